This is an optimization exercise on Yosys and OpenROAD, whose aim is small area, a short achievable clock period and few clock cycles per item, not a production implementation. Where RTL was checked, it was by simulation tests only, not by an equivalence proof against the original. The runs stand in the order in which they began. Some may have run side by side, so a run need not build on the results above it, and the first need not be the original design. Not every run is shown, and edits may drop behaviour that the tests do not exercise. Function not checked in runs 3, 4, 8, 12 to 15, 26, 27, 30, 31 and 36: the RTL went through the layout flow alone.

**flow/config.mk**
```make
export PLATFORM = sky130hd
export DESIGN_NAME = ebpc_encoder
export DESIGN_NICKNAME = ebpc_encoder
export VERILOG_FILES = /design/flow/design.v
export SDC_FILE = /design/flow/constraint.sdc
export NUM_CORES = 4
export LEC_CHECK = 0
export CAP_MARGIN = 20
export CORE_MARGIN = 2
export CORE_UTILIZATION = 40
export PLACE_DENSITY = 0.6
export SLEW_MARGIN = 20
```
**flow/constraint.sdc**
```tcl
create_clock -name core_clock -period 12.0 [get_ports {clk_i}]
set_input_delay 2.4000 -clock core_clock [delete_from_list [all_inputs] [get_ports {clk_i}]]
set_output_delay 2.4000 -clock core_clock [all_outputs]
set_load 0.01 [all_outputs]
```
**flow/design.v**
```verilog
package ebpc_pkg;
  localparam logic [5-1:0] ALL_ONES = 5'b00000;
  localparam logic [5-1:0] DBXZ_DBPNZ = 5'b00001;
  localparam logic [5-1:0] TWO_ONES_PREFIX = 5'b00010;
  localparam logic [5-1:0] SINGLE_ONE_PREFIX = 5'b00011;
  parameter int unsigned   LOG_MAX_WORDS = 24;
  parameter int unsigned   LOG_MAX_ZRLE_LEN = 4;
  parameter int unsigned   MAX_ZRLE_LEN = 2**LOG_MAX_ZRLE_LEN;
  parameter int unsigned   LOG_DATA_W = 3;  
  parameter int unsigned   DATA_W = 2**LOG_DATA_W;
  parameter int unsigned   BLOCK_SIZE = 8;
  parameter int unsigned   MAX_SYMB_LEN = BLOCK_SIZE > 3+$clog2(DATA_W) ? (BLOCK_SIZE > 5+$clog2(BLOCK_SIZE) ? BLOCK_SIZE : 5+$clog2(BLOCK_SIZE)): (3+$clog2(DATA_W)> 5+$clog2(BLOCK_SIZE)? 3+$clog2(DATA_W) : 5+$clog2(BLOCK_SIZE));
  typedef enum             {
                            TWO,
                            THREE_PLUS_LOGM,
                            FIVE,
                            FIVE_PLUS_LOGN,
                            N
                            } symb_len_t;
  typedef struct packed {
    logic [0:DATA_W] [BLOCK_SIZE-2:0] dbp;
    logic [DATA_W-1:0]                base;
  } dbp_block_t;
  typedef struct packed {
    logic [MAX_SYMB_LEN-1:0] symb;
    symb_len_t            len;
    logic                 zero;
  } encoding_t;
endpackage  
module fifo_slice
  #(
    parameter int unsigned W = 1
    )
  (
   input  logic  clk_i,
   input  logic  rst_ni,
   input  logic [W-1:0] din_i,
   input  logic  vld_i,
   output logic  rdy_o,
   output logic [W-1:0] dout_o,
   output logic  vld_o,
   input  logic  rdy_i
   );
  logic [W-1:0] data_d, data_q;
  typedef enum  {empty, full} state_t;
  state_t       state_d, state_q;
  assign dout_o = data_q;
  always_comb begin : fsm
    vld_o   = 1'b0;
    rdy_o = 1'b0;
    data_d  = data_q;
    state_d = state_q;
    case (state_q)
      empty: begin
        rdy_o = 1'b1;
        if (vld_i) begin
          state_d = full;
          data_d  = din_i;
        end
      end
      full: begin
        vld_o = 1'b1;
        if (rdy_i) begin
          rdy_o = 1'b1;
          if (vld_i)
            data_d = din_i;
          else
            state_d = empty;
        end
      end
      endcase  
  end  
  always @(posedge clk_i or negedge rst_ni) begin : sequential
    if (~rst_ni) begin
      state_q <= empty;
      data_q  <= '0;
    end else begin
      state_q <= state_d;
      data_q  <= data_d;
    end
  end
endmodule  
import ebpc_pkg::*;
module bpc_buffer
  (
   input logic               clk_i,
   input logic               rst_ni,
   input logic [DATA_W-1:0]  data_i,
   input logic               last_i,
   input logic               vld_i,
   output logic              rdy_o,
   input logic               was_last_i,
   output logic [DATA_W-1:0] data_o,
   output logic              last_o,
   output logic              vld_o,
   input logic               rdy_i,
   output logic              full_o
   );
  typedef enum               {empty, full, last} state_t;
  state_t                    state_d, state_q;
  logic [DATA_W-1:0]         data_d, data_q;
  assign data_o = data_q;
  always_comb begin : fsm
    last_o  = 1'b0;
    rdy_o   = 1'b0;
    vld_o   = 1'b0;
    data_d  = data_q;
    state_d = state_q;
    full_o = 1'b0;
    case(state_q)
      empty : begin
        rdy_o = 1'b1;
        if (vld_i) begin
          data_d = data_i;
          if (last_i)
            state_d = last;
          else
            state_d = full;
        end
      end
      full : begin
        rdy_o = rdy_i;
        full_o = 1'b1;
        if (vld_i) begin
          vld_o = 1'b1;
          last_o = was_last_i;
          if (rdy_i) begin
            data_d = data_i;
            if (last_i)
              state_d = last;
          end
        end else if (was_last_i) begin
          last_o  = 1'b1;
          vld_o   = 1'b1;
          if (rdy_i)
            state_d = empty;
          else
            state_d = last;
        end
      end  
      last : begin
        vld_o  = 1'b1;
        last_o = 1'b1;
        full_o = 1'b1;
        if (rdy_i) begin
          rdy_o = 1'b1;
          if (vld_i) begin
            data_d = data_i;
            if (~last_i)
              state_d = full;
          end else
            state_d = empty;
        end
      end  
    endcase  
  end  
  always_ff @(posedge clk_i or negedge rst_ni) begin : sequential
    if (~rst_ni) begin
      state_q <= empty;
      data_q  <= 'd0;
    end else begin
      state_q <= state_d;
      data_q  <= data_d;
    end
  end
endmodule  
import ebpc_pkg::*;
module shift_streamer
  (
   input logic                        clk_i,
   input logic                        rst_ni,
   input logic [2*DATA_W-1:0]         data_i,
   input logic [$clog2(DATA_W+1)-1:0] shift_i,
   input logic                        flush_i,
   input logic                        vld_i,
   output logic                       rdy_o,
   output logic [DATA_W-1:0]          data_o,
   output logic                       last_o,
   output logic                       vld_o,
   input logic                        rdy_i,
   output logic                       idle_o
   );
  logic [2*DATA_W-1:0]                    stream_reg_d, stream_reg_q;
  logic [$clog2(DATA_W):0]                shift_cnt_d, shift_cnt_q;
  typedef enum                            {empty, filling, flush, full} state_t;
  state_t                                 st_d, st_q;
  assign data_o = stream_reg_q[2*DATA_W-1:DATA_W];
always_comb begin : fsm
  stream_reg_d = stream_reg_q;
  shift_cnt_d  = shift_cnt_q;
  st_d         = st_q;
  last_o       = 1'b0;
  rdy_o        = 1'b0;
  vld_o        = 1'b0;
  idle_o       = 1'b0;
  case (st_q)
    empty: begin
      shift_cnt_d = 'd0;
      rdy_o       = 1'b1;
      idle_o      = 1'b1;
      if (vld_i) begin
        idle_o       = 1'b0;
        stream_reg_d = stream_reg_q | (data_i>>shift_cnt_q);
        if (shift_i == DATA_W)  
          st_d = full;
        else begin
          st_d = filling;
          shift_cnt_d = shift_cnt_q + shift_i;
        end
      end
    end  
    filling: begin
      rdy_o = 1'b1;
      if (vld_i) begin
        stream_reg_d = stream_reg_q |  (data_i>>shift_cnt_q);
        shift_cnt_d  = shift_cnt_q + shift_i;
        if (shift_cnt_d >= DATA_W) begin
          shift_cnt_d = shift_cnt_d - DATA_W;
          st_d        = full;
        end
      end  
      if (flush_i)
        st_d = flush;
    end  
    full: begin
      vld_o  = 1'b1;
      last_o = flush_i && (shift_cnt_q == 'd0);
      if (rdy_i) begin
        rdy_o       = 1'b1;
        if (vld_i) begin
          shift_cnt_d    = shift_cnt_q + shift_i;
          stream_reg_d = {stream_reg_q[DATA_W-1:0], {DATA_W{1'b0}}} | (data_i>>shift_cnt_q);
          if (shift_cnt_d >= DATA_W)
            shift_cnt_d = shift_cnt_d - DATA_W;
          else
            st_d = filling;
        end else begin  
          stream_reg_d      = {stream_reg_q[DATA_W-1:0], {DATA_W{1'b0}}};
            if (shift_cnt_q == 'd0)
              st_d = empty;
            else if (flush_i)
              st_d = flush;
            else
              st_d   = filling;
          end  
      end  
    end  
    flush: begin
      vld_o = 1'b1;
      last_o = 1'b1;
      if (rdy_i) begin
        stream_reg_d = {stream_reg_q[DATA_W-1:0], {DATA_W{1'b0}}};
        if (shift_cnt_q > DATA_W) begin
          shift_cnt_d = shift_cnt_q - DATA_W;
        end else begin
          shift_cnt_d = 'd0;
          st_d        = empty;
        end
      end
    end  
  endcase  
end  
always @(posedge clk_i or negedge rst_ni) begin : sequential
  if (~rst_ni) begin
    st_q         <= empty;
    stream_reg_q <= '0;
    shift_cnt_q  <= '0;
  end else begin
    st_q         <= st_d;
    stream_reg_q <= stream_reg_d;
    shift_cnt_q  <= shift_cnt_d;
  end
end
endmodule  
import ebpc_pkg::*;
module dbx_compressor
  (
   input logic [0:DATA_W] [BLOCK_SIZE-2:0] dbp,
   input logic [$clog2(DATA_W+1)-1:0] dbp_cnt,
   output ebpc_pkg::encoding_t            code_symb
   );
  localparam LOG2N = $clog2(BLOCK_SIZE);
  logic [0:DATA_W] [BLOCK_SIZE-2:0] dbx;
  always_comb begin : dbx_assignment
    for (int i=0; i<DATA_W+1; i++) begin
      if (i<DATA_W)
        dbx[i]         = dbp[i] ^ dbp[i+1];
      else
        dbx[i] = dbp[i];
    end;
  end
  always_comb begin : encode
    automatic logic [LOG2N-1:0] cnt, pos;
    automatic logic prev_was_one, consec_ones, stop;
    automatic logic [BLOCK_SIZE-2:0] dbp_i, dbx_i;
    dbp_i          = dbp[dbp_cnt];
    dbx_i          = dbx[dbp_cnt];
    code_symb.symb = {1'b1, dbx_i};
    code_symb.len  = N;
    code_symb.zero = 1'b0;
    if (|dbx_i == 1'b0) begin
      code_symb.zero        = 1'b1;
      code_symb.symb        = 'd0; 
      code_symb.len         = TWO;
    end else if (&dbx_i == 1'b1) begin
      code_symb.symb    = {ALL_ONES,{(MAX_SYMB_LEN-5){1'b0}}};
      code_symb.len = FIVE;
    end else if (|dbp_i == 1'b0) begin
      code_symb.symb      = {DBXZ_DBPNZ, {(MAX_SYMB_LEN-5){1'b0}}};
      code_symb.len       = FIVE;
    end else begin
      cnt          = 'd0;
      pos          = 'd0;
      prev_was_one = 1'b0;
      consec_ones = 1'b0;
      stop        = 1'b0;
      for (int i=BLOCK_SIZE-2; i>=0; i--) begin
        if (!stop) begin
          cnt = cnt+dbx_i[i];
          if (dbx_i[i]) begin
            if (prev_was_one)
              consec_ones = 1'b1;
            else
              pos           = BLOCK_SIZE-2-i;
            prev_was_one  = 1'b1;
          end else
            prev_was_one = 1'b0;
          if (cnt >2)
            stop = 1'b1;
        end
      end  
      if (cnt==1) begin
        code_symb.symb = {SINGLE_ONE_PREFIX, pos, {(MAX_SYMB_LEN-5-LOG2N){1'b0}}};
        code_symb.len  = FIVE_PLUS_LOGN;
      end else if (cnt==2 && consec_ones) begin
        code_symb.symb = {TWO_ONES_PREFIX, pos, {(MAX_SYMB_LEN-5-LOG2N){1'b0}}};
        code_symb.len  = FIVE_PLUS_LOGN;
      end
    end  
  end  
endmodule  
import ebpc_pkg::*;
module dbp_dbx_enc
  (
   input logic                     clk_i,
   input logic                     rst_ni,
   input logic signed [DATA_W-1:0] data_i,
   input logic                     flush_i,
   input logic                     vld_i,
   output logic                    rdy_o,
   output ebpc_pkg::dbp_block_t              dbp_block_o,
   output logic                    vld_o,
   input logic                     rdy_i,
   output logic                    flush_o,
   output logic                    idle_o,
   output logic                    waiting_for_data_o
);
  logic [0:BLOCK_SIZE-1][DATA_W:0]        diffs_d, diffs_q;
  logic signed [DATA_W-1:0]               last_item_d, last_item_q;
  typedef enum                     {idle, fill, dbx_comp, wait_out} state_t;
  state_t                          state_d, state_q;
  logic [$clog2(BLOCK_SIZE)-1:0]   fill_cnt_d, fill_cnt_q;
  logic                            shift;
  logic [0:DATA_W] [BLOCK_SIZE-2:0] dbp;
  always_comb begin : dbp_assignment
    for (int i=0; i<BLOCK_SIZE-1; i++) begin
      for (int j=0; j<DATA_W+1; j++) begin
        dbp[j][BLOCK_SIZE-2-i] = diffs_q[BLOCK_SIZE-2-i][DATA_W-j];
      end
    end
  end
  assign dbp_block_o.dbp = dbp;
  assign dbp_block_o.base = diffs_q[BLOCK_SIZE-1][DATA_W-1:0];
  always_comb begin : fsm
    diffs_d            = diffs_q;
    state_d            = state_q;
    fill_cnt_d         = fill_cnt_q;
    rdy_o              = 1'b0;
    vld_o              = 1'b0;
    last_item_d        = last_item_q;
    shift              = 1'b0;
    flush_o            = 1'b0;
    idle_o             = 1'b0;
    waiting_for_data_o = 1'b0;
    case (state_q)
      idle: begin
        fill_cnt_d         = BLOCK_SIZE-1;
        rdy_o              = 1'b1;
        last_item_d        = 'd0;
        idle_o             = 1'b1;
        flush_o            = flush_i;
        waiting_for_data_o = 1'b1;
        if (vld_i) begin
          idle_o      = 1'b0;
          last_item_d = data_i;
          flush_o     = 1'b0;
          shift       = 1'b1;
          state_d     = fill;
          fill_cnt_d  = fill_cnt_q-1;
        end
      end  
      fill: begin
        rdy_o = 1'b1;
        waiting_for_data_o = 1'b1;
        if (vld_i) begin
          shift          = 1'b1;
          last_item_d    = data_i;
          fill_cnt_d     = fill_cnt_q-1;
          if (fill_cnt_q == 0) begin
            waiting_for_data_o = 1'b0;
            last_item_d        = 'd0;
            state_d            = wait_out;
          end
        end
      end
      wait_out: begin
        vld_o = 1'b1;
        if (rdy_i) begin
          rdy_o = 1'b1;
          if (vld_i) begin
            shift       = 1'b1;
            last_item_d = data_i;
            fill_cnt_d  = fill_cnt_q-1;
            state_d     = fill;
          end else
            state_d = idle;
        end
      end  
      default:
        state_d = idle;
    endcase  
      diffs_d[0] = data_i - last_item_q;
      for (int i=1; i<BLOCK_SIZE; i++)
        diffs_d[i] = diffs_q[i-1];
  end  
  always @(posedge clk_i or negedge rst_ni) begin : sequential
    if (~rst_ni) begin
      for (int i=0; i<BLOCK_SIZE; i++)
        diffs_q[i] <= 'd0;
      state_q      <= idle;
      fill_cnt_q   <= BLOCK_SIZE-1;
      last_item_q  <= 'd0;
    end else begin
      for (int i=0; i<BLOCK_SIZE; i++)
        if (shift)
          diffs_q[i] <= diffs_d[i];
      state_q         <= state_d;
      fill_cnt_q      <= fill_cnt_d;
      last_item_q     <= last_item_d;
    end
  end  
endmodule : dbp_dbx_enc
import ebpc_pkg::*;
module seq_coder
  (
   input logic               clk_i,
   input logic               rst_ni,
   input ebpc_pkg::dbp_block_t         dbp_block_i,
   input logic               flush_i,
   input logic               vld_i,
   output logic              rdy_o,
   output logic [DATA_W-1:0] data_o,
   output logic              last_o,
   output logic              vld_o,
   input logic               rdy_i,
   output logic              idle_o,
   output logic              waiting_for_data_o
   );
  function logic[$clog2(BLOCK_SIZE+1)-1:0] get_shift(ebpc_pkg::symb_len_t s);
    if (s == FIVE)
      get_shift = 5;
    else if (s == FIVE_PLUS_LOGN)
      get_shift = 5 + $clog2(BLOCK_SIZE-1);
    else
      get_shift = BLOCK_SIZE;
  endfunction 
  ebpc_pkg::dbp_block_t                  dbp_block_from_fifo;
  ebpc_pkg::encoding_t                 code_symb;
  typedef enum               {idle, fill, flush_st} state_t;
  state_t                    state_d, state_q;
  logic [$clog2(DATA_W+1)-1:0] dbx_cnt_d, dbx_cnt_q;
  logic [$clog2(DATA_W+1)-1:0] zero_cnt_d, zero_cnt_q;
  logic                        vld_from_slice, rdy_to_slice;
  logic                        last_was_zero_d, last_was_zero_q;
  logic                        flush;
  logic [DATA_W-1:0]           data;
  logic [$clog2(DATA_W+1)-1:0] shift;
  logic                        shift_vld, shift_rdy;
  logic                          streamer_idle;
  assign waiting_for_data_o = !vld_from_slice;
  always_comb begin : fsm
    automatic logic [$clog2(DATA_W):0] zeros;
    automatic logic write_zero, stall;
    write_zero                 = 1'b0;
    zeros                      = zero_cnt_q;
    state_d                    = state_q;
    dbx_cnt_d                  = dbx_cnt_q;
    zero_cnt_d                 = zero_cnt_q;
    last_was_zero_d            = last_was_zero_q;
    flush                      = 1'b0;
    rdy_to_slice               = 1'b0;
    data                       = 'd0;
    shift_vld                  = 1'b0;
    shift                      = 'd0;
    stall                      = 1'b0;
    idle_o                     = 1'b0;
    case (state_q)
      idle: begin
        zero_cnt_d = 'd0;
        dbx_cnt_d  = DATA_W;
        idle_o     = streamer_idle;
        flush = flush_i;
        if (vld_from_slice) begin
          idle_o    = 1'b0;
          flush = 1'b0;
          shift     = DATA_W;
          data      = dbp_block_from_fifo.base;
          shift_vld = 1'b1;
          if (shift_rdy)
            state_d = fill;
        end
      end
      fill: begin
        shift_vld       = 1'b1;
        if (code_symb.zero) begin
          if (dbx_cnt_q != 'd0) begin
            zero_cnt_d      = zero_cnt_q+1;
            dbx_cnt_d       = dbx_cnt_q-1;
            last_was_zero_d = 1'b1;
            shift_vld       = 1'b0;
          end else begin
            zeros      = zeros + 1;
            write_zero = 1'b1;
          end
        end else begin  
          if (last_was_zero_q) begin 
            write_zero = 1'b1;
            stall = 1'b1;
          end else begin
            shift         = get_shift(code_symb.len);
            data          = {code_symb.symb, {(DATA_W-MAX_SYMB_LEN){1'b0}}};
          end
        end  
        if (write_zero) begin
          if (zeros == 'd1) begin
            shift = 2;
            data  = {2'b01, {DATA_W-2{1'b0}}};
          end else begin
            shift = 3+$clog2(DATA_W);
            data  = {3'b001, $clog2(DATA_W)'(zeros-2), {DATA_W-3-$clog2(DATA_W){1'b0}}};
          end
        end
        if (shift_rdy) begin
          if (write_zero) begin
            last_was_zero_d = 1'b0;
            zero_cnt_d = 'd0;
          end  
          if (~stall) begin
            if (dbx_cnt_q != 'd0) begin
              dbx_cnt_d = dbx_cnt_q-1;
            end else begin
              rdy_to_slice = 1'b1;
              state_d      = idle;
              dbx_cnt_d    = DATA_W;
            end
          end  
        end  
      end  
      default:
        state_d = idle;
    endcase  
  end  
  always @(posedge clk_i or negedge rst_ni) begin : sequential
    if (~rst_ni) begin
      state_q         <= idle;
      dbx_cnt_q       <= DATA_W;
      zero_cnt_q      <= 'd0;
      last_was_zero_q <= 1'b0;
    end else begin
      state_q         <= state_d;
      dbx_cnt_q       <= dbx_cnt_d;
      zero_cnt_q      <= zero_cnt_d;
      last_was_zero_q <= last_was_zero_d;
    end  
  end  
  fifo_slice #(
               .W((DATA_W+1)*(BLOCK_SIZE-1)+DATA_W)
               )
  slice_i (
           .clk_i(clk_i),
           .rst_ni(rst_ni),
           .din_i(dbp_block_i),
           .vld_i(vld_i),
           .rdy_o(rdy_o),
           .dout_o(dbp_block_from_fifo),
           .vld_o(vld_from_slice),
           .rdy_i(rdy_to_slice)
           );
  dbx_compressor
    compressor_i (
                  .dbp(dbp_block_from_fifo.dbp),
                  .dbp_cnt(dbx_cnt_q),
                  .code_symb(code_symb)
                  );
  shift_streamer
    streamer_i (
                .clk_i(clk_i),
                .rst_ni(rst_ni),
                .data_i({data,{DATA_W{1'b0}}}),
                .shift_i(shift),
                .flush_i(flush),
                .vld_i(shift_vld),
                .rdy_o(shift_rdy),
                .data_o(data_o),
                .last_o(last_o),
                .vld_o(vld_o),
                .rdy_i(rdy_i),
                .idle_o(streamer_idle)
                );
endmodule : seq_coder
import ebpc_pkg::*;
module bpc_encoder
  (
   input logic               clk_i,
   input logic               rst_ni,
   input logic [DATA_W-1:0]  data_i,
   input logic               flush_i,
   input logic               vld_i,
   output logic              rdy_o,
   output logic [DATA_W-1:0] data_o,
   output logic              last_o,
   output logic              vld_o,
   input logic               rdy_i,
   output logic              idle_o,
   output logic              waiting_for_data_o
   );
  ebpc_pkg::dbp_block_t                  dbp_enc_to_coder;
  logic                      vld_enc_to_coder;
  logic                      rdy_coder_to_enc;
  logic                      dbp_dbx_idle;
  logic                      dbp_waiting;
  logic                      seq_coder_idle;
  logic                      sc_waiting;
  logic                      flush_dbp_dbx_to_coder;
  assign idle_o = seq_coder_idle && dbp_dbx_idle;
  assign waiting_for_data_o = sc_waiting & dbp_waiting;
  dbp_dbx_enc
    dbp_dbx_i (
               .clk_i(clk_i),
               .rst_ni(rst_ni),
               .data_i(data_i),
               .flush_i(flush_i),
               .vld_i(vld_i),
               .rdy_o(rdy_o),
               .flush_o(flush_dbp_dbx_to_coder),
               .dbp_block_o(dbp_enc_to_coder),
               .vld_o(vld_enc_to_coder),
               .rdy_i(rdy_coder_to_enc),
               .idle_o(dbp_dbx_idle),
               .waiting_for_data_o(dbp_waiting)
               );
  seq_coder
    seq_coder_i (
                 .clk_i(clk_i),
                 .rst_ni(rst_ni),
                 .dbp_block_i(dbp_enc_to_coder),
                 .flush_i(flush_dbp_dbx_to_coder),
                 .vld_i(vld_enc_to_coder),
                 .rdy_o(rdy_coder_to_enc),
                 .data_o(data_o),
                 .last_o(last_o),
                 .vld_o(vld_o),
                 .rdy_i(rdy_i),
                 .idle_o(seq_coder_idle),
                 .waiting_for_data_o(sc_waiting)
                 );
endmodule  
import ebpc_pkg::*;
module zrle
  (
   input logic               clk_i,
   input logic               rst_ni,
   input logic               is_one_i,
   input logic               flush_i,
   input logic               vld_i,
   output logic              rdy_o,
   output logic [DATA_W-1:0] data_o,
   output logic              last_o,
   output logic              vld_o,
   input logic               rdy_i,
   output logic              idle_o
   );
  typedef enum {empty, filling, full, flush, flush_zeros} state_t;
  state_t      state_d, state_q;
  logic [LOG_MAX_ZRLE_LEN-1:0] zero_cnt_d, zero_cnt_q;
  logic [2*DATA_W-1:0]         stream_reg_d, stream_reg_q;
  logic [$clog2(DATA_W):0]     shift_cnt_d, shift_cnt_q;
  assign data_o = stream_reg_q[2*DATA_W-1:DATA_W];
  always_comb begin : fsm
    state_d      = state_q;
    zero_cnt_d   = zero_cnt_q;
    stream_reg_d = stream_reg_q;
    shift_cnt_d  = shift_cnt_q;
    rdy_o        = 1'b0;
    vld_o        = 1'b0;
    idle_o       = 1'b0;
    last_o       = 1'b0;
    case (state_q)
      empty : begin
        rdy_o = 1'b1;
        idle_o = 1'b1;
        if (vld_i) begin
          idle_o = 1'b0;
          state_d = filling;
          if (is_one_i) begin
            shift_cnt_d  = shift_cnt_q + 1;
            stream_reg_d = stream_reg_q | ({1'b1, {2*DATA_W-1{1'b0}}} >> shift_cnt_q);
          end else begin
            zero_cnt_d = zero_cnt_q + 1;
          end
          if (flush_i) begin
            if (is_one_i)
              state_d = flush;
            else
              state_d = flush_zeros;
          end
        end
      end  
      filling : begin
        rdy_o = 1'b1;
        if (vld_i) begin
          if (is_one_i) begin
            zero_cnt_d   = 'd0;
            if (zero_cnt_q != 'd0) begin
              stream_reg_d = stream_reg_q
                             | ({1'b0, LOG_MAX_ZRLE_LEN'(zero_cnt_q-1), 1'b1, {2*DATA_W-LOG_MAX_ZRLE_LEN-2{1'b0}}}
                                         >> shift_cnt_q);
              shift_cnt_d             = shift_cnt_q + 1 + 1 + LOG_MAX_ZRLE_LEN;
            end else begin
              shift_cnt_d  = shift_cnt_q + 1;
              stream_reg_d = stream_reg_q | ({1'b1, {2*DATA_W-1{1'b0}}} >> shift_cnt_q);
            end
          end else if (zero_cnt_q == MAX_ZRLE_LEN-1) begin
            stream_reg_d          = stream_reg_q |
                                    ({1'b0, LOG_MAX_ZRLE_LEN'(MAX_ZRLE_LEN-1), {2*DATA_W-LOG_MAX_ZRLE_LEN-1{1'b0}}}
                                     >> shift_cnt_q);
            shift_cnt_d = shift_cnt_q + 1 + LOG_MAX_ZRLE_LEN;
            zero_cnt_d  = 'd0;
          end else
            zero_cnt_d = zero_cnt_q + 1;
          if (flush_i) begin
            if (zero_cnt_d != 'd0)
              state_d = flush_zeros;
            else
              state_d                  = flush;
          end else if (shift_cnt_d >= DATA_W) begin
            state_d                = full;
            shift_cnt_d            = shift_cnt_d - DATA_W;
          end
        end  
      end  
      flush_zeros : begin
        zero_cnt_d = 'd0;
        stream_reg_d     = stream_reg_q
                           | ({1'b0, LOG_MAX_ZRLE_LEN'(zero_cnt_q-1), {2*DATA_W-LOG_MAX_ZRLE_LEN-1{1'b0}}}
                              >> shift_cnt_q);
        shift_cnt_d = shift_cnt_q + LOG_MAX_ZRLE_LEN + 1;
        state_d = flush;
      end
      full : begin
        vld_o = 1'b1;
        if (rdy_i) begin
          rdy_o        = 1'b1;
          stream_reg_d = {stream_reg_q[DATA_W-1:0], {DATA_W{1'b0}}};
          state_d = filling;
          if (vld_i) begin
            if (is_one_i) begin
              shift_cnt_d                 = shift_cnt_q+1;
              stream_reg_d                = stream_reg_d | ({1'b1, {2*DATA_W-1{1'b0}}} >> shift_cnt_q);
            end else if (zero_cnt_q == MAX_ZRLE_LEN - 1) begin
              shift_cnt_d = shift_cnt_q + 1 + LOG_MAX_ZRLE_LEN;
              stream_reg_d              = stream_reg_d |
                                          ({1'b0, LOG_MAX_ZRLE_LEN'(MAX_ZRLE_LEN-1), {2*DATA_W-LOG_MAX_ZRLE_LEN-1{1'b0}}}
                                           >> shift_cnt_q);
            end else
              zero_cnt_d = zero_cnt_q + 1;
            if (flush_i) begin
              if (zero_cnt_d != 'd0)
                state_d                = flush_zeros;
              else
                state_d = flush;
            end else if (shift_cnt_d >= DATA_W) begin
                state_d                = full;
                shift_cnt_d            = shift_cnt_d - DATA_W;
            end
          end else begin  
            if (shift_cnt_q == 'd0)
              state_d = empty;
            else
              state_d = filling;
          end  
        end
      end  
      flush : begin
        vld_o = 1'b1;
        if (shift_cnt_q <= DATA_W)
          last_o = 1'b1;
        if (rdy_i) begin
          stream_reg_d = {stream_reg_q[DATA_W-1:0], {DATA_W{1'b0}}};
          if (shift_cnt_q > DATA_W)
            shift_cnt_d = shift_cnt_q-DATA_W;
          else begin
            shift_cnt_d = 'd0;
            state_d     = empty;
          end
      end
      end  
    endcase  
  end
always @(posedge clk_i or negedge rst_ni) begin
  if (~rst_ni) begin
    state_q         <= empty;
    zero_cnt_q      <= 'd0;
    stream_reg_q    <= 'd0;
    shift_cnt_q     <= 'd0;
  end else begin
    state_q      <= state_d;
    zero_cnt_q   <= zero_cnt_d;
    stream_reg_q <= stream_reg_d;
    shift_cnt_q  <= shift_cnt_d;
  end
end
endmodule  
module done_gen
  (
   input logic  clk_i,
   input logic  rst_ni,
   input logic  vld_to_znz_i,
   input logic  znz_last_i,
   input logic  znz_hs_active_i,
   input logic  bpc_idle_i,
   input logic  bpc_last_i,
   input logic  bpc_last_hs_active_i,
   input logic  bpc_was_last_i,
   input logic  bpc_was_last_hs_active_i,
   output logic blk_done_o
   );
  logic        znz_fin, bpc_fin;
  logic signed [3:0] diff_d, diff_q;
  assign znz_fin = znz_last_i && znz_hs_active_i;
  assign bpc_fin = bpc_last_i && bpc_last_hs_active_i;
  always_comb begin : fsm
    diff_d     = diff_q;
    blk_done_o = 1'b0;
    if (znz_fin && bpc_fin) begin
      blk_done_o = 1'b1;
    end else if (znz_fin) begin
      blk_done_o = (diff_q < 0);
      diff_d     = diff_q + 1;
    end else if (bpc_fin) begin
      blk_done_o = (diff_q > 0);
      diff_d     = diff_q - 1;
    end
  end
  always_ff @(posedge clk_i, negedge rst_ni) begin : sequential
    if (~rst_ni) begin
      diff_q <= '0;
    end else begin
      diff_q <= diff_d;
    end
  end
endmodule
import ebpc_pkg::*;
module ebpc_encoder
  (
   input logic               clk_i,
   input logic               rst_ni,
   input logic [DATA_W-1:0]  data_i,
   input logic               last_i,
   input logic               vld_i,
   output logic              rdy_o,
   output logic              idle_o,
   output logic [DATA_W-1:0] znz_data_o,
   output logic              znz_last_o,
   output logic              znz_vld_o,
   input logic               znz_rdy_i,
   output logic [DATA_W-1:0] bpc_data_o,
   output logic              bpc_last_o,
   output logic              bpc_vld_o,
   input logic               bpc_rdy_i,
   output logic              blk_done_o
   );
  logic [DATA_W-1:0]         data_reg_d, data_reg_q;
  logic                      last_d, last_q;
  logic                      flush;
  logic                      data_reg_en;
  logic [DATA_W-1:0]         data_to_bpc;
  logic                      vld_to_bpc, rdy_from_bpc;
  logic                      vld_to_znz, rdy_from_znz;
  logic                      is_one_to_znz;
  logic                      bpc_idle, bpc_waiting;
  logic                      last_from_bpc;
  logic                      znz_idle;
  logic [DATA_W-1:0]         data_from_bpc;
  logic                      vld_from_bpc, rdy_to_bpc;
  logic                      bpc_was_last;
  logic                      bpc_buf_full;
  typedef enum               {idle, running, wait_rdy, flush_st, last_bpc} state_t;
  logic                      wait_rdy_d, wait_rdy_q;
  state_t                    state_d, state_q;
  logic [$clog2(BLOCK_SIZE)-1:0] block_cnt_d, block_cnt_q;
  assign last_d = last_i;
  assign data_reg_d = data_i;
  always_comb begin : fsm
    automatic logic rdy_to_wait_for;
    automatic logic incr_block_cnt;
    incr_block_cnt = 1'd0;
    state_d        = state_q;
    block_cnt_d    = block_cnt_q;
    wait_rdy_d     = wait_rdy_q;
    block_cnt_d    = block_cnt_q;
    data_to_bpc    = data_reg_q;
    vld_to_bpc     = 1'b0;
    is_one_to_znz  = 1'b0;
    vld_to_znz     = 1'b0;
    data_reg_en    = 1'b0;
    rdy_o          = 1'b0;
    idle_o         = 1'b0;
    flush          = 1'b0;
    bpc_was_last   = 1'b0;
    case (state_q)
      idle : begin
        rdy_o = 1'b1;
        if (vld_i) begin
          data_reg_en = 1'b1;
          state_d     = running;
        end
      end
      running : begin
        if (data_reg_q != '0) begin
          is_one_to_znz = 1'b1;
          vld_to_bpc    = 1'b1;
          vld_to_znz    = 1'b1;
          if (rdy_from_bpc && rdy_from_znz) begin
            incr_block_cnt = 1'b1;
            if (last_q)
              state_d  = flush_st;
            else begin
              rdy_o = 1'b1;
              if (vld_i)
                data_reg_en = 1'b1;
              else
                state_d = idle;
            end
          end else if (rdy_from_bpc || rdy_from_znz) begin  
            wait_rdy_d = rdy_from_znz;
            state_d    = wait_rdy;
          end
        end else begin  
          vld_to_znz = 1'b1;
          if (rdy_from_znz) begin
            if (last_q) begin
              if (bpc_idle) begin
                bpc_was_last = 1'b1;
                state_d = idle;
              end else begin
                state_d = flush_st;
              end
            end else begin
              rdy_o = 1'b1;
              if (vld_i) begin
                data_reg_en    = 1'b1;
              end else begin
                state_d = idle;
              end
            end  
          end  
        end  
      end  
      wait_rdy : begin
        is_one_to_znz = 1'b1;
        if (wait_rdy_q) begin
          vld_to_bpc = 1'b1;
          rdy_to_wait_for = rdy_from_bpc;
        end else begin  
          vld_to_znz = 1'b1;
          rdy_to_wait_for = rdy_from_znz;
        end
        if (rdy_to_wait_for) begin
          incr_block_cnt = 1'b1;
          if (last_q)
            state_d = flush_st;
          else begin
              rdy_o = 1'b1;
            if (vld_i) begin
              data_reg_en = 1'b1;
              state_d     = running;
            end else
              state_d = idle;
          end
        end
      end  
      flush_st : begin
        data_to_bpc = 'd0;
        if (block_cnt_q > 0) begin
          vld_to_bpc = 1'b1;
          if (rdy_from_bpc)
            incr_block_cnt = 1'b1;
        end else if (~bpc_idle)
          flush = 1'b1;
        else begin
          bpc_was_last = 1'b1;
          state_d = idle;
        end
      end  
      default : begin
        state_d = idle;
      end
    endcase  
    if (incr_block_cnt)
      if (block_cnt_q == BLOCK_SIZE-1)
        block_cnt_d = 'd0;
      else
        block_cnt_d = block_cnt_q + 1;
  end  
  always @(posedge clk_i or negedge rst_ni) begin : sequential
    if (~rst_ni) begin
      data_reg_q  <= 'd0;
      last_q     <= 'd0;
      wait_rdy_q  <= 1'b0;
      state_q     <= idle;
      block_cnt_q <= 'd0;
    end else begin
      if (data_reg_en) begin
        data_reg_q  <= data_reg_d;
        last_q     <= last_d;
      end
      wait_rdy_q  <= wait_rdy_d;
      state_q     <= state_d;
      block_cnt_q <= block_cnt_d;
    end
  end  
  bpc_encoder
    bpc_encoder_i (
                   .clk_i(clk_i),
                   .rst_ni(rst_ni),
                   .data_i(data_to_bpc),
                   .flush_i(flush),
                   .vld_i(vld_to_bpc),
                   .rdy_o(rdy_from_bpc),
                   .data_o(data_from_bpc),
                   .last_o(last_from_bpc),
                   .vld_o(vld_from_bpc),
                   .rdy_i(rdy_to_bpc),
                   .idle_o(bpc_idle),
                   .waiting_for_data_o(bpc_waiting)
                   );
  bpc_buffer
    bpc_buf_i (
               .clk_i(clk_i),
               .rst_ni(rst_ni),
               .data_i(data_from_bpc),
               .last_i(last_from_bpc),
               .vld_i(vld_from_bpc),
               .rdy_o(rdy_to_bpc),
               .was_last_i(bpc_was_last),
               .data_o(bpc_data_o),
               .last_o(bpc_last_o),
               .vld_o(bpc_vld_o),
               .rdy_i(bpc_rdy_i),
               .full_o(bpc_buf_full)
               );
  zrle
    zrle_i (
            .clk_i(clk_i),
            .rst_ni(rst_ni),
            .is_one_i(is_one_to_znz),
            .flush_i(last_q),
            .vld_i(vld_to_znz),
            .rdy_o(rdy_from_znz),
            .data_o(znz_data_o),
            .last_o(znz_last_o),
            .vld_o(znz_vld_o),
            .rdy_i(znz_rdy_i),
            .idle_o(znz_idle)
            );
  done_gen
    done_gen_i(
               .clk_i(clk_i),
               .rst_ni(rst_ni),
               .vld_to_znz_i(vld_to_znz),
               .znz_last_i(znz_last_o),
               .znz_hs_active_i(znz_vld_o && znz_rdy_i),
               .bpc_idle_i(bpc_idle),
               .bpc_last_i(bpc_last_o),
               .bpc_last_hs_active_i(bpc_vld_o && bpc_rdy_i),
               .bpc_was_last_i(bpc_was_last),
               .bpc_was_last_hs_active_i((vld_from_bpc && rdy_to_bpc) || ~bpc_buf_full),
               .blk_done_o(blk_done_o)
               );
endmodule  
```
**flow/run.sh**
```bash
#!/bin/bash
# synth_recipe.tcl (not shown) runs the flow's synth.tcl, then flattens the netlist and writes it again
# the make line also repeats each setting of config.mk as NAME=value (left out here)
make -C /OpenROAD-flow-scripts/flow DESIGN_CONFIG=/design/flow/config.mk WORK_HOME=/design/flow/orfs CLKGATE_MAP_FILE= SYNTH_SCRIPT=/design/flow/synth_recipe.tcl finish
```
==> results.yml, run 1 <==
floorplanning:
  pin_count: 37
  core.rowCount: 84
  fp.coreArea_sq_um: 52700
  initial_core_util_pct: 40.6
  dieArea_sq_um: 55200
  dieWidth_microns: 235
  die_height_microns: 235
place:
  port_buffers: 35
  gp_congestion: 0.977
  hpwl_microns: 46900
critical_path:
  start_kind: "flop"
  crit_slowest_cell: "dfrtp_4"
  rr_startpoint: "bpc_encoder_i.seq_coder_i.dbx_cnt_q[0]"
  crit_path_max_incr_delay_ps: 710
  path_max_fanout: 36
  r2r_slack_ps: 1260
  critPathArrivalTime_ps: 11270
  worst-path-buf-inv: 4
  cp_top_family: "compound AO/OA/AOI/OAI gates"
  worst-setup-path-type: "reg -> reg"
  end_kind: "flop"
  cpMostUsedCell: "ha_1"
  cp.required_ps: 12530
  r2r_cells: 36
yosys:
  synth_cell_types: 132
  synth_top_family_by_area: "compound AO/OA/AOI/OAI gates"
  syn_area_sq_um: 21400
  synthDominantCellAreaShare_pct: 31.6
  syn_inst: 2441
  synthXorXnorAreaFrac_pct: 4.99
  async_flop_share_pct: 100
  ys_seq_area_share_pct: 32.1
  ys.flop_type: "dfrtp_1"
  synth_area_per_cell_sq_um: 8.75
  synth_area_leaders: "dfrtp_1 (32%), nand2_1 (7.3%), mux2_2 (4.9%)"
  synth-edff-count: 0
  yosys_register_bits: 274
  synthAdderAreaFrac_pct: 3.81
  yosysTopAreaCell: "dfrtp_1"
  synth-simple-area-share_pct: 19.2
  synth_compound_area_share_pct: 22.6
  synthMuxAreaShare_pct: 10.9
  ys_warn_count: 9
job:
  maxCapViolations: 0
routing:
  drt_pass1_iterations: 7
  vias: 19149
  totalWireLength_microns: 66300
  via_per_inst: 6.22
  ant_nets: 0
  post_drt_wl_per_cell_microns: 21.6
  drt_iter0_markers: 1913
  drc: 0
global_routing:
  grt_remaining_overflow: 0
  grt_pass1_vias: 18736
  antenna_found_initial: 1
  grt_usage_pct: 23.7
  grt_first_pass_wirelength_microns: 107000
  grt_max_degree: 168
cells_and_area:
  mostFrequentLayoutCell: "nand2_1"
  fin_nets: 2440
  drive_gt1_share_pct: 13.0
  area_delta_synth_final_pct: 7.12
  most-common-layout-cells: "nand2_1 (412), dfrtp_1 (269), nor2_1 (165)"
  antennaDiodeCount: 0
worst_hold_path:
  min_to: "bpc_encoder_i.dbp_dbx_i.diffs_q[1]"
  min_from: "bpc_encoder_i.dbp_dbx_i.diffs_q[1]"
  hold_path_depth: 2
  hold_class: "reg -> reg"
cts:
  clock-sinks: 274
  clock-root-buffer: "clkbuf_16"
  post_cts_resized: 0
  cts_buffer_depth: 3
  numCtsBuffers: 31
  cts.htree.levels: 1
  clk_pin_slew_worst_paths_ps: 60
  hold_buffers: 0
  cts_tree: "built"
  cts_setup_buffers: 0
  clk-insertion-delay-late_ps: 610
sta:
  period_minus_slack_ps: 10740
  finalSetupTns_ps: 0
  skew_ps: 21.9
  max_slew_margin_pct: 27.1
  hold_viol: 0
  max_freq_mhz: 93.1
  drv_slew: 0
  setup_viol_count_final: 0
  tightest_slew_ps: 1090
  rsz0062_at_grt: "false"
  finalCritPeriodShare_pct: 89.5
run_status:
  outcome: "no timing/DRC/antenna violations"
## stage by stage
stage	util, %	cells	setup WS, ps	hold WS [ps]	area (sq um)
finish	43.4	3077	1260	474	22900
global route	43.4	3077	527	497	22900
CTS	43.4	3077	1350	476	22900
detailed placement	41.5	3019	1370	458	21800
global placement	41.5	3019	1730	461	21800
floorplan	-	2471	2310	440	21500
## Yosys cell counts, types with 33 or more instances
cell type	count
nand2_1	413
dfrtp_1	270
nor2_1	166
a21oi_1	139
o21ai_0	113
mux2_2	93
clkbuf_1	78
buf_2	76
xnor2_1	64
inv_1	59
ha_1	57
nand3_1	53
nor3_1	52
xor2_1	47
a22oi_1	41
mux4_2	40
a31oi_1	36
mux2i_1	33
## how the worst max path moves through the flow
| stage | from | end | slack [ps] | cells past startpoint |
|---|---|---|---|---|
| final | bpc_encoder_i.seq_coder_i.dbx_cnt_q[0] | flop | 1260 | 36 |
| after global routing | bpc_encoder_i.seq_coder_i.dbx_cnt_q[0] | flop | 530 | 35 |
| after CTS | bpc_encoder_i.seq_coder_i.dbx_cnt_q[0] | flop | 1350 | 36 |
| after detailed placement | bpc_encoder_i.seq_coder_i.dbx_cnt_q[0] | flop | 1370 | 36 |
| after global placement | bpc_encoder_i.seq_coder_i.dbx_cnt_q[0] | flop | 1730 | 35 |
| after floorplan | bpc_encoder_i.seq_coder_i.dbx_cnt_q[0] | flop | 2310 | 44 |
## cells by family (layout without fill, tap and decap cells)
logic type / Yosys count / count (layout)
fa+ha+maj: 62 / 62
buf+inv: 272 / 190
flops: 274 / 274
xor+xnor: 116 / 116
compound gates: 671 / 671
other cells: 1 / 31
mux: 170 / 170
simple gates: 875 / 875
## routing by layer
metal | GRT usage [%] | up-vias | share of wire, %
met2 | 36.9 | 833 | 45
met3 | 4.31 | 123 | 7.4
met5 | 0 | - | 0
met1 | 33.6 | 9469 | 45
li1 | - | 8724 | -
met4 | 6.81 | 0 | 2.8
## final cells by class
type,instances,area (sq um)
sequential,274,6870
inverter,70,273
clock inverter,14,153
timing repair buffer,62,571
tap,688,861
multi-input combinational,1925,13300
fill,5223,29800
clock buffer,44,875
## sequential cells by signal, summed over array words and instances, names as in the netlist, 2 cells and up
register	flops
bpc_encoder_i.dbp_dbx_i.diffs_q	71
bpc_encoder_i.seq_coder_i.slice_i.data_q	71
state_q	32
bpc_encoder_i.seq_coder_i.streamer_i.stream_reg_q	16
zrle_i.stream_reg_q	16
bpc_buf_i.data_q	8
bpc_encoder_i.dbp_dbx_i.last_item_q	8
data_reg_q	8
bpc_encoder_i.seq_coder_i.dbx_cnt_q	4
bpc_encoder_i.seq_coder_i.streamer_i.shift_cnt_q	4
bpc_encoder_i.seq_coder_i.zero_cnt_q	4
done_gen_i.diff_q	4
zrle_i.shift_cnt_q	4
zrle_i.zero_cnt_q	4
block_cnt_q	3
bpc_encoder_i.dbp_dbx_i.fill_cnt_q	3
zrle_i.state_q	3
bpc_buf_i.state_q	2
bpc_encoder_i.dbp_dbx_i.state_q	2
bpc_encoder_i.seq_coder_i.streamer_i.st_q	2
## worst reg2reg max path, delay by kind of cell (launching register included)
family          cells  cell delay (ps)
compound gates     11             2950
fa+ha+maj           9             2860
simple gates        8             1760
buf+inv             4             1090
mux                 3              980
flops               1              710
xor+xnor            1              320
Testbench counts, summed over its fixed seeds: cycles 35,656, words 28,155.
Power of run 1 is not shown: default switching activity piles up to over one toggle a cycle in this logic, so the estimate is an artifact.
==> run 2, diff against run 1 <==
==> flow/design.v (replaced) <==
package ebpc_pkg;
  localparam logic [5-1:0] ALL_ONES = 5'b00000;
  localparam logic [5-1:0] DBXZ_DBPNZ = 5'b00001;
  localparam logic [5-1:0] TWO_ONES_PREFIX = 5'b00010;
  localparam logic [5-1:0] SINGLE_ONE_PREFIX = 5'b00011;
  parameter int unsigned   LOG_MAX_WORDS = 24;
  parameter int unsigned   LOG_MAX_ZRLE_LEN = 4;
  parameter int unsigned   MAX_ZRLE_LEN = 2**LOG_MAX_ZRLE_LEN;
  parameter int unsigned   LOG_DATA_W = 3;  
  parameter int unsigned   DATA_W = 2**LOG_DATA_W;
  parameter int unsigned   BLOCK_SIZE = 8;
  parameter int unsigned   MAX_SYMB_LEN = BLOCK_SIZE > 3+$clog2(DATA_W) ? (BLOCK_SIZE > 5+$clog2(BLOCK_SIZE) ? BLOCK_SIZE : 5+$clog2(BLOCK_SIZE)): (3+$clog2(DATA_W)> 5+$clog2(BLOCK_SIZE)? 3+$clog2(DATA_W) : 5+$clog2(BLOCK_SIZE));
  typedef enum             {
                            TWO,
                            THREE_PLUS_LOGM,
                            FIVE,
                            FIVE_PLUS_LOGN,
                            N
                            } symb_len_t;
  typedef struct packed {
    logic [0:DATA_W] [BLOCK_SIZE-2:0] dbp;
    logic [DATA_W-1:0]                base;
  } dbp_block_t;
  typedef struct packed {
    logic [MAX_SYMB_LEN-1:0] symb;
    symb_len_t            len;
    logic                 zero;
  } encoding_t;
endpackage  
module shift_streamer #(
  parameter int unsigned IW = 8    
) (
  input  logic          clk_i,
  input  logic          rst_ni,
  input  logic          vld_i,
  input  logic [IW-1:0] data_i,    
  input  logic [3:0]    len_i,
  input  logic          end_i,
  output logic          room_o,
  output logic [7:0]    data_o,
  output logic          last_o,
  output logic          vld_o,
  input  logic          rdy_i
);
  logic [15:0] acc_d, acc_q;
  logic [4:0]  cnt_d, cnt_q;
  logic [1:0]  lb_d, lb_q;       
  logic [7:0]  o_d, o_q;
  logic        ol_d, ol_q, ov_d, ov_q;
  assign room_o = (cnt_q <= 5'(16 - IW));
  assign data_o = o_q;
  assign last_o = ol_q;
  assign vld_o  = ov_q;
  always_comb begin
    logic [15:0] a;
    logic [4:0]  t, tp;
    logic [1:0]  lbn;
    logic        move;
    a   = acc_q;
    t   = cnt_q;
    if (vld_i) begin
      a = acc_q | ({data_i, {(16-IW){1'b0}}} >> cnt_q);
      t = cnt_q + 5'(len_i);
    end
    tp  = t;
    lbn = lb_q;
    if (vld_i && end_i) begin
      if (t <= 5'd8) begin
        tp  = 5'd8;
        lbn = lb_q | 2'b10;
      end else begin
        tp  = 5'd16;
        lbn = lb_q | 2'b01;
      end
    end
    move = (tp >= 5'd8) && (!ov_q || rdy_i);
    o_d  = o_q;
    ol_d = ol_q;
    if (move) begin
      acc_d = {a[7:0], 8'd0};
      cnt_d = tp - 5'd8;
      lb_d  = {lbn[0], 1'b0};
      o_d   = a[15:8];
      ol_d  = lbn[1];
      ov_d  = 1'b1;
    end else begin
      acc_d = a;
      cnt_d = tp;
      lb_d  = lbn;
      ov_d  = ov_q && !rdy_i;
    end
  end
  always_ff @(posedge clk_i or negedge rst_ni) begin
    if (~rst_ni) begin
      acc_q <= '0;
      cnt_q <= '0;
      lb_q  <= '0;
      ov_q  <= 1'b0;
    end else begin
      acc_q <= acc_d;
      cnt_q <= cnt_d;
      lb_q  <= lb_d;
      ov_q  <= ov_d;
    end
  end
  always_ff @(posedge clk_i) begin
    o_q  <= o_d;
    ol_q <= ol_d;
  end
endmodule
import ebpc_pkg::*;
module dbx_compressor (
  input  logic [BLOCK_SIZE-2:0] dbp_i,
  input  logic [BLOCK_SIZE-2:0] dbx_i,
  output logic [7:0]            symb_o,
  output logic                  short_o     
);
  always_comb begin
    logic single, pair;
    logic [2:0] pos;
    single = 1'b0;
    pair   = 1'b0;
    pos    = '0;
    for (int i = 0; i < 7; i++)
      if (dbx_i == 7'(1 << i)) begin
        single = 1'b1;
        pos    = 3'(6 - i);
      end
    for (int i = 0; i < 6; i++)
      if (dbx_i == 7'(3 << i)) begin
        pair = 1'b1;
        pos  = 3'(5 - i);
      end
    short_o = 1'b0;
    if (&dbx_i) begin
      symb_o  = {ALL_ONES, 3'b000};
      short_o = 1'b1;
    end else if (~|dbp_i) begin
      symb_o  = {DBXZ_DBPNZ, 3'b000};
      short_o = 1'b1;
    end else if (single)
      symb_o = {SINGLE_ONE_PREFIX, pos};
    else if (pair)
      symb_o = {TWO_ONES_PREFIX, pos};
    else
      symb_o = {1'b1, dbx_i};
  end
endmodule
import ebpc_pkg::*;
module dbp_dbx_enc (
  input  logic                                   clk_i,
  input  logic                                   rst_ni,
  input  logic                                   take_i,     
  input  logic                                   nz_i,
  input  logic                                   last_i,
  input  logic [DATA_W-1:0]                      data_i,
  input  logic                                   coder_free_i,
  output logic                                   nz_ok_o,    
  output logic                                   xfer_o,     
  output logic                                   tag_o,      
  output logic [DATA_W-1:0]                      base_o,
  output logic [1:BLOCK_SIZE-1][DATA_W:0]        diffs_o
);
  logic [DATA_W-1:0]                 base_q;
  logic [1:BLOCK_SIZE-1][DATA_W:0]   slot_q;
  logic [DATA_W-1:0]                 prev_q;
  logic [3:0]                        n_q, n_d, n_base;
  logic                              sealed_q, sealed_d;
  logic [DATA_W:0]                   diff, negprev;
  assign nz_ok_o = (sealed_q || n_q == 4'd8) ? coder_free_i : 1'b1;
  assign xfer_o  = coder_free_i && (sealed_q || (n_q == 4'd8 && take_i && nz_i));
  assign tag_o   = sealed_q;
  assign base_o  = base_q;
  assign diff    = {data_i[DATA_W-1], data_i} - {prev_q[DATA_W-1], prev_q};
  assign negprev = (DATA_W+1)'(0) - {prev_q[DATA_W-1], prev_q};
  always_comb begin
    for (int k = 1; k < BLOCK_SIZE; k++) begin
      if (4'(k) < n_q)
        diffs_o[k] = slot_q[k];
      else if (4'(k) == n_q)
        diffs_o[k] = negprev;
      else
        diffs_o[k] = '0;
    end
  end
  always_comb begin
    n_base   = xfer_o ? 4'd0 : n_q;
    n_d      = n_base;
    sealed_d = xfer_o ? 1'b0 : sealed_q;
    if (take_i && nz_i)
      n_d = n_base + 4'd1;
    if (take_i && last_i)
      sealed_d = 1'b1;
  end
  always_ff @(posedge clk_i or negedge rst_ni) begin
    if (~rst_ni) begin
      n_q      <= '0;
      sealed_q <= 1'b0;
    end else begin
      n_q      <= n_d;
      sealed_q <= sealed_d;
    end
  end
  always_ff @(posedge clk_i) begin
    if (take_i && nz_i) begin
      prev_q <= data_i;
      if (n_base == 4'd0)
        base_q <= data_i;
      for (int k = 1; k < BLOCK_SIZE; k++)
        if (n_base == 4'(k))
          slot_q[k] <= diff;
    end
  end
endmodule
import ebpc_pkg::*;
module seq_coder (
  input  logic                            clk_i,
  input  logic                            rst_ni,
  input  logic                            xfer_i,
  input  logic                            tag_i,
  input  logic [DATA_W-1:0]               base_i,
  input  logic [1:BLOCK_SIZE-1][DATA_W:0] diffs_i,
  input  logic                            room_i,     
  output logic                            free_o,     
  output logic                            vld_o,
  output logic [7:0]                      code_o,
  output logic [3:0]                      len_o,
  output logic                            end_o
);
  logic [1:BLOCK_SIZE-1][DATA_W:0] e_d, e_q;
  logic [BLOCK_SIZE-2:0]           q_q, q_d;       
  logic [BLOCK_SIZE-2:0]           p, x;
  logic [3:0]                      s_d, s_q;       
  logic [3:0]                      zr_d, zr_q;     
  logic                            busy_d, busy_q, tag_d, tag_q;
  logic [7:0]                      symb;
  logic                            symb_short;
  assign free_o = !busy_q && room_i;
  always_comb
    for (int k = 1; k < BLOCK_SIZE; k++)
      p[BLOCK_SIZE-1-k] = e_q[k][0];
  assign x = p ^ q_q;
  dbx_compressor compressor_i (
    .dbp_i  (p),
    .dbx_i  (x),
    .symb_o (symb),
    .short_o(symb_short)
  );
  always_comb begin
    logic adv;
    logic [3:0] zeros;
    adv    = 1'b0;
    busy_d = busy_q;
    tag_d  = tag_q;
    s_d    = s_q;
    zr_d   = zr_q;
    e_d    = e_q;
    q_d    = q_q;
    vld_o  = 1'b0;
    code_o = '0;
    len_o  = '0;
    end_o  = 1'b0;
    zeros  = zr_q;
    if (xfer_i) begin
      vld_o  = 1'b1;
      code_o = base_i;
      len_o  = 4'd8;
      busy_d = 1'b1;
      tag_d  = tag_i;
      s_d    = '0;
      zr_d   = '0;
      e_d    = diffs_i;
      q_d    = '0;
    end else if (busy_q) begin
      if (x == '0 && s_q != 4'(DATA_W)) begin
        adv  = 1'b1;
        zr_d = zr_q + 4'd1;
      end else if (room_i) begin
        vld_o = 1'b1;
        if (x == '0 || zr_q != '0) begin
          if (x == '0)
            zeros = zr_q + 4'd1;
          if (zeros == 4'd1) begin
            code_o = 8'b01000000;
            len_o  = 4'd2;
          end else begin
            code_o = {3'b001, 3'(zeros - 4'd2), 2'b00};
            len_o  = 4'd6;
          end
          zr_d = '0;
        end else begin
          code_o = symb;
          len_o  = symb_short ? 4'd5 : 4'd8;
        end
        if (x == '0 || zr_q == '0) begin
          if (s_q == 4'(DATA_W)) begin
            busy_d = 1'b0;
            end_o  = tag_q;
          end else
            adv = 1'b1;
        end
      end
      if (adv) begin
        s_d = s_q + 4'd1;
        q_d = p;
        for (int k = 1; k < BLOCK_SIZE; k++)
          e_d[k] = e_q[k] >> 1;
      end
    end
  end
  always_ff @(posedge clk_i or negedge rst_ni) begin
    if (~rst_ni) busy_q <= 1'b0;
    else         busy_q <= busy_d;
  end
  always_ff @(posedge clk_i) begin
    tag_q <= tag_d;
    s_q   <= s_d;
    zr_q  <= zr_d;
    e_q   <= e_d;
    q_q   <= q_d;
  end
endmodule
module zrle (
  input  logic       clk_i,
  input  logic       rst_ni,
  input  logic       vld_i,       
  input  logic       nz_i,        
  input  logic       last_i,      
  output logic [5:0] code_o,      
  output logic [3:0] len_o
);
  logic [3:0] zc_d, zc_q;
  always_comb begin
    zc_d   = zc_q;
    code_o = '0;
    len_o  = '0;
    if (nz_i) begin
      zc_d = '0;
      if (zc_q != '0) begin
        code_o = {1'b0, zc_q - 4'd1, 1'b1};
        len_o  = 4'd6;
      end else begin
        code_o = 6'b100000;
        len_o  = 4'd1;
      end
    end else if (zc_q == 4'd15 || last_i) begin
      zc_d   = '0;
      code_o = {1'b0, zc_q, 1'b0};
      len_o  = 4'd5;
    end else begin
      zc_d = zc_q + 4'd1;
    end
  end
  always_ff @(posedge clk_i or negedge rst_ni) begin
    if (~rst_ni) zc_q <= '0;
    else if (vld_i) zc_q <= zc_d;
  end
endmodule
module done_gen (
  input  logic clk_i,
  input  logic rst_ni,
  input  logic znz_fin_i,
  input  logic bpc_fin_i,
  output logic blk_done_o
);
  logic signed [3:0] diff_d, diff_q;
  logic              done_d, done_q;
  assign blk_done_o = done_q;
  always_comb begin
    diff_d = diff_q;
    done_d = 1'b0;
    if (znz_fin_i && bpc_fin_i) begin
      done_d = 1'b1;
    end else if (znz_fin_i) begin
      done_d = (diff_q < 0);
      diff_d = diff_q + 4'sd1;
    end else if (bpc_fin_i) begin
      done_d = (diff_q > 0);
      diff_d = diff_q - 4'sd1;
    end
  end
  always_ff @(posedge clk_i or negedge rst_ni) begin
    if (~rst_ni) begin
      diff_q <= '0;
      done_q <= 1'b0;
    end else begin
      diff_q <= diff_d;
      done_q <= done_d;
    end
  end
endmodule
import ebpc_pkg::*;
module ebpc_encoder
  (
   input logic               clk_i,
   input logic               rst_ni,
   input logic [DATA_W-1:0]  data_i,
   input logic               last_i,
   input logic               vld_i,
   output logic              rdy_o,
   output logic              idle_o,
   output logic [DATA_W-1:0] znz_data_o,
   output logic              znz_last_o,
   output logic              znz_vld_o,
   input logic               znz_rdy_i,
   output logic [DATA_W-1:0] bpc_data_o,
   output logic              bpc_last_o,
   output logic              bpc_vld_o,
   input logic               bpc_rdy_i,
   output logic              blk_done_o
   );
  logic              iv_q;
  logic [DATA_W-1:0] id_q;
  logic              il_q, inz_q;
  logic              take;
  logic              znz_room, nz_ok;
  logic [5:0]        znz_code;
  logic [3:0]        znz_len;
  logic              coder_free, xfer, xfer_tag;
  logic [DATA_W-1:0] base;
  logic [1:BLOCK_SIZE-1][DATA_W:0] diffs;
  logic              bpc_room, code_vld, code_end;
  logic [7:0]        code;
  logic [3:0]        code_len;
  assign idle_o = 1'b0;
  assign take   = iv_q && znz_room && (!inz_q || nz_ok);
  assign rdy_o  = !iv_q || (znz_room && (!inz_q || nz_ok));
  always_ff @(posedge clk_i or negedge rst_ni) begin
    if (~rst_ni)
      iv_q <= 1'b0;
    else if (rdy_o)
      iv_q <= vld_i;
  end
  always_ff @(posedge clk_i) begin
    if (rdy_o) begin
      id_q  <= data_i;
      il_q  <= last_i;
      inz_q <= |data_i;
    end
  end
  zrle zrle_i (
    .clk_i (clk_i),
    .rst_ni(rst_ni),
    .vld_i (take),
    .nz_i  (inz_q),
    .last_i(il_q),
    .code_o(znz_code),
    .len_o (znz_len)
  );
  shift_streamer #(.IW(6)) znz_pack_i (
    .clk_i (clk_i),
    .rst_ni(rst_ni),
    .vld_i (take),
    .data_i(znz_code),
    .len_i (znz_len),
    .end_i (il_q),
    .room_o(znz_room),
    .data_o(znz_data_o),
    .last_o(znz_last_o),
    .vld_o (znz_vld_o),
    .rdy_i (znz_rdy_i)
  );
  dbp_dbx_enc collect_i (
    .clk_i       (clk_i),
    .rst_ni      (rst_ni),
    .take_i      (take),
    .nz_i        (inz_q),
    .last_i      (il_q),
    .data_i      (id_q),
    .coder_free_i(coder_free),
    .nz_ok_o     (nz_ok),
    .xfer_o      (xfer),
    .tag_o       (xfer_tag),
    .base_o      (base),
    .diffs_o     (diffs)
  );
  seq_coder coder_i (
    .clk_i  (clk_i),
    .rst_ni (rst_ni),
    .xfer_i (xfer),
    .tag_i  (xfer_tag),
    .base_i (base),
    .diffs_i(diffs),
    .room_i (bpc_room),
    .free_o (coder_free),
    .vld_o  (code_vld),
    .code_o (code),
    .len_o  (code_len),
    .end_o  (code_end)
  );
  shift_streamer #(.IW(8)) bpc_pack_i (
    .clk_i (clk_i),
    .rst_ni(rst_ni),
    .vld_i (code_vld),
    .data_i(code),
    .len_i (code_len),
    .end_i (code_end),
    .room_o(bpc_room),
    .data_o(bpc_data_o),
    .last_o(bpc_last_o),
    .vld_o (bpc_vld_o),
    .rdy_i (bpc_rdy_i)
  );
  done_gen done_gen_i (
    .clk_i     (clk_i),
    .rst_ni    (rst_ni),
    .znz_fin_i (znz_vld_o && znz_rdy_i && znz_last_o),
    .bpc_fin_i (bpc_vld_o && bpc_rdy_i && bpc_last_o),
    .blk_done_o(blk_done_o)
  );
endmodule  
==> run 2 against run 1 <==
Still clean. Global-route usage decreased by 6.0 points. Cell count decreased by 47%. Via count decreased by 52%. Setup slack improved by 4900 ps. Register-to-register slack improved by 5000 ps. Utilization increased by 2.0 points. Routed wire length decreased by 57%. Non-clock buffer count decreased by 17. Design area decreased by 38%. Worst hold slack improved by 5.8 ps. Synthesized area decreased by 41%. Clock skew decreased by 10 ps.
==> results.yml, run 2 <==
yosys:
  ys_warn_count: 8
  synth_cell_types: 79
  yosys_register_bits: 250
  yosysMostFrequentCell: "nor2_1"
  synthDominantCellAreaShare_pct: 40.5
  synth_area_per_cell_sq_um: 10.8
  yosysTopAreaCell: "edfxtp_1"
  syn_area_sq_um: 12700
  async_flop_share_pct: 25.6
  syn_inst: 1179
  synth_area_leaders: "edfxtp_1 (40%), dfrtp_1 (13%), nor2_1 (5.1%)"
  netlist_top_cells_count: "nor2_1 (172), edfxtp_1 (171), nand2_1 (89)"
  ys_seq_area_share_pct: 55.5
  synth-edff-count: 171
  ys.flop_type: "edfxtp_1"
cells_and_area:
  area_delta_synth_final_pct: 12.5
  mostFrequentLayoutCell: "nor2_1"
  drive_gt1_share_pct: 6.92
  antennaDiodeCount: 0
  fin_nets: 1242
  fin_area_sq_um: 14300
  most-common-layout-cells: "nor2_1 (172), edfxtp_1 (171), nand2_1 (89)"
  fin_util_pct: 45.4
  largest_registers: "coder_i.e_q: 63 flops, collect_i.slot_q: 63 flops"
floorplanning:
  pin_count: 37
  dieWidth_microns: 182
  fp.coreArea_sq_um: 31400
  initial_core_util_pct: 40.4
  core.rowCount: 65
  dieArea_sq_um: 33100
  die_height_microns: 182
place:
  dpl_cell_area_sq_um: 13400
  hpwl_microns: 19000
  gp_congestion: 0.859
  port_buffers: 35
global_routing:
  grt_first_pass_wirelength_microns: 47900
  grt_pass1_vias: 9007
  grt_usage_pct: 17.6
  grt_max_degree: 80
  antenna_found_initial: 0
  grt_remaining_overflow: 0
sta:
  max_slew_margin_pct: 36.0
  rsz0062_at_grt: "false"
  finalSetupTns_ps: 0
  finalCritPeriodShare_pct: 48.4
  timing.hold.ws_ps: 479
  setup_viol_count_final: 0
  tightest_slew_ps: 957
  hold_viol: 0
  max_freq_mhz: 172
  drv_slew: 0
  skew_ps: 11.8
  period_minus_slack_ps: 5810
cts:
  clock-sinks: 250
  cts.htree.levels: 1
  numCtsBuffers: 28
  hold_buffers: 0
  post_cts_resized: 0
  clk_pin_slew_worst_paths_ps: 60
  cts_tree: "built"
  clk-insertion-delay-late_ps: 550
  clock-root-buffer: "clkbuf_16"
  cts_buffer_depth: 3
  cts_setup_buffers: 0
routing:
  drt_iter0_markers: 749
  via_per_inst: 5.70
  totalWireLength_microns: 28800
  drt_pass1_iterations: 5
  ant_nets: 0
  drc: 0
  vias: 9216
  post_drt_wl_per_cell_microns: 17.8
critical_path:
  crit_slowest_cell: "clkdlybuf4s50_1"
  start_kind: "flop"
  path_max_fanout: 18
  critical_path.cell_chain: "o31ai_1 -> nand2_1 -> a31oi_1 -> nand2b_1 -> clkdlybuf4s50_1"
  worst-setup-path-type: "reg -> out"
  end_kind: "output pin"
  crit_path_max_incr_delay_ps: 650
  critPathArrivalTime_ps: 3410
  cp.required_ps: 9600
job:
  maxCapViolations: 0
run_status:
  outcome: "no timing/DRC/antenna violations"
worst_hold_path:
  hold_class: "reg -> reg"
-- run 2: area by class of cell --
| class | instances | area [sq um] |
|---|---|---|
| Clock buffer | 38 | 778 |
| Clock inverter | 14 | 115 |
| Fill cell | 2944 | 17100 |
| Inverter | 52 | 196 |
| Multi-Input combinational cell | 815 | 5210 |
| Sequential cell | 250 | 7040 |
| Tap cell | 402 | 503 |
| Timing Repair Buffer | 45 | 420 |
-- run 2: per-stage QoR --
step	cells	worst slack (ps)
finish	1616	6190
global route	1616	5600
CTS	1616	6180
detailed placement	1564	6310
global placement	1564	6430
floorplan	1179	7040
-- run 2: kinds of logic (layout without fill, tap and decap cells) --
group / count (synthesis) / in the layout / synth area share [%]
xor gates and xnor gates: 46 / 46 / 3.30
muxes: 36 / 36 / 2.90
other: 1 / 1 / 0.0296
AOI/OAI and AO/OA: 278 / 278 / 15.6
DFF: 250 / 250 / 55.5
buffers and inverters: 114 / 149 / 3.58
adders and majority gates: 36 / 36 / 3.79
and+or+nand+nor: 418 / 418 / 15.3
-- run 2: worst max-delay path, delay by kind of cell, from the launching register on --
family	cells	cell delay, ps
and+or+nand+nor	2	760
AOI/OAI and AO/OA	2	860
buffers and inverters	1	650
DFF	1	590
-- run 2: final timing paths --
check / from / end / slack [ps] / depth (start not counted)
worst max register to register: coder_i.e_q[9] / bpc_pack_i.acc_q[8] / 6230 / 20
min in group asynchronous: rst_ni / bpc_pack_i.acc_q[13] / 2040 / 2
worst max-delay path: bpc_pack_i.cnt_q[1] / rdy_o / 6190 / 5
worst min register to register: znz_pack_i.acc_q[7] / znz_pack_i.acc_q[7] / 480 / 2
worst min-delay path: znz_pack_i.acc_q[7] / znz_pack_i.acc_q[7] / 480 / 2
max in group asynchronous: rst_ni / znz_pack_i.acc_q[13] / 9390 / 2
-- run 2: layer usage --
layer	vias up	global-route usage, %	part of all wire [%]
met2	281	28.2	46
met4	0	5.06	2.3
met3	61	2.35	5.5
met5	-	0	0
li1	4409	-	-
met1	4465	25.3	46
Testbench counts for the RTL of run 2, summed over its fixed seeds: cycles 29,400, words 28,155.
Power of run 2 is not shown: the default activity estimate is doubtful for this run.
==> run 3, diff against run 2 <==
--- a/flow/design.v
+++ b/flow/design.v
@@ -159,4 +159,7 @@
   output logic                                   xfer_o,     
   output logic                                   tag_o,      
+  output logic                                   open_o,     
+  output logic                                   res_nz_o,   
+  output logic                                   res_last_o, 
   output logic [DATA_W-1:0]                      base_o,
   output logic [1:BLOCK_SIZE-1][DATA_W:0]        diffs_o
@@ -169,6 +172,9 @@
   logic [DATA_W:0]                   diff, negprev;
   assign nz_ok_o = (sealed_q || n_q == 4'd8) ? coder_free_i : 1'b1;
-  assign xfer_o  = coder_free_i && (sealed_q || (n_q == 4'd8 && take_i && nz_i));
-  assign tag_o   = sealed_q;
+  assign xfer_o     = coder_free_i && (sealed_q || n_q == 4'd8);
+  assign tag_o      = sealed_q || (take_i && last_i && !nz_i);
+  assign open_o     = !tag_o && !(take_i && nz_i);
+  assign res_nz_o   = take_i && nz_i;
+  assign res_last_o = take_i && last_i && !nz_i && n_q == 4'd0;
   assign base_o  = base_q;
   assign diff    = {data_i[DATA_W-1], data_i} - {prev_q[DATA_W-1], prev_q};
@@ -190,5 +196,5 @@
     if (take_i && nz_i)
       n_d = n_base + 4'd1;
-    if (take_i && last_i)
+    if (take_i && last_i && (nz_i || n_base != 4'd0))
       sealed_d = 1'b1;
   end
@@ -219,4 +225,7 @@
   input  logic                            xfer_i,
   input  logic                            tag_i,
+  input  logic                            open_i,
+  input  logic                            res_nz_i,
+  input  logic                            res_last_i,
   input  logic [DATA_W-1:0]               base_i,
   input  logic [1:BLOCK_SIZE-1][DATA_W:0] diffs_i,
@@ -233,5 +242,5 @@
   logic [3:0]                      s_d, s_q;       
   logic [3:0]                      zr_d, zr_q;     
-  logic                            busy_d, busy_q, tag_d, tag_q;
+  logic                            busy_d, busy_q, tag_d, tag_q, open_d, open_q;
   logic [7:0]                      symb;
   logic                            symb_short;
@@ -253,4 +262,11 @@
     busy_d = busy_q;
     tag_d  = tag_q;
+    open_d = open_q;
+    if (open_q && res_nz_i)
+      open_d = 1'b0;
+    if (open_q && res_last_i) begin
+      open_d = 1'b0;
+      tag_d  = 1'b1;
+    end
     s_d    = s_q;
     zr_d   = zr_q;
@@ -268,4 +284,5 @@
       busy_d = 1'b1;
       tag_d  = tag_i;
+      open_d = open_i;
       s_d    = '0;
       zr_d   = '0;
@@ -276,5 +293,5 @@
         adv  = 1'b1;
         zr_d = zr_q + 4'd1;
-      end else if (room_i) begin
+      end else if (room_i && !(s_q == 4'(DATA_W) && open_q)) begin
         vld_o = 1'b1;
         if (x == '0 || zr_q != '0) begin
@@ -310,6 +327,11 @@
   end
   always_ff @(posedge clk_i or negedge rst_ni) begin
-    if (~rst_ni) busy_q <= 1'b0;
-    else         busy_q <= busy_d;
+    if (~rst_ni) begin
+      busy_q <= 1'b0;
+      open_q <= 1'b0;
+    end else begin
+      busy_q <= busy_d;
+      open_q <= open_d;
+    end
   end
   always_ff @(posedge clk_i) begin
@@ -423,18 +445,45 @@
   logic [7:0]        code;
   logic [3:0]        code_len;
+  logic              xfer_open, res_nz, res_last;
+  logic              cv_q, ce_q, code_free;
+  logic [7:0]        cd_q;
+  logic [3:0]        cl_q;
   assign idle_o = 1'b0;
   assign take   = iv_q && znz_room && (!inz_q || nz_ok);
-  assign rdy_o  = !iv_q || (znz_room && (!inz_q || nz_ok));
+  logic              sv_q;
+  logic [DATA_W-1:0] sd_q;
+  logic              sl_q, snz_q;
+  logic              accept, main_load;
+  assign rdy_o     = !sv_q;
+  assign accept    = vld_i && !sv_q;
+  assign main_load = take || !iv_q;
   always_ff @(posedge clk_i or negedge rst_ni) begin
-    if (~rst_ni)
+    if (~rst_ni) begin
       iv_q <= 1'b0;
-    else if (rdy_o)
-      iv_q <= vld_i;
+      sv_q <= 1'b0;
+    end else begin
+      if (main_load) begin
+        iv_q <= sv_q || accept;
+        sv_q <= 1'b0;
+      end else if (accept)
+        sv_q <= 1'b1;
+    end
   end
   always_ff @(posedge clk_i) begin
-    if (rdy_o) begin
-      id_q  <= data_i;
-      il_q  <= last_i;
-      inz_q <= |data_i;
+    if (main_load) begin
+      if (sv_q) begin
+        id_q  <= sd_q;
+        il_q  <= sl_q;
+        inz_q <= snz_q;
+      end else begin
+        id_q  <= data_i;
+        il_q  <= last_i;
+        inz_q <= |data_i;
+      end
+    end
+    if (!sv_q) begin
+      sd_q  <= data_i;
+      sl_q  <= last_i;
+      snz_q <= |data_i;
     end
   end
@@ -472,4 +521,7 @@
     .xfer_o      (xfer),
     .tag_o       (xfer_tag),
+    .open_o      (xfer_open),
+    .res_nz_o    (res_nz),
+    .res_last_o  (res_last),
     .base_o      (base),
     .diffs_o     (diffs)
@@ -480,7 +532,10 @@
     .xfer_i (xfer),
     .tag_i  (xfer_tag),
+    .open_i (xfer_open),
+    .res_nz_i  (res_nz),
+    .res_last_i(res_last),
     .base_i (base),
     .diffs_i(diffs),
-    .room_i (bpc_room),
+    .room_i (code_free),
     .free_o (coder_free),
     .vld_o  (code_vld),
@@ -489,11 +544,25 @@
     .end_o  (code_end)
   );
+  assign code_free = !cv_q || bpc_room;
+  always_ff @(posedge clk_i or negedge rst_ni) begin
+    if (~rst_ni)
+      cv_q <= 1'b0;
+    else if (code_free)
+      cv_q <= code_vld;
+  end
+  always_ff @(posedge clk_i) begin
+    if (code_free) begin
+      cd_q <= code;
+      cl_q <= code_len;
+      ce_q <= code_end;
+    end
+  end
   shift_streamer #(.IW(8)) bpc_pack_i (
     .clk_i (clk_i),
     .rst_ni(rst_ni),
-    .vld_i (code_vld),
-    .data_i(code),
-    .len_i (code_len),
-    .end_i (code_end),
+    .vld_i (cv_q && bpc_room),
+    .data_i(cd_q),
+    .len_i (cl_q),
+    .end_i (ce_q),
     .room_o(bpc_room),
     .data_o(bpc_data_o),
--- a/flow/config.mk
+++ b/flow/config.mk
@@ -6,4 +6,5 @@
 export NUM_CORES = 4
 export LEC_CHECK = 0
+export ABC_CLOCK_PERIOD_IN_PS = 3500
 export CAP_MARGIN = 20
 export CORE_MARGIN = 2
==> run 3 against run 2 <==
Routed wire length up 1.6%. Setup slack improved by 1300 ps. Clock skew up 3.3 ps. Fmax increased by 28%. Register-to-register slack better by 1200 ps. First-iteration DRC count grew 9.2%. Non-clock buffer count down 4.
==> results.yml, run 3 <==
run_status:
  outcome: "no timing/DRC/antenna violations"
cts:
  cts_setup_buffers: 0
  post_cts_resized: 0
  numCtsBuffers: 30
  cts_buffer_depth: 3
  clk-insertion-delay-late_ps: 550
  hold_buffers: 0
  clock-sinks: 276
  clock-root-buffer: "clkbuf_16"
  cts.htree.levels: 1
  clk_pin_slew_worst_paths_ps: 60
  cts_tree: "built"
sta:
  finalCritPeriodShare_pct: 37.8
  timing.hold.ws_ps: 461
  hold_viol: 0
  skew_ps: 15.1
  period_minus_slack_ps: 4540
  drv_slew: 0
  finalSetupTns_ps: 0
  setup_viol_count_final: 0
  tightest_slew_ps: 1150
  max_slew_margin_pct: 22.8
  rsz0062_at_grt: "false"
  max_freq_mhz: 220
yosys:
  synthAdderAreaFrac_pct: 3.58
  ys_warn_count: 8
  yosysTopAreaCell: "edfxtp_1"
  yosys_register_bits: 276
  synthMuxAreaShare_pct: 4.56
  synth_compound_area_share_pct: 13.9
  synth_top_family_by_area: "compound AO/OA/AOI/OAI gates"
  syn_area_sq_um: 13400
  synthXorXnorAreaFrac_pct: 2.96
  syn_inst: 1218
  synth_cell_types: 80
  yosysMostFrequentCell: "nor2_1"
  async_flop_share_pct: 24.3
  synth_area_leaders: "edfxtp_1 (41%), dfrtp_1 (12%), nor2_1 (5.3%)"
  ys_seq_area_share_pct: 57.3
  ys.flop_type: "edfxtp_1"
  synthDominantCellAreaShare_pct: 41.1
  synth_area_per_cell_sq_um: 11.0
  netlist_top_cells_count: "nor2_1 (190), edfxtp_1 (184), nand2_1 (97)"
  synth-edff-count: 184
  synth-simple-area-share_pct: 13.7
routing:
  drt_pass1_iterations: 5
  post_drt_wl_per_cell_microns: 17.2
  drc: 0
  vias: 9216
  via_per_inst: 5.42
  totalWireLength_microns: 29200
  ant_nets: 0
  drt_iter0_markers: 818
cells_and_area:
  regArea_sq_um: 7700
  mostFrequentLayoutCell: "nor2_1"
  area_delta_synth_final_pct: 13.2
  most-common-layout-cells: "nor2_1 (190), edfxtp_1 (184), nand2_1 (96)"
  antennaDiodeCount: 0
  n_fill_cell: 3047
  fin_nets: 1277
  fin_util_pct: 45.7
  drive_gt1_share_pct: 8.63
  multi_input_area_sq_um: 5220
  largest_registers: "coder_i.e_q: 63 flops, collect_i.slot_q: 63 flops"
floorplanning:
  core.rowCount: 67
  die_height_microns: 187
  dieArea_sq_um: 35100
  fp.coreArea_sq_um: 33300
  dieWidth_microns: 187
  initial_core_util_pct: 40.4
  pin_count: 37
critical_path:
  path_max_fanout: 26
  end_kind: "flop"
  critPathArrivalTime_ps: 4760
  worst-setup-path-type: "reg -> reg"
  cp.required_ps: 12220
  r2r_slack_ps: 7460
  start_kind: "flop"
worst_hold_path:
  hold_class: "reg -> reg"
global_routing:
  antenna_found_initial: 0
  grt_pass1_vias: 9003
  grt_first_pass_wirelength_microns: 48000
  grt_usage_pct: 16.8
  grt_max_degree: 93
  grt_remaining_overflow: 0
place:
  port_buffers: 35
  hpwl_microns: 19000
  gp_congestion: 0.863
job:
  maxCapViolations: 0
## run 3: cell types whose count changed in the layout (fill, tap and decap cells not counted), moves of 6 or more
cell | before | now
mux2i_1 | 30 | 41
a221oi_1 | 44 | 50
nor2_1 | 172 | 190
edfxtp_1 | 171 | 184
dfxtp_1 | 15 | 25
nor3_1 | 26 | 18
inv_1 | 50 | 62
nand2_1 | 89 | 96
mux2_2 | 6 | 18
a211oi_1 | 11 | 2
## run 3: stage by stage
stage               setup WS (ps)  instance area (sq um)  std cells
floorplan                    7900                  13400       1218
global placement             7710                  14100       1643
detailed placement           7540                  14100       1643
CTS                          7520                  15200       1699
global route                 7160                  15200       1699
finish                       7460                  15200       1699
## run 3: critical path: stages (launching register included)
cell	delay (ps)
dfrtp_1	440
inv_1	150
ha_1	240
nor3b_2	310
nand2b_1	250
inv_1	130
fa_1	440
xor2_1	190
nor3_1	190
and3b_1	200
o21ai_0	310
nand3b_2	240
a31o_2	320
ha_1	230
o22a_4	290
inv_4	270
## run 3: logic make-up (layout without fill, tap and decap cells)
logic type	after synthesis	count (layout)
multiplexers	59	59
buffers and inverters	128	161
other	1	1
adder cells (fa/ha/maj)	36	36
XOR/XNOR	42	42
AO/OA/AOI/OAI	264	264
AND/OR/NAND/NOR	412	412
flip-flops	276	276
## run 3: final cells by class
class | count | share of cell area, %
clock buffers | 42 | 5.96
clock inverters | 14 | 1.19
inverters | 64 | 1.60
multi-input cells | 814 | 34.3
flip-flops and latches | 276 | 50.6
well taps | 448 | 3.69
repair buffers | 41 | 2.58
## run 3: metal layers
metal	part of all wire [%]	up-vias	GRT usage (%)
met2	47	216	27.7
met5	0	-	0
met4	1.9	0	4.03
li1	-	4481	-
met3	5.5	48	2.55
met1	46	4471	23.3
## run 3: path summary, 6_finish.rpt
check                      depth (start not counted)             endpoint      startpoint
min                                                1                snz_q           snz_q
max in group asynchronous                          1       zrle_i.zc_q[2]          rst_ni
max                                               15    znz_pack_i.o_q[1]  zrle_i.zc_q[1]
max reg2reg                                       15    znz_pack_i.o_q[1]  zrle_i.zc_q[1]
min in group asynchronous                          1  bpc_pack_i.acc_q[8]          rst_ni
min reg2reg                                        1                snz_q           snz_q
Power of run 3 is not shown: the default activity estimate is doubtful for this run.
==> run 4, diff against run 3 <==
--- a/flow/config.mk
+++ b/flow/config.mk
@@ -6,5 +6,4 @@
 export NUM_CORES = 4
 export LEC_CHECK = 0
-export ABC_CLOCK_PERIOD_IN_PS = 3500
 export CAP_MARGIN = 20
 export CORE_MARGIN = 2
==> run 4 against run 3 <==
Cell count did not move. Still clean on timing, DRC and antenna. Global-route usage did not move. Fmax did not move. First-iteration DRC count did not move. Worst hold slack did not move.
==> results.yml, run 4 <==
run_status:
  outcome: "no timing/DRC/antenna violations"
global_routing:
  grt_first_pass_wirelength_microns: 48000
  grt_pass1_vias: 9003
  grt_remaining_overflow: 0
  grt_max_degree: 93
  grt_usage_pct: 16.8
  antenna_found_initial: 0
critical_path:
  r2r_slack_ps: 7460
  cp.required_ps: 12220
  start_kind: "flop"
  worst-path-buf-inv: 3
  cp_top_family: "simple AND/OR/NAND/NOR gates"
  crit_slowest_cell: "dfrtp_1"
  r2r_cells: 15
  crit_path_max_incr_delay_ps: 440
  path_max_fanout: 26
  r2r_end: "znz_pack_i.o_q[1]"
  rr_startpoint: "zrle_i.zc_q[1]"
  worst-setup-path-type: "reg -> reg"
  critical_path.cell_chain: "inv_1 -> ha_1 -> nor3b_2 -> nand2b_1 -> inv_1 -> fa_1 -> xor2_1 -> nor3_1 -> and3b_1 -> o21ai_0 -> nand3b_2 -> a31o_2 -> ha_1 -> o22a_4 -> inv_4"
  critPathArrivalTime_ps: 4760
  end_kind: "flop"
sta:
  period_minus_slack_ps: 4540
  max_slew_margin_pct: 22.8
  max_freq_mhz: 220
  finalSetupTns_ps: 0
  finalCritPeriodShare_pct: 37.8
  rsz0062_at_grt: "false"
  timing.hold.ws_ps: 461
  hold_viol: 0
  tightest_slew_ps: 1150
  skew_ps: 15.1
  setup_viol_count_final: 0
  drv_slew: 0
place:
  gp_congestion: 0.863
  port_buffers: 35
  hpwl_microns: 19000
cts:
  hold_buffers: 0
  cts_buffer_depth: 3
  cts_tree: "built"
  clk-insertion-delay-late_ps: 550
  numCtsBuffers: 30
  cts_setup_buffers: 0
  cts.htree.levels: 1
  clock-root-buffer: "clkbuf_16"
  post_cts_resized: 0
  clk_pin_slew_worst_paths_ps: 60
  clock-sinks: 276
routing:
  drt_iter0_markers: 818
  drc: 0
  post_drt_wl_per_cell_microns: 17.2
  via_per_inst: 5.42
  vias: 9216
  drt_pass1_iterations: 5
  ant_nets: 0
  totalWireLength_microns: 29200
worst_hold_path:
  hold_path_depth: 1
  min_to: "snz_q"
  hold_class: "reg -> reg"
  min_from: "snz_q"
yosys:
  synthAdderAreaFrac_pct: 3.58
  async_flop_share_pct: 24.3
  synthXorXnorAreaFrac_pct: 2.96
  synth-edff-count: 184
  yosysTopAreaCell: "edfxtp_1"
  synthMuxAreaShare_pct: 4.56
  synth_area_per_cell_sq_um: 11.0
  synth-simple-area-share_pct: 13.7
  synth_cell_types: 80
  synth_area_leaders: "edfxtp_1 (41%), dfrtp_1 (12%), nor2_1 (5.3%)"
  yosysMostFrequentCell: "nor2_1"
  syn_area_sq_um: 13400
  synth_top_family_by_area: "compound AO/OA/AOI/OAI gates"
  ys.flop_type: "edfxtp_1"
  ys_seq_area_share_pct: 57.3
  ys_warn_count: 8
  yosys_register_bits: 276
  synth_compound_area_share_pct: 13.9
  syn_inst: 1218
  synthDominantCellAreaShare_pct: 41.1
  netlist_top_cells_count: "nor2_1 (190), edfxtp_1 (184), nand2_1 (97)"
floorplanning:
  die_height_microns: 187
  initial_core_util_pct: 40.4
  pin_count: 37
  core.rowCount: 67
  fp.coreArea_sq_um: 33300
  dieArea_sq_um: 35100
  dieWidth_microns: 187
cells_and_area:
  antennaDiodeCount: 0
  mostFrequentLayoutCell: "nor2_1"
  largest_registers: "coder_i.e_q: 63 flops, collect_i.slot_q: 63 flops"
  most-common-layout-cells: "nor2_1 (190), edfxtp_1 (184), nand2_1 (96)"
  n_fill_cell: 3047
  fin_nets: 1277
  fin_util_pct: 45.7
  area_delta_synth_final_pct: 13.2
  drive_gt1_share_pct: 8.63
job:
  maxCapViolations: 0
[run 4: cell families after synthesis]
kind of cell	Yosys count
AND/OR/NAND/NOR	412
flip-flops	276
AO/OA/AOI/OAI	264
buffers and inverters	128
multiplexers	59
XOR/XNOR	42
adder cells (fa/ha/maj)	36
other	1
[run 4: worst register-to-register path, cell delays in order, from the launching register on]
cell      delay [ps]
dfrtp_1          440
inv_1            150
ha_1             240
nor3b_2          310
nand2b_1         250
inv_1            130
fa_1             440
xor2_1           190
nor3_1           190
and3b_1          200
o21ai_0          310
nand3b_2         240
a31o_2           320
ha_1             230
o22a_4           290
inv_4            280
[run 4: final cells by class]
type	count	area (sq um)	share of cell area (%)
Sequential cell	276	7700	50.6
Multi-Input combinational cell	814	5220	34.3
Clock buffer	42	907	5.96
Tap cell	448	561	3.69
Timing Repair Buffer	41	393	2.58
Inverter	64	243	1.60
Clock inverter	14	181	1.19
[run 4: layer usage]
metal | share of wire (%) | vias to the layer above | global-route usage (%)
met1 | 46 | 4471 | 23.3
met4 | 1.9 | 0 | 4.03
met5 | 0 | - | 0
met2 | 47 | 216 | 27.7
met3 | 5.5 | 48 | 2.55
li1 | - | 4481 | -
[run 4: worst max-delay path by stage]
stage | startpoint | to | slack (ps) | cells past startpoint
6_report | zrle_i.zc_q[1] | znz_pack_i.o_q[1] | 7460 | 15
5_1_grt | zrle_i.zc_q[1] | znz_pack_i.o_q[1] | 7160 | 15
4_1_cts | zrle_i.zc_q[1] | znz_pack_i.o_q[1] | 7520 | 15
3_5_place_dp | zrle_i.zc_q[1] | znz_pack_i.o_q[4] | 7540 | 15
3_3_place_gp | znz_rdy_i | done_gen_i.diff_q[3] | 7710 | 8
2_1_floorplan | zrle_i.zc_q[0] | znz_pack_i.o_q[0] | 7900 | 17
[run 4: metrics by stage]
stage	area, sq um	setup WS [ps]	std cells
2_1_floorplan	13400	7900	1218
3_3_place_gp	14100	7710	1643
3_5_place_dp	14100	7540	1643
4_1_cts	15200	7520	1699
5_1_grt	15200	7160	1699
6_report	15200	7460	1699
Power of run 4 is not shown: the default activity estimate is doubtful for this run.
==> run 5, diff against run 4 <==
--- a/flow/design.v
+++ b/flow/design.v
@@ -47,14 +47,14 @@
   logic [1:0]  lb_d, lb_q;       
   logic [7:0]  o_d, o_q;
-  logic        ol_d, ol_q, ov_d, ov_q;
+  logic        ol_d, ol_q, ov_d, ov_q, ovo_q;
   assign room_o = (cnt_q <= 5'(16 - IW));
   assign data_o = o_q;
   assign last_o = ol_q;
-  assign vld_o  = ov_q;
+  assign vld_o  = ovo_q;    
   always_comb begin
     logic [15:0] a;
     logic [4:0]  t, tp;
     logic [1:0]  lbn;
-    logic        move;
+    logic        move, ge8;
     a   = acc_q;
     t   = cnt_q;
@@ -74,5 +74,13 @@
       end
     end
-    move = (tp >= 5'd8) && (!ov_q || rdy_i);
+    ge8 = (cnt_q >= 5'd8);
+    if (vld_i) begin
+      for (int l = 1; l <= IW; l++)
+        if (len_i == 4'(l))
+          ge8 = (cnt_q >= 5'(8 - l));
+      if (end_i)
+        ge8 = 1'b1;
+    end
+    move = ge8 && (!ov_q || rdy_i);
     o_d  = o_q;
     ol_d = ol_q;
@@ -97,5 +105,7 @@
       lb_q  <= '0;
       ov_q  <= 1'b0;
+      ovo_q <= 1'b0;
     end else begin
+      ovo_q <= ov_d;
       acc_q <= acc_d;
       cnt_q <= cnt_d;
@@ -242,4 +252,6 @@
   logic [3:0]                      s_d, s_q;       
   logic [3:0]                      zr_d, zr_q;     
+  logic                            xz_d, xz_q;     
+  logic                            sl_d, sl_q;     
   logic                            busy_d, busy_q, tag_d, tag_q, open_d, open_q;
   logic [7:0]                      symb;
@@ -278,4 +290,6 @@
     end_o  = 1'b0;
     zeros  = zr_q;
+    xz_d   = xz_q;
+    sl_d   = sl_q;
     if (xfer_i) begin
       vld_o  = 1'b1;
@@ -289,12 +303,17 @@
       e_d    = diffs_i;
       q_d    = '0;
+      sl_d   = 1'b0;
+      xz_d   = 1'b1;
+      for (int k = 1; k < BLOCK_SIZE; k++)
+        if (diffs_i[k][0])
+          xz_d = 1'b0;
     end else if (busy_q) begin
-      if (x == '0 && s_q != 4'(DATA_W)) begin
+      if (xz_q && !sl_q) begin
         adv  = 1'b1;
         zr_d = zr_q + 4'd1;
-      end else if (room_i && !(s_q == 4'(DATA_W) && open_q)) begin
+      end else if (room_i && !(sl_q && open_q)) begin
         vld_o = 1'b1;
-        if (x == '0 || zr_q != '0) begin
-          if (x == '0)
+        if (xz_q || zr_q != '0) begin
+          if (xz_q)
             zeros = zr_q + 4'd1;
           if (zeros == 4'd1) begin
@@ -310,6 +329,6 @@
           len_o  = symb_short ? 4'd5 : 4'd8;
         end
-        if (x == '0 || zr_q == '0) begin
-          if (s_q == 4'(DATA_W)) begin
+        if (xz_q || zr_q == '0) begin
+          if (sl_q) begin
             busy_d = 1'b0;
             end_o  = tag_q;
@@ -319,6 +338,11 @@
       end
       if (adv) begin
-        s_d = s_q + 4'd1;
-        q_d = p;
+        s_d  = s_q + 4'd1;
+        sl_d = (s_q == 4'(DATA_W-1));
+        q_d  = p;
+        xz_d = 1'b1;
+        for (int k = 1; k < BLOCK_SIZE; k++)
+          if (e_q[k][1] != p[BLOCK_SIZE-1-k])
+            xz_d = 1'b0;
         for (int k = 1; k < BLOCK_SIZE; k++)
           e_d[k] = e_q[k] >> 1;
@@ -337,4 +361,6 @@
   always_ff @(posedge clk_i) begin
     tag_q <= tag_d;
+    xz_q  <= xz_d;
+    sl_q  <= sl_d;
     s_q   <= s_d;
     zr_q  <= zr_d;
@@ -455,17 +481,22 @@
   logic              sl_q, snz_q;
   logic              accept, main_load;
-  assign rdy_o     = !sv_q;
+  logic              rdy_q;    
+  assign rdy_o     = rdy_q;
   assign accept    = vld_i && !sv_q;
   assign main_load = take || !iv_q;
   always_ff @(posedge clk_i or negedge rst_ni) begin
     if (~rst_ni) begin
-      iv_q <= 1'b0;
-      sv_q <= 1'b0;
+      iv_q  <= 1'b0;
+      sv_q  <= 1'b0;
+      rdy_q <= 1'b1;
     end else begin
       if (main_load) begin
-        iv_q <= sv_q || accept;
-        sv_q <= 1'b0;
-      end else if (accept)
-        sv_q <= 1'b1;
+        iv_q  <= sv_q || accept;
+        sv_q  <= 1'b0;
+        rdy_q <= 1'b1;
+      end else if (accept) begin
+        sv_q  <= 1'b1;
+        rdy_q <= 1'b0;
+      end
     end
   end
--- a/flow/config.mk
+++ b/flow/config.mk
@@ -6,4 +6,5 @@
 export NUM_CORES = 4
 export LEC_CHECK = 0
+export ABC_AREA = 1
 export CAP_MARGIN = 20
 export CORE_MARGIN = 2
==> run 5 against run 4 <==
Still clean. Global-route usage up 0.95 points. Critical path type is now reg -> out. Synthesized area rose by 3.6%. Via count is 11% higher. Highest routed layer unchanged. Critical path depth is 14 lower.
==> results.yml, run 5 <==
run_status:
  outcome: "no timing/DRC/antenna violations"
critical_path:
  start_kind: "flop"
  cp_top_family: "flip-flops"
  critPathArrivalTime_ps: 1570
  path_max_fanout: 2
  end_kind: "output pin"
  cp.required_ps: 9600
  crit_path_max_incr_delay_ps: 530
  critical_path.cell_chain: "clkdlybuf4s50_1"
  worst-setup-path-type: "reg -> out"
  crit_slowest_cell: "dfstp_2"
  worst-path-buf-inv: 1
  r2r_slack_ps: 8420
sta:
  finalSetupTns_ps: 0
  period_minus_slack_ps: 3970
  setup_ws_ps: 8030
  skew_ps: 22.8
  drv_slew: 0
  max_freq_mhz: 252
  setup_viol_count_final: 0
  hold_viol: 0
  finalCritPeriodShare_pct: 33.1
  max_slew_margin_pct: 18.3
  rsz0062_at_grt: "false"
  tightest_slew_ps: 1220
cts:
  clock-root-buffer: "clkbuf_16"
  cts_tree: "built"
  hold_buffers: 0
  clk_pin_slew_worst_paths_ps: 60
  cts.htree.levels: 2
  clk-insertion-delay-late_ps: 520
  numCtsBuffers: 34
  cts_buffer_depth: 3
  clock-sinks: 279
  post_cts_resized: 0
  cts_setup_buffers: 0
yosys:
  synthDominantCellAreaShare_pct: 39.9
  async_flop_share_pct: 24.4
  yosys_register_bits: 279
  ys.flop_type: "edfxtp_1"
  yosysTopAreaCell: "edfxtp_1"
  yosysMostFrequentCell: "nand2_1"
  syn_area_sq_um: 13900
  ys_warn_count: 8
  syn_inst: 1488
  synth_area_per_cell_sq_um: 9.35
  synth_area_leaders: "edfxtp_1 (40%), dfrtp_1 (12%), nand2_1 (12%)"
  synth_cell_types: 68
  netlist_top_cells_count: "nand2_1 (436), edfxtp_1 (185), inv_1 (138)"
  synth-edff-count: 185
  ys_seq_area_share_pct: 55.9
place:
  post-place-ws_ps: 7730
  gp_congestion: 0.842
  port_buffers: 35
  hpwl_microns: 20800
  dpl_cell_area_sq_um: 14700
floorplanning:
  core.rowCount: 68
  dieWidth_microns: 191
  initial_core_util_pct: 40.5
  die_height_microns: 191
  pin_count: 37
  fp.coreArea_sq_um: 34400
  dieArea_sq_um: 36300
routing:
  vias: 10200
  drc: 0
  drt_iter0_markers: 904
  ant_nets: 0
  totalWireLength_microns: 31000
  via_per_inst: 5.09
  drt_pass1_iterations: 7
  post_drt_wl_per_cell_microns: 15.5
global_routing:
  grt_pass1_vias: 9858
  grt_remaining_overflow: 0
  antenna_found_initial: 0
  grt_max_degree: 82
  grt_usage_pct: 17.7
  grt_first_pass_wirelength_microns: 51400
cells_and_area:
  mostFrequentLayoutCell: "nand2_1"
  antennaDiodeCount: 0
  fin_nets: 1569
  most-common-layout-cells: "nand2_1 (435), edfxtp_1 (185), inv_1 (138)"
  fin_area_sq_um: 15700
  n_fill_cell: 3342
  largest_registers: "coder_i.e_q: 63 flops, collect_i.slot_q: 63 flops"
  drive_gt1_share_pct: 8.79
  area_delta_synth_final_pct: 13.0
job:
  maxCapViolations: 0
worst_hold_path:
  hold_class: "reg -> reg"
[run 5: metrics by stage]
step / hold WS [ps] / instances / utilization [%]
floorplan: 414 / 1488 / -
detailed placement: 435 / 1941 / 42.7
global placement: 430 / 1940 / 42.6
finish: 450 / 2002 / 45.7
CTS: 453 / 2002 / 45.7
global route: 476 / 2002 / 45.7
[run 5: tightest hold or removal path: stages, from the launching register on]
cell and delay, ps:
dfxtp_1 310, nand2_1 50, nand2_1 70
[run 5: area by class of cell]
type                            count  area (sq um)  share of cell area [%]
Tap cell                          455           569                    3.62
Inverter                          158           601                    3.82
Multi-Input combinational cell   1008          5330                    33.9
Timing Repair Buffer               41           393                    2.50
Clock buffer                       42           943                    6.00
Clock inverter                     19           105                   0.668
Sequential cell                   279          7780                    49.5
[run 5: cell families after synthesis]
family | share of synthesized area (%)
buffers and inverters | 5.99
other | 0.0269
muxes | 0.153
AOI/OAI and AO/OA | 10.7
xor gates and xnor gates | 2.60
and+or+nand+nor | 21.5
DFF | 55.9
adders and majority gates | 3.18
[run 5: routing by layer]
| metal | wire length (microns) | track usage [%] |
|---|---|---|
| met1 | 14500 | 24.9 |
| met4 | 804 | 6.02 |
| met3 | 1790 | 2.63 |
| met5 | 0 | 0 |
| met2 | 13900 | 28.1 |
[run 5: worst paths after layout]
check                      cells after the start              endpoint                 from
max in group asynchronous                      1  znz_pack_i.acc_q[13]               rst_ni
hold / removal                                 2               sd_q[7]              sd_q[7]
hold reg to reg                                2               sd_q[7]              sd_q[7]
setup reg to reg                              10   collect_i.slot_q[5]  bpc_pack_i.cnt_q[0]
min in group asynchronous                      1      collect_i.n_q[0]               rst_ni
setup / recovery                               1                 rdy_o                rdy_q
Testbench counts for the RTL of run 5, summed over its fixed seeds: cycles 29,247, words 28,155.
Power of run 5 is not shown: the default activity estimate is doubtful for this run.
==> run 6, diff against run 5 <==
--- a/flow/config.mk
+++ b/flow/config.mk
@@ -6,5 +6,4 @@
 export NUM_CORES = 4
 export LEC_CHECK = 0
-export ABC_AREA = 1
 export CAP_MARGIN = 20
 export CORE_MARGIN = 2
==> run 6 against run 5 <==
Still clean. First-iteration DRC count down 19%. Clock skew down 5.8 ps. Clock-buffer cell count down 2. Synthesized cell count down 15%. Routed wire length down 3.0%. Die area down 1.4%. Sequential share of layout area up 1.3 points. Worst hold slack better by 27 ps. Non-clock buffer count up 2. Utilization down 0.14 points. Cell count down 13%. Flip-flop and latch count unchanged. Largest cell class unchanged.
==> results.yml, run 6 <==
global_routing:
  grt_max_degree: 69
  grt_usage_pct: 17.0
  grt_first_pass_wirelength_microns: 49800
  grt_pass1_vias: 9359
  grt_remaining_overflow: 0
  antenna_found_initial: 0
sta:
  setup_ws_ps: 8000
  finalSetupTns_ps: 0
  finalCritPeriodShare_pct: 33.3
  rsz0062_at_grt: "false"
  drv_slew: 0
  tightest_slew_ps: 1030
  hold_viol: 0
  period_minus_slack_ps: 4000
  max_freq_mhz: 250
  max_slew_margin_pct: 30.5
  setup_viol_count_final: 0
  skew_ps: 17.1
floorplanning:
  fp.coreArea_sq_um: 33600
  dieWidth_microns: 189
  pin_count: 37
  die_height_microns: 189
  core.rowCount: 67
  initial_core_util_pct: 40.8
  dieArea_sq_um: 35800
place:
  dpl_cell_area_sq_um: 14400
  hpwl_microns: 19800
  port_buffers: 35
  gp_congestion: 0.844
  post-place-ws_ps: 7590
job:
  maxCapViolations: 0
yosys:
  yosysTopAreaCell: "edfxtp_1"
  syn_inst: 1266
  ys_seq_area_share_pct: 56.7
  ys_warn_count: 8
  netlist_top_cells_count: "nor2_1 (201), edfxtp_1 (185), nand2_1 (91)"
  synth_area_leaders: "edfxtp_1 (40%), dfrtp_1 (12%), nor2_1 (5.5%)"
  ys.flop_type: "edfxtp_1"
  synth-edff-count: 185
  synth_cell_types: 88
  synthDominantCellAreaShare_pct: 40.5
  yosysMostFrequentCell: "nor2_1"
  async_flop_share_pct: 24.4
  yosys_register_bits: 279
  synth_area_per_cell_sq_um: 10.8
  syn_area_sq_um: 13700
worst_hold_path:
  hold_class: "reg -> reg"
cts:
  clock-sinks: 279
  hold_buffers: 0
  numCtsBuffers: 31
  cts_setup_buffers: 0
  clk_pin_slew_worst_paths_ps: 60
  cts_tree: "built"
  cts.htree.levels: 1
  cts_buffer_depth: 3
  post_cts_resized: 0
  clock-root-buffer: "clkbuf_16"
  clk-insertion-delay-late_ps: 540
routing:
  post_drt_wl_per_cell_microns: 17.3
  via_per_inst: 5.57
  drt_pass1_iterations: 5
  drc: 0
  totalWireLength_microns: 30100
  vias: 9691
  ant_nets: 0
  drt_iter0_markers: 736
cells_and_area:
  antennaDiodeCount: 0
  mostFrequentLayoutCell: "nor2_1"
  fin_util_pct: 45.6
  fin_nets: 1319
  most-common-layout-cells: "nor2_1 (201), edfxtp_1 (185), nand2_1 (91)"
  largest_registers: "coder_i.e_q: 63 flops, collect_i.slot_q: 63 flops"
  area_delta_synth_final_pct: 11.7
  drive_gt1_share_pct: 7.35
  fin_area_sq_um: 15300
critical_path:
  r2r_slack_ps: 8620
  critical_path.cell_chain: "clkdlybuf4s50_1"
  crit_slowest_cell: "clkdlybuf4s50_1"
  r2r_end: "collect_i.slot_q[11]"
  cp.required_ps: 9600
  crit_path_end: "rdy_o"
  critPathArrivalTime_ps: 1600
  start_kind: "flop"
  end_kind: "output pin"
  startpoint: "rdy_q"
  path_max_fanout: 2
  r2r_cells: 8
  worst-setup-path-type: "reg -> out"
  crit_path_max_incr_delay_ps: 530
  cp.depth: 1
  rr_startpoint: "bpc_pack_i.cnt_q[2]"
  cp_top_family: "buffers and inverters"
  worst-path-buf-inv: 1
run_status:
  outcome: "no timing/DRC/antenna violations"
[run 6: changes by cell type in the layout (fill, tap and decap cells not counted), sizes merged, moves of 15 or more]
| cell | previous run | this run |
|---|---|---|
| nand2b | 0 | 21 |
| o21ai | 126 | 62 |
| nand3 | 84 | 38 |
| nand2 | 447 | 92 |
| inv | 159 | 41 |
| mux2 | 1 | 18 |
| a31oi | 5 | 20 |
| mux2i | 1 | 21 |
| nor2b | 0 | 15 |
| nor2 | 93 | 202 |
| a221oi | 1 | 47 |
| xnor2 | 11 | 27 |
[run 6: final cells by class]
cell class / count / area (sq um)
repair buffers: 43 / 408
clock buffers: 40 / 820
well taps: 448 / 561
flip-flops and latches: 279 / 7780
inverters: 42 / 159
fillers: 3097 / 18300
multi-input cells: 875 / 5480
clock inverters: 14 / 121
[run 6: how the worst min path moves through the flow]
stage | startpoint | to | slack (ps) | cells after the start
detailed placement | snz_q | snz_q | 460 | 1
finish | sd_q[0] | sd_q[0] | 480 | 1
global route | snz_q | snz_q | 490 | 1
CTS | snz_q | snz_q | 480 | 1
global placement | sd_q[7] | sd_q[7] | 460 | 1
floorplan | iv_q | rdy_q | 400 | 1
[run 6: logic make-up (layout without fill, tap and decap cells)]
kind of cell               after synthesis  after routing  share of synthesized area (%)
AOI/OAI and AO/OA                      298            298                           14.9
xor gates and xnor gates                51             51                           3.37
adders and majority gates               33             33                           3.23
buffers and inverters                  112            139                           3.44
DFF                                    279            279                           56.7
muxes                                   39             39                           3.01
other                                    1              1                         0.0273
and+or+nand+nor                        453            453                           15.3
[run 6: stage by stage]
| stage | cells | hold slack, ps |
|---|---|---|
| 6_report | 1741 | 477 |
| 5_1_grt | 1741 | 494 |
| 4_1_cts | 1741 | 477 |
| 3_5_place_dp | 1687 | 463 |
| 3_3_place_gp | 1687 | 462 |
| 2_1_floorplan | 1266 | 404 |
[run 6: worst register-to-register path, cell delays in order (launching register included)]
cell and delay [ps]:
dfrtp_1 800, nor4_4 110, o21a_2 300, o21ai_4 130
buf_4 560, nand2_1 250, inv_1 130, ha_1 170
and3_1 550
[run 6: metal layers]
metal / routed length, microns / vias up / GRT usage (%) / share of wire (%)
met5: 0 / - / 0 / 0
li1: - / 4649 / - / -
met3: 1390 / 39 / 1.74 / 4.6
met4: 513 / 0 / 3.88 / 1.7
met1: 14200 / 4788 / 24.8 / 47
met2: 14000 / 215 / 27.3 / 46
Power of run 6 is not shown: the default activity estimate is doubtful for this run.
==> run 7, diff against run 6 <==
==> flow/flow/run.sh (new file) <==
#!/bin/bash
# Standard layout, with repair_timing asked for extra setup slack against
# the design's own constraints (same SDC, same clock period).
cp standard.sh standard_copy.sh.txt 2>/dev/null
export SETUP_SLACK_MARGIN=8.6
bash standard.sh > standard_flow.log 2>&1
==> flow/standard.sh (new file) <==
#!/bin/bash
# synth_recipe.tcl (not shown) runs the flow's synth.tcl, then flattens the netlist and writes it again
# the make line also repeats each setting of config.mk as NAME=value (left out here)
make -C /OpenROAD-flow-scripts/flow DESIGN_CONFIG=/design/flow/config.mk WORK_HOME=/design/flow/orfs CLKGATE_MAP_FILE= SYNTH_SCRIPT=/design/flow/synth_recipe.tcl "${@:-finish}"
removed: flow/run.sh
==> run 7 against run 6 <==
Still clean. Via count is 0.82% lower. Die area unchanged. Critical path depth unchanged. Largest cell class unchanged. Highest routed layer unchanged.
==> results.yml, run 7 <==
place:
  hpwl_microns: 19700
  gp_congestion: 0.828
  port_buffers: 35
critical_path:
  critPathArrivalTime_ps: 1190
  cp.depth: 1
  end_kind: "output pin"
  worst-setup-path-type: "reg -> out"
  cp.required_ps: 9600
  rr_startpoint: "collect_i.n_q[3]"
  worst-path-buf-inv: 1
  crit_path_max_incr_delay_ps: 530
  cp_top_family: "flip-flops"
  critical_path.cell_chain: "buf_6"
  start_kind: "flop"
  r2r_cells: 6
  crit_slowest_cell: "dfstp_2"
  startpoint: "rdy_q"
  r2r_slack_ps: 8880
  crit_path_end: "rdy_o"
  r2r_end: "collect_i.slot_q[13]"
  path_max_fanout: 2
yosys:
  synthXorXnorAreaFrac_pct: 3.37
  synthAdderAreaFrac_pct: 3.23
  synth_cell_types: 88
  synth-edff-count: 185
  yosysTopAreaCell: "edfxtp_1"
  synthMuxAreaShare_pct: 3.01
  async_flop_share_pct: 24.4
  synth-simple-area-share_pct: 15.3
  synthDominantCellAreaShare_pct: 40.5
  ys.flop_type: "edfxtp_1"
  syn_inst: 1266
  netlist_top_cells_count: "nor2_1 (201), edfxtp_1 (185), nand2_1 (91)"
  yosysMostFrequentCell: "nor2_1"
  synth_compound_area_share_pct: 14.9
  ys_seq_area_share_pct: 56.7
  yosys_register_bits: 279
  synth_area_per_cell_sq_um: 10.8
  synth_area_leaders: "edfxtp_1 (40%), dfrtp_1 (12%), nor2_1 (5.5%)"
  syn_area_sq_um: 13700
  ys_warn_count: 8
  synth_top_family_by_area: "simple AND/OR/NAND/NOR gates"
routing:
  ant_nets: 0
  via_per_inst: 5.47
  vias: 9612
  drt_iter0_markers: 745
  drt_pass1_iterations: 5
  post_drt_wl_per_cell_microns: 17.1
  totalWireLength_microns: 30100
  drc: 0
cells_and_area:
  most-common-layout-cells: "nor2_1 (200), edfxtp_1 (185), nand2_1 (90)"
  drive_gt1_share_pct: 11.5
  mostFrequentLayoutCell: "nor2_1"
  largest_registers: "coder_i.e_q: 63 flops, collect_i.slot_q: 63 flops"
  area_delta_synth_final_pct: 14.0
  fin_nets: 1331
  antennaDiodeCount: 0
global_routing:
  grt_max_degree: 69
  grt.met2_usage_pct: 27.8
  grt_first_pass_wirelength_microns: 50300
  grt_remaining_overflow: 0
  met1_usage_pct: 24.6
  grt_busiest_layer: "met2"
  grt_pass1_vias: 9568
  grt_usage_pct: 17.1
  grtUsageMet3_pct: 2.04
  antenna_found_initial: 0
cts:
  hold_buffers: 0
  clock-sinks: 279
  clk-insertion-delay-late_ps: 560
  cts_tree: "built"
  numCtsBuffers: 30
  cts.htree.levels: 1
  cts_buffer_depth: 3
  clk_pin_slew_worst_paths_ps: 60
  clock-root-buffer: "clkbuf_16"
sta:
  finalSetupTns_ps: 0
  setup_viol_count_final: 0
  drv_slew: 0
  max_slew_margin_pct: 36.1
  finalCritPeriodShare_pct: 29.9
  tightest_slew_ps: 951
  rsz0062_at_grt: "true"
  max_freq_mhz: 279
  skew_ps: 32.9
  hold_viol: 0
  period_minus_slack_ps: 3590
worst_hold_path:
  hold_path_depth: 1
  hold_class: "reg -> reg"
floorplanning:
  pin_count: 37
  die_height_microns: 189
  dieArea_sq_um: 35800
  fp.coreArea_sq_um: 33600
  dieWidth_microns: 189
  initial_core_util_pct: 40.8
  core.rowCount: 67
job:
  maxCapViolations: 0
run_status:
  outcome: "no timing/DRC/antenna violations"
==> run 7: cell counts after synthesis <==
Identical to the previous run, type by type.
==> run 7: area by class of cell <==
cell class,count,area (sq um)
sequential,279,7780
inverter,42,159
tap,448,561
timing repair buffer,55,504
clock inverter,10,156
clock buffer,46,912
multi-input combinational,876,5560
fill,3039,18000
==> run 7: cells by family (layout without fill, tap and decap cells) <==
kind of cell,Yosys count,after routing
other,1,1
muxes,39,39
adders and majority gates,33,33
buffers and inverters,112,153
xor gates and xnor gates,51,51
and+or+nand+nor,453,453
AOI/OAI and AO/OA,298,299
DFF,279,279
==> run 7: worst min path at each step <==
| stage | from | end | slack (ps) |
|---|---|---|---|
| 3_5_place_dp | sd_q[5] | sd_q[5] | 460 |
| 5_1_grt | sd_q[6] | sd_q[6] | 490 |
| 6_report | sd_q[5] | sd_q[5] | 480 |
| 4_1_cts | snz_q | snz_q | 480 |
| 3_3_place_gp | snz_q | snz_q | 460 |
| 2_1_floorplan | iv_q | rdy_q | 400 |
==> run 7: worst register-to-register path: cells and delay by family, from the launching register on <==
family / cells / cell delay, ps
AOI/OAI and AO/OA: 1 / 160
adders and majority gates: 1 / 190
buffers and inverters: 1 / 260
DFF: 1 / 810
and+or+nand+nor: 3 / 1300
==> run 7: metrics by stage <==
stage                     hold slack (ps)  utilization [%]  worst slack, ps  cells  area, sq um
after floorplan                       404                -             8360   1266        13800
after global routing                  490             46.5             8360   1756        15600
after global placement                458             42.9             7650   1687        14400
after detailed placement              463             42.9             7630   1687        14400
after CTS                             479             46.5             8380   1756        15600
final                                 476             46.5             8410   1756        15600
==> run 7: metal layers <==
| metal | part of all wire [%] | wire length [microns] | vias to the layer above |
|---|---|---|---|
| met5 | 0 | 0 | - |
| met4 | 1.2 | 369 | 0 |
| met3 | 4.2 | 1260 | 29 |
| met2 | 47 | 14000 | 189 |
| met1 | 48 | 14400 | 4710 |
| li1 | - | - | 4684 |
==> run 7: timing repair <==
item                                   4_1_cts  5_1_grt
setup buffers                               10        0
setup endpoints to repair                   97      120
endpoints found under the hold margin        0        0
gates resized for setup                    105        9
cloned                                       3        0
pin swaps                                    1        0
Power of run 7 is not shown: the default activity estimate is doubtful for this run.
==> run 8, diff against run 7 <==
--- a/flow/design.v
+++ b/flow/design.v
@@ -46,56 +46,40 @@
   logic [4:0]  cnt_d, cnt_q;
   logic [1:0]  lb_d, lb_q;       
-  logic [7:0]  o_d, o_q;
-  logic        ol_d, ol_q, ov_d, ov_q, ovo_q;
-  assign room_o = (cnt_q <= 5'(16 - IW));
-  assign data_o = o_q;
-  assign last_o = ol_q;
-  assign vld_o  = ovo_q;    
+  logic        ov_d, ov_q, ovo_q;
+  logic        pop;
+  assign pop    = ov_q && rdy_i;
+  assign room_o = (cnt_q <= 5'(16 - IW)) || pop;
+  assign data_o = acc_q[15:8];
+  assign last_o = lb_q[1];
+  assign vld_o  = ovo_q;         
   always_comb begin
-    logic [15:0] a;
+    logic [23:0] w;
     logic [4:0]  t, tp;
     logic [1:0]  lbn;
-    logic        move, ge8;
-    a   = acc_q;
+    w   = {acc_q, 8'd0};
     t   = cnt_q;
     if (vld_i) begin
-      a = acc_q | ({data_i, {(16-IW){1'b0}}} >> cnt_q);
+      w = w | ({data_i, {(24-IW){1'b0}}} >> cnt_q);
       t = cnt_q + 5'(len_i);
     end
-    tp  = t;
     lbn = lb_q;
+    if (pop) begin
+      t   = t - 5'd8;
+      lbn = {lb_q[0], 1'b0};
+    end
+    tp  = t;
     if (vld_i && end_i) begin
       if (t <= 5'd8) begin
         tp  = 5'd8;
-        lbn = lb_q | 2'b10;
+        lbn = lbn | 2'b10;
       end else begin
         tp  = 5'd16;
-        lbn = lb_q | 2'b01;
+        lbn = lbn | 2'b01;
       end
     end
-    ge8 = (cnt_q >= 5'd8);
-    if (vld_i) begin
-      for (int l = 1; l <= IW; l++)
-        if (len_i == 4'(l))
-          ge8 = (cnt_q >= 5'(8 - l));
-      if (end_i)
-        ge8 = 1'b1;
-    end
-    move = ge8 && (!ov_q || rdy_i);
-    o_d  = o_q;
-    ol_d = ol_q;
-    if (move) begin
-      acc_d = {a[7:0], 8'd0};
-      cnt_d = tp - 5'd8;
-      lb_d  = {lbn[0], 1'b0};
-      o_d   = a[15:8];
-      ol_d  = lbn[1];
-      ov_d  = 1'b1;
-    end else begin
-      acc_d = a;
-      cnt_d = tp;
-      lb_d  = lbn;
-      ov_d  = ov_q && !rdy_i;
-    end
+    acc_d = pop ? w[15:0] : w[23:8];
+    cnt_d = tp;
+    lb_d  = lbn;
+    ov_d  = (tp >= 5'd8);
   end
   always_ff @(posedge clk_i or negedge rst_ni) begin
@@ -107,15 +91,11 @@
       ovo_q <= 1'b0;
     end else begin
-      ovo_q <= ov_d;
       acc_q <= acc_d;
       cnt_q <= cnt_d;
       lb_q  <= lb_d;
       ov_q  <= ov_d;
+      ovo_q <= ov_d;
     end
   end
-  always_ff @(posedge clk_i) begin
-    o_q  <= o_d;
-    ol_q <= ol_d;
-  end
 endmodule
 import ebpc_pkg::*;
@@ -481,6 +461,6 @@
   logic              sl_q, snz_q;
   logic              accept, main_load;
-  logic              rdy_q;    
-  assign rdy_o     = rdy_q;
+  logic              rdy_n_q;  
+  assign rdy_o     = !rdy_n_q;
   assign accept    = vld_i && !sv_q;
   assign main_load = take || !iv_q;
@@ -489,13 +469,13 @@
       iv_q  <= 1'b0;
       sv_q  <= 1'b0;
-      rdy_q <= 1'b1;
+      rdy_n_q <= 1'b0;
     end else begin
       if (main_load) begin
         iv_q  <= sv_q || accept;
         sv_q  <= 1'b0;
-        rdy_q <= 1'b1;
+        rdy_n_q <= 1'b0;
       end else if (accept) begin
         sv_q  <= 1'b1;
-        rdy_q <= 1'b0;
+        rdy_n_q <= 1'b1;
       end
     end
==> run 8 against run 7 <==
Non-clock buffer count grew 108. Die area shrank 0.99%. Critical path depth grew 8. Synthesized area shrank 1.0%. Largest cell class is now multi-input combinational cells.
==> results.yml, run 8 <==
run_status:
  outcome: "no timing/DRC/antenna violations"
cts:
  cts.htree.levels: 1
  cts_buffer_depth: 3
  clk_pin_slew_worst_paths_ps: 60
  hold_buffers: 0
  cts_tree: "built"
  numCtsBuffers: 30
  clock-sinks: 260
  clk-insertion-delay-late_ps: 590
  clock-root-buffer: "clkbuf_16"
yosys:
  ys_warn_count: 8
  ys.flop_type: "edfxtp_1"
  yosysTopAreaCell: "edfxtp_1"
  synth_area_per_cell_sq_um: 10.3
  synthDominantCellAreaShare_pct: 36.9
  ys_seq_area_share_pct: 53.1
  syn_inst: 1316
  yosys_register_bits: 260
  syn_area_sq_um: 13600
  async_flop_share_pct: 25.8
  yosysMostFrequentCell: "nor2_1"
  synth_cell_types: 84
  netlist_top_cells_count: "nor2_1 (176), edfxtp_1 (167), nand2_1 (125)"
  synth-edff-count: 167
  synth_area_leaders: "edfxtp_1 (37%), dfrtp_1 (12%), nor2_1 (4.9%)"
routing:
  drt_iter0_markers: 902
  vias: 10901
  totalWireLength_microns: 39400
  drt_pass1_iterations: 5
  ant_nets: 0
  drc: 0
  via_per_inst: 5.74
  post_drt_wl_per_cell_microns: 20.8
cells_and_area:
  largest_registers: "coder_i.e_q: 63 flops, collect_i.slot_q: 63 flops"
  fin_nets: 1474
  antennaDiodeCount: 0
  most-common-layout-cells: "edfxtp_1 (167), nor2_1 (148), nand2_1 (89)"
  area_delta_synth_final_pct: 35.8
  mostFrequentLayoutCell: "edfxtp_1"
  drive_gt1_share_pct: 30.4
sta:
  drv_slew: 0
  finalSetupTns_ps: 0
  max_freq_mhz: 264
  tightest_slew_ps: 1240
  hold_viol: 0
  rsz0062_at_grt: "true"
  period_minus_slack_ps: 3790
  finalCritPeriodShare_pct: 31.6
  max_slew_margin_pct: 17.3
  setup_viol_count_final: 0
  skew_ps: 29.5
critical_path:
  start_kind: "input pin"
  cp.required_ps: 12290
  worst-path-buf-inv: 4
  crit_slowest_cell: "nor3_2"
  crit_path_max_incr_delay_ps: 490
  critPathArrivalTime_ps: 4080
  startpoint: "bpc_rdy_i"
  path_max_fanout: 5
  critical_path.cell_chain: "buf_8 -> a2bb2oi_4 -> and3_4 -> nor3_2 -> clkbuf_16 -> o21ai_4 -> nor2_4 -> buf_6 -> buf_12"
  cp_top_family: "simple AND/OR/NAND/NOR gates"
  worst-setup-path-type: "in -> reg"
  rr_startpoint: "zrle_i.zc_q[0]"
  end_kind: "flop"
floorplanning:
  fp.coreArea_sq_um: 33400
  dieWidth_microns: 188
  initial_core_util_pct: 40.6
  die_height_microns: 188
  pin_count: 37
  dieArea_sq_um: 35400
  core.rowCount: 67
global_routing:
  antenna_found_initial: 0
  grt_first_pass_wirelength_microns: 61500
  grt_remaining_overflow: 0
  grt_max_degree: 68
  grt_usage_pct: 21.9
  grt_pass1_vias: 10884
worst_hold_path:
  hold_class: "reg -> reg"
  min_from: "snz_q"
place:
  port_buffers: 35
  hpwl_microns: 21500
  gp_congestion: 0.854
job:
  maxCapViolations: 0
==> run 8: what timing repair did <==
item	CTS	global route
pin swaps	48	53
endpoints found under the setup margin	339	300
gates cloned	27	1
buffers inserted	86	17
resized for setup	245	126
==> run 8: area by class of cell <==
cell class,count,area (sq um)
fillers,2686,15000
multi-input cells,934,7310
flip-flops and latches,260,7220
repair buffers,163,1960
clock buffers,42,973
well taps,448,561
clock inverters,14,245
inverters,37,168
repair inverters,1,7.51
==> run 8: cells by family (layout without fill, tap and decap cells) <==
logic type,after synthesis,in the layout,synth area share [%]
XOR/XNOR,55,55,3.66
AO/OA/AOI/OAI,324,324,16.0
flip-flops,260,260,53.1
buffers and inverters,133,257,4.70
adder cells (fa/ha/maj),33,33,3.26
multiplexers,36,36,2.91
other,1,1,0.0276
AND/OR/NAND/NOR,474,485,16.3
==> run 8: path summary, 6_finish.rpt <==
path	endpoint	slack, ps	cells past startpoint
worst max-delay path	collect_i.slot_q[49]	8210	9
worst min-delay path	snz_q	460	1
worst max register to register	znz_pack_i.ovo_q	8690	13
worst min register to register	snz_q	460	1
max in group asynchronous	bpc_pack_i.ov_q	9400	1
min in group asynchronous	bpc_pack_i.acc_q[10]	1950	1
==> run 8: routing by layer <==
layer  track usage, %  vias up  wire, microns
met2             35.8      355          19000
met5                0        -              0
met3             2.74       84           2280
met4             6.84        0           1130
met1             30.3     5402          17000
li1                 -     5060              -
==> run 8: worst reg2reg max path, delay by kind of cell (launching register included) <==
| family | cells | cell delay [ps] |
|---|---|---|
| compound gates | 2 | 520 |
| xor+xnor | 1 | 240 |
| fa+ha+maj | 2 | 600 |
| buf+inv | 2 | 280 |
| flops | 1 | 490 |
| simple gates | 6 | 1090 |
==> run 8: per-stage QoR <==
step                area (sq um)  hold WS, ps  util (%)  setup slack, ps  cells
floorplan                  14200          422         -             7860   1316
global placement           14600          450      43.7             6100   1711
detailed placement         14600          452      43.7             6060   1711
CTS                        17700          466      52.9             8270   1880
global route               18400          491      55.1             8240   1899
finish                     18400          461      55.1             8210   1899
Power of run 8 is not shown: the default activity estimate is doubtful for this run.
==> run 9, diff against run 8 <==
--- a/flow/design.v
+++ b/flow/design.v
@@ -46,40 +46,56 @@
   logic [4:0]  cnt_d, cnt_q;
   logic [1:0]  lb_d, lb_q;       
-  logic        ov_d, ov_q, ovo_q;
-  logic        pop;
-  assign pop    = ov_q && rdy_i;
-  assign room_o = (cnt_q <= 5'(16 - IW)) || pop;
-  assign data_o = acc_q[15:8];
-  assign last_o = lb_q[1];
-  assign vld_o  = ovo_q;         
+  logic [7:0]  o_d, o_q;
+  logic        ol_d, ol_q, ov_d, ov_q, ovo_q;
+  assign room_o = (cnt_q <= 5'(16 - IW));
+  assign data_o = o_q;
+  assign last_o = ol_q;
+  assign vld_o  = ovo_q;    
   always_comb begin
-    logic [23:0] w;
+    logic [15:0] a;
     logic [4:0]  t, tp;
     logic [1:0]  lbn;
-    w   = {acc_q, 8'd0};
+    logic        move, ge8;
+    a   = acc_q;
     t   = cnt_q;
     if (vld_i) begin
-      w = w | ({data_i, {(24-IW){1'b0}}} >> cnt_q);
+      a = acc_q | ({data_i, {(16-IW){1'b0}}} >> cnt_q);
       t = cnt_q + 5'(len_i);
     end
-    lbn = lb_q;
-    if (pop) begin
-      t   = t - 5'd8;
-      lbn = {lb_q[0], 1'b0};
-    end
     tp  = t;
+    lbn = lb_q;
     if (vld_i && end_i) begin
       if (t <= 5'd8) begin
         tp  = 5'd8;
-        lbn = lbn | 2'b10;
+        lbn = lb_q | 2'b10;
       end else begin
         tp  = 5'd16;
-        lbn = lbn | 2'b01;
+        lbn = lb_q | 2'b01;
       end
     end
-    acc_d = pop ? w[15:0] : w[23:8];
-    cnt_d = tp;
-    lb_d  = lbn;
-    ov_d  = (tp >= 5'd8);
+    ge8 = (cnt_q >= 5'd8);
+    if (vld_i) begin
+      for (int l = 1; l <= IW; l++)
+        if (len_i == 4'(l))
+          ge8 = (cnt_q >= 5'(8 - l));
+      if (end_i)
+        ge8 = 1'b1;
+    end
+    move = ge8 && (!ov_q || rdy_i);
+    o_d  = o_q;
+    ol_d = ol_q;
+    if (move) begin
+      acc_d = {a[7:0], 8'd0};
+      cnt_d = tp - 5'd8;
+      lb_d  = {lbn[0], 1'b0};
+      o_d   = a[15:8];
+      ol_d  = lbn[1];
+      ov_d  = 1'b1;
+    end else begin
+      acc_d = a;
+      cnt_d = tp;
+      lb_d  = lbn;
+      ov_d  = ov_q && !rdy_i;
+    end
   end
   always_ff @(posedge clk_i or negedge rst_ni) begin
@@ -89,5 +105,4 @@
       lb_q  <= '0;
       ov_q  <= 1'b0;
-      ovo_q <= 1'b0;
     end else begin
       acc_q <= acc_d;
@@ -95,7 +110,11 @@
       lb_q  <= lb_d;
       ov_q  <= ov_d;
-      ovo_q <= ov_d;
     end
   end
+  always_ff @(posedge clk_i) begin
+    ovo_q <= ov_d;
+    o_q  <= o_d;
+    ol_q <= ol_d;
+  end
 endmodule
 import ebpc_pkg::*;
@@ -461,6 +480,6 @@
   logic              sl_q, snz_q;
   logic              accept, main_load;
-  logic              rdy_n_q;  
-  assign rdy_o     = !rdy_n_q;
+  logic              rdy_q;
+  assign rdy_o     = rdy_q;
   assign accept    = vld_i && !sv_q;
   assign main_load = take || !iv_q;
@@ -469,17 +488,20 @@
       iv_q  <= 1'b0;
       sv_q  <= 1'b0;
-      rdy_n_q <= 1'b0;
     end else begin
       if (main_load) begin
         iv_q  <= sv_q || accept;
         sv_q  <= 1'b0;
-        rdy_n_q <= 1'b0;
       end else if (accept) begin
         sv_q  <= 1'b1;
-        rdy_n_q <= 1'b1;
       end
     end
   end
   always_ff @(posedge clk_i) begin
+    if (main_load)
+      rdy_q <= 1'b1;
+    else if (accept)
+      rdy_q <= 1'b0;
+  end
+  always_ff @(posedge clk_i) begin
     if (main_load) begin
       if (sv_q) begin
==> flow/flow/run.sh (replaced) <==
#!/bin/bash
# Standard layout, with repair_timing asked for extra setup slack against
# the design's own constraints (same SDC, same clock period).
cp standard.sh standard_copy.sh.txt 2>/dev/null
export SETUP_SLACK_MARGIN=9.0
bash standard.sh > standard_flow.log 2>&1
==> run 9 against run 8 <==
Routed wire length decreased by 22%. Highest routed layer unchanged. Clock-buffer cell count down 2. First-iteration DRC count is 22% lower. Largest cell class is now registers.
==> results.yml, run 9 <==
run_status:
  outcome: "no timing/DRC/antenna violations"
yosys:
  syn_area_sq_um: 13600
  synthDominantCellAreaShare_pct: 40.8
  yosysTopAreaCell: "edfxtp_1"
  yosys_register_bits: 281
  synth-edff-count: 185
  yosysMostFrequentCell: "nor2_1"
  netlist_top_cells_count: "nor2_1 (193), edfxtp_1 (185), nand2_1 (92)"
  async_flop_share_pct: 23.8
  synth_area_leaders: "edfxtp_1 (41%), dfrtp_1 (12%), nor2_1 (5.3%)"
  synth_area_per_cell_sq_um: 11.0
  synth_cell_types: 82
  syn_inst: 1239
  ys_seq_area_share_pct: 57.3
  ys_warn_count: 8
  ys.flop_type: "edfxtp_1"
place:
  hpwl_microns: 19800
  post-place-ws_ps: 7770
  gp_congestion: 0.815
  port_buffers: 35
sta:
  finalCritPeriodShare_pct: 29.4
  setup_viol_count_final: 0
  skew_ps: 23.2
  finalSetupTns_ps: 0
  hold_viol: 0
  tightest_slew_ps: 969
  max_freq_mhz: 284
  period_minus_slack_ps: 3520
  setup_ws_ps: 8480
  drv_slew: 0
  max_slew_margin_pct: 35.2
  rsz0062_at_grt: "true"
worst_hold_path:
  hold_class: "reg -> reg"
  min_from: "snz_q"
critical_path:
  critical_path.cell_chain: "buf_2"
  worst-path-buf-inv: 1
  startpoint: "znz_pack_i.ol_q"
  cp.required_ps: 9600
  crit_slowest_cell: "edfxtp_1"
  rr_startpoint: "bpc_pack_i.cnt_q[2]"
  crit_path_max_incr_delay_ps: 390
  path_max_fanout: 2
  cp_top_family: "flip-flops"
  start_kind: "flop"
  worst-setup-path-type: "reg -> out"
  end_kind: "output pin"
  critPathArrivalTime_ps: 1120
routing:
  drt_iter0_markers: 708
  totalWireLength_microns: 30800
  drt_pass1_iterations: 5
  vias: 9624
  drc: 0
  post_drt_wl_per_cell_microns: 17.7
  via_per_inst: 5.51
  ant_nets: 0
floorplanning:
  dieArea_sq_um: 35600
  dieWidth_microns: 189
  initial_core_util_pct: 40.7
  die_height_microns: 189
  fp.coreArea_sq_um: 33500
  core.rowCount: 67
  pin_count: 37
cts:
  cts.htree.levels: 1
  hold_buffers: 0
  cts_buffer_depth: 3
  clock-sinks: 281
  numCtsBuffers: 30
  clk_pin_slew_worst_paths_ps: 60
  clk-insertion-delay-late_ps: 570
  clock-root-buffer: "clkbuf_16"
  cts_tree: "built"
cells_and_area:
  largest_registers: "coder_i.e_q: 63 flops, collect_i.slot_q: 63 flops"
  fin_util_pct: 47.2
  drive_gt1_share_pct: 16.6
  area_delta_synth_final_pct: 16.2
  mostFrequentLayoutCell: "nor2_1"
  fin_nets: 1322
  most-common-layout-cells: "nor2_1 (192), edfxtp_1 (185), nand2_1 (90)"
  antennaDiodeCount: 0
global_routing:
  grt_pass1_vias: 9509
  grt_usage_pct: 17.4
  grt_max_degree: 84
  grt_remaining_overflow: 0
  grt_first_pass_wirelength_microns: 50900
  antenna_found_initial: 0
job:
  maxCapViolations: 0
run 9: changes by cell type in the layout (fill, tap and decap cells not counted), sizes merged, moves of 12 or more:
cell / change
nand2: -41
buf: -89
a31oi: +17
o21ai: -12
edfxtp: +18
and3: -12
a211oi: -14
a21oi: -26
nor2: +17
run 9: per-stage QoR:
stage | cell area, sq um | hold slack [ps] | cells
5_1_grt | 15800 | 490 | 1747
6_report | 15800 | 473 | 1747
4_1_cts | 15700 | 477 | 1737
3_5_place_dp | 14500 | 463 | 1658
2_1_floorplan | 13800 | 445 | 1239
3_3_place_gp | 14500 | 460 | 1658
run 9: what timing repair did:
action / CTS / global route
endpoints found under the hold margin: 0 / 0
pin swaps: 11 / 11
endpoints found under the setup margin: 204 / 139
gates cloned: 3 / 0
gates resized for setup: 133 / 23
buffers inserted: 20 / 10
run 9: area by class of cell:
cell class              instances  area [sq um]
clock buffers                  40           830
clock inverters                16           186
fillers                      3095         17700
inverters                      42           185
multi-input cells             848          5680
flip-flops and latches        281          7830
well taps                     448           561
repair buffers                 71           562
repair inverters                1          8.76
run 9: worst register-to-register path, cell delays in order, from the launching register on:
cell and delay (ps):
dfrtp_2 570, nor4_4 390, nor2_2 150, clkinv_4 170, a21oi_1 90, nor3_2 120, buf_4 260, or2_2 160
buf_6 470
run 9: cell families after synthesis:
logic type,after synthesis,share of synthesized area (%)
simple gates,432,14.9
other cells,1,0.0275
fa+ha+maj,33,3.25
flops,281,57.3
buf+inv,112,3.28
mux,45,3.52
compound gates,283,14.4
xor+xnor,52,3.34
run 9: path summary, 6_finish.rpt:
check | to | depth (start not counted) | slack [ps]
max | znz_last_o | 1 | 8480
min | snz_q | 1 | 470
max reg2reg | coder_i.e_q[40] | 8 | 9180
min reg2reg | snz_q | 1 | 470
max in group asynchronous | bpc_pack_i.cnt_q[1] | 1 | 9310
min in group asynchronous | bpc_pack_i.acc_q[9] | 1 | 1970
run 9: layer usage:
metal	global-route usage [%]	part of all wire, %
met1	24.7	46
met2	28.5	47
met3	2.03	4.1
met4	4.51	2.2
met5	0	0
Testbench counts for the RTL of run 9, summed over its fixed seeds: cycles 29,247, words 28,155.
Power of run 9 is not shown: the default activity estimate is doubtful for this run.
==> run 10, diff against run 9 <==
==> flow/flow/run.sh (replaced) <==
#!/bin/bash
# Standard layout, with repair_timing asked for extra setup slack against
# the design's own constraints (same SDC, same clock period).
cp standard.sh standard_copy.sh.txt 2>/dev/null
export SETUP_SLACK_MARGIN=8.6
bash standard.sh > standard_flow.log 2>&1
==> run 10 against run 9 <==
Flip-flop and latch count unchanged. Highest routed layer unchanged. Critical endpoint unchanged. Register-to-register slack worse by 300 ps. Critical path depth unchanged. Still clean on timing, DRC and antenna.
==> results.yml, run 10 <==
run_status:
  outcome: "no timing/DRC/antenna violations"
critical_path:
  worst-path-buf-inv: 1
  start_kind: "flop"
  crit_path_max_incr_delay_ps: 400
  cp_top_family: "flip-flops"
  end_kind: "output pin"
  worst-setup-path-type: "reg -> out"
  critical_path.cell_chain: "buf_2"
  critPathArrivalTime_ps: 1060
  crit_slowest_cell: "edfxtp_1"
  cp.required_ps: 9600
  path_max_fanout: 2
routing:
  wl_met3_microns: 1390
  drt_iter0_markers: 700
  totalWireLength_microns: 30400
  highest_layer: "met4"
  m1WireLength_microns: 14400
  vias: 9424
  drc: 0
  ant_nets: 0
  drt_pass1_iterations: 7
  via_per_inst: 5.45
  post_drt_wl_per_cell_microns: 17.6
  dr_wl_met2_microns: 14100
sta:
  skew_ps: 24.7
  hold_viol: 0
  tightest_slew_ps: 1010
  finalCritPeriodShare_pct: 28.8
  setup_viol_count_final: 0
  rsz0062_at_grt: "true"
  drv_slew: 0
  max_slew_margin_pct: 32.6
  finalSetupTns_ps: 0
  period_minus_slack_ps: 3460
  max_freq_mhz: 289
yosys:
  ys_warn_count: 8
  synth-simple-area-share_pct: 14.9
  synthMuxAreaShare_pct: 3.52
  async_flop_share_pct: 23.8
  synth-edff-count: 185
  synthXorXnorAreaFrac_pct: 3.34
  yosysMostFrequentCell: "nor2_1"
  synthAdderAreaFrac_pct: 3.25
  yosys_register_bits: 281
  synthDominantCellAreaShare_pct: 40.8
  synth_area_leaders: "edfxtp_1 (41%), dfrtp_1 (12%), nor2_1 (5.3%)"
  synth_area_per_cell_sq_um: 11.0
  yosysTopAreaCell: "edfxtp_1"
  synth_top_family_by_area: "simple AND/OR/NAND/NOR gates"
  syn_area_sq_um: 13600
  ys.flop_type: "edfxtp_1"
  synth_compound_area_share_pct: 14.4
  ys_seq_area_share_pct: 57.3
  netlist_top_cells_count: "nor2_1 (193), edfxtp_1 (185), nand2_1 (92)"
  synth_cell_types: 82
  syn_inst: 1239
floorplanning:
  initial_core_util_pct: 40.7
  dieArea_sq_um: 35600
  pin_count: 37
  core.rowCount: 67
  dieWidth_microns: 189
  die_height_microns: 189
  fp.coreArea_sq_um: 33500
cells_and_area:
  antennaDiodeCount: 0
  mostFrequentLayoutCell: "nor2_1"
  area_delta_synth_final_pct: 13.7
  most-common-layout-cells: "nor2_1 (193), edfxtp_1 (185), nand2_1 (92)"
  drive_gt1_share_pct: 12.3
  fin_nets: 1305
  largest_registers: "coder_i.e_q: 63 flops, collect_i.slot_q: 63 flops"
cts:
  clk-insertion-delay-late_ps: 510
  cts_buffer_depth: 3
  cts.htree.levels: 2
  hold_buffers: 0
  clock-root-buffer: "clkbuf_16"
  clock-sinks: 281
  numCtsBuffers: 34
  cts_tree: "built"
  clk_pin_slew_worst_paths_ps: 60
global_routing:
  antenna_found_initial: 0
  grt_remaining_overflow: 0
  grt_max_degree: 89
  grt_first_pass_wirelength_microns: 50500
  grt_usage_pct: 17.4
  grt_pass1_vias: 9384
place:
  gp_congestion: 0.811
  hpwl_microns: 19600
  port_buffers: 35
job:
  maxCapViolations: 0
worst_hold_path:
  hold_class: "reg -> reg"
run 10: cell counts after synthesis:
Identical to the previous run, type by type.
run 10: cells by family (layout without fill, tap and decap cells):
kind of cell,after synthesis,after routing
DFF,281,281
other,1,1
adders and majority gates,33,33
and+or+nand+nor,432,432
xor gates and xnor gates,52,52
AOI/OAI and AO/OA,283,285
muxes,45,45
buffers and inverters,112,152
run 10: path summary, 6_finish.rpt:
| check | from | endpoint | slack [ps] | depth (start not counted) |
|---|---|---|---|---|
| max reg2reg | zrle_i.zc_q[0] | znz_pack_i.ol_q | 8880 | 12 |
| min | sl_q | sl_q | 480 | 1 |
| min in group asynchronous | rst_ni | bpc_pack_i.acc_q[1] | 2020 | 1 |
| max | znz_pack_i.ol_q | znz_last_o | 8540 | 1 |
| max in group asynchronous | rst_ni | zrle_i.zc_q[0] | 9290 | 1 |
| min reg2reg | sl_q | sl_q | 480 | 1 |
run 10: metal layers:
metal	GRT usage (%)	vias to the layer above
met5	0	-
met4	4.42	0
met3	2.57	44
met2	27.6	197
met1	25.1	4592
li1	-	4591
run 10: metrics by stage:
step / hold slack [ps] / setup slack, ps / instance area (sq um) / utilization (%) / instances
after floorplan: 445 / 8480 / 13600 / - / 1239
after global placement: 463 / 7420 / 14400 / 42.8 / 1658
after detailed placement: 464 / 7320 / 14400 / 42.8 / 1658
after CTS: 479 / 8500 / 15400 / 46.0 / 1727
after global routing: 498 / 8480 / 15500 / 46.2 / 1729
final: 476 / 8540 / 15500 / 46.2 / 1729
run 10: cell type report:
type                       instances  area, sq um
multi-input combinational        848         5500
clock inverter                    14          114
timing repair buffer              50          378
fill                            3138        18000
timing repair inverter             1         6.26
inverter                          42          170
sequential                       281         7820
tap                              448          561
clock buffer                      45          955
run 10: what timing repair did:
action | in CTS | in global routing
gates resized for setup | 98 | 8
pin swaps | 1 | 2
endpoints found under the setup margin | 74 | 105
setup buffers | 8 | 1
gates cloned | 2 | 1
Power of run 10 is not shown: the default activity estimate is doubtful for this run.
==> run 11, diff against run 10 <==
--- a/flow/config.mk
+++ b/flow/config.mk
@@ -9,4 +9,5 @@
 export CORE_MARGIN = 2
 export CORE_UTILIZATION = 40
+export CTS_BUF_LIST = sky130_fd_sc_hd__clkbuf_4 sky130_fd_sc_hd__clkbuf_8
 export PLACE_DENSITY = 0.6
 export SLEW_MARGIN = 20
==> run 11 against run 10 <==
Cell count increased by 1.6%. Setup slack got worse by 79 ps. First-iteration DRC count increased by 0.57%. Utilization decreased by 0.30 points. Flip-flop and latch count unchanged. Via count increased by 2.1%. Global-route usage increased by 0.053 points. Design area decreased by 0.65%. Clock skew increased by 18 ps. Synthesized area unchanged.
==> results.yml, run 11 <==
critical_path:
  crit_slowest_cell: "edfxtp_1"
  cp.depth: 1
  critical_path.cell_chain: "buf_2"
  rr_startpoint: "bpc_pack_i.cnt_q[1]"
  end_kind: "output pin"
  cp.required_ps: 9600
  startpoint: "znz_pack_i.ol_q"
  path_max_fanout: 2
  cp_top_family: "flip-flops"
  r2r_end: "bpc_pack_i.acc_q[10]"
  worst-setup-path-type: "reg -> out"
  r2r_slack_ps: 8850
  r2r_cells: 7
  crit_path_end: "znz_last_o"
  start_kind: "flop"
  crit_path_max_incr_delay_ps: 400
  critPathArrivalTime_ps: 1140
  worst-path-buf-inv: 1
global_routing:
  grt_remaining_overflow: 0
  grt_max_degree: 89
  grt_usage_pct: 17.5
  grt_first_pass_wirelength_microns: 50600
  antenna_found_initial: 0
  grt_pass1_vias: 9425
yosys:
  netlist_top_cells_count: "nor2_1 (193), edfxtp_1 (185), nand2_1 (92)"
  ys.flop_type: "edfxtp_1"
  synthDominantCellAreaShare_pct: 40.8
  synth_top_family_by_area: "simple AND/OR/NAND/NOR gates"
  syn_area_sq_um: 13600
  synth_compound_area_share_pct: 14.4
  synth_area_per_cell_sq_um: 11.0
  yosysTopAreaCell: "edfxtp_1"
  yosysMostFrequentCell: "nor2_1"
  synthAdderAreaFrac_pct: 3.25
  ys_seq_area_share_pct: 57.3
  synth_area_leaders: "edfxtp_1 (41%), dfrtp_1 (12%), nor2_1 (5.3%)"
  ys_warn_count: 8
  async_flop_share_pct: 23.8
  synthMuxAreaShare_pct: 3.52
  synth-edff-count: 185
  syn_inst: 1239
  yosys_register_bits: 281
  synthXorXnorAreaFrac_pct: 3.34
  synth-simple-area-share_pct: 14.9
  synth_cell_types: 82
routing:
  drc: 0
  post_drt_wl_per_cell_microns: 17.4
  via_per_inst: 5.48
  totalWireLength_microns: 30500
  drt_pass1_iterations: 5
  vias: 9626
  drt_iter0_markers: 704
  ant_nets: 0
floorplanning:
  initial_core_util_pct: 40.7
  dieWidth_microns: 189
  core.rowCount: 67
  pin_count: 37
  fp.coreArea_sq_um: 33500
  dieArea_sq_um: 35600
  die_height_microns: 189
cts:
  cts_buffer_depth: 3
  numCtsBuffers: 48
  hold_buffers: 0
  cts.htree.levels: 2
  cts_tree: "built"
  clk_pin_slew_worst_paths_ps: 60
  clock-root-buffer: "clkbuf_8"
  clk-insertion-delay-late_ps: 580
  clock-sinks: 281
cells_and_area:
  antennaDiodeCount: 0
  drive_gt1_share_pct: 13.8
  most-common-layout-cells: "nor2_1 (193), edfxtp_1 (185), nand2_1 (92)"
  area_delta_synth_final_pct: 13.0
  n_fill_cell: 3169
  fin_nets: 1315
  mostFrequentLayoutCell: "nor2_1"
  largest_registers: "coder_i.e_q: 63 flops, collect_i.slot_q: 63 flops"
worst_hold_path:
  hold_class: "reg -> reg"
run_status:
  outcome: "no timing/DRC/antenna violations"
sta:
  setup_viol_count_final: 0
  finalSetupTns_ps: 0
  hold_viol: 0
  finalCritPeriodShare_pct: 29.5
  max_slew_margin_pct: 22.5
  skew_ps: 42.9
  max_freq_mhz: 283
  rsz0062_at_grt: "true"
  period_minus_slack_ps: 3540
  tightest_slew_ps: 1150
  drv_slew: 0
place:
  hpwl_microns: 19600
  port_buffers: 35
  gp_congestion: 0.811
job:
  maxCapViolations: 0
==> run 11: cell counts after synthesis <==
Identical to the previous run, type by type.
==> run 11: cell families (layout without fill, tap and decap cells) <==
group                      after synthesis  after routing
adders and majority gates               33             33
other                                    1              1
DFF                                    281            281
buffers and inverters                  112            179
and+or+nand+nor                        432            432
muxes                                   45             45
xor gates and xnor gates                52             52
AOI/OAI and AO/OA                      283            285
==> run 11: layout make-up <==
type                       instances  area [sq um]  area share (%)
sequential                       281          7820            50.8
multi-input combinational        848          5490            35.6
timing repair inverter             1          6.26          0.0406
inverter                          42           170            1.11
timing repair buffer              46           342            2.22
clock inverter                    27           211            1.37
clock buffer                      63           805            5.22
tap                              448           561            3.64
==> run 11: worst min-delay path by stage <==
stage | cells after the start | endpoint | startpoint | slack [ps]
floorplan | 0 | collect_i.base_q[0] | id_q[0] | 450
detailed placement | 1 | sd_q[5] | sd_q[5] | 460
global route | 1 | snz_q | snz_q | 500
finish | 1 | sl_q | sl_q | 470
CTS | 1 | sl_q | sl_q | 480
global placement | 1 | sd_q[0] | sd_q[0] | 460
==> run 11: timing repair <==
| item | in CTS | in global routing |
|---|---|---|
| gates resized for setup | 103 | 5 |
| pin swaps | 1 | 1 |
| setup buffers | 5 | 0 |
| endpoints found under the setup margin | 72 | 105 |
| gates cloned | 2 | 1 |
==> run 11: per-stage QoR <==
step,setup slack [ps],hold WS [ps],std cells,area (sq um),utilization (%)
final,8460,474,1756,15400,45.9
after global routing,8400,497,1756,15400,45.9
after detailed placement,7320,464,1658,14400,42.8
after floorplan,8480,445,1239,13600,-
after global placement,7420,463,1658,14400,42.8
after CTS,8410,478,1755,15400,45.8
==> run 11: routing by layer <==
layer / wire length (microns) / track usage (%) / up-vias
li1: - / - / 4627
met1: 14200 / 25.0 / 4733
met2: 14200 / 27.6 / 220
met3: 1570 / 2.63 / 46
met4: 509 / 4.87 / 0
met5: 0 / 0 / -
Power of run 11 is not shown: the default activity estimate is doubtful for this run.
==> run 12, diff against run 11 <==
--- a/flow/design.v
+++ b/flow/design.v
@@ -60,5 +60,5 @@
     t   = cnt_q;
     if (vld_i) begin
-      a = acc_q | ({data_i, {(16-IW){1'b0}}} >> cnt_q);
+      a = acc_q | ({data_i, {(16-IW){1'b0}}} >> cnt_q[3:0]);
       t = cnt_q + 5'(len_i);
     end
@@ -171,13 +171,9 @@
   output logic                                   res_nz_o,   
   output logic                                   res_last_o, 
-  output logic [DATA_W-1:0]                      base_o,
-  output logic [1:BLOCK_SIZE-1][DATA_W:0]        diffs_o
+  output logic [0:BLOCK_SIZE-1][DATA_W-1:0]      words_o
 );
-  logic [DATA_W-1:0]                 base_q;
-  logic [1:BLOCK_SIZE-1][DATA_W:0]   slot_q;
-  logic [DATA_W-1:0]                 prev_q;
+  logic [0:BLOCK_SIZE-1][DATA_W-1:0] slot_q;
   logic [3:0]                        n_q, n_d, n_base;
   logic                              sealed_q, sealed_d;
-  logic [DATA_W:0]                   diff, negprev;
   assign nz_ok_o = (sealed_q || n_q == 4'd8) ? coder_free_i : 1'b1;
   assign xfer_o     = coder_free_i && (sealed_q || n_q == 4'd8);
@@ -186,17 +182,7 @@
   assign res_nz_o   = take_i && nz_i;
   assign res_last_o = take_i && last_i && !nz_i && n_q == 4'd0;
-  assign base_o  = base_q;
-  assign diff    = {data_i[DATA_W-1], data_i} - {prev_q[DATA_W-1], prev_q};
-  assign negprev = (DATA_W+1)'(0) - {prev_q[DATA_W-1], prev_q};
-  always_comb begin
-    for (int k = 1; k < BLOCK_SIZE; k++) begin
-      if (4'(k) < n_q)
-        diffs_o[k] = slot_q[k];
-      else if (4'(k) == n_q)
-        diffs_o[k] = negprev;
-      else
-        diffs_o[k] = '0;
-    end
-  end
+  always_comb
+    for (int k = 0; k < BLOCK_SIZE; k++)
+      words_o[k] = (4'(k) < n_q) ? slot_q[k] : '0;
   always_comb begin
     n_base   = xfer_o ? 4'd0 : n_q;
@@ -217,14 +203,8 @@
     end
   end
-  always_ff @(posedge clk_i) begin
-    if (take_i && nz_i) begin
-      prev_q <= data_i;
-      if (n_base == 4'd0)
-        base_q <= data_i;
-      for (int k = 1; k < BLOCK_SIZE; k++)
-        if (n_base == 4'(k))
-          slot_q[k] <= diff;
-    end
-  end
+  always_ff @(posedge clk_i)
+    for (int k = 0; k < BLOCK_SIZE; k++)
+      if (take_i && nz_i && n_base == 4'(k))
+        slot_q[k] <= data_i;
 endmodule
 import ebpc_pkg::*;
@@ -238,5 +218,5 @@
   input  logic                            res_last_i,
   input  logic [DATA_W-1:0]               base_i,
-  input  logic [1:BLOCK_SIZE-1][DATA_W:0] diffs_i,
+  input  logic [0:BLOCK_SIZE-1][DATA_W-1:0] words_i,
   input  logic                            room_i,     
   output logic                            free_o,     
@@ -246,5 +226,7 @@
   output logic                            end_o
 );
-  logic [1:BLOCK_SIZE-1][DATA_W:0] e_d, e_q;
+  logic [0:BLOCK_SIZE-1][DATA_W-1:0] e_d, e_q;     
+  logic [1:BLOCK_SIZE-1]           b_d, b_q, b_n;  
+  logic [BLOCK_SIZE-2:0]           p_n, p_0;       
   logic [BLOCK_SIZE-2:0]           q_q, q_d;       
   logic [BLOCK_SIZE-2:0]           p, x;
@@ -258,6 +240,10 @@
   assign free_o = !busy_q && room_i;
   always_comb
-    for (int k = 1; k < BLOCK_SIZE; k++)
-      p[BLOCK_SIZE-1-k] = e_q[k][0];
+    for (int k = 1; k < BLOCK_SIZE; k++) begin
+      p[BLOCK_SIZE-1-k]   = e_q[k][0] ^ e_q[k-1][0] ^ b_q[k];
+      b_n[k]              = (!e_q[k][0] && e_q[k-1][0]) || (!(e_q[k][0] ^ e_q[k-1][0]) && b_q[k]);
+      p_n[BLOCK_SIZE-1-k] = e_q[k][1] ^ e_q[k-1][1] ^ b_n[k];
+      p_0[BLOCK_SIZE-1-k] = words_i[k][0] ^ words_i[k-1][0];
+    end
   assign x = p ^ q_q;
   dbx_compressor compressor_i (
@@ -283,4 +269,5 @@
     zr_d   = zr_q;
     e_d    = e_q;
+    b_d    = b_q;
     q_d    = q_q;
     vld_o  = 1'b0;
@@ -300,11 +287,9 @@
       s_d    = '0;
       zr_d   = '0;
-      e_d    = diffs_i;
+      e_d    = words_i;
+      b_d    = '0;
       q_d    = '0;
       sl_d   = 1'b0;
-      xz_d   = 1'b1;
-      for (int k = 1; k < BLOCK_SIZE; k++)
-        if (diffs_i[k][0])
-          xz_d = 1'b0;
+      xz_d   = (p_0 == '0);
     end else if (busy_q) begin
       if (xz_q && !sl_q) begin
@@ -340,10 +325,8 @@
         sl_d = (s_q == 4'(DATA_W-1));
         q_d  = p;
-        xz_d = 1'b1;
-        for (int k = 1; k < BLOCK_SIZE; k++)
-          if (e_q[k][1] != p[BLOCK_SIZE-1-k])
-            xz_d = 1'b0;
-        for (int k = 1; k < BLOCK_SIZE; k++)
-          e_d[k] = e_q[k] >> 1;
+        xz_d = (p_n == p);
+        b_d  = b_n;
+        for (int k = 0; k < BLOCK_SIZE; k++)
+          e_d[k] = {e_q[k][DATA_W-1], e_q[k][DATA_W-1:1]};
       end
     end
@@ -365,4 +348,5 @@
     zr_q  <= zr_d;
     e_q   <= e_d;
+    b_q   <= b_d;
     q_q   <= q_d;
   end
@@ -465,6 +449,5 @@
   logic [3:0]        znz_len;
   logic              coder_free, xfer, xfer_tag;
-  logic [DATA_W-1:0] base;
-  logic [1:BLOCK_SIZE-1][DATA_W:0] diffs;
+  logic [0:BLOCK_SIZE-1][DATA_W-1:0] words;
   logic              bpc_room, code_vld, code_end;
   logic [7:0]        code;
@@ -557,6 +540,5 @@
     .res_nz_o    (res_nz),
     .res_last_o  (res_last),
-    .base_o      (base),
-    .diffs_o     (diffs)
+    .words_o     (words)
   );
   seq_coder coder_i (
@@ -568,6 +550,6 @@
     .res_nz_i  (res_nz),
     .res_last_i(res_last),
-    .base_i (base),
-    .diffs_i(diffs),
+    .base_i (words[0]),
+    .words_i(words),
     .room_i (code_free),
     .free_o (coder_free),
--- a/flow/config.mk
+++ b/flow/config.mk
@@ -9,5 +9,4 @@
 export CORE_MARGIN = 2
 export CORE_UTILIZATION = 40
-export CTS_BUF_LIST = sky130_fd_sc_hd__clkbuf_4 sky130_fd_sc_hd__clkbuf_8
 export PLACE_DENSITY = 0.6
 export SLEW_MARGIN = 20
==> run 12 against run 11 <==
Via count down 4.8%. Still clean. Cell count down 3.2%. Non-clock buffer count up 26. Worst hold slack worse by 1.7 ps. Design area down 1.2%. Critical endpoint is now znz_data_o[7]. Global-route usage down 1.1 points. Setup slack better by 33 ps. Synthesized cell count down 3.7%. Sequential share of layout area down 1.2 points. Flip-flop and latch count down 7. Fmax up 0.94%.
==> results.yml, run 12 <==
run_status:
  outcome: "no timing/DRC/antenna violations"
sta:
  finalCritPeriodShare_pct: 29.2
  rsz0062_at_grt: "true"
  max_freq_mhz: 285
  hold_viol: 0
  finalSetupTns_ps: 0
  tightest_slew_ps: 927
  max_slew_margin_pct: 38.2
  period_minus_slack_ps: 3500
  skew_ps: 23.2
  setup_viol_count_final: 0
  drv_slew: 0
critical_path:
  r2r_cells: 20
  critPathArrivalTime_ps: 1100
  end_kind: "output pin"
  critical_path.cell_chain: "buf_2"
  r2r_slack_ps: 8720
  worst-setup-path-type: "reg -> out"
  path_max_fanout: 1
  worst-path-buf-inv: 1
  crit_path_max_incr_delay_ps: 380
  start_kind: "flop"
  r2r_end: "znz_pack_i.cnt_q[4]"
  crit_slowest_cell: "edfxtp_1"
  cp_top_family: "flip-flops"
  cp.required_ps: 9600
  rr_startpoint: "zrle_i.zc_q[0]"
yosys:
  async_flop_share_pct: 24.5
  yosysMostFrequentCell: "edfxtp_1"
  ys.flop_type: "edfxtp_1"
  synth_cell_types: 89
  synth_compound_area_share_pct: 13.3
  synthMuxAreaShare_pct: 3.45
  synthXorXnorAreaFrac_pct: 3.56
  synth_top_family_by_area: "simple AND/OR/NAND/NOR gates"
  synth_area_per_cell_sq_um: 11.0
  synth_area_leaders: "edfxtp_1 (39%), dfrtp_1 (13%), dfxtp_1 (5.5%)"
  syn_area_sq_um: 13200
  yosys_register_bits: 274
  ys_seq_area_share_pct: 57.2
  yosysTopAreaCell: "edfxtp_1"
  synth-simple-area-share_pct: 15.5
  synthAdderAreaFrac_pct: 3.42
  syn_inst: 1193
  ys_warn_count: 8
  netlist_top_cells_count: "edfxtp_1 (171), nand2_1 (169), nor2_1 (80)"
  synthDominantCellAreaShare_pct: 39.0
  synth-edff-count: 171
routing:
  totalWireLength_microns: 28200
  post_drt_wl_per_cell_microns: 16.6
  vias: 9166
  m1WireLength_microns: 13100
  via_per_inst: 5.39
  wl_met3_microns: 1080
  ant_nets: 0
  drc: 0
  highest_layer: "met4"
  drt_iter0_markers: 565
  dr_wl_met2_microns: 13500
  drt_pass1_iterations: 5
cts:
  clock-root-buffer: "clkbuf_16"
  clk-insertion-delay-late_ps: 560
  cts.htree.levels: 1
  cts_tree: "built"
  clock-sinks: 274
  numCtsBuffers: 31
  clk_pin_slew_worst_paths_ps: 60
  cts_buffer_depth: 3
  hold_buffers: 0
global_routing:
  grt_max_degree: 87
  grt_usage_pct: 16.4
  antenna_found_initial: 0
  grt_first_pass_wirelength_microns: 45900
  grt_remaining_overflow: 0
  grt_pass1_vias: 8865
cells_and_area:
  area_delta_synth_final_pct: 15.5
  fin_nets: 1277
  regArea_sq_um: 7540
  most-common-layout-cells: "edfxtp_1 (171), nand2_1 (168), nor2_1 (79)"
  mostFrequentLayoutCell: "edfxtp_1"
  fin_area_sq_um: 15200
  antennaDiodeCount: 0
  largest_registers: "coder_i.e_q: 64 flops, collect_i.slot_q: 64 flops"
  n_fill_cell: 2947
  drive_gt1_share_pct: 15.3
  multi_input_area_sq_um: 5320
worst_hold_path:
  hold_class: "reg -> reg"
  min_to: "sd_q[5]"
  min_from: "sd_q[5]"
  hold_path_depth: 1
job:
  maxCapViolations: 0
floorplanning:
  initial_core_util_pct: 40.6
  dieWidth_microns: 185
  pin_count: 37
  fp.coreArea_sq_um: 32500
  core.rowCount: 66
  die_height_microns: 185
  dieArea_sq_um: 34400
place:
  port_buffers: 35
  dpl_cell_area_sq_um: 13900
  gp_congestion: 0.837
  hpwl_microns: 17700
[run 12: metrics by stage]
| step | hold WS, ps | instances | util [%] | setup WS (ps) |
|---|---|---|---|---|
| after floorplan | 446 | 1193 | - | 8550 |
| after global placement | 456 | 1613 | 42.9 | 7550 |
| after detailed placement | 459 | 1613 | 42.9 | 7510 |
| after CTS | 476 | 1685 | 46.2 | 8410 |
| after global routing | 488 | 1700 | 46.9 | 8460 |
| final | 472 | 1700 | 46.9 | 8500 |
[run 12: worst max-delay path by stage]
stage	from	endpoint	depth (start not counted)
after floorplan	znz_rdy_i	znz_pack_i.acc_q[9]	6
after global placement	znz_rdy_i	znz_pack_i.acc_q[9]	6
after CTS	znz_pack_i.ol_q	znz_last_o	1
final	znz_pack_i.o_q[7]	znz_data_o[7]	1
after detailed placement	znz_rdy_i	znz_pack_i.acc_q[9]	6
after global routing	znz_pack_i.ol_q	znz_last_o	1
[run 12: cells by family (layout without fill, tap and decap cells)]
family	count (synthesis)	after routing
XOR/XNOR	51	51
adder cells (fa/ha/maj)	30	30
multiplexers	40	40
AND/OR/NAND/NOR	431	431
flip-flops	274	274
other	1	1
AO/OA/AOI/OAI	253	253
buffers and inverters	113	178
[run 12: area by class of cell]
cell class	instances	share of cell area (%)
clock buffer	40	5.52
clock inverter	18	1.09
inverter	48	1.27
multi-input combinational	806	34.9
sequential	274	49.6
tap	442	3.63
timing repair buffer	72	3.98
[run 12: what timing repair did]
item,in CTS,in global routing
pin swaps,2,7
setup buffers,14,12
endpoints found under the setup margin,102,100
cloned,0,3
resized for setup,109,22
[run 12: routing by layer]
metal | track usage [%] | vias to the layer above
met5 | 0 | -
met4 | 4.13 | 0
met3 | 2.15 | 46
met2 | 27.5 | 195
met1 | 22.5 | 4493
li1 | - | 4432
Power of run 12 is not shown: the default activity estimate is doubtful for this run.
==> run 13, diff against run 12 <==
==> flow/flow/run.sh (replaced) <==
#!/bin/bash
# Standard layout, with repair_timing asked for extra setup slack against
# the design's own constraints (same SDC, same clock period).
cp standard.sh standard_copy.sh.txt 2>/dev/null
export SETUP_SLACK_MARGIN=8.3
bash standard.sh > standard_flow.log 2>&1
==> run 13 against run 12 <==
Critical path depth stayed put. Routed wire length fell by 2.7%. Sequential share of layout area up 0.59 points. Synthesized area stayed put. Setup slack got worse by 140 ps. Utilization shrank 0.62 points. Synthesized cell count unchanged.
==> results.yml, run 13 <==
critical_path:
  cp_top_family: "flip-flops"
  cp.required_ps: 9600
  crit_path_end: "znz_data_o[4]"
  end_kind: "output pin"
  r2r_end: "znz_pack_i.lb_q[1]"
  startpoint: "znz_pack_i.o_q[4]"
  r2r_cells: 15
  worst-path-buf-inv: 1
  rr_startpoint: "zrle_i.zc_q[0]"
  crit_slowest_cell: "edfxtp_1"
  path_max_fanout: 1
  crit_path_max_incr_delay_ps: 380
  critical_path.cell_chain: "dlygate4sd2_1"
  worst-setup-path-type: "reg -> out"
  start_kind: "flop"
  critPathArrivalTime_ps: 1240
  cp.depth: 1
  r2r_slack_ps: 8490
sta:
  max_slew_margin_pct: 38.8
  drv_slew: 0
  skew_ps: 24.8
  hold_viol: 0
  finalSetupTns_ps: 0
  tightest_slew_ps: 918
  max_freq_mhz: 275
  period_minus_slack_ps: 3640
  setup_viol_count_final: 0
  finalCritPeriodShare_pct: 30.3
  rsz0062_at_grt: "true"
yosys:
  synth_compound_area_share_pct: 13.3
  synthXorXnorAreaFrac_pct: 3.56
  synthAdderAreaFrac_pct: 3.42
  ys.flop_type: "edfxtp_1"
  synth_cell_types: 89
  syn_inst: 1193
  synthDominantCellAreaShare_pct: 39.0
  synthMuxAreaShare_pct: 3.45
  ys_warn_count: 8
  syn_area_sq_um: 13200
  async_flop_share_pct: 24.5
  synth-edff-count: 171
  ys_seq_area_share_pct: 57.2
  synth_area_per_cell_sq_um: 11.0
  synth_area_leaders: "edfxtp_1 (39%), dfrtp_1 (13%), dfxtp_1 (5.5%)"
  synth_top_family_by_area: "simple AND/OR/NAND/NOR gates"
  yosys_register_bits: 274
  yosysTopAreaCell: "edfxtp_1"
  synth-simple-area-share_pct: 15.5
  yosysMostFrequentCell: "edfxtp_1"
  netlist_top_cells_count: "edfxtp_1 (171), nand2_1 (169), nor2_1 (80)"
floorplanning:
  dieArea_sq_um: 34400
  dieWidth_microns: 185
  core.rowCount: 66
  fp.coreArea_sq_um: 32500
  initial_core_util_pct: 40.6
  pin_count: 37
  die_height_microns: 185
cells_and_area:
  fin_nets: 1258
  largest_registers: "coder_i.e_q: 64 flops, collect_i.slot_q: 64 flops"
  area_delta_synth_final_pct: 14.0
  mostFrequentLayoutCell: "edfxtp_1"
  most-common-layout-cells: "edfxtp_1 (171), nand2_1 (169), nor2_1 (80)"
  drive_gt1_share_pct: 10.2
  antennaDiodeCount: 0
  n_fill_cell: 2991
cts:
  clock-root-buffer: "clkbuf_16"
  clk-insertion-delay-late_ps: 560
  clock-sinks: 274
  cts.htree.levels: 1
  numCtsBuffers: 29
  clk_pin_slew_worst_paths_ps: 60
  cts_tree: "built"
  cts_buffer_depth: 3
routing:
  drt_iter0_markers: 605
  vias: 8957
  drt_pass1_iterations: 5
  ant_nets: 0
  post_drt_wl_per_cell_microns: 16.4
  via_per_inst: 5.33
  totalWireLength_microns: 27500
  drc: 0
place:
  gp_congestion: 0.807
  hpwl_microns: 17800
  port_buffers: 35
global_routing:
  grt_first_pass_wirelength_microns: 45100
  grt_busiest_layer: "met2"
  grt_remaining_overflow: 0
  antenna_found_initial: 0
  grt.met2_usage_pct: 25.8
  grtUsageMet3_pct: 2.13
  grt_usage_pct: 16.1
  grt_max_degree: 88
  grt_pass1_vias: 8672
  met1_usage_pct: 23.0
worst_hold_path:
  hold_class: "reg -> reg"
job:
  maxCapViolations: 0
run_status:
  outcome: "no timing/DRC/antenna violations"
==> run 13: changes by cell type in the layout (fill, tap and decap cells not counted), moves of 4 or more <==
| cell | before | now |
|---|---|---|
| buf_2 | 19 | 0 |
| buf_4 | 32 | 16 |
| clkbuf_16 | 34 | 30 |
| clkinv_1 | 5 | 1 |
| clkinv_2 | 8 | 3 |
| dfrtp_1 | 60 | 66 |
| dfrtp_2 | 7 | 1 |
| dlygate4sd2_1 | 1 | 21 |
==> run 13: kinds of logic after synthesis <==
group / count (synthesis)
flops: 274
simple gates: 431
compound gates: 253
xor+xnor: 51
fa+ha+maj: 30
other cells: 1
mux: 40
buf+inv: 113
==> run 13: per-stage QoR <==
| stage | area (sq um) | hold slack, ps | utilization (%) | std cells | setup WS [ps] |
|---|---|---|---|---|---|
| after floorplan | 13200 | 446 | - | 1193 | 8310 |
| after global placement | 13800 | 453 | 42.7 | 1612 | 7570 |
| after detailed placement | 13800 | 461 | 42.7 | 1612 | 7520 |
| after CTS | 14900 | 475 | 45.9 | 1669 | 8300 |
| after global routing | 15000 | 491 | 46.3 | 1679 | 8230 |
| final | 15000 | 473 | 46.3 | 1679 | 8360 |
==> run 13: area by class of cell <==
| cell class | count | area (sq um) | share of cell area [%] |
|---|---|---|---|
| clock buffers | 41 | 842 | 5.61 |
| clock inverters | 13 | 190 | 1.27 |
| inverters | 48 | 193 | 1.28 |
| multi-input cells | 807 | 5230 | 34.8 |
| flip-flops and latches | 274 | 7530 | 50.2 |
| well taps | 442 | 553 | 3.68 |
| repair buffers | 53 | 473 | 3.15 |
| repair inverters | 1 | 8.76 | 0.0583 |
==> run 13: timing repair <==
action | CTS | global route
setup buffers | 3 | 8
endpoints found under the hold margin | 0 | 0
hold buffers | 0 | 0
gates resized for setup | 30 | 13
gates cloned | 0 | 2
endpoints found under the setup margin | 62 | 80
pin swaps | 0 | 1
==> run 13: routing by layer <==
layer  routed length [microns]  part of all wire [%]
met1                     13400                    49
met2                     12500                    46
met3                       942                   3.4
met4                       601                   2.2
met5                         0                     0
==> run 13: worst min-delay path by stage <==
stage	startpoint	end	slack, ps	cells after the start
2_1_floorplan	sd_q[7]	sd_q[7]	450	1
3_3_place_gp	sd_q[6]	sd_q[6]	450	1
3_5_place_dp	sd_q[6]	sd_q[6]	460	1
4_1_cts	sd_q[6]	sd_q[6]	480	1
5_1_grt	sd_q[2]	sd_q[2]	490	1
6_report	sd_q[6]	sd_q[6]	470	1
Power of run 13 is not shown: the default activity estimate is doubtful for this run.
==> run 14, diff against run 13 <==
--- a/flow/design.v
+++ b/flow/design.v
@@ -254,7 +254,9 @@
   );
   always_comb begin
-    logic adv;
+    logic adv, lastz, fin;
     logic [3:0] zeros;
     adv    = 1'b0;
+    lastz  = 1'b0;
+    fin    = 1'b0;
     busy_d = busy_q;
     tag_d  = tag_q;
@@ -293,12 +295,14 @@
       xz_d   = (p_0 == '0);
     end else if (busy_q) begin
-      if (xz_q && !sl_q) begin
+      lastz = (s_q == 4'(DATA_W-1)) && xz_q && (p_n == p);
+      fin   = sl_q || lastz;
+      if (xz_q && !fin) begin
         adv  = 1'b1;
         zr_d = zr_q + 4'd1;
-      end else if (room_i && !(sl_q && open_q)) begin
+      end else if (room_i && !(fin && open_q)) begin
         vld_o = 1'b1;
         if (xz_q || zr_q != '0) begin
           if (xz_q)
-            zeros = zr_q + 4'd1;
+            zeros = zr_q + (lastz ? 4'd2 : 4'd1);
           if (zeros == 4'd1) begin
             code_o = 8'b01000000;
@@ -314,5 +318,5 @@
         end
         if (xz_q || zr_q == '0) begin
-          if (sl_q) begin
+          if (fin) begin
             busy_d = 1'b0;
             end_o  = tag_q;
==> flow/flow/run.sh (replaced) <==
#!/bin/bash
# Standard layout, with repair_timing asked for extra setup slack against
# the design's own constraints (same SDC, same clock period).
cp standard.sh standard_copy.sh.txt 2>/dev/null
export SETUP_SLACK_MARGIN=8.6
bash standard.sh > standard_flow.log 2>&1
==> run 14 against run 13 <==
Clock-buffer cell count decreased by 2. Clock skew is 0.61 ps higher. Synthesized cell count is 1.3% higher. Synthesized area hardly changed. Flip-flop and latch count is the same. First-iteration DRC count down 10%. Worst hold slack better by 0.91 ps. Highest routed layer unchanged. Fmax is 10% lower. Critical path depth increased by 13. Largest cell class unchanged. Design area up 1.6%. Cell count rose by 2.0%. Sequential share of layout area shrank 0.75 points.
==> results.yml, run 14 <==
run_status:
  outcome: "no timing/DRC/antenna violations"
cells_and_area:
  antennaDiodeCount: 0
  area_delta_synth_final_pct: 15.7
  fin_nets: 1292
  regArea_sq_um: 7540
  multi_input_area_sq_um: 5450
  mostFrequentLayoutCell: "nand2_1"
  largest_registers: "coder_i.e_q: 64 flops, collect_i.slot_q: 64 flops"
  fin_util_pct: 47.0
  drive_gt1_share_pct: 14.7
  final_cells: 1712
  most-common-layout-cells: "nand2_1 (200), edfxtp_1 (171), o21ai_0 (97)"
  fin_area_sq_um: 15300
  n_fill_cell: 2963
floorplanning:
  core.rowCount: 66
  die_height_microns: 186
  dieArea_sq_um: 34400
  dieWidth_microns: 186
  initial_core_util_pct: 40.6
  fp.coreArea_sq_um: 32500
  pin_count: 37
critical_path:
  end_kind: "flop"
  path_max_fanout: 4
  critPathArrivalTime_ps: 4480
  cp.required_ps: 12430
  worst-setup-path-type: "reg -> reg"
  start_kind: "flop"
  r2r_slack_ps: 7950
  r2r_cells: 14
yosys:
  synth-edff-count: 171
  ys_seq_area_share_pct: 57.1
  yosys_register_bits: 274
  ys.flop_type: "edfxtp_1"
  yosysMostFrequentCell: "nand2_1"
  syn_inst: 1209
  synthDominantCellAreaShare_pct: 39.0
  synth_area_per_cell_sq_um: 10.9
  ys_warn_count: 8
  synth_cell_types: 86
  netlist_top_cells_count: "nand2_1 (200), edfxtp_1 (171), o21ai_0 (98)"
  yosysTopAreaCell: "edfxtp_1"
  async_flop_share_pct: 24.5
  synth_area_leaders: "edfxtp_1 (39%), dfrtp_1 (13%), nand2_1 (5.7%)"
  syn_area_sq_um: 13200
global_routing:
  grt_first_pass_wirelength_microns: 46500
  grt_remaining_overflow: 0
  grt_pass1_vias: 8991
  grt_usage_pct: 16.7
  grt_max_degree: 82
  antenna_found_initial: 0
job:
  maxCapViolations: 0
cts:
  clock-root-buffer: "clkbuf_16"
  cts_tree: "built"
  cts_buffer_depth: 3
  numCtsBuffers: 31
  clock-sinks: 274
  hold_buffers: 0
  cts.htree.levels: 1
  clk_pin_slew_worst_paths_ps: 60
  clk-insertion-delay-late_ps: 580
routing:
  ant_nets: 0
  drt_iter0_markers: 544
  totalWireLength_microns: 28300
  drt_pass1_iterations: 5
  vias: 9147
  via_per_inst: 5.34
  drc: 0
  post_drt_wl_per_cell_microns: 16.5
place:
  dp_cells: 1630
  hpwl_microns: 18400
  gp_congestion: 0.836
  port_buffers: 35
  dpl_cell_area_sq_um: 13900
sta:
  period_minus_slack_ps: 4050
  max_freq_mhz: 247
  max_slew_margin_pct: 32.3
  tightest_slew_ps: 1020
  finalSetupTns_ps: 0
  finalCritPeriodShare_pct: 33.8
  hold_viol: 0
  skew_ps: 25.4
  rsz0062_at_grt: "true"
  drv_slew: 0
  setup_viol_count_final: 0
worst_hold_path:
  hold_class: "reg -> reg"
  hold_path_depth: 1
-- run 14: per-layer routing --
| metal | vias to the layer above | global-route usage, % | share of wire (%) |
|---|---|---|---|
| met2 | 168 | 27.4 | 47 |
| met4 | 0 | 4.63 | 2.2 |
| li1 | 4480 | - | - |
| met1 | 4455 | 23.1 | 47 |
| met3 | 44 | 2.45 | 3.5 |
| met5 | - | 0 | 0 |
-- run 14: worst paths after layout --
check | startpoint | end
setup / recovery | coder_i.e_q[32] | cd_q[3]
min in group asynchronous | rst_ni | bpc_pack_i.acc_q[3]
hold reg to reg | sd_q[4] | sd_q[4]
hold / removal | sd_q[4] | sd_q[4]
setup reg to reg | coder_i.e_q[32] | cd_q[3]
max in group asynchronous | rst_ni | zrle_i.zc_q[0]
-- run 14: worst max-delay path: stages, from the launching register on --
cell and delay, ps:
edfxtp_1 410, fa_2 570, xor2_1 170, xnor2_1 150
or4b_4 510, nor3_4 140, inv_1 70, ha_2 190
fa_1 520, nor2b_2 50, or2_4 230, o311a_4 140
o221a_4 240, nor3_1 290, a221o_1 220
-- run 14: final cells by class --
cell class                      instances  area share, %
Timing Repair inverter                  1         0.0492
Inverter                               37          0.935
Multi-Input combinational cell        836           35.7
Clock inverter                         19           1.12
Timing Repair Buffer                   64           3.67
Sequential cell                       274           49.4
Tap cell                              442           3.63
Clock buffer                           39           5.48
-- run 14: logic make-up after synthesis --
family | Yosys count | share of synthesized area [%]
simple gates | 419 | 14.8
xor+xnor | 56 | 3.89
fa+ha+maj | 34 | 3.84
compound gates | 294 | 14.7
flops | 274 | 57.1
buf+inv | 99 | 3.02
mux | 32 | 2.58
other cells | 1 | 0.0285
-- run 14: metrics by stage --
| step | hold slack [ps] | worst slack, ps |
|---|---|---|
| detailed placement | 460 | 7580 |
| finish | 474 | 7950 |
| CTS | 480 | 7910 |
| floorplan | 446 | 7860 |
| global placement | 457 | 7670 |
| global route | 497 | 7750 |
-- run 14: timing repair --
action,in CTS,in global routing
setup endpoints to repair,136,102
hold endpoints to repair,0,0
gates cloned,2,0
buffers inserted,15,6
resized for setup,109,20
pin swaps,10,8
Power of run 14 is not shown: the default activity estimate is doubtful for this run.
==> run 15, diff against run 14 <==
==> flow/flow/run.sh (replaced) <==
#!/bin/bash
# Standard layout, with repair_timing asked for extra setup slack against
# the design's own constraints (same SDC, same clock period).
cp standard.sh standard_copy.sh.txt 2>/dev/null
export SETUP_SLACK_MARGIN=8.8
bash standard.sh > standard_flow.log 2>&1
==> run 15 against run 14 <==
Design area rose by 0.93%. Die area unchanged. Critical path depth rose by 1. First-iteration DRC count rose by 29%. Still clean on timing, DRC and antenna. Largest cell class unchanged. Synthesized cell count did not move. Cell count grew 0.29%.
==> results.yml, run 15 <==
sta:
  finalCritPeriodShare_pct: 34.1
  rsz0062_at_grt: "true"
  setup_viol_count_final: 0
  hold_viol: 0
  max_slew_margin_pct: 40.0
  drv_slew: 0
  tightest_slew_ps: 900
  finalSetupTns_ps: 0
  period_minus_slack_ps: 4090
  max_freq_mhz: 244
  skew_ps: 40.9
critical_path:
  worst-path-buf-inv: 2
  cpMostUsedCell: "inv_2"
  critical_path.cell_chain: "inv_2 -> fa_2 -> xor2_1 -> xnor2_1 -> or4b_4 -> nor3_4 -> inv_2 -> ha_4 -> fa_1 -> nor2b_1 -> or2_4 -> o311a_4 -> o221a_4 -> nor3_2 -> a221o_1"
  cp_top_family: "adder cells"
  path_max_fanout: 4
  cp.required_ps: 12330
  start_kind: "flop"
  worst-setup-path-type: "reg -> reg"
  critPathArrivalTime_ps: 4420
  crit_slowest_cell: "fa_2"
  end_kind: "flop"
  crit_path_max_incr_delay_ps: 540
cts:
  cts_buffer_depth: 3
  cts_tree: "built"
  hold_buffers: 0
  clk_pin_slew_worst_paths_ps: 60
  clock-sinks: 274
  clk-insertion-delay-late_ps: 580
  clock-root-buffer: "clkbuf_16"
  cts.htree.levels: 1
  numCtsBuffers: 30
cells_and_area:
  largest_registers: "coder_i.e_q: 64 flops, collect_i.slot_q: 64 flops"
  mostFrequentLayoutCell: "nand2_1"
  fin_nets: 1298
  antennaDiodeCount: 0
  area_delta_synth_final_pct: 16.8
  drive_gt1_share_pct: 17.6
  final_cells: 1717
  most-common-layout-cells: "nand2_1 (199), edfxtp_1 (171), o21ai_0 (96)"
routing:
  drc: 0
  ant_nets: 0
  totalWireLength_microns: 28800
  drt_iter0_markers: 701
  via_per_inst: 5.40
  vias: 9279
  drt_pass1_iterations: 7
  post_drt_wl_per_cell_microns: 16.8
global_routing:
  antenna_found_initial: 0
  grt_pass1_vias: 8918
  grt_max_degree: 68
  grt_usage_pct: 17.0
  grt_remaining_overflow: 0
  grt_first_pass_wirelength_microns: 46900
job:
  maxCapViolations: 0
place:
  hpwl_microns: 18200
  dp_cells: 1630
  port_buffers: 35
  gp_congestion: 0.852
run_status:
  outcome: "no timing/DRC/antenna violations"
yosys:
  yosysMostFrequentCell: "nand2_1"
  synth_cell_types: 86
  synth-edff-count: 171
  async_flop_share_pct: 24.5
  ys_warn_count: 8
  netlist_top_cells_count: "nand2_1 (200), edfxtp_1 (171), o21ai_0 (98)"
  ys.flop_type: "edfxtp_1"
  yosys_register_bits: 274
  synthDominantCellAreaShare_pct: 39.0
  syn_inst: 1209
  syn_area_sq_um: 13200
  yosysTopAreaCell: "edfxtp_1"
  synth_area_leaders: "edfxtp_1 (39%), dfrtp_1 (13%), nand2_1 (5.7%)"
  synth_area_per_cell_sq_um: 10.9
  ys_seq_area_share_pct: 57.1
floorplanning:
  initial_core_util_pct: 40.6
  fp.coreArea_sq_um: 32500
  dieWidth_microns: 186
  dieArea_sq_um: 34400
  core.rowCount: 66
  pin_count: 37
  die_height_microns: 186
worst_hold_path:
  hold_class: "reg -> reg"
## run 15: cell counts after synthesis
Identical to the previous run, type by type.
## run 15: layer usage
metal / vias up / track usage, % / part of all wire, %
met2: 194 / 27.8 / 48
met5: - / 0 / 0
met3: 43 / 2.15 / 4.0
met4: 0 / 4.73 / 1.8
met1: 4540 / 24.0 / 47
li1: 4502 / - / -
## run 15: worst register-to-register path: stages (launching register included)
cell and delay [ps]:
edfxtp_1 390, inv_2 60, fa_2 540, xor2_1 210
xnor2_1 170, or4b_4 520, nor3_4 170, inv_2 80
ha_4 170, fa_1 450, nor2b_1 180, or2_4 150
o311a_4 190, o221a_4 210, nor3_2 60, a221o_1 340
## run 15: layout make-up
type                    count  area [sq um]
repair buffers             65           526
multi-input cells         843          5660
clock buffers              41           842
well taps                 442           553
clock inverters            15           118
flip-flops and latches    274          7540
fillers                  2919         17100
inverters                  37           159
## run 15: cell families (layout without fill, tap and decap cells)
group	count (synthesis)	in the layout	synth area share, %
simple gates	419	426	14.8
compound gates	294	294	14.7
flops	274	274	57.1
buf+inv	99	158	3.02
xor+xnor	56	56	3.89
fa+ha+maj	34	34	3.84
mux	32	32	2.58
other cells	1	1	0.0285
## run 15: path summary, 6_finish.rpt
kind / slack (ps) / to / from / cells past startpoint
min: 470 / sd_q[6] / sd_q[6] / 1
max: 7910 / cd_q[3] / coder_i.e_q[24] / 15
min reg2reg: 470 / sd_q[6] / sd_q[6] / 1
max in group asynchronous: 9400 / zrle_i.zc_q[2] / rst_ni / 1
min in group asynchronous: 1920 / bpc_pack_i.acc_q[15] / rst_ni / 1
max reg2reg: 7910 / cd_q[3] / coder_i.e_q[24] / 15
## run 15: metrics by stage
| step | utilization [%] | hold slack [ps] | setup WS (ps) | area (sq um) |
|---|---|---|---|---|
| finish | 47.4 | 473 | 7910 | 15400 |
| global route | 47.4 | 488 | 7810 | 15400 |
| CTS | 46.8 | 472 | 7910 | 15200 |
| detailed placement | 43.1 | 458 | 7590 | 14000 |
| global placement | 43.1 | 454 | 7680 | 14000 |
| floorplan | - | 446 | 7860 | 13300 |
## run 15: timing repair
item                       4_1_cts  5_1_grt
cloned                           8        0
pin swaps                       12        7
setup endpoints to repair      194      164
resized for setup              134       38
setup buffers                   14        9
Power of run 15 is not shown: the default activity estimate is doubtful for this run.
==> run 16, diff against run 15 <==
--- a/flow/design.v
+++ b/flow/design.v
@@ -235,4 +235,7 @@
   logic                            xz_d, xz_q;     
   logic                            sl_d, sl_q;     
+  logic                            xz2_d, xz2_q;   
+  logic [1:BLOCK_SIZE-1]           b_nn;
+  logic [BLOCK_SIZE-2:0]           p_nn;
   logic                            busy_d, busy_q, tag_d, tag_q, open_d, open_q;
   logic [7:0]                      symb;
@@ -245,4 +248,6 @@
       p_n[BLOCK_SIZE-1-k] = e_q[k][1] ^ e_q[k-1][1] ^ b_n[k];
       p_0[BLOCK_SIZE-1-k] = words_i[k][0] ^ words_i[k-1][0];
+      b_nn[k]             = (!e_q[k][1] && e_q[k-1][1]) || (!(e_q[k][1] ^ e_q[k-1][1]) && b_n[k]);
+      p_nn[BLOCK_SIZE-1-k] = e_q[k][2] ^ e_q[k-1][2] ^ b_nn[k];
     end
   assign x = p ^ q_q;
@@ -279,4 +284,5 @@
     zeros  = zr_q;
     xz_d   = xz_q;
+    xz2_d  = xz2_q;
     sl_d   = sl_q;
     if (xfer_i) begin
@@ -294,6 +300,7 @@
       sl_d   = 1'b0;
       xz_d   = (p_0 == '0);
+      xz2_d  = 1'b0;
     end else if (busy_q) begin
-      lastz = (s_q == 4'(DATA_W-1)) && xz_q && (p_n == p);
+      lastz = (s_q == 4'(DATA_W-1)) && xz_q && xz2_q;
       fin   = sl_q || lastz;
       if (xz_q && !fin) begin
@@ -329,5 +336,6 @@
         sl_d = (s_q == 4'(DATA_W-1));
         q_d  = p;
-        xz_d = (p_n == p);
+        xz_d  = (p_n == p);
+        xz2_d = (p_nn == p_n);
         b_d  = b_n;
         for (int k = 0; k < BLOCK_SIZE; k++)
@@ -348,4 +356,5 @@
     tag_q <= tag_d;
     xz_q  <= xz_d;
+    xz2_q <= xz2_d;
     sl_q  <= sl_d;
     s_q   <= s_d;
==> flow/flow/run.sh (replaced) <==
#!/bin/bash
# Standard layout, with repair_timing asked for extra setup slack against
# the design's own constraints (same SDC, same clock period).
cp standard.sh standard_copy.sh.txt 2>/dev/null
export SETUP_SLACK_MARGIN=8.6
bash standard.sh > standard_flow.log 2>&1
--- a/flow/config.mk
+++ b/flow/config.mk
@@ -8,5 +8,5 @@
 export CAP_MARGIN = 20
 export CORE_MARGIN = 2
-export CORE_UTILIZATION = 40
-export PLACE_DENSITY = 0.6
+export CORE_UTILIZATION = 55
+export PLACE_DENSITY = 0.7
 export SLEW_MARGIN = 20
==> run 16 against run 15 <==
Still clean. Fmax up 17%. Cell count down 6.6%. Worst hold slack worse by 0.52 ps. Sequential share of layout area up 1.6 points. First-iteration DRC count up 16%. Die area down 26%. Clock-buffer cell count down 7. Via count up 1.3%. Critical path type is now reg -> out. Largest cell class unchanged. Highest routed layer unchanged.
==> results.yml, run 16 <==
sta:
  skew_ps: 8.65
  drv_slew: 0
  setup_viol_count_final: 0
  hold_viol: 0
  max_freq_mhz: 285
  finalCritPeriodShare_pct: 29.2
  max_slew_margin_pct: 40.8
  rsz0062_at_grt: "true"
  tightest_slew_ps: 886
  setup_ws_ps: 8500
  finalSetupTns_ps: 0
  period_minus_slack_ps: 3500
critical_path:
  cp.required_ps: 9600
  end_kind: "output pin"
  crit_path_max_incr_delay_ps: 400
  start_kind: "flop"
  critical_path.cell_chain: "buf_2"
  worst-path-buf-inv: 1
  crit_slowest_cell: "edfxtp_1"
  path_max_fanout: 2
  critPathArrivalTime_ps: 1100
  worst-setup-path-type: "reg -> out"
  cp_top_family: "flip-flops"
cells_and_area:
  mostFrequentLayoutCell: "nand2_1"
  drive_gt1_share_pct: 12.0
  largest_registers: "coder_i.e_q: 64 flops, collect_i.slot_q: 64 flops"
  fin_util_pct: 63.2
  final_cells: 1603
  antennaDiodeCount: 0
  fin_nets: 1315
  most-common-layout-cells: "nand2_1 (186), edfxtp_1 (171), nor2_1 (93)"
  area_delta_synth_final_pct: 12.1
yosys:
  synthDominantCellAreaShare_pct: 38.5
  yosysTopAreaCell: "edfxtp_1"
  syn_area_sq_um: 13300
  netlist_top_cells_count: "nand2_1 (187), edfxtp_1 (171), nor2_1 (95)"
  yosysMostFrequentCell: "nand2_1"
  ys.flop_type: "edfxtp_1"
  syn_inst: 1247
  ys_seq_area_share_pct: 56.7
  synth-edff-count: 171
  synth_area_per_cell_sq_um: 10.7
  ys_warn_count: 8
  yosys_register_bits: 275
  synth_cell_types: 73
  async_flop_share_pct: 24.4
  synth_area_leaders: "edfxtp_1 (39%), dfrtp_1 (13%), dfxtp_1 (5.6%)"
floorplanning:
  pin_count: 37
  initial_core_util_pct: 56.4
  core.rowCount: 56
  die_height_microns: 160
  dieArea_sq_um: 25500
  dieWidth_microns: 160
  fp.coreArea_sq_um: 23600
place:
  gp_congestion: 0.843
  port_buffers: 35
  hpwl_microns: 17900
  post-place-ws_ps: 7420
  dp_cells: 1538
routing:
  via_per_inst: 5.87
  post_drt_wl_per_cell_microns: 17.8
  drc: 0
  ant_nets: 0
  highest_layer: "met4"
  drt_pass1_iterations: 5
  m1WireLength_microns: 13100
  dr_wl_met2_microns: 13500
  drt_iter0_markers: 815
  vias: 9404
  totalWireLength_microns: 28600
  wl_met3_microns: 1630
global_routing:
  grt_remaining_overflow: 0
  antenna_found_initial: 0
  grt_pass1_vias: 8976
  grt_first_pass_wirelength_microns: 46400
  grt_max_degree: 68
  grt_usage_pct: 22.1
job:
  maxCapViolations: 0
cts:
  cts_tree: "built"
  clk_pin_slew_worst_paths_ps: 60
  cts.htree.levels: 1
  clk-insertion-delay-late_ps: 550
  clock-sinks: 275
  numCtsBuffers: 29
  clock-root-buffer: "clkbuf_16"
  hold_buffers: 0
  cts_buffer_depth: 3
worst_hold_path:
  hold_class: "reg -> reg"
run_status:
  outcome: "no timing/DRC/antenna violations"
==> run 16: final cells by class <==
cell class              count  area (sq um)
clock buffers              34           776
multi-input cells         849          5410
fillers                  1922          8680
repair buffers             49           380
flip-flops and latches    275          7560
clock inverters            20           186
repair inverters            1          7.51
inverters                  56           216
well taps                 319           399
==> run 16: logic make-up after synthesis <==
kind of cell,after synthesis,share of synthesized area [%]
xor gates and xnor gates,60,3.94
muxes,34,2.86
AOI/OAI and AO/OA,261,12.7
other,1,0.0281
and+or+nand+nor,451,15.4
adders and majority gates,40,4.77
DFF,275,56.7
buffers and inverters,125,3.63
==> run 16: final timing paths <==
check                      slack, ps       startpoint  cells past startpoint                   end
max                             8500  znz_pack_i.ol_q                      1            znz_last_o
min                              470          sd_q[5]                      1               sd_q[5]
max reg2reg                     8670  coder_i.e_q[32]                      8               cd_q[3]
min reg2reg                      470          sd_q[5]                      1               sd_q[5]
max in group asynchronous       9400           rst_ni                      1      collect_i.n_q[3]
min in group asynchronous       1950           rst_ni                      1  bpc_pack_i.acc_q[12]
==> run 16: layer usage <==
metal	global-route usage (%)	vias to the layer above
met2	36.0	249
li1	-	4504
met3	2.75	35
met4	4.17	0
met5	0	-
met1	32.3	4616
==> run 16: what timing repair did <==
action / in CTS / in global routing
gates resized for setup: 103 / 14
endpoints found under the setup margin: 122 / 155
pin swaps: 1 / 3
gates cloned: 2 / 1
buffers inserted: 4 / 4
==> run 16: through the flow <==
step,area [sq um],hold slack (ps)
finish,14900,473
global route,14900,489
CTS,14800,476
detailed placement,13900,462
global placement,13900,453
floorplan,13400,436
Testbench counts for the RTL of run 16, summed over its fixed seeds: cycles 28,903, words 28,155.
Power of run 16 is not shown: the default activity estimate is doubtful for this run.
==> run 17, diff against run 16 <==
--- a/flow/config.mk
+++ b/flow/config.mk
@@ -8,5 +8,5 @@
 export CAP_MARGIN = 20
 export CORE_MARGIN = 2
-export CORE_UTILIZATION = 55
-export PLACE_DENSITY = 0.7
+export CORE_UTILIZATION = 40
+export PLACE_DENSITY = 0.6
 export SLEW_MARGIN = 20
==> run 17 against run 16 <==
Clock-buffer cell count rose by 10. Clock skew rose by 5.8 ps. First-iteration DRC count fell by 20%. Sequential share of layout area fell by 0.80 points. Die area rose by 36%. Register-to-register slack improved by 90 ps. Critical path type unchanged.
==> results.yml, run 17 <==
run_status:
  outcome: "no timing/DRC/antenna violations"
routing:
  ant_nets: 0
  drt_iter0_markers: 655
  vias: 9154
  drc: 0
  drt_pass1_iterations: 5
  post_drt_wl_per_cell_microns: 16.6
  totalWireLength_microns: 28800
  via_per_inst: 5.30
yosys:
  ys_seq_area_share_pct: 56.7
  synth-edff-count: 171
  syn_inst: 1247
  synthAdderAreaFrac_pct: 4.77
  ys_warn_count: 8
  synthMuxAreaShare_pct: 2.86
  synth-simple-area-share_pct: 15.4
  synthDominantCellAreaShare_pct: 38.5
  netlist_top_cells_count: "nand2_1 (187), edfxtp_1 (171), nor2_1 (95)"
  synth_top_family_by_area: "simple AND/OR/NAND/NOR gates"
  yosys_register_bits: 275
  ys.flop_type: "edfxtp_1"
  synth_area_leaders: "edfxtp_1 (39%), dfrtp_1 (13%), dfxtp_1 (5.6%)"
  synthXorXnorAreaFrac_pct: 3.94
  syn_area_sq_um: 13300
  synth_cell_types: 73
  synth_area_per_cell_sq_um: 10.7
  synth_compound_area_share_pct: 12.7
  async_flop_share_pct: 24.4
  yosysMostFrequentCell: "nand2_1"
  yosysTopAreaCell: "edfxtp_1"
critical_path:
  crit_slowest_cell: "edfxtp_1"
  start_kind: "flop"
  crit_path_max_incr_delay_ps: 400
  critical_path.cell_chain: "buf_2"
  end_kind: "output pin"
  cp_top_family: "flip-flops"
  critPathArrivalTime_ps: 1110
  worst-path-buf-inv: 1
  cp.required_ps: 9600
  path_max_fanout: 2
  worst-setup-path-type: "reg -> out"
sta:
  max_freq_mhz: 285
  finalCritPeriodShare_pct: 29.2
  period_minus_slack_ps: 3510
  tightest_slew_ps: 1050
  setup_viol_count_final: 0
  skew_ps: 14.5
  hold_viol: 0
  max_slew_margin_pct: 30.1
  rsz0062_at_grt: "true"
  finalSetupTns_ps: 0
  setup_ws_ps: 8490
  drv_slew: 0
cells_and_area:
  drive_gt1_share_pct: 11.8
  n_fill_cell: 3070
  area_delta_synth_final_pct: 13.9
  largest_registers: "coder_i.e_q: 64 flops, collect_i.slot_q: 64 flops"
  multi_input_area_sq_um: 5440
  mostFrequentLayoutCell: "nand2_1"
  regArea_sq_um: 7560
  most-common-layout-cells: "nand2_1 (186), edfxtp_1 (171), nor2_1 (93)"
  antennaDiodeCount: 0
  fin_nets: 1316
global_routing:
  grt_max_degree: 94
  grt_usage_pct: 16.4
  antenna_found_initial: 0
  grt_first_pass_wirelength_microns: 47400
  grt_remaining_overflow: 0
  grt_pass1_vias: 9080
place:
  post-place-ws_ps: 7360
  hpwl_microns: 18300
  port_buffers: 35
  gp_congestion: 0.844
cts:
  clock-root-buffer: "clkbuf_16"
  clock-sinks: 275
  clk-insertion-delay-late_ps: 550
  cts_buffer_depth: 3
  clk_pin_slew_worst_paths_ps: 60
  cts_tree: "built"
  numCtsBuffers: 30
  cts.htree.levels: 1
job:
  maxCapViolations: 0
floorplanning:
  dieWidth_microns: 187
  core.rowCount: 66
  fp.coreArea_sq_um: 32700
  dieArea_sq_um: 34800
  pin_count: 37
  die_height_microns: 187
  initial_core_util_pct: 40.8
worst_hold_path:
  hold_class: "reg -> reg"
## run 17: layout make-up
type | count | area share, %
Clock buffer | 44 | 5.57
Clock inverter | 12 | 1.11
Inverter | 56 | 1.41
Multi-Input combinational cell | 849 | 35.8
Sequential cell | 275 | 49.8
Tap cell | 442 | 3.64
Timing Repair Buffer | 49 | 2.56
Timing Repair inverter | 1 | 0.0495
## run 17: cell families after synthesis
kind of cell,Yosys count
compound gates,261
xor+xnor,60
fa+ha+maj,40
buf+inv,125
flops,275
mux,34
other cells,1
simple gates,451
## run 17: through the flow
stage                     utilization [%]  cell area [sq um]  hold slack [ps]  cells
after global routing                 46.4              15200              487   1728
after CTS                            46.1              15100              473   1727
after detailed placement             42.9              14000              460   1661
after floorplan                         -              13400              436   1247
after global placement               42.9              14000              457   1661
final                                46.4              15200              468   1728
## run 17: metal layers
metal	GRT usage (%)	vias up	wire length, microns
met5	0	-	0
met4	3.85	0	498
met3	2.22	34	1060
met2	27.3	152	13500
met1	22.8	4465	13700
li1	-	4503	-
## run 17: path summary, 6_finish.rpt
check / start / endpoint / slack (ps) / depth (start not counted)
min reg2reg: snz_q / snz_q / 470 / 1
max: znz_pack_i.ol_q / znz_last_o / 8490 / 1
min: snz_q / snz_q / 470 / 1
max reg2reg: coder_i.e_q[40] / cd_q[3] / 8760 / 8
min in group asynchronous: rst_ni / bpc_pack_i.acc_q[1] / 1960 / 1
max in group asynchronous: rst_ni / collect_i.n_q[3] / 9380 / 1
## run 17: what timing repair did
item	4_1_cts	5_1_grt
buffers inserted	8	0
resized for setup	105	18
pin swaps	2	1
endpoints found under the setup margin	174	175
hold buffers	0	0
cloned	2	1
Power of run 17 is not shown: the default activity estimate is doubtful for this run.
==> run 18, diff against run 17 <==
--- a/flow/config.mk
+++ b/flow/config.mk
@@ -8,5 +8,7 @@
 export CAP_MARGIN = 20
 export CORE_MARGIN = 2
-export CORE_UTILIZATION = 40
-export PLACE_DENSITY = 0.6
+export CORE_UTILIZATION = 55
+export CTS_CLUSTER_DIAMETER = 100
+export CTS_CLUSTER_SIZE = 30
+export PLACE_DENSITY = 0.7
 export SLEW_MARGIN = 20
==> run 18 against run 17 <==
Global-route usage rose by 5.2 points. Fmax up 0.99%. Utilization up 14 points.
==> results.yml, run 18 <==
run_status:
  outcome: "no timing/DRC/antenna violations"
place:
  port_buffers: 35
  dpl_cell_area_sq_um: 13900
  gp_congestion: 0.843
  hpwl_microns: 17900
global_routing:
  grt_remaining_overflow: 0
  antenna_found_initial: 0
  grt_usage_pct: 21.6
  grt_pass1_vias: 8809
  grt_max_degree: 68
  grt_first_pass_wirelength_microns: 45400
critical_path:
  cp.required_ps: 9600
  crit_slowest_cell: "edfxtp_1"
  worst-path-buf-inv: 1
  end_kind: "output pin"
  start_kind: "flop"
  cp_top_family: "flip-flops"
  critPathArrivalTime_ps: 1070
  path_max_fanout: 2
  r2r_slack_ps: 8740
  r2r_end: "cd_q[3]"
  worst-setup-path-type: "reg -> out"
  rr_startpoint: "coder_i.e_q[40]"
  critical_path.cell_chain: "buf_2"
  startpoint: "bpc_pack_i.ol_q"
  crit_path_max_incr_delay_ps: 410
  r2r_cells: 8
routing:
  post_drt_wl_per_cell_microns: 17.7
  drt_iter0_markers: 790
  drc: 0
  totalWireLength_microns: 27900
  drt_pass1_iterations: 5
  ant_nets: 0
  vias: 9298
  via_per_inst: 5.92
sta:
  period_minus_slack_ps: 3470
  rsz0062_at_grt: "true"
  finalCritPeriodShare_pct: 28.9
  setup_viol_count_final: 0
  timing.hold.ws_ps: 484
  max_slew_margin_pct: 39.8
  hold_viol: 0
  max_freq_mhz: 288
  drv_slew: 0
  skew_ps: 36.5
  finalSetupTns_ps: 0
  tightest_slew_ps: 901
cells_and_area:
  most-common-layout-cells: "nand2_1 (186), edfxtp_1 (171), nor2_1 (93)"
  fin_area_sq_um: 14300
  fin_nets: 1299
  area_delta_synth_final_pct: 7.64
  mostFrequentLayoutCell: "nand2_1"
  largest_registers: "coder_i.e_q: 64 flops, collect_i.slot_q: 64 flops"
  drive_gt1_share_pct: 9.58
  antennaDiodeCount: 0
floorplanning:
  die_height_microns: 160
  fp.coreArea_sq_um: 23600
  dieWidth_microns: 160
  initial_core_util_pct: 56.4
  pin_count: 37
  dieArea_sq_um: 25500
  core.rowCount: 56
yosys:
  async_flop_share_pct: 24.4
  yosysMostFrequentCell: "nand2_1"
  ys.flop_type: "edfxtp_1"
  yosys_register_bits: 275
  synth_area_per_cell_sq_um: 10.7
  synth_area_leaders: "edfxtp_1 (39%), dfrtp_1 (13%), dfxtp_1 (5.6%)"
  synthDominantCellAreaShare_pct: 38.5
  ys_seq_area_share_pct: 56.7
  syn_inst: 1247
  netlist_top_cells_count: "nand2_1 (187), edfxtp_1 (171), nor2_1 (95)"
  ys_warn_count: 8
  syn_area_sq_um: 13300
  synth-edff-count: 171
  yosysTopAreaCell: "edfxtp_1"
  synth_cell_types: 73
job:
  maxCapViolations: 0
worst_hold_path:
  min_from: "sd_q[7]"
  hold_path_depth: 1
  min_to: "sd_q[7]"
  hold_class: "reg -> reg"
cts:
  cts_buffer_depth: 3
  clk_pin_slew_worst_paths_ps: 120
  numCtsBuffers: 13
  clock-root-buffer: "clkbuf_16"
  hold_buffers: 0
  clock-sinks: 275
  cts_tree: "built"
  clk-insertion-delay-late_ps: 520
  cts.htree.levels: 1
run 18: cell count changes in the layout (fill, tap and decap cells not counted), moves of 2 or more:
| cell | delta |
|---|---|
| clkbuf_1 | -4 |
| buf_4 | +2 |
| buf_2 | +3 |
| clkinv_2 | -4 |
| clkbuf_8 | -2 |
| clkbuf_16 | -18 |
| bufinv_16 | -4 |
| buf_6 | -5 |
run 18: metal layers:
layer | wire length, microns | part of all wire (%) | GRT usage (%)
met2 | 13100 | 47 | 35.3
met4 | 307 | 1.1 | 3.80
met3 | 1240 | 4.5 | 2.23
met5 | 0 | 0 | 0
met1 | 13200 | 47 | 31.8
run 18: logic make-up after synthesis:
group                      Yosys count  synth area share [%]
AOI/OAI and AO/OA                  261                  12.7
xor gates and xnor gates            60                  3.94
adders and majority gates           40                  4.77
buffers and inverters              125                  3.63
DFF                                275                  56.7
muxes                               34                  2.86
other                                1                0.0281
and+or+nand+nor                    451                  15.4
run 18: repair_timing:
action	4_1_cts	5_1_grt
endpoints found under the hold margin	0	0
buffers inserted	6	2
resized for setup	100	14
cloned	2	1
setup endpoints to repair	122	205
pin swaps	2	2
run 18: how the worst max path moves through the flow:
stage                           endpoint  slack [ps]  cells after the start
floorplan           done_gen_i.diff_q[3]        8580                      6
global placement       znz_pack_i.o_q[5]        7460                      4
detailed placement   znz_pack_i.cnt_q[4]        7420                      6
CTS                           bpc_last_o        8500                      1
global route                  znz_last_o        8480                      1
finish                        bpc_last_o        8530                      1
run 18: layout make-up:
class                   instances  area (sq um)
flip-flops and latches        275          7560
repair inverters                1          7.51
clock inverters                 2          38.8
well taps                     319           399
fillers                      1966          9270
clock buffers                  20           352
repair buffers                 49           362
multi-input cells             849          5410
inverters                      56           216
run 18: stage by stage:
step	instances	setup slack (ps)	util, %
final	1571	8530	60.8
after global routing	1571	8480	60.8
after CTS	1568	8500	60.4
after detailed placement	1538	7420	58.8
after global placement	1538	7460	58.8
after floorplan	1247	8580	-
Power of run 18 is not shown: the default activity estimate is doubtful for this run.
==> run 19, diff against run 18 <==
--- a/flow/config.mk
+++ b/flow/config.mk
@@ -9,5 +9,5 @@
 export CORE_MARGIN = 2
 export CORE_UTILIZATION = 55
-export CTS_CLUSTER_DIAMETER = 100
+export CTS_CLUSTER_DIAMETER = 70
 export CTS_CLUSTER_SIZE = 30
 export PLACE_DENSITY = 0.7
==> run 19 against run 18 <==
Register-to-register slack worse by 20 ps. Utilization is 1.2 points higher. Routed wire length is 0.17% lower. Flip-flop and latch count stayed put. Clock skew is 2.9 ps higher. First-iteration DRC count is 3.9% higher. Non-clock buffer count is 1 lower. Worst hold slack worse by 6.0 ps. Die area stayed put. Setup slack worse by 26 ps.
==> results.yml, run 19 <==
cts:
  clock-sinks: 275
  cts_buffer_depth: 3
  cts.htree.levels: 1
  numCtsBuffers: 18
  clk_pin_slew_worst_paths_ps: 100
  clk-insertion-delay-late_ps: 530
  hold_buffers: 0
  clock-root-buffer: "clkbuf_16"
  cts_tree: "built"
routing:
  post_drt_wl_per_cell_microns: 17.6
  via_per_inst: 5.88
  totalWireLength_microns: 27800
  drt_pass1_iterations: 5
  drt_iter0_markers: 821
  ant_nets: 0
  drc: 0
  vias: 9287
cells_and_area:
  area_delta_synth_final_pct: 9.69
  fin_util_pct: 61.9
  multi_input_area_sq_um: 5400
  regArea_sq_um: 7560
  largest_registers: "coder_i.e_q: 64 flops, collect_i.slot_q: 64 flops"
  fin_nets: 1302
  antennaDiodeCount: 0
  drive_gt1_share_pct: 10.6
  mostFrequentLayoutCell: "nand2_1"
  n_fill_cell: 1937
  most-common-layout-cells: "nand2_1 (186), edfxtp_1 (171), nor2_1 (93)"
critical_path:
  end_kind: "output pin"
  crit_slowest_cell: "edfxtp_1"
  crit_path_max_incr_delay_ps: 410
  start_kind: "flop"
  worst-path-buf-inv: 1
  critPathArrivalTime_ps: 1100
  worst-setup-path-type: "reg -> out"
  cp_top_family: "flip-flops"
  critical_path.cell_chain: "buf_2"
  cp.required_ps: 9600
  path_max_fanout: 2
worst_hold_path:
  hold_class: "reg -> reg"
yosys:
  synth-edff-count: 171
  ys_warn_count: 8
  synth_area_per_cell_sq_um: 10.7
  ys.flop_type: "edfxtp_1"
  yosys_register_bits: 275
  yosysTopAreaCell: "edfxtp_1"
  synthDominantCellAreaShare_pct: 38.5
  ys_seq_area_share_pct: 56.7
  syn_area_sq_um: 13300
  syn_inst: 1247
  async_flop_share_pct: 24.4
  yosysMostFrequentCell: "nand2_1"
  netlist_top_cells_count: "nand2_1 (187), edfxtp_1 (171), nor2_1 (95)"
  synth_area_leaders: "edfxtp_1 (39%), dfrtp_1 (13%), dfxtp_1 (5.6%)"
  synth_cell_types: 73
sta:
  drv_slew: 0
  hold_viol: 0
  finalSetupTns_ps: 0
  tightest_slew_ps: 898
  skew_ps: 39.4
  period_minus_slack_ps: 3500
  max_slew_margin_pct: 40.0
  finalCritPeriodShare_pct: 29.1
  max_freq_mhz: 286
  rsz0062_at_grt: "true"
  setup_viol_count_final: 0
global_routing:
  grt_usage_pct: 21.8
  grt_max_degree: 68
  grt_first_pass_wirelength_microns: 45800
  grt_pass1_vias: 8871
  grt_remaining_overflow: 0
  antenna_found_initial: 0
run_status:
  outcome: "no timing/DRC/antenna violations"
floorplanning:
  dieWidth_microns: 160
  pin_count: 37
  fp.coreArea_sq_um: 23600
  initial_core_util_pct: 56.4
  die_height_microns: 160
  core.rowCount: 56
  dieArea_sq_um: 25500
place:
  hpwl_microns: 17900
  gp_congestion: 0.843
  port_buffers: 35
job:
  maxCapViolations: 0
## run 19: logic make-up (layout without fill, tap and decap cells)
family	Yosys count	after routing	share of synthesized area [%]
other	1	1	0.0281
AND/OR/NAND/NOR	451	452	15.4
AO/OA/AOI/OAI	261	261	12.7
multiplexers	34	34	2.86
flip-flops	275	275	56.7
buffers and inverters	125	137	3.63
XOR/XNOR	60	60	3.94
adder cells (fa/ha/maj)	40	40	4.77
## run 19: layer usage
| layer | up-vias | wire [microns] | global-route usage (%) |
|---|---|---|---|
| li1 | 4464 | - | - |
| met1 | 4594 | 13100 | 32.1 |
| met2 | 204 | 13200 | 35.5 |
| met3 | 25 | 1170 | 2.62 |
| met4 | 0 | 351 | 4.05 |
| met5 | - | 0 | 0 |
## run 19: per-stage QoR
stage	std cells	instance area [sq um]	worst slack, ps	hold slack (ps)
finish	1579	14600	8500	478
global route	1579	14600	8450	497
floorplan	1247	13400	8580	436
global placement	1538	13900	7460	453
CTS	1578	14500	8480	483
detailed placement	1538	13900	7420	462
## run 19: path summary, 6_finish.rpt
path / from / endpoint / slack, ps / cells past startpoint
max in group asynchronous: rst_ni / bpc_pack_i.cnt_q[3] / 9380 / 1
hold reg to reg: coder_i.xz2_q / coder_i.xz2_q / 480 / 2
setup / recovery: znz_pack_i.ol_q / znz_last_o / 8500 / 1
min in group asynchronous: rst_ni / bpc_pack_i.acc_q[12] / 1990 / 1
hold / removal: coder_i.xz2_q / coder_i.xz2_q / 480 / 2
setup reg to reg: collect_i.n_q[2] / coder_i.xz_q / 8720 / 7
## run 19: area by class of cell
cell class | instances | share of cell area [%]
clock buffers | 21 | 3.37
clock inverters | 11 | 1.23
inverters | 56 | 1.50
multi-input cells | 848 | 36.9
flip-flops and latches | 275 | 51.7
well taps | 319 | 2.73
repair buffers | 48 | 2.47
repair inverters | 1 | 0.0514
## run 19: worst reg2reg max path, stage by stage (launching register included)
cell	delay [ps]
dfrtp_1	530
or4b_1	590
and2_1	220
or3_4	600
a21oi_4	350
nand2_2	160
or4_4	560
o211ai_2	90
## run 19: timing repair
item / 4_1_cts / 5_1_grt
endpoints found under the setup margin: 119 / 131
buffers inserted: 6 / 1
resized for setup: 98 / 18
cloned: 2 / 0
hold endpoints to repair: 0 / 0
pin swaps: 2 / 0
Power of run 19 is not shown: the default activity estimate is doubtful for this run.
==> run 20, diff against run 19 <==
--- a/flow/config.mk
+++ b/flow/config.mk
@@ -9,6 +9,6 @@
 export CORE_MARGIN = 2
 export CORE_UTILIZATION = 55
-export CTS_CLUSTER_DIAMETER = 70
-export CTS_CLUSTER_SIZE = 30
+export CTS_CLUSTER_DIAMETER = 100
+export CTS_CLUSTER_SIZE = 25
 export PLACE_DENSITY = 0.7
 export SLEW_MARGIN = 20
==> run 20 against run 19 <==
Non-clock buffer count unchanged. Flip-flop and latch count unchanged. Die area unchanged. Synthesized area unchanged. Still clean on timing, DRC and antenna. Clock skew decreased by 16 ps. Sequential share of layout area increased by 0.97 points. Setup slack improved by 21 ps. Routed wire length increased by 0.78%. Fmax increased by 0.61%. First-iteration DRC count decreased by 3.2%. Worst hold slack improved by 1.4 ps.
==> results.yml, run 20 <==
critical_path:
  end_kind: "output pin"
  worst-setup-path-type: "reg -> out"
  startpoint: "znz_pack_i.ol_q"
  crit_slowest_cell: "edfxtp_1"
  cp.required_ps: 9600
  path_max_fanout: 2
  start_kind: "flop"
  rr_startpoint: "coder_i.e_q[32]"
  critPathArrivalTime_ps: 1080
  worst-path-buf-inv: 1
  crit_path_max_incr_delay_ps: 410
  critical_path.cell_chain: "buf_2"
  cp_top_family: "flip-flops"
routing:
  totalWireLength_microns: 28000
  via_per_inst: 5.90
  drc: 0
  drt_pass1_iterations: 5
  post_drt_wl_per_cell_microns: 17.8
  drt_iter0_markers: 795
  ant_nets: 0
  vias: 9271
yosys:
  synth_cell_types: 73
  syn_inst: 1247
  yosys_register_bits: 275
  ys.flop_type: "edfxtp_1"
  synth-edff-count: 171
  synth_area_per_cell_sq_um: 10.7
  ys_seq_area_share_pct: 56.7
  ys_warn_count: 8
  synthDominantCellAreaShare_pct: 38.5
  async_flop_share_pct: 24.4
  yosysMostFrequentCell: "nand2_1"
  synth_area_leaders: "edfxtp_1 (39%), dfrtp_1 (13%), dfxtp_1 (5.6%)"
  syn_area_sq_um: 13300
  yosysTopAreaCell: "edfxtp_1"
  netlist_top_cells_count: "nand2_1 (187), edfxtp_1 (171), nor2_1 (95)"
place:
  gp_congestion: 0.843
  hpwl_microns: 17900
  port_buffers: 35
cts:
  clk_pin_slew_worst_paths_ps: 100
  clock-sinks: 275
  numCtsBuffers: 14
  clk-insertion-delay-late_ps: 500
  clock-root-buffer: "clkbuf_16"
  cts_tree: "built"
  cts_buffer_depth: 3
  cts.htree.levels: 1
  hold_buffers: 0
global_routing:
  grt_remaining_overflow: 0
  grt_usage_pct: 21.8
  grt_busiest_layer: "met2"
  grt.met2_usage_pct: 35.5
  grtUsageMet3_pct: 2.18
  grt_pass1_vias: 8783
  antenna_found_initial: 0
  met1_usage_pct: 32.2
  grt_first_pass_wirelength_microns: 45700
  grt_max_degree: 68
floorplanning:
  pin_count: 37
  core.rowCount: 56
  initial_core_util_pct: 56.4
  die_height_microns: 160
  dieArea_sq_um: 25500
  fp.coreArea_sq_um: 23600
  dieWidth_microns: 160
sta:
  period_minus_slack_ps: 3480
  rsz0062_at_grt: "true"
  tightest_slew_ps: 880
  max_slew_margin_pct: 41.3
  max_freq_mhz: 288
  finalSetupTns_ps: 0
  finalCritPeriodShare_pct: 29.0
  drv_slew: 0
  setup_viol_count_final: 0
  hold_viol: 0
  skew_ps: 23.1
worst_hold_path:
  hold_class: "reg -> reg"
  min_from: "coder_i.xz2_q"
cells_and_area:
  mostFrequentLayoutCell: "nand2_1"
  largest_registers: "coder_i.e_q: 64 flops, collect_i.slot_q: 64 flops"
  antennaDiodeCount: 0
  most-common-layout-cells: "nand2_1 (186), edfxtp_1 (171), nor2_1 (93)"
  area_delta_synth_final_pct: 7.66
  n_fill_cell: 1975
  drive_gt1_share_pct: 9.34
  fin_nets: 1299
run_status:
  outcome: "no timing/DRC/antenna violations"
job:
  maxCapViolations: 0
[run 20: cell counts after synthesis]
Identical to the previous run, type by type.
[run 20: routing by layer]
layer  vias up  share of wire [%]
li1       4457                  -
met1      4549                 46
met2       238                 47
met3        27                4.9
met4         0                1.2
met5         -                  0
[run 20: logic make-up (layout without fill, tap and decap cells)]
kind of cell | count (synthesis) | after routing | synth area share, %
AOI/OAI and AO/OA | 261 | 261 | 12.7
muxes | 34 | 34 | 2.86
buffers and inverters | 125 | 129 | 3.63
adders and majority gates | 40 | 40 | 4.77
xor gates and xnor gates | 60 | 60 | 3.94
and+or+nand+nor | 451 | 453 | 15.4
other | 1 | 1 | 0.0281
DFF | 275 | 275 | 56.7
[run 20: cell type report]
| cell class | instances | area [sq um] | area share, % |
|---|---|---|---|
| Sequential cell | 275 | 7560 | 52.7 |
| Clock buffer | 24 | 409 | 2.85 |
| Tap cell | 319 | 399 | 2.78 |
| Timing Repair Buffer | 48 | 354 | 2.47 |
| Multi-Input combinational cell | 849 | 5400 | 37.6 |
| Timing Repair inverter | 1 | 7.51 | 0.0523 |
| Inverter | 56 | 216 | 1.51 |
[run 20: what timing repair did]
item,in CTS,in global routing
resized for setup,99,13
setup endpoints to repair,130,195
setup buffers,6,1
cloned,2,1
pin swaps,2,1
[run 20: path summary, 6_finish.rpt]
| check | endpoint | cells after the start | slack [ps] |
|---|---|---|---|
| worst max-delay path | znz_last_o | 1 | 8520 |
| worst max register to register | cd_q[3] | 8 | 8790 |
| min in group asynchronous | bpc_pack_i.acc_q[12] | 1 | 1990 |
| max in group asynchronous | collect_i.n_q[3] | 1 | 9360 |
| worst min register to register | coder_i.xz2_q | 2 | 480 |
| worst min-delay path | coder_i.xz2_q | 2 | 480 |
[run 20: per-stage QoR]
| step | hold WS, ps | cell area [sq um] | utilization [%] | std cells | setup slack [ps] |
|---|---|---|---|---|---|
| finish | 479 | 14300 | 60.8 | 1572 | 8520 |
| global route | 499 | 14300 | 60.8 | 1572 | 8480 |
| CTS | 485 | 14300 | 60.4 | 1570 | 8510 |
| detailed placement | 462 | 13900 | 58.8 | 1538 | 7420 |
| global placement | 453 | 13900 | 58.8 | 1538 | 7460 |
| floorplan | 436 | 13400 | - | 1247 | 8580 |
Power of run 20 is not shown: the default activity estimate is doubtful for this run.
==> run 21, diff against run 20 <==
--- a/flow/config.mk
+++ b/flow/config.mk
@@ -8,7 +8,7 @@
 export CAP_MARGIN = 20
 export CORE_MARGIN = 2
-export CORE_UTILIZATION = 55
+export CORE_UTILIZATION = 70
 export CTS_CLUSTER_DIAMETER = 100
 export CTS_CLUSTER_SIZE = 25
-export PLACE_DENSITY = 0.7
+export PLACE_DENSITY = 0.8
 export SLEW_MARGIN = 20
==> run 21 against run 20 <==
Still clean on timing, DRC and antenna. Synthesized area is the same. Global-route usage up 5.1 points. Sequential share of layout area grew 0.45 points. Critical endpoint unchanged.
==> results.yml, run 21 <==
yosys:
  ys.flop_type: "edfxtp_1"
  netlist_top_cells_count: "nand2_1 (187), edfxtp_1 (171), nor2_1 (95)"
  yosysMostFrequentCell: "nand2_1"
  async_flop_share_pct: 24.4
  synth_area_leaders: "edfxtp_1 (39%), dfrtp_1 (13%), dfxtp_1 (5.6%)"
  yosys_register_bits: 275
  synth-edff-count: 171
  ys_warn_count: 8
  ys_seq_area_share_pct: 56.7
  yosysTopAreaCell: "edfxtp_1"
  synthDominantCellAreaShare_pct: 38.5
  synth_cell_types: 73
  synth_area_per_cell_sq_um: 10.7
  syn_inst: 1247
  syn_area_sq_um: 13300
cells_and_area:
  drive_gt1_share_pct: 9.43
  regArea_sq_um: 7560
  fin_nets: 1297
  area_delta_synth_final_pct: 6.79
  multi_input_area_sq_um: 5410
  antennaDiodeCount: 0
  mostFrequentLayoutCell: "nand2_1"
  most-common-layout-cells: "nand2_1 (186), edfxtp_1 (171), nor2_1 (93)"
  fin_area_sq_um: 14200
  n_fill_cell: 1293
  largest_registers: "coder_i.e_q: 64 flops, collect_i.slot_q: 64 flops"
routing:
  highest_layer: "met4"
  dr_wl_met2_microns: 13200
  m1WireLength_microns: 12100
  wl_met3_microns: 1460
  drt_pass1_iterations: 5
  totalWireLength_microns: 27200
  drc: 0
  post_drt_wl_per_cell_microns: 18.3
  vias: 9423
  ant_nets: 0
  drt_iter0_markers: 923
  via_per_inst: 6.35
cts:
  cts_buffer_depth: 3
  hold_buffers: 0
  cts.htree.levels: 1
  clock-sinks: 275
  numCtsBuffers: 14
  cts_tree: "built"
  clock-root-buffer: "clkbuf_16"
  clk-insertion-delay-late_ps: 500
  clk_pin_slew_worst_paths_ps: 100
run_status:
  outcome: "no timing/DRC/antenna violations"
critical_path:
  end_kind: "output pin"
  cp_top_family: "flip-flops"
  crit_slowest_cell: "edfxtp_1"
  critPathArrivalTime_ps: 1090
  critical_path.cell_chain: "buf_2"
  crit_path_max_incr_delay_ps: 430
  worst-setup-path-type: "reg -> out"
  worst-path-buf-inv: 1
  path_max_fanout: 2
  cp.required_ps: 9600
  start_kind: "flop"
floorplanning:
  dieWidth_microns: 142
  die_height_microns: 142
  initial_core_util_pct: 71.2
  dieArea_sq_um: 20200
  core.rowCount: 50
  pin_count: 37
  fp.coreArea_sq_um: 18700
place:
  hpwl_microns: 17700
  gp_congestion: 0.891
  port_buffers: 35
  post-place-ws_ps: 7370
  dpl_cell_area_sq_um: 13800
sta:
  setup_ws_ps: 8510
  finalCritPeriodShare_pct: 29.1
  skew_ps: 26.5
  hold_viol: 0
  finalSetupTns_ps: 0
  drv_slew: 0
  rsz0062_at_grt: "true"
  setup_viol_count_final: 0
  tightest_slew_ps: 952
  max_freq_mhz: 286
  max_slew_margin_pct: 36.3
  timing.hold.ws_ps: 481
  period_minus_slack_ps: 3490
global_routing:
  grt_pass1_vias: 8860
  grt_max_degree: 94
  grt_usage_pct: 26.9
  grt_remaining_overflow: 0
  grt_first_pass_wirelength_microns: 43800
  antenna_found_initial: 0
job:
  maxCapViolations: 0
worst_hold_path:
  hold_class: "reg -> reg"
==> run 21: cell count changes in the layout (fill, tap and decap cells not counted), moves of 2 or more <==
cell,before,now
buf_4,12,10
xnor2_1,36,32
xnor2_2,1,5
dfrtp_2,3,5
dfrtp_1,64,62
==> run 21: kinds of logic (layout without fill, tap and decap cells) <==
family | count (synthesis) | in the layout | synth area share (%)
flip-flops | 275 | 275 | 56.7
AND/OR/NAND/NOR | 451 | 452 | 15.4
XOR/XNOR | 60 | 60 | 3.94
buffers and inverters | 125 | 128 | 3.63
adder cells (fa/ha/maj) | 40 | 40 | 4.77
other | 1 | 1 | 0.0281
AO/OA/AOI/OAI | 261 | 261 | 12.7
multiplexers | 34 | 34 | 2.86
==> run 21: what timing repair did <==
action	CTS	global route
setup buffers	5	1
pin swaps	1	1
gates resized for setup	99	16
hold endpoints to repair	0	0
gates cloned	1	1
endpoints found under the setup margin	107	119
==> run 21: per-layer routing <==
metal  vias to the layer above  global-route usage [%]
met5                         -                       0
met4                         0                    5.42
met3                        37                    3.30
met2                       316                    43.8
met1                      4630                    39.8
li1                       4440                       -
==> run 21: layout make-up <==
class                      instances  area share, %
tap                              234           2.06
sequential                       275           53.1
clock buffer                      23           2.70
timing repair buffer              47           2.42
timing repair inverter             1         0.0528
inverter                          56           1.50
clock inverter                     1          0.114
multi-input combinational        848           38.0
==> run 21: final timing paths <==
check                                         to  cells past startpoint        startpoint  slack, ps
worst min-delay path                     sd_q[6]                      1           sd_q[6]        480
worst min register to register           sd_q[6]                      1           sd_q[6]        480
min in group asynchronous        znz_pack_i.ov_q                      2            rst_ni       2100
max in group asynchronous       collect_i.n_q[3]                      2            rst_ni       9270
worst max register to register      coder_i.xz_q                      7  collect_i.n_q[2]       8740
worst max-delay path                  znz_last_o                      1   znz_pack_i.ol_q       8510
==> run 21: per-stage QoR <==
step / utilization (%) / cells
after CTS: 75.6 / 1483
after global placement: 73.6 / 1453
final: 76.1 / 1485
after detailed placement: 73.6 / 1453
after global routing: 76.1 / 1485
after floorplan: - / 1247
Power of run 21 is not shown: the default activity estimate is doubtful for this run.
==> run 22, diff against run 21 <==
--- a/flow/design.v
+++ b/flow/design.v
@@ -38,4 +38,5 @@
   input  logic          end_i,
   output logic          room_o,
+  output logic          room_d_o,  
   output logic [7:0]    data_o,
   output logic          last_o,
@@ -48,5 +49,6 @@
   logic [7:0]  o_d, o_q;
   logic        ol_d, ol_q, ov_d, ov_q, ovo_q;
-  assign room_o = (cnt_q <= 5'(16 - IW));
+  assign room_o   = (cnt_q <= 5'(16 - IW));
+  assign room_d_o = (cnt_d <= 5'(16 - IW));
   assign data_o = o_q;
   assign last_o = ol_q;
@@ -166,4 +168,7 @@
   input  logic                                   coder_free_i,
   output logic                                   nz_ok_o,    
+  output logic                                   full_d_o,
+  input  logic                                   coder_free_d_i,
+  output logic                                   nz_ok_d_o,  
   output logic                                   xfer_o,     
   output logic                                   tag_o,      
@@ -176,5 +181,7 @@
   logic [3:0]                        n_q, n_d, n_base;
   logic                              sealed_q, sealed_d;
-  assign nz_ok_o = (sealed_q || n_q == 4'd8) ? coder_free_i : 1'b1;
+  assign nz_ok_o   = (sealed_q || n_q == 4'd8) ? coder_free_i : 1'b1;
+  assign full_d_o  = sealed_d || n_d == 4'd8;
+  assign nz_ok_d_o = full_d_o ? coder_free_d_i : 1'b1;
   assign xfer_o     = coder_free_i && (sealed_q || n_q == 4'd8);
   assign tag_o      = sealed_q || (take_i && last_i && !nz_i);
@@ -221,4 +228,5 @@
   input  logic                            room_i,     
   output logic                            free_o,     
+  output logic                            busy_d_o,
   output logic                            vld_o,
   output logic [7:0]                      code_o,
@@ -236,10 +244,10 @@
   logic                            sl_d, sl_q;     
   logic                            xz2_d, xz2_q;   
-  logic [1:BLOCK_SIZE-1]           b_nn;
-  logic [BLOCK_SIZE-2:0]           p_nn;
+  logic [1:BLOCK_SIZE-1]           z8;
   logic                            busy_d, busy_q, tag_d, tag_q, open_d, open_q;
   logic [7:0]                      symb;
   logic                            symb_short;
-  assign free_o = !busy_q && room_i;
+  assign free_o   = !busy_q && room_i;
+  assign busy_d_o = busy_d;
   always_comb
     for (int k = 1; k < BLOCK_SIZE; k++) begin
@@ -248,6 +256,5 @@
       p_n[BLOCK_SIZE-1-k] = e_q[k][1] ^ e_q[k-1][1] ^ b_n[k];
       p_0[BLOCK_SIZE-1-k] = words_i[k][0] ^ words_i[k-1][0];
-      b_nn[k]             = (!e_q[k][1] && e_q[k-1][1]) || (!(e_q[k][1] ^ e_q[k-1][1]) && b_n[k]);
-      p_nn[BLOCK_SIZE-1-k] = e_q[k][2] ^ e_q[k-1][2] ^ b_nn[k];
+      z8[k] = (e_q[k][1] == e_q[k-1][1]) || (b_n[k] == e_q[k-1][1]);
     end
   assign x = p ^ q_q;
@@ -337,5 +344,5 @@
         q_d  = p;
         xz_d  = (p_n == p);
-        xz2_d = (p_nn == p_n);
+        xz2_d = &z8;    
         b_d  = b_n;
         for (int k = 0; k < BLOCK_SIZE; k++)
@@ -467,52 +474,34 @@
   logic [3:0]        code_len;
   logic              xfer_open, res_nz, res_last;
+  logic              full_d, coder_busy_d;
   logic              cv_q, ce_q, code_free;
   logic [7:0]        cd_q;
   logic [3:0]        cl_q;
   assign idle_o = 1'b0;
-  assign take   = iv_q && znz_room && (!inz_q || nz_ok);
-  logic              sv_q;
-  logic [DATA_W-1:0] sd_q;
-  logic              sl_q, snz_q;
-  logic              accept, main_load;
-  logic              rdy_q;
-  assign rdy_o     = rdy_q;
-  assign accept    = vld_i && !sv_q;
-  assign main_load = take || !iv_q;
+  logic              ok_q, ok_d, iv_d, inz_d;
+  logic              znz_room_d, nz_ok_d, coder_free_d, bpc_room_d, cv_d;
+  logic              accept;
+  logic              rdy_q;    
+  assign take   = iv_q && ok_q;
+  assign rdy_o  = rdy_q;
+  assign accept = vld_i && (!iv_q || ok_q);
+  assign iv_d         = accept || (iv_q && !take);
+  assign inz_d        = accept ? |data_i : inz_q;
+  assign cv_d         = code_free ? code_vld : cv_q;
+  assign coder_free_d = !coder_busy_d && (!cv_d || bpc_room_d);
+  assign ok_d         = znz_room_d && (!inz_d || nz_ok_d);
   always_ff @(posedge clk_i or negedge rst_ni) begin
-    if (~rst_ni) begin
-      iv_q  <= 1'b0;
-      sv_q  <= 1'b0;
-    end else begin
-      if (main_load) begin
-        iv_q  <= sv_q || accept;
-        sv_q  <= 1'b0;
-      end else if (accept) begin
-        sv_q  <= 1'b1;
-      end
-    end
-  end
-  always_ff @(posedge clk_i) begin
-    if (main_load)
-      rdy_q <= 1'b1;
-    else if (accept)
-      rdy_q <= 1'b0;
+    if (~rst_ni)
+      iv_q <= 1'b0;
+    else
+      iv_q <= iv_d;
   end
   always_ff @(posedge clk_i) begin
-    if (main_load) begin
-      if (sv_q) begin
-        id_q  <= sd_q;
-        il_q  <= sl_q;
-        inz_q <= snz_q;
-      end else begin
-        id_q  <= data_i;
-        il_q  <= last_i;
-        inz_q <= |data_i;
-      end
-    end
-    if (!sv_q) begin
-      sd_q  <= data_i;
-      sl_q  <= last_i;
-      snz_q <= |data_i;
+    ok_q  <= ok_d;
+    rdy_q <= !iv_d || ok_d;
+    if (accept) begin
+      id_q  <= data_i;
+      il_q  <= last_i;
+      inz_q <= |data_i;
     end
   end
@@ -534,4 +523,5 @@
     .end_i (il_q),
     .room_o(znz_room),
+    .room_d_o(znz_room_d),
     .data_o(znz_data_o),
     .last_o(znz_last_o),
@@ -548,4 +538,7 @@
     .coder_free_i(coder_free),
     .nz_ok_o     (nz_ok),
+    .full_d_o    (full_d),
+    .coder_free_d_i(coder_free_d),
+    .nz_ok_d_o   (nz_ok_d),
     .xfer_o      (xfer),
     .tag_o       (xfer_tag),
@@ -567,4 +560,5 @@
     .room_i (code_free),
     .free_o (coder_free),
+    .busy_d_o(coder_busy_d),
     .vld_o  (code_vld),
     .code_o (code),
@@ -594,4 +588,5 @@
     .end_i (ce_q),
     .room_o(bpc_room),
+    .room_d_o(bpc_room_d),
     .data_o(bpc_data_o),
     .last_o(bpc_last_o),
--- a/flow/config.mk
+++ b/flow/config.mk
@@ -8,7 +8,7 @@
 export CAP_MARGIN = 20
 export CORE_MARGIN = 2
-export CORE_UTILIZATION = 70
+export CORE_UTILIZATION = 55
 export CTS_CLUSTER_DIAMETER = 100
 export CTS_CLUSTER_SIZE = 25
-export PLACE_DENSITY = 0.8
+export PLACE_DENSITY = 0.7
 export SLEW_MARGIN = 20
==> run 22 against run 21 <==
Cell count is 3.2% higher. Synthesized area is 2.6% lower. Routed wire length is 2.6% lower. Still clean on timing, DRC and antenna. Setup slack better by 27 ps. Critical endpoint unchanged. Clock-buffer cell count is 1 lower. Flip-flop and latch count is 10 lower. Fmax is 0.77% higher. Global-route usage is 5.1 points lower. Die area is 23% higher. Non-clock buffer count is 3 higher.
==> results.yml, run 22 <==
run_status:
  outcome: "no timing/DRC/antenna violations"
yosys:
  ys.flop_type: "edfxtp_1"
  yosysTopAreaCell: "edfxtp_1"
  yosys_register_bits: 265
  synth-edff-count: 170
  synth_area_leaders: "edfxtp_1 (39%), dfrtp_1 (13%), nand2_1 (5.2%)"
  async_flop_share_pct: 24.9
  synthDominantCellAreaShare_pct: 39.3
  ys_warn_count: 8
  ys_seq_area_share_pct: 56.5
  syn_area_sq_um: 13000
  netlist_top_cells_count: "nand2_1 (181), edfxtp_1 (170), o21ai_0 (104)"
  syn_inst: 1201
  synth_area_per_cell_sq_um: 10.8
  synth_cell_types: 86
  yosysMostFrequentCell: "nand2_1"
cts:
  hold_buffers: 0
  cts_tree: "built"
  cts_buffer_depth: 3
  clk_pin_slew_worst_paths_ps: 100
  numCtsBuffers: 14
  clock-root-buffer: "clkbuf_16"
  cts.htree.levels: 1
  clk-insertion-delay-late_ps: 510
  clock-sinks: 265
place:
  dp_cells: 1495
  hpwl_microns: 17300
  port_buffers: 35
  gp_congestion: 0.850
sta:
  skew_ps: 32.2
  tightest_slew_ps: 1010
  setup_viol_count_final: 0
  hold_viol: 0
  period_minus_slack_ps: 3470
  max_freq_mhz: 288
  drv_slew: 0
  rsz0062_at_grt: "true"
  finalSetupTns_ps: 0
  finalCritPeriodShare_pct: 28.9
  max_slew_margin_pct: 32.0
critical_path:
  worst-path-buf-inv: 1
  path_max_fanout: 2
  start_kind: "flop"
  end_kind: "output pin"
  worst-setup-path-type: "reg -> out"
  cp.depth: 1
  cp.required_ps: 9600
  r2r_cells: 14
  critical_path.cell_chain: "buf_2"
  crit_path_max_incr_delay_ps: 410
  cp_top_family: "flip-flops"
  critPathArrivalTime_ps: 1070
  crit_slowest_cell: "edfxtp_1"
job:
  maxCapViolations: 0
routing:
  ant_nets: 0
  drc: 0
  drt_pass1_iterations: 5
  drt_iter0_markers: 752
  via_per_inst: 5.79
  totalWireLength_microns: 26500
  post_drt_wl_per_cell_microns: 17.3
  vias: 8877
global_routing:
  grt_usage_pct: 21.8
  antenna_found_initial: 0
  grt_pass1_vias: 8291
  grt_max_degree: 78
  grt_remaining_overflow: 0
  grt_first_pass_wirelength_microns: 43200
cells_and_area:
  fin_nets: 1252
  largest_registers: "coder_i.e_q: 64 flops, collect_i.slot_q: 64 flops"
  area_delta_synth_final_pct: 8.98
  mostFrequentLayoutCell: "nand2_1"
  drive_gt1_share_pct: 11.5
  final_cells: 1532
  n_fill_cell: 1925
  most-common-layout-cells: "nand2_1 (179), edfxtp_1 (170), o21ai_0 (103)"
  antennaDiodeCount: 0
floorplanning:
  die_height_microns: 158
  initial_core_util_pct: 55.6
  dieWidth_microns: 158
  core.rowCount: 56
  fp.coreArea_sq_um: 23300
  pin_count: 37
  dieArea_sq_um: 24800
worst_hold_path:
  hold_class: "reg -> reg"
  hold_path_depth: 2
==> run 22: timing repair <==
item	CTS	global route
pin swaps	2	7
setup endpoints to repair	157	69
cloned	4	0
gates resized for setup	111	18
buffers inserted	5	4
endpoints found under the hold margin	0	0
==> run 22: cell type report <==
class                      instances  area, sq um  area share, %
clock buffer                      22          380           2.69
clock inverter                     2         27.5          0.195
inverter                          37          141           1.00
multi-input combinational        837         5470           38.7
sequential                       265         7340           51.9
tap                              319          399           2.82
timing repair buffer              50          377           2.66
==> run 22: through the flow <==
step | worst slack, ps | util [%] | cell area (sq um) | hold WS, ps
after CTS | 8510 | 60.2 | 14100 | 486
after floorplan | 8530 | - | 13100 | 436
final | 8530 | 60.6 | 14100 | 483
after detailed placement | 7300 | 58.1 | 13600 | 470
after global placement | 7370 | 58.1 | 13600 | 459
after global routing | 8490 | 60.6 | 14100 | 505
==> run 22: layer usage <==
layer,global-route usage [%],routed length (microns),share of wire (%),vias up
met5,0,0,0,-
li1,-,-,-,4361
met3,2.08,822,3.1,18
met1,32.2,12800,48,4355
met2,35.8,12600,48,143
met4,3.77,301,1.1,0
==> run 22: worst paths after layout <==
| path | startpoint | end | slack [ps] |
|---|---|---|---|
| max in group asynchronous | rst_ni | bpc_pack_i.cnt_q[3] | 9300 |
| setup / recovery | znz_pack_i.ol_q | znz_last_o | 8530 |
| hold / removal | coder_i.s_q[1] | coder_i.s_q[1] | 480 |
| hold reg to reg | coder_i.s_q[1] | coder_i.s_q[1] | 480 |
| setup reg to reg | zrle_i.zc_q[0] | rdy_q | 8790 |
| min in group asynchronous | rst_ni | bpc_pack_i.acc_q[8] | 2080 |
==> run 22: worst min-delay path: stages (launching register included) <==
cell     delay (ps)
dfxtp_1         340
nand3_1          70
nand2_1          40
==> run 22: kinds of logic (layout without fill, tap and decap cells) <==
kind of cell | after synthesis | in the layout | share of synthesized area [%]
simple gates | 422 | 422 | 15.2
compound gates | 298 | 302 | 15.0
flops | 265 | 265 | 56.5
buf+inv | 103 | 111 | 3.37
xor+xnor | 50 | 50 | 3.58
fa+ha+maj | 33 | 33 | 3.82
mux | 29 | 29 | 2.54
other cells | 1 | 1 | 0.0289
Testbench counts for the RTL of run 22, summed over its fixed seeds: cycles 28,903, words 28,155.
Power of run 22 is not shown: the default activity estimate is doubtful for this run.
==> run 23, diff against run 22 <==
==> flow/flow/run.sh (replaced) <==
#!/bin/bash
# Standard layout, with repair_timing asked for extra setup slack against
# the design's own constraints (same SDC, same clock period).
cp standard.sh standard_copy.sh.txt 2>/dev/null
export SETUP_SLACK_MARGIN=8.8
bash standard.sh > standard_flow.log 2>&1
==> run 23 against run 22 <==
Still clean. Non-clock buffer count up 9. Register-to-register slack better by 150 ps. Via count increased by 0.73%. Die area unchanged. Synthesized area unchanged. Setup slack got worse by 49 ps.
==> results.yml, run 23 <==
critical_path:
  crit_path_max_incr_delay_ps: 440
  worst-setup-path-type: "reg -> out"
  path_max_fanout: 2
  start_kind: "flop"
  critical_path.cell_chain: "buf_2"
  worst-path-buf-inv: 1
  critPathArrivalTime_ps: 1120
  cp_top_family: "flip-flops"
  r2r_slack_ps: 8940
  cp.required_ps: 9600
  rr_startpoint: "zrle_i.zc_q[0]"
  r2r_end: "rdy_q"
  r2r_cells: 15
  end_kind: "output pin"
  crit_slowest_cell: "edfxtp_1"
sta:
  period_minus_slack_ps: 3520
  skew_ps: 24.0
  setup_viol_count_final: 0
  finalCritPeriodShare_pct: 29.3
  max_slew_margin_pct: 28.6
  max_freq_mhz: 284
  drv_slew: 0
  hold_viol: 0
  finalSetupTns_ps: 0
  tightest_slew_ps: 1060
  rsz0062_at_grt: "true"
routing:
  drt_iter0_markers: 760
  drc: 0
  via_per_inst: 5.81
  post_drt_wl_per_cell_microns: 17.5
  drt_pass1_iterations: 5
  vias: 8942
  totalWireLength_microns: 26900
  ant_nets: 0
cts:
  clock-sinks: 265
  clock-root-buffer: "clkbuf_16"
  clk_pin_slew_worst_paths_ps: 100
  cts.htree.levels: 1
  hold_buffers: 0
  clk-insertion-delay-late_ps: 510
  cts_tree: "built"
  cts_buffer_depth: 3
  numCtsBuffers: 14
cells_and_area:
  largest_registers: "coder_i.e_q: 64 flops, collect_i.slot_q: 64 flops"
  antennaDiodeCount: 0
  n_fill_cell: 1938
  area_delta_synth_final_pct: 11.0
  fin_nets: 1259
  mostFrequentLayoutCell: "nand2_1"
  drive_gt1_share_pct: 13.3
  most-common-layout-cells: "nand2_1 (179), edfxtp_1 (170), o21ai_0 (98)"
yosys:
  yosysTopAreaCell: "edfxtp_1"
  syn_area_sq_um: 13000
  synthMuxAreaShare_pct: 2.54
  synthDominantCellAreaShare_pct: 39.3
  yosys_register_bits: 265
  yosysMostFrequentCell: "nand2_1"
  synthXorXnorAreaFrac_pct: 3.58
  async_flop_share_pct: 24.9
  synth_top_family_by_area: "simple AND/OR/NAND/NOR gates"
  synth_cell_types: 86
  synth_area_per_cell_sq_um: 10.8
  synth-edff-count: 170
  netlist_top_cells_count: "nand2_1 (181), edfxtp_1 (170), o21ai_0 (104)"
  synth-simple-area-share_pct: 15.2
  synth_area_leaders: "edfxtp_1 (39%), dfrtp_1 (13%), nand2_1 (5.2%)"
  ys_warn_count: 8
  ys.flop_type: "edfxtp_1"
  ys_seq_area_share_pct: 56.5
  synthAdderAreaFrac_pct: 3.82
  synth_compound_area_share_pct: 15.0
  syn_inst: 1201
global_routing:
  grt_usage_pct: 22.3
  antenna_found_initial: 0
  grt_max_degree: 78
  grt_first_pass_wirelength_microns: 44300
  grt_pass1_vias: 8557
  grt_remaining_overflow: 0
floorplanning:
  core.rowCount: 56
  die_height_microns: 158
  dieArea_sq_um: 24800
  fp.coreArea_sq_um: 23300
  dieWidth_microns: 158
  initial_core_util_pct: 55.6
  pin_count: 37
worst_hold_path:
  hold_class: "reg -> reg"
  min_to: "coder_i.b_q[2]"
  hold_path_depth: 2
  min_from: "coder_i.b_q[2]"
job:
  maxCapViolations: 0
place:
  hpwl_microns: 17400
  gp_congestion: 0.862
  port_buffers: 35
run_status:
  outcome: "no timing/DRC/antenna violations"
## run 23: cell counts after synthesis
No cell type changed its count.
## run 23: logic make-up (layout without fill, tap and decap cells)
family	Yosys count	after routing
flip-flops	265	265
multiplexers	29	29
buffers and inverters	103	120
AND/OR/NAND/NOR	422	422
AO/OA/AOI/OAI	298	300
adder cells (fa/ha/maj)	33	33
other	1	1
XOR/XNOR	50	50
## run 23: worst max-delay path by stage
stage	from	to	slack (ps)	depth (start not counted)
after floorplan	znz_rdy_i	done_gen_i.diff_q[3]	8570	6
after global routing	znz_pack_i.ol_q	znz_last_o	8430	1
after detailed placement	bpc_rdy_i	rdy_q	7340	6
after global placement	bpc_rdy_i	rdy_q	7360	6
after CTS	znz_pack_i.ol_q	znz_last_o	8460	1
final	znz_pack_i.ol_q	znz_last_o	8480	1
## run 23: repair_timing
action / in CTS / in global routing
hold endpoints to repair: 0 / 0
endpoints found under the setup margin: 198 / 158
pin swaps: 7 / 4
gates resized for setup: 127 / 29
buffers inserted: 11 / 3
gates cloned: 5 / 0
## run 23: area by class of cell
class / count / area, sq um / area share (%)
flip-flops and latches: 265 / 7350 / 51.0
multi-input cells: 835 / 5580 / 38.7
repair buffers: 59 / 527 / 3.66
well taps: 319 / 399 / 2.77
clock buffers: 22 / 380 / 2.64
inverters: 37 / 141 / 0.982
clock inverters: 2 / 27.5 / 0.191
## run 23: metal layers
metal	routed length, microns	up-vias	track usage (%)	share of wire (%)
met5	0	-	0	0
li1	-	4362	-	-
met3	1020	31	2.38	3.8
met2	12700	203	35.7	47
met4	474	0	5.11	1.8
met1	12700	4346	33.2	47
## run 23: metrics by stage
step	instances	area [sq um]	setup slack, ps	hold WS [ps]	util [%]
after floorplan	1201	13200	8570	436	-
after global placement	1496	13700	7360	459	58.6
after detailed placement	1496	13700	7340	468	58.6
after CTS	1536	14200	8460	491	61.1
after global routing	1539	14400	8430	516	61.7
final	1539	14400	8480	483	61.7
Power of run 23 is not shown: the default activity estimate is doubtful for this run.
==> run 24, diff against run 23 <==
==> flow/flow/run.sh (replaced) <==
#!/bin/bash
# Standard layout, with repair_timing asked for extra setup slack against
# the design's own constraints (same SDC, same clock period).
cp standard.sh standard_copy.sh.txt 2>/dev/null
export SETUP_SLACK_MARGIN=8.6
bash standard.sh > standard_flow.log 2>&1
--- a/flow/config.mk
+++ b/flow/config.mk
@@ -11,4 +11,5 @@
 export CTS_CLUSTER_DIAMETER = 100
 export CTS_CLUSTER_SIZE = 25
+export GPL_ROUTABILITY_DRIVEN = 0
 export PLACE_DENSITY = 0.7
 export SLEW_MARGIN = 20
==> run 24 against run 23 <==
Critical path depth unchanged. Clock-buffer cell count unchanged. Non-clock buffer count fell by 9. Synthesized cell count unchanged. Via count is 0.73% lower. Cell count down 0.45%. Utilization down 1.1 points. Design area shrank 1.8%. Routed wire length shrank 1.5%. Still clean on timing, DRC and antenna. Critical path type unchanged.
==> results.yml, run 24 <==
run_status:
  outcome: "no timing/DRC/antenna violations"
routing:
  drt_pass1_iterations: 5
  totalWireLength_microns: 26500
  drt_iter0_markers: 752
  wl_met3_microns: 822
  vias: 8877
  highest_layer: "met4"
  post_drt_wl_per_cell_microns: 17.3
  drc: 0
  dr_wl_met2_microns: 12600
  via_per_inst: 5.79
  m1WireLength_microns: 12800
  ant_nets: 0
cts:
  clk_pin_slew_worst_paths_ps: 100
  cts_buffer_depth: 3
  clock-sinks: 265
  clk-insertion-delay-late_ps: 510
  cts.htree.levels: 1
  numCtsBuffers: 14
  cts_tree: "built"
  clock-root-buffer: "clkbuf_16"
  hold_buffers: 0
yosys:
  synth-edff-count: 170
  yosysMostFrequentCell: "nand2_1"
  async_flop_share_pct: 24.9
  ys.flop_type: "edfxtp_1"
  yosys_register_bits: 265
  syn_area_sq_um: 13000
  syn_inst: 1201
  synth_area_per_cell_sq_um: 10.8
  yosysTopAreaCell: "edfxtp_1"
  ys_warn_count: 8
  netlist_top_cells_count: "nand2_1 (181), edfxtp_1 (170), o21ai_0 (104)"
  synthDominantCellAreaShare_pct: 39.3
  synth_area_leaders: "edfxtp_1 (39%), dfrtp_1 (13%), nand2_1 (5.2%)"
  synth_cell_types: 86
  ys_seq_area_share_pct: 56.5
cells_and_area:
  drive_gt1_share_pct: 11.5
  n_fill_cell: 1925
  most-common-layout-cells: "nand2_1 (179), edfxtp_1 (170), o21ai_0 (103)"
  largest_registers: "coder_i.e_q: 64 flops, collect_i.slot_q: 64 flops"
  mostFrequentLayoutCell: "nand2_1"
  area_delta_synth_final_pct: 8.98
  fin_nets: 1252
  antennaDiodeCount: 0
  fin_util_pct: 60.6
sta:
  rsz0062_at_grt: "true"
  skew_ps: 32.2
  drv_slew: 0
  max_slew_margin_pct: 32.0
  hold_viol: 0
  period_minus_slack_ps: 3470
  max_freq_mhz: 288
  setup_viol_count_final: 0
  setup_ws_ps: 8530
  tightest_slew_ps: 1010
  finalCritPeriodShare_pct: 28.9
  finalSetupTns_ps: 0
place:
  hpwl_microns: 17300
  post-place-ws_ps: 7300
  port_buffers: 35
floorplanning:
  fp.coreArea_sq_um: 23300
  die_height_microns: 158
  pin_count: 37
  dieWidth_microns: 158
  initial_core_util_pct: 55.6
  dieArea_sq_um: 24800
  core.rowCount: 56
critical_path:
  crit_slowest_cell: "edfxtp_1"
  cp_top_family: "flip-flops"
  end_kind: "output pin"
  start_kind: "flop"
  worst-path-buf-inv: 1
  path_max_fanout: 2
  critical_path.cell_chain: "buf_2"
  r2r_slack_ps: 8790
  worst-setup-path-type: "reg -> out"
  critPathArrivalTime_ps: 1070
  crit_path_max_incr_delay_ps: 410
  cp.required_ps: 9600
global_routing:
  grt_max_degree: 78
  grt_remaining_overflow: 0
  grt_usage_pct: 21.8
  grt_first_pass_wirelength_microns: 43200
  grt_pass1_vias: 8291
  antenna_found_initial: 0
job:
  maxCapViolations: 0
worst_hold_path:
  hold_class: "reg -> reg"
[run 24: cell counts after synthesis]
No cell type changed its count.
[run 24: final timing paths]
path | from | to | cells past startpoint
min in group asynchronous | rst_ni | bpc_pack_i.acc_q[8] | 2
worst min-delay path | coder_i.s_q[1] | coder_i.s_q[1] | 2
worst max-delay path | znz_pack_i.ol_q | znz_last_o | 1
worst min register to register | coder_i.s_q[1] | coder_i.s_q[1] | 2
max in group asynchronous | rst_ni | bpc_pack_i.cnt_q[3] | 2
worst max register to register | zrle_i.zc_q[0] | rdy_q | 14
[run 24: what timing repair did]
action | CTS | global route
cloned | 4 | 0
pin swaps | 2 | 7
gates resized for setup | 111 | 18
endpoints found under the setup margin | 157 | 69
setup buffers | 5 | 4
[run 24: logic make-up (layout without fill, tap and decap cells)]
kind of cell	count (synthesis)	in the layout	share of synthesized area, %
xor gates and xnor gates	50	50	3.58
muxes	29	29	2.54
other	1	1	0.0289
and+or+nand+nor	422	422	15.2
buffers and inverters	103	111	3.37
adders and majority gates	33	33	3.82
DFF	265	265	56.5
AOI/OAI and AO/OA	298	302	15.0
[run 24: layer usage]
layer  up-vias  track usage [%]
met2       143             35.8
met1      4355             32.2
met3        18             2.08
met5         -                0
met4         0             3.77
li1       4361                -
[run 24: per-stage QoR]
step	hold WS, ps	area (sq um)	instances
final	483	14100	1532
after global routing	505	14100	1532
after CTS	486	14100	1528
after detailed placement	470	13600	1495
after global placement	459	13600	1495
after floorplan	436	13100	1201
[run 24: cell type report]
| cell class | count | area, sq um | area share, % |
|---|---|---|---|
| tap | 319 | 399 | 2.82 |
| clock inverter | 2 | 27.5 | 0.195 |
| clock buffer | 22 | 380 | 2.69 |
| timing repair buffer | 50 | 377 | 2.66 |
| sequential | 265 | 7340 | 51.9 |
| inverter | 37 | 141 | 1.00 |
| multi-input combinational | 837 | 5470 | 38.7 |
Power of run 24 is not shown: the default activity estimate is doubtful for this run.
==> run 25, diff against run 24 <==
--- a/flow/config.mk
+++ b/flow/config.mk
@@ -11,5 +11,5 @@
 export CTS_CLUSTER_DIAMETER = 100
 export CTS_CLUSTER_SIZE = 25
-export GPL_ROUTABILITY_DRIVEN = 0
+export GPL_TIMING_DRIVEN = 0
 export PLACE_DENSITY = 0.7
 export SLEW_MARGIN = 20
==> run 25 against run 24 <==
Utilization rose by 0.99 points. Critical path depth did not move. Flip-flop and latch count did not move. Still clean. Die area did not move. Non-clock buffer count rose by 61. First-iteration DRC count rose by 10%. Clock-buffer cell count fell by 1. Worst hold slack improved by 6.0 ps. Routed wire length rose by 5.7%. Clock skew fell by 8.8 ps. Via count rose by 3.4%. Synthesized cell count did not move.
==> results.yml, run 25 <==
run_status:
  outcome: "no timing/DRC/antenna violations"
sta:
  finalCritPeriodShare_pct: 28.8
  hold_viol: 0
  period_minus_slack_ps: 3460
  setup_viol_count_final: 0
  skew_ps: 23.4
  finalSetupTns_ps: 0
  drv_slew: 0
  rsz0062_at_grt: "true"
  max_slew_margin_pct: 32.9
  max_freq_mhz: 289
  tightest_slew_ps: 1000
cells_and_area:
  multi_input_area_sq_um: 5370
  drive_gt1_share_pct: 11.5
  largest_registers: "coder_i.e_q: 64 flops, collect_i.slot_q: 64 flops"
  area_delta_synth_final_pct: 10.8
  antennaDiodeCount: 0
  most-common-layout-cells: "nand2_1 (179), edfxtp_1 (170), o21ai_0 (104)"
  mostFrequentLayoutCell: "nand2_1"
  regArea_sq_um: 7340
  fin_nets: 1309
  n_fill_cell: 1862
critical_path:
  worst-path-buf-inv: 1
  path_max_fanout: 2
  cp_top_family: "flip-flops"
  cp.required_ps: 9600
  startpoint: "znz_pack_i.ol_q"
  critical_path.cell_chain: "clkbuf_2"
  worst-setup-path-type: "reg -> out"
  start_kind: "flop"
  crit_path_max_incr_delay_ps: 420
  critPathArrivalTime_ps: 1060
  crit_slowest_cell: "edfxtp_1"
  end_kind: "output pin"
  rr_startpoint: "zrle_i.zc_q[0]"
floorplanning:
  initial_core_util_pct: 55.6
  dieArea_sq_um: 24800
  pin_count: 37
  die_height_microns: 158
  fp.coreArea_sq_um: 23300
  core.rowCount: 56
  dieWidth_microns: 158
yosys:
  ys_seq_area_share_pct: 56.5
  async_flop_share_pct: 24.9
  syn_area_sq_um: 13000
  ys_warn_count: 8
  yosysTopAreaCell: "edfxtp_1"
  yosysMostFrequentCell: "nand2_1"
  yosys_register_bits: 265
  ys.flop_type: "edfxtp_1"
  netlist_top_cells_count: "nand2_1 (181), edfxtp_1 (170), o21ai_0 (104)"
  synth_cell_types: 86
  synth_area_leaders: "edfxtp_1 (39%), dfrtp_1 (13%), nand2_1 (5.2%)"
  synth-edff-count: 170
  syn_inst: 1201
  synthDominantCellAreaShare_pct: 39.3
  synth_area_per_cell_sq_um: 10.8
worst_hold_path:
  min_from: "coder_i.b_q[6]"
  hold_class: "reg -> reg"
routing:
  via_per_inst: 5.78
  drt_pass1_iterations: 5
  totalWireLength_microns: 28000
  post_drt_wl_per_cell_microns: 17.6
  drc: 0
  vias: 9178
  drt_iter0_markers: 828
  ant_nets: 0
global_routing:
  grt_pass1_vias: 8571
  grt_max_degree: 55
  antenna_found_initial: 0
  grt_usage_pct: 23.1
  grt_remaining_overflow: 0
  grt_first_pass_wirelength_microns: 45800
cts:
  clock-sinks: 265
  cts_tree: "built"
  cts.htree.levels: 1
  hold_buffers: 0
  clock-root-buffer: "clkbuf_16"
  cts_buffer_depth: 3
  clk-insertion-delay-late_ps: 500
  clk_pin_slew_worst_paths_ps: 100
  numCtsBuffers: 14
place:
  port_buffers: 35
  gp_congestion: 0.861
  hpwl_microns: 19500
job:
  maxCapViolations: 0
## run 25: cell count changes in the layout (fill, tap and decap cells not counted), sizes merged
cell           before  now
clkbuf             24   64
buf                37   56
a21oi              62   60
a31oi              14   12
bufinv              0    1
clkdlybuf4s15       0    1
clkdlybuf4s50       9    8
clkinv              3    4
dlygate4sd2         1    2
inv                36   35
## run 25: final timing paths
check	end	slack, ps	cells past startpoint
worst max-delay path	znz_last_o	8540	1
worst min-delay path	coder_i.b_q[6]	490	2
worst max register to register	rdy_q	8820	14
worst min register to register	coder_i.b_q[6]	490	2
max in group asynchronous	zrle_i.zc_q[0]	9680	2
min in group asynchronous	bpc_pack_i.acc_q[3]	1760	1
## run 25: stage by stage
step	hold WS (ps)	setup WS [ps]	instances	area [sq um]	util (%)
4_1_cts	491	8390	1583	14300	61.2
5_1_grt	520	8500	1589	14400	61.6
6_report	489	8540	1589	14400	61.6
2_1_floorplan	436	8530	1201	13100	-
3_5_place_dp	472	7860	1557	13900	59.4
3_3_place_gp	464	6160	1555	13800	59.2
## run 25: what timing repair did
item,4_1_cts,5_1_grt
setup buffers,2,6
setup endpoints to repair,69,77
pin swaps,4,3
gates resized for setup,100,14
## run 25: layer usage
metal	global-route usage, %	up-vias	part of all wire (%)
li1	-	4461	-
met1	34.6	4498	47
met2	37.2	205	48
met5	0	-	0
met3	2.79	14	4.7
met4	3.25	0	0.80
## run 25: cells by family (layout without fill, tap and decap cells)
| kind of cell | after synthesis | in the layout | share of synthesized area, % |
|---|---|---|---|
| muxes | 29 | 29 | 2.54 |
| adders and majority gates | 33 | 33 | 3.82 |
| and+or+nand+nor | 422 | 422 | 15.2 |
| buffers and inverters | 103 | 172 | 3.37 |
| AOI/OAI and AO/OA | 298 | 298 | 15.0 |
| xor gates and xnor gates | 50 | 50 | 3.58 |
| other | 1 | 1 | 0.0289 |
| DFF | 265 | 265 | 56.5 |
## run 25: area by class of cell
type                       instances  area share, %
buffer                            66           2.21
timing repair buffer              45           2.50
clock buffer                      21           2.77
clock inverter                     3          0.348
tap                              319           2.78
sequential                       265           51.1
multi-input combinational        833           37.3
inverter                          37          0.984
Power of run 25 is not shown: the default activity estimate is doubtful for this run.
==> run 26, diff against run 25 <==
--- a/flow/design.v
+++ b/flow/design.v
@@ -477,5 +477,6 @@
   logic              cv_q, ce_q, code_free;
   logic [7:0]        cd_q;
-  logic [3:0]        cl_q;
+  logic [1:0]        cl_q;     
+  logic [3:0]        cl_len;
   assign idle_o = 1'b0;
   logic              ok_q, ok_d, iv_d, inz_d;
@@ -566,4 +567,11 @@
     .end_o  (code_end)
   );
+  always_comb
+    case (cl_q)
+      2'd1:    cl_len = 4'd5;
+      2'd2:    cl_len = 4'd6;
+      2'd3:    cl_len = 4'd2;
+      default: cl_len = 4'd8;
+    endcase
   assign code_free = !cv_q || bpc_room;
   always_ff @(posedge clk_i or negedge rst_ni) begin
@@ -576,5 +584,10 @@
     if (code_free) begin
       cd_q <= code;
-      cl_q <= code_len;
+      case (code_len)
+        4'd5:    cl_q <= 2'd1;
+        4'd6:    cl_q <= 2'd2;
+        4'd2:    cl_q <= 2'd3;
+        default: cl_q <= 2'd0;
+      endcase
       ce_q <= code_end;
     end
@@ -585,5 +598,5 @@
     .vld_i (cv_q && bpc_room),
     .data_i(cd_q),
-    .len_i (cl_q),
+    .len_i (cl_len),
     .end_i (ce_q),
     .room_o(bpc_room),
--- a/flow/config.mk
+++ b/flow/config.mk
@@ -11,5 +11,4 @@
 export CTS_CLUSTER_DIAMETER = 100
 export CTS_CLUSTER_SIZE = 25
-export GPL_TIMING_DRIVEN = 0
 export PLACE_DENSITY = 0.7
 export SLEW_MARGIN = 20
==> run 26 against run 25 <==
Still clean. Clock skew is 11 ps lower. Via count is 1.8% higher. Register-to-register slack got worse by 110 ps. Setup slack better by 16 ps. Fmax rose by 0.45%. Flip-flop and latch count down 2. Global-route usage is 0.68 points lower. Clock-buffer cell count unchanged. Critical path type unchanged. Largest cell class unchanged. Highest routed layer unchanged.
==> results.yml, run 26 <==
run_status:
  outcome: "no timing/DRC/antenna violations"
cells_and_area:
  antennaDiodeCount: 0
  fin_nets: 1327
  drive_gt1_share_pct: 11.6
  most-common-layout-cells: "nand2_1 (188), edfxtp_1 (168), nor2_1 (113)"
  fin_util_pct: 61.6
  mostFrequentLayoutCell: "nand2_1"
  largest_registers: "coder_i.e_q: 64 flops, collect_i.slot_q: 64 flops"
  area_delta_synth_final_pct: 10.1
yosys:
  ys_warn_count: 8
  syn_inst: 1255
  syn_area_sq_um: 13100
  yosysMostFrequentCell: "nand2_1"
  ys_seq_area_share_pct: 55.6
  synth-edff-count: 168
  synth_cell_types: 77
  yosysTopAreaCell: "edfxtp_1"
  synthDominantCellAreaShare_pct: 38.5
  ys.flop_type: "edfxtp_1"
  synth_area_leaders: "edfxtp_1 (39%), dfrtp_1 (13%), nand2_1 (5.4%)"
  async_flop_share_pct: 25.1
  netlist_top_cells_count: "nand2_1 (190), edfxtp_1 (168), nor2_1 (115)"
  synth_area_per_cell_sq_um: 10.4
  yosys_register_bits: 263
place:
  hpwl_microns: 17900
  port_buffers: 35
  gp_congestion: 0.852
routing:
  ant_nets: 0
  drc: 0
  drt_iter0_markers: 717
  vias: 9343
  drt_pass1_iterations: 5
  totalWireLength_microns: 27600
  post_drt_wl_per_cell_microns: 17.2
  via_per_inst: 5.84
sta:
  hold_viol: 0
  skew_ps: 12.8
  max_slew_margin_pct: 40.2
  finalCritPeriodShare_pct: 28.7
  period_minus_slack_ps: 3450
  tightest_slew_ps: 898
  finalSetupTns_ps: 0
  setup_viol_count_final: 0
  max_freq_mhz: 290
  rsz0062_at_grt: "true"
  drv_slew: 0
worst_hold_path:
  hold_class: "reg -> reg"
  min_to: "coder_i.b_q[4]"
  min_from: "coder_i.b_q[4]"
  hold_path_depth: 2
floorplanning:
  initial_core_util_pct: 56.0
  pin_count: 37
  dieArea_sq_um: 25100
  dieWidth_microns: 158
  fp.coreArea_sq_um: 23400
  core.rowCount: 56
  die_height_microns: 158
critical_path:
  cp_top_family: "flip-flops"
  rr_startpoint: "zrle_i.zc_q[0]"
  end_kind: "output pin"
  start_kind: "flop"
  worst-path-buf-inv: 1
  cp.depth: 1
  cp.required_ps: 9600
  path_max_fanout: 2
  critical_path.cell_chain: "buf_2"
  worst-setup-path-type: "reg -> out"
  crit_slowest_cell: "edfxtp_1"
  crit_path_max_incr_delay_ps: 400
  r2r_end: "rdy_q"
  r2r_slack_ps: 8710
  critPathArrivalTime_ps: 1050
  r2r_cells: 13
global_routing:
  grt_max_degree: 67
  grt_remaining_overflow: 0
  grt_first_pass_wirelength_microns: 45100
  grt_pass1_vias: 8720
  antenna_found_initial: 0
  grt_usage_pct: 22.4
cts:
  numCtsBuffers: 14
  clock-sinks: 263
  clk_pin_slew_worst_paths_ps: 100
  hold_buffers: 0
  cts.htree.levels: 1
  clk-insertion-delay-late_ps: 500
  clock-root-buffer: "clkbuf_16"
  cts_buffer_depth: 3
  cts_tree: "built"
job:
  maxCapViolations: 0
-- run 26: changes by cell type after synthesis, sizes merged, moves of 9 or more --
cell | previous run | this run
nand2 | 181 | 190
o21ai | 109 | 88
a211oi | 5 | 16
nor2 | 86 | 116
nand3 | 40 | 30
xnor2 | 35 | 26
a21oi | 60 | 71
clkbuf | 42 | 60
buf | 24 | 9
-- run 26: kinds of logic (layout without fill, tap and decap cells) --
kind of cell / count (synthesis) / after routing / share of synthesized area [%]
mux: 27 / 27 / 2.29
flops: 263 / 263 / 55.6
simple gates: 454 / 454 / 15.8
buf+inv: 111 / 137 / 3.31
xor+xnor: 48 / 48 / 3.38
compound gates: 311 / 311 / 15.2
fa+ha+maj: 40 / 40 / 4.45
other cells: 1 / 1 / 0.0286
-- run 26: routing by layer --
layer / GRT usage (%) / vias to the layer above / part of all wire, %
met5: 0 / - / 0
met2: 36.1 / 198 / 47
met1: 33.4 / 4580 / 48
li1: - / 4541 / -
met3: 2.42 / 24 / 3.8
met4: 4.42 / 0 / 1.1
-- run 26: area by class of cell --
type | instances | area [sq um]
multi-input cells | 881 | 5610
repair inverters | 1 | 5.00
fillers | 1954 | 8980
repair buffers | 70 | 541
well taps | 319 | 399
flip-flops and latches | 263 | 7290
inverters | 42 | 161
clock inverters | 3 | 31.3
clock buffers | 21 | 380
-- run 26: worst max-delay path by stage --
stage                          from                   end  slack, ps
detailed placement        znz_rdy_i   znz_pack_i.acc_q[9]       6880
global placement          znz_rdy_i   znz_pack_i.acc_q[9]       6950
floorplan                 znz_rdy_i  done_gen_i.diff_q[3]       8580
CTS                 bpc_pack_i.ol_q            bpc_last_o       8540
finish              znz_pack_i.ol_q            znz_last_o       8550
global route        znz_pack_i.ol_q            znz_last_o       8500
-- run 26: repair_timing --
action / in CTS / in global routing
buffers inserted: 18 / 8
gates cloned: 1 / 0
endpoints found under the hold margin: 0 / 0
gates resized for setup: 116 / 32
endpoints found under the setup margin: 89 / 46
pin swaps: 5 / 9
-- run 26: stage by stage --
stage	cells	area, sq um	hold WS (ps)	setup WS [ps]
floorplan	1255	13200	449	8580
global placement	1549	13700	462	6950
detailed placement	1549	13700	472	6880
CTS	1592	14200	485	8540
global route	1600	14400	518	8500
finish	1600	14400	483	8550
Power of run 26 is not shown: the default activity estimate is doubtful for this run.
==> run 27, diff against run 26 <==
==> flow/flow/run.sh (replaced) <==
#!/bin/bash
# Standard layout, with repair_timing asked for extra setup slack against
# the design's own constraints (same SDC, same clock period).
cp standard.sh standard_copy.sh.txt 2>/dev/null
export SETUP_SLACK_MARGIN=8.45
bash standard.sh > standard_flow.log 2>&1
==> run 27 against run 26 <==
First-iteration DRC count increased by 2.5%. Die area unchanged. Critical path depth unchanged. Design area decreased by 0.40%. Critical path type unchanged. Critical endpoint is now znz_data_o[2]. Highest routed layer unchanged.
==> results.yml, run 27 <==
run_status:
  outcome: "no timing/DRC/antenna violations"
sta:
  hold_viol: 0
  period_minus_slack_ps: 3510
  finalCritPeriodShare_pct: 29.3
  finalSetupTns_ps: 0
  skew_ps: 20.4
  setup_viol_count_final: 0
  rsz0062_at_grt: "true"
  max_slew_margin_pct: 41.2
  max_freq_mhz: 285
  drv_slew: 0
  tightest_slew_ps: 883
global_routing:
  grt_remaining_overflow: 0
  grt_pass1_vias: 8584
  grt_first_pass_wirelength_microns: 44200
  antenna_found_initial: 0
  grt_usage_pct: 21.9
  grt_max_degree: 67
yosys:
  yosysTopAreaCell: "edfxtp_1"
  ys_warn_count: 8
  synth_area_per_cell_sq_um: 10.4
  synth_cell_types: 77
  syn_inst: 1255
  synthDominantCellAreaShare_pct: 38.5
  synth_area_leaders: "edfxtp_1 (39%), dfrtp_1 (13%), nand2_1 (5.4%)"
  ys.flop_type: "edfxtp_1"
  yosys_register_bits: 263
  syn_area_sq_um: 13100
  async_flop_share_pct: 25.1
  netlist_top_cells_count: "nand2_1 (190), edfxtp_1 (168), nor2_1 (115)"
  ys_seq_area_share_pct: 55.6
  synth-edff-count: 168
  yosysMostFrequentCell: "nand2_1"
critical_path:
  cp_top_family: "flip-flops"
  worst-setup-path-type: "reg -> out"
  worst-path-buf-inv: 1
  path_max_fanout: 1
  critPathArrivalTime_ps: 1110
  start_kind: "flop"
  crit_path_max_incr_delay_ps: 380
  crit_slowest_cell: "edfxtp_1"
  critical_path.cell_chain: "clkdlybuf4s15_1"
  end_kind: "output pin"
  cp.required_ps: 9600
cells_and_area:
  fin_nets: 1322
  mostFrequentLayoutCell: "nand2_1"
  drive_gt1_share_pct: 9.01
  area_delta_synth_final_pct: 9.66
  largest_registers: "coder_i.e_q: 64 flops, collect_i.slot_q: 64 flops"
  antennaDiodeCount: 0
  n_fill_cell: 1943
  most-common-layout-cells: "nand2_1 (189), edfxtp_1 (168), nor2_1 (113)"
routing:
  drt_pass1_iterations: 5
  ant_nets: 0
  totalWireLength_microns: 27000
  post_drt_wl_per_cell_microns: 16.9
  drc: 0
  via_per_inst: 5.76
  drt_iter0_markers: 735
  vias: 9187
place:
  gp_congestion: 0.863
  hpwl_microns: 17900
  port_buffers: 35
cts:
  hold_buffers: 0
  cts_tree: "built"
  cts_buffer_depth: 3
  cts.htree.levels: 1
  clk_pin_slew_worst_paths_ps: 100
  numCtsBuffers: 14
  clock-sinks: 263
  clock-root-buffer: "clkbuf_16"
  clk-insertion-delay-late_ps: 490
floorplanning:
  core.rowCount: 56
  dieWidth_microns: 158
  die_height_microns: 158
  initial_core_util_pct: 56.0
  fp.coreArea_sq_um: 23400
  pin_count: 37
  dieArea_sq_um: 25100
job:
  maxCapViolations: 0
worst_hold_path:
  hold_class: "reg -> reg"
-- run 27: worst paths after layout --
kind,startpoint,endpoint,slack (ps),cells past startpoint
worst max-delay path,znz_pack_i.o_q[2],znz_data_o[2],8490,1
max in group asynchronous,rst_ni,bpc_pack_i.cnt_q[3],9250,2
min in group asynchronous,rst_ni,bpc_pack_i.acc_q[11],2090,2
worst max register to register,zrle_i.zc_q[0],rdy_q,8600,13
worst min register to register,coder_i.s_q[1],coder_i.s_q[1],480,2
worst min-delay path,coder_i.s_q[1],coder_i.s_q[1],480,2
-- run 27: repair_timing --
item | 4_1_cts | 5_1_grt
buffers inserted | 12 | 9
hold endpoints to repair | 0 | 0
pin swaps | 1 | 5
endpoints found under the setup margin | 60 | 48
cloned | 1 | 0
gates resized for setup | 64 | 30
-- run 27: tightest hold or removal path: stages, from the launching register on --
cell     delay, ps
dfxtp_1        340
nand2_1         60
a21oi_1         50
-- run 27: kinds of logic after synthesis --
logic type / after synthesis / share of synthesized area, %
AOI/OAI and AO/OA: 311 / 15.2
xor gates and xnor gates: 48 / 3.38
adders and majority gates: 40 / 4.45
buffers and inverters: 111 / 3.31
DFF: 263 / 55.6
muxes: 27 / 2.29
other: 1 / 0.0286
and+or+nand+nor: 454 / 15.8
-- run 27: layout make-up --
cell class                 instances  area, sq um  share of cell area, %
timing repair inverter             1         5.00                 0.0348
timing repair buffer              65          534                   3.72
inverter                          42          161                   1.12
tap                              319          399                   2.78
clock buffer                      22          402                   2.80
clock inverter                     2         38.8                  0.270
sequential                       263         7290                   50.8
multi-input combinational        881         5530                   38.5
-- run 27: routing by layer --
layer	vias to the layer above	part of all wire, %	global-route usage (%)
li1	4538	-	-
met1	4436	47	32.5
met2	188	48	35.2
met3	25	4.2	2.69
met4	0	0.97	3.90
met5	-	0	0
-- run 27: per-stage QoR --
stage               instance area, sq um  std cells  hold slack (ps)  worst slack (ps)  utilization, %
global route                       14400       1595              510              8410            61.4
finish                             14400       1595              485              8490            61.4
floorplan                          13100       1255              449              8460               -
CTS                                14300       1586              483              8450            61.0
global placement                   13700       1549              462              6970            58.4
detailed placement                 13700       1549              469              6920            58.4
Power of run 27 is not shown: the default activity estimate is doubtful for this run.
==> run 28, diff against run 27 <==
--- a/flow/design.v
+++ b/flow/design.v
@@ -477,6 +477,5 @@
   logic              cv_q, ce_q, code_free;
   logic [7:0]        cd_q;
-  logic [1:0]        cl_q;     
-  logic [3:0]        cl_len;
+  logic [3:0]        cl_q;
   assign idle_o = 1'b0;
   logic              ok_q, ok_d, iv_d, inz_d;
@@ -567,11 +566,4 @@
     .end_o  (code_end)
   );
-  always_comb
-    case (cl_q)
-      2'd1:    cl_len = 4'd5;
-      2'd2:    cl_len = 4'd6;
-      2'd3:    cl_len = 4'd2;
-      default: cl_len = 4'd8;
-    endcase
   assign code_free = !cv_q || bpc_room;
   always_ff @(posedge clk_i or negedge rst_ni) begin
@@ -584,10 +576,5 @@
     if (code_free) begin
       cd_q <= code;
-      case (code_len)
-        4'd5:    cl_q <= 2'd1;
-        4'd6:    cl_q <= 2'd2;
-        4'd2:    cl_q <= 2'd3;
-        default: cl_q <= 2'd0;
-      endcase
+      cl_q <= code_len;
       ce_q <= code_end;
     end
@@ -598,5 +585,5 @@
     .vld_i (cv_q && bpc_room),
     .data_i(cd_q),
-    .len_i (cl_len),
+    .len_i (cl_q),
     .end_i (ce_q),
     .room_o(bpc_room),
==> flow/flow/run.sh (replaced) <==
#!/bin/bash
# Standard layout, with repair_timing asked for extra setup slack against
# the design's own constraints (same SDC, same clock period).
cp standard.sh standard_copy.sh.txt 2>/dev/null
export SETUP_SLACK_MARGIN=8.6
export CTS_ARGS="-sink_clustering_enable -repair_clock_nets -sink_clustering_size 25 -sink_clustering_max_diameter 100 -dont_use_dummy_load -distance_between_buffers 2000 -branching_point_buffers_distance 2000"
bash standard.sh > standard_flow.log 2>&1
==> run 28 against run 27 <==
Still clean. Non-clock buffer count is 13 lower. First-iteration DRC count down 7.1%. Fmax increased by 1.0%. Worst hold slack worse by 1.2 ps. Via count shrank 3.6%. Setup slack improved by 36 ps. Flip-flop and latch count grew 2. Synthesized cell count shrank 4.3%. Cell count fell by 4.5%. Design area fell by 1.9%. Register-to-register slack better by 200 ps. Sequential share of layout area is 1.4 points higher. Critical path type unchanged. Critical endpoint is now znz_last_o. Largest cell class unchanged.
==> results.yml, run 28 <==
global_routing:
  grt_remaining_overflow: 0
  antenna_found_initial: 0
  grtUsageMet3_pct: 1.97
  grt_first_pass_wirelength_microns: 43100
  grt_usage_pct: 21.7
  grt_pass1_vias: 8285
  met1_usage_pct: 32.2
  grt.met2_usage_pct: 35.7
  grt_max_degree: 78
  grt_busiest_layer: "met2"
critical_path:
  crit_path_max_incr_delay_ps: 410
  r2r_slack_ps: 8800
  worst-setup-path-type: "reg -> out"
  worst-path-buf-inv: 1
  path_max_fanout: 2
  r2r_cells: 8
  cp_top_family: "flip-flops"
  start_kind: "flop"
  end_kind: "output pin"
  crit_slowest_cell: "edfxtp_1"
  cp.required_ps: 9600
  critPathArrivalTime_ps: 1080
  rr_startpoint: "coder_i.e_q[8]"
  critical_path.cell_chain: "buf_2"
  r2r_end: "cd_q[4]"
worst_hold_path:
  hold_class: "reg -> reg"
  hold_path_depth: 2
  min_to: "coder_i.s_q[1]"
  min_from: "coder_i.s_q[1]"
floorplanning:
  dieWidth_microns: 158
  die_height_microns: 158
  dieArea_sq_um: 24800
  core.rowCount: 56
  initial_core_util_pct: 55.6
  pin_count: 37
  fp.coreArea_sq_um: 23300
routing:
  ant_nets: 0
  post_drt_wl_per_cell_microns: 17.4
  drt_pass1_iterations: 5
  vias: 8857
  drc: 0
  totalWireLength_microns: 26500
  drt_iter0_markers: 683
  via_per_inst: 5.81
yosys:
  synth_area_leaders: "edfxtp_1 (39%), dfrtp_1 (13%), nand2_1 (5.2%)"
  ys_warn_count: 8
  syn_inst: 1201
  yosys_register_bits: 265
  async_flop_share_pct: 24.9
  yosysMostFrequentCell: "nand2_1"
  ys.flop_type: "edfxtp_1"
  netlist_top_cells_count: "nand2_1 (181), edfxtp_1 (170), o21ai_0 (104)"
  synth_area_per_cell_sq_um: 10.8
  synth_cell_types: 86
  synth-edff-count: 170
  syn_area_sq_um: 13000
  ys_seq_area_share_pct: 56.5
  yosysTopAreaCell: "edfxtp_1"
  synthDominantCellAreaShare_pct: 39.3
sta:
  finalCritPeriodShare_pct: 29.0
  skew_ps: 55.8
  rsz0062_at_grt: "true"
  max_slew_margin_pct: 32.1
  period_minus_slack_ps: 3480
  timing.hold.ws_ps: 483
  finalSetupTns_ps: 0
  drv_slew: 0
  tightest_slew_ps: 1010
  max_freq_mhz: 288
  setup_viol_count_final: 0
  hold_viol: 0
cts:
  numCtsBuffers: 14
  clock-root-buffer: "clkbuf_16"
  clock-sinks: 265
  clk_pin_slew_worst_paths_ps: 100
  cts_tree: "built"
  cts_buffer_depth: 3
  hold_buffers: 0
  cts.htree.levels: 1
  clk-insertion-delay-late_ps: 510
place:
  gp_congestion: 0.850
  port_buffers: 35
  hpwl_microns: 17300
run_status:
  outcome: "no timing/DRC/antenna violations"
cells_and_area:
  drive_gt1_share_pct: 11.5
  antennaDiodeCount: 0
  largest_registers: "coder_i.e_q: 64 flops, collect_i.slot_q: 64 flops"
  mostFrequentLayoutCell: "nand2_1"
  n_fill_cell: 1932
  most-common-layout-cells: "nand2_1 (179), edfxtp_1 (170), o21ai_0 (103)"
  area_delta_synth_final_pct: 8.56
  regArea_sq_um: 7340
  fin_nets: 1254
  multi_input_area_sq_um: 5480
job:
  maxCapViolations: 0
[run 28: logic make-up after synthesis]
group           share of synthesized area, %
buf+inv                                 3.37
flops                                   56.5
fa+ha+maj                               3.82
xor+xnor                                3.58
simple gates                            15.2
mux                                     2.54
other cells                           0.0289
compound gates                          15.0
[run 28: stage by stage]
| stage | area, sq um | utilization [%] | instances | setup WS [ps] |
|---|---|---|---|---|
| 2_1_floorplan | 13100 | - | 1201 | 8530 |
| 3_3_place_gp | 13600 | 58.1 | 1495 | 7370 |
| 3_5_place_dp | 13600 | 58.1 | 1495 | 7300 |
| 4_1_cts | 14000 | 60.0 | 1519 | 8510 |
| 5_1_grt | 14100 | 60.4 | 1524 | 8470 |
| 6_report | 14100 | 60.4 | 1524 | 8520 |
[run 28: worst max path at each step]
stage	startpoint	endpoint	slack (ps)	cells after the start
after floorplan	znz_rdy_i	done_gen_i.diff_q[3]	8530	7
after global placement	bpc_rdy_i	rdy_q	7370	6
after detailed placement	bpc_rdy_i	rdy_q	7300	6
after CTS	znz_pack_i.ol_q	znz_last_o	8510	1
after global routing	znz_pack_i.ol_q	znz_last_o	8470	1
final	znz_pack_i.ol_q	znz_last_o	8520	1
[run 28: cell type report]
cell class / instances / area share [%]
multi-input combinational: 837 / 38.9
sequential: 265 / 52.1
tap: 319 / 2.83
clock buffer: 14 / 2.49
timing repair buffer: 52 / 2.66
inverter: 37 / 1.00
[run 28: tightest hold or removal path: cells and delay by family, from the launching register on]
kind             cells  cell delay (ps)
and+or+nand+nor      2              120
DFF                  1              340
[run 28: routing by layer]
| layer | routed length (microns) | vias to the layer above |
|---|---|---|
| li1 | - | 4352 |
| met1 | 12800 | 4355 |
| met2 | 12500 | 130 |
| met3 | 749 | 20 |
| met4 | 353 | 0 |
| met5 | 0 | - |
[run 28: what timing repair did]
item	in CTS	in global routing
pin swaps	2	7
setup buffers	6	5
gates cloned	4	0
endpoints found under the hold margin	0	0
endpoints found under the setup margin	157	71
resized for setup	112	18
Testbench counts for the RTL of run 28, summed over its fixed seeds: cycles 28,903, words 28,155.
Power of run 28 is not shown: the default activity estimate is doubtful for this run.
==> run 29, diff against run 28 <==
==> flow/flow/run.sh (replaced) <==
#!/bin/bash
# Standard layout, with repair_timing asked for extra setup slack against
# the design's own constraints (same SDC, same clock period).
cp standard.sh standard_copy.sh.txt 2>/dev/null
export SETUP_SLACK_MARGIN=8.6
export CTS_ARGS="-sink_clustering_enable -repair_clock_nets -sink_clustering_size 25 -sink_clustering_max_diameter 100 -dont_use_dummy_load -sink_clustering_levels 1"
bash standard.sh > standard_flow.log 2>&1
==> run 29 against run 28 <==
Still clean on timing, DRC and antenna. Setup slack is the same. Non-clock buffer count is the same. Utilization is the same. Critical path depth is the same. Fmax is the same. Synthesized area is the same. Clock skew is the same. Via count is the same.
==> results.yml, run 29 <==
floorplanning:
  die_height_microns: 158
  pin_count: 37
  dieArea_sq_um: 24800
  initial_core_util_pct: 55.6
  fp.coreArea_sq_um: 23300
  core.rowCount: 56
  dieWidth_microns: 158
yosys:
  ys_seq_area_share_pct: 56.5
  async_flop_share_pct: 24.9
  netlist_top_cells_count: "nand2_1 (181), edfxtp_1 (170), o21ai_0 (104)"
  yosysMostFrequentCell: "nand2_1"
  synthDominantCellAreaShare_pct: 39.3
  synth-edff-count: 170
  synth_cell_types: 86
  synth_area_per_cell_sq_um: 10.8
  syn_inst: 1201
  yosysTopAreaCell: "edfxtp_1"
  synth_area_leaders: "edfxtp_1 (39%), dfrtp_1 (13%), nand2_1 (5.2%)"
  syn_area_sq_um: 13000
  ys.flop_type: "edfxtp_1"
  ys_warn_count: 8
  yosys_register_bits: 265
sta:
  setup_viol_count_final: 0
  finalSetupTns_ps: 0
  skew_ps: 55.8
  period_minus_slack_ps: 3480
  max_slew_margin_pct: 32.1
  finalCritPeriodShare_pct: 29.0
  rsz0062_at_grt: "true"
  drv_slew: 0
  hold_viol: 0
  tightest_slew_ps: 1010
  max_freq_mhz: 288
critical_path:
  start_kind: "flop"
  path_max_fanout: 2
  cp.depth: 1
  r2r_cells: 8
  worst-setup-path-type: "reg -> out"
  crit_slowest_cell: "edfxtp_1"
  crit_path_max_incr_delay_ps: 410
  critical_path.cell_chain: "buf_2"
  cp_top_family: "flip-flops"
  end_kind: "output pin"
  cp.required_ps: 9600
  critPathArrivalTime_ps: 1080
  worst-path-buf-inv: 1
  r2r_slack_ps: 8800
worst_hold_path:
  hold_class: "reg -> reg"
  hold_path_depth: 2
cells_and_area:
  n_fill_cell: 1932
  mostFrequentLayoutCell: "nand2_1"
  fin_nets: 1254
  drive_gt1_share_pct: 11.5
  largest_registers: "coder_i.e_q: 64 flops, collect_i.slot_q: 64 flops"
  most-common-layout-cells: "nand2_1 (179), edfxtp_1 (170), o21ai_0 (103)"
  antennaDiodeCount: 0
  area_delta_synth_final_pct: 8.56
run_status:
  outcome: "no timing/DRC/antenna violations"
global_routing:
  grt_max_degree: 78
  antenna_found_initial: 0
  grt_pass1_vias: 8285
  grt_remaining_overflow: 0
  grt_usage_pct: 21.7
  grt_first_pass_wirelength_microns: 43100
place:
  port_buffers: 35
  hpwl_microns: 17300
  gp_congestion: 0.850
routing:
  post_drt_wl_per_cell_microns: 17.4
  via_per_inst: 5.81
  drt_iter0_markers: 683
  totalWireLength_microns: 26500
  ant_nets: 0
  drc: 0
  drt_pass1_iterations: 5
  vias: 8857
cts:
  cts_tree: "built"
  cts.htree.levels: 1
  clk-insertion-delay-late_ps: 510
  clock-sinks: 265
  clock-root-buffer: "clkbuf_16"
  clk_pin_slew_worst_paths_ps: 100
  cts_buffer_depth: 3
  numCtsBuffers: 14
job:
  maxCapViolations: 0
-- run 29: cell counts after synthesis --
No cell type changed its count.
-- run 29: cell families after synthesis --
| kind of cell | Yosys count | synth area share [%] |
|---|---|---|
| other | 1 | 0.0289 |
| XOR/XNOR | 50 | 3.58 |
| adder cells (fa/ha/maj) | 33 | 3.82 |
| buffers and inverters | 103 | 3.37 |
| AO/OA/AOI/OAI | 298 | 15.0 |
| AND/OR/NAND/NOR | 422 | 15.2 |
| flip-flops | 265 | 56.5 |
| multiplexers | 29 | 2.54 |
-- run 29: final cells by class --
cell class                 count  area [sq um]  share of cell area (%)
tap                          319           399                    2.83
timing repair buffer          52           375                    2.66
inverter                      37           141                    1.00
multi-input combinational    837          5480                    38.9
sequential                   265          7340                    52.1
clock buffer                  14           350                    2.49
-- run 29: per-stage QoR --
step / util (%) / hold slack [ps] / cell area, sq um / std cells / worst slack, ps
floorplan: - / 436 / 13100 / 1201 / 8530
global placement: 58.1 / 459 / 13600 / 1495 / 7370
detailed placement: 58.1 / 470 / 13600 / 1495 / 7300
CTS: 60.0 / 486 / 14000 / 1519 / 8510
global route: 60.4 / 505 / 14100 / 1524 / 8470
finish: 60.4 / 483 / 14100 / 1524 / 8520
-- run 29: path summary, 6_finish.rpt --
kind / from / to
worst max-delay path: znz_pack_i.ol_q / znz_last_o
worst min-delay path: coder_i.s_q[1] / coder_i.s_q[1]
worst max register to register: coder_i.e_q[8] / cd_q[4]
worst min register to register: coder_i.s_q[1] / coder_i.s_q[1]
max in group asynchronous: rst_ni / bpc_pack_i.cnt_q[3]
min in group asynchronous: rst_ni / bpc_pack_i.acc_q[8]
-- run 29: repair_timing --
| action | 4_1_cts | 5_1_grt |
|---|---|---|
| gates cloned | 4 | 0 |
| resized for setup | 112 | 18 |
| setup endpoints to repair | 157 | 71 |
| hold buffers | 0 | 0 |
| buffers inserted | 6 | 5 |
| pin swaps | 2 | 7 |
-- run 29: routing by layer --
layer	GRT usage (%)	part of all wire, %
met1	32.2	49
met2	35.7	47
met3	1.97	2.8
met4	3.94	1.3
met5	0	0
Power of run 29 is not shown: the default activity estimate is doubtful for this run.
==> run 30, diff against run 29 <==
--- a/flow/design.v
+++ b/flow/design.v
@@ -477,5 +477,6 @@
   logic              cv_q, ce_q, code_free;
   logic [7:0]        cd_q;
-  logic [3:0]        cl_q;
+  logic [1:0]        cl_q;     
+  logic [3:0]        cl_len;
   assign idle_o = 1'b0;
   logic              ok_q, ok_d, iv_d, inz_d;
@@ -566,4 +567,11 @@
     .end_o  (code_end)
   );
+  always_comb
+    case (cl_q)
+      2'd1:    cl_len = 4'd5;
+      2'd2:    cl_len = 4'd6;
+      2'd3:    cl_len = 4'd2;
+      default: cl_len = 4'd8;
+    endcase
   assign code_free = !cv_q || bpc_room;
   always_ff @(posedge clk_i or negedge rst_ni) begin
@@ -576,5 +584,10 @@
     if (code_free) begin
       cd_q <= code;
-      cl_q <= code_len;
+      case (code_len)
+        4'd5:    cl_q <= 2'd1;
+        4'd6:    cl_q <= 2'd2;
+        4'd2:    cl_q <= 2'd3;
+        default: cl_q <= 2'd0;
+      endcase
       ce_q <= code_end;
     end
@@ -585,5 +598,5 @@
     .vld_i (cv_q && bpc_room),
     .data_i(cd_q),
-    .len_i (cl_q),
+    .len_i (cl_len),
     .end_i (ce_q),
     .room_o(bpc_room),
==> flow/flow/run.sh (replaced) <==
#!/bin/bash
# Standard layout, with repair_timing asked for extra setup slack against
# the design's own constraints (same SDC, same clock period).
cp standard.sh standard_copy.sh.txt 2>/dev/null
export SETUP_SLACK_MARGIN=8.6
export CTS_ARGS="-sink_clustering_enable -repair_clock_nets -sink_clustering_size 25 -sink_clustering_max_diameter 100 -dont_use_dummy_load -distance_between_buffers 2000 -branching_point_buffers_distance 2000"
bash standard.sh > standard_flow.log 2>&1
==> run 30 against run 29 <==
Still clean on timing, DRC and antenna. Synthesized area increased by 0.93%. Flip-flop and latch count decreased by 2. Design area increased by 2.0%. Die area increased by 0.90%. Highest routed layer unchanged.
==> results.yml, run 30 <==
sta:
  max_slew_margin_pct: 39.6
  rsz0062_at_grt: "true"
  tightest_slew_ps: 906
  hold_viol: 0
  setup_ws_ps: 8590
  max_freq_mhz: 293
  setup_viol_count_final: 0
  skew_ps: 52.6
  finalSetupTns_ps: 0
  period_minus_slack_ps: 3410
  finalCritPeriodShare_pct: 28.4
  drv_slew: 0
  timing.hold.ws_ps: 482
yosys:
  synthDominantCellAreaShare_pct: 38.5
  yosysMostFrequentCell: "nand2_1"
  synth_cell_types: 77
  yosysTopAreaCell: "edfxtp_1"
  async_flop_share_pct: 25.1
  ys_warn_count: 8
  synth_area_per_cell_sq_um: 10.4
  synth-edff-count: 168
  ys_seq_area_share_pct: 55.6
  ys.flop_type: "edfxtp_1"
  netlist_top_cells_count: "nand2_1 (190), edfxtp_1 (168), nor2_1 (115)"
  yosys_register_bits: 263
  syn_inst: 1255
  syn_area_sq_um: 13100
  synth_area_leaders: "edfxtp_1 (39%), dfrtp_1 (13%), nand2_1 (5.4%)"
routing:
  via_per_inst: 5.86
  post_drt_wl_per_cell_microns: 17.3
  drc: 0
  vias: 9318
  ant_nets: 0
  totalWireLength_microns: 27600
  drt_iter0_markers: 730
  drt_pass1_iterations: 4
critical_path:
  cp.required_ps: 9600
  crit_slowest_cell: "edfxtp_1"
  critPathArrivalTime_ps: 1010
  cp_top_family: "flip-flops"
  critical_path.cell_chain: "buf_2"
  worst-path-buf-inv: 1
  worst-setup-path-type: "reg -> out"
  start_kind: "flop"
  crit_path_max_incr_delay_ps: 400
  end_kind: "output pin"
  path_max_fanout: 2
place:
  gp_congestion: 0.852
  port_buffers: 35
  hpwl_microns: 17900
  post-place-ws_ps: 6880
global_routing:
  met1_usage_pct: 33.5
  grt.met2_usage_pct: 36.2
  grt_remaining_overflow: 0
  grt_first_pass_wirelength_microns: 45000
  grtUsageMet3_pct: 2.04
  antenna_found_initial: 0
  grt_busiest_layer: "met2"
  grt_usage_pct: 22.3
  grt_pass1_vias: 8695
  grt_max_degree: 67
floorplanning:
  fp.coreArea_sq_um: 23400
  pin_count: 37
  dieWidth_microns: 158
  die_height_microns: 158
  initial_core_util_pct: 56.0
  core.rowCount: 56
  dieArea_sq_um: 25100
cts:
  numCtsBuffers: 14
  cts_buffer_depth: 3
  clk_pin_slew_worst_paths_ps: 90
  cts_tree: "built"
  clock-sinks: 263
  clk-insertion-delay-late_ps: 500
  cts.htree.levels: 1
  clock-root-buffer: "clkbuf_16"
  hold_buffers: 0
worst_hold_path:
  hold_class: "reg -> reg"
cells_and_area:
  drive_gt1_share_pct: 11.5
  fin_nets: 1326
  mostFrequentLayoutCell: "nand2_1"
  antennaDiodeCount: 0
  largest_registers: "coder_i.e_q: 64 flops, collect_i.slot_q: 64 flops"
  area_delta_synth_final_pct: 9.76
  most-common-layout-cells: "nand2_1 (188), edfxtp_1 (168), nor2_1 (113)"
job:
  maxCapViolations: 0
run_status:
  outcome: "no timing/DRC/antenna violations"
-- run 30: repair_timing --
action | in CTS | in global routing
setup buffers | 19 | 6
gates resized for setup | 120 | 35
pin swaps | 7 | 9
cloned | 1 | 0
setup endpoints to repair | 100 | 39
-- run 30: layout make-up --
cell class              count  area, sq um
inverters                  42          164
multi-input cells         881         5630
clock buffers              14          350
well taps                 319          399
flip-flops and latches    263         7300
repair inverters            1         5.00
repair buffers             69          528
fillers                  1955         9030
-- run 30: cells by family after synthesis --
family          count (synthesis)  synth area share, %
buf+inv                       111                 3.31
xor+xnor                       48                 3.38
flops                         263                 55.6
other cells                     1               0.0286
mux                            27                 2.29
fa+ha+maj                      40                 4.45
compound gates                311                 15.2
simple gates                  454                 15.8
-- run 30: layer usage --
metal  part of all wire (%)  up-vias
li1                       -     4528
met1                     48     4558
met2                     47      211
met3                    4.0       21
met4                    1.0        0
met5                      0        -
-- run 30: worst paths after layout --
| check | start | to | slack (ps) | cells after the start |
|---|---|---|---|---|
| max | znz_pack_i.ol_q | znz_last_o | 8590 | 1 |
| min | coder_i.s_q[1] | coder_i.s_q[1] | 480 | 2 |
| max reg2reg | zrle_i.zc_q[1] | rdy_q | 8700 | 13 |
| min reg2reg | coder_i.s_q[1] | coder_i.s_q[1] | 480 | 2 |
| max in group asynchronous | rst_ni | bpc_pack_i.cnt_q[3] | 9200 | 2 |
| min in group asynchronous | rst_ni | bpc_pack_i.acc_q[9] | 2120 | 2 |
-- run 30: worst min-delay path, cell delays in order (launching register included) --
cell     delay [ps]
dfxtp_1         330
nand2_1          60
a21oi_1          50
-- run 30: through the flow --
stage | instance area, sq um | util [%] | instances
2_1_floorplan | 13200 | - | 1255
3_3_place_gp | 13700 | 58.5 | 1549
3_5_place_dp | 13700 | 58.5 | 1549
4_1_cts | 14200 | 60.7 | 1583
5_1_grt | 14400 | 61.4 | 1589
6_report | 14400 | 61.4 | 1589
Power of run 30 is not shown: the default activity estimate is doubtful for this run.
==> run 31, diff against run 30 <==
--- a/flow/design.v
+++ b/flow/design.v
@@ -236,10 +236,11 @@
   logic [0:BLOCK_SIZE-1][DATA_W-1:0] e_d, e_q;     
   logic [1:BLOCK_SIZE-1]           b_d, b_q, b_n;  
-  logic [BLOCK_SIZE-2:0]           p_n, p_0;       
   logic [BLOCK_SIZE-2:0]           q_q, q_d;       
   logic [BLOCK_SIZE-2:0]           p, x;
   logic [3:0]                      s_d, s_q;       
   logic [3:0]                      zr_d, zr_q;     
-  logic                            xz_d, xz_q;     
+  logic                            xz;             
+  logic [2:0]                      bi;             
+  logic [0:BLOCK_SIZE-1]           eb;             
   logic                            sl_d, sl_q;     
   logic                            xz2_d, xz2_q;   
@@ -250,13 +251,16 @@
   assign free_o   = !busy_q && room_i;
   assign busy_d_o = busy_d;
+  assign bi = s_q[3] ? 3'(DATA_W-1) : s_q[2:0];
+  always_comb
+    for (int k = 0; k < BLOCK_SIZE; k++)
+      eb[k] = e_q[k][bi];
   always_comb
     for (int k = 1; k < BLOCK_SIZE; k++) begin
-      p[BLOCK_SIZE-1-k]   = e_q[k][0] ^ e_q[k-1][0] ^ b_q[k];
-      b_n[k]              = (!e_q[k][0] && e_q[k-1][0]) || (!(e_q[k][0] ^ e_q[k-1][0]) && b_q[k]);
-      p_n[BLOCK_SIZE-1-k] = e_q[k][1] ^ e_q[k-1][1] ^ b_n[k];
-      p_0[BLOCK_SIZE-1-k] = words_i[k][0] ^ words_i[k-1][0];
-      z8[k] = (e_q[k][1] == e_q[k-1][1]) || (b_n[k] == e_q[k-1][1]);
+      p[BLOCK_SIZE-1-k] = eb[k] ^ eb[k-1] ^ b_q[k];
+      b_n[k]            = (!eb[k] && eb[k-1]) || (!(eb[k] ^ eb[k-1]) && b_q[k]);
+      z8[k] = (e_q[k][DATA_W-1] == e_q[k-1][DATA_W-1]) || (b_n[k] == e_q[k-1][DATA_W-1]);
     end
-  assign x = p ^ q_q;
+  assign x  = p ^ q_q;
+  assign xz = (x == '0);
   dbx_compressor compressor_i (
     .dbp_i  (p),
@@ -290,5 +294,4 @@
     end_o  = 1'b0;
     zeros  = zr_q;
-    xz_d   = xz_q;
     xz2_d  = xz2_q;
     sl_d   = sl_q;
@@ -306,16 +309,15 @@
       q_d    = '0;
       sl_d   = 1'b0;
-      xz_d   = (p_0 == '0);
       xz2_d  = 1'b0;
     end else if (busy_q) begin
-      lastz = (s_q == 4'(DATA_W-1)) && xz_q && xz2_q;
+      lastz = (s_q == 4'(DATA_W-1)) && xz && xz2_q;
       fin   = sl_q || lastz;
-      if (xz_q && !fin) begin
+      if (xz && !fin) begin
         adv  = 1'b1;
         zr_d = zr_q + 4'd1;
       end else if (room_i && !(fin && open_q)) begin
         vld_o = 1'b1;
-        if (xz_q || zr_q != '0) begin
-          if (xz_q)
+        if (xz || zr_q != '0) begin
+          if (xz)
             zeros = zr_q + (lastz ? 4'd2 : 4'd1);
           if (zeros == 4'd1) begin
@@ -331,5 +333,5 @@
           len_o  = symb_short ? 4'd5 : 4'd8;
         end
-        if (xz_q || zr_q == '0) begin
+        if (xz || zr_q == '0) begin
           if (fin) begin
             busy_d = 1'b0;
@@ -343,9 +345,6 @@
         sl_d = (s_q == 4'(DATA_W-1));
         q_d  = p;
-        xz_d  = (p_n == p);
         xz2_d = &z8;    
         b_d  = b_n;
-        for (int k = 0; k < BLOCK_SIZE; k++)
-          e_d[k] = {e_q[k][DATA_W-1], e_q[k][DATA_W-1:1]};
       end
     end
@@ -362,5 +361,4 @@
   always_ff @(posedge clk_i) begin
     tag_q <= tag_d;
-    xz_q  <= xz_d;
     xz2_q <= xz2_d;
     sl_q  <= sl_d;
@@ -477,6 +475,5 @@
   logic              cv_q, ce_q, code_free;
   logic [7:0]        cd_q;
-  logic [1:0]        cl_q;     
-  logic [3:0]        cl_len;
+  logic [3:0]        cl_q;
   assign idle_o = 1'b0;
   logic              ok_q, ok_d, iv_d, inz_d;
@@ -567,11 +564,4 @@
     .end_o  (code_end)
   );
-  always_comb
-    case (cl_q)
-      2'd1:    cl_len = 4'd5;
-      2'd2:    cl_len = 4'd6;
-      2'd3:    cl_len = 4'd2;
-      default: cl_len = 4'd8;
-    endcase
   assign code_free = !cv_q || bpc_room;
   always_ff @(posedge clk_i or negedge rst_ni) begin
@@ -584,10 +574,5 @@
     if (code_free) begin
       cd_q <= code;
-      case (code_len)
-        4'd5:    cl_q <= 2'd1;
-        4'd6:    cl_q <= 2'd2;
-        4'd2:    cl_q <= 2'd3;
-        default: cl_q <= 2'd0;
-      endcase
+      cl_q <= code_len;
       ce_q <= code_end;
     end
@@ -598,5 +583,5 @@
     .vld_i (cv_q && bpc_room),
     .data_i(cd_q),
-    .len_i (cl_len),
+    .len_i (cl_q),
     .end_i (ce_q),
     .room_o(bpc_room),
==> flow/flow/run.sh (replaced) <==
#!/bin/bash
# Standard layout, with repair_timing asked for extra setup slack against
# the design's own constraints (same SDC, same clock period).
cp standard.sh standard_copy.sh.txt 2>/dev/null
export SETUP_SLACK_MARGIN=8.6
bash standard.sh > standard_flow.log 2>&1
==> run 31 against run 30 <==
Still clean. Setup slack worse by 1000 ps. Fmax down 23%. Worst hold slack better by 5.6 ps. Design area up 8.4%. Sequential share of layout area down 3.7 points. Synthesized cell count down 12%. Critical endpoint is now cd_q[3].
==> results.yml, run 31 <==
routing:
  totalWireLength_microns: 29100
  drt_iter0_markers: 655
  ant_nets: 0
  vias: 9000
  drt_pass1_iterations: 5
  via_per_inst: 5.90
  drc: 0
  post_drt_wl_per_cell_microns: 19.1
yosys:
  syn_area_sq_um: 13000
  synthDominantCellAreaShare_pct: 39.0
  ys_seq_area_share_pct: 56.2
  synth-edff-count: 169
  syn_inst: 1100
  synth_area_leaders: "edfxtp_1 (39%), dfrtp_1 (13%), dfxtp_1 (4.5%)"
  synth_cell_types: 87
  netlist_top_cells_count: "edfxtp_1 (169), nor2_1 (103), nand2_1 (67)"
  async_flop_share_pct: 25.0
  yosysTopAreaCell: "edfxtp_1"
  yosys_register_bits: 264
  yosysMostFrequentCell: "edfxtp_1"
  synth_area_per_cell_sq_um: 11.8
  ys.flop_type: "edfxtp_1"
  ys_warn_count: 8
place:
  gp_congestion: 0.851
  hpwl_microns: 17800
  port_buffers: 35
  dpl_cell_area_sq_um: 13800
  post-place-ws_ps: 6240
cells_and_area:
  most-common-layout-cells: "edfxtp_1 (169), nor2_1 (88), buf_4 (67)"
  area_delta_synth_final_pct: 19.9
  n_fill_cell: 1701
  regArea_sq_um: 7330
  fin_area_sq_um: 15600
  multi_input_area_sq_um: 6170
  fin_nets: 1245
  largest_registers: "coder_i.e_q: 64 flops, collect_i.slot_q: 64 flops"
  mostFrequentLayoutCell: "edfxtp_1"
  drive_gt1_share_pct: 26.6
  antennaDiodeCount: 0
sta:
  setup_viol_count_final: 0
  drv_slew: 0
  timing.hold.ws_ps: 488
  hold_viol: 0
  max_freq_mhz: 225
  max_slew_margin_pct: 40.5
  rsz0062_at_grt: "true"
  setup_ws_ps: 7560
  period_minus_slack_ps: 4440
  skew_ps: 27.5
  tightest_slew_ps: 893
  finalCritPeriodShare_pct: 37.0
  finalSetupTns_ps: 0
run_status:
  outcome: "no timing/DRC/antenna violations"
global_routing:
  grt.met2_usage_pct: 38.0
  grtUsageMet3_pct: 2.76
  grt_max_degree: 83
  grt_first_pass_wirelength_microns: 46100
  grt_busiest_layer: "met2"
  antenna_found_initial: 0
  grt_pass1_vias: 8616
  met1_usage_pct: 34.3
  grt_remaining_overflow: 0
  grt_usage_pct: 23.6
critical_path:
  r2r_cells: 18
  cp.required_ps: 12340
  path_max_fanout: 5
  end_kind: "flop"
  critPathArrivalTime_ps: 4790
  start_kind: "flop"
  worst-setup-path-type: "reg -> reg"
floorplanning:
  die_height_microns: 158
  fp.coreArea_sq_um: 23300
  pin_count: 37
  dieArea_sq_um: 24900
  initial_core_util_pct: 55.7
  dieWidth_microns: 158
  core.rowCount: 56
job:
  maxCapViolations: 0
cts:
  clk_pin_slew_worst_paths_ps: 110
  clock-sinks: 264
  clock-root-buffer: "clkbuf_16"
  numCtsBuffers: 14
  cts.htree.levels: 1
  clk-insertion-delay-late_ps: 500
  cts_buffer_depth: 3
  cts_tree: "built"
worst_hold_path:
  hold_class: "reg -> reg"
  hold_path_depth: 2
-- run 31: cell types whose count changed in the layout (fill, tap and decap cells not counted), sizes merged, moves of 11 or more --
cell	delta
o21ai	-37
nor2b	+43
nor2	-12
mux2i	+18
mux4	+17
nand2	-123
a21oi	-11
and3	-13
and2	+25
buf	+61
-- run 31: metrics by stage --
stage | util (%) | std cells
final | 66.8 | 1525
after CTS | 65.4 | 1512
after floorplan | - | 1100
after global placement | 59.3 | 1410
after detailed placement | 59.3 | 1410
after global routing | 66.8 | 1525
-- run 31: routing by layer --
layer | share of wire [%] | up-vias
met5 | 0 | -
met4 | 2.3 | 0
met3 | 4.6 | 53
met2 | 48 | 255
met1 | 45 | 4458
li1 | - | 4234
-- run 31: cells by family (layout without fill, tap and decap cells) --
logic type      Yosys count  in the layout  synth area share [%]
simple gates            370            370                  14.7
flops                   264            264                  56.2
compound gates          243            244                  12.8
buf+inv                  88            193                  2.75
mux                      60             60                  6.47
xor+xnor                 41             41                  3.17
fa+ha+maj                33             33                  3.81
other cells               1              1                0.0289
-- run 31: worst max-delay path, cell delays in order, from the launching register on --
cell       delay (ps)
dfxtp_4           370
nor2_4            180
buf_6             150
mux4_2            490
mux2_4            310
fa_2              620
xnor2_4           150
nand4_4           140
nor2_4            150
nand2_4            90
inv_4              80
ha_4              190
a21o_1            200
and3_4            200
o2111ai_4         170
a22oi_2           120
or3_4             370
a211o_1           250
o211ai_2           60
-- run 31: worst paths after layout --
check | start | end | slack [ps]
hold reg to reg | bpc_pack_i.acc_q[2] | bpc_pack_i.acc_q[2] | 490
setup / recovery | coder_i.s_q[0] | cd_q[3] | 7560
setup reg to reg | coder_i.s_q[0] | cd_q[3] | 7560
min in group asynchronous | rst_ni | bpc_pack_i.acc_q[13] | 2070
hold / removal | bpc_pack_i.acc_q[2] | bpc_pack_i.acc_q[2] | 490
max in group asynchronous | rst_ni | bpc_pack_i.cnt_q[1] | 9260
-- run 31: cell type report --
| class | instances | share of cell area, % |
|---|---|---|
| Clock buffer | 21 | 2.42 |
| Tap cell | 319 | 2.56 |
| Timing Repair Buffer | 130 | 7.24 |
| Multi-Input combinational cell | 749 | 39.6 |
| Clock inverter | 3 | 0.193 |
| Inverter | 39 | 0.964 |
| Sequential cell | 264 | 47.0 |
-- run 31: repair_timing --
item / 4_1_cts / 5_1_grt
endpoints found under the setup margin: 223 / 129
buffers inserted: 73 / 13
resized for setup: 204 / 53
pin swaps: 53 / 26
hold buffers: 0 / 0
cloned: 5 / 0
Power of run 31 is not shown: default switching activity piles up to over one toggle a cycle in this logic, so the estimate is an artifact.
==> run 32, diff against run 31 <==
==> flow/design.v: back to that of run 22 <==
--- a/flow/config.mk
+++ b/flow/config.mk
@@ -6,4 +6,5 @@
 export NUM_CORES = 4
 export LEC_CHECK = 0
+export ABC_AREA = 1
 export CAP_MARGIN = 20
 export CORE_MARGIN = 2
==> run 32 against run 31 <==
Global-route usage decreased by 1.4 points. Largest cell class unchanged. Cell count increased by 7.6%. Critical path type is now reg -> out. Synthesized cell count grew 19%. Clock skew up 3.2 ps. Utilization fell by 5.4 points. Synthesized area down 2.3%. Clock-buffer cell count increased by 1.
==> results.yml, run 32 <==
sta:
  setup_viol_count_final: 0
  skew_ps: 30.8
  rsz0062_at_grt: "true"
  drv_slew: 0
  finalCritPeriodShare_pct: 28.8
  tightest_slew_ps: 874
  finalSetupTns_ps: 0
  max_freq_mhz: 289
  max_slew_margin_pct: 41.7
  period_minus_slack_ps: 3460
  hold_viol: 0
critical_path:
  r2r_cells: 13
  cp_top_family: "flip-flops"
  cp.required_ps: 9600
  worst-path-buf-inv: 1
  path_max_fanout: 2
  crit_path_max_incr_delay_ps: 400
  worst-setup-path-type: "reg -> out"
  rr_startpoint: "coder_i.e_q[48]"
  critPathArrivalTime_ps: 1060
  start_kind: "flop"
  critical_path.cell_chain: "buf_2"
  r2r_end: "cd_q[7]"
  end_kind: "output pin"
  crit_slowest_cell: "edfxtp_1"
  r2r_slack_ps: 8810
yosys:
  async_flop_share_pct: 24.9
  ys_warn_count: 8
  ys.flop_type: "edfxtp_1"
  ys_seq_area_share_pct: 57.8
  yosys_register_bits: 265
  synthDominantCellAreaShare_pct: 40.2
  yosysTopAreaCell: "edfxtp_1"
  netlist_top_cells_count: "nand2_1 (301), edfxtp_1 (170), o21ai_0 (149)"
  syn_area_sq_um: 12700
  synth_area_leaders: "edfxtp_1 (40%), dfrtp_1 (13%), nand2_1 (8.9%)"
  syn_inst: 1314
  synth_cell_types: 55
  yosysMostFrequentCell: "nand2_1"
  synth-edff-count: 170
  synth_area_per_cell_sq_um: 9.66
worst_hold_path:
  min_from: "coder_i.sl_q"
  min_to: "coder_i.sl_q"
  hold_class: "reg -> reg"
  hold_path_depth: 1
cells_and_area:
  most-common-layout-cells: "nand2_1 (297), edfxtp_1 (170), o21ai_0 (148)"
  antennaDiodeCount: 0
  largest_registers: "coder_i.e_q: 64 flops, collect_i.slot_q: 64 flops"
  drive_gt1_share_pct: 9.88
  area_delta_synth_final_pct: 9.43
  mostFrequentLayoutCell: "nand2_1"
  fin_nets: 1395
floorplanning:
  dieArea_sq_um: 24300
  die_height_microns: 156
  pin_count: 37
  fp.coreArea_sq_um: 22600
  initial_core_util_pct: 56.1
  core.rowCount: 55
  dieWidth_microns: 156
routing:
  ant_nets: 0
  drt_iter0_markers: 655
  post_drt_wl_per_cell_microns: 15.9
  drc: 0
  vias: 9044
  drt_pass1_iterations: 8
  totalWireLength_microns: 26100
  via_per_inst: 5.51
job:
  maxCapViolations: 0
cts:
  cts_buffer_depth: 3
  numCtsBuffers: 14
  cts_tree: "built"
  clock-root-buffer: "clkbuf_16"
  hold_buffers: 0
  cts.htree.levels: 1
  clk_pin_slew_worst_paths_ps: 100
  clock-sinks: 265
  clk-insertion-delay-late_ps: 510
global_routing:
  grt_remaining_overflow: 0
  grt_first_pass_wirelength_microns: 43300
  antenna_found_initial: 0
  grt_max_degree: 78
  grt_usage_pct: 22.1
  grt_pass1_vias: 8638
place:
  hpwl_microns: 17700
  gp_congestion: 0.840
  port_buffers: 35
run_status:
  outcome: "no timing/DRC/antenna violations"
## run 32: cell types whose count changed in the layout (fill, tap and decap cells not counted), sizes merged, moves of 34 or more
cell   previous run  this run
nand2            67       313
o21ai            51       160
inv              38       135
buf             118        41
nor2b            48         0
and2             37         0
nand3            21        55
## run 32: kinds of logic after synthesis
kind of cell / share of synthesized area (%)
other: 0.0295
adder cells (fa/ha/maj): 3.90
AND/OR/NAND/NOR: 17.6
AO/OA/AOI/OAI: 12.0
flip-flops: 57.8
buffers and inverters: 5.61
multiplexers: 0.0789
XOR/XNOR: 2.95
## run 32: worst max path at each step
stage | slack [ps] | depth (start not counted) | end | from
2_1_floorplan | 8610 | 7 | done_gen_i.diff_q[3] | znz_rdy_i
3_3_place_gp | 7420 | 10 | cd_q[3] | bpc_pack_i.cnt_q[1]
3_5_place_dp | 7300 | 13 | ok_q | bpc_pack_i.cnt_q[1]
4_1_cts | 8460 | 1 | znz_last_o | znz_pack_i.ol_q
5_1_grt | 8490 | 1 | znz_last_o | znz_pack_i.ol_q
6_report | 8540 | 1 | znz_last_o | znz_pack_i.ol_q
## run 32: timing repair
action,4_1_cts,5_1_grt
resized for setup,114,16
setup buffers,8,4
endpoints found under the hold margin,0,0
pin swaps,1,2
gates cloned,3,0
endpoints found under the setup margin,234,128
## run 32: cell type report
cell class                 instances  area (sq um)
sequential                       265          7340
inverter                         140           541
fill                            1906          8750
multi-input combinational        872          4800
clock inverter                     2          25.0
tap                              285           357
timing repair inverter             1          7.51
clock buffer                      22           390
timing repair buffer              54           428
## run 32: metal layers
layer,track usage (%),share of wire [%],wire length (microns),up-vias
met4,4.85,2.0,527,0
met3,2.17,3.8,980,32
met2,36.6,47,12400,208
met1,32.2,47,12300,4324
li1,-,-,-,4480
met5,0,0,0,-
## run 32: metrics by stage
stage | instances | hold slack [ps] | utilization (%) | setup WS (ps) | cell area, sq um
after floorplan | 1314 | 441 | - | 8610 | 12700
after global placement | 1602 | 459 | 58.7 | 7420 | 13300
after detailed placement | 1602 | 459 | 58.8 | 7300 | 13300
after CTS | 1637 | 483 | 61.0 | 8460 | 13800
after global routing | 1641 | 499 | 61.4 | 8490 | 13900
final | 1641 | 479 | 61.4 | 8540 | 13900
Testbench counts for the RTL of run 32, summed over its fixed seeds: cycles 28,903, words 28,155.
Power of run 32 is not shown: the default activity estimate is doubtful for this run.
==> run 33, diff against run 32 <==
==> flow/flow/run.sh (replaced) <==
#!/bin/bash
# Standard layout, with repair_timing asked for extra setup slack against
# the design's own constraints (same SDC, same clock period).
cp standard.sh standard_copy.sh.txt 2>/dev/null
export SETUP_SLACK_MARGIN=8.8
bash standard.sh > standard_flow.log 2>&1
==> run 33 against run 32 <==
Still clean. Clock skew decreased by 7.2 ps. Sequential share of layout area is 0.62 points lower. Via count grew 0.42%. Fmax up 0.25%. Clock-buffer cell count stayed put. Synthesized cell count stayed put. Setup slack better by 8.5 ps. Die area unchanged. Worst hold slack better by 13 ps. Critical path type unchanged. Critical endpoint unchanged.
==> results.yml, run 33 <==
run_status:
  outcome: "no timing/DRC/antenna violations"
yosys:
  synthDominantCellAreaShare_pct: 40.2
  synthXorXnorAreaFrac_pct: 2.95
  synth_compound_area_share_pct: 12.0
  synthMuxAreaShare_pct: 0.0789
  ys.flop_type: "edfxtp_1"
  synth_cell_types: 55
  synth_top_family_by_area: "simple AND/OR/NAND/NOR gates"
  syn_area_sq_um: 12700
  synth_area_per_cell_sq_um: 9.66
  netlist_top_cells_count: "nand2_1 (301), edfxtp_1 (170), o21ai_0 (149)"
  syn_inst: 1314
  synth-edff-count: 170
  ys_seq_area_share_pct: 57.8
  synth-simple-area-share_pct: 17.6
  synth_area_leaders: "edfxtp_1 (40%), dfrtp_1 (13%), nand2_1 (8.9%)"
  synthAdderAreaFrac_pct: 3.90
  ys_warn_count: 8
  yosysTopAreaCell: "edfxtp_1"
  yosys_register_bits: 265
  yosysMostFrequentCell: "nand2_1"
  async_flop_share_pct: 24.9
routing:
  drc: 0
  via_per_inst: 5.52
  drt_pass1_iterations: 5
  totalWireLength_microns: 26100
  ant_nets: 0
  post_drt_wl_per_cell_microns: 15.9
  drt_iter0_markers: 699
  vias: 9082
sta:
  skew_ps: 23.6
  max_freq_mhz: 290
  setup_viol_count_final: 0
  period_minus_slack_ps: 3450
  finalSetupTns_ps: 0
  tightest_slew_ps: 863
  drv_slew: 0
  max_slew_margin_pct: 42.5
  rsz0062_at_grt: "true"
  finalCritPeriodShare_pct: 28.8
  hold_viol: 0
critical_path:
  start_kind: "flop"
  cp.required_ps: 9600
  crit_slowest_cell: "edfxtp_1"
  end_kind: "output pin"
  worst-path-buf-inv: 1
  crit_path_max_incr_delay_ps: 410
  path_max_fanout: 2
  worst-setup-path-type: "reg -> out"
  critical_path.cell_chain: "buf_2"
  r2r_cells: 13
  cp_top_family: "flip-flops"
  critPathArrivalTime_ps: 1050
  cp.depth: 1
global_routing:
  grt_first_pass_wirelength_microns: 43000
  grt_remaining_overflow: 0
  grt_max_degree: 82
  antenna_found_initial: 0
  grt_usage_pct: 21.9
  grt_pass1_vias: 8562
cts:
  cts_buffer_depth: 3
  cts.htree.levels: 1
  clk_pin_slew_worst_paths_ps: 100
  clock-root-buffer: "clkbuf_16"
  hold_buffers: 0
  clk-insertion-delay-late_ps: 510
  cts_tree: "built"
  numCtsBuffers: 14
  clock-sinks: 265
cells_and_area:
  most-common-layout-cells: "nand2_1 (293), edfxtp_1 (170), o21ai_0 (146)"
  largest_registers: "coder_i.e_q: 64 flops, collect_i.slot_q: 64 flops"
  drive_gt1_share_pct: 12.1
  mostFrequentLayoutCell: "nand2_1"
  fin_nets: 1400
  antennaDiodeCount: 0
  multi_input_area_sq_um: 4910
  regArea_sq_um: 7350
  area_delta_synth_final_pct: 10.8
  n_fill_cell: 1839
place:
  hpwl_microns: 17400
  gp_congestion: 0.843
  port_buffers: 35
worst_hold_path:
  hold_path_depth: 1
  hold_class: "reg -> reg"
floorplanning:
  core.rowCount: 55
  fp.coreArea_sq_um: 22600
  dieArea_sq_um: 24300
  pin_count: 37
  initial_core_util_pct: 56.1
  dieWidth_microns: 156
  die_height_microns: 156
job:
  maxCapViolations: 0
-- run 33: changes by cell type in the layout (fill, tap and decap cells not counted), sizes merged, moves of 2 or more --
cell,before,now
clkbuf,22,24
clkdlybuf4s50,10,2
clkinvlp,3,1
dlymetal6s2s,0,7
buf,41,47
-- run 33: logic make-up after synthesis --
kind of cell / count (synthesis)
AO/OA/AOI/OAI: 268
XOR/XNOR: 41
adder cells (fa/ha/maj): 33
buffers and inverters: 178
flip-flops: 265
multiplexers: 1
other: 1
AND/OR/NAND/NOR: 527
-- run 33: final cells by class --
type                            count  area share [%]
Inverter                          140            3.87
Clock buffer                       22            2.71
Clock inverter                      2           0.196
Timing Repair Buffer               59            3.54
Multi-Input combinational cell    873            34.9
Tap cell                          285            2.54
Sequential cell                   265            52.3
-- run 33: final timing paths --
path | from | endpoint | slack, ps
max | znz_pack_i.ol_q | znz_last_o | 8550
min | coder_i.sl_q | coder_i.sl_q | 490
max reg2reg | coder_i.e_q[48] | cd_q[7] | 8980
min reg2reg | coder_i.sl_q | coder_i.sl_q | 490
max in group asynchronous | rst_ni | bpc_pack_i.cnt_q[0] | 9300
min in group asynchronous | rst_ni | bpc_pack_i.acc_q[10] | 2090
-- run 33: stage by stage --
| step | utilization [%] | worst slack [ps] | hold slack (ps) | area, sq um | instances |
|---|---|---|---|---|---|
| 2_1_floorplan | - | 8630 | 441 | 12800 | 1314 |
| 3_3_place_gp | 58.8 | 7390 | 452 | 13300 | 1601 |
| 3_5_place_dp | 58.8 | 7270 | 463 | 13300 | 1601 |
| 4_1_cts | 61.0 | 8530 | 497 | 13800 | 1634 |
| 5_1_grt | 62.1 | 8510 | 513 | 14100 | 1646 |
| 6_report | 62.1 | 8550 | 491 | 14100 | 1646 |
-- run 33: what timing repair did --
action	in CTS	in global routing
cloned	1	2
setup endpoints to repair	278	142
pin swaps	4	11
resized for setup	124	43
setup buffers	8	10
-- run 33: layer usage --
layer	GRT usage (%)	wire length (microns)	vias up
met1	32.0	12000	4355
met5	0	0	-
met4	3.45	320	0
li1	-	-	4493
met3	3.31	1370	31
met2	35.7	12400	203
Power of run 33 is not shown: the default activity estimate is doubtful for this run.
==> run 34, diff against run 33 <==
==> flow/flow/run.sh (replaced) <==
#!/bin/bash
# Standard layout, with repair_timing asked for extra setup slack against
# the design's own constraints (same SDC, same clock period).
cp standard.sh standard_copy.sh.txt 2>/dev/null
export SETUP_SLACK_MARGIN=8.4
bash standard.sh > standard_flow.log 2>&1
==> run 34 against run 33 <==
Still clean on timing, DRC and antenna. Global-route usage shrank 0.42 points. Routed wire length decreased by 1.5%. Cell count fell by 0.73%. Sequential share of layout area grew 0.81 points. First-iteration DRC count decreased by 4.6%.
==> results.yml, run 34 <==
yosys:
  synth_area_per_cell_sq_um: 9.66
  yosysTopAreaCell: "edfxtp_1"
  syn_inst: 1314
  synth_area_leaders: "edfxtp_1 (40%), dfrtp_1 (13%), nand2_1 (8.9%)"
  syn_area_sq_um: 12700
  async_flop_share_pct: 24.9
  ys_seq_area_share_pct: 57.8
  yosys_register_bits: 265
  yosysMostFrequentCell: "nand2_1"
  synth-edff-count: 170
  synth_cell_types: 55
  ys_warn_count: 8
  ys.flop_type: "edfxtp_1"
  synthDominantCellAreaShare_pct: 40.2
  netlist_top_cells_count: "nand2_1 (301), edfxtp_1 (170), o21ai_0 (149)"
sta:
  max_slew_margin_pct: 42.0
  tightest_slew_ps: 870
  finalSetupTns_ps: 0
  rsz0062_at_grt: "true"
  setup_ws_ps: 8430
  skew_ps: 17.3
  hold_viol: 0
  setup_viol_count_final: 0
  drv_slew: 0
  period_minus_slack_ps: 3570
  max_freq_mhz: 280
  finalCritPeriodShare_pct: 29.8
cells_and_area:
  fin_nets: 1388
  area_delta_synth_final_pct: 8.94
  final_cells: 1634
  n_fill_cell: 1912
  fin_area_sq_um: 13800
  drive_gt1_share_pct: 6.75
  mostFrequentLayoutCell: "nand2_1"
  most-common-layout-cells: "nand2_1 (300), edfxtp_1 (170), o21ai_0 (148)"
  largest_registers: "coder_i.e_q: 64 flops, collect_i.slot_q: 64 flops"
  antennaDiodeCount: 0
cts:
  cts_tree: "built"
  hold_buffers: 0
  cts_buffer_depth: 3
  clk_pin_slew_worst_paths_ps: 100
  clock-sinks: 265
  cts.htree.levels: 1
  clk-insertion-delay-late_ps: 500
  numCtsBuffers: 14
  clock-root-buffer: "clkbuf_16"
place:
  dp_cells: 1602
  gp_congestion: 0.828
  post-place-ws_ps: 7300
  dpl_cell_area_sq_um: 13300
  hpwl_microns: 17500
  port_buffers: 35
routing:
  vias: 8840
  drt_pass1_iterations: 5
  post_drt_wl_per_cell_microns: 15.7
  drc: 0
  ant_nets: 0
  drt_iter0_markers: 667
  totalWireLength_microns: 25700
  via_per_inst: 5.41
critical_path:
  worst-path-buf-inv: 1
  crit_path_max_incr_delay_ps: 390
  critical_path.cell_chain: "dlygate4sd2_1"
  end_kind: "output pin"
  r2r_end: "rdy_q"
  start_kind: "flop"
  r2r_cells: 22
  path_max_fanout: 2
  crit_slowest_cell: "dfxtp_1"
  worst-setup-path-type: "reg -> out"
  cp_top_family: "flip-flops"
  critPathArrivalTime_ps: 1170
  rr_startpoint: "zrle_i.zc_q[1]"
  r2r_slack_ps: 8730
  cp.required_ps: 9600
floorplanning:
  dieArea_sq_um: 24300
  dieWidth_microns: 156
  initial_core_util_pct: 56.1
  core.rowCount: 55
  pin_count: 37
  fp.coreArea_sq_um: 22600
  die_height_microns: 156
global_routing:
  grt_pass1_vias: 8256
  grt_usage_pct: 21.5
  antenna_found_initial: 0
  grt_max_degree: 82
  grt_remaining_overflow: 0
  grt_first_pass_wirelength_microns: 41600
run_status:
  outcome: "no timing/DRC/antenna violations"
worst_hold_path:
  hold_class: "reg -> reg"
  min_from: "coder_i.sl_q"
  min_to: "coder_i.sl_q"
  hold_path_depth: 1
job:
  maxCapViolations: 0
-- run 34: cell counts after synthesis --
Identical to the previous run, type by type.
-- run 34: logic make-up (layout without fill, tap and decap cells) --
family,after synthesis,count (layout),synth area share [%]
muxes,1,1,0.0789
and+or+nand+nor,527,527,17.6
adders and majority gates,33,33,3.90
AOI/OAI and AO/OA,268,269,12.0
DFF,265,265,57.8
buffers and inverters,178,212,5.61
other,1,1,0.0295
xor gates and xnor gates,41,41,2.95
-- run 34: worst max-delay path by stage --
stage / from / endpoint / depth (start not counted)
after floorplan: znz_rdy_i / done_gen_i.diff_q[3] / 7
after global placement: bpc_pack_i.cnt_q[1] / rdy_q / 13
after detailed placement: bpc_pack_i.cnt_q[1] / cd_q[0] / 10
after CTS: vld_i / rdy_q / 9
after global routing: znz_pack_i.ovo_q / znz_vld_o / 1
final: znz_pack_i.ovo_q / znz_vld_o / 1
-- run 34: final cells by class --
type | count | area, sq um | area share [%]
Sequential cell | 265 | 7340 | 53.1
Clock buffer | 22 | 402 | 2.90
Tap cell | 285 | 357 | 2.58
Clock inverter | 2 | 12.5 | 0.0905
Timing Repair inverter | 1 | 7.51 | 0.0543
Timing Repair Buffer | 47 | 425 | 3.08
Inverter | 140 | 543 | 3.93
Multi-Input combinational cell | 872 | 4740 | 34.3
-- run 34: layer usage --
metal	wire length (microns)	global-route usage [%]	vias to the layer above
li1	-	-	4455
met3	1200	2.47	29
met2	12200	35.0	196
met1	11900	31.5	4160
met4	442	4.41	0
met5	0	0	-
-- run 34: metrics by stage --
stage | hold slack (ps) | utilization [%]
after detailed placement | 467 | 58.6
after global routing | 501 | 61.1
final | 485 | 61.1
after floorplan | 441 | -
after CTS | 489 | 60.6
after global placement | 457 | 58.6
-- run 34: what timing repair did --
action	CTS	global route
setup endpoints to repair	110	89
pin swaps	0	1
setup buffers	2	4
gates cloned	1	1
resized for setup	38	19
Power of run 34 is not shown: the default activity estimate is doubtful for this run.
==> run 35, diff against run 34 <==
==> flow/flow/run.sh (replaced) <==
#!/bin/bash
# Standard layout, with repair_timing asked for extra setup slack against
# the design's own constraints (same SDC, same clock period).
cp standard.sh standard_copy.sh.txt 2>/dev/null
export SETUP_SLACK_MARGIN=8.6
export CTS_ARGS="-sink_clustering_enable -repair_clock_nets -sink_clustering_size 25 -sink_clustering_max_diameter 100 -dont_use_dummy_load"
bash standard.sh > standard_flow.log 2>&1
==> run 35 against run 34 <==
Synthesized area is the same. Critical path depth unchanged. Utilization is essentially flat. Global-route usage grew 0.66 points. Sequential share of layout area is 0.074 points higher. Die area is the same. Flip-flop and latch count is the same. Non-clock buffer count up 4.
==> results.yml, run 35 <==
run_status:
  outcome: "no timing/DRC/antenna violations"
critical_path:
  worst-setup-path-type: "reg -> out"
  start_kind: "flop"
  worst-path-buf-inv: 1
  path_max_fanout: 2
  critPathArrivalTime_ps: 1060
  crit_slowest_cell: "edfxtp_1"
  end_kind: "output pin"
  rr_startpoint: "coder_i.e_q[48]"
  cp_top_family: "flip-flops"
  critical_path.cell_chain: "buf_2"
  cp.required_ps: 9600
  startpoint: "znz_pack_i.ol_q"
  crit_path_max_incr_delay_ps: 400
cells_and_area:
  area_delta_synth_final_pct: 8.88
  antennaDiodeCount: 0
  fin_nets: 1392
  multi_input_area_sq_um: 4820
  fin_area_sq_um: 13800
  n_fill_cell: 1906
  regArea_sq_um: 7340
  most-common-layout-cells: "nand2_1 (297), edfxtp_1 (170), o21ai_0 (148)"
  mostFrequentLayoutCell: "nand2_1"
  largest_registers: "coder_i.e_q: 64 flops, collect_i.slot_q: 64 flops"
  drive_gt1_share_pct: 9.61
floorplanning:
  pin_count: 37
  fp.coreArea_sq_um: 22600
  dieArea_sq_um: 24300
  core.rowCount: 55
  dieWidth_microns: 156
  initial_core_util_pct: 56.1
  die_height_microns: 156
cts:
  numCtsBuffers: 14
  cts.htree.levels: 1
  cts_buffer_depth: 3
  clock-root-buffer: "clkbuf_16"
  cts_tree: "built"
  hold_buffers: 0
  clock-sinks: 265
  clk_pin_slew_worst_paths_ps: 100
  clk-insertion-delay-late_ps: 500
global_routing:
  grt_usage_pct: 22.1
  grt_remaining_overflow: 0
  grt_max_degree: 78
  antenna_found_initial: 0
  grt_pass1_vias: 8624
  grt_first_pass_wirelength_microns: 43300
yosys:
  synth_cell_types: 55
  yosysTopAreaCell: "edfxtp_1"
  syn_area_sq_um: 12700
  ys_warn_count: 8
  yosys_register_bits: 265
  ys_seq_area_share_pct: 57.8
  async_flop_share_pct: 24.9
  synthDominantCellAreaShare_pct: 40.2
  synth_area_per_cell_sq_um: 9.66
  synth-edff-count: 170
  netlist_top_cells_count: "nand2_1 (301), edfxtp_1 (170), o21ai_0 (149)"
  ys.flop_type: "edfxtp_1"
  syn_inst: 1314
  synth_area_leaders: "edfxtp_1 (40%), dfrtp_1 (13%), nand2_1 (8.9%)"
  yosysMostFrequentCell: "nand2_1"
place:
  post-place-ws_ps: 7300
  dpl_cell_area_sq_um: 13300
  port_buffers: 35
  gp_congestion: 0.840
  hpwl_microns: 17700
routing:
  drt_iter0_markers: 652
  via_per_inst: 5.50
  post_drt_wl_per_cell_microns: 16.0
  vias: 8954
  ant_nets: 0
  drt_pass1_iterations: 5
  drc: 0
  totalWireLength_microns: 26000
worst_hold_path:
  hold_class: "reg -> reg"
  min_from: "coder_i.sl_q"
sta:
  skew_ps: 49.9
  rsz0062_at_grt: "true"
  setup_ws_ps: 8540
  max_freq_mhz: 289
  finalCritPeriodShare_pct: 28.8
  drv_slew: 0
  finalSetupTns_ps: 0
  setup_viol_count_final: 0
  period_minus_slack_ps: 3460
  tightest_slew_ps: 871
  max_slew_margin_pct: 42.0
  hold_viol: 0
job:
  maxCapViolations: 0
==> run 35: through the flow <==
stage               utilization [%]  hold WS [ps]  cells
global placement               58.7           459   1602
detailed placement             58.8           459   1602
floorplan                         -           441   1314
finish                         61.0           479   1628
global route                   61.0           498   1628
CTS                            60.7           482   1627
==> run 35: kinds of logic after synthesis <==
kind of cell    synth area share, %
simple gates                   17.6
compound gates                 12.0
flops                          57.8
buf+inv                        5.61
xor+xnor                       2.95
fa+ha+maj                      3.90
other cells                  0.0295
mux                          0.0789
==> run 35: final timing paths <==
path | to | cells after the start | slack (ps)
setup / recovery | znz_last_o | 1 | 8540
hold / removal | coder_i.sl_q | 1 | 480
setup reg to reg | cd_q[7] | 13 | 8860
hold reg to reg | coder_i.sl_q | 1 | 480
max in group asynchronous | bpc_pack_i.cnt_q[0] | 2 | 9250
min in group asynchronous | done_gen_i.done_q | 2 | 2110
==> run 35: metal layers <==
layer	GRT usage (%)	vias to the layer above	share of wire [%]
met4	4.54	0	2.0
li1	-	4462	-
met1	32.1	4274	47
met3	2.19	37	4.3
met5	0	-	0
met2	36.8	181	47
==> run 35: repair_timing <==
action                     in CTS  in global routing
resized for setup             115                 18
setup buffers                   8                  1
pin swaps                       1                  1
setup endpoints to repair     232                121
cloned                          3                  0
==> run 35: final cells by class <==
class,instances,area share [%]
clock buffer,14,2.53
inverter,140,3.91
multi-input combinational,872,34.8
sequential,265,53.1
tap,285,2.58
timing repair buffer,51,2.93
timing repair inverter,1,0.0543
Power of run 35 is not shown: the default activity estimate is doubtful for this run.
==> run 36, diff against run 35 <==
--- a/flow/design.v
+++ b/flow/design.v
@@ -477,5 +477,6 @@
   logic              cv_q, ce_q, code_free;
   logic [7:0]        cd_q;
-  logic [3:0]        cl_q;
+  logic [1:0]        cl_q;     
+  logic [3:0]        cl_len;
   assign idle_o = 1'b0;
   logic              ok_q, ok_d, iv_d, inz_d;
@@ -566,4 +567,11 @@
     .end_o  (code_end)
   );
+  always_comb
+    case (cl_q)
+      2'd1:    cl_len = 4'd5;
+      2'd2:    cl_len = 4'd6;
+      2'd3:    cl_len = 4'd2;
+      default: cl_len = 4'd8;
+    endcase
   assign code_free = !cv_q || bpc_room;
   always_ff @(posedge clk_i or negedge rst_ni) begin
@@ -576,5 +584,10 @@
     if (code_free) begin
       cd_q <= code;
-      cl_q <= code_len;
+      case (code_len)
+        4'd5:    cl_q <= 2'd1;
+        4'd6:    cl_q <= 2'd2;
+        4'd2:    cl_q <= 2'd3;
+        default: cl_q <= 2'd0;
+      endcase
       ce_q <= code_end;
     end
@@ -585,5 +598,5 @@
     .vld_i (cv_q && bpc_room),
     .data_i(cd_q),
-    .len_i (cl_q),
+    .len_i (cl_len),
     .end_i (ce_q),
     .room_o(bpc_room),
==> run 36 against run 35 <==
Still clean. Critical path depth did not move. Cell count increased by 3.5%. Via count grew 0.13%. Clock-buffer cell count unchanged. Global-route usage decreased by 0.83 points. Fmax shrank 0.57%. Design area increased by 1.4%. Utilization fell by 1.0 points. Routed wire length shrank 2.1%. Register-to-register slack improved by 40 ps. Critical endpoint is now bpc_last_o. Largest cell class unchanged.
==> results.yml, run 36 <==
place:
  hpwl_microns: 17600
  port_buffers: 35
  gp_congestion: 0.852
floorplanning:
  fp.coreArea_sq_um: 23300
  initial_core_util_pct: 55.6
  dieArea_sq_um: 24800
  die_height_microns: 158
  dieWidth_microns: 158
  core.rowCount: 56
  pin_count: 37
yosys:
  async_flop_share_pct: 25.1
  synth_cell_types: 68
  synthDominantCellAreaShare_pct: 38.9
  yosys_register_bits: 263
  synth-edff-count: 168
  yosysTopAreaCell: "edfxtp_1"
  yosysMostFrequentCell: "nand2_1"
  ys_warn_count: 8
  syn_area_sq_um: 13000
  ys_seq_area_share_pct: 56.1
  ys.flop_type: "edfxtp_1"
  netlist_top_cells_count: "nand2_1 (327), edfxtp_1 (168), inv_1 (116)"
  syn_inst: 1343
  synth_area_per_cell_sq_um: 9.67
  synth_area_leaders: "edfxtp_1 (39%), dfrtp_1 (13%), nand2_1 (9.5%)"
critical_path:
  end_kind: "output pin"
  path_max_fanout: 2
  cp_top_family: "flip-flops"
  r2r_slack_ps: 8900
  crit_path_max_incr_delay_ps: 440
  critPathArrivalTime_ps: 1080
  critical_path.cell_chain: "buf_2"
  cp.required_ps: 9600
  worst-path-buf-inv: 1
  crit_slowest_cell: "edfxtp_1"
  start_kind: "flop"
  worst-setup-path-type: "reg -> out"
cells_and_area:
  fin_nets: 1422
  largest_registers: "coder_i.e_q: 64 flops, collect_i.slot_q: 64 flops"
  n_fill_cell: 1949
  multi_input_area_sq_um: 5100
  most-common-layout-cells: "nand2_1 (324), edfxtp_1 (168), inv_1 (114)"
  drive_gt1_share_pct: 11.0
  area_delta_synth_final_pct: 7.91
  antennaDiodeCount: 0
  regArea_sq_um: 7280
  mostFrequentLayoutCell: "nand2_1"
sta:
  tightest_slew_ps: 852
  setup_viol_count_final: 0
  skew_ps: 30.5
  period_minus_slack_ps: 3480
  hold_viol: 0
  finalSetupTns_ps: 0
  max_freq_mhz: 288
  finalCritPeriodShare_pct: 29.0
  drv_slew: 0
  rsz0062_at_grt: "true"
  max_slew_margin_pct: 43.2
cts:
  numCtsBuffers: 14
  clock-root-buffer: "clkbuf_16"
  cts_buffer_depth: 3
  cts_tree: "built"
  cts.htree.levels: 1
  clk_pin_slew_worst_paths_ps: 90
  clk-insertion-delay-late_ps: 490
  hold_buffers: 0
  clock-sinks: 263
routing:
  drt_iter0_markers: 675
  drt_pass1_iterations: 6
  drc: 0
  totalWireLength_microns: 25500
  via_per_inst: 5.32
  vias: 8966
  ant_nets: 0
  post_drt_wl_per_cell_microns: 15.1
global_routing:
  grt_usage_pct: 21.3
  grt_first_pass_wirelength_microns: 42300
  grt_max_degree: 83
  grt_pass1_vias: 8469
  grt_remaining_overflow: 0
  antenna_found_initial: 0
worst_hold_path:
  hold_class: "reg -> reg"
run_status:
  outcome: "no timing/DRC/antenna violations"
job:
  maxCapViolations: 0
## run 36: cell families (layout without fill, tap and decap cells)
group | after synthesis | in the layout | synth area share [%]
simple gates | 580 | 581 | 19.6
flops | 263 | 263 | 56.1
compound gates | 224 | 224 | 9.96
buf+inv | 179 | 201 | 5.70
xor+xnor | 51 | 51 | 3.79
fa+ha+maj | 40 | 40 | 4.49
mux | 5 | 5 | 0.395
other cells | 1 | 1 | 0.0289
## run 36: final cells by class
class	count	share of cell area [%]
Timing Repair Buffer	48	2.41
Inverter	139	3.84
Multi-Input combinational cell	902	36.4
Tap cell	319	2.85
Sequential cell	263	52.0
Clock buffer	14	2.50
## run 36: layer usage
layer / up-vias / global-route usage, % / share of wire [%]
met3: 25 / 2.24 / 3.8
li1: 4527 / - / -
met2: 171 / 33.9 / 47
met1: 4243 / 32.0 / 47
met5: - / 0 / 0
met4: 0 / 4.33 / 1.4
## run 36: repair_timing
item                                    in CTS  in global routing
gates cloned                                 1                  0
pin swaps                                    1                  3
setup buffers                                4                  2
gates resized for setup                    101                 19
endpoints found under the setup margin     155                 40
## run 36: worst paths after layout
check,start,endpoint,depth (start not counted)
min in group asynchronous,rst_ni,bpc_pack_i.acc_q[15],2
worst min register to register,coder_i.s_q[2],coder_i.s_q[2],1
worst max register to register,bpc_pack_i.cnt_q[3],rdy_q,18
max in group asynchronous,rst_ni,bpc_pack_i.cnt_q[0],2
worst min-delay path,coder_i.s_q[2],coder_i.s_q[2],1
worst max-delay path,bpc_pack_i.ol_q,bpc_last_o,1
## run 36: stage by stage
stage          hold WS [ps]  instances  setup slack (ps)  area [sq um]  utilization (%)
2_1_floorplan           434       1343              8540         13000                -
3_3_place_gp            456       1664              7830         13600             58.3
3_5_place_dp            463       1664              7750         13600             58.3
4_1_cts                 477       1683              8400         13900             59.7
5_1_grt                 487       1685              8480         14000             60.0
6_report                474       1685              8520         14000             60.0
Power of run 36 is not shown: the default activity estimate is doubtful for this run.
==> run 37, diff against run 36 <==
--- a/flow/design.v
+++ b/flow/design.v
@@ -477,6 +477,5 @@
   logic              cv_q, ce_q, code_free;
   logic [7:0]        cd_q;
-  logic [1:0]        cl_q;     
-  logic [3:0]        cl_len;
+  logic [3:0]        cl_q;
   assign idle_o = 1'b0;
   logic              ok_q, ok_d, iv_d, inz_d;
@@ -567,11 +566,4 @@
     .end_o  (code_end)
   );
-  always_comb
-    case (cl_q)
-      2'd1:    cl_len = 4'd5;
-      2'd2:    cl_len = 4'd6;
-      2'd3:    cl_len = 4'd2;
-      default: cl_len = 4'd8;
-    endcase
   assign code_free = !cv_q || bpc_room;
   always_ff @(posedge clk_i or negedge rst_ni) begin
@@ -584,10 +576,5 @@
     if (code_free) begin
       cd_q <= code;
-      case (code_len)
-        4'd5:    cl_q <= 2'd1;
-        4'd6:    cl_q <= 2'd2;
-        4'd2:    cl_q <= 2'd3;
-        default: cl_q <= 2'd0;
-      endcase
+      cl_q <= code_len;
       ce_q <= code_end;
     end
@@ -598,5 +585,5 @@
     .vld_i (cv_q && bpc_room),
     .data_i(cd_q),
-    .len_i (cl_len),
+    .len_i (cl_q),
     .end_i (ce_q),
     .room_o(bpc_room),
--- a/flow/config.mk
+++ b/flow/config.mk
@@ -9,7 +9,7 @@
 export CAP_MARGIN = 20
 export CORE_MARGIN = 2
-export CORE_UTILIZATION = 55
+export CORE_UTILIZATION = 65
 export CTS_CLUSTER_DIAMETER = 100
 export CTS_CLUSTER_SIZE = 25
-export PLACE_DENSITY = 0.7
+export PLACE_DENSITY = 0.8
 export SLEW_MARGIN = 20
==> run 37 against run 36 <==
Still clean. First-iteration DRC count is 21% higher. Routed wire length is 2.7% higher. Clock-buffer cell count stayed put. Fmax is 1.5% higher. Largest cell class unchanged. Highest routed layer unchanged.
==> results.yml, run 37 <==
sta:
  skew_ps: 30.8
  setup_viol_count_final: 0
  hold_viol: 0
  tightest_slew_ps: 866
  max_slew_margin_pct: 42.3
  period_minus_slack_ps: 3420
  finalCritPeriodShare_pct: 28.5
  rsz0062_at_grt: "true"
  drv_slew: 0
  finalSetupTns_ps: 0
  max_freq_mhz: 292
worst_hold_path:
  hold_path_depth: 2
  min_from: "znz_pack_i.acc_q[5]"
  hold_class: "reg -> reg"
  min_to: "znz_pack_i.acc_q[5]"
critical_path:
  critical_path.cell_chain: "buf_2"
  critPathArrivalTime_ps: 1020
  worst-path-buf-inv: 1
  r2r_cells: 23
  start_kind: "flop"
  crit_slowest_cell: "edfxtp_1"
  r2r_end: "rdy_q"
  rr_startpoint: "zrle_i.zc_q[1]"
  path_max_fanout: 1
  end_kind: "output pin"
  cp_top_family: "flip-flops"
  cp.required_ps: 9600
  crit_path_max_incr_delay_ps: 400
  worst-setup-path-type: "reg -> out"
  r2r_slack_ps: 8820
routing:
  ant_nets: 0
  drt_pass1_iterations: 5
  drc: 0
  post_drt_wl_per_cell_microns: 16.2
  totalWireLength_microns: 26200
  via_per_inst: 5.71
  drt_iter0_markers: 816
  vias: 9213
floorplanning:
  pin_count: 37
  core.rowCount: 51
  dieWidth_microns: 144
  initial_core_util_pct: 65.7
  dieArea_sq_um: 20700
  fp.coreArea_sq_um: 19300
  die_height_microns: 144
global_routing:
  grt_first_pass_wirelength_microns: 41600
  grt_pass1_vias: 8607
  grt_usage_pct: 25.1
  grt_remaining_overflow: 0
  grt_max_degree: 83
  antenna_found_initial: 0
yosys:
  synth_compound_area_share_pct: 12.0
  synthXorXnorAreaFrac_pct: 2.95
  ys.flop_type: "edfxtp_1"
  synth_area_per_cell_sq_um: 9.66
  synth_top_family_by_area: "simple AND/OR/NAND/NOR gates"
  synth-edff-count: 170
  yosys_register_bits: 265
  ys_seq_area_share_pct: 57.8
  yosysMostFrequentCell: "nand2_1"
  syn_inst: 1314
  synthAdderAreaFrac_pct: 3.90
  synth_area_leaders: "edfxtp_1 (40%), dfrtp_1 (13%), nand2_1 (8.9%)"
  synth_cell_types: 55
  synth-simple-area-share_pct: 17.6
  async_flop_share_pct: 24.9
  netlist_top_cells_count: "nand2_1 (301), edfxtp_1 (170), o21ai_0 (149)"
  yosysTopAreaCell: "edfxtp_1"
  synthDominantCellAreaShare_pct: 40.2
  syn_area_sq_um: 12700
  synthMuxAreaShare_pct: 0.0789
  ys_warn_count: 8
cells_and_area:
  antennaDiodeCount: 0
  largest_registers: "coder_i.e_q: 64 flops, collect_i.slot_q: 64 flops"
  mostFrequentLayoutCell: "nand2_1"
  area_delta_synth_final_pct: 8.76
  fin_util_pct: 71.4
  fin_area_sq_um: 13800
  fin_nets: 1397
  drive_gt1_share_pct: 10.2
  most-common-layout-cells: "nand2_1 (298), edfxtp_1 (170), o21ai_0 (149)"
cts:
  clk-insertion-delay-late_ps: 490
  clock-sinks: 265
  clk_pin_slew_worst_paths_ps: 90
  cts_buffer_depth: 3
  cts.htree.levels: 1
  clock-root-buffer: "clkbuf_16"
  cts_tree: "built"
  hold_buffers: 0
  numCtsBuffers: 14
place:
  dpl_cell_area_sq_um: 13300
  hpwl_microns: 17500
  port_buffers: 35
  gp_congestion: 0.840
job:
  maxCapViolations: 0
run_status:
  outcome: "no timing/DRC/antenna violations"
[run 37: cell type report]
type / instances / area (sq um)
clock buffers: 14 / 350
fillers: 1408 / 5530
inverters: 140 / 536
multi-input cells: 873 / 4810
flip-flops and latches: 265 / 7350
well taps: 265 / 332
repair buffers: 56 / 433
[run 37: worst reg2reg max path: stages (launching register included)]
cell	delay, ps
dfrtp_1	400
inv_2	70
ha_1	200
nand2_1	140
nor2_1	80
nand2_2	110
nand2_1	70
ha_1	210
fa_1	390
nand2_1	80
inv_1	40
o21ai_0	120
o21ai_1	110
nand3_1	100
nand2_1	70
nand2_1	90
nor2_1	70
a21oi_2	190
nand2_1	120
xor2_2	160
nand2_1	90
inv_1	40
nand2_1	70
nand2_1	50
[run 37: worst max-delay path by stage]
stage,start,to,depth (start not counted)
2_1_floorplan,znz_rdy_i,done_gen_i.diff_q[3],7
3_3_place_gp,bpc_pack_i.cnt_q[1],collect_i.slot_q[10],12
3_5_place_dp,bpc_pack_i.cnt_q[1],collect_i.slot_q[52],12
4_1_cts,znz_pack_i.o_q[5],znz_data_o[5],1
5_1_grt,znz_pack_i.o_q[5],znz_data_o[5],1
6_report,znz_pack_i.o_q[5],znz_data_o[5],1
[run 37: repair_timing]
action,CTS,global route
buffers inserted,9,6
gates cloned,1,2
gates resized for setup,117,16
endpoints found under the setup margin,240,119
[run 37: kinds of logic after synthesis]
group	Yosys count
compound gates	268
xor+xnor	41
fa+ha+maj	33
buf+inv	178
flops	265
mux	1
other cells	1
simple gates	527
[run 37: layer usage]
metal / share of wire [%] / wire length [microns] / track usage [%]
met4: 1.6 / 415 / 6.04
met1: 44 / 11500 / 36.9
met5: 0 / 0 / 0
met2: 49 / 12800 / 40.8
met3: 5.7 / 1480 / 2.57
[run 37: through the flow]
step	hold WS (ps)	worst slack (ps)	std cells
floorplan	441	8610	1314
global route	506	8540	1613
finish	488	8580	1613
global placement	457	7340	1581
CTS	492	8580	1605
detailed placement	470	7170	1581
Testbench counts for the RTL of run 37, summed over its fixed seeds: cycles 28,903, words 28,155.
Power of run 37 is not shown: the default activity estimate is doubtful for this run.

==> port drivers added, routing unchanged <==
Ports are ideal in the flow. The routed layouts listed here were re-timed in OpenROAD.
Step 1 (the two cells are an assumption about what drives the block):
set clk [get_ports {clk_i}]
set_driving_cell -lib_cell sky130_fd_sc_hd__clkbuf_16 $clk
set_driving_cell -lib_cell sky130_fd_sc_hd__buf_2 [delete_from_list [all_inputs] $clk]
Step 2 adds t to the input delays and takes it off the output delays; t is the mean of the earliest and latest rising clock arrival at the registers after step 1. Input paths then give back, and output paths get back, about the clock's delay inside the block.
Three values: ideal, step 1, step 2; two values: the first two.
run | t, ns | slack for setup (ns) | slew at the worst register clock pin (ns) | worst slew at a driven data input, ns
run 1 | 0.663 | 1.261 / 1.261 / 1.261 | 0.07 / 0.07 | 0.05
run 2 | 0.596 | 6.194 / 6.144 / 6.233 | 0.06 / 0.06 | 0.04
run 3 | 0.598 | 7.459 / 7.459 / 7.459 | 0.06 / 0.06 | 0.04
run 4 | 0.598 | 7.459 / 7.459 / 7.459 | 0.06 / 0.06 | 0.04
run 5 | 0.559 | 8.029 / 7.978 / 7.721 | 0.06 / 0.06 | 0.03
run 6 | 0.587 | 8.002 / 7.951 / 7.602 | 0.06 / 0.06 | 0.03
run 7 | 0.595 | 8.411 / 8.360 / 8.100 | 0.06 / 0.06 | 0.03
run 8 | 0.633 | 8.208 / 8.206 / 7.573 | 0.07 / 0.07 | 0.05
run 9 | 0.612 | 8.477 / 8.425 / 8.337 | 0.06 / 0.06 | 0.06
run 10 | 0.543 | 8.542 / 8.493 / 8.130 | 0.06 / 0.06 | 0.03
run 11 | 0.610 | 8.463 / 8.415 / 8.050 | 0.07 / 0.07 | 0.03
run 12 | 0.598 | 8.496 / 8.451 / 8.040 | 0.06 / 0.06 | 0.03
run 13 | 0.591 | 8.361 / 8.314 / 7.933 | 0.06 / 0.06 | 0.03
run 14 | 0.609 | 7.947 / 7.947 / 7.947 | 0.06 / 0.06 | 0.04
run 15 | 0.601 | 7.905 / 7.905 / 7.905 | 0.06 / 0.06 | 0.03
run 16 | 0.593 | 8.497 / 8.450 / 8.112 | 0.06 / 0.06 | 0.03
run 17 | 0.589 | 8.494 / 8.446 / 8.106 | 0.06 / 0.06 | 0.03
run 18 | 0.545 | 8.529 / 8.481 / 8.136 | 0.12 / 0.12 | 0.03
run 19 | 0.555 | 8.503 / 8.456 / 8.109 | 0.11 / 0.11 | 0.03
run 20 | 0.542 | 8.524 / 8.473 / 8.126 | 0.10 / 0.10 | 0.03
run 21 | 0.536 | 8.505 / 8.459 / 8.128 | 0.10 / 0.10 | 0.04
run 22 | 0.544 | 8.532 / 8.484 / 8.161 | 0.10 / 0.10 | 0.03
run 23 | 0.547 | 8.483 / 8.433 / 8.334 | 0.10 / 0.10 | 0.03
run 24 | 0.544 | 8.532 / 8.484 / 8.161 | 0.10 / 0.10 | 0.03
run 25 | 0.540 | 8.538 / 8.491 / 8.134 | 0.10 / 0.10 | 0.04
run 26 | 0.542 | 8.554 / 8.507 / 8.144 | 0.10 / 0.10 | 0.04
run 27 | 0.525 | 8.489 / 8.443 / 7.993 | 0.10 / 0.10 | 0.04
run 28 | 0.534 | 8.525 / 8.477 / 8.170 | 0.10 / 0.10 | 0.03
run 29 | 0.534 | 8.525 / 8.477 / 8.170 | 0.10 / 0.10 | 0.03
run 30 | 0.524 | 8.591 / 8.545 / 8.157 | 0.10 / 0.10 | 0.04
run 31 | 0.536 | 7.557 / 7.557 / 7.557 | 0.11 / 0.11 | 0.03
run 32 | 0.540 | 8.540 / 8.494 / 8.206 | 0.10 / 0.10 | 0.03
run 33 | 0.542 | 8.549 / 8.500 / 8.360 | 0.10 / 0.10 | 0.03
run 34 | 0.538 | 8.429 / 8.382 / 8.117 | 0.10 / 0.10 | 0.04
run 35 | 0.522 | 8.545 / 8.498 / 8.216 | 0.10 / 0.10 | 0.03
run 36 | 0.525 | 8.525 / 8.475 / 8.164 | 0.10 / 0.10 | 0.05
run 37 | 0.518 | 8.575 / 8.530 / 8.187 | 0.10 / 0.10 | 0.04
After both steps setup and hold are still met in every run listed. For run 8, which loses most, drivers alone change the setup slack by -0.002 ns; drivers and shift together by -0.635 ns.
